Context: an optimization exercise on an open-source flow, tuned for small area and a short achievable clock period. The choices shown serve that exercise and are no tape-out recipe. At most, simulation tests tie the RTL to the original design; equivalence was not proved. Runs are listed by start time; runs that overlapped did not see each other's results, and the first one shown may already differ from the original design. Some runs may be left out. An edit can pass the tests and still lose a function that they never use. Function not checked in runs 2, 12, 14, 15, 23, 25, 30 and 35 to 37: the RTL went through the layout flow alone. Power figures rest on the tool's default switching activity, not on a simulated workload.

==> design.v <==
module ula (
    input [31:0] In1,    
    input [31:0] In2,    
    input [4:0] OP,    
    output reg [31:0] Result,    
    output reg Zero_flag    
);
    always @(*) begin
        case (OP)
            5'b00000: begin    
                Result = In1 & In2;
            end
            5'b00001: begin    
                Result = In1 | In2;
            end
            5'b00010: begin    
                Result = In1 + In2;
            end
            5'b00011: begin    
                Result = In1 ^ In2;
            end
            5'b00100: begin    
                Result = ~(In1 | In2);
            end
            5'b00101: begin    
                Result = (In1 < In2) ? 32'h1 : 32'h0;
            end
            5'b00110: begin    
                Result = In1 - In2;
            end
            5'b00111: begin    
                Result = ($unsigned(In1) < $unsigned(In2)) ? 32'h1 : 32'h0;
            end
            5'b01000: begin    
                Result = In1 << In2[4:0];
            end
            5'b01001: begin    
                Result = In1 >> In2[4:0];
            end
            5'b01010: begin    
                Result = $signed(In1) >>> In2[4:0];
            end
            5'b01011: begin    
                Result = In1 << (In2 & 5'h1F);
            end
            5'b01100: begin    
                Result = In1 >> (In2 & 5'h1F);
            end
            5'b01101: begin    
                Result = $signed(In1) >>> (In2 & 5'h1F);
            end
            5'b01110: begin    
                Result = In1;
            end
            5'b01111: begin    
                Result = 32'h0;
            end
            5'b10000: begin    
                Result = In1 + {16'b0, In2};
            end
            5'b10001: begin    
                Result = In1 & {16'b0, In2};
            end
            5'b10010: begin    
                Result = In1 | {16'b0, In2};
            end
            5'b10011: begin    
                Result = In1 ^ {16'b0, In2};
            end
            5'b10100: begin    
                Result = In1 == In2 ? 32'h1 : 32'h0;
            end
            5'b10101: begin    
                Result = In1 != In2 ? 32'h1 : 32'h0;
            end
            5'b10111: begin    
                Result = (In1 < {16'b0, In2}) ? 32'h1 : 32'h0;
            end
            5'b11000: begin    
                Result = ($unsigned(In1) < {16'b0, In2}) ? 32'h1 : 32'h0;
            end
            5'b11001: begin    
                Result = {In2, 16'b0};
            end
            5'b11010: begin    
                Result = In1;
            end
            5'b11011: begin    
                Result = In1;
            end
            default: begin    
                Result = 32'h0;
            end
        endcase
    end
    always @(*) begin
        Zero_flag = (Result == 32'h0) ? 1'b1 : 1'b0;
    end
endmodule
module ula_top (
    input         clk,
    input  [31:0] in1,
    input  [31:0] in2,
    input  [4:0]  op,
    output [31:0] result,
    output        zero
);
    reg [31:0] in1_q, in2_q;
    reg [4:0]  op_q;
    reg [31:0] result_q;
    reg        zero_q;
    wire [31:0] alu_result;
    wire        alu_zero;
    ula u_ula (
        .In1(in1_q),
        .In2(in2_q),
        .OP(op_q),
        .Result(alu_result),
        .Zero_flag(alu_zero)
    );
    always @(posedge clk) begin
        in1_q    <= in1;
        in2_q    <= in2;
        op_q     <= op;
        result_q <= alu_result;
        zero_q   <= alu_zero;
    end
    assign result = result_q;
    assign zero   = zero_q;
endmodule
==> run.sh <==
#!/bin/bash
# synth_recipe.tcl (not shown) runs the flow's synth.tcl, then flattens the netlist and writes it again
# the make line also repeats each setting of config.mk as NAME=value (left out here)
make -C /OpenROAD-flow-scripts/flow DESIGN_CONFIG=/design/flow/config.mk WORK_HOME=/design/flow/orfs CLKGATE_MAP_FILE= SYNTH_SCRIPT=/design/flow/synth_recipe.tcl finish
==> config.mk <==
export PLATFORM = sky130hd
export DESIGN_NAME = ula_top
export DESIGN_NICKNAME = ula_top
export VERILOG_FILES = /design/flow/design.v
export SDC_FILE = /design/flow/constraint.sdc
export NUM_CORES = 4
export LEC_CHECK = 0
export CAP_MARGIN = 20
export CORE_MARGIN = 2
export CORE_UTILIZATION = 40
export SLEW_MARGIN = 20
==> constraint.sdc <==
create_clock -name core_clock -period 5.5 [get_ports {clk}]
set_input_delay 1.1000 -clock core_clock [delete_from_list [all_inputs] [get_ports {clk}]]
set_output_delay 1.1000 -clock core_clock [all_outputs]
set_load 0.01 [all_outputs]
==> reports/qor.yml, run 1 <==
path_clk_slew_ns: 0.10
synth.yosys.seq_area_share: 0.159
clock_sinks: 102
via_per_inst: 7.10
vias: 14900
grt_max_degree: 70
finalCriticalPeriod_ns: 5.29
status: "timing/DRC/antenna clean"
worst_slack_ns: 0.214
wirelength_um: 67200
cp.arrival_ns: 5.59
place_area_sq_um: 14600
cts_root_buf: "clkbuf_16"
track_usage: 0.396
hold_violations: 0
fin_nets: 1859
synthArstFlopShare: 0
ant_nets: 0
grt_pass1_vias: 13800
switchingPower_mw: 1.24
drive_above_1_share: 0.144
crit_required_ns: 5.80
worstMarginPinSlew_ns: 1.31
ir_drop_mv: 0.170
crit_fanout: 34
timing.final.crit_share: 0.961
powerDensity_nw_per_um2: 197
synth-compound-area-share: 0.286
gp_congestion: 1.02
clockBufferDepth: 2
die_h_um: 183
grt_pass1_wl_um: 97000
grt_antenna_before_repair: 3
p_int_mw: 1.69
ys_seq_elements: 102
synthSimpleGateAreaFrac: 0.196
ctsResizeCount: 0
netlist_area_sq_um: 12800
start_util: 0.407
p_sw_frac: 0.424
synth_top_family_by_area: "compound AO/OA/AOI/OAI gates"
drc: 0
leakage_nw: 6.05
synth_fa_ha_area_frac: 0.0977
die_w_um: 183
synth_xor_area_frac: 0.0150
synth_edf_count: 0
final_area_sq_um: 14900
avgSynthCellArea_sq_um: 7.96
seq_power_share: 0.297
num_rows: 65
fmax_ghz: 0.189
holdBufCountCts: 0
finalNonFillerCells: 2098
ys_warn_count: 2
start_kind: "flop"
die_area_sq_um: 33500
wl_per_cell_um: 32.0
syn_inst: 1612
drv_cap: 0
ys.flop_type: "dfxtp_1"
drv_slew: 0
pwr-share-comb: 0.463
place_inst: 2081
synth_mux_area_frac: 0.167
end_kind: "flop"
port_buffers: 102
critPathKind: "reg2reg"
numCtsBuffers: 9
clk_latency_ns: 0.41
slew-limit-headroom: 0.127
clock_power_share: 0.240
fin_util: 0.473
detailedPlace.worstSlack_ns: 0.429
worst_hold_slack_ns: 0.877
synth_fp_nets: 1781
place.detailed.hpwl_um: 51200
synth.distinct_cells: 95
first_pass_iters: 7
cts_setup_buffers: 0
area_delta_synth_final_pct: 16.2
cts_tree: "done"
h-tree-depth: 3
setup_violations: 0
core_area_sq_um: 31600
drt-initial-drc-count: 2338
rsz0062_at_grt: "false"
grt_overflow: 0
finalClockSkew_ns: 0.0239
hp-class: "reg2reg"
finalPower_mw: 2.94
tns_ns: 0
io_pins: 103
[kinds of logic (layout without fill, tap and decap cells)]
| family | count (synthesis) | after routing |
|---|---|---|
| AOI/OAI and AO/OA | 513 | 513 |
| xor gates and xnor gates | 22 | 22 |
| adders and majority gates | 99 | 99 |
| buffers and inverters | 240 | 323 |
| DFF | 102 | 102 |
| muxes | 142 | 142 |
| other | 0 | 1 |
| and+or+nand+nor | 494 | 494 |
[power by group through the flow]
stage | Combinational [mW] | Clock (mW) | Sequential (mW)
2_1_floorplan | 0.767 | 0 | 0.877
3_3_place_gp | 1.30 | 0 | 0.884
3_5_place_dp | 1.30 | 0 | 0.885
4_1_cts | 1.31 | 0.719 | 0.870
5_1_grt | 1.42 | 0.735 | 0.877
6_report | 1.36 | 0.704 | 0.872
[cells in the mapped netlist, types with 12 or more instances]
cell type	instances	area (sq um)
mux2_2	24	270
ha_1	97	1210
and2_1	12	75.1
inv_1	91	342
mux2i_1	62	621
a21oi_1	104	521
xnor2_1	18	158
dfxtp_1	102	2040
o211ai_1	31	233
nand3_1	43	215
nand2_1	114	428
or4_1	14	105
a211o_1	21	184
nor4_1	17	106
a211oi_1	26	195
nand4_1	18	113
mux4_2	55	1240
o221ai_1	14	123
and3_1	13	81.3
o22ai_1	19	119
a2111oi_0	12	105
a222oi_1	18	180
buf_2	24	120
buf_4	12	90.1
clkbuf_1	87	327
a31oi_1	20	125
a21o_1	22	165
nor3_1	43	215
nand2b_1	17	106
nor2_1	119	447
o21ai_0	70	350
or3_1	16	100
a221oi_1	13	114
buf_1	16	60.1
nor2b_1	17	106
o21bai_1	12	90.1
[layout make-up]
cell class | count | area (sq um)
diodes | 1 | 2.50
clock inverters | 5 | 45.0
inverters | 95 | 357
multi-input cells | 1270 | 9810
fillers | 3150 | 16600
well taps | 402 | 503
clock buffers | 11 | 253
flip-flops and latches | 102 | 2050
repair buffers | 212 | 1880
[critical path, cell delays in order, from the launching register on]
cell and delay, ns:
dfxtp_4 0.68, buf_4 0.32, mux4_2 0.53, o21ai_0 0.40
a211oi_1 0.23, o32ai_1 0.43, o2111ai_1 0.37, a2111oi_0 0.55
nand3b_1 0.15, or4_1 0.57, or4_1 0.44, nand4bb_1 0.23
nor4_2 0.25
[metal layers]
layer  vias up  GRT usage  wire length [um]
met1      7122      0.544             27500
met3       247      0.115              8790
met5         -          0                12
met2      1228      0.552             26600
met4         2      0.219              4270
li1       6304          -                 -
[path summary, 6_finish.rpt]
| check | startpoint | to | slack (ns) | cells past startpoint |
|---|---|---|---|---|
| max reg2reg | in2_q[0] | zero_q | 0.21 | 12 |
| min reg2reg | in1_q[18] | result_q[18] | 0.88 | 5 |
| min | in1_q[18] | result_q[18] | 0.88 | 5 |
| max | in2_q[0] | zero_q | 0.21 | 12 |
[cells in the final DEF, fill, tap and decap left out, types with 11 or more instances in the layout]
master	synthesis	layout
nand3_1	43	43
a211oi_1	26	26
nand2_1	114	114
o211ai_1	31	31
a31oi_1	20	20
nor2b_1	17	17
buf_4	12	107
o221ai_1	14	14
a2111oi_0	12	11
mux2i_1	62	62
xnor2_1	18	18
a211o_1	21	21
o21bai_1	12	12
mux4_2	55	55
o21ai_0	70	70
and3_1	13	13
dfxtp_1	102	98
nand4_1	18	18
mux2_2	24	24
or3_1	16	16
nor3_1	43	42
o22ai_1	19	19
inv_1	91	90
nor4_1	17	17
a21oi_1	104	104
and2_1	12	12
nand2b_1	17	17
o31ai_1	11	11
a222oi_1	18	18
clkdlybuf4s50_1	0	102
or4_1	14	14
nor2_1	119	117
ha_1	97	97
a221oi_1	13	13
a21o_1	22	22
[flip-flops by register name (all words and copies together), names as in the netlist]
| name | count |
|---|---|
| op_q | 5 |
| zero_q | 1 |
| in1_q | 32 |
| result_q | 32 |
| in2_q | 32 |
==> run 2: changes to the inputs <==
==> design.v (replaced) <==
module ula (
    input  [31:0] In1,
    input  [31:0] In2,
    input  [4:0]  OP,
    output [31:0] Result
);
    reg c_and, c_or, c_add, c_xor, c_nor, c_lt, c_sub, c_sll, c_srl, c_sra,
        c_pass, c_eq, c_ne, c_lui;
    always @(*) begin
        {c_and, c_or, c_add, c_xor, c_nor, c_lt, c_sub, c_sll, c_srl, c_sra,
         c_pass, c_eq, c_ne, c_lui} = 14'b0;
        case (OP)
            5'd0, 5'd17:                c_and  = 1'b1;
            5'd1, 5'd18:                c_or   = 1'b1;
            5'd2, 5'd16:                c_add  = 1'b1;
            5'd3, 5'd19:                c_xor  = 1'b1;
            5'd4:                       c_nor  = 1'b1;
            5'd5, 5'd7, 5'd23, 5'd24:   c_lt   = 1'b1;
            5'd6:                       c_sub  = 1'b1;
            5'd8, 5'd11:                c_sll  = 1'b1;
            5'd9, 5'd12:                c_srl  = 1'b1;
            5'd10, 5'd13:               c_sra  = 1'b1;
            5'd14, 5'd26, 5'd27:        c_pass = 1'b1;
            5'd20:                      c_eq   = 1'b1;
            5'd21:                      c_ne   = 1'b1;
            5'd25:                      c_lui  = 1'b1;
            default: ;
        endcase
    end
    wire        inv = c_sub | c_lt;
    wire [31:0] bx  = In2 ^ {32{inv}};
    wire [33:0] s1  = {1'b0, In1, 1'b1} + {1'b0, bx, inv};
    wire [31:0] sum = s1[32:1];
    wire        ltu = ~s1[33];
    wire [31:0] x  = In1 ^ In2;
    wire        eq = ~|x;
    wire [4:0]  sh = In2[4:0];
    wire [30:0] hi = c_sll ? {1'b0, In1[31:1]} : {31{c_sra & In1[31]}};
    wire [31:0] lo = c_sll ? {In1[0], 31'b0} : In1;
    wire [4:0]  s  = c_sll ? ~sh : sh;
    wire [62:0] fx = {hi, lo} >> s;
    wire [31:0] shf = fx[31:0];
    assign Result =
          ({32{c_and}}          & (In1 & In2))
        | ({32{c_or}}           & (In1 | In2))
        | ({32{c_xor}}          & x)
        | ({32{c_nor}}          & ~(In1 | In2))
        | ({32{c_add | c_sub}}  & sum)
        | ({32{c_sll | c_srl | c_sra}} & shf)
        | ({32{c_pass}}         & In1)
        | ({32{c_lui}}          & {In2[15:0], 16'h0000})
        | {31'b0, (c_lt & ltu) | (c_eq & eq) | (c_ne & ~eq)};
endmodule
module ula_top (
    input         clk,
    input  [31:0] in1,
    input  [31:0] in2,
    input  [4:0]  op,
    output [31:0] result,
    output        zero
);
    reg [31:0] in1_q, in2_q;
    reg [4:0]  op_q;
    reg [31:0] result_q;
    wire [31:0] alu_result;
    ula u_ula (
        .In1(in1_q),
        .In2(in2_q),
        .OP(op_q),
        .Result(alu_result)
    );
    always @(posedge clk) begin
        in1_q    <= in1;
        in2_q    <= in2;
        op_q     <= op;
        result_q <= alu_result;
    end
    assign result = result_q;
    assign zero   = ~|result_q;
endmodule
==> run 2 against run 1 <==
- utilization is 0.44 points lower
- critical path type unchanged
- die area is 21% lower
- sequential share of layout area is 5.1 points higher
- clock-buffer cell count is 2 lower
- final cell count is 24% lower
- sequential power is 12% higher
- first-iteration DRC count is 45% lower
- total power is 5.9% lower
- critical path depth is 1 lower
- register-to-register slack better by 1.5 ns
- clock skew is 0.013 ns lower
- largest power group unchanged
- highest routed layer is now met4
- still clean
==> reports/qor.yml, run 2 <==
status: "timing/DRC/antenna clean"
worst_slack_ns: 1.73  # +1.51 ns
ys_seq_elements: 110  # +7.8%
io_pins: 103  # unchanged
die_w_um: 163  # -11%
grt_max_degree: 44  # -37%
wl_per_cell_um: 24.5  # -23%
cts_setup_buffers: 0  # unchanged
clk_latency_ns: 0.37  # -0.04 ns
detailedPlace.worstSlack_ns: 1.78  # +1.35 ns
hp-class: "reg2reg"
start_util: 0.403  # -0.00350
fin_util: 0.468  # -0.00440
synth_top_area_share: 0.219  # +0.0597
tns_ns: 0  # unchanged
vias: 9967  # -33%
setup_violations: 0  # unchanged
start_kind: "flop"
hold_violations: 0  # unchanged
layout_commonest_cell: "nand2_1"
track_usage: 0.295  # -0.101
path_clk_slew_ns: 0.09  # about the same
ir_drop_mv: 0.138  # -19%
clockBufferDepth: 2  # unchanged
end_kind: "flop"
place_inst: 1573  # -24%
crit_fanout: 23  # -32%
finalNonFillerCells: 1589  # -24%
drc: 0  # unchanged
ys_warn_count: 2  # unchanged
netlist_area_sq_um: 10100  # -22%
grt_pass1_wl_um: 58100  # -40%
place.detailed.hpwl_um: 30400  # -41%
critPathKind: "reg2reg"
syn_inst: 1201  # -25%
multiInputGateArea_sq_um: 7300  # -26%
synth.yosys.seq_area_share: 0.219  # +0.0597
clock_sinks: 110  # +7.8%
n_antenna_cell: 0  # -1
timing.final.crit_share: 0.686  # -0.275
slew-limit-headroom: 0.265  # +0.138
mostFrequentLayoutCells: "nand2_1, dfxtp_1, ha_1, clkdlybuf4s50_1, mux2i_1"
synth.distinct_cells: 73  # -23%
synth_edf_count: 0  # unchanged
drv_cap: 0  # unchanged
die_h_um: 163  # -11%
synth.most_common_cell: "nand2_1"
cts_root_buf: "clkbuf_16"
num_rows: 58  # -11%
core_area_sq_um: 25000  # -21%
area_delta_synth_final_pct: 16.1  # about the same
fmax_ghz: 0.265  # +40%
reg.largest.list: "in1_q (32), in2_q (32), result_q (32)"
synth_common_cells: "nand2_1, dfxtp_1, ha_1"
cts_tree: "done"
drv_slew: 0  # unchanged
ys.flop_type: "dfxtp_1"
powerDensity_nw_per_um2: 236  # +20%
synth_area_leaders: "dfxtp_1, ha_1, mux2i_1, mux4_2, xnor2_1"
cp.arrival_ns: 4.02  # -1.57 ns
grt_antenna_before_repair: 0  # -3
grt_pass1_vias: 9280  # -33%
synth_fp_nets: 1375  # -23%
grt_overflow: 0  # unchanged
gp_congestion: 0.984  # -3.3%
yosysTopAreaCell: "dfxtp_1"
ctsResizeCount: 0  # unchanged
rsz0062_at_grt: "false"
fin_nets: 1428  # -23%
seq_area_sq_um: 2210  # +7.6%
fillers: 2502  # -21%
h-tree-depth: 3  # unchanged
holdBufCountCts: 0  # unchanged
leakage_nw: 4.80  # -21%
first_pass_iters: 7  # unchanged
crit_required_ns: 5.75  # -0.05 ns
port_buffers: 102  # unchanged
avgSynthCellArea_sq_um: 8.38  # +5.3%
via_per_inst: 6.27  # -12%
synthArstFlopShare: 0  # unchanged
wirelength_um: 39000  # -42%
ant_nets: 0  # unchanged
finalCriticalPeriod_ns: 3.77  # -1.51 ns
drt-initial-drc-count: 1296  # -45%
numCtsBuffers: 9  # unchanged
drive_above_1_share: 0.0739  # -0.0701
finalClockSkew_ns: 0.0111  # -0.0128 ns
worstMarginPinSlew_ns: 1.10  # -0.205 ns
die_area_sq_um: 26500  # -21%
==> run 2: kinds of logic (layout without fill, tap and decap cells) <==
group,count (synthesis),after routing,share of synthesized area
AND/OR/NAND/NOR,325,325,0.157
adder cells (fa/ha/maj),104,104,0.129
multiplexers,114,114,0.141
buffers and inverters,154,212,0.0626
AO/OA/AOI/OAI,332,332,0.237
XOR/XNOR,62,62,0.0539
flip-flops,110,110,0.219
==> run 2: path summary, 6_finish.rpt <==
check | start | end | slack, ns | cells after the start
worst max-delay path | u_ula.c_sub | result_q[30] | 1.73 | 11
worst min-delay path | u_ula.c_lt | result_q[0] | 0.72 | 2
worst max register to register | u_ula.c_sub | result_q[30] | 1.73 | 11
worst min register to register | u_ula.c_lt | result_q[0] | 0.72 | 2
==> run 2: report_power, final <==
part | internal (mW) | switching (mW) | total [mW]
sequential | 0.866 | 0.109 | 0.975
combinational | 0.479 | 0.622 | 1.10
clock | 0.328 | 0.357 | 0.685
==> run 2: through the flow <==
| step | power, mW | hold slack (ns) | area, sq um |
|---|---|---|---|
| final | 2.76 | 0.715 | 11700 |
| after detailed placement | 2.07 | 0.691 | 11400 |
| after global placement | 2.07 | 0.684 | 11400 |
| after floorplan | 1.65 | 0.519 | 10100 |
| after global routing | 2.90 | 0.755 | 11700 |
| after CTS | 2.75 | 0.715 | 11700 |
==> run 2: worst max-delay path, stage by stage (launching register included) <==
cell and delay, ns:
dfxtp_1 0.37, nor2_4 0.72, buf_4 0.36, xnor2_1 0.10, ha_1 0.22, a21o_1 0.24
a2111oi_4 0.38, a31oi_4 0.17, a2111oi_4 0.33, nor3_2 0.12, nor4b_4 0.14, or4_1 0.48
==> run 2: area by class of cell <==
type / instances / area share
multi-input cells: 937 / 0.625
flip-flops and latches: 110 / 0.189
repair buffers: 123 / 0.101
well taps: 330 / 0.0353
inverters: 73 / 0.0234
clock buffers: 9 / 0.0193
clock inverters: 7 / 0.00771
==> run 2: routing by layer <==
metal  vias to the layer above  routed length [um]  global-route usage
met4                         0                1860               0.128
met1                      4707               16700               0.413
li1                       4585                   -                   -
met2                       568               16800               0.452
met5                         -                   0                   0
met3                       107                3620              0.0428
==> run 3: changes to the inputs <==
==> design.v (replaced) <==
module ula (
    input  [31:0] A,        
    input  [31:0] B,        
    input         Cin,      
    input         Fill,     
    input         SelSum,   
    input         SelShr,   
    input         SelShl,   
    input         SelSet,   
    input         SetInv,
    output [31:0] Result
);
    wire [33:0] s    = {1'b0, A, 1'b1} + {1'b0, B, Cin};
    wire [31:0] sum  = s[32:1];
    wire        cout = s[33];
    wire [4:0]  sh = B[4:0];
    wire [31:0] r0 = sh[0] ? {{1{Fill}},  A[31:1]}  : A;
    wire [31:0] r1 = sh[1] ? {{2{Fill}},  r0[31:2]} : r0;
    wire [31:0] r2 = sh[2] ? {{4{Fill}},  r1[31:4]} : r1;
    wire [31:0] r3 = sh[3] ? {{8{Fill}},  r2[31:8]} : r2;
    wire [31:0] shr = sh[4] ? {{16{Fill}}, r3[31:16]} : r3;
    wire [31:0] shl;
    genvar i;
    generate
        for (i = 0; i < 32; i = i + 1) begin : g_rev
            assign shl[i] = shr[31 - i];
        end
    endgenerate
    assign Result = ({32{SelSum}} & sum)
                  | ({32{SelShr}} & shr)
                  | ({32{SelShl}} & shl)
                  | {31'b0, SelSet & (cout ^ SetInv)};
endmodule
module ula_top (
    input         clk,
    input  [31:0] in1,
    input  [31:0] in2,
    input  [4:0]  op,
    output [31:0] result,
    output        zero
);
    reg [3:0] lut;
    reg       rev, lui, bkeep, binv, cin, sel_sum, sel_shr, sel_shl, sel_set,
              set_inv, sra;
    always @(*) begin
        lut = 4'b1100;    
        {rev, lui, bkeep, binv, cin, sel_sum, sel_shr, sel_shl, sel_set,
         set_inv, sra} = 11'b0;
        case (op)
            5'd0, 5'd17: begin lut = 4'b1000; sel_sum = 1'b1; end   
            5'd1, 5'd18: begin lut = 4'b1110; sel_sum = 1'b1; end   
            5'd3, 5'd19: begin lut = 4'b0110; sel_sum = 1'b1; end   
            5'd4:        begin lut = 4'b0001; sel_sum = 1'b1; end   
            5'd2, 5'd16: begin bkeep = 1'b1; sel_sum = 1'b1; end    
            5'd6: begin bkeep = 1'b1; binv = 1'b1; cin = 1'b1; sel_sum = 1'b1; end  
            5'd5, 5'd7, 5'd23, 5'd24: begin                         
                bkeep = 1'b1; binv = 1'b1; cin = 1'b1; sel_set = 1'b1; set_inv = 1'b1;
            end
            5'd20: begin lut = 4'b0110; binv = 1'b1; sel_set = 1'b1; set_inv = 1'b1; end  
            5'd21: begin lut = 4'b0110; binv = 1'b1; sel_set = 1'b1; end  
            5'd8, 5'd11:  begin lut = 4'b0000; rev = 1'b1; bkeep = 1'b1; sel_shl = 1'b1; end  
            5'd9, 5'd12:  begin bkeep = 1'b1; sel_shr = 1'b1; end    
            5'd10, 5'd13: begin bkeep = 1'b1; sel_shr = 1'b1; sra = 1'b1; end  
            5'd14, 5'd26, 5'd27: sel_sum = 1'b1;                     
            5'd25: begin lut = 4'b0000; lui = 1'b1; sel_sum = 1'b1; end  
            default: begin lut = 4'b0000; sel_sum = 1'b1; end        
        endcase
    end
    wire [31:0] a_n, b_n;
    genvar i;
    generate
        for (i = 0; i < 32; i = i + 1) begin : g_prep
            wire l = lut[{in1[i], in2[i]}];
            wire r = rev & in1[31 - i];
            if (i >= 16) begin : g_hi
                assign a_n[i] = l | r | (lui & in2[i - 16]);
            end else begin : g_lo
                assign a_n[i] = l | r;
            end
        end
    endgenerate
    assign b_n = (in2 & {32{bkeep}}) ^ {32{binv}};
    reg [31:0] a_q, b_q;
    reg        cin_q, fill_q, sel_sum_q, sel_shr_q, sel_shl_q, sel_set_q, set_inv_q;
    reg [31:0] result_q;
    wire [31:0] alu_result;
    ula u_ula (
        .A(a_q),
        .B(b_q),
        .Cin(cin_q),
        .Fill(fill_q),
        .SelSum(sel_sum_q),
        .SelShr(sel_shr_q),
        .SelShl(sel_shl_q),
        .SelSet(sel_set_q),
        .SetInv(set_inv_q),
        .Result(alu_result)
    );
    always @(posedge clk) begin
        a_q       <= a_n;
        b_q       <= b_n;
        cin_q     <= cin;
        fill_q    <= sra & in1[31];
        sel_sum_q <= sel_sum;
        sel_shr_q <= sel_shr;
        sel_shl_q <= sel_shl;
        sel_set_q <= sel_set;
        set_inv_q <= set_inv;
        result_q  <= alu_result;
    end
    assign result = result_q;
    assign zero   = ~|result_q;
endmodule
--- a/config.mk
+++ b/config.mk
@@ -9,3 +9,4 @@
 export CORE_MARGIN = 2
 export CORE_UTILIZATION = 40
+export SETUP_SLACK_MARGIN = 2.5
 export SLEW_MARGIN = 20
==> run 3 against run 2 <==
- setup slack gained 0.89 ns
- area after synthesis shrank 16%
- hold slack lost 0.11 ns
- largest power group unchanged
- critical path type unchanged
- sequential power increased by 9%
- register-to-register slack gained 0.89 ns
- combinational power up 62%
- total power up 30%
- clock power up 9.8%
==> reports/qor.yml, run 3 <==
crit_required_ns: 5.73  # -0.02 ns
cp.arrival_ns: 3.12  # -0.90 ns
crit_fanout: 18  # -22%
synthArstFlopShare: 0  # unchanged
cts_root_buf: "clkbuf_16"
synth.distinct_cells: 71  # -2.7%
io_pins: 103  # unchanged
numCtsBuffers: 9  # unchanged
ys_warn_count: 1  # -1
synth_mux_area_frac: 0.182  # +0.0405
gp_congestion: 0.968  # -1.7%
cpPeakStageDelay_ns: 0.65  # -0.07 ns
synth_top_area_share: 0.243  # +0.0246
start_kind: "flop"
drive_above_1_share: 0.120  # +0.0460
yosysTopAreaCell: "dfxtp_1"
hold_violations: 0  # unchanged
wirelength_um: 30500  # -22%
cts_tree: "done"
via_per_inst: 6.15  # -2.0%
clock_sinks: 103  # -6.4%
die_area_sq_um: 22400  # -15%
synth_fp_nets: 1111  # -19%
synth_fa_ha_area_frac: 0.0614  # -0.0678
critPathSlowestCell: "mux4_2"
synth.most_common_cell: "nand2_1"
ys_seq_elements: 103  # -6.4%
clk_latency_ns: 0.36  # about the same
worstMarginPinSlew_ns: 1.10  # -0.00510 ns
timing.final.crit_share: 0.525  # -0.161
setup_violations: 0  # unchanged
port_buffers: 102  # unchanged
start_util: 0.406  # +0.00231
ys.flop_type: "dfxtp_1"
synth_area_leaders: "dfxtp_1, mux4_2, ha_1, nand2_1, xnor2_1"
rr_startpoint: "b_q[0]"
finalClockSkew_ns: 0.0124  # +0.00128 ns
netlist_area_sq_um: 8470  # -16%
ant_nets: 0  # unchanged
drv_cap: 0  # unchanged
synth_edf_count: 0  # unchanged
end_kind: "flop"
die_w_um: 150  # -8.1%
fin_nets: 1174  # -18%
mostFrequentLayoutCells: "nand2_1, dfxtp_1, clkdlybuf4s50_1, nor2_1, o21ai_0"
vias: 8253  # -17%
h-tree-depth: 3  # unchanged
drv_slew: 0  # unchanged
drt-initial-drc-count: 791  # -39%
clockBufferDepth: 2  # unchanged
layout_commonest_cell: "nand2_1"
synthSimpleGateAreaFrac: 0.150  # -0.00673
avgSynthCellArea_sq_um: 8.47  # +1.1%
holdCritStartpoint: "sel_set_q"
pwr-share-comb: 0.496  # +0.097
wl_per_cell_um: 22.7  # -7.3%
p_int_mw: 2.15  # +28%
seq_power_share: 0.295  # -0.058
fmax_ghz: 0.346  # +31%
slew-limit-headroom: 0.269  # +0.00357
area_delta_synth_final_pct: 19.4
grt_pass1_wl_um: 45400  # -22%
synth-compound-area-share: 0.241  # +0.00458
n_antenna_cell: 0  # unchanged
synth_common_cells: "nand2_1, dfxtp_1, nor2_1"
tns_ns: 0  # unchanged
drc: 0  # unchanged
syn_inst: 1000  # -17%
powerDensity_nw_per_um2: 355  # +50%
synth.yosys.seq_area_share: 0.243  # +0.0246
worst-r2r-setup-slack_ns: 2.61  # +0.89 ns
place.detailed.hpwl_um: 23500  # -23%
detailedPlace.worstSlack_ns: 1.38  # -0.407 ns
grt_overflow: 0  # unchanged
ir_drop_mv: 0.142  # +2.7%
synth_top_family_by_area: "compound AO/OA/AOI/OAI gates"
p_sw_frac: 0.403  # +0.00892
status: "timing/DRC/antenna clean"
core_area_sq_um: 20900  # -16%
grt_max_degree: 55  # +25%
path_clk_slew_ns: 0.07  # -0.02 ns
crit_chain: "buf_4, mux4_2, mux2_4, a22oi_2, nor2_1, a221o_1, a221oi_2, a21boi_1, o21ai_1"
grt_pass1_vias: 7584  # -18%
rsz0062_at_grt: "true"
clock_power_share: 0.209  # -0.039
leakage_nw: 3.98  # -17%
grt_antenna_before_repair: 0  # unchanged
switchingPower_mw: 1.45  # +33%
hp-class: "reg2reg"
synth_xor_area_frac: 0.0610  # +0.00705
critPathKind: "reg2reg"
first_pass_iters: 5  # -2
track_usage: 0.270  # -0.0249
num_rows: 53  # -8.6%
cp-startpoint: "b_q[0]"
reg.largest.list: "a_q (32), b_q (32), result_q (32)"
finalCriticalPeriod_ns: 2.89  # -0.886 ns
worst_slack_ns: 2.61  # +0.886 ns
die_h_um: 150  # -8.1%
run 3: final timing paths:
kind	endpoint	cells after the start
min	result_q[0]	2
max	result_q[0]	9
min reg2reg	result_q[0]	2
max reg2reg	result_q[0]	9
run 3: worst max-delay path: cells and delay by family, from the launching register on:
kind / cells / cell delay, ns
AO/OA/AOI/OAI: 5 / 1.07
multiplexers: 2 / 0.97
flip-flops: 1 / 0.38
buffers and inverters: 1 / 0.30
AND/OR/NAND/NOR: 1 / 0.05
run 3: per-layer routing:
metal | GRT usage | routed length [um]
met3 | 0.0293 | 2150
met1 | 0.369 | 13100
met2 | 0.431 | 14000
met4 | 0.120 | 1370
met5 | 0 | 0
run 3: repair_timing:
item	in CTS	in global routing
hold buffers	0	0
cloned	2	1
setup buffers	2	8
gates resized for setup	24	23
pin swaps	1	3
setup endpoints to repair	89	81
run 3: metrics by stage:
step	cells	total power [mW]	cell area (sq um)	hold slack, ns	util
floorplan	1000	2.15	8530	0.479	-
global placement	1314	2.77	9570	0.592	0.458
detailed placement	1314	2.77	9570	0.596	0.458
CTS	1334	3.53	9990	0.604	0.478
global route	1343	3.77	10100	0.634	0.484
finish	1343	3.59	10100	0.608	0.484
run 3: kinds of logic (layout without fill, tap and decap cells):
kind of cell	count (synthesis)	after routing
AO/OA/AOI/OAI	304	304
AND/OR/NAND/NOR	289	292
buffers and inverters	109	174
flip-flops	103	103
multiplexers	95	95
XOR/XNOR	59	59
adder cells (fa/ha/maj)	41	41
run 3: layout make-up:
type / instances / area [sq um]
fill: 2083 / 10800
timing repair buffer: 122 / 1190
clock buffer: 9 / 225
multi-input combinational: 791 / 6030
sequential: 103 / 2070
tap: 275 / 344
clock inverter: 7 / 124
inverter: 36 / 140
run 3: power by group through the flow:
stage | logic (mW) | clock network, mW | registers (mW)
finish | 1.78 | 0.752 | 1.06
global route | 1.91 | 0.788 | 1.08
CTS | 1.71 | 0.759 | 1.06
detailed placement | 1.69 | 0 | 1.08
global placement | 1.69 | 0 | 1.08
floorplan | 1.11 | 0 | 1.04
==> run 4: changes to the inputs <==
==> flow/run.sh (new file) <==
#!/bin/bash
# Standard layout, with plain buf_1 cells as the port buffers.
export BUFFER_PORTS_ARGS="-buffer_cell sky130_fd_sc_hd__buf_1"
bash standard.sh > standard.log 2>&1
==> standard.sh (new file) <==
#!/bin/bash
# synth_recipe.tcl (not shown) runs the flow's synth.tcl, then flattens the netlist and writes it again
# the make line also repeats each setting of config.mk as NAME=value (left out here)
make -C /OpenROAD-flow-scripts/flow DESIGN_CONFIG=/design/flow/config.mk WORK_HOME=/design/flow/orfs CLKGATE_MAP_FILE= SYNTH_SCRIPT=/design/flow/synth_recipe.tcl "${@:-finish}"
removed: run.sh
==> run 4 against run 3 <==
- still clean
- clock power shrank 17%
- register-to-register slack gained 0.03 ns
- wire length shrank 0.81%
==> reports/qor.yml, run 4 <==
synth_edf_count: 0  # unchanged
wl_per_cell_um: 22.7  # -0.14%
start_kind: "primary input"
finalClockSkew_ns: 0.00901  # -0.00336 ns
worstMarginPinSlew_ns: 1.13  # +0.0305 ns
port_buffers: 102  # unchanged
grt_pass1_wl_um: 44900  # -1.2%
met2_usage: 0.413  # -0.0179
synth.most_common_cell: "nand2_1"
crit_fanout: 32  # +14
detailedPlace.worstSlack_ns: 1.64  # +0.263 ns
path_clk_slew_ns: 0.07  # about the same
timing.final.crit_share: 0.531  # +0.00644
synth_top_area_share: 0.243  # unchanged
fin_nets: 1165  # -0.77%
met1_usage: 0.371  # +0.00273
rsz0062_at_grt: "false"
cpPeakStageDelay_ns: 0.50  # -0.15 ns
powerDensity_nw_per_um2: 353  # -0.69%
synthArstFlopShare: 0  # unchanged
die_w_um: 150  # unchanged
drv_cap: 0  # unchanged
setup_violations: 0  # unchanged
rr_startpoint: "b_q[1]"
r2r_end: "result_q[22]"
wirelength_um: 30300  # -0.81%
ys.flop_type: "dfxtp_1"
io_pins: 103  # unchanged
synth.yosys.seq_area_share: 0.243  # unchanged
via_per_inst: 6.10  # -0.65%
hold_violations: 0  # unchanged
holdCritStartpoint: "sel_set_q"
h-tree-depth: 3  # unchanged
gp_congestion: 0.904  # -6.6%
fmax_ghz: 0.342  # -1.2%
crit_required_ns: 5.74  # about the same
crit_chain: "buf_2, inv_2, ha_4, nand2b_1, o22ai_1, nor2_1, a21oi_1, or2_4, mux4_2, a221o_1"
netlist_area_sq_um: 8470  # unchanged
tns_ns: 0  # unchanged
critPathKind: "in2reg"
drc: 0  # unchanged
mostFrequentLayoutCells: "nand2_1, dfxtp_1, buf_1, nor2_1, o21ai_0"
critPathSlowestCell: "mux4_2"
ys_seq_elements: 103  # unchanged
yosysTopAreaCell: "dfxtp_1"
grt_overflow: 0  # unchanged
status: "timing/DRC/antenna clean"
drv_slew: 0  # unchanged
avgSynthCellArea_sq_um: 8.47  # unchanged
ys_warn_count: 1  # unchanged
slew-limit-headroom: 0.248  # -0.0203
ir_drop_mv: 0.131  # -7.4%
synth_fp_nets: 1111  # unchanged
drive_above_1_share: 0.110  # -0.0103
first_pass_iters: 6  # +1
synth.distinct_cells: 71  # unchanged
clock_sinks: 103  # unchanged
holdPathStages: 2  # unchanged
fillers: 2131  # +2.3%
die_area_sq_um: 22400  # unchanged
numCtsBuffers: 9  # unchanged
ant_nets: 0  # unchanged
hp-class: "reg2reg"
hold_end: "result_q[0]"
core_area_sq_um: 20900  # unchanged
die_h_um: 150  # unchanged
drt-initial-drc-count: 946  # +20%
start_util: 0.406  # unchanged
synth_area_leaders: "dfxtp_1, mux4_2, ha_1, nand2_1, xnor2_1"
place.detailed.hpwl_um: 23600  # +0.42%
cp.arrival_ns: 3.16  # +0.04 ns
top_usage_layer: "met2"
clk_latency_ns: 0.36  # about the same
worst-r2r-setup-slack_ns: 2.64  # +0.03 ns
grt_max_degree: 54  # -1.8%
finalCriticalPeriod_ns: 2.92  # +0.0354 ns
clockBufferDepth: 2  # unchanged
syn_inst: 1000  # unchanged
num_rows: 53  # unchanged
layout_commonest_cell: "nand2_1"
track_usage: 0.270  # -0.000371
grt_pass1_vias: 7476  # -1.4%
end_kind: "flop"
synth_common_cells: "nand2_1, dfxtp_1, nor2_1"
cts_tree: "done"
reg2reg_depth: 7  # -2
reg.largest.list: "a_q (32), b_q (32), result_q (32)"
n_antenna_cell: 0  # unchanged
vias: 8144  # -1.3%
grt.met3_usage: 0.0323  # +0.00305
grt_antenna_before_repair: 0  # unchanged
area_delta_synth_final_pct: 10.3
cts_root_buf: "clkbuf_16"
worst_slack_ns: 2.58  # -0.0354 ns
leakage_nw: 3.65  # -8.3%
## run 4: kinds of logic after synthesis
family          after synthesis  share of synthesized area
compound gates              304                      0.241
xor+xnor                     59                     0.0610
fa+ha+maj                    41                     0.0614
buf+inv                     109                     0.0604
flops                       103                      0.243
mux                          95                      0.182
simple gates                289                      0.150
## run 4: worst max-delay path: cells and delay by family
kind | cells | cell delay (ns)
muxes | 1 | 0.50
buffers and inverters | 2 | 0.25
AOI/OAI and AO/OA | 3 | 0.45
adders and majority gates | 1 | 0.26
and+or+nand+nor | 3 | 0.59
## run 4: metrics by stage
| stage | std cells | utilization | instance area (sq um) | hold WS (ns) | total power [mW] |
|---|---|---|---|---|---|
| 6_report | 1334 | 0.447 | 9350 | 0.616 | 3.30 |
| 5_1_grt | 1334 | 0.447 | 9350 | 0.634 | 3.49 |
| 4_1_cts | 1330 | 0.443 | 9260 | 0.598 | 3.26 |
| 3_3_place_gp | 1314 | 0.428 | 8940 | 0.592 | 2.63 |
| 2_1_floorplan | 1000 | - | 8530 | 0.479 | 2.15 |
| 3_5_place_dp | 1314 | 0.428 | 8940 | 0.598 | 2.63 |
## run 4: repair_timing
action | in CTS | in global routing
setup buffers | 0 | 4
pin swaps | 0 | 5
resized for setup | 14 | 13
hold buffers | 0 | 0
setup endpoints to repair | 86 | 75
gates cloned | 0 | 0
## run 4: how the worst max path moves through the flow
stage                             end  cells past startpoint  startpoint  slack, ns
final                         a_q[30]                     10       op[1]       2.58
after global routing      result_q[0]                      9      b_q[3]       2.50
after CTS                     a_q[30]                      9       op[0]       2.49
after detailed placement      a_q[30]                     10       op[0]       1.64
after global placement        a_q[23]                     10       op[0]       1.73
after floorplan               a_q[16]                      9       op[0]       2.51
## run 4: layout make-up
type	count	area, sq um	share of cell area
Inverter	36	138	0.0147
Timing Repair Buffer	116	512	0.0548
Multi-Input combinational cell	788	5990	0.641
Sequential cell	103	2070	0.222
Clock inverter	6	62.6	0.00669
Tap cell	275	344	0.0368
Clock buffer	10	229	0.0245
## run 4: where the power goes
group / total [mW] / switching [mW] / leakage (nW) / internal (mW)
registers: 1.07 / 0.164 / 0.864 / 0.906
clock network: 0.624 / 0.305 / 0.142 / 0.319
logic: 1.60 / 0.965 / 2.65 / 0.637
## run 4: layer usage
layer | up-vias | routed length [um]
met1 | 3859 | 13400
met3 | 67 | 1990
li1 | 3846 | -
met5 | - | 0
met2 | 372 | 13500
met4 | 0 | 1490
==> run 5: changes to the inputs <==
==> flow/run.sh (replaced) <==
#!/bin/bash
# Own layout flow: the standard flow (standard.sh) with two changes:
#  - synthesis maps the logic with the ABC script in flow/abc.script
#    (registers are mapped by the standard steps, unchanged);
#  - the port buffers are plain buf_1 cells.
# Each tool's output goes to a log file in this folder.
set -euo pipefail
HERE=$(pwd)
# synthesis script: the standard one, with ORFS's synth.tcl calling abc with our script
sed "s#log_cmd abc {\*}\$abc_args#set abc_args [lreplace \$abc_args 1 1 $HERE/flow/abc.script]\n  log_cmd abc {*}\$abc_args#" \
    "$FLOW_HOME/scripts/synth.tcl" > "$HERE/synth_own.tcl"
grep -q "flow/abc.script" "$HERE/synth_own.tcl"
sed "s#source \$::env(SCRIPTS_DIR)/synth.tcl#source $HERE/synth_own.tcl#" synth_recipe.tcl > synth_recipe_own.tcl
grep -q "synth_own.tcl" synth_recipe_own.tcl
export BUFFER_PORTS_ARGS="-buffer_cell sky130_fd_sc_hd__buf_1"
bash standard.sh SYNTH_SCRIPT="$HERE/synth_recipe_own.tcl" finish > standard.log 2>&1
==> flow/abc.script (new file) <==
&get -n
&st
&dch
&nf -D 1500
&put
buffer -c
topo
stime -c
upsize -c
dnsize -c
==> run 5 against run 4 <==
- total power down 3.8%
- hold slack worse by 0.15 ns
- setup slack better by 0.081 ns
- wire length down 8.7%
- global-route usage down 1.1 points
- clock-buffer cell count unchanged
- combinational power down 8%
- non-clock buffer count up 2
- sequential power about the same
- via count down 1.3%
- final cell count up 1.6%
- sequential share of layout area up 1.1 points
- critical path type is now reg2reg
==> reports/qor.yml, run 5 <==
start_kind: "flop"
core_area_sq_um: 19500  # -6.8%
syn_inst: 1014  # +1.4%
synth_edf_count: 0  # unchanged
r2r_end: "result_q[0]"
yosysTopAreaCell: "dfxtp_1"
layout_commonest_cell: "nand2_1"
wl_per_cell_um: 20.4  # -10%
timing.final.crit_share: 0.517  # -0.0147
critPathSlowestCell: "a21oi_1"
holdCritStartpoint: "sel_set_q"
cts_root_buf: "clkbuf_16"
slew-limit-headroom: 0.355  # +0.106
clk_latency_ns: 0.37  # about the same
rr_startpoint: "b_q[1]"
powerDensity_nw_per_um2: 357  # +1.2%
vias: 8038  # -1.3%
fmax_ghz: 0.352  # +2.8%
tns_ns: 0  # unchanged
cpPeakStageDelay_ns: 0.38  # -0.12 ns
crit_required_ns: 5.75  # about the same
drc: 0  # unchanged
area_delta_synth_final_pct: 11.8
end_kind: "flop"
setup_violations: 0  # unchanged
critPathKind: "reg2reg"
ir_drop_mv: 0.146  # +11%
synth.most_common_cell: "nand2_1"
worst-r2r-setup-slack_ns: 2.66  # +0.02 ns
reg.largest.list: "a_q (32), b_q (32), result_q (32)"
finalPower_mw: 3.17  # -3.8%
die_area_sq_um: 21000  # -6.0%
ant_nets: 0  # unchanged
die_w_um: 145  # -3.0%
gp_congestion: 0.933  # +3.2%
fin_util: 0.457  # +0.00932
ys.flop_type: "dfxtp_1"
crit_fanout: 33  # +3.1%
cts_tree: "done"
grt_pass1_wl_um: 42900  # -4.5%
n_antenna_cell: 0  # unchanged
io_pins: 103  # unchanged
start_util: 0.409  # +0.00305
clockBufferDepth: 2  # unchanged
synth.distinct_cells: 56  # -21%
synthArstFlopShare: 0  # unchanged
fin_nets: 1196  # +2.7%
avgSynthCellArea_sq_um: 7.84  # -7.4%
synth_area_leaders: "dfxtp_1, nand2_1, mux4_2, ha_1, a21oi_1"
worst_slack_ns: 2.66  # +0.0810 ns
hold_violations: 0  # unchanged
cp-startpoint: "b_q[1]"
crit_chain: "buf_6, ha_1, a21oi_1, o21ai_0, a211oi_2, o21ai_0, a21oi_1, xor2_1, o21ai_1"
holdPathStages: 2  # unchanged
synth_common_cells: "nand2_1, dfxtp_1, nor2_1"
hp-class: "reg2reg"
drive_above_1_share: 0.0780  # -0.0316
drv_slew: 0  # unchanged
leakage_nw: 3.34  # -8.5%
track_usage: 0.259  # -0.0108
status: "timing/DRC/antenna clean"
grt_overflow: 0  # unchanged
wirelength_um: 27700  # -8.7%
path_clk_slew_ns: 0.08  # about the same
netlist_area_sq_um: 7950  # -6.1%
cp.arrival_ns: 3.10  # -0.06 ns
critPathTopFamily: "compound AO/OA/AOI/OAI gates"
detailedPlace.worstSlack_ns: 1.94  # +0.301 ns
ys_seq_elements: 103  # unchanged
die_h_um: 145  # -3.0%
hold_end: "result_q[0]"
first_pass_iters: 5  # -1
place_area_sq_um: 8520  # -4.6%
synth.yosys.seq_area_share: 0.259  # +0.0159
mostFrequentLayoutCells: "nand2_1, dfxtp_1, buf_1, nor2_1, a21oi_1"
reg2reg_depth: 9  # +2
grt_max_degree: 40  # -26%
worstMarginPinSlew_ns: 0.967  # -0.159 ns
final_area_sq_um: 8890  # -4.9%
critPathBufInv: 1  # -1
h-tree-depth: 3  # unchanged
num_rows: 51  # -3.8%
place.detailed.hpwl_um: 21700  # -8.0%
numCtsBuffers: 9  # unchanged
finalClockSkew_ns: 0.0214  # +0.0124 ns
via_per_inst: 5.93  # -2.8%
rsz0062_at_grt: "false"
grt_pass1_vias: 7409  # -0.90%
synth_top_area_share: 0.259  # +0.0159
finalCriticalPeriod_ns: 2.84  # -0.0810 ns
drv_cap: 0  # unchanged
drt-initial-drc-count: 782  # -17%
synth_fp_nets: 1125  # +1.3%
clock_sinks: 103  # unchanged
ys_warn_count: 1  # unchanged
port_buffers: 102  # unchanged
grt_antenna_before_repair: 0  # unchanged
==> run 5: through the flow <==
step	std cells	hold slack, ns
after floorplan	1014	0.418
after global placement	1335	0.440
after detailed placement	1335	0.450
after CTS	1351	0.462
after global routing	1355	0.489
final	1355	0.462
==> run 5: power by group <==
| group | internal [mW] | switching [mW] | leakage, nW |
|---|---|---|---|
| registers | 0.909 | 0.136 | 0.865 |
| logic | 0.562 | 0.905 | 2.33 |
| clock network | 0.332 | 0.329 | 0.145 |
| total | 1.80 | 1.37 | 3.34 |
==> run 5: worst max-delay path by stage <==
stage / to / cells after the start / slack (ns)
after floorplan: a_q[12] / 10 / 2.76
after global placement: b_q[17] / 9 / 1.98
after detailed placement: b_q[28] / 7 / 1.94
after CTS: result_q[27] / 10 / 2.54
after global routing: result_q[27] / 10 / 2.52
final: result_q[0] / 9 / 2.66
==> run 5: metal layers <==
layer,global-route usage,share of wire,vias up
li1,-,-,3888
met1,0.373,0.47,3669
met2,0.382,0.42,426
met3,0.0362,0.071,55
met4,0.118,0.042,0
met5,0,0,-
==> run 5: cell type report <==
cell class	count	area (sq um)
fill	1994	10600
sequential	103	2070
clock buffer	10	239
inverter	15	56.3
multi-input combinational	838	5610
tap	265	332
timing repair buffer	118	523
clock inverter	6	63.8
==> run 5: cell families after synthesis <==
family          Yosys count  synth area share
buf+inv                  73            0.0398
mux                      59             0.117
flops                   103             0.259
simple gates            307             0.156
compound gates          367             0.292
fa+ha+maj                41            0.0654
xor+xnor                 64            0.0705
==> run 5: timing repair <==
item                       CTS  global route
hold buffers                 0             0
gates resized for setup      5             9
pin swaps                    0             0
setup endpoints to repair   34            44
buffers inserted             0             4
==> run 5: worst min-delay path: cells and delay by family, from the launching register on <==
family / cells / cell delay, ns
DFF: 1 / 0.31
AOI/OAI and AO/OA: 1 / 0.06
buffers and inverters: 1 / 0.05
==> run 6: changes to the inputs <==
--- a/config.mk
+++ b/config.mk
@@ -9,4 +9,4 @@
 export CORE_MARGIN = 2
 export CORE_UTILIZATION = 40
-export SETUP_SLACK_MARGIN = 2.5
+export SETUP_SLACK_MARGIN = 2.9
 export SLEW_MARGIN = 20
==> run 6 against run 5 <==
- sequential power about the same
- setup slack improved by 0.28 ns
- final cell count increased by 1.0%
- hold slack got worse by 0.015 ns
- design area increased by 5.4%
- die area unchanged
- wire length increased by 4.3%
- sequential share of layout area decreased by 1.1 points
- register-to-register slack improved by 0.28 ns
- clock skew decreased by 0.0083 ns
- maximum frequency increased by 11%
==> reports/qor.yml, run 6 <==
clk_latency_ns: 0.36  # about the same
layout_commonest_cell: "nand2_1"
grt_pass1_vias: 7393  # -0.22%
drive_above_1_share: 0.120  # +0.0425
grt_pass1_wl_um: 43000  # +0.18%
via_per_inst: 5.94  # +0.15%
first_pass_iters: 6  # +1
grt_max_degree: 40  # unchanged
worstMarginPinSlew_ns: 1.12  # +0.157 ns
fin_nets: 1211  # +1.3%
setup_violations: 0  # unchanged
area_delta_synth_final_pct: 17.8
start_util: 0.409  # unchanged
drt-initial-drc-count: 748  # -4.3%
mostFrequentLayoutCells: "nand2_1, dfxtp_1, buf_1, nor2_1, a21oi_1"
slew-limit-headroom: 0.250  # -0.105
synth_edf_count: 0  # unchanged
detailedPlace.worstSlack_ns: 1.75  # -0.187 ns
synth.yosys.seq_area_share: 0.259  # unchanged
hold_violations: 0  # unchanged
start_kind: "primary input"
synth.distinct_cells: 56  # unchanged
synth_common_cells: "nand2_1, dfxtp_1, nor2_1"
numCtsBuffers: 9  # unchanged
grt_overflow: 0  # unchanged
r2r_end: "result_q[30]"
rsz0062_at_grt: "true"
reg2reg_depth: 9  # unchanged
holdPathStages: 2  # unchanged
status: "timing/DRC/antenna clean"
synth_area_leaders: "dfxtp_1, nand2_1, mux4_2, ha_1, a21oi_1"
worst-r2r-setup-slack_ns: 2.94  # +0.28 ns
die_w_um: 145  # unchanged
io_pins: 103  # unchanged
holdCritStartpoint: "sel_set_q"
powerDensity_nw_per_um2: 360  # +0.82%
crit_required_ns: 5.79  # +0.04 ns
place.detailed.hpwl_um: 21700  # about the same
cts_root_buf: "clkbuf_16"
h-tree-depth: 3  # unchanged
synth.most_common_cell: "nand2_1"
die_h_um: 145  # unchanged
hold_end: "result_q[0]"
cts_tree: "done"
leakage_nw: 3.49  # +4.3%
reg.largest.list: "a_q (32), b_q (32), result_q (32)"
tns_ns: 0  # unchanged
grt_antenna_before_repair: 0  # unchanged
hp-class: "reg2reg"
die_area_sq_um: 21000  # unchanged
drv_cap: 0  # unchanged
synth_fp_nets: 1125  # unchanged
synthArstFlopShare: 0  # unchanged
syn_inst: 1014  # unchanged
cp.arrival_ns: 2.85  # -0.25 ns
place_area_sq_um: 8530  # +0.13%
num_rows: 51  # unchanged
wirelength_um: 28900  # +4.3%
ys.flop_type: "dfxtp_1"
drv_slew: 0  # unchanged
path_clk_slew_ns: 0.08  # about the same
clockBufferDepth: 2  # unchanged
timing.final.crit_share: 0.465  # -0.0516
gp_congestion: 0.942  # +0.90%
fillers: 1940  # -2.7%
netlist_area_sq_um: 7950  # unchanged
ys_warn_count: 1  # unchanged
finalClockSkew_ns: 0.0131  # -0.00832 ns
synth_top_area_share: 0.259  # unchanged
avgSynthCellArea_sq_um: 7.84  # unchanged
final_area_sq_um: 9370  # +5.4%
ir_drop_mv: 0.161  # +11%
port_buffers: 102  # unchanged
crit_fanout: 8  # -76%
core_area_sq_um: 19500  # unchanged
ys_seq_elements: 103  # unchanged
finalPower_mw: 3.37  # +6.2%
clock_sinks: 103  # unchanged
rr_startpoint: "b_q[1]"
drc: 0  # unchanged
wl_per_cell_um: 21.1  # +3.3%
track_usage: 0.261  # +0.00238
yosysTopAreaCell: "dfxtp_1"
critPathKind: "in2reg"
fmax_ghz: 0.391  # +11%
ant_nets: 0  # unchanged
n_antenna_cell: 0  # unchanged
end_kind: "flop"
vias: 8133  # +1.2%
worst_slack_ns: 2.94  # +0.284 ns
finalCriticalPeriod_ns: 2.56  # -0.284 ns
-- run 6: cell counts after synthesis --
Identical to the previous run, type by type.
-- run 6: per-stage QoR --
step / util / hold WS, ns / instances
floorplan: - / 0.418 / 1014
global placement: 0.439 / 0.429 / 1334
detailed placement: 0.439 / 0.452 / 1334
CTS: 0.463 / 0.455 / 1353
global route: 0.481 / 0.486 / 1369
finish: 0.481 / 0.448 / 1369
-- run 6: kinds of logic (layout without fill, tap and decap cells) --
group                      Yosys count  after routing  synth area share
xor gates and xnor gates            64             64            0.0705
adders and majority gates           41             41            0.0654
and+or+nand+nor                    307            307             0.156
DFF                                103            103             0.259
muxes                               59             59             0.117
AOI/OAI and AO/OA                  367            368             0.292
buffers and inverters               73            162            0.0398
-- run 6: cell type report --
type	count	area, sq um	share of cell area
clock buffer	9	225	0.0240
sequential	103	2070	0.221
tap	265	332	0.0354
multi-input combinational	839	5790	0.619
clock inverter	6	103	0.0110
timing repair inverter	1	5.00	0.000534
timing repair buffer	131	774	0.0827
inverter	15	63.8	0.00681
-- run 6: worst max path at each step --
stage	slack (ns)	cells past startpoint	start	to
finish	2.94	11	op[0]	a_q[2]
global route	2.85	9	b_q[1]	result_q[28]
CTS	2.91	9	b_q[1]	result_q[24]
detailed placement	1.75	11	op[0]	a_q[26]
global placement	1.84	11	op[0]	a_q[26]
floorplan	2.89	8	op[3]	b_q[10]
-- run 6: per-layer routing --
metal	vias up	routed length, um	track usage
met5	-	0	0
met1	3731	12900	0.373
met3	63	2250	0.0358
met4	0	1500	0.138
li1	3905	-	-
met2	434	12200	0.381
-- run 6: what timing repair did --
| item | in CTS | in global routing |
|---|---|---|
| resized for setup | 32 | 42 |
| cloned | 1 | 5 |
| endpoints found under the setup margin | 97 | 84 |
| hold buffers | 0 | 0 |
| setup buffers | 3 | 11 |
| pin swaps | 2 | 13 |
-- run 6: power by group --
| group | leakage [nW] | switching (mW) | internal (mW) | total, mW |
|---|---|---|---|---|
| Clock | 0.159 | 0.316 | 0.405 | 0.721 |
| Sequential | 0.865 | 0.163 | 0.911 | 1.07 |
| Combinational | 2.46 | 0.944 | 0.632 | 1.58 |
| Total | 3.49 | 1.42 | 1.95 | 3.37 |
-- run 6: critical path, stage by stage --
cell	delay [ns]
clkbuf_4	0.16
clkinvlp_4	0.15
ha_2	0.24
or3_1	0.41
o311ai_1	0.14
a21oi_2	0.07
buf_4	0.17
clkbuf_16	0.16
nand2_1	0.06
o211ai_1	0.09
o211ai_1	0.10
==> run 7: changes to the inputs <==
--- a/config.mk
+++ b/config.mk
@@ -9,4 +9,4 @@
 export CORE_MARGIN = 2
 export CORE_UTILIZATION = 40
-export SETUP_SLACK_MARGIN = 2.9
+export SETUP_SLACK_MARGIN = 3.2
 export SLEW_MARGIN = 20
==> run 7 against run 6 <==
- global-route usage increased by 2.0 points
- via count increased by 7.0%
- die area unchanged
- critical endpoint is now zero
- area after synthesis unchanged
- sequential share of layout area decreased by 3.1 points
- non-clock buffer count increased by 49
- utilization increased by 8.7 points
- clock power decreased by 5.3%
- clock-buffer cell count increased by 1
- register-to-register slack improved by 0.13 ns
==> reports/qor.yml, run 7 <==
status: "timing/DRC/antenna clean"
crit_required_ns: 4.40  # -1.39 ns
synth-compound-area-share: 0.292  # unchanged
synth_xor_area_frac: 0.0705  # unchanged
synth_top_family_by_area: "compound AO/OA/AOI/OAI gates"
synth_fa_ha_area_frac: 0.0654  # unchanged
num_rows: 51  # unchanged
drv_cap: 0  # unchanged
clock_sinks: 103  # unchanged
area_delta_synth_final_pct: 39.0
ir_drop_mv: 0.158  # -2.0%
synth.most_common_cell: "nand2_1"
clk_latency_ns: 0.37  # about the same
synth_mux_area_frac: 0.117  # unchanged
slew-limit-headroom: 0.375  # +0.125
via_per_inst: 6.11  # +2.8%
drc: 0  # unchanged
port_buffers: 102  # unchanged
finalClockSkew_ns: 0.0103  # -0.00284 ns
place.detailed.hpwl_um: 21700  # about the same
holdCritStartpoint: "sel_set_q"
drive_above_1_share: 0.338  # +0.217
hp-class: "reg2reg"
fin_nets: 1266  # +4.5%
ys_seq_elements: 103  # unchanged
r2r_end: "result_q[27]"
rr_startpoint: "b_q[0]"
synth_top_area_share: 0.259  # unchanged
multiInputGateArea_sq_um: 6820  # +18%
cp.arrival_ns: 1.40  # -1.45 ns
powerDensity_nw_per_um2: 341  # -5.4%
wirelength_um: 32400  # +12%
first_pass_iters: 6  # unchanged
setup_violations: 0  # unchanged
ant_nets: 0  # unchanged
synth_edf_count: 0  # unchanged
vias: 8704  # +7.0%
path_clk_slew_ns: 0.07  # about the same
synth_common_cells: "nand2_1, dfxtp_1, nor2_1"
reg2reg_depth: 11  # +2
finalNonFillerCells: 1425  # +4.1%
grt_overflow: 0  # unchanged
grt_max_degree: 40  # unchanged
hold_end: "result_q[0]"
mostFrequentLayoutCells: "nand2_1, buf_1, dfxtp_1, nor2_1, nand2_2"
gp_congestion: 1.02  # +8.0%
end_kind: "output port"
leakage_nw: 3.98  # +14%
holdPathStages: 2  # unchanged
ys_warn_count: 1  # unchanged
track_usage: 0.281  # +0.0195
ys.flop_type: "dfxtp_1"
critPathKind: "reg2out"
start_util: 0.409  # unchanged
timing.final.crit_share: 0.454  # -0.0108
numCtsBuffers: 9  # unchanged
seq_area_sq_um: 2100  # +1.4%
core_area_sq_um: 19500  # unchanged
rsz0062_at_grt: "true"
place_inst: 1333  # -0.075%
worstMarginPinSlew_ns: 0.936  # -0.188 ns
finalCriticalPeriod_ns: 2.50  # -0.0593 ns
netlist_area_sq_um: 7950  # unchanged
drv_slew: 0  # unchanged
wl_per_cell_um: 22.8  # +7.9%
yosysTopAreaCell: "dfxtp_1"
h-tree-depth: 3  # unchanged
io_pins: 103  # unchanged
crit_fanout: 2  # -6
n_antenna_cell: 0  # unchanged
grt_pass1_vias: 7751  # +4.8%
synth_area_leaders: "dfxtp_1, nand2_1, mux4_2, ha_1, a21oi_1"
synth.yosys.seq_area_share: 0.259  # unchanged
holdBufCountCts: 0  # unchanged
synthSimpleGateAreaFrac: 0.156  # unchanged
start_kind: "flop"
avgSynthCellArea_sq_um: 7.84  # unchanged
grt_pass1_wl_um: 45800  # +6.6%
grt_antenna_before_repair: 0  # unchanged
syn_inst: 1014  # unchanged
clockBufferDepth: 2  # unchanged
die_area_sq_um: 21000  # unchanged
cts_tree: "done"
hold_violations: 0  # unchanged
synthArstFlopShare: 0  # unchanged
die_w_um: 145  # unchanged
fmax_ghz: 0.400  # +2.4%
fillers: 1732  # -11%
synth_fp_nets: 1125  # unchanged
die_h_um: 145  # unchanged
layout_commonest_cell: "nand2_1"
synth.distinct_cells: 56  # unchanged
reg.largest.list: "a_q (32), b_q (32), result_q (32)"
drt-initial-drc-count: 852  # +14%
worst-r2r-setup-slack_ns: 3.07  # +0.13 ns
cts_root_buf: "clkbuf_16"
tns_ns: 0  # unchanged
[run 7: cell counts after synthesis]
Identical to the previous run, type by type.
[run 7: logic make-up after synthesis]
logic type	after synthesis
mux	59
simple gates	307
compound gates	367
xor+xnor	64
fa+ha+maj	41
flops	103
buf+inv	73
[run 7: metal layers]
| layer | global-route usage | part of all wire | wire, um | up-vias |
|---|---|---|---|---|
| li1 | - | - | - | 4058 |
| met1 | 0.381 | 0.42 | 13700 | 4011 |
| met2 | 0.438 | 0.45 | 14600 | 542 |
| met3 | 0.0396 | 0.079 | 2560 | 93 |
| met5 | 0 | 0 | 0 | - |
| met4 | 0.138 | 0.047 | 1530 | 0 |
[run 7: stage by stage]
stage | util | total power, mW | cell area [sq um] | worst slack [ns] | hold WS, ns
2_1_floorplan | - | 2.06 | 8190 | 2.96 | 0.418
3_3_place_gp | 0.444 | 2.50 | 8650 | 1.82 | 0.498
3_5_place_dp | 0.445 | 2.50 | 8660 | 2.12 | 0.496
4_1_cts | 0.516 | 3.43 | 10000 | 2.99 | 0.498
5_1_grt | 0.568 | 3.93 | 11100 | 2.95 | 0.527
6_report | 0.568 | 3.77 | 11100 | 3.00 | 0.499
[run 7: what timing repair did]
action                                  4_1_cts  5_1_grt
endpoints found under the setup margin       97       95
pin swaps                                    35       84
resized for setup                           146      182
cloned                                       11        7
buffers inserted                             36       22
[run 7: critical path: stages (launching register included)]
cell and delay [ns]:
dfxtp_2 0.34, nor4_4 0.31, nand4_1 0.15, nor2_1 0.10
buf_2 0.13
[run 7: worst max path at each step]
stage	slack [ns]	startpoint	endpoint
2_1_floorplan	2.96	op[1]	a_q[12]
3_3_place_gp	1.82	op[0]	a_q[2]
3_5_place_dp	2.12	op[2]	b_q[24]
4_1_cts	2.99	result_q[2]	zero
5_1_grt	2.95	result_q[1]	zero
6_report	3.00	result_q[1]	zero
[run 7: final cells by class]
| type | instances | area share |
|---|---|---|
| flip-flops and latches | 103 | 0.190 |
| multi-input cells | 845 | 0.617 |
| inverters | 15 | 0.00713 |
| repair inverters | 1 | 0.000679 |
| clock inverters | 6 | 0.00668 |
| clock buffers | 10 | 0.0216 |
| well taps | 265 | 0.0300 |
| repair buffers | 180 | 0.127 |
[run 7: where the power goes]
part / switching [mW] / internal, mW
combinational: 1.16 / 0.850
sequential: 0.158 / 0.915
clock: 0.311 / 0.372
==> run 8: changes to the inputs <==
--- a/config.mk
+++ b/config.mk
@@ -9,4 +9,4 @@
 export CORE_MARGIN = 2
 export CORE_UTILIZATION = 40
-export SETUP_SLACK_MARGIN = 3.2
+export SETUP_SLACK_MARGIN = 3.5
 export SLEW_MARGIN = 20
==> run 8 against run 7 <==
- still clean on timing, DRC and antenna
- flip-flop and latch count unchanged
- total power increased by 5.8%
- design area increased by 7.6%
- critical path depth increased by 7
- maximum frequency decreased by 4.9%
- largest power group unchanged
==> reports/qor.yml, run 8 <==
avgSynthCellArea_sq_um: 7.84  # unchanged
detailedPlace.worstSlack_ns: 2.16  # +0.0349 ns
synthArstFlopShare: 0  # unchanged
die_area_sq_um: 21000  # unchanged
leakage_nw: 4.43  # +11%
area_delta_synth_final_pct: 49.6
ant_nets: 0  # unchanged
slew-limit-headroom: 0.370  # -0.00500
crit_required_ns: 5.81  # +1.41 ns
vias: 9068  # +4.2%
numCtsBuffers: 9  # unchanged
drive_above_1_share: 0.380  # +0.0423
critPathTopFamily: "simple AND/OR/NAND/NOR gates"
pwr-share-comb: 0.545  # +0.011
drv_cap: 0  # unchanged
core_area_sq_um: 19500  # unchanged
clock_sinks: 103  # unchanged
h-tree-depth: 3  # unchanged
hold_violations: 0  # unchanged
netlist_area_sq_um: 7950  # unchanged
yosysTopAreaCell: "dfxtp_1"
worstMarginPinSlew_ns: 0.944  # +0.00750 ns
mostFrequentLayoutCells: "nand2_1, buf_1, dfxtp_1, nor2_1, a21oi_1"
finalPower_mw: 3.98  # +5.8%
place_inst: 1332  # -0.075%
worst_hold_slack_ns: 0.512  # +0.0125 ns
clk_latency_ns: 0.38  # about the same
p_int_mw: 2.27  # +6.3%
grt_max_degree: 34  # -15%
synth_fp_nets: 1125  # unchanged
fin_nets: 1288  # +1.7%
hp-class: "reg2reg"
die_w_um: 145  # unchanged
place.detailed.hpwl_um: 21900  # +0.94%
synth_area_leaders: "dfxtp_1, nand2_1, mux4_2, ha_1, a21oi_1"
cts_tree: "done"
critPathBufInv: 4  # +3
rr_startpoint: "a_q[9]"
grt_pass1_wl_um: 49400  # +7.9%
grt_overflow: 0  # unchanged
powerDensity_nw_per_um2: 335  # -1.7%
clockBufferDepth: 2  # unchanged
place_area_sq_um: 8710  # +0.61%
final_area_sq_um: 11900  # +7.6%
wl_per_cell_um: 23.8  # +4.7%
tns_ns: 0  # unchanged
worst-r2r-setup-slack_ns: 3.00  # -0.07 ns
ys.flop_type: "dfxtp_1"
synth_common_cells: "nand2_1, dfxtp_1, nor2_1"
synth_top_area_share: 0.259  # unchanged
crit_fanout: 9  # +7
wirelength_um: 34500  # +6.2%
start_util: 0.409  # unchanged
cts_root_buf: "clkbuf_16"
critPathKind: "in2reg"
switchingPower_mw: 1.71  # +5.0%
synth_edf_count: 0  # unchanged
worst_slack_ns: 2.87  # -0.128 ns
start_kind: "primary input"
grt_pass1_vias: 8317  # +7.3%
num_rows: 51  # unchanged
drv_slew: 0  # unchanged
synth.distinct_cells: 56  # unchanged
end_kind: "flop"
syn_inst: 1014  # unchanged
cp-startpoint: "op[3]"
rsz0062_at_grt: "true"
grt_antenna_before_repair: 0  # unchanged
holdBufCountCts: 0  # unchanged
cp.arrival_ns: 2.94  # +1.54 ns
first_pass_iters: 6  # unchanged
ir_drop_mv: 0.171  # +8.0%
timing.final.crit_share: 0.478  # +0.0233
reg.largest.list: "a_q (32), b_q (32), result_q (32)"
n_antenna_cell: 0  # unchanged
fin_util: 0.611  # +0.0432
ys_seq_elements: 103  # unchanged
finalCriticalPeriod_ns: 2.63  # +0.128 ns
seq_power_share: 0.271  # -0.014
finalNonFillerCells: 1446  # +1.5%
holdCritStartpoint: "sel_set_q"
path_clk_slew_ns: 0.07  # about the same
gp_congestion: 0.989  # -2.8%
critPathSlowestCell: "or3_4"
die_h_um: 145  # unchanged
layout_commonest_cell: "nand2_1"
fmax_ghz: 0.381  # -4.9%
cpPeakStageDelay_ns: 0.51  # +0.17 ns
setup_violations: 0  # unchanged
synth.most_common_cell: "nand2_1"
drt-initial-drc-count: 894  # +4.9%
crit_chain: "buf_8, nand2b_2, or3_4, o311ai_2, a21oi_2, buf_4, buf_6, buf_16, nand2_2, o211ai_1, nand2_1"
io_pins: 103  # unchanged
drc: 0  # unchanged
port_buffers: 102  # unchanged
status: "timing/DRC/antenna clean"
clock_power_share: 0.184  # +0.003
synth.yosys.seq_area_share: 0.259  # unchanged
track_usage: 0.302  # +0.0219
via_per_inst: 6.27  # +2.7%
finalClockSkew_ns: 0.0167  # +0.00643 ns
p_sw_frac: 0.429  # -0.00302
ys_warn_count: 1  # unchanged
[run 8: cell counts after synthesis]
No cell type changed its count.
[run 8: logic make-up (layout without fill, tap and decap cells)]
family,Yosys count,in the layout,share of synthesized area
DFF,103,103,0.259
xor gates and xnor gates,64,64,0.0705
adders and majority gates,41,41,0.0654
AOI/OAI and AO/OA,367,370,0.292
buffers and inverters,73,234,0.0398
and+or+nand+nor,307,310,0.156
muxes,59,59,0.117
[run 8: what timing repair did]
action	in CTS	in global routing
resized for setup	272	150
setup endpoints to repair	103	107
pin swaps	90	84
buffers inserted	52	26
cloned	20	1
[run 8: layout make-up]
cell class                      count  area [sq um]
Fill cell                        1577          7560
Sequential cell                   103          2100
Tap cell                          265           332
Timing Repair inverter              1          7.51
Clock buffer                        9           225
Multi-Input combinational cell    844          7250
Clock inverter                      6           103
Inverter                           15          73.8
Timing Repair Buffer              203          1810
[run 8: power by group through the flow]
stage	Clock, mW	Sequential [mW]	Combinational (mW)
after detailed placement	0	1.07	1.45
after global placement	0	1.07	1.45
after floorplan	0	1.05	1.03
after CTS	0.730	1.06	1.89
final	0.734	1.08	2.17
after global routing	0.765	1.09	2.29
[run 8: final timing paths]
kind                       end  cells past startpoint
hold reg to reg    result_q[0]                      2
setup / recovery       a_q[10]                     11
setup reg to reg  result_q[26]                      8
hold / removal     result_q[0]                      2
[run 8: per-layer routing]
| layer | part of all wire | global-route usage |
|---|---|---|
| met1 | 0.40 | 0.396 |
| met2 | 0.45 | 0.493 |
| met3 | 0.082 | 0.0421 |
| met4 | 0.066 | 0.143 |
| met5 | 0 | 0 |
[run 8: tightest hold or removal path, delay by kind of cell, from the launching register on]
kind	cells	cell delay [ns]
buffers and inverters	1	0.06
AO/OA/AOI/OAI	1	0.09
flip-flops	1	0.31
==> run 9: changes to the inputs <==
--- a/config.mk
+++ b/config.mk
@@ -9,4 +9,5 @@
 export CORE_MARGIN = 2
 export CORE_UTILIZATION = 40
-export SETUP_SLACK_MARGIN = 3.5
+export CTS_BUF_LIST = sky130_fd_sc_hd__clkbuf_8
+export SETUP_SLACK_MARGIN = 2.9
 export SLEW_MARGIN = 20
==> run 9 against run 8 <==
- still clean
- area after synthesis stayed put
- total power decreased by 20%
- setup slack better by 0.054 ns
- non-clock buffer count decreased by 80
- largest cell class unchanged
==> reports/qor.yml, run 9 <==
leakage_nw: 3.38  # -24%
ys_seq_elements: 103  # unchanged
ant_nets: 0  # unchanged
synth_area_leaders: "dfxtp_1, nand2_1, mux4_2, ha_1, a21oi_1"
port_buffers: 102  # unchanged
drc: 0  # unchanged
crit_fanout: 34  # +25
cpPeakStageDelay_ns: 0.38  # -0.13 ns
worstMarginPinSlew_ns: 1.11  # +0.170 ns
reg.largest.list: "a_q (32), b_q (32), result_q (32)"
clockBufferDepth: 2  # unchanged
grt_max_degree: 40  # +18%
powerDensity_nw_per_um2: 349  # +4.1%
cts_tree: "done"
worst_hold_slack_ns: 0.456  # -0.0558 ns
finalPower_mw: 3.19  # -20%
clk_latency_ns: 0.40  # +0.02 ns
finalCriticalPeriod_ns: 2.57  # -0.0536 ns
wirelength_um: 28800  # -16%
path_clk_slew_ns: 0.11  # +0.04 ns
synth_edf_count: 0  # unchanged
tns_ns: 0  # unchanged
via_per_inst: 5.99  # -4.5%
num_rows: 51  # unchanged
start_kind: "flop"
start_util: 0.409  # unchanged
critPathSlowestCell: "ha_2"
vias: 8154  # -10%
grt_pass1_wl_um: 42300  # -14%
avgSynthCellArea_sq_um: 7.84  # unchanged
hp-class: "reg2reg"
finalClockSkew_ns: 0.0197  # +0.00307 ns
grt_overflow: 0  # unchanged
rsz0062_at_grt: "true"
numCtsBuffers: 9  # unchanged
synth_fp_nets: 1125  # unchanged
fin_nets: 1204  # -6.5%
drt-initial-drc-count: 660  # -26%
gp_congestion: 0.942  # -4.8%
track_usage: 0.257  # -0.0457
cp.arrival_ns: 2.84  # -0.10 ns
wl_per_cell_um: 21.2  # -11%
seq_area_sq_um: 2070  # -1.1%
place.detailed.hpwl_um: 21700  # -0.90%
layout_commonest_cell: "nand2_1"
synth_common_cells: "nand2_1, dfxtp_1, nor2_1"
timing.final.crit_share: 0.468  # -0.00974
ys_warn_count: 1  # unchanged
mostFrequentLayoutCells: "nand2_1, dfxtp_1, buf_1, nor2_1, a21oi_1"
first_pass_iters: 5  # -1
grt_antenna_before_repair: 0  # unchanged
drive_above_1_share: 0.116  # -0.264
grt_pass1_vias: 7327  # -12%
netlist_area_sq_um: 7950  # unchanged
die_area_sq_um: 21000  # unchanged
setup_violations: 0  # unchanged
synth.most_common_cell: "nand2_1"
slew-limit-headroom: 0.256  # -0.114
critPathKind: "reg2reg"
die_h_um: 145  # unchanged
n_antenna_cell: 0  # unchanged
synth.yosys.seq_area_share: 0.259  # unchanged
yosysTopAreaCell: "dfxtp_1"
multiInputGateArea_sq_um: 5810  # -20%
die_w_um: 145  # unchanged
synth.distinct_cells: 56  # unchanged
clock_sinks: 103  # unchanged
io_pins: 103  # unchanged
cts_root_buf: "clkbuf_8"
fillers: 1976  # +25%
hold_violations: 0  # unchanged
drv_cap: 0  # unchanged
crit_required_ns: 5.76  # -0.05 ns
area_delta_synth_final_pct: 15.0
core_area_sq_um: 19500  # unchanged
status: "timing/DRC/antenna clean"
ir_drop_mv: 0.130  # -24%
end_kind: "flop"
synthArstFlopShare: 0  # unchanged
drv_slew: 0  # unchanged
h-tree-depth: 3  # unchanged
fmax_ghz: 0.389  # +2.1%
syn_inst: 1014  # unchanged
cp_common_cell: "o21ai_1"
holdBufCountCts: 0  # unchanged
ys.flop_type: "dfxtp_1"
crit_chain: "buf_8, ha_2, a21oi_2, o21ai_1, o211ai_1, a21oi_1, a31oi_1, xor2_1, o21ai_1"
synth_top_area_share: 0.259  # unchanged
-- run 9: cell counts after synthesis --
Identical to the previous run, type by type.
-- run 9: layout make-up --
cell class / instances / area share
tap: 265 / 0.0362
inverter: 15 / 0.00698
multi-input combinational: 840 / 0.635
clock buffer: 9 / 0.0135
timing repair buffer: 123 / 0.0699
timing repair inverter: 1 / 0.000547
sequential: 103 / 0.227
clock inverter: 6 / 0.0112
-- run 9: final timing paths --
check                  from            to  slack (ns)  cells past startpoint
setup / recovery     b_q[3]  result_q[28]        2.93                      9
hold / removal    sel_set_q   result_q[0]        0.46                      2
setup reg to reg     b_q[3]  result_q[28]        2.93                      9
hold reg to reg   sel_set_q   result_q[0]        0.46                      2
-- run 9: per-stage QoR --
step / instance area, sq um / std cells / setup WS (ns) / util
global placement: 8530 / 1334 / 1.84 / 0.439
finish: 9150 / 1362 / 2.93 / 0.470
CTS: 8870 / 1350 / 2.90 / 0.456
detailed placement: 8530 / 1334 / 1.75 / 0.439
floorplan: 7980 / 1014 / 2.89 / -
global route: 9150 / 1362 / 2.85 / 0.470
-- run 9: report_power, final --
group          internal [mW]  switching [mW]
Clock                  0.262           0.296
Combinational          0.613           0.941
Sequential             0.911           0.165
-- run 9: what timing repair did --
item	CTS	global route
cloned	0	5
pin swaps	3	13
endpoints found under the setup margin	97	84
gates resized for setup	30	41
setup buffers	1	7
-- run 9: metal layers --
metal  vias up  share of wire  global-route usage
li1       3894              -                   -
met2       425           0.43               0.376
met5         -              0                   0
met4         0          0.046               0.127
met1      3778           0.46               0.370
met3        57          0.072              0.0346
-- run 9: critical path: cells and delay by family, from the launching register on --
kind | cells | cell delay [ns]
DFF | 1 | 0.35
adders and majority gates | 1 | 0.38
AOI/OAI and AO/OA | 6 | 1.19
buffers and inverters | 1 | 0.23
xor gates and xnor gates | 1 | 0.27
-- run 9: logic make-up (layout without fill, tap and decap cells) --
kind of cell / Yosys count / in the layout / synth area share
adder cells (fa/ha/maj): 41 / 41 / 0.0654
buffers and inverters: 73 / 154 / 0.0398
XOR/XNOR: 64 / 64 / 0.0705
AND/OR/NAND/NOR: 307 / 307 / 0.156
AO/OA/AOI/OAI: 367 / 369 / 0.292
multiplexers: 59 / 59 / 0.117
flip-flops: 103 / 103 / 0.259
==> run 10: changes to the inputs <==
--- a/config.mk
+++ b/config.mk
@@ -8,5 +8,5 @@
 export CAP_MARGIN = 20
 export CORE_MARGIN = 2
-export CORE_UTILIZATION = 40
+export CORE_UTILIZATION = 70
 export CTS_BUF_LIST = sky130_fd_sc_hd__clkbuf_8
 export SETUP_SLACK_MARGIN = 2.9
==> run 10 against run 9 <==
- area after synthesis unchanged
- total power decreased by 2.2%
- setup slack got worse by 0.31 ns
- sequential share of layout area increased by 0.45 points
- final cell count decreased by 9.0%
- hold slack improved by 0.018 ns
- wire length decreased by 3.6%
- die area decreased by 42%
- design area decreased by 2.1%
- utilization increased by 35 points
- clock skew decreased by 0.0047 ns
- critical endpoint is now result_q[0]
- still clean on timing, DRC and antenna
- clock power decreased by about 10%
- critical path type unchanged
==> reports/qor.yml, run 10 <==
ant_nets: 0  # unchanged
critPathSlowestCell: "a211oi_2"
synth_common_cells: "nand2_1, dfxtp_1, nor2_1"
yosysTopAreaCell: "dfxtp_1"
seq_area_sq_um: 2070  # -0.18%
reg.largest.list: "a_q (32), b_q (32), result_q (32)"
area_delta_synth_final_pct: 12.6
wl_per_cell_um: 22.4  # +5.9%
ys_warn_count: 1  # unchanged
avgSynthCellArea_sq_um: 7.84  # unchanged
cp.arrival_ns: 3.16  # +0.32 ns
reg2reg_depth: 9  # unchanged
grt_pass1_vias: 7740  # +5.6%
crit_required_ns: 5.77  # about the same
synth_top_area_share: 0.259  # unchanged
num_rows: 38  # -25%
drt-initial-drc-count: 1250  # +89%
synth_fp_nets: 1125  # unchanged
numCtsBuffers: 9  # unchanged
die_w_um: 111  # -24%
start_util: 0.724  # +0.316
ys_seq_elements: 103  # unchanged
ys.flop_type: "dfxtp_1"
first_pass_iters: 6  # +1
synth.distinct_cells: 56  # unchanged
ir_drop_mv: 0.263  # +100%
end_kind: "flop"
wirelength_um: 27800  # -3.6%
cts_tree: "done"
track_usage: 0.428  # +0.171
timing.final.crit_share: 0.524  # +0.0565
clock_sinks: 103  # unchanged
drive_above_1_share: 0.113  # -0.00294
netlist_area_sq_um: 7950  # unchanged
start_kind: "flop"
worst-r2r-setup-slack_ns: 2.62  # -0.31 ns
crit_chain: "buf_12, ha_2, a21oi_4, o21ai_1, a211oi_2, o21ai_2, a21oi_4, xor2_1, o21ai_1"
synth_area_leaders: "dfxtp_1, nand2_1, mux4_2, ha_1, a21oi_1"
setup.worst_path.end: "result_q[0]"
powerDensity_nw_per_um2: 348  # about the same
hold_violations: 0  # unchanged
crit_fanout: 33  # -2.9%
slew-limit-headroom: 0.225  # -0.0312
cp-startpoint: "b_q[1]"
drv_cap: 0  # unchanged
fmax_ghz: 0.347  # -11%
synthArstFlopShare: 0  # unchanged
r2r_end: "result_q[0]"
gp_congestion: 1.18  # +25%
die_area_sq_um: 12200  # -42%
finalClockSkew_ns: 0.0150  # -0.00475 ns
fin_nets: 1205  # +0.083%
tns_ns: 0  # unchanged
status: "timing/DRC/antenna clean"
cpPeakStageDelay_ns: 0.53  # +0.15 ns
leakage_nw: 3.36  # -0.51%
setup_violations: 0  # unchanged
n_antenna_cell: 0  # unchanged
hp-class: "reg2reg"
worstMarginPinSlew_ns: 1.16  # +0.0467 ns
grt_pass1_wl_um: 41500  # -1.9%
rsz0062_at_grt: "true"
path_clk_slew_ns: 0.10  # about the same
layout_commonest_cell: "nand2_1"
critPathKind: "reg2reg"
cts_root_buf: "clkbuf_8"
place.detailed.hpwl_um: 19400  # -11%
via_per_inst: 7.04  # +18%
rr_startpoint: "b_q[1]"
synth.yosys.seq_area_share: 0.259  # unchanged
io_pins: 103  # unchanged
synth.most_common_cell: "nand2_1"
clockBufferDepth: 2  # unchanged
grt_overflow: 0  # unchanged
clk_latency_ns: 0.41  # about the same
mostFrequentLayoutCells: "nand2_1, dfxtp_1, buf_1, nor2_1, a21oi_1"
grt_antenna_before_repair: 0  # unchanged
syn_inst: 1014  # unchanged
core_area_sq_um: 11000  # -44%
worst_hold_slack_ns: 0.474  # +0.0181 ns
port_buffers: 102  # unchanged
finalCriticalPeriod_ns: 2.88  # +0.311 ns
drv_slew: 0  # unchanged
multiInputGateArea_sq_um: 5820  # +0.24%
h-tree-depth: 3  # unchanged
fillers: 755  # -62%
drc: 0  # unchanged
grt_max_degree: 40  # unchanged
vias: 8722  # +7.0%
die_h_um: 111  # -24%
synth_edf_count: 0  # unchanged
[run 10: cell counts after synthesis]
No cell type changed its count.
[run 10: kinds of logic (layout without fill, tap and decap cells)]
family	Yosys count	count (layout)	share of synthesized area
DFF	103	103	0.259
muxes	59	59	0.117
buffers and inverters	73	155	0.0398
AOI/OAI and AO/OA	367	369	0.292
xor gates and xnor gates	64	64	0.0705
adders and majority gates	41	41	0.0654
and+or+nand+nor	307	308	0.156
[run 10: what timing repair did]
action | in CTS | in global routing
setup buffers | 5 | 6
gates resized for setup | 37 | 37
gates cloned | 2 | 2
pin swaps | 4 | 11
hold buffers | 0 | 0
setup endpoints to repair | 97 | 83
[run 10: how the worst min path moves through the flow]
stage                    from     endpoint  slack (ns)  cells past startpoint
floorplan           sel_set_q  result_q[0]        0.42                      2
global placement    sel_set_q  result_q[0]        0.45                      2
detailed placement  sel_set_q  result_q[0]        0.46                      2
CTS                 sel_set_q  result_q[0]        0.47                      2
global route        sel_set_q  result_q[0]        0.48                      2
finish              sel_set_q  result_q[0]        0.47                      2
[run 10: stage by stage]
| stage | instances | setup WS [ns] | total power, mW | utilization | instance area [sq um] |
|---|---|---|---|---|---|
| detailed placement | 1208 | 1.94 | 2.43 | 0.762 | 8370 |
| CTS | 1231 | 2.90 | 2.97 | 0.798 | 8760 |
| global route | 1239 | 2.52 | 3.26 | 0.815 | 8950 |
| global placement | 1208 | 1.99 | 2.40 | 0.762 | 8370 |
| finish | 1239 | 2.62 | 3.12 | 0.815 | 8950 |
| floorplan | 1014 | 2.89 | 2.03 | - | 7980 |
[run 10: power breakdown]
group / switching, mW / total, mW / internal [mW]
Combinational: 0.953 / 1.56 / 0.606
Clock: 0.316 / 0.499 / 0.183
Sequential: 0.151 / 1.06 / 0.910
[run 10: cell type report]
type,instances,area share
Clock buffer,9,0.0138
Clock inverter,7,0.00936
Inverter,15,0.00713
Multi-Input combinational cell,841,0.650
Sequential cell,103,0.231
Tap cell,140,0.0196
Timing Repair Buffer,123,0.0683
Timing Repair inverter,1,0.000559
[run 10: metal layers]
| metal | global-route usage | routed length, um | vias up |
|---|---|---|---|
| met3 | 0.0856 | 3330 | 182 |
| met1 | 0.552 | 10300 | 3868 |
| met4 | 0.251 | 2240 | 0 |
| met5 | 0 | 0 | - |
| li1 | - | - | 3909 |
| met2 | 0.667 | 11900 | 763 |
[run 10: worst max-delay path: cells and delay by family, from the launching register on]
family / cells / cell delay [ns]
flops: 1 / 0.37
fa+ha+maj: 1 / 0.40
compound gates: 6 / 1.55
buf+inv: 1 / 0.22
xor+xnor: 1 / 0.20
==> run 11: changes to the inputs <==
--- a/config.mk
+++ b/config.mk
@@ -8,5 +8,5 @@
 export CAP_MARGIN = 20
 export CORE_MARGIN = 2
-export CORE_UTILIZATION = 70
+export CORE_UTILIZATION = 60
 export CTS_BUF_LIST = sky130_fd_sc_hd__clkbuf_8
 export SETUP_SLACK_MARGIN = 2.9
==> run 11 against run 10 <==
- area after synthesis stayed put
- global-route usage is 5.0 points lower
- first-iteration DRC count fell by 24%
- combinational power shrank 3%
- sequential power hardly changed
- largest power group unchanged
==> reports/qor.yml, run 11 <==
status: "timing/DRC/antenna clean"
reg.largest.list: "a_q (32), b_q (32), result_q (32)"
yosysTopAreaCell: "dfxtp_1"
worst_hold_slack_ns: 0.511  # +0.0374 ns
syn_inst: 1014  # unchanged
clockBufferDepth: 2  # unchanged
synth_common_cells: "nand2_1, dfxtp_1, nor2_1"
wirelength_um: 26700  # -3.8%
grt_antenna_before_repair: 0  # unchanged
synth.most_common_cell: "nand2_1"
h-tree-depth: 3  # unchanged
synth.distinct_cells: 56  # unchanged
clk_latency_ns: 0.41  # about the same
io_pins: 103  # unchanged
fin_nets: 1199  # -0.50%
mostFrequentLayoutCells: "nand2_1, dfxtp_1, buf_1, nor2_1, a21oi_1"
rr_startpoint: "b_q[0]"
via_per_inst: 6.48  # -7.9%
place_inst: 1244  # +3.0%
worstMarginPinSlew_ns: 1.13  # -0.0321 ns
timing.final.crit_share: 0.465  # -0.0598
grt_max_degree: 40  # unchanged
cts_tree: "done"
wl_per_cell_um: 21.1  # -6.1%
drv_cap: 0  # unchanged
numCtsBuffers: 9  # unchanged
area_delta_synth_final_pct: 12.5  # about the same
ys_seq_elements: 103  # unchanged
cts_root_buf: "clkbuf_8"
drt-initial-drc-count: 952  # -24%
ys_warn_count: 1  # unchanged
core_area_sq_um: 13100  # +19%
drc: 0  # unchanged
fmax_ghz: 0.391  # +13%
ant_nets: 0  # unchanged
finalCriticalPeriod_ns: 2.56  # -0.329 ns
synth_area_leaders: "dfxtp_1, nand2_1, mux4_2, ha_1, a21oi_1"
finalClockSkew_ns: 0.0110  # -0.00402 ns
die_h_um: 119  # +7.7%
synth_top_area_share: 0.259  # unchanged
hold_violations: 0  # unchanged
start_kind: "flop"
start_util: 0.608  # -0.116
r2r_end: "result_q[26]"
layout_commonest_cell: "nand2_1"
clock_sinks: 103  # unchanged
port_buffers: 102  # unchanged
avgSynthCellArea_sq_um: 7.84  # unchanged
track_usage: 0.378  # -0.0497
first_pass_iters: 8  # +2
crit_fanout: 2  # -94%
hold_end: "result_q[0]"
path_clk_slew_ns: 0.11  # about the same
gp_congestion: 0.999  # -15%
n_antenna_cell: 0  # unchanged
hp-class: "reg2reg"
critPathKind: "reg2out"
slew-limit-headroom: 0.247  # +0.0214
drv_slew: 0  # unchanged
synth_edf_count: 0  # unchanged
synth_fp_nets: 1125  # unchanged
worst-r2r-setup-slack_ns: 2.95  # +0.33 ns
die_w_um: 119  # +7.7%
grt_pass1_vias: 7432  # -4.0%
vias: 8223  # -5.7%
synthArstFlopShare: 0  # unchanged
tns_ns: 0  # unchanged
leakage_nw: 3.34  # -0.74%
rsz0062_at_grt: "true"
holdPathStages: 2  # unchanged
grt_pass1_wl_um: 41200  # -0.61%
num_rows: 42  # +11%
ir_drop_mv: 0.130  # -51%
powerDensity_nw_per_um2: 346  # -0.76%
die_area_sq_um: 14200  # +16%
place.detailed.hpwl_um: 20200  # +4.3%
setup_violations: 0  # unchanged
ys.flop_type: "dfxtp_1"
finalNonFillerCells: 1269  # +2.4%
reg2reg_depth: 8  # -1
drive_above_1_share: 0.111  # -0.00213
crit_required_ns: 4.40  # -1.37 ns
end_kind: "output port"
holdCritStartpoint: "sel_set_q"
grt_overflow: 0  # unchanged
cp.arrival_ns: 1.46  # -1.70 ns
netlist_area_sq_um: 7950  # unchanged
synth.yosys.seq_area_share: 0.259  # unchanged
## run 11: cell count changes in the layout (fill, tap and decap cells not counted), sizes merged
cell,previous run,this run
clkinv,4,0
clkbuf,11,12
buf,121,117
inv,16,19
nor2,91,90
clkinvlp,3,4
o22a,3,1
## run 11: worst max-delay path: stages (launching register included)
cell,delay (ns)
dfxtp_2,0.35
nor4_4,0.31
nand4_1,0.16
nor2_1,0.10
buf_2,0.13
## run 11: worst max-delay path by stage
stage | startpoint | to | slack, ns
finish | result_q[1] | zero | 2.94
global route | result_q[1] | zero | 2.86
CTS | b_q[1] | result_q[0] | 2.87
detailed placement | op[0] | a_q[3] | 1.85
global placement | op[0] | a_q[3] | 1.92
floorplan | op[3] | b_q[10] | 2.89
## run 11: metal layers
metal,wire length [um],vias up,track usage
met3,2490,102,0.0675
met1,11000,3716,0.512
met5,0,-,0
met4,1740,0,0.222
met2,11500,523,0.564
li1,-,3882,-
## run 11: repair_timing
item                                    in CTS  in global routing
hold buffers                                 0                  0
gates cloned                                 1                  1
pin swaps                                    4                  9
resized for setup                           33                 39
setup buffers                                2                  5
endpoints found under the setup margin      97                 82
## run 11: cells by family (layout without fill, tap and decap cells)
group | count (synthesis) | in the layout | synth area share
flops | 103 | 103 | 0.259
buf+inv | 73 | 152 | 0.0398
mux | 59 | 59 | 0.117
simple gates | 307 | 307 | 0.156
compound gates | 367 | 367 | 0.292
xor+xnor | 64 | 64 | 0.0705
fa+ha+maj | 41 | 41 | 0.0654
## run 11: layout make-up
class                           count  area (sq um)
Multi-Input combinational cell    838          5790
Fill cell                        1159          4130
Sequential cell                   103          2070
Timing Repair Buffer              120           598
Tap cell                          176           220
Clock buffer                        9           124
Clock inverter                      7          75.1
Inverter                           15          63.8
Timing Repair inverter              1          5.00
## run 11: through the flow
stage / instance area, sq um / setup slack [ns] / power [mW] / utilization
floorplan: 7980 / 2.89 / 2.03 / -
global placement: 8420 / 1.92 / 2.44 / 0.643
detailed placement: 8420 / 1.85 / 2.45 / 0.643
CTS: 8750 / 2.87 / 2.99 / 0.669
global route: 8950 / 2.86 / 3.26 / 0.684
finish: 8950 / 2.94 / 3.09 / 0.684
## run 11: where the power goes
group / total [mW] / internal [mW] / switching (mW)
Clock: 0.514 / 0.184 / 0.330
Sequential: 1.06 / 0.910 / 0.149
Combinational: 1.52 / 0.599 / 0.922
==> run 12: changes to the inputs <==
--- a/design.v
+++ b/design.v
@@ -14,10 +14,10 @@
     wire [31:0] sum  = s[32:1];
     wire        cout = s[33];
-    wire [4:0]  sh = B[4:0];
+    wire [3:0]  sh = B[3:0];
     wire [31:0] r0 = sh[0] ? {{1{Fill}},  A[31:1]}  : A;
     wire [31:0] r1 = sh[1] ? {{2{Fill}},  r0[31:2]} : r0;
     wire [31:0] r2 = sh[2] ? {{4{Fill}},  r1[31:4]} : r1;
     wire [31:0] r3 = sh[3] ? {{8{Fill}},  r2[31:8]} : r2;
-    wire [31:0] shr = sh[4] ? {{16{Fill}}, r3[31:16]} : r3;
+    wire [31:0] shr = r3;
     wire [31:0] shl;
     genvar i;
@@ -67,14 +67,20 @@
         endcase
     end
+    wire        s16   = in2[4];
+    wire [3:0]  lut_s = ((sel_shr | sel_shl) & s16) ? 4'b0000 : lut;
+    wire        rev0  = rev & ~s16;
+    wire        rev16 = rev & s16;
+    wire        shr16 = sel_shr & s16;
+    wire        fil16 = shr16 & sra & in1[31];
     wire [31:0] a_n, b_n;
     genvar i;
     generate
         for (i = 0; i < 32; i = i + 1) begin : g_prep
-            wire l = lut[{in1[i], in2[i]}];
-            wire r = rev & in1[31 - i];
+            wire l = lut_s[{in1[i], in2[i]}];
+            wire r = rev0 & in1[31 - i];
             if (i >= 16) begin : g_hi
-                assign a_n[i] = l | r | (lui & in2[i - 16]);
+                assign a_n[i] = l | r | (lui & in2[i - 16]) | fil16;
             end else begin : g_lo
-                assign a_n[i] = l | r;
+                assign a_n[i] = l | r | (rev16 & in1[15 - i]) | (shr16 & in1[i + 16]);
             end
         end
==> run 12 against run 11 <==
- synthesized cell count rose by 0.30%
- utilization rose by 3.7 points
- flip-flop and latch count did not move
- clock-buffer cell count rose by 1
- hold slack improved by 0.060 ns
- design area rose by 2.0%
- wire length rose by 7.9%
- combinational power rose by 5%
- largest power group unchanged
- highest routed layer unchanged
==> reports/qor.yml, run 12 <==
worst-r2r-setup-slack_ns: 2.89  # -0.06 ns
track_usage: 0.388  # +0.00982
p_int_mw: 1.71  # +1.3%
drv_slew: 0  # unchanged
pwr-share-comb: 0.512  # +0.020
synth_area_leaders: "dfxtp_1, nand2_1, a21oi_1, ha_1, o21ai_0"
rr_startpoint: "b_q[1]"
fin_nets: 1211  # +1.0%
place_area_sq_um: 8270  # -1.7%
grt_antenna_before_repair: 0  # unchanged
synth_edf_count: 0  # unchanged
synth_top_family_by_area: "compound AO/OA/AOI/OAI gates"
synth_top_area_share: 0.264  # +0.00427
fin_util: 0.721  # +0.0367
drv_cap: 0  # unchanged
critPathKind: "in2reg"
end_kind: "flop"
num_rows: 41  # -2.4%
synth_xor_area_frac: 0.0683  # -0.00220
area_delta_synth_final_pct: 16.7
synth_common_cells: "nand2_1, a21oi_1, dfxtp_1"
syn_inst: 1017  # +0.30%
synth_mux_area_frac: 0.102  # -0.0147
wl_per_cell_um: 22.6  # +7.2%
final_area_sq_um: 9130  # +2.0%
wirelength_um: 28800  # +7.9%
port_buffers: 102  # unchanged
reg2reg_depth: 8  # unchanged
cts_root_buf: "clkbuf_8"
fmax_ghz: 0.376  # -3.9%
rsz0062_at_grt: "true"
holdBufCountCts: 0  # unchanged
yosysTopAreaCell: "dfxtp_1"
synth.distinct_cells: 51  # -8.9%
fillers: 1039  # -10%
timing.final.crit_share: 0.483  # +0.0186
cts_tree: "done"
ir_drop_mv: 0.146  # +12%
die_h_um: 118  # -0.78%
clock_sinks: 103  # unchanged
holdPathStages: 2  # unchanged
ys_warn_count: 1  # unchanged
synth_fp_nets: 1128  # +0.27%
core_area_sq_um: 12700  # -3.2%
n_antenna_cell: 0  # unchanged
worstMarginPinSlew_ns: 0.890  # -0.238 ns
cp.arrival_ns: 2.94  # +1.48 ns
die_area_sq_um: 14000  # -1.6%
drc: 0  # unchanged
slew-limit-headroom: 0.406  # +0.159
gp_congestion: 1.02  # +1.7%
via_per_inst: 6.88  # +6.1%
vias: 8781  # +6.8%
seq_power_share: 0.335  # -0.007
p_sw_frac: 0.453  # about the same
place_inst: 1237  # -0.56%
finalCriticalPeriod_ns: 2.66  # +0.103 ns
hold_violations: 0  # unchanged
first_pass_iters: 14  # +6
io_pins: 103  # unchanged
crit_fanout: 16  # +14
clk_latency_ns: 0.40  # about the same
grt_max_degree: 51  # +28%
synthArstFlopShare: 0  # unchanged
hp-class: "reg2reg"
netlist_area_sq_um: 7830  # -1.6%
finalNonFillerCells: 1277  # +0.63%
r2r_end: "result_q[0]"
setup.worst_path.end: "a_q[26]"
status: "timing/DRC/antenna clean"
cp-startpoint: "op[1]"
clockBufferDepth: 2  # unchanged
drive_above_1_share: 0.142  # +0.0314
clock_power_share: 0.153  # -0.013
reg.largest.list: "a_q (32), b_q (32), result_q (32)"
synth.yosys.seq_area_share: 0.264  # +0.00427
start_kind: "primary input"
synth.most_common_cell: "nand2_1"
drt-initial-drc-count: 1353  # +42%
synthSimpleGateAreaFrac: 0.160  # +0.00353
h-tree-depth: 3  # unchanged
setup_violations: 0  # unchanged
ant_nets: 0  # unchanged
start_util: 0.618  # +0.00970
ys_seq_elements: 103  # unchanged
grt_pass1_vias: 7564  # +1.8%
powerDensity_nw_per_um2: 343  # -0.67%
mostFrequentLayoutCells: "nand2_1, dfxtp_1, buf_1, a21oi_1, o21ai_0"
grt_overflow: 0  # unchanged
layout_commonest_cell: "nand2_1"
leakage_nw: 3.35  # +0.27%
worst_hold_slack_ns: 0.571  # +0.0601 ns
path_clk_slew_ns: 0.11  # about the same
place.detailed.hpwl_um: 20300  # +0.50%
die_w_um: 118  # -0.78%
grt_pass1_wl_um: 42100  # +2.2%
numCtsBuffers: 9  # unchanged
tns_ns: 0  # unchanged
crit_required_ns: 5.78  # +1.38 ns
ys.flop_type: "dfxtp_1"
finalClockSkew_ns: 0.0209  # +0.00991 ns
synth-compound-area-share: 0.296  # +0.00433
avgSynthCellArea_sq_um: 7.69  # -1.9%
switchingPower_mw: 1.42  # +1.4%
synth_fa_ha_area_frac: 0.0665  # +0.00108
-- run 12: cell count changes after synthesis, sizes merged, moves of 12 or more --
cell	delta
a211oi	-28
a21oi	+18
a222oi	+15
a22oi	-18
mux2	+25
mux4	-23
nand2	-35
nand3	+26
nor2	-22
o21ai	+22
o221ai	+12
-- run 12: how the worst min path moves through the flow --
stage,slack [ns],from,end
global route,0.63,sel_set_q,result_q[0]
finish,0.57,sel_set_q,result_q[0]
floorplan,0.47,sel_set_q,result_q[0]
detailed placement,0.57,sel_set_q,result_q[0]
CTS,0.58,sel_set_q,result_q[0]
global placement,0.57,sel_set_q,result_q[0]
-- run 12: cell type report --
type | instances | area (sq um) | area share
clock buffers | 10 | 138 | 0.0151
clock inverters | 6 | 53.8 | 0.00589
multi-input cells | 843 | 5850 | 0.641
repair buffers | 128 | 738 | 0.0808
flip-flops and latches | 103 | 2070 | 0.227
well taps | 172 | 215 | 0.0236
inverters | 15 | 63.8 | 0.00699
-- run 12: cell families (layout without fill, tap and decap cells) --
logic type	after synthesis	after routing
flip-flops	103	103
buffers and inverters	77	159
AND/OR/NAND/NOR	290	295
adder cells (fa/ha/maj)	41	41
XOR/XNOR	61	61
AO/OA/AOI/OAI	373	374
multiplexers	72	72
-- run 12: through the flow --
step | total power, mW | worst slack [ns]
finish | 3.13 | 2.84
floorplan | 2.02 | 2.59
global route | 3.28 | 2.78
global placement | 2.44 | 1.84
CTS | 3.00 | 2.88
detailed placement | 2.45 | 1.70
-- run 12: per-layer routing --
layer | vias up | routed length [um] | GRT usage
li1 | 3973 | - | -
met1 | 3959 | 11200 | 0.516
met2 | 719 | 12800 | 0.613
met3 | 130 | 3170 | 0.0449
met4 | 0 | 1730 | 0.212
met5 | - | 0 | 0
-- run 12: worst max-delay path, cell delays in order --
cell and delay, ns:
buf_12 0.09, clkinvlp_4 0.15, buf_4 0.17, buf_4 0.12, ha_1 0.19, o21ai_1 0.13, nor2_1 0.07, and3_2 0.38
a221oi_2 0.39, nand3_1 0.13
-- run 12: power groups by stage --
stage	combinational (mW)	sequential (mW)	clock (mW)
2_1_floorplan	0.976	1.05	0
3_3_place_gp	1.40	1.05	0
3_5_place_dp	1.40	1.05	0
4_1_cts	1.48	1.04	0.478
5_1_grt	1.71	1.06	0.513
6_report	1.60	1.05	0.480
-- run 12: what timing repair did --
action / in CTS / in global routing
endpoints found under the setup margin: 87 / 72
cloned: 7 / 3
buffers inserted: 8 / 6
resized for setup: 58 / 45
pin swaps: 14 / 13
==> run 13: changes to the inputs <==
--- a/design.v
+++ b/design.v
@@ -14,10 +14,10 @@
     wire [31:0] sum  = s[32:1];
     wire        cout = s[33];
-    wire [3:0]  sh = B[3:0];
+    wire [4:0]  sh = B[4:0];
     wire [31:0] r0 = sh[0] ? {{1{Fill}},  A[31:1]}  : A;
     wire [31:0] r1 = sh[1] ? {{2{Fill}},  r0[31:2]} : r0;
     wire [31:0] r2 = sh[2] ? {{4{Fill}},  r1[31:4]} : r1;
     wire [31:0] r3 = sh[3] ? {{8{Fill}},  r2[31:8]} : r2;
-    wire [31:0] shr = r3;
+    wire [31:0] shr = sh[4] ? {{16{Fill}}, r3[31:16]} : r3;
     wire [31:0] shl;
     genvar i;
@@ -67,20 +67,14 @@
         endcase
     end
-    wire        s16   = in2[4];
-    wire [3:0]  lut_s = ((sel_shr | sel_shl) & s16) ? 4'b0000 : lut;
-    wire        rev0  = rev & ~s16;
-    wire        rev16 = rev & s16;
-    wire        shr16 = sel_shr & s16;
-    wire        fil16 = shr16 & sra & in1[31];
     wire [31:0] a_n, b_n;
     genvar i;
     generate
         for (i = 0; i < 32; i = i + 1) begin : g_prep
-            wire l = lut_s[{in1[i], in2[i]}];
-            wire r = rev0 & in1[31 - i];
+            wire l = lut[{in1[i], in2[i]}];
+            wire r = rev & in1[31 - i];
             if (i >= 16) begin : g_hi
-                assign a_n[i] = l | r | (lui & in2[i - 16]) | fil16;
+                assign a_n[i] = l | r | (lui & in2[i - 16]);
             end else begin : g_lo
-                assign a_n[i] = l | r | (rev16 & in1[15 - i]) | (shr16 & in1[i + 16]);
+                assign a_n[i] = l | r;
             end
         end
--- a/config.mk
+++ b/config.mk
@@ -8,6 +8,5 @@
 export CAP_MARGIN = 20
 export CORE_MARGIN = 2
-export CORE_UTILIZATION = 60
-export CTS_BUF_LIST = sky130_fd_sc_hd__clkbuf_8
+export CORE_UTILIZATION = 50
 export SETUP_SLACK_MARGIN = 2.9
 export SLEW_MARGIN = 20
==> run 13 against run 12 <==
- die area up 21%
- wire length down 2.6%
- sequential share of layout area down 0.27 points
- clock skew down 0.0095 ns
==> reports/qor.yml, run 13 <==
fmax_ghz: 0.382  # +1.5%
seq_area_sq_um: 2070  # about the same
mostFrequentLayoutCells: "nand2_1, dfxtp_1, buf_1, nor2_1, a21oi_1"
synth_common_cells: "nand2_1, dfxtp_1, nor2_1"
end_kind: "flop"
ys.flop_type: "dfxtp_1"
first_pass_iters: 7  # -7
drv_cap: 0  # unchanged
avgSynthCellArea_sq_um: 7.84  # +1.9%
critPathKind: "reg2reg"
synth_mux_area_frac: 0.117  # +0.0147
h-tree-depth: 3  # unchanged
vias: 8152  # -7.2%
drive_above_1_share: 0.121  # -0.0209
worstMarginPinSlew_ns: 1.15  # +0.264 ns
grt_overflow: 0  # unchanged
hold_violations: 0  # unchanged
io_pins: 103  # unchanged
wirelength_um: 28100  # -2.6%
rsz0062_at_grt: "true"
multiInputGateArea_sq_um: 5830  # -0.47%
area_delta_synth_final_pct: 16.2
synth-compound-area-share: 0.292  # -0.00433
die_area_sq_um: 16900  # +21%
numCtsBuffers: 9  # unchanged
holdPathStages: 2  # unchanged
leakage_nw: 3.46  # +3.5%
synth_fa_ha_area_frac: 0.0654  # -0.00108
cp.arrival_ns: 2.86  # -0.08 ns
cts_root_buf: "clkbuf_16"
synth.yosys.seq_area_share: 0.259  # -0.00427
slew-limit-headroom: 0.230  # -0.176
port_buffers: 102  # unchanged
die_w_um: 130  # +10%
status: "timing/DRC/antenna clean"
drt-initial-drc-count: 668  # -51%
gp_congestion: 0.934  # -8.1%
crit_chain: "ha_1, nand2_1, o21ai_0, a211oi_2, buf_4, o21ai_2, a21oi_2, xor2_1, o21ai_1"
synth_fp_nets: 1125  # -0.27%
cts_tree: "done"
cpPeakStageDelay_ns: 0.52  # +0.13 ns
synth_top_family_by_area: "compound AO/OA/AOI/OAI gates"
holdBufCountCts: 0  # unchanged
num_rows: 46  # +12%
ant_nets: 0  # unchanged
drv_slew: 0  # unchanged
place.detailed.hpwl_um: 21300  # +5.0%
wl_per_cell_um: 21.2  # -5.9%
layout_commonest_cell: "nand2_1"
synthArstFlopShare: 0  # unchanged
clockBufferDepth: 2  # unchanged
reg2reg_depth: 9  # +1
die_h_um: 130  # +10%
ir_drop_mv: 0.180  # +24%
timing.final.crit_share: 0.476  # -0.00725
syn_inst: 1014  # -0.29%
critPathSlowestCell: "o21ai_0"
clk_latency_ns: 0.37  # -0.03 ns
grt_pass1_wl_um: 40900  # -3.0%
grt_pass1_vias: 7163  # -5.3%
synth.most_common_cell: "nand2_1"
setup_violations: 0  # unchanged
ys_warn_count: 1  # unchanged
worst-r2r-setup-slack_ns: 2.88  # about the same
powerDensity_nw_per_um2: 353  # +3.0%
grt_max_degree: 40  # -22%
tns_ns: 0  # unchanged
worst_hold_slack_ns: 0.498  # -0.0734 ns
hold_end: "result_q[0]"
synth_top_area_share: 0.259  # -0.00427
crit_fanout: 5  # -11
hp-class: "reg2reg"
synthSimpleGateAreaFrac: 0.156  # -0.00353
r2r_end: "result_q[0]"
track_usage: 0.323  # -0.0648
path_clk_slew_ns: 0.08  # -0.03 ns
crit_required_ns: 5.74  # -0.04 ns
netlist_area_sq_um: 7950  # +1.6%
finalPower_mw: 3.27  # +4.3%
reg.largest.list: "a_q (32), b_q (32), result_q (32)"
yosysTopAreaCell: "dfxtp_1"
start_kind: "flop"
via_per_inst: 6.17  # -10%
clock_sinks: 103  # unchanged
drc: 0  # unchanged
start_util: 0.506  # -0.111
ys_seq_elements: 103  # unchanged
core_area_sq_um: 15700  # +24%
holdCritStartpoint: "sel_set_q"
fillers: 1507  # +45%
synth_xor_area_frac: 0.0705  # +0.00220
grt_antenna_before_repair: 1  # +1
finalCriticalPeriod_ns: 2.62  # -0.0399 ns
finalClockSkew_ns: 0.0114  # -0.00949 ns
synth_edf_count: 0  # unchanged
synth.distinct_cells: 56  # +9.8%
synth_area_leaders: "dfxtp_1, nand2_1, mux4_2, ha_1, a21oi_1"
fin_nets: 1212  # +0.083%
n_antenna_cell: 0  # unchanged
rr_startpoint: "a_q[7]"
run 13: cell types whose count changed after synthesis, sizes merged, moves of 18 or more:
| cell | delta |
|---|---|
| a21oi | -18 |
| nand3 | -26 |
| a22oi | +18 |
| mux4 | +23 |
| nand2 | +35 |
| mux2 | -25 |
| o21ai | -22 |
| a211oi | +28 |
| nor2 | +22 |
run 13: what timing repair did:
action / CTS / global route
hold endpoints to repair: 0 / 0
setup buffers: 11 / 6
gates cloned: 1 / 3
pin swaps: 6 / 7
endpoints found under the setup margin: 97 / 81
gates resized for setup: 36 / 39
run 13: worst max path at each step:
stage                startpoint      endpoint  slack (ns)
detailed placement        op[0]       a_q[24]        1.78
CTS                 result_q[2]          zero        2.91
global placement          op[0]       a_q[24]        1.81
floorplan                 op[3]       b_q[10]        2.89
global route             b_q[2]  result_q[26]        2.82
finish                   a_q[7]   result_q[0]        2.88
run 13: layout make-up:
cell class | instances | share of cell area
Multi-Input combinational cell | 840 | 0.630
Sequential cell | 103 | 0.224
Clock inverter | 7 | 0.00866
Inverter | 15 | 0.00690
Tap cell | 216 | 0.0292
Timing Repair inverter | 1 | 0.000541
Clock buffer | 9 | 0.0244
Timing Repair Buffer | 131 | 0.0762
run 13: kinds of logic after synthesis:
family / count (synthesis)
adder cells (fa/ha/maj): 41
multiplexers: 59
flip-flops: 103
AND/OR/NAND/NOR: 307
buffers and inverters: 73
XOR/XNOR: 64
AO/OA/AOI/OAI: 367
run 13: stage by stage:
step | util | setup WS (ns) | std cells | area [sq um]
finish | 0.588 | 2.88 | 1322 | 9250
floorplan | - | 2.89 | 1014 | 7980
global route | 0.588 | 2.82 | 1322 | 9250
detailed placement | 0.540 | 1.78 | 1285 | 8480
global placement | 0.540 | 1.81 | 1285 | 8480
CTS | 0.574 | 2.91 | 1313 | 9020
run 13: power breakdown:
| part | total, mW | switching (mW) | internal (mW) | leakage [nW] |
|---|---|---|---|---|
| Sequential | 1.06 | 0.148 | 0.910 | 0.865 |
| Combinational | 1.54 | 0.927 | 0.616 | 2.45 |
| Clock | 0.667 | 0.340 | 0.327 | 0.146 |
| Total | 3.27 | 1.42 | 1.85 | 3.46 |
run 13: worst max-delay path: cells and delay by family (launching register included):
kind,cells,cell delay [ns]
adder cells (fa/ha/maj),1,0.43
buffers and inverters,1,0.18
AND/OR/NAND/NOR,1,0.19
flip-flops,1,0.36
XOR/XNOR,1,0.21
AO/OA/AOI/OAI,5,1.11
run 13: metal layers:
metal | part of all wire | up-vias | GRT usage
li1 | - | 3919 | -
met1 | 0.42 | 3663 | 0.430
met2 | 0.44 | 494 | 0.499
met3 | 0.082 | 76 | 0.0472
met4 | 0.060 | 0 | 0.191
met5 | 0 | - | 0
==> run 14: changes to the inputs <==
--- a/design.v
+++ b/design.v
@@ -11,7 +11,7 @@
     output [31:0] Result
 );
-    wire [33:0] s    = {1'b0, A, 1'b1} + {1'b0, B, Cin};
-    wire [31:0] sum  = s[32:1];
-    wire        cout = s[33];
+    wire [31:0] sum;
+    wire        cout;
+    add32_sk u_add (.a(A), .b(B), .cin(Cin), .sum(sum), .cout(cout));
     wire [4:0]  sh = B[4:0];
     wire [31:0] r0 = sh[0] ? {{1{Fill}},  A[31:1]}  : A;
@@ -31,4 +31,207 @@
                   | ({32{SelShl}} & shl)
                   | {31'b0, SelSet & (cout ^ SetInv)};
+endmodule
+module add32_sk(input [31:0] a, input [31:0] b, input cin, output [31:0] sum, output cout);
+  wire [32:0] g0, p0;
+  assign g0 = {a & b, cin};
+  assign p0 = {a ^ b, 1'b0};
+  wire g1 = g0[1] | (p0[1] & g0[0]);
+  wire p1 = p0[1] & p0[0];
+  wire g2 = g0[3] | (p0[3] & g0[2]);
+  wire p2 = p0[3] & p0[2];
+  wire g3 = g0[5] | (p0[5] & g0[4]);
+  wire p3 = p0[5] & p0[4];
+  wire g4 = g0[7] | (p0[7] & g0[6]);
+  wire p4 = p0[7] & p0[6];
+  wire g5 = g0[9] | (p0[9] & g0[8]);
+  wire p5 = p0[9] & p0[8];
+  wire g6 = g0[11] | (p0[11] & g0[10]);
+  wire p6 = p0[11] & p0[10];
+  wire g7 = g0[13] | (p0[13] & g0[12]);
+  wire p7 = p0[13] & p0[12];
+  wire g8 = g0[15] | (p0[15] & g0[14]);
+  wire p8 = p0[15] & p0[14];
+  wire g9 = g0[17] | (p0[17] & g0[16]);
+  wire p9 = p0[17] & p0[16];
+  wire g10 = g0[19] | (p0[19] & g0[18]);
+  wire p10 = p0[19] & p0[18];
+  wire g11 = g0[21] | (p0[21] & g0[20]);
+  wire p11 = p0[21] & p0[20];
+  wire g12 = g0[23] | (p0[23] & g0[22]);
+  wire p12 = p0[23] & p0[22];
+  wire g13 = g0[25] | (p0[25] & g0[24]);
+  wire p13 = p0[25] & p0[24];
+  wire g14 = g0[27] | (p0[27] & g0[26]);
+  wire p14 = p0[27] & p0[26];
+  wire g15 = g0[29] | (p0[29] & g0[28]);
+  wire p15 = p0[29] & p0[28];
+  wire g16 = g0[31] | (p0[31] & g0[30]);
+  wire p16 = p0[31] & p0[30];
+  wire g17 = g0[2] | (p0[2] & g1);
+  wire p17 = p0[2] & p1;
+  wire g18 = g2 | (p2 & g1);
+  wire p18 = p2 & p1;
+  wire g19 = g0[6] | (p0[6] & g3);
+  wire p19 = p0[6] & p3;
+  wire g20 = g4 | (p4 & g3);
+  wire p20 = p4 & p3;
+  wire g21 = g0[10] | (p0[10] & g5);
+  wire p21 = p0[10] & p5;
+  wire g22 = g6 | (p6 & g5);
+  wire p22 = p6 & p5;
+  wire g23 = g0[14] | (p0[14] & g7);
+  wire p23 = p0[14] & p7;
+  wire g24 = g8 | (p8 & g7);
+  wire p24 = p8 & p7;
+  wire g25 = g0[18] | (p0[18] & g9);
+  wire p25 = p0[18] & p9;
+  wire g26 = g10 | (p10 & g9);
+  wire p26 = p10 & p9;
+  wire g27 = g0[22] | (p0[22] & g11);
+  wire p27 = p0[22] & p11;
+  wire g28 = g12 | (p12 & g11);
+  wire p28 = p12 & p11;
+  wire g29 = g0[26] | (p0[26] & g13);
+  wire p29 = p0[26] & p13;
+  wire g30 = g14 | (p14 & g13);
+  wire p30 = p14 & p13;
+  wire g31 = g0[30] | (p0[30] & g15);
+  wire p31 = p0[30] & p15;
+  wire g32 = g16 | (p16 & g15);
+  wire p32 = p16 & p15;
+  wire g33 = g0[4] | (p0[4] & g18);
+  wire p33 = p0[4] & p18;
+  wire g34 = g3 | (p3 & g18);
+  wire p34 = p3 & p18;
+  wire g35 = g19 | (p19 & g18);
+  wire p35 = p19 & p18;
+  wire g36 = g20 | (p20 & g18);
+  wire p36 = p20 & p18;
+  wire g37 = g0[12] | (p0[12] & g22);
+  wire p37 = p0[12] & p22;
+  wire g38 = g7 | (p7 & g22);
+  wire p38 = p7 & p22;
+  wire g39 = g23 | (p23 & g22);
+  wire p39 = p23 & p22;
+  wire g40 = g24 | (p24 & g22);
+  wire p40 = p24 & p22;
+  wire g41 = g0[20] | (p0[20] & g26);
+  wire p41 = p0[20] & p26;
+  wire g42 = g11 | (p11 & g26);
+  wire p42 = p11 & p26;
+  wire g43 = g27 | (p27 & g26);
+  wire p43 = p27 & p26;
+  wire g44 = g28 | (p28 & g26);
+  wire p44 = p28 & p26;
+  wire g45 = g0[28] | (p0[28] & g30);
+  wire p45 = p0[28] & p30;
+  wire g46 = g15 | (p15 & g30);
+  wire p46 = p15 & p30;
+  wire g47 = g31 | (p31 & g30);
+  wire p47 = p31 & p30;
+  wire g48 = g32 | (p32 & g30);
+  wire p48 = p32 & p30;
+  wire g49 = g0[8] | (p0[8] & g36);
+  wire p49 = p0[8] & p36;
+  wire g50 = g5 | (p5 & g36);
+  wire p50 = p5 & p36;
+  wire g51 = g21 | (p21 & g36);
+  wire p51 = p21 & p36;
+  wire g52 = g22 | (p22 & g36);
+  wire p52 = p22 & p36;
+  wire g53 = g37 | (p37 & g36);
+  wire p53 = p37 & p36;
+  wire g54 = g38 | (p38 & g36);
+  wire p54 = p38 & p36;
+  wire g55 = g39 | (p39 & g36);
+  wire p55 = p39 & p36;
+  wire g56 = g40 | (p40 & g36);
+  wire p56 = p40 & p36;
+  wire g57 = g0[24] | (p0[24] & g44);
+  wire p57 = p0[24] & p44;
+  wire g58 = g13 | (p13 & g44);
+  wire p58 = p13 & p44;
+  wire g59 = g29 | (p29 & g44);
+  wire p59 = p29 & p44;
+  wire g60 = g30 | (p30 & g44);
+  wire p60 = p30 & p44;
+  wire g61 = g45 | (p45 & g44);
+  wire p61 = p45 & p44;
+  wire g62 = g46 | (p46 & g44);
+  wire p62 = p46 & p44;
+  wire g63 = g47 | (p47 & g44);
+  wire p63 = p47 & p44;
+  wire g64 = g48 | (p48 & g44);
+  wire p64 = p48 & p44;
+  wire g65 = g0[16] | (p0[16] & g56);
+  wire p65 = p0[16] & p56;
+  wire g66 = g9 | (p9 & g56);
+  wire p66 = p9 & p56;
+  wire g67 = g25 | (p25 & g56);
+  wire p67 = p25 & p56;
+  wire g68 = g26 | (p26 & g56);
+  wire p68 = p26 & p56;
+  wire g69 = g41 | (p41 & g56);
+  wire p69 = p41 & p56;
+  wire g70 = g42 | (p42 & g56);
+  wire p70 = p42 & p56;
+  wire g71 = g43 | (p43 & g56);
+  wire p71 = p43 & p56;
+  wire g72 = g44 | (p44 & g56);
+  wire p72 = p44 & p56;
+  wire g73 = g57 | (p57 & g56);
+  wire p73 = p57 & p56;
+  wire g74 = g58 | (p58 & g56);
+  wire p74 = p58 & p56;
+  wire g75 = g59 | (p59 & g56);
+  wire p75 = p59 & p56;
+  wire g76 = g60 | (p60 & g56);
+  wire p76 = p60 & p56;
+  wire g77 = g61 | (p61 & g56);
+  wire p77 = p61 & p56;
+  wire g78 = g62 | (p62 & g56);
+  wire p78 = p62 & p56;
+  wire g79 = g63 | (p63 & g56);
+  wire p79 = p63 & p56;
+  wire g80 = g64 | (p64 & g56);
+  wire p80 = p64 & p56;
+  wire g81 = g0[32] | (p0[32] & g80);
+  wire p81 = p0[32] & p80;
+  wire [32:0] c;
+  assign c[0] = g0[0];
+  assign c[1] = g1;
+  assign c[2] = g17;
+  assign c[3] = g18;
+  assign c[4] = g33;
+  assign c[5] = g34;
+  assign c[6] = g35;
+  assign c[7] = g36;
+  assign c[8] = g49;
+  assign c[9] = g50;
+  assign c[10] = g51;
+  assign c[11] = g52;
+  assign c[12] = g53;
+  assign c[13] = g54;
+  assign c[14] = g55;
+  assign c[15] = g56;
+  assign c[16] = g65;
+  assign c[17] = g66;
+  assign c[18] = g67;
+  assign c[19] = g68;
+  assign c[20] = g69;
+  assign c[21] = g70;
+  assign c[22] = g71;
+  assign c[23] = g72;
+  assign c[24] = g73;
+  assign c[25] = g74;
+  assign c[26] = g75;
+  assign c[27] = g76;
+  assign c[28] = g77;
+  assign c[29] = g78;
+  assign c[30] = g79;
+  assign c[31] = g80;
+  assign c[32] = g81;
+  assign sum = p0[32:1] ^ c[31:0];
+  assign cout = c[32];
 endmodule
 module ula_top (
--- a/config.mk
+++ b/config.mk
@@ -8,5 +8,5 @@
 export CAP_MARGIN = 20
 export CORE_MARGIN = 2
-export CORE_UTILIZATION = 50
+export CORE_UTILIZATION = 60
 export SETUP_SLACK_MARGIN = 2.9
 export SLEW_MARGIN = 20
==> run 14 against run 13 <==
- clock power is 2% higher
- critical endpoint unchanged
- sequential share of layout area fell by 0.37 points
- register-to-register slack worse by 0.34 ns
- clock skew decreased by 0.0023 ns
- synthesized cell count is 11% lower
- critical path type unchanged
- combinational power is 5% higher
- area after synthesis is 4.2% lower
- still clean on timing, DRC and antenna
- utilization is 17 points higher
- non-clock buffer count grew 26
- largest cell class unchanged
- design area grew 2.7%
- critical path depth rose by 5
==> reports/qor.yml, run 14 <==
status: "timing/DRC/antenna clean"
fin_nets: 1123  # -7.3%
avgSynthCellArea_sq_um: 8.48  # +8.1%
holdBufCountCts: 0  # unchanged
synthSimpleGateAreaFrac: 0.127  # -0.0287
crit_required_ns: 5.74  # about the same
drt-initial-drc-count: 996  # +49%
mostFrequentLayoutCells: "nand2_1, buf_1, dfxtp_1, nor2_1, o21ai_0"
grt_pass1_wl_um: 40000  # -2.1%
place.detailed.hpwl_um: 18500  # -13%
grt_overflow: 0  # unchanged
grt_max_degree: 47  # +18%
n_antenna_cell: 0  # unchanged
worstMarginPinSlew_ns: 0.755  # -0.399 ns
synth_fp_nets: 1012  # -10%
powerDensity_nw_per_um2: 353  # -0.19%
ant_nets: 0  # unchanged
rsz0062_at_grt: "true"
drv_slew: 0  # unchanged
holdPathStages: 2  # unchanged
rr_startpoint: "b_q[2]"
layout_commonest_cell: "nand2_1"
slew-limit-headroom: 0.496  # +0.267
start_kind: "flop"
die_w_um: 117  # -10%
setup_violations: 0  # unchanged
finalPower_mw: 3.35  # +2.5%
numCtsBuffers: 9  # unchanged
critPathKind: "reg2reg"
ys.flop_type: "dfxtp_1"
drc: 0  # unchanged
clock_sinks: 103  # unchanged
critPathSlowestCell: "dfxtp_4"
synth_area_leaders: "dfxtp_1, mux4_2, ha_1, nand2_1, o21ai_0"
reg2reg_depth: 14  # +5
drive_above_1_share: 0.206  # +0.0850
synth.yosys.seq_area_share: 0.271  # +0.0115
path_clk_slew_ns: 0.07  # about the same
hold_end: "result_q[0]"
end_kind: "flop"
finalClockSkew_ns: 0.00910  # -0.00230 ns
synth.most_common_cell: "dfxtp_1"
crit_fanout: 2  # -3
synth_edf_count: 0  # unchanged
synth_top_area_share: 0.271  # +0.0115
track_usage: 0.393  # +0.0695
finalCriticalPeriod_ns: 2.96  # +0.345 ns
synth_mux_area_frac: 0.141  # +0.0238
worst_hold_slack_ns: 0.614  # +0.116 ns
port_buffers: 102  # unchanged
synth_xor_area_frac: 0.0644  # -0.00607
yosysTopAreaCell: "dfxtp_1"
r2r_end: "result_q[0]"
synthArstFlopShare: 0  # unchanged
area_delta_synth_final_pct: 24.7
hp-class: "reg2reg"
wirelength_um: 28100  # about the same
first_pass_iters: 6  # -1
core_area_sq_um: 12500  # -20%
clk_latency_ns: 0.37  # about the same
gp_congestion: 1.01  # +8.6%
io_pins: 103  # unchanged
die_area_sq_um: 13600  # -20%
fmax_ghz: 0.338  # -12%
ir_drop_mv: 0.202  # +12%
synth.distinct_cells: 55  # -1.8%
vias: 8180  # +0.34%
synth_common_cells: "dfxtp_1, nand2_1, nor2_1, o21ai_0, a21oi_1"
synth_top_family_by_area: "compound AO/OA/AOI/OAI gates"
ys_seq_elements: 103  # unchanged
num_rows: 41  # -11%
cpPeakStageDelay_ns: 0.36  # -0.16 ns
die_h_um: 117  # -10%
synth_fa_ha_area_frac: 0.0782  # +0.0128
start_util: 0.608  # +0.102
clockBufferDepth: 2  # unchanged
holdCritStartpoint: "sel_set_q"
timing.final.crit_share: 0.539  # +0.0627
wl_per_cell_um: 23.7  # +11%
cp.arrival_ns: 3.20  # +0.34 ns
cts_tree: "done"
grt_antenna_before_repair: 0  # -1
cts_root_buf: "clkbuf_16"
syn_inst: 898  # -11%
grt_pass1_vias: 7179  # +0.22%
drv_cap: 0  # unchanged
hold_violations: 0  # unchanged
via_per_inst: 6.90  # +12%
h-tree-depth: 3  # unchanged
worst-r2r-setup-slack_ns: 2.54  # -0.34 ns
ys_warn_count: 1  # unchanged
crit_chain: "buf_12, ha_4, and3_4, a211oi_4, o311a_4, o41ai_4, buf_4, a21boi_2, nor2_1, a211oi_2, fa_2, xnor2_1, a222oi_1, nand2_1"
netlist_area_sq_um: 7620  # -4.2%
tns_ns: 0  # unchanged
leakage_nw: 3.62  # +4.5%
reg.largest.list: "a_q (32), b_q (32), result_q (32)"
synth-compound-area-share: 0.274  # -0.0179
run 14: cell types whose count changed after synthesis, moves of 6 or more:
cell | previous run | this run
a211o_1 | 5 | 17
o21ai_0 | 63 | 70
nand3_1 | 8 | 14
a21oi_1 | 85 | 54
nor3_1 | 2 | 10
o21ai_1 | 41 | 17
a211oi_1 | 38 | 46
nand2_1 | 177 | 102
mux2i_1 | 24 | 34
nor2_1 | 90 | 70
o211ai_1 | 38 | 17
run 14: how the worst max path moves through the flow:
stage,startpoint,to,slack (ns),cells after the start
6_report,b_q[2],result_q[0],2.54,14
5_1_grt,b_q[2],result_q[0],2.42,14
4_1_cts,b_q[2],result_q[0],2.42,14
3_5_place_dp,op[0],a_q[6],1.63,10
3_3_place_gp,op[0],a_q[12],1.79,10
2_1_floorplan,a_q[2],result_q[0],2.74,13
run 14: layout make-up:
type                    instances  area, sq um
multi-input cells             718         5710
fillers                       942         3020
flip-flops and latches        103         2090
repair buffers                157         1090
clock buffers                  10          229
well taps                     172          215
clock inverters                 6         80.1
inverters                      20         78.8
run 14: cells by family (layout without fill, tap and decap cells):
logic type                 count (synthesis)  in the layout
buffers and inverters                     81            193
xor gates and xnor gates                  56             56
and+or+nand+nor                          228            228
adders and majority gates                 44             44
muxes                                     72             72
DFF                                      103            103
AOI/OAI and AO/OA                        314            318
run 14: where the power goes:
group | switching, mW | leakage [nW] | internal [mW] | total [mW]
registers | 0.155 | 0.868 | 0.910 | 1.07
clock network | 0.317 | 0.146 | 0.361 | 0.678
logic | 0.892 | 2.60 | 0.715 | 1.61
run 14: what timing repair did:
action | in CTS | in global routing
buffers inserted | 20 | 15
gates resized for setup | 58 | 60
cloned | 8 | 4
setup endpoints to repair | 94 | 83
pin swaps | 20 | 32
run 14: metal layers:
| metal | GRT usage | up-vias | routed length [um] |
|---|---|---|---|
| met1 | 0.510 | 3803 | 10600 |
| met3 | 0.0607 | 144 | 2720 |
| met2 | 0.597 | 636 | 12600 |
| met5 | 0 | - | 0 |
| met4 | 0.282 | 0 | 2080 |
| li1 | - | 3597 | - |
run 14: critical path: cells and delay by family (launching register included):
kind	cells	cell delay, ns
compound gates	6	1.01
buf+inv	2	0.32
xor+xnor	1	0.13
simple gates	3	0.42
flops	1	0.36
fa+ha+maj	2	0.61
run 14: metrics by stage:
| stage | worst slack [ns] | cell area (sq um) | std cells | utilization |
|---|---|---|---|---|
| floorplan | 2.74 | 7770 | 898 | - |
| global placement | 1.79 | 8210 | 1123 | 0.656 |
| detailed placement | 1.63 | 8210 | 1123 | 0.656 |
| CTS | 2.42 | 9060 | 1167 | 0.724 |
| global route | 2.42 | 9500 | 1186 | 0.759 |
| finish | 2.54 | 9500 | 1186 | 0.759 |
==> run 15: changes to the inputs <==
==> design.v: back to that of run 12 <==
--- a/config.mk
+++ b/config.mk
@@ -8,5 +8,5 @@
 export CAP_MARGIN = 20
 export CORE_MARGIN = 2
-export CORE_UTILIZATION = 60
+export CORE_UTILIZATION = 50
 export SETUP_SLACK_MARGIN = 2.9
 export SLEW_MARGIN = 20
==> run 15 against run 14 <==
- critical path depth shrank 5
- hold slack lost 0.025 ns
- sequential share of layout area is essentially flat
- clock skew grew 0.0078 ns
- total power shrank 0.86%
- wire length grew 4.9%
==> reports/qor.yml, run 15 <==
status: "timing/DRC/antenna clean"
area_delta_synth_final_pct: 20.1
detailedPlace.worstSlack_ns: 1.69  # +0.0618 ns
ir_drop_mv: 0.193  # -4.5%
cpPeakStageDelay_ns: 0.50  # +0.14 ns
mostFrequentLayoutCells: "nand2_1, dfxtp_1, buf_1, a21oi_1, o21ai_0"
critPathKind: "in2reg"
worst-r2r-setup-slack_ns: 2.90  # +0.36 ns
avgSynthCellArea_sq_um: 7.69  # -9.3%
synthArstFlopShare: 0  # unchanged
powerDensity_nw_per_um2: 354  # +0.20%
crit_fanout: 16  # +14
synth_fp_nets: 1128  # +11%
synth_top_area_share: 0.264  # -0.00723
n_antenna_cell: 0  # unchanged
finalPower_mw: 3.32  # -0.86%
tns_ns: 0  # unchanged
cp.arrival_ns: 2.89  # -0.31 ns
netlist_area_sq_um: 7830  # +2.7%
drt-initial-drc-count: 930  # -6.6%
r2r_end: "result_q[28]"
via_per_inst: 6.39  # -7.3%
reg2reg_depth: 8  # -6
setup.worst_path.end: "a_q[22]"
grt_pass1_vias: 7658  # +6.7%
synth.most_common_cell: "nand2_1"
end_kind: "flop"
worstMarginPinSlew_ns: 0.823  # +0.0686 ns
ant_nets: 0  # unchanged
port_buffers: 102  # unchanged
finalCriticalPeriod_ns: 2.65  # -0.318 ns
num_rows: 45  # +9.8%
cts_tree: "done"
drv_cap: 0  # unchanged
leakage_nw: 3.45  # -4.6%
holdBufCountCts: 0  # unchanged
die_w_um: 129  # +11%
ys_warn_count: 1  # unchanged
path_clk_slew_ns: 0.08  # about the same
rsz0062_at_grt: "true"
die_area_sq_um: 16700  # +22%
synth_edf_count: 0  # unchanged
finalClockSkew_ns: 0.0169  # +0.00779 ns
start_kind: "primary input"
gp_congestion: 1.02  # +1.0%
drc: 0  # unchanged
grt_max_degree: 51  # +8.5%
grt_pass1_wl_um: 43500  # +8.7%
cts_root_buf: "clkbuf_16"
crit_required_ns: 5.74  # about the same
finalNonFillerCells: 1327  # +12%
vias: 8486  # +3.7%
grt_antenna_before_repair: 0  # unchanged
clock_sinks: 103  # unchanged
core_area_sq_um: 15300  # +22%
fin_nets: 1222  # +8.8%
cp-startpoint: "op[1]"
place_inst: 1278  # +14%
yosysTopAreaCell: "dfxtp_1"
slew-limit-headroom: 0.450  # -0.0459
ys.flop_type: "dfxtp_1"
synth_area_leaders: "dfxtp_1, nand2_1, a21oi_1, ha_1, o21ai_0"
wirelength_um: 29400  # +4.9%
synth.yosys.seq_area_share: 0.264  # -0.00723
grt_overflow: 0  # unchanged
hp-class: "reg2reg"
fmax_ghz: 0.378  # +12%
track_usage: 0.346  # -0.0463
h-tree-depth: 3  # unchanged
ys_seq_elements: 103  # unchanged
worst_slack_ns: 2.85  # +0.318 ns
reg.largest.list: "a_q (32), b_q (32), result_q (32)"
syn_inst: 1017  # +13%
drv_slew: 0  # unchanged
synth.distinct_cells: 51  # -7.3%
wl_per_cell_um: 22.2  # -6.2%
setup_violations: 0  # unchanged
start_util: 0.513  # -0.0956
clockBufferDepth: 2  # unchanged
numCtsBuffers: 9  # unchanged
layout_commonest_cell: "nand2_1"
drive_above_1_share: 0.162  # -0.0439
io_pins: 103  # unchanged
synth_common_cells: "nand2_1, a21oi_1, dfxtp_1"
clk_latency_ns: 0.37  # about the same
hold_violations: 0  # unchanged
die_h_um: 129  # +11%
timing.final.crit_share: 0.481  # -0.0578
rr_startpoint: "a_q[13]"
first_pass_iters: 10  # +4
place.detailed.hpwl_um: 21600  # +17%
crit_chain: "buf_12, clkinvlp_4, buf_4, ha_1, o21ai_1, nor2_1, and3_2, a221oi_1, nand3_1"
critPathSlowestCell: "a221oi_1"
==> run 15: cell count changes in the layout (fill, tap and decap cells not counted), sizes merged, moves of 12 or more <==
| cell | change |
|---|---|
| a21oi | +50 |
| nand2 | +40 |
| o21ai | +39 |
| a211oi | -36 |
| mux4 | -24 |
| mux2 | +23 |
| nand3 | +20 |
| o211ai | +18 |
| a211o | -14 |
| a222oi | +14 |
| a22oi | -14 |
| buf | -14 |
| o221ai | +12 |
==> run 15: power by group <==
group / total, mW / switching [mW] / internal, mW / leakage [nW]
registers: 1.05 / 0.139 / 0.916 / 0.866
clock network: 0.656 / 0.334 / 0.322 / 0.147
logic: 1.61 / 0.983 / 0.628 / 2.44
==> run 15: metrics by stage <==
step / utilization / area (sq um) / hold slack [ns]
floorplan: - / 7870 / 0.473
global placement: 0.546 / 8340 / 0.565
detailed placement: 0.546 / 8340 / 0.558
CTS: 0.596 / 9090 / 0.568
global route: 0.616 / 9400 / 0.631
finish: 0.616 / 9400 / 0.589
==> run 15: repair_timing <==
action,in CTS,in global routing
endpoints found under the setup margin,87,78
gates resized for setup,63,56
pin swaps,13,40
cloned,7,2
buffers inserted,17,7
==> run 15: worst max-delay path, delay by kind of cell <==
family	cells	cell delay, ns
and+or+nand+nor	3	0.55
adders and majority gates	1	0.19
AOI/OAI and AO/OA	2	0.63
buffers and inverters	3	0.39
==> run 15: cell type report <==
| cell class | count | area (sq um) |
|---|---|---|
| Sequential cell | 103 | 2070 |
| Inverter | 15 | 63.8 |
| Clock buffer | 9 | 225 |
| Tap cell | 211 | 264 |
| Timing Repair Buffer | 139 | 842 |
| Fill cell | 1437 | 5860 |
| Multi-Input combinational cell | 843 | 5860 |
| Clock inverter | 7 | 73.8 |
==> run 15: routing by layer <==
metal / track usage / vias to the layer above / part of all wire
met5: 0 / - / 0
met4: 0.224 / 0 / 0.063
met3: 0.0442 / 90 / 0.079
met2: 0.545 / 514 / 0.45
met1: 0.447 / 3891 / 0.41
li1: - / 3991 / -
==> run 15: worst min-delay path by stage <==
| stage | end | cells past startpoint | from |
|---|---|---|---|
| after floorplan | result_q[0] | 2 | sel_set_q |
| after global placement | result_q[0] | 2 | sel_set_q |
| after detailed placement | result_q[0] | 2 | sel_set_q |
| after CTS | result_q[0] | 2 | sel_set_q |
| after global routing | result_q[0] | 2 | sel_set_q |
| final | result_q[0] | 2 | sel_set_q |
==> run 15: kinds of logic (layout without fill, tap and decap cells) <==
kind of cell | after synthesis | after routing | share of synthesized area
xor gates and xnor gates | 61 | 61 | 0.0683
DFF | 103 | 103 | 0.264
AOI/OAI and AO/OA | 373 | 374 | 0.296
adders and majority gates | 41 | 41 | 0.0665
buffers and inverters | 77 | 170 | 0.0435
and+or+nand+nor | 290 | 295 | 0.160
muxes | 72 | 72 | 0.102
==> run 16: changes to the inputs <==
--- a/design.v
+++ b/design.v
@@ -14,10 +14,10 @@
     wire [31:0] sum  = s[32:1];
     wire        cout = s[33];
-    wire [3:0]  sh = B[3:0];
+    wire [4:0]  sh = B[4:0];
     wire [31:0] r0 = sh[0] ? {{1{Fill}},  A[31:1]}  : A;
     wire [31:0] r1 = sh[1] ? {{2{Fill}},  r0[31:2]} : r0;
     wire [31:0] r2 = sh[2] ? {{4{Fill}},  r1[31:4]} : r1;
     wire [31:0] r3 = sh[3] ? {{8{Fill}},  r2[31:8]} : r2;
-    wire [31:0] shr = r3;
+    wire [31:0] shr = sh[4] ? {{16{Fill}}, r3[31:16]} : r3;
     wire [31:0] shl;
     genvar i;
@@ -67,20 +67,14 @@
         endcase
     end
-    wire        s16   = in2[4];
-    wire [3:0]  lut_s = ((sel_shr | sel_shl) & s16) ? 4'b0000 : lut;
-    wire        rev0  = rev & ~s16;
-    wire        rev16 = rev & s16;
-    wire        shr16 = sel_shr & s16;
-    wire        fil16 = shr16 & sra & in1[31];
     wire [31:0] a_n, b_n;
     genvar i;
     generate
         for (i = 0; i < 32; i = i + 1) begin : g_prep
-            wire l = lut_s[{in1[i], in2[i]}];
-            wire r = rev0 & in1[31 - i];
+            wire l = lut[{in1[i], in2[i]}];
+            wire r = rev & in1[31 - i];
             if (i >= 16) begin : g_hi
-                assign a_n[i] = l | r | (lui & in2[i - 16]) | fil16;
+                assign a_n[i] = l | r | (lui & in2[i - 16]);
             end else begin : g_lo
-                assign a_n[i] = l | r | (rev16 & in1[15 - i]) | (shr16 & in1[i + 16]);
+                assign a_n[i] = l | r;
             end
         end
--- a/config.mk
+++ b/config.mk
@@ -8,5 +8,5 @@
 export CAP_MARGIN = 20
 export CORE_MARGIN = 2
-export CORE_UTILIZATION = 50
+export CORE_UTILIZATION = 60
 export SETUP_SLACK_MARGIN = 2.9
 export SLEW_MARGIN = 20
==> run 16 against run 15 <==
- final cell count shrank 4.1%
- critical path depth shrank 1
- sequential share of layout area grew 0.71 points
- largest power group unchanged
- register-to-register slack gained 0.03 ns
- utilization grew 7.9 points
- still clean
- flip-flop and latch count is the same
==> reports/qor.yml, run 16 <==
status: "timing/DRC/antenna clean"
start_kind: "flop"
holdBufCountCts: 0  # unchanged
ir_drop_mv: 0.178  # -7.7%
fillers: 1125  # -22%
wl_per_cell_um: 21.1  # -4.7%
critPathTopFamily: "compound AO/OA/AOI/OAI gates"
p_sw_frac: 0.434  # -0.00380
seq_power_share: 0.324  # +0.007
multiInputGateArea_sq_um: 5790  # -1.2%
tns_ns: 0  # unchanged
switchingPower_mw: 1.42  # -2.8%
mostFrequentLayoutCells: "nand2_1, dfxtp_1, buf_1, nor2_1, a21oi_1"
path_clk_slew_ns: 0.08  # about the same
finalNonFillerCells: 1272  # -4.1%
synth_edf_count: 0  # unchanged
clk_latency_ns: 0.37  # about the same
fmax_ghz: 0.389  # +2.8%
finalPower_mw: 3.26  # -1.9%
crit_chain: "clkbuf_16, mux4_2, mux2i_1, nor2_1, a21oi_2, o21ai_1, a22oi_2, o21ai_1"
first_pass_iters: 5  # -5
setup_violations: 0  # unchanged
area_delta_synth_final_pct: 14.3
start_util: 0.608  # +0.0950
drv_cap: 0  # unchanged
critPathKind: "reg2reg"
numCtsBuffers: 9  # unchanged
h-tree-depth: 3  # unchanged
syn_inst: 1014  # -0.29%
slew-limit-headroom: 0.242  # -0.209
synth.distinct_cells: 56  # +9.8%
reg.largest.list: "a_q (32), b_q (32), result_q (32)"
drt-initial-drc-count: 1036  # +11%
grt_pass1_vias: 7468  # -2.5%
core_area_sq_um: 13100  # -14%
hold_violations: 0  # unchanged
cts_tree: "done"
die_h_um: 119  # -7.7%
grt_max_degree: 40  # -22%
grt_pass1_wl_um: 41100  # -5.4%
die_w_um: 119  # -7.7%
vias: 8304  # -2.1%
ys_warn_count: 1  # unchanged
synth_top_area_share: 0.259  # -0.00427
cp.arrival_ns: 2.80  # -0.09 ns
drc: 0  # unchanged
fin_nets: 1202  # -1.6%
ys_seq_elements: 103  # unchanged
synth.most_common_cell: "nand2_1"
crit_fanout: 9  # -7
leakage_nw: 3.41  # -1.2%
via_per_inst: 6.53  # +2.1%
wirelength_um: 26900  # -8.7%
finalCriticalPeriod_ns: 2.57  # -0.0724 ns
synthArstFlopShare: 0  # unchanged
timing.final.crit_share: 0.468  # -0.0132
io_pins: 103  # unchanged
synth_fp_nets: 1125  # -0.27%
rsz0062_at_grt: "true"
layout_commonest_cell: "nand2_1"
worst_hold_slack_ns: 0.497  # -0.0921 ns
track_usage: 0.376  # +0.0299
seq_area_sq_um: 2070  # -0.12%
clock_power_share: 0.206  # +0.008
place.detailed.hpwl_um: 20200  # -6.5%
place_inst: 1244  # -2.7%
worstMarginPinSlew_ns: 1.14  # +0.313 ns
pwr-share-comb: 0.470  # -0.015
cp_common_cell: "o21ai_1"
crit_required_ns: 5.73  # about the same
finalClockSkew_ns: 0.00702  # -0.00987 ns
synth_common_cells: "nand2_1, dfxtp_1, nor2_1"
clockBufferDepth: 2  # unchanged
port_buffers: 102  # unchanged
n_antenna_cell: 0  # unchanged
netlist_area_sq_um: 7950  # +1.6%
critPathBufInv: 1  # -2
num_rows: 42  # -6.7%
drive_above_1_share: 0.111  # -0.0509
critPathSlowestCell: "mux4_2"
grt_overflow: 0  # unchanged
ys.flop_type: "dfxtp_1"
gp_congestion: 0.999  # -2.5%
cts_root_buf: "clkbuf_16"
synth_area_leaders: "dfxtp_1, nand2_1, mux4_2, ha_1, a21oi_1"
powerDensity_nw_per_um2: 358  # +1.4%
clock_sinks: 103  # unchanged
drv_slew: 0  # unchanged
grt_antenna_before_repair: 0  # unchanged
hp-class: "reg2reg"
cpPeakStageDelay_ns: 0.53  # +0.03 ns
end_kind: "flop"
p_int_mw: 1.84  # -1.2%
yosysTopAreaCell: "dfxtp_1"
ant_nets: 0  # unchanged
die_area_sq_um: 14200  # -15%
synth.yosys.seq_area_share: 0.259  # -0.00427
avgSynthCellArea_sq_um: 7.84  # +1.9%
## run 16: cell count changes in the layout (fill, tap and decap cells not counted), moves of 21 or more
| cell | delta |
|---|---|
| nor2_1 | +22 |
| o21ai_1 | +21 |
| o21ai_0 | -38 |
| mux4_2 | +23 |
| a211oi_1 | +30 |
| nand2_1 | +54 |
| mux2_2 | -24 |
| nand3_1 | -26 |
## run 16: logic make-up after synthesis
logic type	synth area share
AO/OA/AOI/OAI	0.292
AND/OR/NAND/NOR	0.156
flip-flops	0.259
buffers and inverters	0.0398
XOR/XNOR	0.0705
multiplexers	0.117
adder cells (fa/ha/maj)	0.0654
## run 16: path summary, 6_finish.rpt
| kind | start | to | slack (ns) | cells after the start |
|---|---|---|---|---|
| max | b_q[0] | result_q[31] | 2.93 | 8 |
| max reg2reg | b_q[0] | result_q[31] | 2.93 | 8 |
| min reg2reg | sel_set_q | result_q[0] | 0.50 | 2 |
| min | sel_set_q | result_q[0] | 0.50 | 2 |
## run 16: power by group through the flow
stage	logic (mW)	clock network, mW	registers, mW
after global placement	1.38	0	1.06
after global routing	1.66	0.697	1.07
after detailed placement	1.39	0	1.06
after floorplan	0.982	0	1.05
final	1.53	0.672	1.06
after CTS	1.43	0.669	1.05
## run 16: worst min-delay path, cell delays in order, from the launching register on
cell,delay [ns]
dfxtp_1,0.33
inv_1,0.06
o21ai_1,0.07
## run 16: layer usage
metal / vias to the layer above / global-route usage / part of all wire
met1: 3778 / 0.508 / 0.41
met2: 519 / 0.571 / 0.44
met5: - / 0 / 0
met4: 0 / 0.227 / 0.065
li1: 3897 / - / -
met3: 110 / 0.0541 / 0.088
## run 16: through the flow
stage          utilization  setup WS, ns  cell area [sq um]
4_1_cts              0.677          2.90               8860
3_5_place_dp         0.643          1.85               8420
2_1_floorplan            -          2.89               7980
5_1_grt              0.695          2.86               9090
6_report             0.695          2.93               9090
3_3_place_gp         0.643          1.92               8420
## run 16: final cells by class
| cell class | instances | area share |
|---|---|---|
| tap | 176 | 0.0242 |
| clock buffer | 9 | 0.0248 |
| multi-input combinational | 838 | 0.636 |
| timing repair inverter | 1 | 0.000550 |
| sequential | 103 | 0.228 |
| timing repair buffer | 123 | 0.0715 |
| clock inverter | 7 | 0.00825 |
| inverter | 15 | 0.00702 |
## run 16: repair_timing
action | 4_1_cts | 5_1_grt
setup endpoints to repair | 97 | 82
endpoints found under the hold margin | 0 | 0
gates cloned | 1 | 2
buffers inserted | 2 | 7
pin swaps | 2 | 9
gates resized for setup | 34 | 39
==> run 17: changes to the inputs <==
--- a/config.mk
+++ b/config.mk
@@ -9,4 +9,6 @@
 export CORE_MARGIN = 2
 export CORE_UTILIZATION = 60
+export CTS_BUF_LIST = sky130_fd_sc_hd__clkbuf_8
+export CTS_CLUSTER_SIZE = 12
 export SETUP_SLACK_MARGIN = 2.9
 export SLEW_MARGIN = 20
==> run 17 against run 16 <==
- still clean on timing, DRC and antenna
- via count is 0.98% lower
- wire length shrank 0.62%
- clock skew is 0.0040 ns higher
- critical endpoint is now zero
- clock-buffer cell count stayed put
- maximum frequency increased by 0.68%
==> reports/qor.yml, run 17 <==
numCtsBuffers: 9  # unchanged
drive_above_1_share: 0.111  # -0.000609
fillers: 1159  # +3.0%
tns_ns: 0  # unchanged
wirelength_um: 26700  # -0.62%
die_w_um: 119  # unchanged
die_area_sq_um: 14200  # unchanged
num_rows: 42  # unchanged
status: "timing/DRC/antenna clean"
crit_required_ns: 4.40  # -1.33 ns
gp_congestion: 0.999  # unchanged
synth_mux_area_frac: 0.117  # unchanged
place.detailed.hpwl_um: 20200  # unchanged
critPathKind: "reg2out"
yosysTopAreaCell: "dfxtp_1"
vias: 8223  # -0.98%
ir_drop_mv: 0.130  # -27%
synth_fp_nets: 1125  # unchanged
powerDensity_nw_per_um2: 346  # -3.6%
clockBufferDepth: 2  # unchanged
netlist_area_sq_um: 7950  # unchanged
via_per_inst: 6.48  # -0.74%
synth-compound-area-share: 0.292  # unchanged
grt_pass1_wl_um: 41200  # +0.20%
grt_overflow: 0  # unchanged
n_antenna_cell: 0  # unchanged
synth_common_cells: "nand2_1, dfxtp_1, nor2_1"
first_pass_iters: 8  # +3
synth_top_area_share: 0.259  # unchanged
setup_violations: 0  # unchanged
slew-limit-headroom: 0.247  # +0.00512
port_buffers: 102  # unchanged
worst-r2r-setup-slack_ns: 2.95  # +0.02 ns
cts_root_buf: "clkbuf_8"
synth_top_family_by_area: "compound AO/OA/AOI/OAI gates"
core_area_sq_um: 13100  # unchanged
reg.largest.list: "a_q (32), b_q (32), result_q (32)"
ys.flop_type: "dfxtp_1"
ys_warn_count: 1  # unchanged
clock_sinks: 103  # unchanged
grt_antenna_before_repair: 0  # unchanged
finalCriticalPeriod_ns: 2.56  # -0.0174 ns
avgSynthCellArea_sq_um: 7.84  # unchanged
setup.worst_path.end: "zero"
finalNonFillerCells: 1269  # -0.24%
finalClockSkew_ns: 0.0110  # +0.00396 ns
syn_inst: 1014  # unchanged
drt-initial-drc-count: 952  # -8.1%
drv_cap: 0  # unchanged
cp-startpoint: "result_q[1]"
fmax_ghz: 0.391  # +0.68%
ys_seq_elements: 103  # unchanged
clk_latency_ns: 0.41  # +0.04 ns
wl_per_cell_um: 21.1  # -0.39%
r2r_end: "result_q[26]"
drc: 0  # unchanged
reg2reg_depth: 8  # unchanged
synth.most_common_cell: "nand2_1"
drv_slew: 0  # unchanged
rr_startpoint: "b_q[0]"
cp.arrival_ns: 1.46  # -1.34 ns
rsz0062_at_grt: "true"
worstMarginPinSlew_ns: 1.13  # -0.00766 ns
grt_pass1_vias: 7432  # -0.48%
grt_max_degree: 40  # unchanged
synth_fa_ha_area_frac: 0.0654  # unchanged
synth.distinct_cells: 56  # unchanged
fin_nets: 1199  # -0.25%
end_kind: "output port"
start_util: 0.608  # unchanged
h-tree-depth: 3  # unchanged
leakage_nw: 3.34  # -2.2%
die_h_um: 119  # unchanged
synth_area_leaders: "dfxtp_1, nand2_1, mux4_2, ha_1, a21oi_1"
synthArstFlopShare: 0  # unchanged
io_pins: 103  # unchanged
synth_edf_count: 0  # unchanged
place_inst: 1244  # unchanged
hp-class: "reg2reg"
synth.yosys.seq_area_share: 0.259  # unchanged
hold_violations: 0  # unchanged
layout_commonest_cell: "nand2_1"
synthSimpleGateAreaFrac: 0.156  # unchanged
cts_tree: "done"
area_delta_synth_final_pct: 12.5
mostFrequentLayoutCells: "nand2_1, dfxtp_1, buf_1, nor2_1, a21oi_1"
crit_fanout: 2  # -7
track_usage: 0.378  # +0.00190
start_kind: "flop"
synth_xor_area_frac: 0.0705  # unchanged
timing.final.crit_share: 0.465  # -0.00317
path_clk_slew_ns: 0.11  # +0.03 ns
ant_nets: 0  # unchanged
## run 17: cell counts after synthesis
No cell type changed its count.
## run 17: worst min-delay path by stage
stage | start | end | slack [ns] | cells after the start
3_5_place_dp | sel_set_q | result_q[0] | 0.49 | 2
5_1_grt | sel_set_q | result_q[0] | 0.53 | 2
6_report | sel_set_q | result_q[0] | 0.51 | 2
4_1_cts | sel_set_q | result_q[0] | 0.50 | 2
3_3_place_gp | sel_set_q | result_q[0] | 0.47 | 2
2_1_floorplan | sel_set_q | result_q[0] | 0.42 | 2
## run 17: layout make-up
class,count,area [sq um],share of cell area
tap,176,220,0.0246
inverter,15,63.8,0.00713
timing repair buffer,120,598,0.0668
sequential,103,2070,0.232
multi-input combinational,838,5790,0.647
clock inverter,7,75.1,0.00839
timing repair inverter,1,5.00,0.000559
clock buffer,9,124,0.0138
## run 17: cells by family after synthesis
family | after synthesis
AOI/OAI and AO/OA | 367
and+or+nand+nor | 307
DFF | 103
buffers and inverters | 73
xor gates and xnor gates | 64
muxes | 59
adders and majority gates | 41
## run 17: repair_timing
item,in CTS,in global routing
setup endpoints to repair,97,82
gates cloned,1,1
hold buffers,0,0
resized for setup,33,39
pin swaps,4,9
setup buffers,2,5
## run 17: layer usage
layer / vias to the layer above / track usage / share of wire
met1: 3716 / 0.512 / 0.41
met4: 0 / 0.222 / 0.065
met3: 102 / 0.0675 / 0.093
li1: 3882 / - / -
met5: - / 0 / 0
met2: 523 / 0.564 / 0.43
## run 17: where the power goes
group / switching [mW] / internal [mW]
Clock: 0.330 / 0.184
Sequential: 0.149 / 0.910
Combinational: 0.922 / 0.599
Total: 1.40 / 1.69
## run 17: per-stage QoR
stage	worst slack (ns)	util	hold WS [ns]	instance area, sq um	power (mW)
after CTS	2.87	0.669	0.495	8750	2.99
after floorplan	2.89	-	0.418	7980	2.03
after detailed placement	1.85	0.643	0.485	8420	2.45
after global routing	2.86	0.684	0.532	8950	3.26
after global placement	1.92	0.643	0.466	8420	2.44
final	2.94	0.684	0.511	8950	3.09
## run 17: critical path: stages (launching register included)
cell and delay [ns]:
dfxtp_2 0.35, nor4_4 0.31, nand4_1 0.16, nor2_1 0.10
buf_2 0.13
==> run 18: changes to the inputs <==
--- a/config.mk
+++ b/config.mk
@@ -9,6 +9,5 @@
 export CORE_MARGIN = 2
 export CORE_UTILIZATION = 60
-export CTS_BUF_LIST = sky130_fd_sc_hd__clkbuf_8
-export CTS_CLUSTER_SIZE = 12
 export SETUP_SLACK_MARGIN = 2.9
 export SLEW_MARGIN = 20
+export TNS_END_PERCENT = 5
==> run 18 against run 17 <==
- via count hardly changed
- setup slack worse by 0.12 ns
- clock skew decreased by 0.0033 ns
- non-clock buffer count decreased by 1
- largest cell class unchanged
==> reports/qor.yml, run 18 <==
finalPower_mw: 3.23  # +4.4%
gp_congestion: 0.999  # unchanged
timing.final.crit_share: 0.486  # +0.0217
ys.flop_type: "dfxtp_1"
mostFrequentLayoutCells: "nand2_1, dfxtp_1, buf_1, nor2_1, a21oi_1"
cts_tree: "done"
status: "timing/DRC/antenna clean"
path_clk_slew_ns: 0.08  # -0.03 ns
fmax_ghz: 0.374  # -4.5%
die_w_um: 119  # unchanged
synth_edf_count: 0  # unchanged
hp-class: "reg2reg"
cts_root_buf: "clkbuf_16"
via_per_inst: 6.49  # +0.14%
synth.yosys.seq_area_share: 0.259  # unchanged
num_rows: 42  # unchanged
clk_latency_ns: 0.37  # -0.04 ns
ir_drop_mv: 0.180  # +38%
multiInputGateArea_sq_um: 5720  # -1.3%
critPathKind: "reg2reg"
track_usage: 0.373  # -0.00491
end_kind: "flop"
numCtsBuffers: 9  # unchanged
grt_pass1_wl_um: 40900  # -0.87%
ys_seq_elements: 103  # unchanged
detailedPlace.worstSlack_ns: 1.85  # unchanged
crit_fanout: 18  # +16
grt.met3_usage: 0.0570  # -0.0105
ys_warn_count: 1  # unchanged
place.detailed.hpwl_um: 20200  # unchanged
h-tree-depth: 3  # unchanged
leakage_nw: 3.37  # +1.1%
met1_usage: 0.502  # -0.0103
synthArstFlopShare: 0  # unchanged
setup_violations: 0  # unchanged
clockBufferDepth: 2  # unchanged
cp.arrival_ns: 2.90  # +1.44 ns
drc: 0  # unchanged
place_inst: 1244  # unchanged
worst-r2r-setup-slack_ns: 2.83  # -0.12 ns
rsz0062_at_grt: "true"
ant_nets: 0  # unchanged
met2_usage: 0.562  # -0.00251
clock_sinks: 103  # unchanged
vias: 8228  # +0.061%
syn_inst: 1014  # unchanged
wirelength_um: 26800  # +0.41%
grt_antenna_before_repair: 0  # unchanged
finalClockSkew_ns: 0.00766  # -0.00333 ns
start_kind: "flop"
avgSynthCellArea_sq_um: 7.84  # unchanged
die_h_um: 119  # unchanged
synth.most_common_cell: "nand2_1"
reg.largest.list: "a_q (32), b_q (32), result_q (32)"
tns_ns: 0  # unchanged
core_area_sq_um: 13100  # unchanged
worst_slack_ns: 2.83  # -0.119 ns
finalCriticalPeriod_ns: 2.67  # +0.119 ns
drv_slew: 0  # unchanged
synth.distinct_cells: 56  # unchanged
synth_top_area_share: 0.259  # unchanged
n_antenna_cell: 0  # unchanged
die_area_sq_um: 14200  # unchanged
synth_area_leaders: "dfxtp_1, nand2_1, mux4_2, ha_1, a21oi_1"
synth_common_cells: "nand2_1, dfxtp_1, nor2_1"
fillers: 1156  # -0.26%
worstMarginPinSlew_ns: 1.10  # -0.0316 ns
drt-initial-drc-count: 1078  # +13%
top_usage_layer: "met2"
wl_per_cell_um: 21.2  # +0.49%
layout_commonest_cell: "nand2_1"
finalNonFillerCells: 1268  # -0.079%
fin_nets: 1198  # -0.083%
grt_max_degree: 40  # unchanged
first_pass_iters: 6  # -2
io_pins: 103  # unchanged
grt_pass1_vias: 7414  # -0.24%
seq_area_sq_um: 2070  # -0.18%
synth_fp_nets: 1125  # unchanged
crit_required_ns: 5.73  # +1.33 ns
grt_overflow: 0  # unchanged
powerDensity_nw_per_um2: 359  # +4.0%
drive_above_1_share: 0.101  # -0.00997
netlist_area_sq_um: 7950  # unchanged
yosysTopAreaCell: "dfxtp_1"
slew-limit-headroom: 0.268  # +0.0211
hold_violations: 0  # unchanged
drv_cap: 0  # unchanged
port_buffers: 102  # unchanged
start_util: 0.608  # unchanged
area_delta_synth_final_pct: 12.9
-- run 18: cell count changes in the layout (fill, tap and decap cells not counted), moves of 3 or more --
cell / before / now
a21oi_1: 75 / 79
a21oi_2: 9 / 6
buf_4: 11 / 8
clkbuf_16: 1 / 11
clkbuf_8: 9 / 0
-- run 18: cell families (layout without fill, tap and decap cells) --
family / count (synthesis) / in the layout / synth area share
buffers and inverters: 73 / 151 / 0.0398
AOI/OAI and AO/OA: 367 / 367 / 0.292
DFF: 103 / 103 / 0.259
and+or+nand+nor: 307 / 307 / 0.156
xor gates and xnor gates: 64 / 64 / 0.0705
adders and majority gates: 41 / 41 / 0.0654
muxes: 59 / 59 / 0.117
-- run 18: through the flow --
step,hold slack (ns),utilization,cell area (sq um)
CTS,0.492,0.673,8800
finish,0.507,0.687,8980
global route,0.528,0.687,8980
detailed placement,0.485,0.643,8420
global placement,0.466,0.643,8420
floorplan,0.418,-,7980
-- run 18: final cells by class --
class	instances	share of cell area
Clock inverter	7	0.00836
Inverter	15	0.00710
Multi-Input combinational cell	838	0.636
Timing Repair inverter	1	0.000557
Tap cell	176	0.0245
Clock buffer	9	0.0251
Sequential cell	103	0.230
Timing Repair Buffer	119	0.0675
-- run 18: worst paths after layout --
kind              startpoint      endpoint  cells after the start
setup reg to reg      b_q[0]  result_q[31]                      8
hold reg to reg    sel_set_q   result_q[0]                      2
hold / removal     sel_set_q   result_q[0]                      2
setup / recovery      b_q[0]  result_q[31]                      8
-- run 18: worst max-delay path: stages (launching register included) --
cell	delay (ns)
dfxtp_2	0.44
buf_12	0.21
mux4_2	0.55
mux2i_1	0.29
nor2_1	0.09
a21oi_2	0.20
o21ai_1	0.12
a22oi_1	0.49
o21ai_1	0.13
-- run 18: power breakdown --
group	leakage (nW)	internal (mW)	total, mW	switching (mW)
sequential	0.865	0.909	1.06	0.146
combinational	2.36	0.590	1.50	0.910
clock	0.146	0.327	0.674	0.347
total	3.37	1.83	3.23	1.40
-- run 18: layer usage --
metal | wire (um) | vias to the layer above
met5 | 0 | -
met4 | 1700 | 0
met3 | 2540 | 95
met2 | 11700 | 519
met1 | 10900 | 3722
li1 | - | 3892
-- run 18: what timing repair did --
item                                    in CTS  in global routing
gates cloned                                 1                  2
gates resized for setup                     22                 34
pin swaps                                    1                  6
endpoints found under the setup margin      97                 92
setup buffers                                1                  4
hold buffers                                 0                  0
==> run 19: changes to the inputs <==
==> flow/abc.script (replaced) <==
&get -n
&st
&dch
&nf -p -R 100
&put
buffer -c
topo
stime -c
upsize -c
dnsize -c
--- a/config.mk
+++ b/config.mk
@@ -9,5 +9,5 @@
 export CORE_MARGIN = 2
 export CORE_UTILIZATION = 60
+export CTS_BUF_LIST = sky130_fd_sc_hd__clkbuf_8
 export SETUP_SLACK_MARGIN = 2.9
 export SLEW_MARGIN = 20
-export TNS_END_PERCENT = 5
==> run 19 against run 18 <==
- still clean on timing, DRC and antenna
- hold slack improved by 0.010 ns
- setup slack improved by 0.14 ns
- flip-flop and latch count is the same
- global-route usage about the same
- design area decreased by 0.47%
- sequential share of layout area up 0.19 points
==> reports/qor.yml, run 19 <==
status: "timing/DRC/antenna clean"
grt_pass1_wl_um: 40600  # -0.66%
reg2reg_depth: 11  # +3
finalNonFillerCells: 1353  # +6.7%
h-tree-depth: 3  # unchanged
ys.flop_type: "dfxtp_1"
die_h_um: 118  # -0.54%
vias: 8541  # +3.8%
drv_cap: 0  # unchanged
area_delta_synth_final_pct: 13.7
worst-r2r-setup-slack_ns: 2.96  # +0.14 ns
path_clk_slew_ns: 0.11  # +0.03 ns
clock_sinks: 103  # unchanged
hp-class: "reg2reg"
r2r_end: "result_q[24]"
port_buffers: 102  # unchanged
grt_overflow: 0  # unchanged
crit_required_ns: 5.79  # +0.06 ns
via_per_inst: 6.31  # -2.7%
p_int_mw: 1.68  # -8.0%
detailedPlace.worstSlack_ns: 1.73  # -0.121 ns
met1_usage: 0.494  # -0.00750
place_inst: 1319  # +6.0%
cts_root_buf: "clkbuf_8"
setup_violations: 0  # unchanged
clock_power_share: 0.160  # -0.049
die_w_um: 118  # -0.54%
critPathKind: "reg2reg"
fin_util: 0.703  # +0.0162
synth.distinct_cells: 49  # -13%
crit_chain: "buf_12, ha_2, a21oi_2, o21ai_1, a21o_1, a21oi_2, o21ai_2, a31oi_1, xnor2_1, a22oi_1, nand2_1"
met2_usage: 0.581  # +0.0195
drive_above_1_share: 0.106  # +0.00511
worstMarginPinSlew_ns: 1.11  # +0.0150 ns
powerDensity_nw_per_um2: 345  # -4.0%
synth_top_area_share: 0.262  # +0.00293
grt.met3_usage: 0.0483  # -0.00873
p_sw_frac: 0.455  # +0.0206
ant_nets: 0  # unchanged
grt_pass1_vias: 7480  # +0.89%
wirelength_um: 26700  # -0.44%
ys_seq_elements: 103  # unchanged
netlist_area_sq_um: 7870  # -1.1%
avgSynthCellArea_sq_um: 7.16  # -8.7%
end_kind: "flop"
synth.most_common_cell: "nand2_1"
reg.largest.list: "a_q (32), b_q (32), result_q (32)"
cp_common_cell: "a21oi_2"
synth.yosys.seq_area_share: 0.262  # +0.00293
cts_tree: "done"
grt_max_degree: 58  # +45%
setup.worst_path.end: "result_q[24]"
mostFrequentLayoutCells: "nand2_1, a21oi_1, nor2_1, buf_1, dfxtp_1"
drv_slew: 0  # unchanged
fin_nets: 1287  # +7.4%
core_area_sq_um: 12700  # -2.8%
clockBufferDepth: 2  # unchanged
start_util: 0.618  # +0.0104
final_area_sq_um: 8940  # -0.47%
crit_fanout: 42  # +24
synth_fp_nets: 1209  # +7.5%
wl_per_cell_um: 19.7  # -6.7%
yosysTopAreaCell: "dfxtp_1"
hold_violations: 0  # unchanged
worst_slack_ns: 2.96  # +0.136 ns
first_pass_iters: 5  # -1
finalPower_mw: 3.08  # -4.5%
critPathSlowestCell: "dfxtp_1"
ys_warn_count: 1  # unchanged
track_usage: 0.373  # about the same
gp_congestion: 0.960  # -3.9%
num_rows: 41  # -2.4%
start_kind: "flop"
synth_area_leaders: "dfxtp_1, nand2_1, a21oi_1, o21ai_0, ha_1"
drt-initial-drc-count: 1031  # -4.4%
cpPeakStageDelay_ns: 0.38  # -0.17 ns
cp-startpoint: "b_q[3]"
layout_commonest_cell: "nand2_1"
syn_inst: 1098  # +8.3%
cp.arrival_ns: 2.83  # -0.07 ns
grt_antenna_before_repair: 0  # unchanged
leakage_nw: 3.51  # +3.9%
slew-limit-headroom: 0.258  # -0.00999
io_pins: 103  # unchanged
tns_ns: 0  # unchanged
holdBufCountCts: 0  # unchanged
finalClockSkew_ns: 0.0158  # +0.00817 ns
numCtsBuffers: 9  # unchanged
seq_power_share: 0.339  # +0.012
n_antenna_cell: 0  # unchanged
drc: 0  # unchanged
die_area_sq_um: 14000  # -1.1%
timing.final.crit_share: 0.462  # -0.0247
synth_common_cells: "nand2_1, a21oi_1, nor2_1"
place.detailed.hpwl_um: 20000  # -1.3%
finalCriticalPeriod_ns: 2.54  # -0.136 ns
clk_latency_ns: 0.41  # +0.04 ns
top_usage_layer: "met2"
pwr-share-comb: 0.502  # +0.038
place_area_sq_um: 8270  # -1.7%
ir_drop_mv: 0.147  # -18%
worst_hold_slack_ns: 0.517  # +0.0100 ns
rsz0062_at_grt: "true"
fmax_ghz: 0.394  # +5.4%
synth_edf_count: 0  # unchanged
switchingPower_mw: 1.40  # about the same
rr_startpoint: "b_q[3]"
synthArstFlopShare: 0  # unchanged
-- run 19: cells by family (layout without fill, tap and decap cells) --
kind of cell	Yosys count	in the layout	share of synthesized area
XOR/XNOR	54	54	0.0601
multiplexers	47	47	0.0673
buffers and inverters	75	156	0.0457
AND/OR/NAND/NOR	389	390	0.200
flip-flops	103	103	0.262
adder cells (fa/ha/maj)	41	41	0.0662
AO/OA/AOI/OAI	389	390	0.298
-- run 19: metal layers --
layer  wire, um  vias to the layer above  part of all wire
met3       2570                      103             0.096
met4       1680                        0             0.063
met2      11600                      549              0.43
met5          0                        -                 0
li1           -                     4108                 -
met1      10900                     3781              0.41
-- run 19: worst min path at each step --
stage              start          end  slack [ns]  depth (start not counted)
2_1_floorplan  sel_set_q  result_q[0]        0.39                          2
3_3_place_gp   sel_set_q  result_q[0]        0.46                          2
3_5_place_dp   sel_set_q  result_q[0]        0.48                          2
4_1_cts        sel_set_q  result_q[0]        0.50                          2
5_1_grt        sel_set_q  result_q[0]        0.55                          2
6_report       sel_set_q  result_q[0]        0.52                          2
-- run 19: critical path: cells and delay by family, from the launching register on --
family / cells / cell delay [ns]
buffers and inverters: 1 / 0.21
and+or+nand+nor: 1 / 0.08
DFF: 1 / 0.38
xor gates and xnor gates: 1 / 0.12
AOI/OAI and AO/OA: 7 / 1.29
adders and majority gates: 1 / 0.34
-- run 19: final cells by class --
type | instances | area (sq um)
clock buffer | 9 | 124
clock inverter | 7 | 70.1
sequential | 103 | 2080
multi-input combinational | 922 | 5680
timing repair buffer | 128 | 719
tap | 172 | 215
fill | 1127 | 3780
inverter | 12 | 52.6
-- run 19: what timing repair did --
| action | CTS | global route |
|---|---|---|
| setup buffers | 13 | 1 |
| gates resized for setup | 27 | 61 |
| pin swaps | 4 | 7 |
| setup endpoints to repair | 97 | 48 |
| cloned | 2 | 2 |
-- run 19: power groups by stage --
| stage | Clock (mW) | Sequential (mW) | Combinational, mW |
|---|---|---|---|
| finish | 0.492 | 1.04 | 1.55 |
| global route | 0.520 | 1.06 | 1.69 |
| CTS | 0.487 | 1.03 | 1.44 |
| detailed placement | 0 | 1.07 | 1.37 |
| global placement | 0 | 1.06 | 1.36 |
| floorplan | 0 | 1.03 | 0.995 |
==> run 20: changes to the inputs <==
==> flow/abc.script (replaced) <==
&get -n
&st
&dch
&nf -p -R 25
&put
buffer -c
topo
stime -c
upsize -c
dnsize -c
==> run 20 against run 19 <==
- design area up 0.14%
- combinational power decreased by 3%
- non-clock buffer count is 2 higher
- via count fell by 1.9%
- total power decreased by 0.88%
- critical path depth shrank 7
- largest cell class unchanged
- highest routed layer unchanged
==> reports/qor.yml, run 20 <==
ant_nets: 0  # unchanged
fin_nets: 1216  # -5.5%
tns_ns: 0  # unchanged
crit_fanout: 2  # -95%
synth_edf_count: 0  # unchanged
first_pass_iters: 8  # +3
status: "timing/DRC/antenna clean"
timing.final.crit_share: 0.462  # about the same
grt_max_degree: 46  # -21%
core_area_sq_um: 12700  # -0.40%
finalNonFillerCells: 1282  # -5.2%
fin_util: 0.707  # +0.00383
netlist_area_sq_um: 7830  # -0.48%
syn_inst: 1023  # -6.8%
ys_warn_count: 1  # unchanged
place_inst: 1249  # -5.3%
place.detailed.hpwl_um: 19600  # -1.8%
numCtsBuffers: 9  # unchanged
worstMarginPinSlew_ns: 1.19  # +0.0821 ns
synthArstFlopShare: 0  # unchanged
holdBufCountCts: 0  # unchanged
port_buffers: 102  # unchanged
track_usage: 0.365  # -0.00808
wl_per_cell_um: 20.9  # +6.0%
leakage_nw: 3.50  # -0.33%
die_h_um: 118  # -0.23%
end_kind: "output port"
cp.arrival_ns: 1.44  # -1.39 ns
grt_antenna_before_repair: 0  # unchanged
crit_required_ns: 4.40  # -1.39 ns
slew-limit-headroom: 0.203  # -0.0548
drt-initial-drc-count: 1027  # -0.39%
powerDensity_nw_per_um2: 341  # -1.0%
synth_common_cells: "nand2_1, o21ai_0, dfxtp_1"
finalCriticalPeriod_ns: 2.54  # +0.00217 ns
finalClockSkew_ns: 0.0163  # +0.000507 ns
wirelength_um: 26800  # +0.44%
synth.most_common_cell: "nand2_1"
clock_sinks: 103  # unchanged
yosysTopAreaCell: "dfxtp_1"
die_area_sq_um: 14000  # -0.46%
n_antenna_cell: 0  # unchanged
cts_root_buf: "clkbuf_8"
ir_drop_mv: 0.125  # -15%
die_w_um: 118  # -0.23%
highest_layer: "met4"
hold_violations: 0  # unchanged
drv_slew: 0  # unchanged
p_int_mw: 1.68  # about the same
clockBufferDepth: 2  # unchanged
place_area_sq_um: 8320  # +0.61%
rsz0062_at_grt: "true"
synth_fp_nets: 1134  # -6.2%
layout_commonest_cell: "nand2_1"
synth_area_leaders: "dfxtp_1, nand2_1, o21ai_0, ha_1, a21oi_1"
fillers: 1084  # -3.8%
clock_power_share: 0.162  # +0.002
clk_latency_ns: 0.41  # about the same
synth.yosys.seq_area_share: 0.263  # +0.00126
critPathKind: "reg2out"
ys_seq_elements: 103  # unchanged
avgSynthCellArea_sq_um: 7.65  # +6.8%
switchingPower_mw: 1.38  # -1.9%
m1WireLength_um: 10900  # +0.39%
final_area_sq_um: 8950  # +0.14%
io_pins: 103  # unchanged
grt_overflow: 0  # unchanged
hp-class: "reg2reg"
drc: 0  # unchanged
seq_power_share: 0.344  # +0.005
start_kind: "flop"
area_delta_synth_final_pct: 14.4
vias: 8379  # -1.9%
mostFrequentLayoutCells: "nand2_1, dfxtp_1, buf_1, a21oi_1, o21ai_0"
met3WireLength_um: 2710  # +5.8%
worst_slack_ns: 2.96  # -0.00217 ns
synth_top_area_share: 0.263  # +0.00126
drive_above_1_share: 0.115  # +0.00947
path_clk_slew_ns: 0.11  # about the same
grt_pass1_vias: 7178  # -4.0%
fmax_ghz: 0.394  # about the same
ys.flop_type: "dfxtp_1"
cts_tree: "done"
detailedPlace.worstSlack_ns: 1.71  # -0.0247 ns
setup_violations: 0  # unchanged
pwr-share-comb: 0.494  # -0.008
p_sw_frac: 0.450  # -0.00479
drv_cap: 0  # unchanged
reg.largest.list: "a_q (32), b_q (32), result_q (32)"
gp_congestion: 0.984  # +2.5%
start_util: 0.618  # about the same
via_per_inst: 6.54  # +3.5%
synth.distinct_cells: 49  # unchanged
route.met2.wl_um: 11600  # +0.25%
num_rows: 41  # unchanged
h-tree-depth: 3  # unchanged
grt_pass1_wl_um: 39600  # -2.4%
-- run 20: cell count changes in the layout (fill, tap and decap cells not counted), sizes merged, moves of 4 or more --
| cell | before | now |
|---|---|---|
| xor2 | 3 | 25 |
| xnor2 | 51 | 37 |
| mux2 | 19 | 35 |
| a211o | 8 | 16 |
| a21oi | 119 | 99 |
| nor3 | 16 | 10 |
| a21o | 9 | 13 |
| o21a | 8 | 4 |
| o21ai | 128 | 111 |
| nor2 | 109 | 91 |
| mux2i | 27 | 42 |
| nand2 | 224 | 146 |
-- run 20: cell type report --
cell class                      count  area (sq um)  share of cell area
Inverter                           14          60.1             0.00671
Multi-Input combinational cell    847          5650               0.631
Clock inverter                      7          75.1             0.00838
Tap cell                          172           215              0.0240
Sequential cell                   103          2080               0.232
Clock buffer                        9           124              0.0138
Timing Repair Buffer              130           752              0.0840
-- run 20: cells by family after synthesis --
group	share of synthesized area
compound gates	0.294
simple gates	0.155
flops	0.263
mux	0.113
buf+inv	0.0385
xor+xnor	0.0694
fa+ha+maj	0.0665
-- run 20: routing by layer --
layer / GRT usage / up-vias
met1: 0.493 / 3842
li1: - / 3911
met2: 0.548 / 537
met4: 0.217 / 0
met3: 0.0560 / 89
met5: 0 / -
-- run 20: worst paths after layout --
kind | startpoint | end | slack (ns) | cells past startpoint
setup / recovery | result_q[2] | zero | 2.96 | 4
hold reg to reg | sel_set_q | result_q[0] | 0.53 | 2
setup reg to reg | b_q[3] | result_q[0] | 2.97 | 10
hold / removal | sel_set_q | result_q[0] | 0.53 | 2
-- run 20: repair_timing --
action,4_1_cts,5_1_grt
gates cloned,1,4
pin swaps,3,5
resized for setup,33,39
buffers inserted,11,1
hold endpoints to repair,0,0
endpoints found under the setup margin,90,76
-- run 20: critical path: stages, from the launching register on --
cell,delay (ns)
dfxtp_2,0.35
nor4_4,0.29
nand4_1,0.15
nor2_1,0.11
buf_2,0.13
-- run 20: power by group through the flow --
| stage | clock, mW | sequential (mW) | combinational (mW) |
|---|---|---|---|
| after floorplan | 0 | 1.04 | 0.952 |
| after global placement | 0 | 1.05 | 1.34 |
| after detailed placement | 0 | 1.06 | 1.35 |
| after CTS | 0.491 | 1.04 | 1.41 |
| after global routing | 0.519 | 1.06 | 1.63 |
| final | 0.495 | 1.05 | 1.51 |
-- run 20: per-stage QoR --
step	hold slack (ns)	total power [mW]
detailed placement	0.501	2.40
CTS	0.516	2.94
floorplan	0.427	1.99
global placement	0.486	2.39
global route	0.533	3.21
finish	0.533	3.06
==> run 21: changes to the inputs <==
==> flow/abc.script (replaced) <==
&get -n
&st
&dch
&nf -p -R 100
&put
buffer -c
topo
stime -c
upsize -c
dnsize -c
--- a/config.mk
+++ b/config.mk
@@ -10,4 +10,4 @@
 export CORE_UTILIZATION = 60
 export CTS_BUF_LIST = sky130_fd_sc_hd__clkbuf_8
-export SETUP_SLACK_MARGIN = 2.9
+export SETUP_SLACK_MARGIN = 3.1
 export SLEW_MARGIN = 20
==> run 21 against run 20 <==
- sequential power is essentially flat
- die area grew 0.46%
- register-to-register slack improved by 0.14 ns
- clock skew down 0.0011 ns
- synthesized cell count grew 7.3%
- critical endpoint is now a_q[29]
- highest routed layer unchanged
==> reports/qor.yml, run 21 <==
track_usage: 0.400  # +0.0353
die_h_um: 118  # +0.23%
core_area_sq_um: 12700  # +0.40%
wl_per_cell_um: 21.5  # +2.6%
start_kind: "primary input"
finalCriticalPeriod_ns: 2.67  # +0.125 ns
critPathKind: "in2reg"
crit_required_ns: 5.84  # +1.44 ns
finalNonFillerCells: 1391  # +8.5%
via_per_inst: 6.45  # -1.3%
powerDensity_nw_per_um2: 338  # -1.0%
met2_usage: 0.637  # +0.0892
rsz0062_at_grt: "true"
grt_max_degree: 34  # -26%
synth_area_leaders: "dfxtp_1, nand2_1, a21oi_1, o21ai_0, ha_1"
io_pins: 103  # unchanged
synth.yosys.seq_area_share: 0.262  # -0.00126
p_int_mw: 1.84  # +9.7%
status: "timing/DRC/antenna clean"
h-tree-depth: 3  # unchanged
synth_fp_nets: 1209  # +6.6%
met1_usage: 0.518  # +0.0249
clock_power_share: 0.162  # about the same
synth.most_common_cell: "nand2_1"
clk_latency_ns: 0.40  # about the same
cts_tree: "done"
layout_commonest_cell: "nand2_1"
place_inst: 1320  # +5.7%
timing.final.crit_share: 0.485  # +0.0228
port_buffers: 102  # unchanged
holdBufCountCts: 0  # unchanged
synth.distinct_cells: 49  # unchanged
switchingPower_mw: 1.50  # +8.7%
grt_pass1_vias: 7826  # +9.0%
worst_hold_slack_ns: 0.513  # -0.0202 ns
grt_antenna_before_repair: 0  # unchanged
synthArstFlopShare: 0  # unchanged
finalClockSkew_ns: 0.0153  # -0.00108 ns
ys_warn_count: 1  # unchanged
drc: 0  # unchanged
detailedPlace.worstSlack_ns: 1.65  # -0.0560 ns
n_antenna_cell: 0  # unchanged
die_w_um: 118  # +0.23%
finalPower_mw: 3.34  # +9.3%
fin_util: 0.777  # +0.0703
tns_ns: 0  # unchanged
syn_inst: 1098  # +7.3%
drt-initial-drc-count: 1135  # +11%
cpPeakStageDelay_ns: 0.41  # +0.06 ns
mostFrequentLayoutCells: "nand2_1, nor2_1, buf_1, a21oi_1, dfxtp_1"
first_pass_iters: 6  # -2
setup_violations: 0  # unchanged
crit_chain: "buf_12, clkinvlp_4, buf_4, buf_4, nor4_4, a31oi_4, buf_4, a211oi_1, a21oi_1, nand3_1"
die_area_sq_um: 14000  # +0.46%
synth_edf_count: 0  # unchanged
end_kind: "flop"
drive_above_1_share: 0.208  # +0.0931
path_clk_slew_ns: 0.11  # about the same
clockBufferDepth: 2  # unchanged
numCtsBuffers: 9  # unchanged
leakage_nw: 3.80  # +8.6%
cp.arrival_ns: 3.01  # +1.57 ns
grt_pass1_wl_um: 43400  # +9.6%
top_usage_layer: "met2"
num_rows: 41  # unchanged
ir_drop_mv: 0.187  # +50%
clock_sinks: 103  # unchanged
pwr-share-comb: 0.526  # +0.032
hold_violations: 0  # unchanged
hp-class: "reg2reg"
ys.flop_type: "dfxtp_1"
avgSynthCellArea_sq_um: 7.16  # -6.4%
ant_nets: 0  # unchanged
p_sw_frac: 0.448  # -0.00248
cts_root_buf: "clkbuf_8"
critPathSlowestCell: "a211oi_1"
synth_common_cells: "nand2_1, a21oi_1, nor2_1"
seq_power_share: 0.312  # -0.032
gp_congestion: 0.968  # -1.6%
slew-limit-headroom: 0.233  # +0.0297
wirelength_um: 29900  # +11%
netlist_area_sq_um: 7870  # +0.48%
fmax_ghz: 0.375  # -4.7%
worst_slack_ns: 2.83  # -0.125 ns
area_delta_synth_final_pct: 25.7
ys_seq_elements: 103  # unchanged
final_area_sq_um: 9880  # +10%
grt_overflow: 0  # unchanged
crit_fanout: 6  # +4
cp_common_cell: "buf_4"
drv_cap: 0  # unchanged
grt.met3_usage: 0.0603  # +0.00434
vias: 8977  # +7.1%
place_area_sq_um: 8320  # about the same
drv_slew: 0  # unchanged
fin_nets: 1325  # +9.0%
worstMarginPinSlew_ns: 1.15  # -0.0445 ns
start_util: 0.618  # about the same
yosysTopAreaCell: "dfxtp_1"
place.detailed.hpwl_um: 20000  # +2.3%
synth_top_area_share: 0.262  # -0.00126
reg.largest.list: "a_q (32), b_q (32), result_q (32)"
run 21: cell types whose count changed in the layout (fill, tap and decap cells not counted), sizes merged, moves of 15 or more:
cell,delta
nand2,+79
buf,+34
xor2,-22
a21oi,+21
nor2,+18
o21ai,+17
mux2,-16
mux2i,-15
run 21: power by group through the flow:
| stage | clock network, mW | logic (mW) | registers [mW] |
|---|---|---|---|
| final | 0.540 | 1.76 | 1.04 |
| after global routing | 0.567 | 1.89 | 1.05 |
| after CTS | 0.534 | 1.55 | 1.03 |
| after detailed placement | 0 | 1.38 | 1.06 |
| after global placement | 0 | 1.37 | 1.06 |
| after floorplan | 0 | 1.01 | 1.03 |
run 21: worst paths after layout:
kind | depth (start not counted) | to | start | slack, ns
worst max-delay path | 10 | a_q[29] | op[0] | 2.83
worst min-delay path | 2 | result_q[0] | sel_set_q | 0.51
worst max register to register | 11 | result_q[27] | a_q[4] | 3.11
worst min register to register | 2 | result_q[0] | sel_set_q | 0.51
run 21: routing by layer:
metal  wire (um)  share of wire  up-vias
li1            -              -     4189
met1       11400           0.38     3984
met2       13200           0.44      656
met3        2940          0.098      148
met4        2260          0.076        0
met5           0              0        -
run 21: worst max-delay path: cells and delay by family:
kind	cells	cell delay [ns]
AND/OR/NAND/NOR	2	0.49
buffers and inverters	5	0.72
AO/OA/AOI/OAI	3	0.68
run 21: cell type report:
cell class,count,area [sq um]
clock buffers,10,138
clock inverters,6,86.3
fillers,952,2840
inverters,12,55.1
multi-input cells,926,6170
flip-flops and latches,103,2110
well taps,172,215
repair buffers,162,1110
run 21: cell families after synthesis:
group | synth area share
AO/OA/AOI/OAI | 0.298
AND/OR/NAND/NOR | 0.200
flip-flops | 0.262
buffers and inverters | 0.0457
XOR/XNOR | 0.0601
multiplexers | 0.0673
adder cells (fa/ha/maj) | 0.0662
run 21: repair_timing:
action / CTS / global route
pin swaps: 15 / 46
setup endpoints to repair: 97 / 86
gates cloned: 10 / 0
resized for setup: 94 / 141
buffers inserted: 22 / 23
==> run 22: changes to the inputs <==
--- a/config.mk
+++ b/config.mk
@@ -10,4 +10,4 @@
 export CORE_UTILIZATION = 60
 export CTS_BUF_LIST = sky130_fd_sc_hd__clkbuf_8
-export SETUP_SLACK_MARGIN = 3.1
+export SETUP_SLACK_MARGIN = 3.0
 export SLEW_MARGIN = 20
==> run 22 against run 21 <==
- setup slack better by 0.10 ns
- sequential share of layout area is 1.2 points higher
- critical path depth is 6 lower
- register-to-register slack worse by 0.04 ns
- hold slack worse by 0.0011 ns
- sequential power hardly changed
- via count is 2.0% lower
- final cell count is 1.3% lower
- total power is 4.4% lower
- die area stayed put
==> reports/qor.yml, run 22 <==
ys_warn_count: 1  # unchanged
num_rows: 41  # unchanged
timing.final.crit_share: 0.466  # -0.0190
holdBufCountCts: 0  # unchanged
syn_inst: 1098  # unchanged
track_usage: 0.390  # -0.00978
synth.distinct_cells: 49  # unchanged
synth.yosys.seq_area_share: 0.262  # unchanged
yosysTopAreaCell: "dfxtp_1"
synth_fp_nets: 1209  # unchanged
clockBufferDepth: 2  # unchanged
grt_max_degree: 58  # +71%
core_area_sq_um: 12700  # unchanged
place.detailed.hpwl_um: 20200  # +1.0%
status: "timing/DRC/antenna clean"
slew-limit-headroom: 0.263  # +0.0303
layout_commonest_cell: "nand2_1"
grt_antenna_before_repair: 0  # unchanged
critPathKind: "reg2out"
vias: 8798  # -2.0%
port_buffers: 102  # unchanged
cts_tree: "done"
synth-compound-area-share: 0.298  # unchanged
synthSimpleGateAreaFrac: 0.200  # unchanged
synth_mux_area_frac: 0.0673  # unchanged
cpPeakStageDelay_ns: 0.34  # -0.07 ns
die_w_um: 118  # unchanged
mostFrequentLayoutCells: "nand2_1, a21oi_1, nor2_1, buf_1, o21ai_0"
crit_fanout: 2  # -4
clk_latency_ns: 0.42  # +0.02 ns
die_area_sq_um: 14000  # unchanged
h-tree-depth: 3  # unchanged
synthArstFlopShare: 0  # unchanged
synth_area_leaders: "dfxtp_1, nand2_1, a21oi_1, o21ai_0, ha_1"
synth_xor_area_frac: 0.0601  # unchanged
end_kind: "output port"
finalCriticalPeriod_ns: 2.56  # -0.104 ns
powerDensity_nw_per_um2: 342  # +1.2%
critPathSlowestCell: "dfxtp_2"
cp.arrival_ns: 1.46  # -1.55 ns
wl_per_cell_um: 21.2  # -1.3%
ys.flop_type: "dfxtp_1"
io_pins: 103  # unchanged
reg.largest.list: "a_q (32), b_q (32), result_q (32)"
drt-initial-drc-count: 1044  # -8.0%
grt_pass1_vias: 7696  # -1.7%
ys_seq_elements: 103  # unchanged
synth_edf_count: 0  # unchanged
ir_drop_mv: 0.138  # -26%
rr_startpoint: "b_q[3]"
finalClockSkew_ns: 0.0137  # -0.00152 ns
numCtsBuffers: 9  # unchanged
crit_chain: "nor4_2, nand4_1, nor2_1, buf_2"
grt_pass1_wl_um: 42400  # -2.3%
reg2reg_depth: 11  # unchanged
gp_congestion: 0.967  # about the same
cts_root_buf: "clkbuf_8"
start_kind: "flop"
path_clk_slew_ns: 0.11  # about the same
drc: 0  # unchanged
hold_violations: 0  # unchanged
netlist_area_sq_um: 7870  # unchanged
fillers: 1066  # +12%
synth_common_cells: "nand2_1, a21oi_1, nor2_1"
start_util: 0.618  # unchanged
detailedPlace.worstSlack_ns: 1.60  # -0.0481 ns
n_antenna_cell: 0  # unchanged
tns_ns: 0  # unchanged
synth_fa_ha_area_frac: 0.0662  # unchanged
clock_sinks: 103  # unchanged
synth_top_area_share: 0.262  # unchanged
worstMarginPinSlew_ns: 1.10  # -0.0453 ns
r2r_end: "result_q[24]"
rsz0062_at_grt: "true"
grt_overflow: 0  # unchanged
drive_above_1_share: 0.143  # -0.0652
drv_cap: 0  # unchanged
fmax_ghz: 0.390  # +4.1%
worst-r2r-setup-slack_ns: 3.07  # -0.04 ns
avgSynthCellArea_sq_um: 7.16  # unchanged
synth_top_family_by_area: "compound AO/OA/AOI/OAI gates"
wirelength_um: 29100  # -2.6%
synth.most_common_cell: "nand2_1"
first_pass_iters: 7  # +1
drv_slew: 0  # unchanged
area_delta_synth_final_pct: 18.7
fin_nets: 1307  # -1.4%
setup.worst_path.end: "zero"
via_per_inst: 6.41  # -0.71%
hp-class: "reg2reg"
crit_required_ns: 4.40  # -1.44 ns
ant_nets: 0  # unchanged
die_h_um: 118  # unchanged
worst_slack_ns: 2.94  # +0.104 ns
setup_violations: 0  # unchanged
cp-startpoint: "result_q[2]"
leakage_nw: 3.64  # -4.2%
run 22: metrics by stage:
step	area, sq um	util	power (mW)	hold slack (ns)	std cells
4_1_cts	8930	0.702	3.03	0.513	1358
6_report	9340	0.734	3.19	0.512	1373
3_5_place_dp	8320	0.654	2.45	0.496	1322
2_1_floorplan	7950	-	2.04	0.392	1098
5_1_grt	9340	0.734	3.36	0.530	1373
3_3_place_gp	8320	0.654	2.43	0.474	1322
run 22: worst min-delay path by stage:
stage | startpoint | cells after the start | slack [ns] | end
2_1_floorplan | sel_set_q | 2 | 0.39 | result_q[0]
3_3_place_gp | sel_set_q | 2 | 0.47 | result_q[0]
3_5_place_dp | sel_set_q | 2 | 0.50 | result_q[0]
4_1_cts | sel_set_q | 2 | 0.51 | result_q[0]
5_1_grt | sel_set_q | 2 | 0.53 | result_q[0]
6_report | sel_set_q | 2 | 0.51 | result_q[0]
run 22: cell type report:
type                    count  area [sq um]  share of cell area
multi-input cells         925          5850               0.626
flip-flops and latches    103          2100               0.225
repair buffers            145           908              0.0973
well taps                 172           215              0.0230
clock buffers               9           124              0.0133
clock inverters             7          90.1             0.00965
inverters                  12          55.1             0.00590
run 22: critical path, delay by kind of cell (launching register included):
family,cells,cell delay [ns]
DFF,1,0.34
buffers and inverters,1,0.14
and+or+nand+nor,3,0.57
run 22: logic make-up after synthesis:
group,count (synthesis)
DFF,103
and+or+nand+nor,389
adders and majority gates,41
xor gates and xnor gates,54
muxes,47
buffers and inverters,75
AOI/OAI and AO/OA,389
run 22: layer usage:
| metal | vias to the layer above | wire, um | share of wire | global-route usage |
|---|---|---|---|---|
| li1 | 4154 | - | - | - |
| met1 | 3901 | 11300 | 0.39 | 0.498 |
| met2 | 610 | 12900 | 0.44 | 0.625 |
| met3 | 133 | 2830 | 0.097 | 0.0569 |
| met4 | 0 | 2050 | 0.071 | 0.232 |
| met5 | - | 0 | 0 | 0 |
run 22: where the power goes:
part	switching, mW	internal [mW]
Clock	0.308	0.222
Sequential	0.136	0.909
Combinational	0.992	0.626
run 22: timing repair:
action | CTS | global route
setup endpoints to repair | 97 | 87
pin swaps | 7 | 13
gates resized for setup | 52 | 85
hold endpoints to repair | 0 | 0
cloned | 5 | 3
buffers inserted | 15 | 12
==> run 23: changes to the inputs <==
--- a/design.v
+++ b/design.v
@@ -14,10 +14,10 @@
     wire [31:0] sum  = s[32:1];
     wire        cout = s[33];
-    wire [4:0]  sh = B[4:0];
+    wire [3:0]  sh = B[3:0];
     wire [31:0] r0 = sh[0] ? {{1{Fill}},  A[31:1]}  : A;
     wire [31:0] r1 = sh[1] ? {{2{Fill}},  r0[31:2]} : r0;
     wire [31:0] r2 = sh[2] ? {{4{Fill}},  r1[31:4]} : r1;
     wire [31:0] r3 = sh[3] ? {{8{Fill}},  r2[31:8]} : r2;
-    wire [31:0] shr = sh[4] ? {{16{Fill}}, r3[31:16]} : r3;
+    wire [31:0] shr = r3;
     wire [31:0] shl;
     genvar i;
@@ -67,14 +67,20 @@
         endcase
     end
+    wire        s16   = in2[4];
+    wire [3:0]  lut_s = ((sel_shr | sel_shl) & s16) ? 4'b0000 : lut;
+    wire        rev0  = rev & ~s16;
+    wire        rev16 = rev & s16;
+    wire        shr16 = sel_shr & s16;
+    wire        fil16 = shr16 & sra & in1[31];
     wire [31:0] a_n, b_n;
     genvar i;
     generate
         for (i = 0; i < 32; i = i + 1) begin : g_prep
-            wire l = lut[{in1[i], in2[i]}];
-            wire r = rev & in1[31 - i];
+            wire l = lut_s[{in1[i], in2[i]}];
+            wire r = rev0 & in1[31 - i];
             if (i >= 16) begin : g_hi
-                assign a_n[i] = l | r | (lui & in2[i - 16]);
+                assign a_n[i] = l | r | (lui & in2[i - 16]) | fil16;
             end else begin : g_lo
-                assign a_n[i] = l | r;
+                assign a_n[i] = l | r | (rev16 & in1[15 - i]) | (shr16 & in1[i + 16]);
             end
         end
--- a/config.mk
+++ b/config.mk
@@ -10,4 +10,4 @@
 export CORE_UTILIZATION = 60
 export CTS_BUF_LIST = sky130_fd_sc_hd__clkbuf_8
-export SETUP_SLACK_MARGIN = 3.0
+export SETUP_SLACK_MARGIN = 2.9
 export SLEW_MARGIN = 20
==> run 23 against run 22 <==
- clock power is 14% lower
- largest power group unchanged
- clock-buffer cell count is 1 higher
- critical path type is now reg2reg
- design area is 1.6% lower
- first-iteration DRC count is 2.1% higher
- largest cell class unchanged
- area after synthesis is 0.19% higher
- die area is 0.19% higher
- synthesized cell count is 3.5% lower
==> reports/qor.yml, run 23 <==
status: "timing/DRC/antenna clean"
wirelength_um: 27900  # -3.9%
fin_util: 0.722  # -0.0118
clockBufferDepth: 2  # unchanged
crit_required_ns: 5.78  # +1.38 ns
port_buffers: 102  # unchanged
wl_per_cell_um: 21.3  # +0.42%
ys_warn_count: 1  # unchanged
synthArstFlopShare: 0  # unchanged
area_delta_synth_final_pct: 16.6
slew-limit-headroom: 0.468  # +0.205
grt_pass1_wl_um: 41400  # -2.5%
switchingPower_mw: 1.45  # +1.2%
place_area_sq_um: 8260  # -0.69%
synth_common_cells: "nand2_1, a21oi_1, o21ai_0"
syn_inst: 1060  # -3.5%
cp_common_cell: "a21oi_1"
vias: 8739  # -0.67%
crit_chain: "ha_1, a21oi_1, o21ai_0, a21o_1, a21oi_1, nand2_1, a21oi_1, xnor2_2, a22oi_1, o21ai_0"
synth.distinct_cells: 57  # +16%
start_util: 0.619  # +0.00118
drc: 0  # unchanged
cts_tree: "done"
start_kind: "flop"
tns_ns: 0  # unchanged
powerDensity_nw_per_um2: 349  # +2.0%
reg.largest.list: "a_q (32), b_q (32), result_q (32)"
core_area_sq_um: 12700  # unchanged
worst_hold_slack_ns: 0.521  # +0.00890 ns
cp.arrival_ns: 2.86  # +1.40 ns
path_clk_slew_ns: 0.10  # about the same
p_int_mw: 1.75  # -0.40%
yosysTopAreaCell: "dfxtp_1"
finalClockSkew_ns: 0.0216  # +0.00783 ns
pwr-share-comb: 0.531  # +0.024
die_h_um: 119  # about the same
critPathKind: "reg2reg"
num_rows: 41  # unchanged
track_usage: 0.376  # -0.0149
die_w_um: 119  # about the same
hp-class: "reg2reg"
via_per_inst: 6.65  # +3.8%
drt-initial-drc-count: 1066  # +2.1%
gp_congestion: 1.00  # +3.5%
synth_fp_nets: 1171  # -3.1%
worstMarginPinSlew_ns: 0.798  # -0.306 ns
end_kind: "flop"
leakage_nw: 3.48  # -4.2%
ys.flop_type: "dfxtp_1"
holdBufCountCts: 0  # unchanged
timing.final.crit_share: 0.470  # +0.00420
synth_area_leaders: "dfxtp_1, nand2_1, a21oi_1, o21ai_0, ha_1"
grt_overflow: 0  # unchanged
drv_cap: 0  # unchanged
place.detailed.hpwl_um: 20200  # -0.49%
crit_fanout: 7  # +5
finalCriticalPeriod_ns: 2.58  # +0.0231 ns
worst_slack_ns: 2.92  # -0.0231 ns
rsz0062_at_grt: "true"
layout_commonest_cell: "nand2_1"
fin_nets: 1248  # -4.5%
clk_latency_ns: 0.41  # about the same
cts_root_buf: "clkbuf_8"
critPathTopFamily: "compound AO/OA/AOI/OAI gates"
drv_slew: 0  # unchanged
cpPeakStageDelay_ns: 0.40  # +0.06 ns
ir_drop_mv: 0.148  # +6.9%
synth.yosys.seq_area_share: 0.262  # -0.000500
clock_power_share: 0.143  # -0.023
synth.most_common_cell: "nand2_1"
ys_seq_elements: 103  # unchanged
fmax_ghz: 0.387  # -0.89%
detailedPlace.worstSlack_ns: 1.57  # -0.0309 ns
synth_top_area_share: 0.262  # -0.000500
io_pins: 103  # unchanged
avgSynthCellArea_sq_um: 7.43  # +3.8%
numCtsBuffers: 9  # unchanged
grt_pass1_vias: 7514  # -2.4%
die_area_sq_um: 14100  # +0.19%
clock_sinks: 103  # unchanged
seq_power_share: 0.326  # about the same
h-tree-depth: 3  # unchanged
grt_max_degree: 48  # -17%
hold_violations: 0  # unchanged
mostFrequentLayoutCells: "nand2_1, o21ai_0, a21oi_1, buf_1, dfxtp_1"
synth_edf_count: 0  # unchanged
first_pass_iters: 7  # unchanged
netlist_area_sq_um: 7880  # +0.19%
p_sw_frac: 0.454  # +0.00402
critPathBufInv: 0  # -1
setup_violations: 0  # unchanged
critPathSlowestCell: "ha_1"
final_area_sq_um: 9190  # -1.6%
grt_antenna_before_repair: 0  # unchanged
n_antenna_cell: 0  # unchanged
drive_above_1_share: 0.137  # -0.00574
ant_nets: 0  # unchanged
==> run 23: changes by cell type in the layout (fill, tap and decap cells not counted), moves of 12 or more <==
| cell | previous run | this run |
|---|---|---|
| dfxtp_1 | 83 | 95 |
| o21ai_1 | 36 | 8 |
| nand3_1 | 10 | 41 |
| a222oi_1 | 1 | 16 |
| a22oi_1 | 30 | 12 |
| o21ai_0 | 84 | 112 |
| a211oi_1 | 38 | 5 |
| nor2_1 | 99 | 74 |
| nand2_1 | 221 | 165 |
| o211ai_1 | 20 | 37 |
==> run 23: metal layers <==
layer  track usage  wire [um]
met1         0.516      11100
met2         0.555      11900
met3        0.0516       2840
met4         0.231       2090
met5             0          0
==> run 23: cells by family after synthesis <==
kind of cell | synth area share
adder cells (fa/ha/maj) | 0.0661
AO/OA/AOI/OAI | 0.309
flip-flops | 0.262
AND/OR/NAND/NOR | 0.190
multiplexers | 0.0589
buffers and inverters | 0.0508
XOR/XNOR | 0.0634
==> run 23: power by group through the flow <==
| stage | logic [mW] | clock network (mW) | registers (mW) |
|---|---|---|---|
| 2_1_floorplan | 1.01 | 0 | 1.04 |
| 3_3_place_gp | 1.44 | 0 | 1.04 |
| 3_5_place_dp | 1.44 | 0 | 1.05 |
| 4_1_cts | 1.55 | 0.458 | 1.03 |
| 5_1_grt | 1.82 | 0.491 | 1.06 |
| 6_report | 1.70 | 0.458 | 1.04 |
==> run 23: path summary, 6_finish.rpt <==
check / startpoint / endpoint / slack (ns) / cells after the start
setup reg to reg: a_q[18] / result_q[27] / 2.92 / 10
hold reg to reg: sel_set_q / result_q[0] / 0.52 / 1
setup / recovery: a_q[18] / result_q[27] / 2.92 / 10
hold / removal: sel_set_q / result_q[0] / 0.52 / 1
==> run 23: metrics by stage <==
step | cells | total power, mW
floorplan | 1060 | 2.05
global placement | 1273 | 2.48
detailed placement | 1273 | 2.49
CTS | 1298 | 3.04
global route | 1314 | 3.36
finish | 1314 | 3.20
==> run 23: worst register-to-register path, cell delays in order, from the launching register on <==
cell	delay, ns
dfxtp_1	0.36
ha_1	0.41
a21oi_1	0.32
o21ai_0	0.22
a21o_1	0.24
a21oi_1	0.15
nand2_1	0.07
a21oi_1	0.24
xnor2_2	0.15
a22oi_1	0.19
o21ai_0	0.11
==> run 23: repair_timing <==
action / CTS / global route
cloned: 3 / 4
resized for setup: 49 / 59
setup endpoints to repair: 85 / 80
buffers inserted: 6 / 11
pin swaps: 5 / 19
==> run 23: final cells by class <==
type | instances | area (sq um)
clock buffer | 10 | 138
clock inverter | 6 | 46.3
fill | 1111 | 3530
inverter | 15 | 60.1
multi-input combinational | 875 | 5850
sequential | 103 | 2080
tap | 172 | 215
timing repair buffer | 133 | 792
==> run 24: changes to the inputs <==
--- a/design.v
+++ b/design.v
@@ -4,8 +4,5 @@
     input         Cin,      
     input         Fill,     
-    input         SelSum,   
-    input         SelShr,   
-    input         SelShl,   
-    input         SelSet,   
+    input  [1:0]  Sel,      
     input         SetInv,
     output [31:0] Result
@@ -14,10 +11,10 @@
     wire [31:0] sum  = s[32:1];
     wire        cout = s[33];
-    wire [3:0]  sh = B[3:0];
+    wire [4:0]  sh = B[4:0];
     wire [31:0] r0 = sh[0] ? {{1{Fill}},  A[31:1]}  : A;
     wire [31:0] r1 = sh[1] ? {{2{Fill}},  r0[31:2]} : r0;
     wire [31:0] r2 = sh[2] ? {{4{Fill}},  r1[31:4]} : r1;
     wire [31:0] r3 = sh[3] ? {{8{Fill}},  r2[31:8]} : r2;
-    wire [31:0] shr = r3;
+    wire [31:0] shr = sh[4] ? {{16{Fill}}, r3[31:16]} : r3;
     wire [31:0] shl;
     genvar i;
@@ -27,4 +24,8 @@
         end
     endgenerate
+    wire SelSum = (Sel == 2'd0);
+    wire SelShr = (Sel == 2'd1);
+    wire SelShl = (Sel == 2'd2);
+    wire SelSet = (Sel == 2'd3);
     assign Result = ({32{SelSum}} & sum)
                   | ({32{SelShr}} & shr)
@@ -67,20 +68,14 @@
         endcase
     end
-    wire        s16   = in2[4];
-    wire [3:0]  lut_s = ((sel_shr | sel_shl) & s16) ? 4'b0000 : lut;
-    wire        rev0  = rev & ~s16;
-    wire        rev16 = rev & s16;
-    wire        shr16 = sel_shr & s16;
-    wire        fil16 = shr16 & sra & in1[31];
     wire [31:0] a_n, b_n;
     genvar i;
     generate
         for (i = 0; i < 32; i = i + 1) begin : g_prep
-            wire l = lut_s[{in1[i], in2[i]}];
-            wire r = rev0 & in1[31 - i];
+            wire l = lut[{in1[i], in2[i]}];
+            wire r = rev & in1[31 - i];
             if (i >= 16) begin : g_hi
-                assign a_n[i] = l | r | (lui & in2[i - 16]) | fil16;
+                assign a_n[i] = l | r | (lui & in2[i - 16]);
             end else begin : g_lo
-                assign a_n[i] = l | r | (rev16 & in1[15 - i]) | (shr16 & in1[i + 16]);
+                assign a_n[i] = l | r;
             end
         end
@@ -88,5 +83,6 @@
     assign b_n = (in2 & {32{bkeep}}) ^ {32{binv}};
     reg [31:0] a_q, b_q;
-    reg        cin_q, fill_q, sel_sum_q, sel_shr_q, sel_shl_q, sel_set_q, set_inv_q;
+    reg        cin_q, fill_q, set_inv_q;
+    reg [1:0]  sel_q;
     reg [31:0] result_q;
     wire [31:0] alu_result;
@@ -96,8 +92,5 @@
         .Cin(cin_q),
         .Fill(fill_q),
-        .SelSum(sel_sum_q),
-        .SelShr(sel_shr_q),
-        .SelShl(sel_shl_q),
-        .SelSet(sel_set_q),
+        .Sel(sel_q),
         .SetInv(set_inv_q),
         .Result(alu_result)
@@ -108,8 +101,5 @@
         cin_q     <= cin;
         fill_q    <= sra & in1[31];
-        sel_sum_q <= sel_sum;
-        sel_shr_q <= sel_shr;
-        sel_shl_q <= sel_shl;
-        sel_set_q <= sel_set;
+        sel_q     <= {sel_shl | sel_set, sel_shr | sel_set};
         set_inv_q <= set_inv;
         result_q  <= alu_result;
==> run 24 against run 23 <==
- still clean
- largest power group unchanged
- global-route usage down 2.9 points
- maximum frequency rose by 1.4%
- first-iteration DRC count decreased by 27%
- hold slack better by 0.061 ns
- setup slack better by 0.036 ns
- critical path depth up 2
==> reports/qor.yml, run 24 <==
fin_nets: 1246  # -0.16%
drive_above_1_share: 0.104  # -0.0339
crit_fanout: 8  # +1
fillers: 1113  # +0.18%
synth_fp_nets: 1172  # +0.085%
place.detailed.hpwl_um: 18900  # -6.5%
synth_xor_area_frac: 0.0719  # +0.00853
area_delta_synth_final_pct: 13.9
drt-initial-drc-count: 775  # -27%
avgSynthCellArea_sq_um: 7.36  # -1.0%
n_antenna_cell: 0  # unchanged
grt_max_degree: 57  # +19%
crit_required_ns: 5.78  # about the same
ys_seq_elements: 101  # -1.9%
track_usage: 0.347  # -0.0287
wl_per_cell_um: 19.4  # -9.0%
ys.flop_type: "dfxtp_1"
drv_cap: 0  # unchanged
via_per_inst: 6.23  # -6.3%
drc: 0  # unchanged
reg.largest.list: "a_q (32), b_q (32), result_q (32)"
p_sw_frac: 0.448  # -0.00569
netlist_area_sq_um: 7800  # -1.0%
ys_warn_count: 1  # unchanged
core_area_sq_um: 12700  # -0.40%
start_kind: "primary input"
ant_nets: 0  # unchanged
mostFrequentLayoutCells: "nand2_1, o21ai_0, a21oi_1, nor2_1"
clock_sinks: 101  # -1.9%
synthArstFlopShare: 0  # unchanged
synth_area_leaders: "dfxtp_1, o21ai_0, nand2_1, a21oi_1, ha_1"
synth_common_cells: "nand2_1, o21ai_0, a21oi_1"
critPathKind: "in2reg"
critPathBufInv: 4  # +4
seq_power_share: 0.348  # +0.022
finalCriticalPeriod_ns: 2.55  # -0.0356 ns
yosysTopAreaCell: "dfxtp_1"
clockBufferDepth: 2  # unchanged
crit_chain: "buf_8, clkinvlp_4, ha_4, o21ai_4, a21oi_2, nand2b_1, o311ai_2, a21oi_2, buf_6, clkbuf_16, a21oi_2, a211o_1"
hold_violations: 0  # unchanged
end_kind: "flop"
io_pins: 103  # unchanged
fmax_ghz: 0.392  # +1.4%
leakage_nw: 3.40  # -2.5%
worstMarginPinSlew_ns: 0.773  # -0.0256 ns
die_h_um: 118  # -0.51%
grt_antenna_before_repair: 0  # unchanged
switchingPower_mw: 1.37  # -5.7%
cts_tree: "done"
clk_latency_ns: 0.39  # -0.02 ns
cts_root_buf: "clkbuf_8"
grt_pass1_vias: 6998  # -6.9%
tns_ns: 0  # unchanged
h-tree-depth: 3  # unchanged
die_w_um: 118  # -0.51%
cpPeakStageDelay_ns: 0.28  # -0.12 ns
vias: 8170  # -6.5%
layout_commonest_cell: "nand2_1"
critPathTopFamily: "compound AO/OA/AOI/OAI gates"
powerDensity_nw_per_um2: 344  # -1.3%
first_pass_iters: 5  # -2
synth.yosys.seq_area_share: 0.259  # -0.00236
critPathSlowestCell: "ha_4"
status: "timing/DRC/antenna clean"
pwr-share-comb: 0.503  # -0.028
clock_power_share: 0.149  # +0.006
p_int_mw: 1.69  # -3.6%
wirelength_um: 25400  # -9.2%
synth-compound-area-share: 0.314  # +0.00488
numCtsBuffers: 9  # unchanged
synth.most_common_cell: "nand2_1"
grt_overflow: 0  # unchanged
cp_common_cell: "a21oi_2"
synth_edf_count: 0  # unchanged
synth.distinct_cells: 48  # -16%
synth_fa_ha_area_frac: 0.0684  # +0.00230
gp_congestion: 0.979  # -2.2%
synthSimpleGateAreaFrac: 0.169  # -0.0211
synth_mux_area_frac: 0.0735  # +0.0146
grt_pass1_wl_um: 38000  # -8.3%
timing.final.crit_share: 0.463  # -0.00648
finalClockSkew_ns: 0.0138  # -0.00775 ns
num_rows: 41  # unchanged
slew-limit-headroom: 0.484  # +0.0160
worst_hold_slack_ns: 0.582  # +0.0609 ns
syn_inst: 1060  # unchanged
synth_top_area_share: 0.259  # -0.00236
start_util: 0.615  # -0.00401
setup_violations: 0  # unchanged
synth_top_family_by_area: "compound AO/OA/AOI/OAI gates"
drv_slew: 0  # unchanged
port_buffers: 102  # unchanged
rsz0062_at_grt: "true"
cp.arrival_ns: 2.83  # -0.03 ns
ir_drop_mv: 0.145  # -2.0%
path_clk_slew_ns: 0.10  # about the same
hp-class: "reg2reg"
die_area_sq_um: 13900  # -1.0%
-- run 24: tightest hold or removal path: stages, from the launching register on --
cell and delay, ns:
dfxtp_1 0.37, nand3_1 0.09, o211ai_1 0.08
-- run 24: what timing repair did --
action | in CTS | in global routing
setup buffers | 2 | 13
setup endpoints to repair | 97 | 85
hold buffers | 0 | 0
gates resized for setup | 17 | 50
pin swaps | 2 | 8
gates cloned | 1 | 3
-- run 24: worst paths after layout --
check / start / to / slack, ns / cells past startpoint
setup reg to reg: b_q[0] / result_q[31] / 2.99 / 8
setup / recovery: op[0] / a_q[1] / 2.95 / 12
hold reg to reg: sel_q[1] / result_q[0] / 0.58 / 2
hold / removal: sel_q[1] / result_q[0] / 0.58 / 2
-- run 24: per-stage QoR --
| stage | instance area [sq um] | power, mW | cells | worst slack, ns | utilization |
|---|---|---|---|---|---|
| after floorplan | 7840 | 2.04 | 1060 | 2.87 | - |
| after global placement | 8230 | 2.45 | 1276 | 1.85 | 0.650 |
| after CTS | 8520 | 2.92 | 1295 | 2.88 | 0.672 |
| after global routing | 8880 | 3.25 | 1311 | 2.87 | 0.701 |
| final | 8880 | 3.06 | 1311 | 2.95 | 0.701 |
| after detailed placement | 8240 | 2.46 | 1276 | 2.13 | 0.650 |
-- run 24: cells by family after synthesis --
| family | count (synthesis) |
|---|---|
| xor gates and xnor gates | 64 |
| buffers and inverters | 79 |
| DFF | 101 |
| AOI/OAI and AO/OA | 411 |
| muxes | 48 |
| adders and majority gates | 42 |
| and+or+nand+nor | 315 |
-- run 24: final cells by class --
class / count / area (sq um) / area share
multi-input cells: 881 / 5650 / 0.636
flip-flops and latches: 101 / 2030 / 0.229
repair buffers: 129 / 743 / 0.0837
well taps: 172 / 215 / 0.0242
clock buffers: 10 / 138 / 0.0155
clock inverters: 6 / 51.3 / 0.00578
inverters: 12 / 48.8 / 0.00549
-- run 24: per-layer routing --
metal / part of all wire / wire [um] / GRT usage
met5: 0 / 0 / 0
met4: 0.067 / 1690 / 0.215
met3: 0.085 / 2160 / 0.0383
met2: 0.42 / 10700 / 0.516
met1: 0.43 / 10800 / 0.479
-- run 24: power by group through the flow --
stage | clock (mW) | combinational, mW | sequential, mW
after floorplan | 0 | 0.986 | 1.06
after global placement | 0 | 1.37 | 1.08
after detailed placement | 0 | 1.38 | 1.08
after CTS | 0.455 | 1.41 | 1.05
after global routing | 0.487 | 1.69 | 1.08
final | 0.456 | 1.54 | 1.06
==> run 25: changes to the inputs <==
--- a/design.v
+++ b/design.v
@@ -3,7 +3,6 @@
     input  [31:0] B,        
     input         Cin,      
-    input         Fill,     
     input  [1:0]  Sel,      
-    input         SetInv,
+    input         SetInv,   
     output [31:0] Result
 );
@@ -11,4 +10,5 @@
     wire [31:0] sum  = s[32:1];
     wire        cout = s[33];
+    wire        Fill = SetInv & A[31];
     wire [4:0]  sh = B[4:0];
     wire [31:0] r0 = sh[0] ? {{1{Fill}},  A[31:1]}  : A;
@@ -83,5 +83,5 @@
     assign b_n = (in2 & {32{bkeep}}) ^ {32{binv}};
     reg [31:0] a_q, b_q;
-    reg        cin_q, fill_q, set_inv_q;
+    reg        cin_q, set_inv_q;
     reg [1:0]  sel_q;
     reg [31:0] result_q;
@@ -91,5 +91,4 @@
         .B(b_q),
         .Cin(cin_q),
-        .Fill(fill_q),
         .Sel(sel_q),
         .SetInv(set_inv_q),
@@ -100,7 +99,6 @@
         b_q       <= b_n;
         cin_q     <= cin;
-        fill_q    <= sra & in1[31];
         sel_q     <= {sel_shl | sel_set, sel_shr | sel_set};
-        set_inv_q <= set_inv;
+        set_inv_q <= set_inv | sra;
         result_q  <= alu_result;
     end
==> run 25 against run 24 <==
- global-route usage rose by 0.50 points
- clock-buffer cell count is 1 lower
- setup slack got worse by 0.0042 ns
- final cell count is 1.7% higher
- critical path type is now reg2out
- clock power grew 5.9%
- via count up 0.72%
- first-iteration DRC count up 16%
- still clean on timing, DRC and antenna
- critical path depth decreased by 8
==> reports/qor.yml, run 25 <==
status: "timing/DRC/antenna clean"
holdCritStartpoint: "sel_q[0]"
drv_cap: 0  # unchanged
yosysTopAreaCell: "dfxtp_1"
clk_latency_ns: 0.40  # about the same
end_kind: "output port"
rsz0062_at_grt: "true"
leakage_nw: 3.35  # -1.4%
reg2reg_depth: 11  # +3
seq_power_share: 0.337  # -0.011
reg.largest.list: "a_q (32), b_q (32), result_q (32)"
netlist_area_sq_um: 7820  # +0.29%
finalClockSkew_ns: 0.0224  # +0.00860 ns
powerDensity_nw_per_um2: 353  # +2.5%
p_sw_frac: 0.461  # +0.0129
n_antenna_cell: 0  # unchanged
ir_drop_mv: 0.128  # -12%
grt_pass1_wl_um: 38700  # +1.8%
start_util: 0.617  # +0.00178
start_kind: "flop"
num_rows: 41  # unchanged
hold_end: "result_q[0]"
synth_common_cells: "nand2_1, o21ai_0, a21oi_1"
wirelength_um: 25200  # -0.89%
timing.final.crit_share: 0.464  # +0.000758
die_area_sq_um: 14000  # +0.28%
switchingPower_mw: 1.44  # +5.2%
via_per_inst: 6.17  # -0.94%
clockBufferDepth: 2  # unchanged
first_pass_iters: 5  # unchanged
rr_startpoint: "b_q[3]"
hp-class: "reg2reg"
synth-compound-area-share: 0.317  # +0.00326
core_area_sq_um: 12700  # unchanged
grt_overflow: 0  # unchanged
drt-initial-drc-count: 901  # +16%
grt_pass1_vias: 7228  # +3.3%
drive_above_1_share: 0.0999  # -0.00369
synth_xor_area_frac: 0.0717  # -0.000207
ys_seq_elements: 100  # -0.99%
drv_slew: 0  # unchanged
synth_fa_ha_area_frac: 0.0682  # -0.000197
h-tree-depth: 3  # unchanged
cts_root_buf: "clkbuf_8"
setup_violations: 0  # unchanged
synth_edf_count: 0  # unchanged
worst-r2r-setup-slack_ns: 2.95  # -0.04 ns
fin_nets: 1268  # +1.8%
die_h_um: 118  # +0.14%
path_clk_slew_ns: 0.12  # +0.02 ns
die_w_um: 118  # +0.14%
synth_top_area_share: 0.256  # -0.00331
tns_ns: 0  # unchanged
r2r_end: "result_q[0]"
synthArstFlopShare: 0  # unchanged
clock_sinks: 100  # -0.99%
syn_inst: 1082  # +2.1%
synth.yosys.seq_area_share: 0.256  # -0.00331
area_delta_synth_final_pct: 13.3
fillers: 1131  # +1.6%
vias: 8229  # +0.72%
pwr-share-comb: 0.509  # +0.006
crit_required_ns: 4.40  # -1.38 ns
io_pins: 103  # unchanged
crit_fanout: 2  # -6
slew-limit-headroom: 0.669  # +0.185
synth_area_leaders: "dfxtp_1, o21ai_0, nand2_1, a21oi_1, ha_1"
worstMarginPinSlew_ns: 0.490  # -0.282 ns
gp_congestion: 0.956  # -2.4%
p_int_mw: 1.69  # -0.18%
cp.arrival_ns: 1.45  # -1.38 ns
numCtsBuffers: 9  # unchanged
mostFrequentLayoutCells: "nand2_1, o21ai_0, a21oi_1, nor2_1, buf_1"
synth_mux_area_frac: 0.0554  # -0.0181
fmax_ghz: 0.392  # -0.16%
synth_fp_nets: 1194  # +1.9%
avgSynthCellArea_sq_um: 7.23  # -1.8%
finalCriticalPeriod_ns: 2.55  # +0.00417 ns
synth.most_common_cell: "nand2_1"
place.detailed.hpwl_um: 19100  # +1.3%
track_usage: 0.352  # +0.00498
grt_max_degree: 58  # +1.8%
fin_util: 0.699  # -0.00188
clock_power_share: 0.155  # +0.006
grt_antenna_before_repair: 0  # unchanged
holdBufCountCts: 0  # unchanged
seq_area_sq_um: 2020  # -0.86%
ant_nets: 0  # unchanged
hold_violations: 0  # unchanged
cts_tree: "done"
synth_top_family_by_area: "compound AO/OA/AOI/OAI gates"
layout_commonest_cell: "nand2_1"
synth.distinct_cells: 54  # +13%
multiInputGateArea_sq_um: 5620  # -0.55%
port_buffers: 102  # unchanged
ys_warn_count: 1  # unchanged
wl_per_cell_um: 18.9  # -2.5%
ys.flop_type: "dfxtp_1"
synthSimpleGateAreaFrac: 0.182  # +0.0133
holdPathStages: 2  # unchanged
critPathKind: "reg2out"
drc: 0  # unchanged
==> run 25: changes by cell type in the layout (fill, tap and decap cells not counted), sizes merged, moves of 4 or more <==
cell,delta
a21oi,+10
mux2,-10
nand2,+7
nor2,+7
a22oi,-5
o21a,-5
xnor2,+5
xor2,-5
a21o,-4
a31oi,+4
o221ai,+4
==> run 25: how the worst max path moves through the flow <==
stage | start | endpoint | slack, ns | cells after the start
after floorplan | op[0] | a_q[8] | 2.87 | 10
after global routing | b_q[3] | result_q[0] | 2.84 | 11
after detailed placement | op[0] | a_q[11] | 1.78 | 11
after CTS | b_q[3] | result_q[0] | 2.89 | 11
after global placement | op[0] | a_q[11] | 1.87 | 11
final | result_q[13] | zero | 2.95 | 4
==> run 25: cell type report <==
class | instances | area share
Multi-Input combinational cell | 900 | 0.635
Sequential cell | 100 | 0.228
Timing Repair Buffer | 131 | 0.0842
Tap cell | 172 | 0.0243
Clock buffer | 9 | 0.0140
Clock inverter | 7 | 0.00904
Inverter | 14 | 0.00636
==> run 25: worst max-delay path: stages, from the launching register on <==
cell and delay, ns:
dfxtp_1 0.32, nor4_1 0.33, nand4_1 0.18, nor2_1 0.11, buf_2 0.13
==> run 25: kinds of logic after synthesis <==
logic type | count (synthesis)
buf+inv | 82
flops | 100
mux | 39
fa+ha+maj | 42
compound gates | 417
simple gates | 338
xor+xnor | 64
==> run 25: timing repair <==
action,4_1_cts,5_1_grt
pin swaps,3,2
setup buffers,9,5
endpoints found under the setup margin,69,55
gates resized for setup,19,40
gates cloned,0,2
==> run 25: per-stage QoR <==
step | power, mW | hold WS (ns) | std cells | setup WS [ns] | cell area, sq um
finish | 3.13 | 0.637 | 1333 | 2.95 | 8860
global route | 3.32 | 0.695 | 1333 | 2.84 | 8860
CTS | 3.04 | 0.628 | 1326 | 2.89 | 8650
detailed placement | 2.51 | 0.613 | 1301 | 1.78 | 8260
global placement | 2.50 | 0.604 | 1301 | 1.87 | 8260
floorplan | 2.08 | 0.528 | 1082 | 2.87 | 7870
==> run 25: power by group through the flow <==
stage | Sequential, mW | Clock [mW] | Combinational [mW]
3_5_place_dp | 1.09 | 0 | 1.42
2_1_floorplan | 1.05 | 0 | 1.03
6_report | 1.05 | 0.483 | 1.59
3_3_place_gp | 1.09 | 0 | 1.42
5_1_grt | 1.07 | 0.515 | 1.74
4_1_cts | 1.05 | 0.486 | 1.50
==> run 25: metal layers <==
layer  vias to the layer above  track usage  part of all wire
met3                        73       0.0328             0.086
li1                       4056            -                 -
met4                         0        0.182             0.054
met5                         -            0                 0
met1                      3618        0.481              0.43
met2                       482        0.551              0.43
==> run 26: changes to the inputs <==
--- a/design.v
+++ b/design.v
@@ -3,6 +3,7 @@
     input  [31:0] B,        
     input         Cin,      
+    input         Fill,     
     input  [1:0]  Sel,      
-    input         SetInv,   
+    input         SetInv,
     output [31:0] Result
 );
@@ -10,5 +11,4 @@
     wire [31:0] sum  = s[32:1];
     wire        cout = s[33];
-    wire        Fill = SetInv & A[31];
     wire [4:0]  sh = B[4:0];
     wire [31:0] r0 = sh[0] ? {{1{Fill}},  A[31:1]}  : A;
@@ -83,5 +83,5 @@
     assign b_n = (in2 & {32{bkeep}}) ^ {32{binv}};
     reg [31:0] a_q, b_q;
-    reg        cin_q, set_inv_q;
+    reg        cin_q, fill_q, set_inv_q;
     reg [1:0]  sel_q;
     reg [31:0] result_q;
@@ -91,4 +91,5 @@
         .B(b_q),
         .Cin(cin_q),
+        .Fill(fill_q),
         .Sel(sel_q),
         .SetInv(set_inv_q),
@@ -99,6 +100,7 @@
         b_q       <= b_n;
         cin_q     <= cin;
+        fill_q    <= sra & in1[31];
         sel_q     <= {sel_shl | sel_set, sel_shr | sel_set};
-        set_inv_q <= set_inv | sra;
+        set_inv_q <= set_inv;
         result_q  <= alu_result;
     end
--- a/config.mk
+++ b/config.mk
@@ -10,4 +10,5 @@
 export CORE_UTILIZATION = 60
 export CTS_BUF_LIST = sky130_fd_sc_hd__clkbuf_8
+export PLACE_DENSITY = 0.7
 export SETUP_SLACK_MARGIN = 2.9
 export SLEW_MARGIN = 20
==> run 26 against run 25 <==
- hold slack worse by 0.055 ns
- still clean on timing, DRC and antenna
- utilization is 0.19 points higher
- area after synthesis is 0.29% lower
- maximum frequency is 0.16% higher
==> reports/qor.yml, run 26 <==
n_antenna_cell: 0  # unchanged
synth.most_common_cell: "nand2_1"
die_area_sq_um: 13900  # -0.28%
area_delta_synth_final_pct: 13.9
cpPeakStageDelay_ns: 0.28  # -0.05 ns
drv_slew: 0  # unchanged
syn_inst: 1060  # -2.0%
clockBufferDepth: 2  # unchanged
start_kind: "primary input"
fillers: 1113  # -1.6%
start_util: 0.615  # -0.00178
ant_nets: 0  # unchanged
mostFrequentLayoutCells: "nand2_1, o21ai_0, a21oi_1, nor2_1"
crit_required_ns: 5.78  # +1.38 ns
cts_root_buf: "clkbuf_8"
die_h_um: 118  # -0.14%
fin_nets: 1246  # -1.7%
cp.arrival_ns: 2.83  # +1.38 ns
tns_ns: 0  # unchanged
drc: 0  # unchanged
port_buffers: 102  # unchanged
place_inst: 1276  # -1.9%
place.detailed.hpwl_um: 18900  # -1.3%
clk_latency_ns: 0.39  # about the same
synth_area_leaders: "dfxtp_1, o21ai_0, nand2_1, a21oi_1, ha_1"
drive_above_1_share: 0.104  # +0.00369
crit_fanout: 8  # +6
layout_commonest_cell: "nand2_1"
clock_power_share: 0.149  # -0.006
first_pass_iters: 5  # unchanged
finalNonFillerCells: 1311  # -1.7%
rsz0062_at_grt: "true"
worst-r2r-setup-slack_ns: 2.99  # +0.04 ns
r2r_end: "result_q[31]"
worst_slack_ns: 2.95  # +0.00417 ns
grt_max_degree: 57  # -1.7%
netlist_area_sq_um: 7800  # -0.29%
numCtsBuffers: 9  # unchanged
path_clk_slew_ns: 0.10  # -0.02 ns
core_area_sq_um: 12700  # unchanged
ys_warn_count: 1  # unchanged
rr_startpoint: "b_q[0]"
synth.distinct_cells: 48  # -11%
drv_cap: 0  # unchanged
worstMarginPinSlew_ns: 0.773  # +0.282 ns
finalClockSkew_ns: 0.0138  # -0.00860 ns
status: "timing/DRC/antenna clean"
switchingPower_mw: 1.37  # -4.9%
pwr-share-comb: 0.503  # -0.006
synth_common_cells: "nand2_1, o21ai_0, a21oi_1"
synthArstFlopShare: 0  # unchanged
wirelength_um: 25400  # +0.89%
synth_fp_nets: 1172  # -1.8%
multiInputGateArea_sq_um: 5650  # +0.56%
slew-limit-headroom: 0.484  # -0.185
ys.flop_type: "dfxtp_1"
track_usage: 0.347  # -0.00498
cts_tree: "done"
critPathSlowestCell: "ha_4"
cp_common_cell: "a21oi_2"
fmax_ghz: 0.392  # +0.16%
hold_violations: 0  # unchanged
crit_chain: "buf_8, clkinvlp_4, ha_4, o21ai_4, a21oi_2, nand2b_1, o311ai_2, a21oi_2, buf_6, clkbuf_16, a21oi_2, a211o_1"
grt_overflow: 0  # unchanged
worst_hold_slack_ns: 0.582  # -0.0551 ns
grt_pass1_wl_um: 38000  # -1.8%
critPathKind: "in2reg"
wl_per_cell_um: 19.4  # +2.6%
p_sw_frac: 0.448  # -0.0129
finalCriticalPeriod_ns: 2.55  # -0.00417 ns
timing.final.crit_share: 0.463  # -0.000758
synth.yosys.seq_area_share: 0.259  # +0.00331
detailedPlace.worstSlack_ns: 2.13  # +0.349 ns
setup.worst_path.end: "a_q[1]"
ir_drop_mv: 0.145  # +13%
reg.largest.list: "a_q (32), b_q (32), result_q (32)"
die_w_um: 118  # -0.14%
cp-startpoint: "op[0]"
gp_congestion: 0.979  # +2.5%
drt-initial-drc-count: 775  # -14%
clock_sinks: 101  # +1.0%
leakage_nw: 3.40  # +1.4%
reg2reg_depth: 8  # -3
ys_seq_elements: 101  # +1.0%
io_pins: 103  # unchanged
synth_edf_count: 0  # unchanged
grt_pass1_vias: 6998  # -3.2%
avgSynthCellArea_sq_um: 7.36  # +1.8%
setup_violations: 0  # unchanged
p_int_mw: 1.69  # +0.18%
seq_power_share: 0.348  # +0.011
powerDensity_nw_per_um2: 344  # -2.4%
via_per_inst: 6.23  # +0.95%
vias: 8170  # -0.72%
finalPower_mw: 3.06  # -2.2%
end_kind: "flop"
num_rows: 41  # unchanged
synth_top_area_share: 0.259  # +0.00331
h-tree-depth: 3  # unchanged
grt_antenna_before_repair: 0  # unchanged
seq_area_sq_um: 2030  # +0.87%
hp-class: "reg2reg"
yosysTopAreaCell: "dfxtp_1"
## run 26: cell count changes in the layout (fill, tap and decap cells not counted), sizes merged, moves of 5 or more
cell and change:
a21oi -10, nor2 -7, nand2 -7, o21a +5, xor2 +5, xnor2 -5
a22oi +5, mux2 +10
## run 26: worst max-delay path, delay by kind of cell
family / cells / cell delay [ns]
AOI/OAI and AO/OA: 6 / 0.81
adders and majority gates: 1 / 0.28
buffers and inverters: 4 / 0.54
and+or+nand+nor: 1 / 0.10
## run 26: worst min-delay path by stage
stage                        endpoint     start  depth (start not counted)  slack (ns)
after CTS                 result_q[0]  sel_q[1]                          2        0.56
after global placement    result_q[0]  sel_q[1]                          2        0.53
after global routing      result_q[0]  sel_q[1]                          2        0.66
after detailed placement  result_q[0]  sel_q[1]                          2        0.55
after floorplan           result_q[0]  sel_q[1]                          2        0.50
final                     result_q[0]  sel_q[1]                          2        0.58
## run 26: cells by family after synthesis
logic type / Yosys count / share of synthesized area
buffers and inverters: 79 / 0.0440
muxes: 48 / 0.0735
and+or+nand+nor: 315 / 0.169
DFF: 101 / 0.259
adders and majority gates: 42 / 0.0684
xor gates and xnor gates: 64 / 0.0719
AOI/OAI and AO/OA: 411 / 0.314
## run 26: power by group through the flow
stage,combinational (mW),clock (mW),sequential [mW]
floorplan,0.986,0,1.06
global placement,1.37,0,1.08
detailed placement,1.38,0,1.08
CTS,1.41,0.455,1.05
global route,1.69,0.487,1.08
finish,1.54,0.456,1.06
## run 26: stage by stage
| step | instance area, sq um | utilization |
|---|---|---|
| 5_1_grt | 8880 | 0.701 |
| 3_3_place_gp | 8230 | 0.650 |
| 2_1_floorplan | 7840 | - |
| 6_report | 8880 | 0.701 |
| 4_1_cts | 8520 | 0.672 |
| 3_5_place_dp | 8240 | 0.650 |
## run 26: layer usage
metal / global-route usage / wire length [um] / vias to the layer above / part of all wire
met5: 0 / 0 / - / 0
met4: 0.215 / 1690 / 0 / 0.067
met3: 0.0383 / 2160 / 87 / 0.085
met2: 0.516 / 10700 / 480 / 0.42
met1: 0.479 / 10800 / 3616 / 0.43
li1: - / - / 3987 / -
## run 26: layout make-up
type                            count  area share
Tap cell                          172      0.0242
Clock inverter                      6     0.00578
Sequential cell                   101       0.229
Inverter                           12     0.00549
Timing Repair Buffer              129      0.0837
Multi-Input combinational cell    881       0.636
Clock buffer                       10      0.0155
## run 26: timing repair
item,4_1_cts,5_1_grt
gates cloned,1,3
hold buffers,0,0
setup endpoints to repair,97,85
buffers inserted,2,13
pin swaps,2,8
gates resized for setup,17,50
==> run 27: changes to the inputs <==
--- a/config.mk
+++ b/config.mk
@@ -10,5 +10,5 @@
 export CORE_UTILIZATION = 60
 export CTS_BUF_LIST = sky130_fd_sc_hd__clkbuf_8
-export PLACE_DENSITY = 0.7
+export PLACE_DENSITY = 0.5
 export SETUP_SLACK_MARGIN = 2.9
 export SLEW_MARGIN = 20
==> run 27 against run 26 <==
- largest cell class unchanged
- area after synthesis unchanged
- via count did not move
- highest routed layer unchanged
- sequential share of layout area did not move
- final cell count stayed put
==> reports/qor.yml, run 27 <==
status: "timing/DRC/antenna clean"
final_area_sq_um: 8880  # unchanged
core_area_sq_um: 12700  # unchanged
crit_required_ns: 5.78  # about the same
drv_slew: 0  # unchanged
yosysTopAreaCell: "dfxtp_1"
cp_common_cell: "a21oi_2"
grt_overflow: 0  # unchanged
finalCriticalPeriod_ns: 2.55  # unchanged
grt_pass1_wl_um: 38000  # unchanged
track_usage: 0.347  # unchanged
clock_power_share: 0.149  # about the same
leakage_nw: 3.40  # unchanged
synth_edf_count: 0  # unchanged
syn_inst: 1060  # unchanged
synthArstFlopShare: 0  # unchanged
drt-initial-drc-count: 775  # unchanged
worst-r2r-setup-slack_ns: 2.99  # about the same
timing.final.crit_share: 0.463  # unchanged
drive_above_1_share: 0.104  # unchanged
grt_max_degree: 57  # unchanged
rr_startpoint: "b_q[0]"
avgSynthCellArea_sq_um: 7.36  # unchanged
fin_nets: 1246  # unchanged
r2r_end: "result_q[31]"
p_int_mw: 1.69  # unchanged
gp_congestion: 0.979  # unchanged
end_kind: "flop"
wirelength_um: 25400  # unchanged
clk_latency_ns: 0.39  # about the same
grt_pass1_vias: 6998  # unchanged
powerDensity_nw_per_um2: 344  # unchanged
first_pass_iters: 5  # unchanged
synth_fp_nets: 1172  # unchanged
setup.worst_path.end: "a_q[1]"
start_util: 0.615  # unchanged
fmax_ghz: 0.392  # unchanged
seq_power_share: 0.348  # about the same
reg2reg_depth: 8  # unchanged
ant_nets: 0  # unchanged
clockBufferDepth: 2  # unchanged
rsz0062_at_grt: "true"
via_per_inst: 6.23  # unchanged
drv_cap: 0  # unchanged
synth_common_cells: "nand2_1, o21ai_0, a21oi_1"
ys_seq_elements: 101  # unchanged
cp.arrival_ns: 2.83  # about the same
slew-limit-headroom: 0.484  # unchanged
clock_sinks: 101  # unchanged
path_clk_slew_ns: 0.10  # about the same
start_kind: "primary input"
pwr-share-comb: 0.503  # about the same
ys.flop_type: "dfxtp_1"
io_pins: 103  # unchanged
layout_commonest_cell: "nand2_1"
grt_antenna_before_repair: 0  # unchanged
ir_drop_mv: 0.145  # unchanged
port_buffers: 102  # unchanged
hold_violations: 0  # unchanged
place_area_sq_um: 8240  # unchanged
synth_top_area_share: 0.259  # unchanged
critPathSlowestCell: "ha_4"
place.detailed.hpwl_um: 18900  # unchanged
vias: 8170  # unchanged
synth_area_leaders: "dfxtp_1, o21ai_0, nand2_1, a21oi_1, ha_1"
crit_fanout: 8  # unchanged
setup_violations: 0  # unchanged
synth.yosys.seq_area_share: 0.259  # unchanged
cts_root_buf: "clkbuf_8"
drc: 0  # unchanged
cp-startpoint: "op[0]"
crit_chain: "buf_8, clkinvlp_4, ha_4, o21ai_4, a21oi_2, nand2b_1, o311ai_2, a21oi_2, buf_6, clkbuf_16, a21oi_2, a211o_1"
h-tree-depth: 3  # unchanged
wl_per_cell_um: 19.4  # unchanged
worstMarginPinSlew_ns: 0.773  # unchanged
ys_warn_count: 1  # unchanged
die_w_um: 118  # unchanged
area_delta_synth_final_pct: 13.9  # unchanged
reg.largest.list: "a_q (32), b_q (32), result_q (32)"
p_sw_frac: 0.448  # unchanged
die_area_sq_um: 13900  # unchanged
numCtsBuffers: 9  # unchanged
synth.most_common_cell: "nand2_1"
finalClockSkew_ns: 0.0138  # unchanged
die_h_um: 118  # unchanged
critPathKind: "in2reg"
netlist_area_sq_um: 7800  # unchanged
tns_ns: 0  # unchanged
hp-class: "reg2reg"
mostFrequentLayoutCells: "nand2_1, o21ai_0, a21oi_1, nor2_1"
cpPeakStageDelay_ns: 0.28  # about the same
num_rows: 41  # unchanged
synth.distinct_cells: 48  # unchanged
n_antenna_cell: 0  # unchanged
cts_tree: "done"
switchingPower_mw: 1.37  # unchanged
[run 27: worst min-delay path by stage]
stage | from | to | slack [ns] | cells past startpoint
4_1_cts | sel_q[1] | result_q[0] | 0.56 | 2
3_5_place_dp | sel_q[1] | result_q[0] | 0.55 | 2
3_3_place_gp | sel_q[1] | result_q[0] | 0.53 | 2
2_1_floorplan | sel_q[1] | result_q[0] | 0.50 | 2
5_1_grt | sel_q[1] | result_q[0] | 0.66 | 2
6_report | sel_q[1] | result_q[0] | 0.58 | 2
[run 27: per-layer routing]
layer | part of all wire | routed length, um | GRT usage
met3 | 0.085 | 2160 | 0.0383
met1 | 0.43 | 10800 | 0.479
met4 | 0.067 | 1690 | 0.215
met2 | 0.42 | 10700 | 0.516
met5 | 0 | 0 | 0
[run 27: layout make-up]
| type | count | area (sq um) |
|---|---|---|
| clock inverters | 6 | 51.3 |
| flip-flops and latches | 101 | 2030 |
| repair buffers | 129 | 743 |
| fillers | 1113 | 3790 |
| clock buffers | 10 | 138 |
| inverters | 12 | 48.8 |
| multi-input cells | 881 | 5650 |
| well taps | 172 | 215 |
[run 27: kinds of logic after synthesis]
family,synth area share
AOI/OAI and AO/OA,0.314
buffers and inverters,0.0440
muxes,0.0735
adders and majority gates,0.0684
and+or+nand+nor,0.169
DFF,0.259
xor gates and xnor gates,0.0719
[run 27: worst max-delay path: cells and delay by family]
kind	cells	cell delay, ns
AOI/OAI and AO/OA	6	0.81
buffers and inverters	4	0.54
adders and majority gates	1	0.28
and+or+nand+nor	1	0.10
[run 27: through the flow]
step | total power, mW | setup slack, ns | instances | utilization | hold WS (ns)
6_report | 3.06 | 2.95 | 1311 | 0.701 | 0.582
5_1_grt | 3.25 | 2.87 | 1311 | 0.701 | 0.660
4_1_cts | 2.92 | 2.88 | 1295 | 0.672 | 0.561
3_5_place_dp | 2.46 | 2.13 | 1276 | 0.650 | 0.545
3_3_place_gp | 2.45 | 1.85 | 1276 | 0.650 | 0.527
2_1_floorplan | 2.04 | 2.87 | 1060 | - | 0.495
[run 27: power groups by stage]
stage	Clock, mW	Combinational, mW	Sequential, mW
floorplan	0	0.986	1.06
global placement	0	1.37	1.08
detailed placement	0	1.38	1.08
CTS	0.455	1.41	1.05
global route	0.487	1.69	1.08
finish	0.456	1.54	1.06
[run 27: what timing repair did]
item | 4_1_cts | 5_1_grt
gates cloned | 1 | 3
setup buffers | 2 | 13
pin swaps | 2 | 8
endpoints found under the hold margin | 0 | 0
endpoints found under the setup margin | 97 | 85
hold buffers | 0 | 0
gates resized for setup | 17 | 50
==> run 28: changes to the inputs <==
--- a/flow/run.sh
+++ b/flow/run.sh
@@ -1,6 +1,8 @@
 #!/bin/bash
-# Own layout flow: the standard flow (standard.sh) with two changes:
+# Own layout flow: the standard flow (standard.sh) with three changes:
 #  - synthesis maps the logic with the ABC script in flow/abc.script
 #    (registers are mapped by the standard steps, unchanged);
+#  - synthesis leaves the adder's half adders to ABC instead of mapping
+#    them to ha cells first (no ADDER_MAP_FILE);
 #  - the port buffers are plain buf_1 cells.
 # Each tool's output goes to a log file in this folder.
@@ -14,3 +16,3 @@
 grep -q "synth_own.tcl" synth_recipe_own.tcl
 export BUFFER_PORTS_ARGS="-buffer_cell sky130_fd_sc_hd__buf_1"
-bash standard.sh SYNTH_SCRIPT="$HERE/synth_recipe_own.tcl" finish > standard.log 2>&1
+bash standard.sh SYNTH_SCRIPT="$HERE/synth_recipe_own.tcl" ADDER_MAP_FILE= finish > standard.log 2>&1
--- a/config.mk
+++ b/config.mk
@@ -10,5 +10,4 @@
 export CORE_UTILIZATION = 60
 export CTS_BUF_LIST = sky130_fd_sc_hd__clkbuf_8
-export PLACE_DENSITY = 0.5
 export SETUP_SLACK_MARGIN = 2.9
 export SLEW_MARGIN = 20
==> run 28 against run 27 <==
- still clean on timing, DRC and antenna
- sequential power is essentially flat
- total power grew 1.4%
- global-route usage grew 2.6 points
- synthesized cell count grew 2.3%
- wire length grew 5.3%
- critical path type unchanged
- highest routed layer unchanged
==> reports/qor.yml, run 28 <==
status: "timing/DRC/antenna clean"
switchingPower_mw: 1.43  # +4.4%
timing.final.crit_share: 0.465  # +0.00127
r2r_end: "result_q[24]"
seq_area_sq_um: 2030  # unchanged
h-tree-depth: 3  # unchanged
crit_required_ns: 5.78  # about the same
drive_above_1_share: 0.105  # +0.00166
critPathSlowestCell: "a211o_1"
wl_per_cell_um: 20.1  # +3.7%
synth_top_area_share: 0.264  # +0.00423
ys.flop_type: "dfxtp_1"
area_delta_synth_final_pct: 14.6
synthArstFlopShare: 0  # unchanged
clock_power_share: 0.158  # +0.009
core_area_sq_um: 12600  # -0.81%
synth_edf_count: 0  # unchanged
wirelength_um: 26700  # +5.3%
cts_tree: "done"
die_area_sq_um: 13700  # -1.6%
die_w_um: 117  # -0.78%
seq_power_share: 0.347  # about the same
grt_max_degree: 51  # -11%
grt_pass1_wl_um: 38600  # +1.8%
grt_pass1_vias: 7038  # +0.57%
worst-r2r-setup-slack_ns: 2.95  # -0.04 ns
syn_inst: 1084  # +2.3%
p_sw_frac: 0.461  # +0.0130
tns_ns: 0  # unchanged
end_kind: "flop"
finalClockSkew_ns: 0.0195  # +0.00566 ns
vias: 8492  # +3.9%
finalCriticalPeriod_ns: 2.56  # +0.00700 ns
rsz0062_at_grt: "true"
powerDensity_nw_per_um2: 353  # +2.4%
p_int_mw: 1.67  # -0.96%
holdBufCountCts: 0  # unchanged
place_inst: 1305  # +2.3%
cp_common_cell: "a21oi_1"
num_rows: 41  # unchanged
cp-startpoint: "op[2]"
synth-compound-area-share: 0.321  # +0.00659
synthSimpleGateAreaFrac: 0.208  # +0.0388
numCtsBuffers: 9  # unchanged
grt_overflow: 0  # unchanged
synth_common_cells: "nand2_1, o21ai_0, nor2_1"
worst_slack_ns: 2.94  # -0.00700 ns
synth.yosys.seq_area_share: 0.264  # +0.00423
via_per_inst: 6.38  # +2.4%
detailedPlace.worstSlack_ns: 2.13  # +0.000580 ns
rr_startpoint: "b_q[3]"
path_clk_slew_ns: 0.12  # +0.02 ns
place.detailed.hpwl_um: 19100  # +1.2%
leakage_nw: 3.17  # -6.6%
cp.arrival_ns: 2.83  # about the same
first_pass_iters: 7  # +2
synth_top_family_by_area: "compound AO/OA/AOI/OAI gates"
grt_antenna_before_repair: 0  # unchanged
synth.distinct_cells: 60  # +25%
crit_fanout: 32  # +24
fin_util: 0.700  # -0.00115
synth_fa_ha_area_frac: 0.00130  # -0.0671
clk_latency_ns: 0.39  # about the same
synth.most_common_cell: "nand2_1"
clockBufferDepth: 2  # unchanged
hold_end: "result_q[0]"
hold_violations: 0  # unchanged
pwr-share-comb: 0.495  # -0.008
port_buffers: 102  # unchanged
ant_nets: 0  # unchanged
holdPathStages: 2  # unchanged
netlist_area_sq_um: 7670  # -1.6%
n_antenna_cell: 0  # unchanged
fmax_ghz: 0.391  # -0.27%
start_util: 0.610  # -0.00493
io_pins: 103  # unchanged
finalNonFillerCells: 1331  # +1.5%
multiInputGateArea_sq_um: 5660  # +0.18%
gp_congestion: 0.971  # -0.87%
fin_nets: 1224  # -1.8%
setup_violations: 0  # unchanged
drv_slew: 0  # unchanged
drc: 0  # unchanged
ir_drop_mv: 0.135  # -6.7%
hp-class: "reg2reg"
crit_chain: "buf_2, nor2b_2, nand2b_1, nor2_4, a21oi_1, o21ai_1, a21oi_2, buf_8, a21oi_1, a211o_1"
slew-limit-headroom: 0.265  # -0.219
track_usage: 0.373  # +0.0264
mostFrequentLayoutCells: "nand2_1, o21ai_0, nor2_1, a21oi_1"
cts_root_buf: "clkbuf_8"
critPathBufInv: 2  # -2
synth_xor_area_frac: 0.102  # +0.0305
critPathKind: "in2reg"
yosysTopAreaCell: "dfxtp_1"
synth_mux_area_frac: 0.0677  # -0.00581
worstMarginPinSlew_ns: 1.10  # +0.325 ns
drv_cap: 0  # unchanged
drt-initial-drc-count: 1035  # +34%
start_kind: "primary input"
clock_sinks: 101  # unchanged
die_h_um: 117  # -0.78%
reg2reg_depth: 14  # +6
fillers: 1124  # +0.99%
layout_commonest_cell: "nand2_1"
synth_area_leaders: "dfxtp_1, o21ai_0, nand2_1, a21oi_1, nor2_1"
ys_warn_count: 1  # unchanged
cpPeakStageDelay_ns: 0.32  # +0.04 ns
synth_fp_nets: 1154  # -1.5%
reg.largest.list: "a_q (32), b_q (32), result_q (32)"
avgSynthCellArea_sq_um: 7.08  # -3.8%
ys_seq_elements: 101  # unchanged
critPathTopFamily: "compound AO/OA/AOI/OAI gates"
holdCritStartpoint: "sel_q[1]"
==> run 28: cell count changes after synthesis, sizes merged, moves of 7 or more <==
| cell | before | now |
|---|---|---|
| a211oi | 31 | 38 |
| a21o | 10 | 2 |
| a21oi | 116 | 109 |
| buf | 25 | 18 |
| ha | 41 | 0 |
| mux2 | 23 | 15 |
| nand2 | 159 | 176 |
| nand4 | 11 | 3 |
| nor2 | 99 | 127 |
| o21ai | 158 | 150 |
| xor2 | 23 | 48 |
==> run 28: worst reg2reg max path, stage by stage, from the launching register on <==
cell and delay, ns:
dfxtp_4 0.39, buf_12 0.17, xor2_4 0.20, nand2_1 0.08
nand2_1 0.08, a21oi_1 0.18, a21oi_2 0.07, nand3_1 0.16
nand2_1 0.14, a21oi_2 0.23, inv_1 0.06, a21oi_1 0.18
xor2_1 0.36, nand2_1 0.09, o221ai_1 0.08
==> run 28: kinds of logic (layout without fill, tap and decap cells) <==
family,after synthesis,after routing
AOI/OAI and AO/OA,403,404
and+or+nand+nor,376,378
DFF,101,101
xor gates and xnor gates,88,88
buffers and inverters,70,142
muxes,45,45
adders and majority gates,1,1
==> run 28: cell type report <==
class / count / area share
inverters: 6 / 0.00256
clock buffers: 10 / 0.0156
multi-input cells: 916 / 0.644
clock inverters: 6 / 0.00669
flip-flops and latches: 101 / 0.231
well taps: 172 / 0.0245
repair buffers: 120 / 0.0757
==> run 28: per-layer routing <==
metal | wire length (um) | up-vias | global-route usage
met2 | 11700 | 586 | 0.564
met5 | 0 | - | 0
met3 | 2460 | 91 | 0.0422
met1 | 11100 | 3780 | 0.520
met4 | 1450 | 0 | 0.205
li1 | - | 4035 | -
==> run 28: metrics by stage <==
| step | area [sq um] | power (mW) | hold WS, ns |
|---|---|---|---|
| after floorplan | 7710 | 2.03 | 0.486 |
| after global placement | 8130 | 2.43 | 0.525 |
| after detailed placement | 8130 | 2.44 | 0.533 |
| after CTS | 8480 | 2.96 | 0.531 |
| after global routing | 8790 | 3.30 | 0.574 |
| final | 8790 | 3.10 | 0.525 |
==> run 28: power by group through the flow <==
stage          sequential, mW  clock, mW  combinational [mW]
5_1_grt                  1.10      0.518                1.68
4_1_cts                  1.05      0.490                1.42
3_5_place_dp             1.06          0                1.39
6_report                 1.08      0.492                1.54
2_1_floorplan            1.07          0               0.962
3_3_place_gp             1.05          0                1.38
==> run 28: worst max path at each step <==
stage / cells past startpoint / slack, ns / endpoint
3_5_place_dp: 7 / 2.13 / b_q[27]
5_1_grt: 4 / 2.74 / zero
2_1_floorplan: 6 / 2.90 / b_q[10]
4_1_cts: 6 / 2.85 / b_q[0]
6_report: 10 / 2.94 / a_q[0]
3_3_place_gp: 7 / 2.19 / b_q[29]
==> run 28: what timing repair did <==
item / 4_1_cts / 5_1_grt
setup endpoints to repair: 82 / 77
pin swaps: 5 / 1
gates cloned: 2 / 5
buffers inserted: 2 / 1
resized for setup: 24 / 54
==> run 29: changes to the inputs <==
==> flow/abc.script (replaced) <==
&get -n
&st
&dch
&nf -p -R 100
&put
==> run 29 against run 28 <==
- non-clock buffer count up 16
- sequential share of layout area up 0.12 points
- hold slack better by 0.052 ns
- utilization up 3.5 points
- maximum frequency down 0.63%
==> reports/qor.yml, run 29 <==
worst_hold_slack_ns: 0.577  # +0.0524 ns
die_h_um: 115  # -2.1%
die_w_um: 115  # -2.1%
cp.depth: 10  # unchanged
critPathBufInv: 0  # -2
synth_fa_ha_area_frac: 0.00136  # +0.0000589
drive_above_1_share: 0.0994  # -0.00586
finalClockSkew_ns: 0.0226  # +0.00312 ns
synthSimpleGateAreaFrac: 0.214  # +0.00682
ant_nets: 0  # unchanged
end_kind: "flop"
ir_drop_mv: 0.204  # +50%
synth.most_common_cell: "nand2_1"
yosysTopAreaCell: "dfxtp_1"
ys_warn_count: 1  # unchanged
num_rows: 40  # -2.4%
clockBufferDepth: 2  # unchanged
synth.distinct_cells: 42  # -30%
r2r_end: "result_q[29]"
layout_commonest_cell: "nand2_1"
netlist_area_sq_um: 7340  # -4.3%
io_pins: 103  # unchanged
critPathKind: "reg2reg"
critPathTopFamily: "simple AND/OR/NAND/NOR gates"
ys_seq_elements: 101  # unchanged
worst_slack_ns: 2.93  # -0.0161 ns
setup_violations: 0  # unchanged
synth_mux_area_frac: 0.0707  # +0.00306
holdBufCountCts: 0  # unchanged
detailedPlace.worstSlack_ns: 1.99  # -0.147 ns
place_area_sq_um: 8080  # -0.72%
path_clk_slew_ns: 0.12  # about the same
fin_nets: 1242  # +1.5%
vias: 8729  # +2.8%
cts_root_buf: "clkbuf_8"
worstMarginPinSlew_ns: 0.911  # -0.187 ns
synth_xor_area_frac: 0.105  # +0.00258
grt_antenna_before_repair: 0  # unchanged
synth_edf_count: 0  # unchanged
drt-initial-drc-count: 1037  # +0.19%
start_kind: "flop"
ys.flop_type: "dfxtp_1"
mostFrequentLayoutCells: "nand2_1, o21ai_0, nor2_1, a21oi_1, buf_1"
final_area_sq_um: 8790  # about the same
synthArstFlopShare: 0  # unchanged
hp-class: "reg2reg"
cp.arrival_ns: 2.85  # +0.02 ns
avgSynthCellArea_sq_um: 7.20  # +1.7%
wl_per_cell_um: 20.2  # +0.61%
drv_cap: 0  # unchanged
crit_required_ns: 5.78  # about the same
cp-startpoint: "b_q[0]"
holdPathStages: 2  # unchanged
reg.largest.list: "a_q (32), b_q (32), result_q (32)"
finalCriticalPeriod_ns: 2.57  # +0.0161 ns
synth-compound-area-share: 0.330  # +0.00920
numCtsBuffers: 9  # unchanged
syn_inst: 1020  # -5.9%
leakage_nw: 3.19  # +0.52%
synth_top_area_share: 0.275  # +0.0119
synth.yosys.seq_area_share: 0.275  # +0.0119
crit_chain: "or2_1, and3_2, nand2b_4, a311oi_1, or2_1, or3_1, o211ai_1, a31oi_1, xor2_1, o21ai_0"
clock_sinks: 101  # unchanged
first_pass_iters: 6  # -1
fmax_ghz: 0.389  # -0.63%
grt_max_degree: 33  # -35%
worst-r2r-setup-slack_ns: 2.93  # -0.02 ns
rr_startpoint: "b_q[0]"
drc: 0  # unchanged
place.detailed.hpwl_um: 18500  # -3.1%
synth_common_cells: "nand2_1, o21ai_0, nor2_1"
fin_util: 0.735  # +0.0354
grt_overflow: 0  # unchanged
core_area_sq_um: 12000  # -4.8%
via_per_inst: 6.59  # +3.3%
wirelength_um: 26800  # about the same
crit_fanout: 5  # -84%
clk_latency_ns: 0.41  # +0.02 ns
reg2reg_depth: 10  # -4
hold_violations: 0  # unchanged
n_antenna_cell: 0  # unchanged
start_util: 0.614  # +0.00325
cts_tree: "done"
hold_end: "result_q[0]"
rsz0062_at_grt: "true"
grt_pass1_vias: 7535  # +7.1%
drv_slew: 0  # unchanged
synth_top_family_by_area: "compound AO/OA/AOI/OAI gates"
area_delta_synth_final_pct: 19.8
critPathSlowestCell: "dfxtp_4"
synth_fp_nets: 1090  # -5.5%
h-tree-depth: 3  # unchanged
timing.final.crit_share: 0.468  # +0.00293
tns_ns: 0  # unchanged
synth_area_leaders: "dfxtp_1, o21ai_0, nand2_1, a21oi_1, nor2_1"
finalPower_mw: 3.04  # -2.0%
cp_common_cell: "or2_1"
port_buffers: 102  # unchanged
place_inst: 1278  # -2.1%
holdCritStartpoint: "sel_q[0]"
slew-limit-headroom: 0.392  # +0.127
status: "timing/DRC/antenna clean"
track_usage: 0.397  # +0.0240
die_area_sq_um: 13100  # -4.2%
cpPeakStageDelay_ns: 0.38  # +0.06 ns
powerDensity_nw_per_um2: 346  # -2.0%
grt_pass1_wl_um: 40100  # +3.7%
gp_congestion: 0.916  # -5.6%
finalNonFillerCells: 1324  # -0.53%
run 29: cell types whose count changed after synthesis, sizes merged:
cell    before  now
clkbuf      46    0
clkinv       0    6
inv          6    0
buf         18    0
and2b        1    0
nor2b        9   10
run 29: worst max path at each step:
| stage | to | slack [ns] |
|---|---|---|
| floorplan | a_q[12] | 2.91 |
| global placement | a_q[4] | 2.02 |
| detailed placement | a_q[7] | 1.99 |
| CTS | a_q[7] | 2.87 |
| global route | result_q[28] | 2.84 |
| finish | result_q[29] | 2.93 |
run 29: tightest hold or removal path, stage by stage, from the launching register on:
cell	delay, ns
dfxtp_1	0.39
nand2_1	0.09
o21ai_0	0.06
run 29: area by class of cell:
type	count	area [sq um]
clock buffer	9	124
multi-input combinational	918	5650
tap	147	184
inverter	6	23.8
timing repair buffer	136	712
sequential	101	2040
clock inverter	7	57.6
fill	1021	3170
run 29: routing by layer:
metal / track usage / routed length (um) / vias up
li1: - / - / 4078
met1: 0.517 / 10800 / 3958
met3: 0.0577 / 2490 / 115
met4: 0.228 / 1600 / 0
met5: 0 / 0 / -
met2: 0.628 / 11900 / 578
run 29: where the power goes:
group / internal [mW] / switching (mW) / leakage (nW)
sequential: 0.907 / 0.182 / 0.851
combinational: 0.557 / 0.931 / 2.25
clock: 0.171 / 0.290 / 0.0871
total: 1.64 / 1.40 / 3.19
run 29: cells by family after synthesis:
kind of cell / Yosys count
compound gates: 403
mux: 45
fa+ha+maj: 1
simple gates: 376
flops: 101
buf+inv: 6
xor+xnor: 88
run 29: timing repair:
action	4_1_cts	5_1_grt
gates cloned	5	0
hold endpoints to repair	0	0
setup buffers	18	7
endpoints found under the setup margin	97	76
gates resized for setup	18	46
pin swaps	5	6
==> run 30: changes to the inputs <==
--- a/design.v
+++ b/design.v
@@ -8,7 +8,7 @@
     output [31:0] Result
 );
-    wire [33:0] s    = {1'b0, A, 1'b1} + {1'b0, B, Cin};
-    wire [31:0] sum  = s[32:1];
-    wire        cout = s[33];
+    wire [31:0] sum;
+    wire        cout;
+    add32_sk u_add (.a(A), .b(B), .cin(Cin), .sum(sum), .cout(cout));
     wire [4:0]  sh = B[4:0];
     wire [31:0] r0 = sh[0] ? {{1{Fill}},  A[31:1]}  : A;
@@ -32,4 +32,207 @@
                   | ({32{SelShl}} & shl)
                   | {31'b0, SelSet & (cout ^ SetInv)};
+endmodule
+module add32_sk(input [31:0] a, input [31:0] b, input cin, output [31:0] sum, output cout);
+  wire [32:0] g0, p0;
+  assign g0 = {a & b, cin};
+  assign p0 = {a ^ b, 1'b0};
+  wire g1 = g0[1] | (p0[1] & g0[0]);
+  wire p1 = p0[1] & p0[0];
+  wire g2 = g0[3] | (p0[3] & g0[2]);
+  wire p2 = p0[3] & p0[2];
+  wire g3 = g0[5] | (p0[5] & g0[4]);
+  wire p3 = p0[5] & p0[4];
+  wire g4 = g0[7] | (p0[7] & g0[6]);
+  wire p4 = p0[7] & p0[6];
+  wire g5 = g0[9] | (p0[9] & g0[8]);
+  wire p5 = p0[9] & p0[8];
+  wire g6 = g0[11] | (p0[11] & g0[10]);
+  wire p6 = p0[11] & p0[10];
+  wire g7 = g0[13] | (p0[13] & g0[12]);
+  wire p7 = p0[13] & p0[12];
+  wire g8 = g0[15] | (p0[15] & g0[14]);
+  wire p8 = p0[15] & p0[14];
+  wire g9 = g0[17] | (p0[17] & g0[16]);
+  wire p9 = p0[17] & p0[16];
+  wire g10 = g0[19] | (p0[19] & g0[18]);
+  wire p10 = p0[19] & p0[18];
+  wire g11 = g0[21] | (p0[21] & g0[20]);
+  wire p11 = p0[21] & p0[20];
+  wire g12 = g0[23] | (p0[23] & g0[22]);
+  wire p12 = p0[23] & p0[22];
+  wire g13 = g0[25] | (p0[25] & g0[24]);
+  wire p13 = p0[25] & p0[24];
+  wire g14 = g0[27] | (p0[27] & g0[26]);
+  wire p14 = p0[27] & p0[26];
+  wire g15 = g0[29] | (p0[29] & g0[28]);
+  wire p15 = p0[29] & p0[28];
+  wire g16 = g0[31] | (p0[31] & g0[30]);
+  wire p16 = p0[31] & p0[30];
+  wire g17 = g0[2] | (p0[2] & g1);
+  wire p17 = p0[2] & p1;
+  wire g18 = g2 | (p2 & g1);
+  wire p18 = p2 & p1;
+  wire g19 = g0[6] | (p0[6] & g3);
+  wire p19 = p0[6] & p3;
+  wire g20 = g4 | (p4 & g3);
+  wire p20 = p4 & p3;
+  wire g21 = g0[10] | (p0[10] & g5);
+  wire p21 = p0[10] & p5;
+  wire g22 = g6 | (p6 & g5);
+  wire p22 = p6 & p5;
+  wire g23 = g0[14] | (p0[14] & g7);
+  wire p23 = p0[14] & p7;
+  wire g24 = g8 | (p8 & g7);
+  wire p24 = p8 & p7;
+  wire g25 = g0[18] | (p0[18] & g9);
+  wire p25 = p0[18] & p9;
+  wire g26 = g10 | (p10 & g9);
+  wire p26 = p10 & p9;
+  wire g27 = g0[22] | (p0[22] & g11);
+  wire p27 = p0[22] & p11;
+  wire g28 = g12 | (p12 & g11);
+  wire p28 = p12 & p11;
+  wire g29 = g0[26] | (p0[26] & g13);
+  wire p29 = p0[26] & p13;
+  wire g30 = g14 | (p14 & g13);
+  wire p30 = p14 & p13;
+  wire g31 = g0[30] | (p0[30] & g15);
+  wire p31 = p0[30] & p15;
+  wire g32 = g16 | (p16 & g15);
+  wire p32 = p16 & p15;
+  wire g33 = g0[4] | (p0[4] & g18);
+  wire p33 = p0[4] & p18;
+  wire g34 = g3 | (p3 & g18);
+  wire p34 = p3 & p18;
+  wire g35 = g19 | (p19 & g18);
+  wire p35 = p19 & p18;
+  wire g36 = g20 | (p20 & g18);
+  wire p36 = p20 & p18;
+  wire g37 = g0[12] | (p0[12] & g22);
+  wire p37 = p0[12] & p22;
+  wire g38 = g7 | (p7 & g22);
+  wire p38 = p7 & p22;
+  wire g39 = g23 | (p23 & g22);
+  wire p39 = p23 & p22;
+  wire g40 = g24 | (p24 & g22);
+  wire p40 = p24 & p22;
+  wire g41 = g0[20] | (p0[20] & g26);
+  wire p41 = p0[20] & p26;
+  wire g42 = g11 | (p11 & g26);
+  wire p42 = p11 & p26;
+  wire g43 = g27 | (p27 & g26);
+  wire p43 = p27 & p26;
+  wire g44 = g28 | (p28 & g26);
+  wire p44 = p28 & p26;
+  wire g45 = g0[28] | (p0[28] & g30);
+  wire p45 = p0[28] & p30;
+  wire g46 = g15 | (p15 & g30);
+  wire p46 = p15 & p30;
+  wire g47 = g31 | (p31 & g30);
+  wire p47 = p31 & p30;
+  wire g48 = g32 | (p32 & g30);
+  wire p48 = p32 & p30;
+  wire g49 = g0[8] | (p0[8] & g36);
+  wire p49 = p0[8] & p36;
+  wire g50 = g5 | (p5 & g36);
+  wire p50 = p5 & p36;
+  wire g51 = g21 | (p21 & g36);
+  wire p51 = p21 & p36;
+  wire g52 = g22 | (p22 & g36);
+  wire p52 = p22 & p36;
+  wire g53 = g37 | (p37 & g36);
+  wire p53 = p37 & p36;
+  wire g54 = g38 | (p38 & g36);
+  wire p54 = p38 & p36;
+  wire g55 = g39 | (p39 & g36);
+  wire p55 = p39 & p36;
+  wire g56 = g40 | (p40 & g36);
+  wire p56 = p40 & p36;
+  wire g57 = g0[24] | (p0[24] & g44);
+  wire p57 = p0[24] & p44;
+  wire g58 = g13 | (p13 & g44);
+  wire p58 = p13 & p44;
+  wire g59 = g29 | (p29 & g44);
+  wire p59 = p29 & p44;
+  wire g60 = g30 | (p30 & g44);
+  wire p60 = p30 & p44;
+  wire g61 = g45 | (p45 & g44);
+  wire p61 = p45 & p44;
+  wire g62 = g46 | (p46 & g44);
+  wire p62 = p46 & p44;
+  wire g63 = g47 | (p47 & g44);
+  wire p63 = p47 & p44;
+  wire g64 = g48 | (p48 & g44);
+  wire p64 = p48 & p44;
+  wire g65 = g0[16] | (p0[16] & g56);
+  wire p65 = p0[16] & p56;
+  wire g66 = g9 | (p9 & g56);
+  wire p66 = p9 & p56;
+  wire g67 = g25 | (p25 & g56);
+  wire p67 = p25 & p56;
+  wire g68 = g26 | (p26 & g56);
+  wire p68 = p26 & p56;
+  wire g69 = g41 | (p41 & g56);
+  wire p69 = p41 & p56;
+  wire g70 = g42 | (p42 & g56);
+  wire p70 = p42 & p56;
+  wire g71 = g43 | (p43 & g56);
+  wire p71 = p43 & p56;
+  wire g72 = g44 | (p44 & g56);
+  wire p72 = p44 & p56;
+  wire g73 = g57 | (p57 & g56);
+  wire p73 = p57 & p56;
+  wire g74 = g58 | (p58 & g56);
+  wire p74 = p58 & p56;
+  wire g75 = g59 | (p59 & g56);
+  wire p75 = p59 & p56;
+  wire g76 = g60 | (p60 & g56);
+  wire p76 = p60 & p56;
+  wire g77 = g61 | (p61 & g56);
+  wire p77 = p61 & p56;
+  wire g78 = g62 | (p62 & g56);
+  wire p78 = p62 & p56;
+  wire g79 = g63 | (p63 & g56);
+  wire p79 = p63 & p56;
+  wire g80 = g64 | (p64 & g56);
+  wire p80 = p64 & p56;
+  wire g81 = g0[32] | (p0[32] & g80);
+  wire p81 = p0[32] & p80;
+  wire [32:0] c;
+  assign c[0] = g0[0];
+  assign c[1] = g1;
+  assign c[2] = g17;
+  assign c[3] = g18;
+  assign c[4] = g33;
+  assign c[5] = g34;
+  assign c[6] = g35;
+  assign c[7] = g36;
+  assign c[8] = g49;
+  assign c[9] = g50;
+  assign c[10] = g51;
+  assign c[11] = g52;
+  assign c[12] = g53;
+  assign c[13] = g54;
+  assign c[14] = g55;
+  assign c[15] = g56;
+  assign c[16] = g65;
+  assign c[17] = g66;
+  assign c[18] = g67;
+  assign c[19] = g68;
+  assign c[20] = g69;
+  assign c[21] = g70;
+  assign c[22] = g71;
+  assign c[23] = g72;
+  assign c[24] = g73;
+  assign c[25] = g74;
+  assign c[26] = g75;
+  assign c[27] = g76;
+  assign c[28] = g77;
+  assign c[29] = g78;
+  assign c[30] = g79;
+  assign c[31] = g80;
+  assign c[32] = g81;
+  assign sum = p0[32:1] ^ c[31:0];
+  assign cout = c[32];
 endmodule
 module ula_top (
==> flow/abc.script (replaced) <==
&get -n
&st
&dch
&nf -p -R 100
&put
buffer -c
topo
stime -c
upsize -c
dnsize -c
==> run 30 against run 29 <==
- sequential power about the same
- maximum frequency fell by 1.4%
- final cell count decreased by 5.7%
- combinational power grew 3%
- design area is 0.37% higher
- wire length shrank 4.7%
- hold slack improved by 0.036 ns
- flip-flop and latch count unchanged
- setup slack got worse by 0.035 ns
- synthesized cell count down 2.0%
- critical path type unchanged
- largest cell class unchanged
==> reports/qor.yml, run 30 <==
status: "timing/DRC/antenna clean"
core_area_sq_um: 11900  # -0.84%
port_buffers: 102  # unchanged
grt_pass1_vias: 6968  # -7.5%
drive_above_1_share: 0.172  # +0.0723
yosysTopAreaCell: "dfxtp_1"
synth.most_common_cell: "nand2_1"
fin_util: 0.744  # +0.00895
die_w_um: 114  # -0.81%
setup_violations: 0  # unchanged
finalNonFillerCells: 1248  # -5.7%
holdBufCountCts: 0  # unchanged
track_usage: 0.369  # -0.0281
ir_drop_mv: 0.148  # -27%
synth_top_area_share: 0.280  # +0.00468
n_antenna_cell: 0  # unchanged
finalClockSkew_ns: 0.0199  # -0.00270 ns
ys.flop_type: "dfxtp_1"
drv_cap: 0  # unchanged
die_h_um: 114  # -0.81%
layout_commonest_cell: "nand2_1"
syn_inst: 1000  # -2.0%
clockBufferDepth: 2  # unchanged
ant_nets: 0  # unchanged
gp_congestion: 0.938  # +2.4%
drv_slew: 0  # unchanged
wl_per_cell_um: 20.4  # +1.1%
detailedPlace.worstSlack_ns: 1.79  # -0.192 ns
io_pins: 103  # unchanged
ys_seq_elements: 101  # unchanged
num_rows: 40  # unchanged
synth_common_cells: "nand2_1, nor2_1, dfxtp_1"
worstMarginPinSlew_ns: 0.608  # -0.302 ns
worst_slack_ns: 2.89  # -0.0353 ns
place_inst: 1200  # -6.1%
critPathKind: "reg2reg"
start_kind: "flop"
synthArstFlopShare: 0  # unchanged
mostFrequentLayoutCells: "nand2_1, nor2_1, buf_1, o21ai_0, dfxtp_1"
grt_max_degree: 44  # +33%
leakage_nw: 3.37  # +5.8%
synth.distinct_cells: 59  # +40%
numCtsBuffers: 9  # unchanged
grt_overflow: 0  # unchanged
synth_edf_count: 0  # unchanged
die_area_sq_um: 12900  # -1.6%
avgSynthCellArea_sq_um: 7.22  # +0.30%
tns_ns: 0  # unchanged
netlist_area_sq_um: 7220  # -1.7%
ys_warn_count: 1  # unchanged
crit_required_ns: 5.78  # about the same
path_clk_slew_ns: 0.11  # about the same
place.detailed.hpwl_um: 16900  # -8.6%
cts_tree: "done"
vias: 8104  # -7.2%
clock_sinks: 101  # unchanged
area_delta_synth_final_pct: 22.3
cts_root_buf: "clkbuf_8"
hp-class: "reg2reg"
rsz0062_at_grt: "true"
grt_pass1_wl_um: 37100  # -7.4%
clk_latency_ns: 0.40  # about the same
synth_fp_nets: 1070  # -1.8%
timing.final.crit_share: 0.474  # +0.00641
h-tree-depth: 3  # unchanged
cp.arrival_ns: 2.89  # +0.04 ns
crit_fanout: 3  # -2
finalCriticalPeriod_ns: 2.61  # +0.0353 ns
grt_antenna_before_repair: 0  # unchanged
fillers: 977  # -4.3%
wirelength_um: 25500  # -4.7%
drc: 0  # unchanged
first_pass_iters: 6  # unchanged
fin_nets: 1167  # -6.0%
drt-initial-drc-count: 881  # -15%
finalPower_mw: 3.11  # +2.2%
end_kind: "flop"
via_per_inst: 6.49  # -1.5%
powerDensity_nw_per_um2: 352  # +1.8%
slew-limit-headroom: 0.591  # +0.199
synth_area_leaders: "dfxtp_1, nand2_1, o21ai_0, xor2_1, nor2_1"
hold_violations: 0  # unchanged
start_util: 0.609  # -0.00516
synth.yosys.seq_area_share: 0.280  # +0.00468
fmax_ghz: 0.384  # -1.4%
reg.largest.list: "a_q (32), b_q (32), result_q (32)"
run 30: cell count changes after synthesis, moves of 7 or more:
cell	change
and2_0	-7
o21ai_0	-60
nor2_1	-21
nand2_1	+14
nor3_1	-7
mux2_2	+16
clkbuf_1	+53
o21ai_1	+16
xnor2_1	-22
a21oi_1	-32
nor2b_1	+12
mux2_1	-15
run 30: cells by family (layout without fill, tap and decap cells):
family | after synthesis | in the layout | share of synthesized area
AOI/OAI and AO/OA | 339 | 341 | 0.301
xor gates and xnor gates | 70 | 70 | 0.0860
adders and majority gates | 2 | 2 | 0.00295
buffers and inverters | 72 | 169 | 0.0388
DFF | 101 | 101 | 0.280
muxes | 46 | 46 | 0.0735
and+or+nand+nor | 370 | 372 | 0.218
run 30: per-stage QoR:
stage                     area (sq um)  hold WS (ns)
final                             8830         0.613
after global routing              8830         0.636
after CTS                         8360         0.604
after detailed placement          7700         0.598
after global placement            7690         0.605
after floorplan                   7270         0.477
run 30: per-layer routing:
metal,vias to the layer above,routed length [um],track usage,part of all wire
li1,3764,-,-,-
met1,3667,9950,0.486,0.39
met2,547,11400,0.579,0.45
met3,126,2610,0.0648,0.10
met4,0,1480,0.199,0.058
met5,-,0,0,0
run 30: power breakdown:
group / switching (mW) / internal [mW] / total (mW)
clock: 0.285 / 0.212 / 0.497
combinational: 0.911 / 0.618 / 1.53
sequential: 0.174 / 0.904 / 1.08
total: 1.37 / 1.73 / 3.11
run 30: what timing repair did:
action,4_1_cts,5_1_grt
pin swaps,13,30
setup endpoints to repair,71,87
gates cloned,6,4
resized for setup,54,82
buffers inserted,12,11
run 30: path summary, 6_finish.rpt:
path | slack, ns | end | start | depth (start not counted)
min | 0.61 | result_q[31] | sel_q[0] | 1
min reg2reg | 0.61 | result_q[31] | sel_q[0] | 1
max reg2reg | 2.89 | result_q[0] | a_q[17] | 11
max | 2.89 | result_q[0] | a_q[17] | 11
run 30: area by class of cell:
cell class | count | area [sq um] | area share
Clock buffer | 9 | 124 | 0.0140
Clock inverter | 6 | 70.1 | 0.00794
Inverter | 7 | 26.3 | 0.00298
Multi-Input combinational cell | 831 | 5430 | 0.616
Sequential cell | 101 | 2060 | 0.233
Tap cell | 147 | 184 | 0.0208
Timing Repair Buffer | 147 | 932 | 0.106
run 30: worst max-delay path, stage by stage (launching register included):
cell and delay [ns]:
dfxtp_4 0.41, nand2_4 0.06, nor2b_4 0.13, and2_4 0.17
a221oi_4 0.26, o21bai_1 0.14, maj3_2 0.38, a221oi_4 0.31
o21ai_4 0.13, a22oi_2 0.18, xnor2_1 0.11, a31o_1 0.21
==> run 31: changes to the inputs <==
==> design.v (replaced) <==
module ula (
    input  [31:0] A,        
    input  [31:0] B,        
    input         Cin,      
    input         Fill,     
    input  [1:0]  Sel,      
    input         SetInv,
    output [31:0] Result
);
    wire [31:0] sum;
    wire        cout;
    add32_hc u_add (.a(A), .b(B), .cin(Cin), .sum(sum), .cout(cout));
    wire [4:0]  sh = B[4:0];
    wire [31:0] r0 = sh[0] ? {{1{Fill}},  A[31:1]}  : A;
    wire [31:0] r1 = sh[1] ? {{2{Fill}},  r0[31:2]} : r0;
    wire [31:0] r2 = sh[2] ? {{4{Fill}},  r1[31:4]} : r1;
    wire [31:0] r3 = sh[3] ? {{8{Fill}},  r2[31:8]} : r2;
    wire [31:0] shr = sh[4] ? {{16{Fill}}, r3[31:16]} : r3;
    wire [31:0] shl;
    genvar i;
    generate
        for (i = 0; i < 32; i = i + 1) begin : g_rev
            assign shl[i] = shr[31 - i];
        end
    endgenerate
    wire SelSum = (Sel == 2'd0);
    wire SelShr = (Sel == 2'd1);
    wire SelShl = (Sel == 2'd2);
    wire SelSet = (Sel == 2'd3);
    assign Result = ({32{SelSum}} & sum)
                  | ({32{SelShr}} & shr)
                  | ({32{SelShl}} & shl)
                  | {31'b0, SelSet & (cout ^ SetInv)};
endmodule
module add32_hc(input [31:0] a, input [31:0] b, input cin, output [31:0] sum, output cout);
  wire [32:0] g0, p0;
  assign g0 = {a & b, cin};
  assign p0 = {a ^ b, 1'b0};
  wire g1 = g0[1] | (p0[1] & g0[0]);
  wire p1 = p0[1] & p0[0];
  wire g2 = g0[3] | (p0[3] & g0[2]);
  wire p2 = p0[3] & p0[2];
  wire g3 = g0[5] | (p0[5] & g0[4]);
  wire p3 = p0[5] & p0[4];
  wire g4 = g0[7] | (p0[7] & g0[6]);
  wire p4 = p0[7] & p0[6];
  wire g5 = g0[9] | (p0[9] & g0[8]);
  wire p5 = p0[9] & p0[8];
  wire g6 = g0[11] | (p0[11] & g0[10]);
  wire p6 = p0[11] & p0[10];
  wire g7 = g0[13] | (p0[13] & g0[12]);
  wire p7 = p0[13] & p0[12];
  wire g8 = g0[15] | (p0[15] & g0[14]);
  wire p8 = p0[15] & p0[14];
  wire g9 = g0[17] | (p0[17] & g0[16]);
  wire p9 = p0[17] & p0[16];
  wire g10 = g0[19] | (p0[19] & g0[18]);
  wire p10 = p0[19] & p0[18];
  wire g11 = g0[21] | (p0[21] & g0[20]);
  wire p11 = p0[21] & p0[20];
  wire g12 = g0[23] | (p0[23] & g0[22]);
  wire p12 = p0[23] & p0[22];
  wire g13 = g0[25] | (p0[25] & g0[24]);
  wire p13 = p0[25] & p0[24];
  wire g14 = g0[27] | (p0[27] & g0[26]);
  wire p14 = p0[27] & p0[26];
  wire g15 = g0[29] | (p0[29] & g0[28]);
  wire p15 = p0[29] & p0[28];
  wire g16 = g0[31] | (p0[31] & g0[30]);
  wire p16 = p0[31] & p0[30];
  wire g17 = g2 | (p2 & g1);
  wire p17 = p2 & p1;
  wire g18 = g3 | (p3 & g2);
  wire p18 = p3 & p2;
  wire g19 = g4 | (p4 & g3);
  wire p19 = p4 & p3;
  wire g20 = g5 | (p5 & g4);
  wire p20 = p5 & p4;
  wire g21 = g6 | (p6 & g5);
  wire p21 = p6 & p5;
  wire g22 = g7 | (p7 & g6);
  wire p22 = p7 & p6;
  wire g23 = g8 | (p8 & g7);
  wire p23 = p8 & p7;
  wire g24 = g9 | (p9 & g8);
  wire p24 = p9 & p8;
  wire g25 = g10 | (p10 & g9);
  wire p25 = p10 & p9;
  wire g26 = g11 | (p11 & g10);
  wire p26 = p11 & p10;
  wire g27 = g12 | (p12 & g11);
  wire p27 = p12 & p11;
  wire g28 = g13 | (p13 & g12);
  wire p28 = p13 & p12;
  wire g29 = g14 | (p14 & g13);
  wire p29 = p14 & p13;
  wire g30 = g15 | (p15 & g14);
  wire p30 = p15 & p14;
  wire g31 = g16 | (p16 & g15);
  wire p31 = p16 & p15;
  wire g32 = g18 | (p18 & g1);
  wire p32 = p18 & p1;
  wire g33 = g19 | (p19 & g17);
  wire p33 = p19 & p17;
  wire g34 = g20 | (p20 & g18);
  wire p34 = p20 & p18;
  wire g35 = g21 | (p21 & g19);
  wire p35 = p21 & p19;
  wire g36 = g22 | (p22 & g20);
  wire p36 = p22 & p20;
  wire g37 = g23 | (p23 & g21);
  wire p37 = p23 & p21;
  wire g38 = g24 | (p24 & g22);
  wire p38 = p24 & p22;
  wire g39 = g25 | (p25 & g23);
  wire p39 = p25 & p23;
  wire g40 = g26 | (p26 & g24);
  wire p40 = p26 & p24;
  wire g41 = g27 | (p27 & g25);
  wire p41 = p27 & p25;
  wire g42 = g28 | (p28 & g26);
  wire p42 = p28 & p26;
  wire g43 = g29 | (p29 & g27);
  wire p43 = p29 & p27;
  wire g44 = g30 | (p30 & g28);
  wire p44 = p30 & p28;
  wire g45 = g31 | (p31 & g29);
  wire p45 = p31 & p29;
  wire g46 = g34 | (p34 & g1);
  wire p46 = p34 & p1;
  wire g47 = g35 | (p35 & g17);
  wire p47 = p35 & p17;
  wire g48 = g36 | (p36 & g32);
  wire p48 = p36 & p32;
  wire g49 = g37 | (p37 & g33);
  wire p49 = p37 & p33;
  wire g50 = g38 | (p38 & g34);
  wire p50 = p38 & p34;
  wire g51 = g39 | (p39 & g35);
  wire p51 = p39 & p35;
  wire g52 = g40 | (p40 & g36);
  wire p52 = p40 & p36;
  wire g53 = g41 | (p41 & g37);
  wire p53 = p41 & p37;
  wire g54 = g42 | (p42 & g38);
  wire p54 = p42 & p38;
  wire g55 = g43 | (p43 & g39);
  wire p55 = p43 & p39;
  wire g56 = g44 | (p44 & g40);
  wire p56 = p44 & p40;
  wire g57 = g45 | (p45 & g41);
  wire p57 = p45 & p41;
  wire g58 = g50 | (p50 & g1);
  wire p58 = p50 & p1;
  wire g59 = g51 | (p51 & g17);
  wire p59 = p51 & p17;
  wire g60 = g52 | (p52 & g32);
  wire p60 = p52 & p32;
  wire g61 = g53 | (p53 & g33);
  wire p61 = p53 & p33;
  wire g62 = g54 | (p54 & g46);
  wire p62 = p54 & p46;
  wire g63 = g55 | (p55 & g47);
  wire p63 = p55 & p47;
  wire g64 = g56 | (p56 & g48);
  wire p64 = p56 & p48;
  wire g65 = g57 | (p57 & g49);
  wire p65 = p57 & p49;
  wire g66 = g0[2] | (p0[2] & g1);
  wire p66 = p0[2] & p1;
  wire g67 = g0[4] | (p0[4] & g17);
  wire p67 = p0[4] & p17;
  wire g68 = g0[6] | (p0[6] & g32);
  wire p68 = p0[6] & p32;
  wire g69 = g0[8] | (p0[8] & g33);
  wire p69 = p0[8] & p33;
  wire g70 = g0[10] | (p0[10] & g46);
  wire p70 = p0[10] & p46;
  wire g71 = g0[12] | (p0[12] & g47);
  wire p71 = p0[12] & p47;
  wire g72 = g0[14] | (p0[14] & g48);
  wire p72 = p0[14] & p48;
  wire g73 = g0[16] | (p0[16] & g49);
  wire p73 = p0[16] & p49;
  wire g74 = g0[18] | (p0[18] & g58);
  wire p74 = p0[18] & p58;
  wire g75 = g0[20] | (p0[20] & g59);
  wire p75 = p0[20] & p59;
  wire g76 = g0[22] | (p0[22] & g60);
  wire p76 = p0[22] & p60;
  wire g77 = g0[24] | (p0[24] & g61);
  wire p77 = p0[24] & p61;
  wire g78 = g0[26] | (p0[26] & g62);
  wire p78 = p0[26] & p62;
  wire g79 = g0[28] | (p0[28] & g63);
  wire p79 = p0[28] & p63;
  wire g80 = g0[30] | (p0[30] & g64);
  wire p80 = p0[30] & p64;
  wire g81 = g0[32] | (p0[32] & g65);
  wire p81 = p0[32] & p65;
  wire [32:0] c;
  assign c[0] = g0[0];
  assign c[1] = g1;
  assign c[2] = g66;
  assign c[3] = g17;
  assign c[4] = g67;
  assign c[5] = g32;
  assign c[6] = g68;
  assign c[7] = g33;
  assign c[8] = g69;
  assign c[9] = g46;
  assign c[10] = g70;
  assign c[11] = g47;
  assign c[12] = g71;
  assign c[13] = g48;
  assign c[14] = g72;
  assign c[15] = g49;
  assign c[16] = g73;
  assign c[17] = g58;
  assign c[18] = g74;
  assign c[19] = g59;
  assign c[20] = g75;
  assign c[21] = g60;
  assign c[22] = g76;
  assign c[23] = g61;
  assign c[24] = g77;
  assign c[25] = g62;
  assign c[26] = g78;
  assign c[27] = g63;
  assign c[28] = g79;
  assign c[29] = g64;
  assign c[30] = g80;
  assign c[31] = g65;
  assign c[32] = g81;
  assign sum = p0[32:1] ^ c[31:0];
  assign cout = c[32];
endmodule
module ula_top (
    input         clk,
    input  [31:0] in1,
    input  [31:0] in2,
    input  [4:0]  op,
    output [31:0] result,
    output        zero
);
    reg [3:0] lut;
    reg       rev, lui, bkeep, binv, cin, sel_sum, sel_shr, sel_shl, sel_set,
              set_inv, sra;
    always @(*) begin
        lut = 4'b1100;    
        {rev, lui, bkeep, binv, cin, sel_sum, sel_shr, sel_shl, sel_set,
         set_inv, sra} = 11'b0;
        case (op)
            5'd0, 5'd17: begin lut = 4'b1000; sel_sum = 1'b1; end   
            5'd1, 5'd18: begin lut = 4'b1110; sel_sum = 1'b1; end   
            5'd3, 5'd19: begin lut = 4'b0110; sel_sum = 1'b1; end   
            5'd4:        begin lut = 4'b0001; sel_sum = 1'b1; end   
            5'd2, 5'd16: begin bkeep = 1'b1; sel_sum = 1'b1; end    
            5'd6: begin bkeep = 1'b1; binv = 1'b1; cin = 1'b1; sel_sum = 1'b1; end  
            5'd5, 5'd7, 5'd23, 5'd24: begin                         
                bkeep = 1'b1; binv = 1'b1; cin = 1'b1; sel_set = 1'b1; set_inv = 1'b1;
            end
            5'd20: begin lut = 4'b0110; binv = 1'b1; sel_set = 1'b1; set_inv = 1'b1; end  
            5'd21: begin lut = 4'b0110; binv = 1'b1; sel_set = 1'b1; end  
            5'd8, 5'd11:  begin lut = 4'b0000; rev = 1'b1; bkeep = 1'b1; sel_shl = 1'b1; end  
            5'd9, 5'd12:  begin bkeep = 1'b1; sel_shr = 1'b1; end    
            5'd10, 5'd13: begin bkeep = 1'b1; sel_shr = 1'b1; sra = 1'b1; end  
            5'd14, 5'd26, 5'd27: sel_sum = 1'b1;                     
            5'd25: begin lut = 4'b0000; lui = 1'b1; sel_sum = 1'b1; end  
            default: begin lut = 4'b0000; sel_sum = 1'b1; end        
        endcase
    end
    wire [31:0] a_n, b_n;
    genvar i;
    generate
        for (i = 0; i < 32; i = i + 1) begin : g_prep
            wire l = lut[{in1[i], in2[i]}];
            wire r = rev & in1[31 - i];
            if (i >= 16) begin : g_hi
                assign a_n[i] = l | r | (lui & in2[i - 16]);
            end else begin : g_lo
                assign a_n[i] = l | r;
            end
        end
    endgenerate
    assign b_n = (in2 & {32{bkeep}}) ^ {32{binv}};
    reg [31:0] a_q, b_q;
    reg        cin_q, fill_q, set_inv_q;
    reg [1:0]  sel_q;
    reg [31:0] result_q;
    wire [31:0] alu_result;
    ula u_ula (
        .A(a_q),
        .B(b_q),
        .Cin(cin_q),
        .Fill(fill_q),
        .Sel(sel_q),
        .SetInv(set_inv_q),
        .Result(alu_result)
    );
    always @(posedge clk) begin
        a_q       <= a_n;
        b_q       <= b_n;
        cin_q     <= cin;
        fill_q    <= sra & in1[31];
        sel_q     <= {sel_shl | sel_set, sel_shr | sel_set};
        set_inv_q <= set_inv;
        result_q  <= alu_result;
    end
    assign result = result_q;
    assign zero   = ~|result_q;
endmodule
==> run 31 against run 30 <==
- die area increased by 1.9%
- clock power rose by 11%
- final cell count grew 0.48%
- via count is 2.7% lower
- still clean
- critical endpoint is now result_q[16]
==> reports/qor.yml, run 31 <==
cts_tree: "done"
yosysTopAreaCell: "dfxtp_1"
wirelength_um: 24700  # -3.1%
ant_nets: 0  # unchanged
fin_nets: 1172  # +0.43%
hp-class: "reg2reg"
slew-limit-headroom: 0.362  # -0.230
first_pass_iters: 6  # unchanged
status: "timing/DRC/antenna clean"
port_buffers: 102  # unchanged
reg.largest.list: "a_q (32), b_q (32), result_q (32)"
drt-initial-drc-count: 957  # +8.6%
grt_pass1_vias: 6838  # -1.9%
path_clk_slew_ns: 0.11  # about the same
rsz0062_at_grt: "true"
grt_max_degree: 51  # +16%
synth_top_area_share: 0.275  # -0.00543
clockBufferDepth: 2  # unchanged
setup_violations: 0  # unchanged
core_area_sq_um: 12000  # +1.3%
leakage_nw: 3.20  # -5.2%
end_kind: "flop"
finalCriticalPeriod_ns: 2.57  # -0.0421 ns
clk_latency_ns: 0.41  # about the same
die_h_um: 115  # +0.95%
place.detailed.hpwl_um: 17000  # +0.84%
seq_power_share: 0.355  # +0.008
holdBufCountCts: 0  # unchanged
cp.arrival_ns: 2.81  # -0.08 ns
drv_slew: 0  # unchanged
timing.final.crit_share: 0.466  # -0.00765
die_w_um: 115  # +0.95%
drv_cap: 0  # unchanged
synth_fp_nets: 1081  # +1.0%
critPathKind: "reg2reg"
clock_sinks: 101  # unchanged
start_util: 0.613  # +0.00427
synth.distinct_cells: 61  # +3.4%
synth_edf_count: 0  # unchanged
worstMarginPinSlew_ns: 0.951  # +0.343 ns
tns_ns: 0  # unchanged
pwr-share-comb: 0.465  # -0.028
finalClockSkew_ns: 0.0172  # -0.00266 ns
track_usage: 0.364  # -0.00472
drive_above_1_share: 0.145  # -0.0262
drc: 0  # unchanged
clock_power_share: 0.180  # +0.020
ys_warn_count: 1  # unchanged
ir_drop_mv: 0.139  # -6.5%
start_kind: "flop"
synth_area_leaders: "dfxtp_1, o21ai_0, nand2_1, xor2_1, a21oi_1"
switchingPower_mw: 1.33  # -2.9%
p_sw_frac: 0.435  # -0.00670
cts_root_buf: "clkbuf_8"
area_delta_synth_final_pct: 18.6
ys.flop_type: "dfxtp_1"
gp_congestion: 0.978  # +4.2%
syn_inst: 1011  # +1.1%
avgSynthCellArea_sq_um: 7.28  # +0.87%
fmax_ghz: 0.390  # +1.6%
num_rows: 40  # unchanged
layout_commonest_cell: "nand2_1"
worst_slack_ns: 2.93  # +0.0421 ns
ys_seq_elements: 101  # unchanged
io_pins: 103  # unchanged
grt_overflow: 0  # unchanged
n_antenna_cell: 0  # unchanged
grt_pass1_wl_um: 36900  # -0.57%
synth_common_cells: "nand2_1, o21ai_0, dfxtp_1"
netlist_area_sq_um: 7360  # +2.0%
wl_per_cell_um: 19.7  # -3.5%
synth.yosys.seq_area_share: 0.275  # -0.00543
numCtsBuffers: 9  # unchanged
h-tree-depth: 3  # unchanged
p_int_mw: 1.73  # -0.22%
synth.most_common_cell: "nand2_1"
crit_required_ns: 5.74  # -0.04 ns
powerDensity_nw_per_um2: 351  # -0.34%
vias: 7885  # -2.7%
detailedPlace.worstSlack_ns: 1.80  # +0.00469 ns
die_area_sq_um: 13200  # +1.9%
synthArstFlopShare: 0  # unchanged
hold_violations: 0  # unchanged
via_per_inst: 6.29  # -3.2%
mostFrequentLayoutCells: "nand2_1, o21ai_0, buf_1, dfxtp_1, nor2_1"
grt_antenna_before_repair: 0  # unchanged
crit_fanout: 17  # +14
[run 31: changes by cell type in the layout (fill, tap and decap cells not counted), sizes merged, moves of 5 or more]
cell and change:
xor2 +6, nor2 -24, nand2 -19, o21ai +40, clkbuf -5, a21oi +15, xnor2 +10, a21boi -5
a31oi -5
[run 31: layout make-up]
type	instances	area, sq um
flip-flops and latches	101	2050
inverters	6	22.5
clock inverters	7	96.3
clock buffers	9	124
well taps	147	184
multi-input cells	840	5390
fillers	1029	3280
repair buffers	144	867
[run 31: final timing paths]
path | start | end | slack [ns] | cells after the start
worst min register to register | set_inv_q | result_q[0] | 0.56 | 2
worst max register to register | b_q[1] | result_q[16] | 2.93 | 9
worst min-delay path | set_inv_q | result_q[0] | 0.56 | 2
worst max-delay path | b_q[1] | result_q[16] | 2.93 | 9
[run 31: power by group through the flow]
stage / clock (mW) / combinational, mW / sequential [mW]
detailed placement: 0 / 1.22 / 1.09
global placement: 0 / 1.21 / 1.09
floorplan: 0 / 0.874 / 1.06
finish: 0.551 / 1.42 / 1.09
global route: 0.572 / 1.55 / 1.11
CTS: 0.543 / 1.31 / 1.07
[run 31: cells by family after synthesis]
family	after synthesis	synth area share
muxes	46	0.0654
buffers and inverters	73	0.0406
AOI/OAI and AO/OA	372	0.315
adders and majority gates	5	0.00731
DFF	101	0.275
xor gates and xnor gates	86	0.104
and+or+nand+nor	328	0.192
[run 31: worst max-delay path: stages, from the launching register on]
cell and delay (ns):
dfxtp_4 0.50, nand2_1 0.15, o21ai_1 0.26, a21oi_4 0.10, o41ai_4 0.45, a21oi_4 0.13
buf_4 0.17, o21ai_0 0.18, xor2_1 0.27, o21ai_0 0.20
[run 31: what timing repair did]
action                                  in CTS  in global routing
endpoints found under the setup margin      90                 67
pin swaps                                   10                 18
buffers inserted                            12                 16
cloned                                       4                  2
gates resized for setup                     34                 53
[run 31: per-layer routing]
layer | share of wire | vias to the layer above | GRT usage
met4 | 0.052 | 0 | 0.195
met1 | 0.42 | 3550 | 0.502
li1 | - | 3806 | -
met3 | 0.086 | 74 | 0.0506
met5 | 0 | - | 0
met2 | 0.44 | 455 | 0.555
[run 31: metrics by stage]
stage | cells | utilization | hold WS [ns] | instance area [sq um] | power (mW)
5_1_grt | 1254 | 0.727 | 0.601 | 8730 | 3.23
2_1_floorplan | 1011 | - | 0.443 | 7430 | 1.94
3_3_place_gp | 1204 | 0.651 | 0.501 | 7820 | 2.30
3_5_place_dp | 1204 | 0.651 | 0.510 | 7820 | 2.32
4_1_cts | 1236 | 0.695 | 0.531 | 8350 | 2.92
6_report | 1254 | 0.727 | 0.563 | 8730 | 3.06
==> run 32: changes to the inputs <==
==> design.v: back to that of run 24 <==
--- a/flow/run.sh
+++ b/flow/run.sh
@@ -1,8 +1,6 @@
 #!/bin/bash
-# Own layout flow: the standard flow (standard.sh) with three changes:
+# Own layout flow: the standard flow (standard.sh) with two changes:
 #  - synthesis maps the logic with the ABC script in flow/abc.script
 #    (registers are mapped by the standard steps, unchanged);
-#  - synthesis leaves the adder's half adders to ABC instead of mapping
-#    them to ha cells first (no ADDER_MAP_FILE);
 #  - the port buffers are plain buf_1 cells.
 # Each tool's output goes to a log file in this folder.
@@ -16,3 +14,3 @@
 grep -q "synth_own.tcl" synth_recipe_own.tcl
 export BUFFER_PORTS_ARGS="-buffer_cell sky130_fd_sc_hd__buf_1"
-bash standard.sh SYNTH_SCRIPT="$HERE/synth_recipe_own.tcl" ADDER_MAP_FILE= finish > standard.log 2>&1
+bash standard.sh SYNTH_SCRIPT="$HERE/synth_recipe_own.tcl" finish > standard.log 2>&1
--- a/config.mk
+++ b/config.mk
@@ -8,5 +8,5 @@
 export CAP_MARGIN = 20
 export CORE_MARGIN = 2
-export CORE_UTILIZATION = 60
+export CORE_UTILIZATION = 55
 export CTS_BUF_LIST = sky130_fd_sc_hd__clkbuf_8
 export SETUP_SLACK_MARGIN = 2.9
==> run 32 against run 31 <==
- still clean
- total power up 0.75%
- wire length increased by 3.7%
- sequential power barely moved
- via count is 2.2% higher
- synthesized cell count up 4.8%
- flip-flop and latch count unchanged
- critical path depth up 4
==> reports/qor.yml, run 32 <==
synth_common_cells: "nand2_1, o21ai_0, a21oi_1"
cpPeakStageDelay_ns: 0.25  # -0.25 ns
cp.arrival_ns: 2.85  # +0.04 ns
synth_area_leaders: "dfxtp_1, o21ai_0, nand2_1, a21oi_1, ha_1"
multiInputGateArea_sq_um: 5650  # +4.7%
finalPower_mw: 3.09  # +0.75%
finalClockSkew_ns: 0.0194  # +0.00215 ns
cts_tree: "done"
area_delta_synth_final_pct: 14.0
grt_pass1_wl_um: 38800  # +5.0%
grt_max_degree: 57  # +12%
critPathBufInv: 4  # +3
rsz0062_at_grt: "true"
slew-limit-headroom: 0.508  # +0.146
mostFrequentLayoutCells: "nand2_1, o21ai_0, a21oi_1, nor2_1, buf_1"
worstMarginPinSlew_ns: 0.738  # -0.214 ns
p_int_mw: 1.69  # -2.4%
cts_root_buf: "clkbuf_8"
n_antenna_cell: 0  # unchanged
start_kind: "primary input"
synth.most_common_cell: "nand2_1"
avgSynthCellArea_sq_um: 7.36  # +1.0%
clock_power_share: 0.154  # -0.026
cp_common_cell: "a21oi_1"
synth_top_area_share: 0.259  # -0.0154
clockBufferDepth: 2  # unchanged
hp-class: "reg2reg"
die_area_sq_um: 15100  # +15%
synth_edf_count: 0  # unchanged
drv_cap: 0  # unchanged
grt_pass1_vias: 7095  # +3.8%
critPathKind: "in2reg"
seq_power_share: 0.345  # -0.010
synth.yosys.seq_area_share: 0.259  # -0.0154
grt_overflow: 0  # unchanged
num_rows: 43  # +7.5%
wirelength_um: 25600  # +3.7%
layout_commonest_cell: "nand2_1"
port_buffers: 102  # unchanged
drt-initial-drc-count: 750  # -22%
holdBufCountCts: 0  # unchanged
core_area_sq_um: 13900  # +16%
p_sw_frac: 0.453  # +0.0178
start_util: 0.562  # -0.0511
via_per_inst: 6.13  # -2.4%
wl_per_cell_um: 19.5  # -1.0%
yosysTopAreaCell: "dfxtp_1"
clock_sinks: 101  # unchanged
finalCriticalPeriod_ns: 2.57  # +0.00944 ns
die_h_um: 123  # +7.2%
reg.largest.list: "a_q (32), b_q (32), result_q (32)"
path_clk_slew_ns: 0.12  # about the same
status: "timing/DRC/antenna clean"
gp_congestion: 0.943  # -3.5%
h-tree-depth: 3  # unchanged
fillers: 1269  # +23%
grt_antenna_before_repair: 0  # unchanged
crit_required_ns: 5.77  # +0.03 ns
pwr-share-comb: 0.501  # +0.036
end_kind: "flop"
fmax_ghz: 0.388  # -0.37%
synth.distinct_cells: 48  # -21%
synthArstFlopShare: 0  # unchanged
ys_seq_elements: 101  # unchanged
setup_violations: 0  # unchanged
ir_drop_mv: 0.143  # +2.8%
io_pins: 103  # unchanged
crit_fanout: 14  # -3
ys_warn_count: 1  # unchanged
fin_nets: 1241  # +5.9%
synth_fp_nets: 1172  # +8.4%
powerDensity_nw_per_um2: 347  # -1.0%
timing.final.crit_share: 0.468  # +0.00172
leakage_nw: 3.40  # +6.2%
place.detailed.hpwl_um: 19600  # +15%
netlist_area_sq_um: 7800  # +5.9%
vias: 8060  # +2.2%
ant_nets: 0  # unchanged
track_usage: 0.337  # -0.0274
tns_ns: 0  # unchanged
crit_chain: "clkbuf_4, clkinvlp_4, ha_4, o21ai_4, a21oi_2, nand2b_1, o311ai_2, a21oi_4, buf_12, buf_8, a21oi_1, a21oi_1, o21ai_0"
critPathTopFamily: "compound AO/OA/AOI/OAI gates"
die_w_um: 123  # +7.2%
hold_violations: 0  # unchanged
numCtsBuffers: 9  # unchanged
drv_slew: 0  # unchanged
critPathSlowestCell: "ha_4"
switchingPower_mw: 1.40  # +4.9%
first_pass_iters: 6  # unchanged
clk_latency_ns: 0.40  # about the same
seq_area_sq_um: 2040  # -0.43%
syn_inst: 1060  # +4.8%
drive_above_1_share: 0.102  # -0.0431
drc: 0  # unchanged
ys.flop_type: "dfxtp_1"
[run 32: path summary, 6_finish.rpt]
| path | startpoint | end | slack [ns] | cells after the start |
|---|---|---|---|---|
| worst max-delay path | op[0] | a_q[2] | 2.93 | 13 |
| worst min-delay path | sel_q[1] | result_q[0] | 0.61 | 2 |
| worst max register to register | b_q[0] | result_q[14] | 2.97 | 8 |
| worst min register to register | sel_q[1] | result_q[0] | 0.61 | 2 |
[run 32: repair_timing]
item                                    4_1_cts  5_1_grt
hold endpoints to repair                      0        0
buffers inserted                              4        6
resized for setup                            22       46
endpoints found under the setup margin       97       71
gates cloned                                  0        3
pin swaps                                     3        4
[run 32: stage by stage]
| step | area (sq um) | hold slack [ns] | util | std cells | setup slack [ns] |
|---|---|---|---|---|---|
| after global placement | 8250 | 0.530 | 0.594 | 1285 | 1.87 |
| after CTS | 8560 | 0.556 | 0.616 | 1305 | 2.82 |
| after detailed placement | 8250 | 0.538 | 0.594 | 1285 | 1.83 |
| final | 8890 | 0.608 | 0.640 | 1314 | 2.93 |
| after global routing | 8890 | 0.626 | 0.640 | 1314 | 2.82 |
| after floorplan | 7840 | 0.495 | - | 1060 | 2.87 |
[run 32: metal layers]
| metal | track usage | vias to the layer above | part of all wire |
|---|---|---|---|
| li1 | - | 3987 | - |
| met1 | 0.471 | 3614 | 0.45 |
| met2 | 0.510 | 405 | 0.43 |
| met3 | 0.0494 | 54 | 0.075 |
| met4 | 0.159 | 0 | 0.045 |
| met5 | 0 | - | 0 |
[run 32: cell type report]
cell class	instances	share of cell area
inverter	12	0.00549
multi-input combinational	880	0.635
sequential	101	0.229
timing repair buffer	125	0.0828
clock buffer	9	0.0139
tap	180	0.0253
clock inverter	7	0.00788
[run 32: power groups by stage]
stage,clock [mW],combinational [mW],sequential [mW]
final,0.474,1.55,1.06
after global routing,0.504,1.71,1.08
after CTS,0.475,1.44,1.05
after detailed placement,0,1.39,1.08
after global placement,0,1.39,1.08
after floorplan,0,0.986,1.06
[run 32: cells by family after synthesis]
| group | count (synthesis) | synth area share |
|---|---|---|
| XOR/XNOR | 64 | 0.0719 |
| multiplexers | 48 | 0.0735 |
| AO/OA/AOI/OAI | 411 | 0.314 |
| adder cells (fa/ha/maj) | 42 | 0.0684 |
| buffers and inverters | 79 | 0.0440 |
| flip-flops | 101 | 0.259 |
| AND/OR/NAND/NOR | 315 | 0.169 |
[run 32: tightest hold or removal path, delay by kind of cell (launching register included)]
kind / cells / cell delay [ns]
AO/OA/AOI/OAI: 1 / 0.09
flip-flops: 1 / 0.37
AND/OR/NAND/NOR: 1 / 0.09
==> run 33: changes to the inputs <==
==> design.v: back to that of run 31 <==
--- a/flow/run.sh
+++ b/flow/run.sh
@@ -1,6 +1,8 @@
 #!/bin/bash
-# Own layout flow: the standard flow (standard.sh) with two changes:
+# Own layout flow: the standard flow (standard.sh) with three changes:
 #  - synthesis maps the logic with the ABC script in flow/abc.script
 #    (registers are mapped by the standard steps, unchanged);
+#  - synthesis leaves the adder's half adders to ABC instead of mapping
+#    them to ha cells first (no ADDER_MAP_FILE);
 #  - the port buffers are plain buf_1 cells.
 # Each tool's output goes to a log file in this folder.
@@ -14,3 +16,3 @@
 grep -q "synth_own.tcl" synth_recipe_own.tcl
 export BUFFER_PORTS_ARGS="-buffer_cell sky130_fd_sc_hd__buf_1"
-bash standard.sh SYNTH_SCRIPT="$HERE/synth_recipe_own.tcl" finish > standard.log 2>&1
+bash standard.sh SYNTH_SCRIPT="$HERE/synth_recipe_own.tcl" ADDER_MAP_FILE= finish > standard.log 2>&1
--- a/config.mk
+++ b/config.mk
@@ -8,6 +8,6 @@
 export CAP_MARGIN = 20
 export CORE_MARGIN = 2
-export CORE_UTILIZATION = 55
+export CORE_UTILIZATION = 60
 export CTS_BUF_LIST = sky130_fd_sc_hd__clkbuf_8
-export SETUP_SLACK_MARGIN = 2.9
+export SETUP_SLACK_MARGIN = 2.95
 export SLEW_MARGIN = 20
==> run 33 against run 32 <==
- flip-flop and latch count stayed put
- wire length shrank 7.0%
- via count decreased by 4.4%
- area after synthesis decreased by 5.6%
- still clean
- first-iteration DRC count down 3.6%
==> reports/qor.yml, run 33 <==
status: "timing/DRC/antenna clean"
end_kind: "flop"
r2r_end: "result_q[0]"
crit_required_ns: 5.78  # about the same
ys.flop_type: "dfxtp_1"
mostFrequentLayoutCells: "nand2_1, o21ai_0, buf_1, dfxtp_1, nor2_1"
clock_sinks: 101  # unchanged
crit_fanout: 32  # +18
seq_power_share: 0.361  # +0.016
port_buffers: 102  # unchanged
grt_pass1_vias: 6669  # -6.0%
hold_violations: 0  # unchanged
wl_per_cell_um: 19.1  # -1.8%
via_per_inst: 6.19  # +0.88%
yosysTopAreaCell: "dfxtp_1"
tns_ns: 0  # unchanged
path_clk_slew_ns: 0.10  # -0.02 ns
io_pins: 103  # unchanged
holdBufCountCts: 0  # unchanged
place.detailed.hpwl_um: 17100  # -13%
drv_cap: 0  # unchanged
drive_above_1_share: 0.137  # +0.0343
avgSynthCellArea_sq_um: 7.28  # -1.0%
synth_fp_nets: 1081  # -7.8%
start_kind: "primary input"
layout_commonest_cell: "nand2_1"
critPathKind: "in2reg"
worst-r2r-setup-slack_ns: 2.97  # about the same
ir_drop_mv: 0.166  # +17%
multiInputGateArea_sq_um: 5310  # -6.0%
timing.final.crit_share: 0.462  # -0.00603
netlist_area_sq_um: 7360  # -5.6%
wirelength_um: 23800  # -7.0%
seq_area_sq_um: 2040  # +0.37%
p_sw_frac: 0.429  # -0.0230
pwr-share-comb: 0.461  # -0.040
finalClockSkew_ns: 0.0153  # -0.00410 ns
fin_util: 0.719  # +0.0791
clockBufferDepth: 2  # unchanged
ys_warn_count: 1  # unchanged
finalPower_mw: 2.99  # -3.0%
die_w_um: 115  # -6.8%
ys_seq_elements: 101  # unchanged
core_area_sq_um: 12000  # -13%
holdCritStartpoint: "set_inv_q"
die_h_um: 115  # -6.8%
drt-initial-drc-count: 723  # -3.6%
synth_area_leaders: "dfxtp_1, o21ai_0, nand2_1, xor2_1, a21oi_1"
cp-startpoint: "op[1]"
rr_startpoint: "a_q[24]"
final_area_sq_um: 8640  # -2.8%
synthArstFlopShare: 0  # unchanged
cts_tree: "done"
numCtsBuffers: 9  # unchanged
synth_top_area_share: 0.275  # +0.0154
p_int_mw: 1.71  # +1.0%
cp.arrival_ns: 2.82  # -0.03 ns
fillers: 1034  # -19%
clk_latency_ns: 0.39  # about the same
leakage_nw: 3.16  # -7.0%
drc: 0  # unchanged
grt_antenna_before_repair: 0  # unchanged
grt_overflow: 0  # unchanged
finalCriticalPeriod_ns: 2.54  # -0.0331 ns
die_area_sq_um: 13200  # -13%
vias: 7704  # -4.4%
grt_max_degree: 51  # -11%
hp-class: "reg2reg"
switchingPower_mw: 1.28  # -8.0%
synth_edf_count: 0  # unchanged
slew-limit-headroom: 0.466  # -0.0417
setup_violations: 0  # unchanged
setup.worst_path.end: "a_q[15]"
fin_nets: 1163  # -6.3%
track_usage: 0.353  # +0.0161
reg.largest.list: "a_q (32), b_q (32), result_q (32)"
synth.yosys.seq_area_share: 0.275  # +0.0154
place_area_sq_um: 7820  # -5.3%
drv_slew: 0  # unchanged
powerDensity_nw_per_um2: 346  # -0.27%
synth.distinct_cells: 61  # +27%
n_antenna_cell: 0  # unchanged
synth.most_common_cell: "nand2_1"
num_rows: 40  # -7.0%
reg2reg_depth: 10  # +2
rsz0062_at_grt: "true"
h-tree-depth: 3  # unchanged
worstMarginPinSlew_ns: 0.797  # +0.0596 ns
grt_pass1_wl_um: 35600  # -8.1%
clock_power_share: 0.178  # +0.024
synth_common_cells: "nand2_1, o21ai_0, dfxtp_1"
cts_root_buf: "clkbuf_8"
fmax_ghz: 0.393  # +1.3%
gp_congestion: 0.952  # +0.94%
first_pass_iters: 6  # unchanged
syn_inst: 1011  # -4.6%
start_util: 0.613  # +0.0511
ant_nets: 0  # unchanged
area_delta_synth_final_pct: 17.4
run 33: cell count changes in the layout (fill, tap and decap cells not counted), sizes merged, moves of 6 or more:
cell / before / now
ha: 41 / 0
xor2: 23 / 58
a21oi: 116 / 92
buf: 120 / 136
nor2b: 5 / 20
nand2: 159 / 173
nor2: 99 / 85
xnor2: 41 / 28
o21ai: 158 / 147
a21o: 10 / 0
a211oi: 31 / 38
nand4: 11 / 4
mux2: 23 / 17
mux2i: 23 / 29
run 33: per-stage QoR:
step / hold WS (ns) / worst slack [ns] / instances
2_1_floorplan: 0.443 / 2.65 / 1011
3_3_place_gp: 0.504 / 2.26 / 1203
3_5_place_dp: 0.516 / 2.23 / 1204
4_1_cts: 0.539 / 2.81 / 1231
5_1_grt: 0.592 / 2.82 / 1245
6_report: 0.538 / 2.96 / 1245
run 33: worst min-delay path by stage:
stage | to | slack (ns) | depth (start not counted)
after global routing | result_q[0] | 0.59 | 2
after CTS | result_q[0] | 0.54 | 2
after global placement | result_q[0] | 0.50 | 2
after floorplan | result_q[0] | 0.44 | 2
final | result_q[0] | 0.54 | 2
after detailed placement | result_q[0] | 0.52 | 2
run 33: final cells by class:
class,count,area share
Clock inverter,7,0.0111
Sequential cell,101,0.237
Multi-Input combinational cell,837,0.614
Clock buffer,9,0.0143
Tap cell,147,0.0213
Timing Repair Buffer,138,0.0999
Inverter,6,0.00261
run 33: metal layers:
metal | global-route usage | up-vias | wire length [um]
li1 | - | 3786 | -
met1 | 0.483 | 3439 | 10200
met2 | 0.562 | 419 | 10900
met3 | 0.0427 | 60 | 1790
met4 | 0.160 | 0 | 994
met5 | 0 | - | 0
run 33: power by group through the flow:
stage / logic (mW) / clock network, mW / registers [mW]
2_1_floorplan: 0.876 / 0 / 1.06
3_3_place_gp: 1.20 / 0 / 1.11
3_5_place_dp: 1.20 / 0 / 1.11
4_1_cts: 1.27 / 0.534 / 1.08
5_1_grt: 1.51 / 0.557 / 1.10
6_report: 1.38 / 0.534 / 1.08
run 33: critical path: stages:
cell and delay (ns):
buf_12 0.11, or2_4 0.25, and2_4 0.16, buf_4 0.13
a311oi_2 0.27, a21oi_2 0.07, buf_6 0.21, o21ai_1 0.24
a21oi_4 0.04, a211o_1 0.23
run 33: kinds of logic after synthesis:
kind of cell,after synthesis,synth area share
compound gates,372,0.315
flops,101,0.275
buf+inv,73,0.0406
fa+ha+maj,5,0.00731
simple gates,328,0.192
xor+xnor,86,0.104
mux,46,0.0654
run 33: repair_timing:
item,4_1_cts,5_1_grt
resized for setup,24,68
endpoints found under the setup margin,80,51
gates cloned,2,2
pin swaps,8,15
buffers inserted,9,12
==> run 34: changes to the inputs <==
--- a/config.mk
+++ b/config.mk
@@ -10,4 +10,4 @@
 export CORE_UTILIZATION = 60
 export CTS_BUF_LIST = sky130_fd_sc_hd__clkbuf_8
-export SETUP_SLACK_MARGIN = 2.95
+export SETUP_SLACK_MARGIN = 3.0
 export SLEW_MARGIN = 20
==> run 34 against run 33 <==
- still clean on timing, DRC and antenna
- combinational power up 13%
- die area unchanged
- synthesized cell count is the same
- hold slack got worse by 0.014 ns
- first-iteration DRC count grew 13%
- area after synthesis stayed put
- wire length up 5.7%
- sequential power about the same
- register-to-register slack gained 0.03 ns
- clock power shrank 11%
- setup slack got worse by 0.0091 ns
- maximum frequency decreased by 0.36%
- critical endpoint is now a_q[3]
- largest power group unchanged
- highest routed layer unchanged
==> reports/qor.yml, run 34 <==
ys_seq_elements: 101  # unchanged
wirelength_um: 25200  # +5.7%
crit_fanout: 8  # -75%
track_usage: 0.360  # +0.00723
die_w_um: 115  # unchanged
setup.worst_path.end: "a_q[3]"
start_util: 0.613  # unchanged
numCtsBuffers: 9  # unchanged
crit_chain: "buf_12, or3_4, a32oi_2, nor2_2, a211oi_4, buf_6, buf_6, buf_16, a21oi_2, a211o_1"
core_area_sq_um: 12000  # unchanged
holdPathStages: 2  # unchanged
die_area_sq_um: 13200  # unchanged
fin_util: 0.763  # +0.0435
cp.arrival_ns: 2.85  # +0.03 ns
wl_per_cell_um: 19.9  # +3.9%
die_h_um: 115  # unchanged
via_per_inst: 6.32  # +2.1%
finalPower_mw: 3.12  # +4.3%
layout_commonest_cell: "nand2_1"
netlist_area_sq_um: 7360  # unchanged
reg.largest.list: "a_q (32), b_q (32), result_q (32)"
holdBufCountCts: 0  # unchanged
critPathSlowestCell: "or3_4"
mostFrequentLayoutCells: "nand2_1, o21ai_0, buf_1, dfxtp_1, nor2_1"
drv_slew: 0  # unchanged
area_delta_synth_final_pct: 24.5
yosysTopAreaCell: "dfxtp_1"
synth.distinct_cells: 61  # unchanged
synthArstFlopShare: 0  # unchanged
ir_drop_mv: 0.175  # +5.3%
synth_edf_count: 0  # unchanged
slew-limit-headroom: 0.477  # +0.0108
drv_cap: 0  # unchanged
gp_congestion: 0.977  # +2.7%
synth_top_area_share: 0.275  # unchanged
synth.yosys.seq_area_share: 0.275  # unchanged
finalClockSkew_ns: 0.0172  # +0.00192 ns
synth.most_common_cell: "nand2_1"
finalCriticalPeriod_ns: 2.55  # +0.00907 ns
worst-r2r-setup-slack_ns: 3.00  # +0.03 ns
cpPeakStageDelay_ns: 0.40  # +0.13 ns
worstMarginPinSlew_ns: 0.781  # -0.0162 ns
synth_fp_nets: 1081  # unchanged
worst_slack_ns: 2.95  # -0.00907 ns
status: "timing/DRC/antenna clean"
detailedPlace.worstSlack_ns: 2.20  # -0.0252 ns
io_pins: 103  # unchanged
hp-class: "reg2reg"
port_buffers: 102  # unchanged
vias: 8004  # +3.9%
first_pass_iters: 13  # +7
rr_startpoint: "b_q[2]"
setup_violations: 0  # unchanged
ant_nets: 0  # unchanged
drc: 0  # unchanged
ys_warn_count: 1  # unchanged
grt_max_degree: 51  # unchanged
num_rows: 40  # unchanged
grt_pass1_vias: 6796  # +1.9%
syn_inst: 1011  # unchanged
place.detailed.hpwl_um: 17100  # -0.28%
clock_sinks: 101  # unchanged
drive_above_1_share: 0.201  # +0.0643
grt_overflow: 0  # unchanged
h-tree-depth: 3  # unchanged
path_clk_slew_ns: 0.11  # about the same
fin_nets: 1185  # +1.9%
grt_antenna_before_repair: 0  # unchanged
powerDensity_nw_per_um2: 340  # -1.7%
tns_ns: 0  # unchanged
drt-initial-drc-count: 816  # +13%
clk_latency_ns: 0.40  # about the same
avgSynthCellArea_sq_um: 7.28  # unchanged
cp_common_cell: "buf_6"
cp-startpoint: "op[0]"
synth_common_cells: "nand2_1, o21ai_0, dfxtp_1"
critPathKind: "in2reg"
ys.flop_type: "dfxtp_1"
start_kind: "primary input"
fmax_ghz: 0.392  # -0.36%
n_antenna_cell: 0  # unchanged
end_kind: "flop"
rsz0062_at_grt: "true"
synth_area_leaders: "dfxtp_1, o21ai_0, nand2_1, xor2_1, a21oi_1"
hold_violations: 0  # unchanged
cts_root_buf: "clkbuf_8"
cts_tree: "done"
crit_required_ns: 5.80  # +0.02 ns
reg2reg_depth: 14  # +4
r2r_end: "result_q[24]"
grt_pass1_wl_um: 36600  # +2.7%
leakage_nw: 3.39  # +7.1%
clockBufferDepth: 2  # unchanged
timing.final.crit_share: 0.464  # +0.00165
worst_hold_slack_ns: 0.524  # -0.0142 ns
[run 34: cell counts after synthesis]
Identical to the previous run, type by type.
[run 34: metrics by stage]
stage / instance area (sq um) / std cells
2_1_floorplan: 7450 / 1011
3_3_place_gp: 7820 / 1204
3_5_place_dp: 7820 / 1204
4_1_cts: 8420 / 1235
5_1_grt: 9160 / 1267
6_report: 9160 / 1267
[run 34: what timing repair did]
| item | CTS | global route |
|---|---|---|
| gates cloned | 4 | 3 |
| gates resized for setup | 44 | 133 |
| endpoints found under the setup margin | 97 | 66 |
| pin swaps | 12 | 34 |
| buffers inserted | 11 | 29 |
[run 34: how the worst min path moves through the flow]
stage,from,to,slack [ns]
floorplan,set_inv_q,result_q[0],0.44
global placement,set_inv_q,result_q[0],0.50
detailed placement,set_inv_q,result_q[0],0.48
CTS,set_inv_q,result_q[0],0.49
global route,set_inv_q,result_q[0],0.57
finish,set_inv_q,result_q[0],0.52
[run 34: logic make-up (layout without fill, tap and decap cells)]
logic type	after synthesis	after routing	synth area share
AND/OR/NAND/NOR	328	328	0.192
AO/OA/AOI/OAI	372	373	0.315
flip-flops	101	101	0.275
XOR/XNOR	86	86	0.104
adder cells (fa/ha/maj)	5	5	0.00731
multiplexers	46	46	0.0654
buffers and inverters	73	181	0.0406
[run 34: power by group]
group | internal [mW] | total (mW) | switching (mW)
Clock | 0.180 | 0.477 | 0.297
Combinational | 0.639 | 1.56 | 0.917
Sequential | 0.908 | 1.09 | 0.179
[run 34: routing by layer]
metal,vias up,global-route usage,share of wire
li1,3845,-,-
met1,3577,0.495,0.41
met2,495,0.563,0.45
met3,87,0.0469,0.091
met4,0,0.173,0.045
met5,-,0,0
[run 34: critical path: cells and delay by family]
family                 cells  cell delay, ns
and+or+nand+nor            2            0.48
AOI/OAI and AO/OA          4            0.75
buffers and inverters      4            0.51
[run 34: area by class of cell]
type / count / area [sq um]
fillers: 954 / 2850
clock inverters: 7 / 76.3
inverters: 6 / 22.5
repair buffers: 159 / 1100
multi-input cells: 838 / 5600
flip-flops and latches: 101 / 2060
well taps: 147 / 184
clock buffers: 9 / 124
==> run 35: changes to the inputs <==
--- a/design.v
+++ b/design.v
@@ -3,7 +3,6 @@
     input  [31:0] B,        
     input         Cin,      
-    input         Fill,     
     input  [1:0]  Sel,      
-    input         SetInv,
+    input         SetInv,   
     output [31:0] Result
 );
@@ -11,4 +10,5 @@
     wire        cout;
     add32_hc u_add (.a(A), .b(B), .cin(Cin), .sum(sum), .cout(cout));
+    wire        Fill = SetInv & A[31];
     wire [4:0]  sh = B[4:0];
     wire [31:0] r0 = sh[0] ? {{1{Fill}},  A[31:1]}  : A;
@@ -286,5 +286,5 @@
     assign b_n = (in2 & {32{bkeep}}) ^ {32{binv}};
     reg [31:0] a_q, b_q;
-    reg        cin_q, fill_q, set_inv_q;
+    reg        cin_q, set_inv_q;
     reg [1:0]  sel_q;
     reg [31:0] result_q;
@@ -294,5 +294,4 @@
         .B(b_q),
         .Cin(cin_q),
-        .Fill(fill_q),
         .Sel(sel_q),
         .SetInv(set_inv_q),
@@ -303,7 +302,6 @@
         b_q       <= b_n;
         cin_q     <= cin;
-        fill_q    <= sra & in1[31];
         sel_q     <= {sel_shl | sel_set, sel_shr | sel_set};
-        set_inv_q <= set_inv;
+        set_inv_q <= set_inv | sra;
         result_q  <= alu_result;
     end
--- a/config.mk
+++ b/config.mk
@@ -10,4 +10,4 @@
 export CORE_UTILIZATION = 60
 export CTS_BUF_LIST = sky130_fd_sc_hd__clkbuf_8
-export SETUP_SLACK_MARGIN = 3.0
+export SETUP_SLACK_MARGIN = 2.95
 export SLEW_MARGIN = 20
==> run 35 against run 34 <==
- still clean on timing, DRC and antenna
- die area shrank 0.95%
- clock-buffer cell count is the same
- hold slack gained 0.086 ns
- clock power grew 8.8%
- sequential power is essentially flat
- setup slack lost 0.045 ns
- via count grew 2.7%
- utilization shrank 2.0 points
- combinational power is essentially flat
- wire length shrank 0.92%
- non-clock buffer count shrank 12
- register-to-register slack lost 0.095 ns
==> reports/qor.yml, run 35 <==
ys_seq_elements: 100  # -0.99%
grt_pass1_vias: 6980  # +2.7%
grt_antenna_before_repair: 0  # unchanged
rsz0062_at_grt: "true"
p_int_mw: 1.73  # +0.45%
synth.most_common_cell: "nand2_1"
critPathKind: "reg2reg"
place.detailed.hpwl_um: 17300  # +1.2%
die_w_um: 114  # -0.47%
wl_per_cell_um: 19.2  # -3.4%
fmax_ghz: 0.385  # -1.7%
cts_tree: "done"
fin_nets: 1217  # +2.7%
vias: 8220  # +2.7%
numCtsBuffers: 9  # unchanged
crit_fanout: 3  # -5
tns_ns: 0  # unchanged
ir_drop_mv: 0.147  # -16%
avgSynthCellArea_sq_um: 6.93  # -4.8%
synth_fp_nets: 1121  # +3.7%
netlist_area_sq_um: 7290  # -0.99%
hp-class: "reg2reg"
num_rows: 40  # unchanged
ys_warn_count: 1  # unchanged
syn_inst: 1051  # +4.0%
drc: 0  # unchanged
p_sw_frac: 0.446  # about the same
seq_area_sq_um: 2030  # -1.8%
port_buffers: 102  # unchanged
ant_nets: 0  # unchanged
drt-initial-drc-count: 850  # +4.2%
synth_area_leaders: "dfxtp_1, nand2_1, o21ai_0, a21oi_1, xor2_1"
area_delta_synth_final_pct: 21.4
cts_root_buf: "clkbuf_8"
wirelength_um: 25000  # -0.92%
holdBufCountCts: 0  # unchanged
clock_sinks: 100  # -0.99%
detailedPlace.worstSlack_ns: 2.08  # -0.128 ns
track_usage: 0.362  # +0.00131
h-tree-depth: 3  # unchanged
synthArstFlopShare: 0  # unchanged
path_clk_slew_ns: 0.11  # about the same
end_kind: "flop"
worst_slack_ns: 2.90  # -0.0448 ns
drv_slew: 0  # unchanged
drv_cap: 0  # unchanged
synth.distinct_cells: 56  # -8.2%
synth_top_area_share: 0.275  # about the same
status: "timing/DRC/antenna clean"
die_area_sq_um: 13000  # -0.95%
core_area_sq_um: 11900  # -0.83%
grt_pass1_wl_um: 36600  # about the same
clk_latency_ns: 0.39  # about the same
finalClockSkew_ns: 0.0171  # -0.000141 ns
slew-limit-headroom: 0.602  # +0.124
worstMarginPinSlew_ns: 0.598  # -0.184 ns
yosysTopAreaCell: "dfxtp_1"
via_per_inst: 6.33  # +0.17%
clock_power_share: 0.166  # +0.013
setup_violations: 0  # unchanged
timing.final.crit_share: 0.472  # +0.00815
clockBufferDepth: 2  # unchanged
multiInputGateArea_sq_um: 5460  # -2.4%
layout_commonest_cell: "nand2_1"
fillers: 978  # +2.5%
mostFrequentLayoutCells: "nand2_1, o21ai_0, buf_1, a21oi_1, dfxtp_1"
io_pins: 103  # unchanged
finalCriticalPeriod_ns: 2.60  # +0.0448 ns
synth.yosys.seq_area_share: 0.275  # about the same
synth_common_cells: "nand2_1, o21ai_0, a21oi_1"
ys.flop_type: "dfxtp_1"
switchingPower_mw: 1.40  # +0.46%
grt_overflow: 0  # unchanged
hold_violations: 0  # unchanged
first_pass_iters: 6  # -7
start_util: 0.612  # -0.000943
cp.arrival_ns: 2.88  # +0.03 ns
reg.largest.list: "a_q (32), b_q (32), result_q (32)"
n_antenna_cell: 0  # unchanged
start_kind: "flop"
gp_congestion: 0.940  # -3.8%
powerDensity_nw_per_um2: 354  # +4.1%
seq_power_share: 0.339  # -0.010
grt_max_degree: 52  # +2.0%
die_h_um: 114  # -0.47%
synth_edf_count: 0  # unchanged
worst_hold_slack_ns: 0.610  # +0.0860 ns
crit_required_ns: 5.79  # about the same
drive_above_1_share: 0.152  # -0.0490
leakage_nw: 3.34  # -1.3%
pwr-share-comb: 0.495  # -0.004
-- run 35: cell families (layout without fill, tap and decap cells) --
| family | after synthesis | in the layout | share of synthesized area |
|---|---|---|---|
| buffers and inverters | 74 | 172 | 0.0403 |
| AO/OA/AOI/OAI | 369 | 370 | 0.303 |
| flip-flops | 100 | 100 | 0.275 |
| AND/OR/NAND/NOR | 390 | 392 | 0.230 |
| adder cells (fa/ha/maj) | 2 | 2 | 0.00292 |
| multiplexers | 42 | 42 | 0.0603 |
| XOR/XNOR | 74 | 74 | 0.0889 |
-- run 35: metrics by stage --
step,instance area [sq um],util,std cells,power [mW]
global placement,7750,0.651,1247,2.31
floorplan,7330,-,1051,1.93
CTS,8410,0.706,1283,2.95
finish,8850,0.743,1299,3.13
global route,8850,0.743,1299,3.31
detailed placement,7760,0.651,1247,2.32
-- run 35: repair_timing --
item,4_1_cts,5_1_grt
setup buffers,17,11
cloned,3,5
gates resized for setup,54,68
pin swaps,22,29
setup endpoints to repair,88,52
-- run 35: worst paths after layout --
kind         startpoint           end  slack, ns  cells after the start
max reg2reg     b_q[26]   result_q[0]       2.90                     11
min reg2reg    sel_q[1]  result_q[30]       0.61                      1
max             b_q[26]   result_q[0]       2.90                     11
min            sel_q[1]  result_q[30]       0.61                      1
-- run 35: layer usage --
layer | share of wire | wire length (um) | global-route usage
met5 | 0 | 0 | 0
met4 | 0.055 | 1380 | 0.175
met3 | 0.10 | 2560 | 0.0588
met2 | 0.43 | 10700 | 0.551
met1 | 0.41 | 10300 | 0.499
-- run 35: power groups by stage --
stage | Clock (mW) | Combinational, mW | Sequential [mW]
floorplan | 0 | 0.883 | 1.05
global placement | 0 | 1.27 | 1.04
detailed placement | 0 | 1.27 | 1.05
CTS | 0.517 | 1.39 | 1.04
global route | 0.548 | 1.68 | 1.08
finish | 0.519 | 1.55 | 1.06
-- run 35: worst max-delay path: stages, from the launching register on --
cell	delay [ns]
dfxtp_1	0.36
xnor2_2	0.22
o21ai_0	0.19
a21oi_2	0.18
or3_1	0.15
o21ai_0	0.15
a211oi_2	0.38
o311ai_4	0.21
maj3_2	0.33
xor2_1	0.14
nand3_1	0.10
nand4b_1	0.09
-- run 35: area by class of cell --
| type | count | share of cell area |
|---|---|---|
| clock buffer | 9 | 0.0140 |
| multi-input combinational | 880 | 0.617 |
| timing repair buffer | 147 | 0.105 |
| tap | 147 | 0.0208 |
| sequential | 100 | 0.229 |
| clock inverter | 7 | 0.0100 |
| inverter | 9 | 0.00382 |
==> run 36: changes to the inputs <==
--- a/design.v
+++ b/design.v
@@ -1,15 +1,15 @@
 module ula (
     input  [31:0] A,        
-    input  [31:0] B,        
+    input  [31:0] P,        
     input         Cin,      
+    input         Fill,     
     input  [1:0]  Sel,      
-    input         SetInv,   
+    input         SetInv,
     output [31:0] Result
 );
     wire [31:0] sum;
     wire        cout;
-    add32_hc u_add (.a(A), .b(B), .cin(Cin), .sum(sum), .cout(cout));
-    wire        Fill = SetInv & A[31];
-    wire [4:0]  sh = B[4:0];
+    add32p_hc u_add (.a(A), .p(P), .cin(Cin), .sum(sum), .cout(cout));
+    wire [4:0]  sh = P[4:0] ^ A[4:0];
     wire [31:0] r0 = sh[0] ? {{1{Fill}},  A[31:1]}  : A;
     wire [31:0] r1 = sh[1] ? {{2{Fill}},  r0[31:2]} : r0;
@@ -33,8 +33,8 @@
                   | {31'b0, SelSet & (cout ^ SetInv)};
 endmodule
-module add32_hc(input [31:0] a, input [31:0] b, input cin, output [31:0] sum, output cout);
+module add32p_hc(input [31:0] a, input [31:0] p, input cin, output [31:0] sum, output cout);
   wire [32:0] g0, p0;
-  assign g0 = {a & b, cin};
-  assign p0 = {a ^ b, 1'b0};
+  assign g0 = {a & ~p, cin};
+  assign p0 = {p, 1'b0};
   wire g1 = g0[1] | (p0[1] & g0[0]);
   wire p1 = p0[1] & p0[0];
@@ -285,6 +285,6 @@
     endgenerate
     assign b_n = (in2 & {32{bkeep}}) ^ {32{binv}};
-    reg [31:0] a_q, b_q;
-    reg        cin_q, set_inv_q;
+    reg [31:0] a_q, p_q;
+    reg        cin_q, fill_q, set_inv_q;
     reg [1:0]  sel_q;
     reg [31:0] result_q;
@@ -292,6 +292,7 @@
     ula u_ula (
         .A(a_q),
-        .B(b_q),
+        .P(p_q),
         .Cin(cin_q),
+        .Fill(fill_q),
         .Sel(sel_q),
         .SetInv(set_inv_q),
@@ -300,8 +301,9 @@
     always @(posedge clk) begin
         a_q       <= a_n;
-        b_q       <= b_n;
+        p_q       <= a_n ^ b_n;
         cin_q     <= cin;
+        fill_q    <= sra & in1[31];
         sel_q     <= {sel_shl | sel_set, sel_shr | sel_set};
-        set_inv_q <= set_inv | sra;
+        set_inv_q <= set_inv;
         result_q  <= alu_result;
     end
==> run 36 against run 35 <==
- still clean
- clock skew barely moved
- die area is 1.1% higher
- sequential power grew 16%
- largest cell class unchanged
- highest routed layer unchanged
==> reports/qor.yml, run 36 <==
crit_required_ns: 5.79  # about the same
cp.arrival_ns: 2.93  # +0.05 ns
grt.met3_usage: 0.0416  # -0.0171
met1_usage: 0.492  # -0.00706
grt_antenna_before_repair: 0  # unchanged
start_kind: "primary input"
fmax_ghz: 0.380  # -1.5%
tns_ns: 0  # unchanged
drt-initial-drc-count: 798  # -6.1%
die_h_um: 115  # +0.53%
grt_overflow: 0  # unchanged
vias: 8112  # -1.3%
finalClockSkew_ns: 0.0174  # +0.000300 ns
io_pins: 103  # unchanged
status: "timing/DRC/antenna clean"
ir_drop_mv: 0.159  # +7.9%
critPathKind: "in2reg"
n_antenna_cell: 0  # unchanged
critPathSlowestCell: "or3_4"
slew-limit-headroom: 0.289  # -0.313
synth.yosys.seq_area_share: 0.274  # about the same
leakage_nw: 3.45  # +3.1%
start_util: 0.613  # +0.00157
multiInputGateArea_sq_um: 5570  # +2.0%
hold_violations: 0  # unchanged
wl_per_cell_um: 19.3  # +0.35%
met2_usage: 0.526  # -0.0254
die_w_um: 115  # +0.53%
track_usage: 0.350  # -0.0115
fillers: 919  # -6.0%
grt_pass1_wl_um: 35800  # -2.3%
port_buffers: 102  # unchanged
yosysTopAreaCell: "dfxtp_1"
worstMarginPinSlew_ns: 1.06  # +0.465 ns
rsz0062_at_grt: "true"
top_usage_layer: "met2"
reg.largest.list: "a_q (32), p_q (32), result_q (32)"
crit_fanout: 32  # +29
hp-class: "reg2reg"
drive_above_1_share: 0.161  # +0.00958
grt_pass1_vias: 6690  # -4.2%
setup_violations: 0  # unchanged
ys.flop_type: "dfxtp_1"
via_per_inst: 6.37  # +0.62%
synth_area_leaders: "dfxtp_1, xnor2_1, nand2_1, o21ai_0, a21oi_1"
mostFrequentLayoutCells: "nand2_1, nor2_1, buf_1, dfxtp_1, o21ai_0"
layout_commonest_cell: "nand2_1"
end_kind: "flop"
synth_common_cells: "nand2_1, nor2_1, o21ai_0"
synth_edf_count: 0  # unchanged
synth_fp_nets: 1098  # -2.1%
cpPeakStageDelay_ns: 0.38  # about the same
core_area_sq_um: 12000  # +0.84%
ys_seq_elements: 101  # +1.0%
clk_latency_ns: 0.38  # about the same
netlist_area_sq_um: 7370  # +1.1%
finalCriticalPeriod_ns: 2.63  # +0.0391 ns
grt_max_degree: 40  # -23%
drv_cap: 0  # unchanged
drv_slew: 0  # unchanged
ys_warn_count: 1  # unchanged
numCtsBuffers: 9  # unchanged
synth.most_common_cell: "nand2_1"
area_delta_synth_final_pct: 21.2
seq_area_sq_um: 2040  # +0.86%
first_pass_iters: 8  # +2
avgSynthCellArea_sq_um: 7.17  # +3.4%
place.detailed.hpwl_um: 17700  # +2.3%
timing.final.crit_share: 0.479  # +0.00711
num_rows: 40  # unchanged
cts_tree: "done"
cp_common_cell: "buf_12"
syn_inst: 1028  # -2.2%
place_inst: 1231  # -1.3%
powerDensity_nw_per_um2: 460  # +30%
ant_nets: 0  # unchanged
synthArstFlopShare: 0  # unchanged
die_area_sq_um: 13200  # +1.1%
synth_top_area_share: 0.274  # about the same
gp_congestion: 0.985  # +4.8%
cts_root_buf: "clkbuf_8"
path_clk_slew_ns: 0.11  # about the same
drc: 0  # unchanged
wirelength_um: 24600  # -1.6%
h-tree-depth: 3  # unchanged
fin_nets: 1192  # -2.1%
clock_sinks: 101  # +1.0%
synth.distinct_cells: 54  # -3.6%
crit_chain: "buf_12, or3_4, a311oi_2, buf_4, a21oi_2, buf_12, o21ai_0, a21oi_1, a211o_1, xnor2_1"
clockBufferDepth: 2  # unchanged
finalNonFillerCells: 1274  # -1.9%
[run 36: cell types whose count changed after synthesis, moves of 6 or more]
cell	change
nand2_1	-55
xnor2_1	+53
nor2_1	+44
o21ai_0	-32
xor2_1	-27
a211o_1	+15
mux2_2	-13
a22oi_1	-11
and2_1	-11
mux2i_1	+9
nor2b_1	-9
nor3_1	-8
clkbuf_1	-7
o21ai_1	+6
[run 36: final cells by class]
cell class | instances | share of cell area
Multi-Input combinational cell | 857 | 0.624
Sequential cell | 101 | 0.229
Clock inverter | 7 | 0.00575
Timing Repair Buffer | 143 | 0.102
Inverter | 10 | 0.00462
Tap cell | 147 | 0.0206
Clock buffer | 9 | 0.0139
[run 36: metal layers]
layer	routed length [um]	part of all wire	vias to the layer above
met5	0	0	-
met4	1340	0.055	0
met3	2010	0.082	79
met2	10900	0.44	522
met1	10300	0.42	3667
li1	-	-	3844
[run 36: cell families (layout without fill, tap and decap cells)]
| logic type | count (synthesis) | count (layout) | synth area share |
|---|---|---|---|
| AOI/OAI and AO/OA | 365 | 365 | 0.308 |
| xor gates and xnor gates | 101 | 103 | 0.121 |
| and+or+nand+nor | 351 | 351 | 0.201 |
| DFF | 101 | 101 | 0.274 |
| muxes | 38 | 38 | 0.0520 |
| buffers and inverters | 72 | 169 | 0.0431 |
[run 36: worst max-delay path: cells and delay by family]
kind	cells	cell delay (ns)
AOI/OAI and AO/OA	5	0.78
buffers and inverters	3	0.45
and+or+nand+nor	1	0.38
xor gates and xnor gates	1	0.21
[run 36: metrics by stage]
step | utilization | power (mW) | cell area, sq um | hold slack, ns | setup WS (ns)
floorplan | - | 2.67 | 7470 | 0.499 | 2.70
detailed placement | 0.659 | 3.30 | 7920 | 0.552 | 2.08
finish | 0.743 | 4.11 | 8930 | 0.581 | 2.87
global placement | 0.659 | 3.29 | 7920 | 0.538 | 2.12
CTS | 0.699 | 3.81 | 8400 | 0.566 | 2.87
global route | 0.743 | 4.35 | 8930 | 0.635 | 2.82
[run 36: timing repair]
item                       CTS  global route
setup buffers                8            12
hold buffers                 0             0
setup endpoints to repair   97            92
resized for setup           52           100
cloned                       2             5
pin swaps                   13            39
[run 36: worst paths after layout]
kind                            cells past startpoint           end     start  slack, ns
worst max-delay path                               10        p_q[0]     op[0]       2.87
worst min-delay path                                2   result_q[0]  sel_q[0]       0.58
worst max register to register                     12  result_q[10]    p_q[0]       2.93
worst min register to register                      2   result_q[0]  sel_q[0]       0.58
[run 36: where the power goes]
group,leakage [nW],internal [mW],switching [mW]
sequential,0.852,0.964,0.266
combinational,2.51,0.933,1.52
clock,0.0846,0.166,0.263
==> run 37: changes to the inputs <==
--- a/design.v
+++ b/design.v
@@ -1,5 +1,5 @@
 module ula (
     input  [31:0] A,        
-    input  [31:0] P,        
+    input  [31:0] B,        
     input         Cin,      
     input         Fill,     
@@ -10,11 +10,11 @@
     wire [31:0] sum;
     wire        cout;
-    add32p_hc u_add (.a(A), .p(P), .cin(Cin), .sum(sum), .cout(cout));
-    wire [4:0]  sh = P[4:0] ^ A[4:0];
+    add32_hc u_add (.a(A), .b(B), .cin(Cin), .sum(sum), .cout(cout));
+    wire [3:0]  sh = B[3:0];
     wire [31:0] r0 = sh[0] ? {{1{Fill}},  A[31:1]}  : A;
     wire [31:0] r1 = sh[1] ? {{2{Fill}},  r0[31:2]} : r0;
     wire [31:0] r2 = sh[2] ? {{4{Fill}},  r1[31:4]} : r1;
     wire [31:0] r3 = sh[3] ? {{8{Fill}},  r2[31:8]} : r2;
-    wire [31:0] shr = sh[4] ? {{16{Fill}}, r3[31:16]} : r3;
+    wire [31:0] shr = r3;
     wire [31:0] shl;
     genvar i;
@@ -33,8 +33,8 @@
                   | {31'b0, SelSet & (cout ^ SetInv)};
 endmodule
-module add32p_hc(input [31:0] a, input [31:0] p, input cin, output [31:0] sum, output cout);
+module add32_hc(input [31:0] a, input [31:0] b, input cin, output [31:0] sum, output cout);
   wire [32:0] g0, p0;
-  assign g0 = {a & ~p, cin};
-  assign p0 = {p, 1'b0};
+  assign g0 = {a & b, cin};
+  assign p0 = {a ^ b, 1'b0};
   wire g1 = g0[1] | (p0[1] & g0[0]);
   wire p1 = p0[1] & p0[0];
@@ -271,19 +271,25 @@
         endcase
     end
+    wire        s16   = in2[4];
+    wire [3:0]  lut_s = ((sel_shr | sel_shl) & s16) ? 4'b0000 : lut;
+    wire        rev0  = rev & ~s16;
+    wire        rev16 = rev & s16;
+    wire        shr16 = sel_shr & s16;
+    wire        fil16 = shr16 & sra & in1[31];
     wire [31:0] a_n, b_n;
     genvar i;
     generate
         for (i = 0; i < 32; i = i + 1) begin : g_prep
-            wire l = lut[{in1[i], in2[i]}];
-            wire r = rev & in1[31 - i];
+            wire l = lut_s[{in1[i], in2[i]}];
+            wire r = rev0 & in1[31 - i];
             if (i >= 16) begin : g_hi
-                assign a_n[i] = l | r | (lui & in2[i - 16]);
+                assign a_n[i] = l | r | (lui & in2[i - 16]) | fil16;
             end else begin : g_lo
-                assign a_n[i] = l | r;
+                assign a_n[i] = l | r | (rev16 & in1[15 - i]) | (shr16 & in1[i + 16]);
             end
         end
     endgenerate
     assign b_n = (in2 & {32{bkeep}}) ^ {32{binv}};
-    reg [31:0] a_q, p_q;
+    reg [31:0] a_q, b_q;
     reg        cin_q, fill_q, set_inv_q;
     reg [1:0]  sel_q;
@@ -292,5 +298,5 @@
     ula u_ula (
         .A(a_q),
-        .P(p_q),
+        .B(b_q),
         .Cin(cin_q),
         .Fill(fill_q),
@@ -301,5 +307,5 @@
     always @(posedge clk) begin
         a_q       <= a_n;
-        p_q       <= a_n ^ b_n;
+        b_q       <= b_n;
         cin_q     <= cin;
         fill_q    <= sra & in1[31];
==> run 37 against run 36 <==
- combinational power shrank 37%
- setup slack better by 0.030 ns
- non-clock buffer count grew 6
- critical path type is now reg2reg
- flip-flop and latch count unchanged
- first-iteration DRC count is 1.1% higher
- clock power increased by 25%
- critical path depth increased by 1
- sequential power decreased by 12%
==> reports/qor.yml, run 37 <==
status: "timing/DRC/antenna clean"
crit_fanout: 4  # -88%
finalCriticalPeriod_ns: 2.60  # -0.0301 ns
ir_drop_mv: 0.182  # +15%
vias: 8275  # +2.0%
synth_area_leaders: "dfxtp_1, nand2_1, a21oi_1, o21ai_0, xor2_1"
drv_cap: 0  # unchanged
ys_warn_count: 1  # unchanged
yosysTopAreaCell: "dfxtp_1"
synthArstFlopShare: 0  # unchanged
numCtsBuffers: 9  # unchanged
track_usage: 0.394  # +0.0437
ys_seq_elements: 101  # unchanged
grt_max_degree: 34  # -15%
port_buffers: 102  # unchanged
clk_latency_ns: 0.40  # +0.02 ns
synth.most_common_cell: "nand2_1"
area_delta_synth_final_pct: 23.1
grt_overflow: 0  # unchanged
num_rows: 40  # unchanged
clock_sinks: 101  # unchanged
synth.yosys.seq_area_share: 0.280  # +0.00513
timing.final.crit_share: 0.474  # -0.00547
synth_fp_nets: 1102  # +0.36%
hp-class: "reg2reg"
h-tree-depth: 3  # unchanged
place.detailed.hpwl_um: 17900  # +1.2%
tns_ns: 0  # unchanged
drt-initial-drc-count: 807  # +1.1%
grt_pass1_vias: 7264  # +8.6%
fmax_ghz: 0.384  # +1.2%
gp_congestion: 0.980  # -0.44%
slew-limit-headroom: 0.539  # +0.250
drive_above_1_share: 0.162  # +0.000624
crit_required_ns: 5.79  # about the same
synth_common_cells: "nand2_1, a21oi_1, nor2_1"
path_clk_slew_ns: 0.11  # about the same
place_area_sq_um: 7690  # -2.9%
io_pins: 103  # unchanged
die_h_um: 114  # -0.89%
cts_tree: "done"
powerDensity_nw_per_um2: 356  # -23%
holdBufCountCts: 0  # unchanged
critPathKind: "reg2reg"
drc: 0  # unchanged
finalClockSkew_ns: 0.0165  # -0.000888 ns
synth_top_area_share: 0.280  # +0.00513
hold_violations: 0  # unchanged
n_antenna_cell: 0  # unchanged
first_pass_iters: 9  # +1
avgSynthCellArea_sq_um: 7.01  # -2.2%
die_w_um: 114  # -0.89%
netlist_area_sq_um: 7230  # -1.8%
leakage_nw: 3.30  # -4.4%
wirelength_um: 25900  # +5.4%
cts_root_buf: "clkbuf_8"
cp.arrival_ns: 2.90  # -0.03 ns
synth_edf_count: 0  # unchanged
ant_nets: 0  # unchanged
fin_nets: 1200  # +0.67%
synth.distinct_cells: 53  # -1.9%
via_per_inst: 6.45  # +1.4%
wl_per_cell_um: 20.2  # +4.8%
grt_antenna_before_repair: 1  # +1
seq_area_sq_um: 2060  # +0.73%
syn_inst: 1032  # +0.39%
mostFrequentLayoutCells: "nand2_1, a21oi_1, nor2_1, buf_1, o21ai_0"
reg.largest.list: "a_q (32), b_q (32), result_q (32)"
core_area_sq_um: 11900  # -0.83%
final_area_sq_um: 8900  # -0.29%
setup_violations: 0  # unchanged
layout_commonest_cell: "nand2_1"
start_kind: "flop"
fillers: 946  # +2.9%
drv_slew: 0  # unchanged
grt_pass1_wl_um: 39400  # +10%
end_kind: "flop"
ys.flop_type: "dfxtp_1"
worstMarginPinSlew_ns: 0.691  # -0.371 ns
multiInputGateArea_sq_um: 5430  # -2.5%
die_area_sq_um: 12900  # -1.8%
clockBufferDepth: 2  # unchanged
rsz0062_at_grt: "true"
start_util: 0.607  # -0.00619
==> run 37: cell count changes after synthesis, sizes merged, moves of 7 or more <==
cell    previous run  this run
xor2              19        53
nor2             132       116
a211oi            32        53
a21oi            104       121
a211o             17         1
mux2               2        18
inv               10         2
nand3             10        28
xnor2             82        32
nor2b              7        23
nand2b            16         9
mux2i             36        18
o21ai            125       132
o211ai            17         2
==> run 37: where the power goes <==
part | switching, mW | internal, mW
Combinational | 0.911 | 0.644
Sequential | 0.168 | 0.912
Clock | 0.301 | 0.235
Total | 1.38 | 1.79
==> run 37: cell type report <==
type                       instances  area share
multi-input combinational        866       0.610
clock buffer                      10      0.0155
tap                              147      0.0207
sequential                       101       0.231
timing repair buffer             149       0.112
inverter                           3     0.00126
clock inverter                     6     0.00942
==> run 37: per-stage QoR <==
step | worst slack, ns | hold slack [ns] | total power, mW | std cells | utilization
floorplan | 2.90 | 0.499 | 1.91 | 1032 | -
global placement | 1.52 | 0.563 | 2.29 | 1229 | 0.645
detailed placement | 1.45 | 0.577 | 2.30 | 1229 | 0.645
CTS | 2.83 | 0.592 | 3.05 | 1271 | 0.725
global route | 2.78 | 0.630 | 3.33 | 1282 | 0.747
finish | 2.90 | 0.594 | 3.17 | 1282 | 0.747
==> run 37: cells by family (layout without fill, tap and decap cells) <==
logic type | Yosys count | after routing | share of synthesized area
buf+inv | 67 | 168 | 0.0358
xor+xnor | 85 | 85 | 0.103
flops | 101 | 101 | 0.280
simple gates | 375 | 377 | 0.222
compound gates | 361 | 361 | 0.295
mux | 37 | 37 | 0.0560
fa+ha+maj | 6 | 6 | 0.00830
==> run 37: repair_timing <==
action	in CTS	in global routing
hold endpoints to repair	0	0
setup endpoints to repair	87	59
pin swaps	27	18
resized for setup	90	46
gates cloned	8	1
buffers inserted	18	10
==> run 37: layer usage <==
metal / up-vias / wire [um] / part of all wire / GRT usage
met4: 2 / 1480 / 0.057 / 0.199
met1: 3721 / 10100 / 0.39 / 0.511
met3: 113 / 2630 / 0.10 / 0.0627
met2: 575 / 11700 / 0.45 / 0.637
li1: 3864 / - / - / -
met5: - / 13 / 0.00050 / 0
==> run 37: final timing paths <==
kind | start | end | slack (ns) | cells past startpoint
min | sel_q[1] | result_q[0] | 0.59 | 2
max reg2reg | a_q[26] | result_q[0] | 2.90 | 11
max | a_q[26] | result_q[0] | 2.90 | 11
min reg2reg | sel_q[1] | result_q[0] | 0.59 | 2
==> run 37: critical path, cell delays in order (launching register included) <==
cell	delay [ns]
dfxtp_2	0.39
xnor2_2	0.27
nor2_1	0.08
a21oi_1	0.17
a21boi_0	0.30
nor3_1	0.13
a2111oi_4	0.36
o31ai_4	0.18
maj3_2	0.33
xor2_1	0.14
nand3_1	0.08
nand3_1	0.07
==> run 38: changes to the inputs <==
--- a/design.v
+++ b/design.v
@@ -11,10 +11,10 @@
     wire        cout;
     add32_hc u_add (.a(A), .b(B), .cin(Cin), .sum(sum), .cout(cout));
-    wire [3:0]  sh = B[3:0];
+    wire [4:0]  sh = B[4:0];
     wire [31:0] r0 = sh[0] ? {{1{Fill}},  A[31:1]}  : A;
     wire [31:0] r1 = sh[1] ? {{2{Fill}},  r0[31:2]} : r0;
     wire [31:0] r2 = sh[2] ? {{4{Fill}},  r1[31:4]} : r1;
     wire [31:0] r3 = sh[3] ? {{8{Fill}},  r2[31:8]} : r2;
-    wire [31:0] shr = r3;
+    wire [31:0] shr = sh[4] ? {{16{Fill}}, r3[31:16]} : r3;
     wire [31:0] shl;
     genvar i;
@@ -271,20 +271,14 @@
         endcase
     end
-    wire        s16   = in2[4];
-    wire [3:0]  lut_s = ((sel_shr | sel_shl) & s16) ? 4'b0000 : lut;
-    wire        rev0  = rev & ~s16;
-    wire        rev16 = rev & s16;
-    wire        shr16 = sel_shr & s16;
-    wire        fil16 = shr16 & sra & in1[31];
     wire [31:0] a_n, b_n;
     genvar i;
     generate
         for (i = 0; i < 32; i = i + 1) begin : g_prep
-            wire l = lut_s[{in1[i], in2[i]}];
-            wire r = rev0 & in1[31 - i];
+            wire l = lut[{in1[i], in2[i]}];
+            wire r = rev & in1[31 - i];
             if (i >= 16) begin : g_hi
-                assign a_n[i] = l | r | (lui & in2[i - 16]) | fil16;
+                assign a_n[i] = l | r | (lui & in2[i - 16]);
             end else begin : g_lo
-                assign a_n[i] = l | r | (rev16 & in1[15 - i]) | (shr16 & in1[i + 16]);
+                assign a_n[i] = l | r;
             end
         end
--- a/flow/run.sh
+++ b/flow/run.sh
@@ -1,8 +1,6 @@
 #!/bin/bash
-# Own layout flow: the standard flow (standard.sh) with three changes:
+# Own layout flow: the standard flow (standard.sh) with two changes:
 #  - synthesis maps the logic with the ABC script in flow/abc.script
 #    (registers are mapped by the standard steps, unchanged);
-#  - synthesis leaves the adder's half adders to ABC instead of mapping
-#    them to ha cells first (no ADDER_MAP_FILE);
 #  - the port buffers are plain buf_1 cells.
 # Each tool's output goes to a log file in this folder.
@@ -16,3 +14,3 @@
 grep -q "synth_own.tcl" synth_recipe_own.tcl
 export BUFFER_PORTS_ARGS="-buffer_cell sky130_fd_sc_hd__buf_1"
-bash standard.sh SYNTH_SCRIPT="$HERE/synth_recipe_own.tcl" ADDER_MAP_FILE= finish > standard.log 2>&1
+bash standard.sh SYNTH_SCRIPT="$HERE/synth_recipe_own.tcl" finish > standard.log 2>&1
==> run 38 against run 37 <==
- register-to-register slack worse by 0.28 ns
- largest cell class unchanged
- still clean on timing, DRC and antenna
- global-route usage fell by 2.3 points
- utilization barely moved
- first-iteration DRC count is 8.2% lower
- die area rose by 3.1%
- clock-buffer cell count down 1
- design area up 1.3%
- critical path depth increased by 4
- setup slack worse by 0.28 ns
- highest routed layer unchanged
- total power grew 0.31%
==> reports/qor.yml, run 38 <==
ys_seq_elements: 101  # unchanged
area_delta_synth_final_pct: 20.8
ys.flop_type: "dfxtp_1"
synth_area_leaders: "dfxtp_1, nand2_1, ha_1, a21oi_1, xor2_1"
wirelength_um: 24800  # -4.1%
end_kind: "flop"
wl_per_cell_um: 20.0  # -0.95%
vias: 7689  # -7.1%
fmax_ghz: 0.347  # -9.6%
place.detailed.hpwl_um: 17400  # -2.6%
hold_violations: 0  # unchanged
num_rows: 40  # unchanged
port_buffers: 102  # unchanged
worst-r2r-setup-slack_ns: 2.62  # -0.28 ns
timing.final.crit_share: 0.524  # +0.0504
ir_drop_mv: 0.144  # -21%
crit_chain: "buf_12, ha_1, a21o_1, a31oi_4, nor3_2, nor2_2, nor3_2, nor2_2, nor3_2, nor2_1, o31ai_2, buf_4, a21oi_2, fa_2, o21ai_2"
finalCriticalPeriod_ns: 2.88  # +0.277 ns
die_w_um: 116  # +1.5%
seq_area_sq_um: 2030  # -1.2%
synth_fp_nets: 1100  # -0.18%
ant_nets: 0  # unchanged
drc: 0  # unchanged
status: "timing/DRC/antenna clean"
r2r_end: "result_q[27]"
fin_util: 0.748  # about the same
hp-class: "reg2reg"
multiInputGateArea_sq_um: 5350  # -1.4%
start_util: 0.619  # +0.0115
n_antenna_cell: 0  # unchanged
gp_congestion: 0.976  # -0.44%
rsz0062_at_grt: "true"
io_pins: 103  # unchanged
ys_warn_count: 1  # unchanged
slew-limit-headroom: 0.528  # -0.0106
hold_end: "result_q[0]"
grt_pass1_wl_um: 37400  # -5.0%
worst_slack_ns: 2.62  # -0.277 ns
synth.most_common_cell: "nand2_1"
via_per_inst: 6.20  # -4.0%
cts_root_buf: "clkbuf_8"
setup_violations: 0  # unchanged
cp.arrival_ns: 3.19  # +0.29 ns
crit_required_ns: 5.81  # +0.02 ns
die_area_sq_um: 13300  # +3.1%
drv_slew: 0  # unchanged
core_area_sq_um: 12100  # +1.3%
crit_fanout: 19  # +15
worst_hold_slack_ns: 0.541  # -0.0529 ns
drt-initial-drc-count: 741  # -8.2%
holdBufCountCts: 0  # unchanged
cpPeakStageDelay_ns: 0.49  # +0.10 ns
powerDensity_nw_per_um2: 353  # -0.96%
synth_edf_count: 0  # unchanged
layout_commonest_cell: "nand2_1"
avgSynthCellArea_sq_um: 7.66  # +9.3%
fin_nets: 1195  # -0.42%
cp_common_cell: "nor3_2"
first_pass_iters: 7  # -2
holdCritStartpoint: "sel_q[0]"
grt_pass1_vias: 6919  # -4.7%
detailedPlace.worstSlack_ns: 2.01  # +0.557 ns
synth_top_area_share: 0.271  # -0.00862
drive_above_1_share: 0.149  # -0.0130
clock_sinks: 101  # unchanged
syn_inst: 974  # -5.6%
start_kind: "flop"
fillers: 952  # +0.63%
holdPathStages: 2  # unchanged
yosysTopAreaCell: "dfxtp_1"
synth.distinct_cells: 50  # -5.7%
reg.largest.list: "a_q (32), b_q (32), result_q (32)"
netlist_area_sq_um: 7460  # +3.2%
grt_max_degree: 58  # +71%
leakage_nw: 3.57  # +8.3%
die_h_um: 116  # +1.5%
finalClockSkew_ns: 0.0142  # -0.00230 ns
grt_overflow: 0  # unchanged
numCtsBuffers: 9  # unchanged
grt_antenna_before_repair: 1  # unchanged
rr_startpoint: "b_q[1]"
track_usage: 0.371  # -0.0231
synth_common_cells: "nand2_1, dfxtp_1, nor2_1"
synth.yosys.seq_area_share: 0.271  # -0.00862
drv_cap: 0  # unchanged
reg2reg_depth: 15  # +4
synthArstFlopShare: 0  # unchanged
h-tree-depth: 3  # unchanged
worstMarginPinSlew_ns: 0.707  # +0.0159 ns
mostFrequentLayoutCells: "nand2_1, buf_1, dfxtp_1, nor2_1, a21oi_1"
cts_tree: "done"
tns_ns: 0  # unchanged
path_clk_slew_ns: 0.09  # -0.02 ns
clk_latency_ns: 0.40  # about the same
critPathKind: "reg2reg"
critPathSlowestCell: "fa_2"
clockBufferDepth: 2  # unchanged
[run 38: changes by cell type in the layout (fill, tap and decap cells not counted), sizes merged, moves of 19 or more]
cell,before,now
nand3,28,1
o21ai,132,109
nor2,116,97
xnor2,32,7
a21oi,121,88
inv,6,44
nand2,166,137
ha,0,39
[run 38: metal layers]
metal	wire, um	global-route usage	vias to the layer above	share of wire
met1	10100	0.481	3483	0.40
met2	11300	0.598	468	0.46
met4	1240	0.190	2	0.050
met5	13	0	-	0.00052
li1	-	-	3658	-
met3	2190	0.0617	78	0.088
[run 38: cell families after synthesis]
| kind of cell | count (synthesis) | share of synthesized area |
|---|---|---|
| AOI/OAI and AO/OA | 352 | 0.297 |
| and+or+nand+nor | 279 | 0.155 |
| buffers and inverters | 109 | 0.0652 |
| DFF | 101 | 0.271 |
| adders and majority gates | 56 | 0.111 |
| xor gates and xnor gates | 48 | 0.0563 |
| muxes | 29 | 0.0444 |
[run 38: worst max-delay path by stage]
stage / start / to / slack [ns] / cells past startpoint
final: b_q[1] / result_q[27] / 2.62 / 15
after global placement: op[0] / b_q[16] / 2.08 / 9
after CTS: b_q[1] / result_q[25] / 2.60 / 14
after detailed placement: op[0] / b_q[0] / 2.01 / 9
after global routing: b_q[0] / result_q[28] / 2.45 / 16
after floorplan: b_q[0] / result_q[31] / 2.55 / 16
[run 38: what timing repair did]
action / in CTS / in global routing
pin swaps: 30 / 15
setup endpoints to repair: 86 / 55
gates resized for setup: 77 / 31
buffers inserted: 24 / 6
cloned: 6 / 2
[run 38: layout make-up]
| type | count | share of cell area |
|---|---|---|
| Tap cell | 168 | 0.0233 |
| Multi-Input combinational cell | 766 | 0.594 |
| Timing Repair Buffer | 149 | 0.115 |
| Clock buffer | 9 | 0.0137 |
| Sequential cell | 101 | 0.226 |
| Inverter | 42 | 0.0180 |
| Clock inverter | 6 | 0.0107 |
[run 38: where the power goes]
| part | total (mW) | switching, mW | internal (mW) |
|---|---|---|---|
| clock network | 0.534 | 0.274 | 0.259 |
| logic | 1.60 | 0.945 | 0.652 |
| registers | 1.05 | 0.139 | 0.911 |
[run 38: through the flow]
stage,power [mW],cell area [sq um],std cells
floorplan,1.94,7530,974
global placement,2.35,7910,1188
detailed placement,2.36,7910,1188
CTS,3.08,8810,1233
global route,3.36,9020,1241
finish,3.18,9020,1241
[run 38: critical path: cells and delay by family, from the launching register on]
| kind | cells | cell delay, ns |
|---|---|---|
| AOI/OAI and AO/OA | 5 | 0.80 |
| adders and majority gates | 2 | 0.67 |
| buffers and inverters | 2 | 0.32 |
| DFF | 1 | 0.36 |
| and+or+nand+nor | 6 | 0.66 |
==> run 39: changes to the inputs <==
--- a/flow/run.sh
+++ b/flow/run.sh
@@ -1,6 +1,8 @@
 #!/bin/bash
-# Own layout flow: the standard flow (standard.sh) with two changes:
+# Own layout flow: the standard flow (standard.sh) with three changes:
 #  - synthesis maps the logic with the ABC script in flow/abc.script
 #    (registers are mapped by the standard steps, unchanged);
+#  - synthesis leaves the adder's half adders to ABC instead of mapping
+#    them to ha cells first (no ADDER_MAP_FILE);
 #  - the port buffers are plain buf_1 cells.
 # Each tool's output goes to a log file in this folder.
@@ -14,3 +16,3 @@
 grep -q "synth_own.tcl" synth_recipe_own.tcl
 export BUFFER_PORTS_ARGS="-buffer_cell sky130_fd_sc_hd__buf_1"
-bash standard.sh SYNTH_SCRIPT="$HERE/synth_recipe_own.tcl" finish > standard.log 2>&1
+bash standard.sh SYNTH_SCRIPT="$HERE/synth_recipe_own.tcl" ADDER_MAP_FILE= finish > standard.log 2>&1
--- a/config.mk
+++ b/config.mk
@@ -8,5 +8,5 @@
 export CAP_MARGIN = 20
 export CORE_MARGIN = 2
-export CORE_UTILIZATION = 60
+export CORE_UTILIZATION = 65
 export CTS_BUF_LIST = sky130_fd_sc_hd__clkbuf_8
 export SETUP_SLACK_MARGIN = 2.95
==> run 39 against run 38 <==
- global-route usage decreased by 1.3 points
- area after synthesis down 1.4%
- flip-flop and latch count stayed put
- via count is 4.8% higher
- register-to-register slack gained 0.32 ns
- critical path type is now in2reg
==> reports/qor.yml, run 39 <==
synth_fa_ha_area_frac: 0.00731  # -0.104
reg.largest.list: "a_q (32), b_q (32), result_q (32)"
crit_required_ns: 5.77  # -0.04 ns
layout_commonest_cell: "nand2_1"
fin_nets: 1183  # -1.0%
synth_mux_area_frac: 0.0654  # +0.0210
grt_pass1_wl_um: 35600  # -4.8%
track_usage: 0.358  # -0.0128
ys_seq_elements: 101  # unchanged
crit_chain: "buf_12, or3_4, a32oi_1, nor2_1, a211oi_4, buf_12, buf_8, buf_6, a21oi_2, a211o_1"
setup_violations: 0  # unchanged
holdBufCountCts: 0  # unchanged
die_w_um: 110  # -4.4%
cp.arrival_ns: 2.85  # -0.34 ns
wirelength_um: 23700  # -4.5%
die_area_sq_um: 12200  # -8.7%
rsz0062_at_grt: "true"
critPathKind: "in2reg"
cts_tree: "done"
synth-compound-area-share: 0.315  # +0.0181
end_kind: "flop"
grt_antenna_before_repair: 0  # -1
leakage_nw: 3.27  # -8.5%
grt_max_degree: 51  # -12%
crit_fanout: 6  # -13
worstMarginPinSlew_ns: 0.756  # +0.0491 ns
clock_sinks: 101  # unchanged
finalCriticalPeriod_ns: 2.58  # -0.302 ns
ys_warn_count: 1  # unchanged
avgSynthCellArea_sq_um: 7.28  # -5.0%
via_per_inst: 6.41  # +3.4%
synthSimpleGateAreaFrac: 0.192  # +0.0373
worst_slack_ns: 2.92  # +0.302 ns
mostFrequentLayoutCells: "nand2_1, o21ai_0, buf_1, dfxtp_1, nor2_1"
detailedPlace.worstSlack_ns: 1.96  # -0.0489 ns
powerDensity_nw_per_um2: 343  # -2.9%
io_pins: 103  # unchanged
vias: 8058  # +4.8%
synth.most_common_cell: "nand2_1"
core_area_sq_um: 10900  # -9.3%
yosysTopAreaCell: "dfxtp_1"
die_h_um: 110  # -4.4%
synth_xor_area_frac: 0.104  # +0.0480
synth_edf_count: 0  # unchanged
synth_fp_nets: 1081  # -1.7%
synthArstFlopShare: 0  # unchanged
h-tree-depth: 3  # unchanged
cpPeakStageDelay_ns: 0.39  # -0.10 ns
synth_common_cells: "nand2_1, o21ai_0, dfxtp_1"
tns_ns: 0  # unchanged
grt_pass1_vias: 6937  # +0.26%
drv_cap: 0  # unchanged
slew-limit-headroom: 0.496  # -0.0327
syn_inst: 1011  # +3.8%
drive_above_1_share: 0.157  # +0.00741
grt_overflow: 0  # unchanged
synth.yosys.seq_area_share: 0.275  # +0.00378
synth_area_leaders: "dfxtp_1, o21ai_0, nand2_1, xor2_1, a21oi_1"
fmax_ghz: 0.388  # +12%
finalClockSkew_ns: 0.0182  # +0.00402 ns
clockBufferDepth: 2  # unchanged
first_pass_iters: 8  # +1
synth.distinct_cells: 61  # +22%
synth_top_family_by_area: "compound AO/OA/AOI/OAI gates"
clk_latency_ns: 0.38  # -0.02 ns
ant_nets: 0  # unchanged
synth_top_area_share: 0.275  # +0.00378
cts_root_buf: "clkbuf_8"
status: "timing/DRC/antenna clean"
num_rows: 38  # -5.0%
drc: 0  # unchanged
area_delta_synth_final_pct: 19.9
place.detailed.hpwl_um: 16500  # -5.2%
ys.flop_type: "dfxtp_1"
worst_hold_slack_ns: 0.505  # -0.0358 ns
cp_common_cell: "buf_12"
port_buffers: 102  # unchanged
drv_slew: 0  # unchanged
fillers: 766  # -20%
hp-class: "reg2reg"
netlist_area_sq_um: 7360  # -1.4%
n_antenna_cell: 0  # unchanged
drt-initial-drc-count: 799  # +7.8%
wl_per_cell_um: 18.9  # -5.8%
hold_violations: 0  # unchanged
start_util: 0.673  # +0.0543
numCtsBuffers: 9  # unchanged
gp_congestion: 0.970  # -0.59%
ir_drop_mv: 0.285  # +98%
timing.final.crit_share: 0.469  # -0.0549
path_clk_slew_ns: 0.11  # +0.02 ns
critPathSlowestCell: "or3_4"
start_kind: "primary input"
-- run 39: per-stage QoR --
stage               total power [mW]  instance area (sq um)  utilization  std cells
floorplan                       1.94                   7450            -       1011
global placement                2.29                   7820        0.715       1199
detailed placement              2.31                   7830        0.716       1199
CTS                             2.83                   8260        0.755       1226
global route                    3.18                   8820        0.807       1258
finish                          3.02                   8820        0.807       1258
-- run 39: cell families (layout without fill, tap and decap cells) --
logic type      Yosys count  count (layout)
flops                   101             101
xor+xnor                 86              86
compound gates          372             373
mux                      46              46
simple gates            328             328
buf+inv                  73             179
fa+ha+maj                 5               5
-- run 39: path summary, 6_finish.rpt --
| check | from | endpoint | slack (ns) | cells past startpoint |
|---|---|---|---|---|
| hold reg to reg | set_inv_q | result_q[0] | 0.51 | 2 |
| setup / recovery | op[1] | a_q[2] | 2.92 | 10 |
| setup reg to reg | b_q[0] | result_q[30] | 2.94 | 10 |
| hold / removal | set_inv_q | result_q[0] | 0.51 | 2 |
-- run 39: repair_timing --
item | in CTS | in global routing
hold endpoints to repair | 0 | 0
setup buffers | 9 | 29
gates cloned | 2 | 3
endpoints found under the setup margin | 79 | 52
resized for setup | 26 | 77
pin swaps | 6 | 26
-- run 39: power breakdown --
group	internal [mW]	switching, mW
logic	0.592	0.876
registers	0.907	0.175
clock network	0.178	0.293
-- run 39: critical path, delay by kind of cell --
kind | cells | cell delay, ns
compound gates | 4 | 0.80
simple gates | 2 | 0.49
buf+inv | 4 | 0.46
-- run 39: cell type report --
class	instances	area (sq um)	share of cell area
clock inverter	7	77.6	0.00879
multi-input combinational	838	5360	0.607
inverter	6	22.5	0.00255
tap	140	175	0.0199
timing repair buffer	157	1020	0.116
clock buffer	9	124	0.0140
sequential	101	2050	0.232
-- run 39: layer usage --
layer / vias to the layer above / GRT usage / part of all wire
met5: - / 0 / 0
met4: 0 / 0.163 / 0.053
met3: 97 / 0.0467 / 0.11
met2: 574 / 0.556 / 0.43
met1: 3558 / 0.496 / 0.41
li1: 3829 / - / -
==> run 40: changes to the inputs <==
==> flow/abc.script (replaced) <==
&get -n
&st
&dch
&nf -p -R 100
&put
--- a/config.mk
+++ b/config.mk
@@ -8,5 +8,5 @@
 export CAP_MARGIN = 20
 export CORE_MARGIN = 2
-export CORE_UTILIZATION = 65
+export CORE_UTILIZATION = 60
 export CTS_BUF_LIST = sky130_fd_sc_hd__clkbuf_8
 export SETUP_SLACK_MARGIN = 2.95
==> run 40 against run 39 <==
- largest power group unchanged
- maximum frequency grew 1.4%
- highest routed layer unchanged
- sequential share of layout area shrank 0.19 points
- critical endpoint is now result_q[30]
- total power grew 3.4%
- first-iteration DRC count grew 63%
- still clean on timing, DRC and antenna
- critical path depth grew 3
- clock-buffer cell count is the same
- register-to-register slack gained 0.02 ns
==> reports/qor.yml, run 40 <==
numCtsBuffers: 9  # unchanged
cpPeakStageDelay_ns: 0.39  # about the same
critPathTopFamily: "simple AND/OR/NAND/NOR gates"
rsz0062_at_grt: "true"
grt_pass1_wl_um: 37600  # +5.6%
drv_slew: 0  # unchanged
drv_cap: 0  # unchanged
track_usage: 0.377  # +0.0194
io_pins: 103  # unchanged
hold_violations: 0  # unchanged
fin_util: 0.790  # -0.0168
cts_tree: "done"
synth.most_common_cell: "nand2_1"
cp_common_cell: "nor2_2"
cp.arrival_ns: 2.82  # -0.03 ns
drt-initial-drc-count: 1299  # +63%
gp_congestion: 1.03  # +6.0%
yosysTopAreaCell: "dfxtp_1"
place.detailed.hpwl_um: 16100  # -2.3%
synthArstFlopShare: 0  # unchanged
core_area_sq_um: 11400  # +4.0%
end_kind: "flop"
worst-r2r-setup-slack_ns: 2.96  # +0.02 ns
die_area_sq_um: 12500  # +2.3%
avgSynthCellArea_sq_um: 7.37  # +1.2%
ys.flop_type: "dfxtp_1"
rr_startpoint: "a_q[1]"
synth.yosys.seq_area_share: 0.291  # +0.0160
grt_pass1_vias: 7138  # +2.9%
clock_sinks: 101  # unchanged
cts_root_buf: "clkbuf_8"
timing.final.crit_share: 0.463  # -0.00650
worstMarginPinSlew_ns: 0.723  # -0.0336 ns
fmax_ghz: 0.393  # +1.4%
holdBufCountCts: 0  # unchanged
fin_nets: 1195  # +1.0%
r2r_end: "result_q[30]"
worst_slack_ns: 2.96  # +0.0357 ns
grt_antenna_before_repair: 1  # +1
critPathBufInv: 1  # -3
syn_inst: 944  # -6.6%
synth_area_leaders: "dfxtp_1, o21ai_0, nand2_1, xor2_1, a21oi_1"
finalClockSkew_ns: 0.00902  # -0.00918 ns
crit_chain: "or2_4, nand2_4, nor2_2, a21oi_2, buf_6, nor2_1, nor2_2, nor3_2, nor2_2, o211ai_1, maj3_2, xnor2_2, o21bai_1"
wl_per_cell_um: 19.9  # +5.5%
reg2reg_depth: 13  # +3
ys_seq_elements: 101  # unchanged
clk_latency_ns: 0.40  # +0.02 ns
powerDensity_nw_per_um2: 348  # +1.6%
setup_violations: 0  # unchanged
start_kind: "flop"
crit_required_ns: 5.78  # about the same
drive_above_1_share: 0.172  # +0.0152
die_w_um: 112  # +1.1%
critPathKind: "reg2reg"
port_buffers: 102  # unchanged
tns_ns: 0  # unchanged
path_clk_slew_ns: 0.11  # about the same
crit_fanout: 4  # -2
synth.distinct_cells: 41  # -33%
synth_top_area_share: 0.291  # +0.0160
synth_fp_nets: 1014  # -6.2%
vias: 8282  # +2.8%
drc: 0  # unchanged
n_antenna_cell: 0  # unchanged
ir_drop_mv: 0.326  # +14%
mostFrequentLayoutCells: "nand2_1, o21ai_0, buf_1, nor2_1, dfxtp_1"
via_per_inst: 6.51  # +1.6%
ys_warn_count: 1  # unchanged
critPathSlowestCell: "maj3_2"
synth_common_cells: "nand2_1, o21ai_0, dfxtp_1"
area_delta_synth_final_pct: 29.1
holdCritStartpoint: "set_inv_q"
status: "timing/DRC/antenna clean"
synth_edf_count: 0  # unchanged
reg.largest.list: "a_q (32), b_q (32), result_q (32)"
h-tree-depth: 3  # unchanged
clockBufferDepth: 2  # unchanged
first_pass_iters: 6  # -2
leakage_nw: 3.33  # +2.0%
finalCriticalPeriod_ns: 2.54  # -0.0357 ns
netlist_area_sq_um: 6960  # -5.5%
detailedPlace.worstSlack_ns: 2.11  # +0.157 ns
die_h_um: 112  # +1.1%
holdPathStages: 2  # unchanged
wirelength_um: 25300  # +6.8%
hold_end: "result_q[0]"
num_rows: 39  # +2.6%
layout_commonest_cell: "nand2_1"
hp-class: "reg2reg"
slew-limit-headroom: 0.518  # +0.0224
start_util: 0.612  # -0.0614
grt_overflow: 0  # unchanged
ant_nets: 0  # unchanged
grt_max_degree: 33  # -35%
[run 40: cell types whose count changed in the layout (fill, tap and decap cells not counted), moves of 4 or more]
cell,before,now
buf_4,39,47
inv_1,5,0
mux2_1,0,17
o21ai_1,21,26
buf_6,5,9
dfxtp_1,87,77
dfxtp_2,11,18
clkinv_1,0,4
o21ai_0,122,118
mux2_2,17,0
[run 40: timing repair]
item,CTS,global route
resized for setup,62,98
gates cloned,3,1
pin swaps,15,43
endpoints found under the setup margin,88,64
setup buffers,28,27
[run 40: cell type report]
class                           instances  area [sq um]
Clock buffer                            9           124
Clock inverter                          7          56.3
Fill cell                             817          2390
Inverter                                6          28.8
Multi-Input combinational cell        838          5420
Sequential cell                       101          2070
Tap cell                              143           179
Timing Repair Buffer                  169          1110
[run 40: worst max-delay path by stage]
stage	start	to	slack (ns)	cells after the start
5_1_grt	b_q[0]	result_q[0]	2.87	14
3_5_place_dp	op[3]	b_q[7]	2.11	7
3_3_place_gp	op[3]	b_q[25]	2.18	7
4_1_cts	b_q[0]	result_q[20]	2.92	14
2_1_floorplan	op[0]	a_q[0]	2.55	6
6_report	a_q[1]	result_q[30]	2.96	13
[run 40: per-layer routing]
metal | GRT usage | vias up | wire length, um
met5 | 0 | - | 0
met1 | 0.496 | 3766 | 9900
met2 | 0.596 | 565 | 11700
li1 | - | 3849 | -
met4 | 0.160 | 0 | 1130
met3 | 0.0904 | 102 | 2590
[run 40: worst reg2reg max path: cells and delay by family, from the launching register on]
kind                       cells  cell delay (ns)
DFF                            1             0.38
adders and majority gates      1             0.39
xor gates and xnor gates       1             0.20
AOI/OAI and AO/OA              3             0.44
and+or+nand+nor                7             0.87
buffers and inverters          1             0.14
[run 40: kinds of logic after synthesis]
group,share of synthesized area
compound gates,0.323
simple gates,0.199
flops,0.291
xor+xnor,0.108
mux,0.0693
buf+inv,0.00324
fa+ha+maj,0.00720
[run 40: per-stage QoR]
| stage | hold slack [ns] | power (mW) | std cells | cell area (sq um) |
|---|---|---|---|---|
| finish | 0.558 | 3.13 | 1273 | 8980 |
| global route | 0.599 | 3.28 | 1273 | 8980 |
| CTS | 0.545 | 2.90 | 1245 | 8460 |
| detailed placement | 0.521 | 2.27 | 1198 | 7710 |
| global placement | 0.502 | 2.26 | 1197 | 7690 |
| floorplan | 0.458 | 1.86 | 944 | 7060 |
[run 40: power by group]
| part | internal, mW | total, mW | switching, mW | leakage, nW |
|---|---|---|---|---|
| logic | 0.623 | 1.56 | 0.937 | 2.38 |
| clock network | 0.173 | 0.467 | 0.294 | 0.0982 |
| registers | 0.912 | 1.10 | 0.188 | 0.853 |
==> run 41: changes to the inputs <==
==> flow/abc.script (replaced) <==
&get -n
&st
&dch
&nf -p -R 100
&put
buffer -c
topo
stime -c
upsize -c
dnsize -c
--- a/config.mk
+++ b/config.mk
@@ -10,4 +10,4 @@
 export CORE_UTILIZATION = 60
 export CTS_BUF_LIST = sky130_fd_sc_hd__clkbuf_8
-export SETUP_SLACK_MARGIN = 2.95
+export SETUP_SLACK_MARGIN = 2.92
 export SLEW_MARGIN = 20
==> run 41 against run 40 <==
- utilization down 6.3 points
- clock skew up 0.012 ns
- largest power group unchanged
- global-route usage shrank 2.5 points
- register-to-register slack is essentially flat
- die area up 5.6%
- flip-flop and latch count unchanged
- clock-buffer cell count unchanged
- largest cell class unchanged
- critical path type is now in2reg
- still clean on timing, DRC and antenna
- first-iteration DRC count is 36% lower
==> reports/qor.yml, run 41 <==
first_pass_iters: 6  # unchanged
grt_pass1_wl_um: 35800  # -4.8%
yosysTopAreaCell: "dfxtp_1"
timing.final.crit_share: 0.469  # +0.00601
mostFrequentLayoutCells: "nand2_1, o21ai_0, buf_1, dfxtp_1"
synth_area_leaders: "dfxtp_1, o21ai_0, nand2_1, xor2_1, a21oi_1"
synth_mux_area_frac: 0.0654  # -0.00381
n_antenna_cell: 0  # unchanged
synth_edf_count: 0  # unchanged
synthSimpleGateAreaFrac: 0.192  # -0.00670
grt_pass1_vias: 6644  # -6.9%
wl_per_cell_um: 19.5  # -2.2%
port_buffers: 102  # unchanged
core_area_sq_um: 12000  # +5.6%
h-tree-depth: 3  # unchanged
syn_inst: 1011  # +7.1%
crit_required_ns: 5.77  # about the same
place_area_sq_um: 7830  # +1.6%
drv_cap: 0  # unchanged
end_kind: "flop"
ys_seq_elements: 101  # unchanged
area_delta_synth_final_pct: 18.7
fin_nets: 1167  # -2.3%
slew-limit-headroom: 0.537  # +0.0188
clockBufferDepth: 2  # unchanged
ys.flop_type: "dfxtp_1"
synth.most_common_cell: "nand2_1"
finalClockSkew_ns: 0.0214  # +0.0124 ns
grt_overflow: 0  # unchanged
drv_slew: 0  # unchanged
synth_top_area_share: 0.275  # -0.0160
grt_max_degree: 60  # +82%
grt_antenna_before_repair: 0  # -1
ant_nets: 0  # unchanged
top_usage_layer: "met2"
clk_latency_ns: 0.40  # about the same
ys_warn_count: 1  # unchanged
reg.largest.list: "a_q (32), b_q (32), result_q (32)"
synth.distinct_cells: 61  # +49%
layout_commonest_cell: "nand2_1"
critPathKind: "in2reg"
hp-class: "reg2reg"
die_area_sq_um: 13200  # +5.6%
place.detailed.hpwl_um: 17200  # +6.8%
met2_usage: 0.546  # -0.0500
holdPathStages: 2  # unchanged
avgSynthCellArea_sq_um: 7.28  # -1.2%
status: "timing/DRC/antenna clean"
vias: 7908  # -4.5%
gp_congestion: 0.984  # -4.4%
track_usage: 0.352  # -0.0254
fillers: 1023  # +25%
worstMarginPinSlew_ns: 0.693  # -0.0297 ns
numCtsBuffers: 9  # unchanged
ir_drop_mv: 0.134  # -59%
grt.met3_usage: 0.0416  # -0.0487
synthArstFlopShare: 0  # unchanged
die_h_um: 115  # +2.8%
start_kind: "primary input"
clock_sinks: 101  # unchanged
synth_common_cells: "nand2_1, o21ai_0, dfxtp_1"
tns_ns: 0  # unchanged
start_util: 0.613  # +0.00106
synth_fa_ha_area_frac: 0.00731  # +0.000114
cts_root_buf: "clkbuf_8"
cts_tree: "done"
via_per_inst: 6.34  # -2.6%
finalCriticalPeriod_ns: 2.58  # +0.0331 ns
synth_fp_nets: 1081  # +6.6%
num_rows: 40  # +2.6%
holdBufCountCts: 0  # unchanged
synth-compound-area-share: 0.315  # -0.00705
fmax_ghz: 0.388  # -1.3%
leakage_nw: 3.21  # -3.6%
cp.arrival_ns: 2.84  # +0.02 ns
drt-initial-drc-count: 825  # -36%
synth.yosys.seq_area_share: 0.275  # -0.0160
powerDensity_nw_per_um2: 348  # about the same
synth_top_family_by_area: "compound AO/OA/AOI/OAI gates"
setup_violations: 0  # unchanged
rsz0062_at_grt: "true"
synth_xor_area_frac: 0.104  # -0.00392
drive_above_1_share: 0.143  # -0.0291
drc: 0  # unchanged
io_pins: 103  # unchanged
hold_violations: 0  # unchanged
wirelength_um: 24300  # -4.1%
crit_fanout: 16  # +12
met1_usage: 0.493  # -0.00248
final_area_sq_um: 8740  # -2.7%
reg2reg_depth: 10  # -3
die_w_um: 115  # +2.8%
netlist_area_sq_um: 7360  # +5.8%
path_clk_slew_ns: 0.11  # about the same
==> run 41: kinds of logic after synthesis <==
logic type	Yosys count
AO/OA/AOI/OAI	372
flip-flops	101
AND/OR/NAND/NOR	328
adder cells (fa/ha/maj)	5
XOR/XNOR	86
buffers and inverters	73
multiplexers	46
==> run 41: timing repair <==
item,in CTS,in global routing
setup endpoints to repair,65,67
resized for setup,43,51
cloned,4,4
pin swaps,6,19
setup buffers,7,12
==> run 41: final cells by class <==
class | count | area [sq um] | share of cell area
inverter | 6 | 22.5 | 0.00258
sequential | 101 | 2040 | 0.234
clock buffer | 9 | 124 | 0.0142
timing repair buffer | 140 | 903 | 0.103
tap | 147 | 184 | 0.0211
clock inverter | 6 | 80.1 | 0.00917
multi-input combinational | 839 | 5380 | 0.616
==> run 41: path summary, 6_finish.rpt <==
kind | start | endpoint | slack [ns]
max | op[1] | a_q[11] | 2.92
min | set_inv_q | result_q[0] | 0.52
max reg2reg | b_q[0] | result_q[27] | 2.95
min reg2reg | set_inv_q | result_q[0] | 0.52
==> run 41: where the power goes <==
group | total, mW | switching (mW) | internal, mW
Combinational | 1.47 | 0.886 | 0.581
Clock | 0.503 | 0.286 | 0.217
Sequential | 1.07 | 0.163 | 0.906
Total | 3.04 | 1.33 | 1.70
==> run 41: through the flow <==
step                hold WS, ns  utilization  cells  total power [mW]  setup slack [ns]
floorplan                 0.443            -   1011              1.94              2.65
global placement          0.482        0.652   1206              2.32              2.18
detailed placement        0.479        0.652   1206              2.33              2.10
CTS                       0.506        0.698   1232              2.91              2.88
global route              0.564        0.727   1248              3.20              2.78
finish                    0.516        0.727   1248              3.04              2.92
==> run 41: routing by layer <==
metal	vias to the layer above	part of all wire
met5	-	0
met4	0	0.047
met3	81	0.094
met2	520	0.44
met1	3504	0.42
li1	3803	-
==> run 41: worst max-delay path, stage by stage <==
cell and delay [ns]:
buf_4 0.14, or2_4 0.25, and2_4 0.19, a32oi_2 0.17
nor2_2 0.07, a211oi_4 0.30, buf_12 0.20, a21oi_1 0.10
a21oi_1 0.17, o21ai_0 0.15
==> run 42: changes to the inputs <==
--- a/config.mk
+++ b/config.mk
@@ -10,4 +10,4 @@
 export CORE_UTILIZATION = 60
 export CTS_BUF_LIST = sky130_fd_sc_hd__clkbuf_8
-export SETUP_SLACK_MARGIN = 2.92
+export SETUP_SLACK_MARGIN = 2.98
 export SLEW_MARGIN = 20
==> run 42 against run 41 <==
- sequential power hardly changed
- non-clock buffer count is 11 higher
- register-to-register slack hardly changed
- still clean
- critical path depth is 6 lower
- sequential share of layout area is 0.22 points lower
- synthesized cell count stayed put
- critical endpoint is now zero
- maximum frequency is 0.74% higher
==> reports/qor.yml, run 42 <==
cp-startpoint: "result_q[31]"
numCtsBuffers: 9  # unchanged
timing.final.crit_share: 0.465  # -0.00346
place_inst: 1204  # -0.17%
fin_util: 0.740  # +0.0122
cts_root_buf: "clkbuf_8"
tns_ns: 0  # unchanged
io_pins: 103  # unchanged
slew-limit-headroom: 0.504  # -0.0327
ys_seq_elements: 101  # unchanged
port_buffers: 102  # unchanged
drc: 0  # unchanged
wl_per_cell_um: 19.5  # +0.12%
netlist_area_sq_um: 7360  # unchanged
grt_pass1_vias: 6816  # +2.6%
core_area_sq_um: 12000  # unchanged
synth_area_leaders: "dfxtp_1, o21ai_0, nand2_1, xor2_1, a21oi_1"
cts_tree: "done"
synth.yosys.seq_area_share: 0.275  # unchanged
clock_sinks: 101  # unchanged
mostFrequentLayoutCells: "nand2_1, o21ai_0, buf_1, dfxtp_1, nor2_1"
synth.distinct_cells: 61  # unchanged
track_usage: 0.357  # +0.00450
worstMarginPinSlew_ns: 0.744  # +0.0505 ns
crit_fanout: 2  # -14
syn_inst: 1011  # unchanged
synth_common_cells: "nand2_1, o21ai_0, dfxtp_1"
num_rows: 40  # unchanged
ys.flop_type: "dfxtp_1"
start_util: 0.613  # unchanged
via_per_inst: 6.33  # -0.17%
die_h_um: 115  # unchanged
wirelength_um: 24500  # +0.92%
grt_max_degree: 33  # -45%
worst_slack_ns: 2.94  # +0.0190 ns
gp_congestion: 0.946  # -3.8%
end_kind: "output port"
clk_latency_ns: 0.39  # about the same
yosysTopAreaCell: "dfxtp_1"
synth_top_area_share: 0.275  # unchanged
holdPathStages: 2  # unchanged
h-tree-depth: 3  # unchanged
die_w_um: 115  # unchanged
finalPower_mw: 3.08  # +1.4%
finalClockSkew_ns: 0.0180  # -0.00335 ns
ys_warn_count: 1  # unchanged
reg.largest.list: "a_q (32), b_q (32), result_q (32)"
synth_fp_nets: 1081  # unchanged
hp-class: "reg2reg"
path_clk_slew_ns: 0.11  # about the same
cp.arrival_ns: 1.46  # -1.38 ns
synth.most_common_cell: "nand2_1"
rsz0062_at_grt: "true"
drv_slew: 0  # unchanged
layout_commonest_cell: "nand2_1"
area_delta_synth_final_pct: 20.7
grt_overflow: 0  # unchanged
n_antenna_cell: 0  # unchanged
clockBufferDepth: 2  # unchanged
finalNonFillerCells: 1258  # +0.80%
powerDensity_nw_per_um2: 347  # -0.24%
drt-initial-drc-count: 986  # +20%
finalCriticalPeriod_ns: 2.56  # -0.0190 ns
synthArstFlopShare: 0  # unchanged
rr_startpoint: "b_q[4]"
ir_drop_mv: 0.156  # +16%
start_kind: "flop"
avgSynthCellArea_sq_um: 7.28  # unchanged
leakage_nw: 3.29  # +2.3%
place.detailed.hpwl_um: 17200  # -0.34%
setup_violations: 0  # unchanged
synth_edf_count: 0  # unchanged
die_area_sq_um: 13200  # unchanged
detailedPlace.worstSlack_ns: 1.91  # -0.188 ns
critPathKind: "reg2out"
holdCritStartpoint: "set_inv_q"
first_pass_iters: 6  # unchanged
hold_violations: 0  # unchanged
ant_nets: 0  # unchanged
drive_above_1_share: 0.173  # +0.0302
grt_antenna_before_repair: 0  # unchanged
grt_pass1_wl_um: 36400  # +1.6%
fin_nets: 1176  # +0.77%
crit_required_ns: 4.40  # -1.37 ns
fmax_ghz: 0.391  # +0.74%
status: "timing/DRC/antenna clean"
drv_cap: 0  # unchanged
reg2reg_depth: 12  # +2
vias: 7958  # +0.63%
[run 42: cell counts after synthesis]
No cell type changed its count.
[run 42: worst max-delay path, stage by stage (launching register included)]
cell	delay, ns
dfxtp_1	0.42
nor4_1	0.28
nand4_1	0.13
nor2_1	0.11
buf_2	0.13
[run 42: logic make-up (layout without fill, tap and decap cells)]
| group | Yosys count | count (layout) | share of synthesized area |
|---|---|---|---|
| fa+ha+maj | 5 | 5 | 0.00731 |
| compound gates | 372 | 372 | 0.315 |
| flops | 101 | 101 | 0.275 |
| mux | 46 | 46 | 0.0654 |
| simple gates | 328 | 328 | 0.192 |
| buf+inv | 73 | 173 | 0.0406 |
| xor+xnor | 86 | 86 | 0.104 |
[run 42: final cells by class]
| cell class | instances | area (sq um) |
|---|---|---|
| Fill cell | 979 | 3130 |
| Tap cell | 147 | 184 |
| Sequential cell | 101 | 2060 |
| Clock inverter | 6 | 63.8 |
| Clock buffer | 10 | 138 |
| Inverter | 6 | 22.5 |
| Timing Repair Buffer | 151 | 985 |
| Multi-Input combinational cell | 837 | 5430 |
[run 42: report_power, final]
group | internal, mW | total [mW] | switching [mW]
clock network | 0.190 | 0.486 | 0.296
registers | 0.908 | 1.08 | 0.171
logic | 0.611 | 1.52 | 0.907
[run 42: repair_timing]
item,4_1_cts,5_1_grt
setup endpoints to repair,93,54
hold endpoints to repair,0,0
setup buffers,15,16
hold buffers,0,0
resized for setup,40,98
pin swaps,10,24
gates cloned,3,3
[run 42: metrics by stage]
step / cell area [sq um] / hold slack [ns]
4_1_cts: 8360 / 0.522
6_report: 8880 / 0.535
2_1_floorplan: 7450 / 0.443
5_1_grt: 8880 / 0.547
3_3_place_gp: 7820 / 0.505
3_5_place_dp: 7820 / 0.495
[run 42: final timing paths]
kind                            slack (ns)           to
worst max-delay path                  2.94         zero
worst min-delay path                  0.54  result_q[0]
worst max register to register        2.95  result_q[0]
worst min register to register        0.54  result_q[0]
[run 42: layer usage]
layer	vias to the layer above	global-route usage	wire length, um
met5	-	0	0
met2	520	0.547	10800
li1	3808	-	-
met4	0	0.158	1100
met1	3545	0.498	10300
met3	85	0.0564	2260

-- afterwards: timing with drivers on the ports --
How much do the figures lean on ideal ports? The routed layouts below were timed once more, with nothing changed but the port constraints. Step 1 assumes that a clkbuf_16 drives the clock port and a buf_2 every other input. Step 2 also shifts input and output timing later by t, the mid clock arrival at the registers, as if the neighbouring blocks saw the same clock. Slacks: ideal / step 1 / step 2; pairs: ideal / step 1.
| run | shift t [ns] | slack for setup (ns) | worst setup path after step 2 | slew at the worst register clock pin (ns) | worst data-port slew with drivers (ns) |
|---|---|---|---|---|---|
| run 1 | 0.446 | 0.214 / 0.214 / 0.214 | register to register | 0.10 / 0.10 | 0.05 |
| run 2 | 0.415 | 1.727 / 1.727 / 1.727 | register to register | 0.09 / 0.09 | 0.04 |
| run 3 | 0.398 | 2.613 / 2.582 / 2.247 | input to register | 0.08 / 0.08 | 0.04 |
| run 4 | 0.403 | 2.578 / 2.600 / 2.197 | input to register | 0.08 / 0.08 | 0.05 |
| run 5 | 0.409 | 2.659 / 2.659 / 2.358 | input to register | 0.09 / 0.09 | 0.04 |
| run 6 | 0.405 | 2.942 / 2.945 / 2.560 | input to register | 0.08 / 0.08 | 0.04 |
| run 7 | 0.415 | 3.001 / 2.951 / 2.613 | input to register | 0.07 / 0.07 | 0.06 |
| run 8 | 0.416 | 2.873 / 2.882 / 2.465 | input to register | 0.08 / 0.08 | 0.08 |
| run 9 | 0.437 | 2.927 / 2.927 / 2.570 | input to register | 0.11 / 0.11 | 0.04 |
| run 10 | 0.435 | 2.616 / 2.616 / 2.553 | input to register | 0.12 / 0.12 | 0.04 |
| run 11 | 0.448 | 2.945 / 2.906 / 2.621 | input to register | 0.12 / 0.12 | 0.04 |
| run 12 | 0.435 | 2.842 / 2.825 / 2.389 | input to register | 0.11 / 0.11 | 0.06 |
| run 13 | 0.401 | 2.882 / 2.882 / 2.590 | input to register | 0.08 / 0.08 | 0.05 |
| run 14 | 0.407 | 2.537 / 2.537 / 2.437 | input to register | 0.08 / 0.08 | 0.06 |
| run 15 | 0.401 | 2.855 / 2.836 / 2.435 | input to register | 0.08 / 0.08 | 0.06 |
| run 16 | 0.411 | 2.927 / 2.927 / 2.630 | input to register | 0.08 / 0.08 | 0.04 |
| run 17 | 0.448 | 2.945 / 2.906 / 2.621 | input to register | 0.12 / 0.12 | 0.04 |
| run 18 | 0.410 | 2.826 / 2.826 / 2.634 | input to register | 0.08 / 0.08 | 0.04 |
| run 19 | 0.437 | 2.962 / 2.935 / 2.565 | input to register | 0.12 / 0.12 | 0.04 |
| run 20 | 0.442 | 2.959 / 2.923 / 2.515 | input to register | 0.12 / 0.12 | 0.05 |
| run 21 | 0.440 | 2.834 / 2.814 / 2.374 | input to register | 0.11 / 0.11 | 0.06 |
| run 22 | 0.448 | 2.939 / 2.899 / 2.507 | input to register | 0.11 / 0.11 | 0.06 |
| run 23 | 0.440 | 2.915 / 2.897 / 2.457 | input to register | 0.11 / 0.11 | 0.06 |
| run 24 | 0.420 | 2.951 / 2.934 / 2.516 | input to register | 0.11 / 0.11 | 0.05 |
| run 25 | 0.428 | 2.947 / 2.911 / 2.533 | input to register | 0.12 / 0.12 | 0.04 |
| run 26 | 0.420 | 2.951 / 2.934 / 2.516 | input to register | 0.11 / 0.11 | 0.05 |
| run 27 | 0.420 | 2.951 / 2.934 / 2.516 | input to register | 0.11 / 0.11 | 0.05 |
| run 28 | 0.421 | 2.944 / 2.935 / 2.540 | input to register | 0.12 / 0.12 | 0.04 |
| run 29 | 0.434 | 2.928 / 2.928 / 2.537 | input to register | 0.12 / 0.12 | 0.04 |
| run 30 | 0.426 | 2.893 / 2.871 / 2.598 | input to register | 0.11 / 0.11 | 0.04 |
| run 31 | 0.442 | 2.935 / 2.927 / 2.552 | input to register | 0.11 / 0.11 | 0.04 |
| run 32 | 0.433 | 2.925 / 2.929 / 2.502 | input to register | 0.12 / 0.12 | 0.04 |
| run 33 | 0.423 | 2.958 / 2.924 / 2.527 | input to register | 0.11 / 0.11 | 0.06 |
| run 34 | 0.427 | 2.949 / 2.914 / 2.514 | input to register | 0.11 / 0.11 | 0.06 |
| run 35 | 0.417 | 2.905 / 2.905 / 2.587 | input to register | 0.11 / 0.11 | 0.04 |
| run 36 | 0.407 | 2.865 / 2.846 / 2.439 | input to register | 0.11 / 0.11 | 0.07 |
| run 37 | 0.425 | 2.896 / 2.896 / 2.546 | input to register | 0.11 / 0.11 | 0.04 |
| run 38 | 0.427 | 2.618 / 2.618 / 2.539 | input to register | 0.10 / 0.10 | 0.05 |
| run 39 | 0.412 | 2.920 / 2.882 / 2.469 | input to register | 0.12 / 0.12 | 0.11 |
| run 40 | 0.437 | 2.956 / 2.914 / 2.477 | input to register | 0.11 / 0.11 | 0.12 |
| run 41 | 0.427 | 2.923 / 2.910 / 2.504 | input to register | 0.11 / 0.11 | 0.04 |
| run 42 | 0.414 | 2.942 / 2.905 / 2.549 | input to register | 0.12 / 0.12 | 0.06 |
After both steps setup and hold are still met in every run listed. For run 40, which loses most, drivers alone change the setup slack by -0.042 ns; drivers and shift together by -0.479 ns.
